Source: an optimization exercise on an open RTL-to-GDS flow (aim: small area, a short achievable clock period and few clock cycles). Production flows keep margins and buffers that such runs may drop.
At most, simulation tests tie the RTL to the original design; equivalence was not proved.
The runs stand in the order in which they began. Some may have run side by side, so a run need not build on the results above it, and the first need not be the original design.
The series may have gaps, and a smaller design here may also do less where the tests do not look.
Function not checked in runs 1 to 8, 15 to 17, 22 and 23: the RTL went through the layout flow alone.
Power and IR drop assume default switching activity.

$ cat flow/design.v
typedef enum logic [4:0] {
	S_IDLE,
	S_UART_RX,
	S_M1,
	S_M2,
	S_M3
} top_state_type;
typedef enum logic [1:0] {
	S_RXC_IDLE,
	S_RXC_SYNC,
	S_RXC_ASSEMBLE_DATA,
	S_RXC_STOP_BIT
} RX_Controller_state_type;
typedef enum logic [2:0] {
	S_US_IDLE,
	S_US_STRIP_FILE_HEADER_1,
	S_US_STRIP_FILE_HEADER_2,
	S_US_START_FIRST_BYTE_RECEIVE,
	S_US_WRITE_FIRST_BYTE,
	S_US_START_SECOND_BYTE_RECEIVE,
	S_US_WRITE_SECOND_BYTE
} UART_SRAM_state_type;
typedef enum logic [3:0] {
	S_VS_WAIT_NEW_PIXEL_ROW,
	S_VS_NEW_PIXEL_ROW_DELAY_1,
	S_VS_NEW_PIXEL_ROW_DELAY_2,
	S_VS_NEW_PIXEL_ROW_DELAY_3,
	S_VS_NEW_PIXEL_ROW_DELAY_4,
	S_VS_NEW_PIXEL_ROW_DELAY_5,
	S_VS_FETCH_PIXEL_DATA_0,
	S_VS_FETCH_PIXEL_DATA_1,
	S_VS_FETCH_PIXEL_DATA_2,
	S_VS_FETCH_PIXEL_DATA_3
} VGA_SRAM_state_type;
typedef enum logic[6:0]{
    S_LEADIN_0,
    S_LEADIN_1,
    S_LEADIN_2,
    S_LEADIN_3,
    S_LEADIN_4,
    S_LEADIN_5,
    S_LEADIN_6,
    S_LEADIN_7,
    S_LEADIN_8,
    S_LEADIN_9,
    S_LEADIN_10,
    S_LEADIN_11,
    S_LEADIN_12,
    S_LEADIN_13,
    S_LEADIN_14,
    S_LEADIN_15,
    S_LEADIN_16,
    S_LEADIN_17,
    S_LEADIN_18,
    CC_0,
    CC_1,
    CC_2,
    CC_3,
    CC_4,
    CC_5,
    CC_6,
    S_LEADOUT_0,
    S_LEADOUT_1,
    S_LEADOUT_2,
    S_LEADOUT_3,
    S_LEADOUT_4,
    S_LEADOUT_5,
    S_LEADOUT_6,
    S_LEADOUT_7,
    S_LEADOUT_8,
    S_LEADOUT_9,
    S_LEADOUT_10,
    S_LEADOUT_11,
    S_LEADOUT_12,
    S_LEADOUT_13,
    S_LEADOUT_14,
    S_LEADOUT_15,
    S_LEADOUT_16,
    S_LEADOUT_17
} M1_state_type;
typedef enum logic[8:0]{
	S_IDLE_M2,
	 S_LEADIN_Fs_0,
    S_LEADIN_Fs_1,
    S_LEADIN_Fs_2,
    S_LEADIN_Fs_3,
    S_LEADIN_Fs_4,
    S_LEADIN_Fs_5,
    S_LEADIN_Fs_6,
    S_LEADIN_Fs_7,
    S_LEADIN_Fs_8,
    S_LEADIN_Fs_9,
    S_LEADIN_Fs_10,
    S_LEADIN_Fs_11,
    S_LEADIN_Fs_12,
    S_LEADIN_Fs_13,
    S_LEADIN_Fs_14,
    S_LEADIN_Fs_15,
    S_LEADIN_Fs_16,
    S_LEADIN_Fs_17,
    S_LEADIN_Fs_18,
	 S_LEADIN_CC_Fs,
    CC_Fs_0,
    CC_Fs_1,
    CC_Fs_2,
    CC_Fs_3,
    CC_Fs_4,
    CC_Fs_5,
    CC_Fs_6,
    S_LEADOUT_Fs_0,
    S_LEADOUT_Fs_1,
    S_LEADOUT_Fs_2,
    S_LEADOUT_Fs_3,
    S_LEADOUT_Fs_4,
    S_LEADOUT_Fs_5,
    S_LEADOUT_Fs_6,
    S_LEADOUT_Fs_7,
    S_LEADOUT_Fs_8,
    S_LEADOUT_Fs_9,
    S_LEADOUT_Fs_10,
    S_LEADOUT_Fs_11,
    S_LEADOUT_Fs_12,
    S_LEADOUT_Fs_13,
    S_LEADOUT_Fs_14,
    S_LEADOUT_Fs_15,
    S_LEADOUT_Fs_16,
    S_LEADOUT_Fs_17,
	 S_WS_CT_LI_WRITE_LAST_S,
	 S_LEADIN_CT_0_0,
	 S_LEADIN_CT_0,
    S_LEADIN_CT_1,
    S_LEADIN_CT_2,
    S_LEADIN_CT_3,
    S_LEADIN_CT_4,
    S_LEADIN_CT_5,
    S_LEADIN_CT_6,
    S_LEADIN_CT_7,
    S_LEADIN_CT_8,
    S_LEADIN_CT_9,
    S_LEADIN_CT_10,
    S_LEADIN_CT_11,
    S_LEADIN_CT_12,
    S_LEADIN_CT_13,
    S_LEADIN_CT_14,
    S_LEADIN_CT_15,
    S_LEADIN_CT_16,
    S_LEADIN_CT_17,
    S_LEADIN_CT_18,
    S_CC_CT_0,
    S_CC_CT_1,
    S_CC_CT_2,
    S_CC_CT_3,
    S_CC_CT_4,
    S_CC_CT_5,
    S_CC_CT_6,
	 S_CC_CT_7,
	 S_CC_CT_LO_0,
	 S_CC_CT_LO_1,
    S_LEADOUT_CT_0,
    S_LEADOUT_CT_1,
    S_LEADOUT_CT_2,
    S_LEADOUT_CT_3,
    S_LEADOUT_CT_4,
    S_LEADOUT_CT_5,
    S_LEADOUT_CT_6,
    S_LEADOUT_CT_7,
    S_LEADOUT_CT_8,
    S_LEADOUT_CT_9,
    S_LEADOUT_CT_10,
    S_LEADOUT_CT_11,
    S_LEADOUT_CT_12,
    S_LEADOUT_CT_13,
    S_LEADOUT_CT_14,
    S_LEADOUT_CT_15,
    S_LEADOUT_CT_16,
    S_LEADOUT_CT_17,
	 S_WS_CT_LI_hold,
	 S_CS_FS_LI_0,
	 S_CS_FS_LI_1,
	 S_CS_FS_LI_2,
	 S_CS_FS_LI_3,
	 S_CS_FS_LI_4,
	 S_CS_FS_LI_5,
	 S_CS_FS_LI_6,
	 S_CS_FS_LI_7,
	 S_CS_FS_LI_8,
	 S_CS_FS_CC_0,
	 S_CS_FS_CC_1,
	 S_CS_FS_CC_2,
	 S_CS_FS_CC_3,
	 S_CS_FS_CC_4,
	 S_CS_FS_CC_5,
	 S_CS_FS_CC_6,
	 S_CS_FS_CC_7,
	 S_CS_FS_LO_0,
	 S_CS_FS_LO_1,
	 S_CS_FS_LO_2,
	 S_WS_CT_LI_0,
	 S_WS_CT_LI_1,
	 S_WS_CT_LI_2,
	 S_WS_CT_LI_3,
	 S_WS_CT_LI_4,
	 S_WS_CT_LI_5,
	 S_WS_CT_LI_6,
	 S_WS_CT_LI_7,
	 S_WS_CT_LI_8,
	 S_WS_CT_LI_9,
	 S_WS_CT_CC_0,
	 S_WS_CT_CC_1,
	 S_WS_CT_CC_2,
	 S_WS_CT_CC_3,
	 S_WS_CT_CC_4,
	 S_WS_CT_CC_5,
	 S_WS_CT_CC_6,
	 S_WS_CT_CC_7,
	 S_WS_CT_CC_8,
	 S_WS_CT_LO_0,
	 S_LAST_WRITE_LI_0,
	 S_LAST_WRITE_LI_1,
	 S_LAST_WRITE_LI_2,
	 S_LAST_WRITE_LI_3,
	 S_LAST_WRITE_LO_0
} M2_state_type;
typedef enum logic[6:0]{
	S_IDLE_M3,
	S_THE_HUB,
   S_READ_16_BIT_1,
	S_READ_16_BIT_2,
	S_READ_16_BIT_3,
	S_READ_16_BIT_4,
	S_WRITE_WORD_2,
	S_WRITE_WORD_3,
	S_WRITE_WORD_4,
	S_00X,
	S_01X,
	S_100,
	S_101,
	S_110,
	S_111,
	S_ONE_DEL,
	S_READ_HEADER_0,
	S_READ_HEADER_1,
	S_READ_HEADER_2,
	S_READ_HEADER_3,
	S_READ_HEADER_4,
	S_DEQUANT
} M3_state_type;
parameter 
   VIEW_AREA_LEFT = 160,
   VIEW_AREA_RIGHT = 480,
   VIEW_AREA_TOP = 120,
   VIEW_AREA_BOTTOM = 360;
module dual_port_RAM_0 (
	input  logic        clock,
	input  logic        wren,
	input  logic [5:0]  waddr,
	input  logic [21:0] wdata,
	input  logic [5:0]  raddr,
	output logic [21:0] rdata
);
logic [21:0] mem [0:63];
always_ff @ (posedge clock) begin
	if (wren) mem[waddr] <= wdata;
end
assign rdata = mem[raddr];
endmodule
`timescale 1ns/100ps
`default_nettype none
module M2 (
	input  logic        Clock_50,
	input  logic        Resetn,
	input  logic [15:0] SRAM_read_data,
	input  logic        M2_start,
	output logic        SRAM_we_n,
	output logic        M2_done,
	output logic [15:0] SRAM_write_data,
	output logic [17:0] SRAM_address
);
function automatic logic signed [11:0] coef(input logic [2:0] n, input logic [1:0] j);
	case ({n, j})
		{3'd0,2'd0}: coef =  12'sd1448; {3'd0,2'd1}: coef =  12'sd1448; {3'd0,2'd2}: coef =  12'sd1448; {3'd0,2'd3}: coef =  12'sd1448;
		{3'd1,2'd0}: coef =  12'sd2008; {3'd1,2'd1}: coef =  12'sd1702; {3'd1,2'd2}: coef =  12'sd1137; {3'd1,2'd3}: coef =  12'sd399;
		{3'd2,2'd0}: coef =  12'sd1892; {3'd2,2'd1}: coef =  12'sd783;  {3'd2,2'd2}: coef = -12'sd783;  {3'd2,2'd3}: coef = -12'sd1892;
		{3'd3,2'd0}: coef =  12'sd1702; {3'd3,2'd1}: coef = -12'sd399;  {3'd3,2'd2}: coef = -12'sd2008; {3'd3,2'd3}: coef = -12'sd1137;
		{3'd4,2'd0}: coef =  12'sd1448; {3'd4,2'd1}: coef = -12'sd1448; {3'd4,2'd2}: coef = -12'sd1448; {3'd4,2'd3}: coef =  12'sd1448;
		{3'd5,2'd0}: coef =  12'sd1137; {3'd5,2'd1}: coef = -12'sd2008; {3'd5,2'd2}: coef =  12'sd399;  {3'd5,2'd3}: coef =  12'sd1702;
		{3'd6,2'd0}: coef =  12'sd783;  {3'd6,2'd1}: coef = -12'sd1892; {3'd6,2'd2}: coef =  12'sd1892; {3'd6,2'd3}: coef = -12'sd783;
		default:     coef = (j == 2'd0) ? 12'sd399 : (j == 2'd1) ? -12'sd1137 : (j == 2'd2) ? 12'sd1702 : -12'sd2008;
	endcase
endfunction
function automatic logic [7:0] clip(input logic [31:0] s);
	clip = s[31] ? 8'd0 : (|s[30:24]) ? 8'd255 : s[23:16];
endfunction
logic        run, go;
logic [1:0]  ph;             
logic        rd_on;          
assign go = run | (M2_start & ~M2_done);
logic [17:0] raddr;
logic [2:0]  rn, rk;
logic [5:0]  rbc;
logic [4:0]  rbr;
logic [1:0]  rpl;
logic        r_last_bc;
logic [17:0] rinc;
assign r_last_bc = (rpl == 2'd0) ? (rbc == 6'd39) : (rbc == 6'd19);
always_comb begin
	if (rn != 3'd7)      rinc = 18'd1;
	else if (rk != 3'd7) rinc = (rpl == 2'd0) ? 18'd313 : 18'd153;
	else if (!r_last_bc) rinc = (rpl == 2'd0) ? -18'sd2239 : -18'sd1119;
	else                 rinc = 18'd1;
end
logic [16:0] waddr;
logic [2:0]  wk;
logic [1:0]  wp;
logic [5:0]  wbc;
logic [4:0]  wbr;
logic [1:0]  wpl;
logic        w_last_bc;
logic [16:0] winc;
assign w_last_bc = (wpl == 2'd0) ? (wbc == 6'd39) : (wbc == 6'd19);
always_comb begin
	if (wk != 3'd7)                    winc = (wpl == 2'd0) ? 17'd160 : 17'd80;
	else if (wp != 2'd3 || !w_last_bc) winc = (wpl == 2'd0) ? -17'sd1119 : -17'sd559;
	else                               winc = 17'd1;
end
logic [15:0] wb [0:7];
logic [3:0]  wb_cnt;
logic        last_write;
assign last_write = (wpl == 2'd2) && (wbr == 5'd29) && w_last_bc && (wp == 2'd3) && (wk == 3'd7);
logic iss0, iss1, iss2;
always_ff @(posedge Clock_50 or negedge Resetn) begin
	if (!Resetn) begin
		run <= 1'b0; ph <= 2'd0; rd_on <= 1'b1;
		raddr <= 18'd76800; rn <= 3'd0; rk <= 3'd0; rbc <= 6'd0; rbr <= 5'd0; rpl <= 2'd0;
		waddr <= 17'd0; wk <= 3'd0; wp <= 2'd0; wbc <= 6'd0; wbr <= 5'd0; wpl <= 2'd0;
		SRAM_address <= 18'd0; SRAM_we_n <= 1'b1; SRAM_write_data <= 16'd0;
		M2_done <= 1'b0;
		iss0 <= 1'b0; iss1 <= 1'b0; iss2 <= 1'b0;
	end else begin
		iss1 <= iss0; iss2 <= iss1;
		iss0 <= 1'b0;
		SRAM_we_n <= 1'b1;
		if (go) begin
			run <= 1'b1;
			ph <= (ph == 2'd2) ? 2'd0 : ph + 2'd1;
			if (ph != 2'd2) begin
				if (rd_on) begin
					SRAM_address <= raddr;
					iss0 <= 1'b1;
					raddr <= raddr + rinc;
					rn <= rn + 3'd1;
					if (rn == 3'd7) begin
						rk <= rk + 3'd1;
						if (rk == 3'd7) begin
							if (!r_last_bc) rbc <= rbc + 6'd1;
							else begin
								rbc <= 6'd0;
								if (rbr != 5'd29) rbr <= rbr + 5'd1;
								else begin
									rbr <= 5'd0;
									if (rpl == 2'd2) rd_on <= 1'b0;
									else rpl <= rpl + 2'd1;
								end
							end
						end
					end
				end
			end else if (wb_cnt != 4'd0) begin
				SRAM_address <= {1'b0, waddr};
				SRAM_we_n <= 1'b0;
				SRAM_write_data <= wb[0];
				waddr <= waddr + winc;
				wk <= wk + 3'd1;
				if (wk == 3'd7) begin
					wp <= wp + 2'd1;
					if (wp == 2'd3) begin
						if (!w_last_bc) wbc <= wbc + 6'd1;
						else begin
							wbc <= 6'd0;
							if (wbr != 5'd29) wbr <= wbr + 5'd1;
							else begin
								wbr <= 5'd0;
								wpl <= wpl + 2'd1;
							end
						end
					end
				end
				if (last_write) begin
					M2_done <= 1'b1;
					run <= 1'b0;
				end
			end
		end
	end
end
logic [15:0] xr;
logic        xv;
logic [2:0]  rp_n, rp_k;
logic        rp_par;
always_ff @(posedge Clock_50) xr <= SRAM_read_data;
logic signed [27:0] rp_p [0:3];
logic        rp_pv;
logic [2:0]  rp_pn;
logic signed [29:0] rp_a [0:3];
logic signed [29:0] rp_b [0:3];
logic signed [29:0] rp_an [0:3];
logic signed [29:0] rp_bn [0:3];
always_ff @(posedge Clock_50) begin
	for (int j = 0; j < 4; j++) rp_p[j] <= $signed(xr) * coef(rp_n, j[1:0]);
	rp_pn <= rp_n;
end
always_comb begin
	for (int j = 0; j < 4; j++) begin
		rp_an[j] = (rp_pn == 3'd0 ? 30'sd0 : rp_a[j]) + rp_p[j];
		rp_bn[j] = (rp_pn == 3'd0 ? 30'sd0 : rp_b[j]) + (rp_pn[0] ? -rp_p[j] : rp_p[j]);
	end
end
always_ff @(posedge Clock_50) begin
	if (rp_pv) begin
		for (int j = 0; j < 4; j++) begin
			rp_a[j] <= rp_an[j];
			rp_b[j] <= rp_bn[j];
		end
	end
end
logic [21:0] stg [0:7];
logic        row_end;
logic [3:0]  tw_cnt;
logic [2:0]  tw_m, tw_k;
logic        tw_par;
assign row_end = rp_pv && (rp_pn == 3'd7);
always_ff @(posedge Clock_50) begin
	if (row_end) begin
		for (int j = 0; j < 4; j++) begin
			stg[j]     <= rp_an[j][29:8];
			stg[7 - j] <= rp_bn[j][29:8];
		end
	end else begin
		for (int j = 0; j < 7; j++) stg[j] <= stg[j + 1];
	end
end
logic        cp_on;
logic [2:0]  cp_m;
logic [3:0]  cp_t;
logic        cp_par;
always_ff @(posedge Clock_50 or negedge Resetn) begin
	if (!Resetn) begin
		xv <= 1'b0; rp_n <= 3'd0; rp_k <= 3'd0; rp_par <= 1'b0; rp_pv <= 1'b0;
		tw_cnt <= 4'd0; tw_m <= 3'd0; tw_k <= 3'd0; tw_par <= 1'b0;
		cp_on <= 1'b0; cp_m <= 3'd0; cp_t <= 4'd0; cp_par <= 1'b0;
	end else begin
		xv <= iss2;
		rp_pv <= xv;
		if (xv) rp_n <= rp_n + 3'd1;
		if (row_end) begin
			rp_k <= rp_k + 3'd1;
			if (rp_k == 3'd7) rp_par <= ~rp_par;
			tw_cnt <= 4'd8; tw_m <= 3'd0; tw_k <= rp_k; tw_par <= rp_par;
		end else if (tw_cnt != 4'd0) begin
			tw_cnt <= tw_cnt - 4'd1;
			tw_m <= tw_m + 3'd1;
		end
		if (row_end && rp_k == 3'd7) begin
			cp_on <= 1'b1; cp_m <= 3'd0; cp_t <= 4'd0; cp_par <= rp_par;
		end else if (cp_on) begin
			if (cp_t == 4'd11) begin
				cp_t <= 4'd0;
				cp_m <= cp_m + 3'd1;
				if (cp_m == 3'd7) cp_on <= 1'b0;
			end else cp_t <= cp_t + 4'd1;
		end
	end
end
logic [5:0]  tb_waddr, tb_raddr;
logic [21:0] tb_rdata;
assign tb_waddr = tw_par ? {tw_m, tw_k} : {tw_k, tw_m};
assign tb_raddr = cp_par ? {cp_m, cp_t[2:0]} : {cp_t[2:0], cp_m};
dual_port_RAM_0 tbuf (
	.clock(Clock_50), .wren(tw_cnt != 4'd0), .waddr(tb_waddr), .wdata(stg[0]),
	.raddr(tb_raddr), .rdata(tb_rdata)
);
logic [21:0] cx;
logic        cxv, cx_odd;
logic [2:0]  cxn;
logic signed [31:0] cp_p [0:3];
logic        cp_pv, cp_p_odd;
logic [2:0]  cp_pn;
logic signed [31:0] cp_a [0:3];
logic signed [31:0] cp_b [0:3];
logic        col_done, col_odd;
always_ff @(posedge Clock_50) begin
	cx <= tb_rdata;
	cxn <= cp_t[2:0];
	cx_odd <= cp_m[0];
	for (int j = 0; j < 4; j++) cp_p[j] <= $signed(cx) * coef(cxn, j[1:0]);
	cp_pn <= cxn;
	cp_p_odd <= cx_odd;
	if (cp_pv) begin
		for (int j = 0; j < 4; j++) begin
			cp_a[j] <= (cp_pn == 3'd0 ? 32'sd0 : cp_a[j]) + cp_p[j];
			cp_b[j] <= (cp_pn == 3'd0 ? 32'sd0 : cp_b[j]) + (cp_pn[0] ? -cp_p[j] : cp_p[j]);
		end
	end
	col_odd <= cp_p_odd;
end
always_ff @(posedge Clock_50 or negedge Resetn) begin
	if (!Resetn) begin
		cxv <= 1'b0; cp_pv <= 1'b0; col_done <= 1'b0;
	end else begin
		cxv <= cp_on && (cp_t < 4'd8);
		cp_pv <= cxv;
		col_done <= cp_pv && (cp_pn == 3'd7);
	end
end
logic [7:0] ev [0:7];
always_ff @(posedge Clock_50) begin
	if (col_done && !col_odd) begin
		for (int j = 0; j < 4; j++) begin
			ev[j]     <= clip(cp_a[j]);
			ev[7 - j] <= clip(cp_b[j]);
		end
	end
	if (col_done && col_odd) begin
		for (int j = 0; j < 4; j++) begin
			wb[j]     <= {ev[j], clip(cp_a[j])};
			wb[7 - j] <= {ev[7 - j], clip(cp_b[j])};
		end
	end else if (go && ph == 2'd2 && wb_cnt != 4'd0) begin
		for (int j = 0; j < 7; j++) wb[j] <= wb[j + 1];
	end
end
always_ff @(posedge Clock_50 or negedge Resetn) begin
	if (!Resetn) wb_cnt <= 4'd0;
	else if (col_done && col_odd) wb_cnt <= 4'd8;
	else if (go && ph == 2'd2 && wb_cnt != 4'd0) wb_cnt <= wb_cnt - 4'd1;
end
endmodule
$ cat flow/run.sh
#!/bin/bash
# synth_recipe.tcl (not shown) runs the flow's synth.tcl, then flattens the netlist and writes it again
# the make line also repeats each setting of config.mk as NAME=value (left out here)
make -C /OpenROAD-flow-scripts/flow DESIGN_CONFIG=/design/flow/config.mk WORK_HOME=/design/flow/orfs CLKGATE_MAP_FILE= SYNTH_SCRIPT=/design/flow/synth_recipe.tcl finish
$ cat flow/config.mk
export PLATFORM = sky130hd
export DESIGN_NAME = M2
export DESIGN_NICKNAME = M2
export VERILOG_FILES = /design/flow/design.v
export SDC_FILE = /design/flow/constraint.sdc
export NUM_CORES = 8
export LEC_CHECK = 0
export CAP_MARGIN = 20
export CORE_MARGIN = 2
export CORE_UTILIZATION = 40
export SLEW_MARGIN = 20
export SYNTH_MEMORY_MAX_BITS = 4096
$ cat flow/constraint.sdc
create_clock -name core_clock -period 12.0 [get_ports {Clock_50}]
set_input_delay 2.4000 -clock core_clock [delete_from_list [all_inputs] [get_ports {Clock_50}]]
set_output_delay 2.4000 -clock core_clock [all_outputs]
set_load 0.01 [all_outputs]
==> summary.txt, run 1 <==
TIMING
------------------------------------------------------------------------------------
Setup repair after global routing missed its margin                               no
Final-report max-slew violation count                                              0
Slew at the pin closest to its max-slew limit                                1.34 ns
Count of final hold-check violations                                               0
Post-route setup slack                                                       2.88 ns
Fmax achieved                                                                110 MHz
Setup TNS                                                                       0 ns
Worst slew margin                                                              10.3%
Final worst clock skew                                                     0.0921 ns
Number of setup violations in the final report                                     0
Fin crit share                                                                 76.0%
Min Clock Period, post-route                                                 9.12 ns

DIE
------------------------------------------------------------------------------------
Ports                                                                             55
Die width                                                                692 microns
Die footprint                                                            0.479 sq mm
Number of standard-cell rows in the floorplan                                    252
Area of the placeable core                                               0.471 sq mm
Die Y                                                                    692 microns
Starting utilization of the core area                                          40.2%

LOGIC SYNTHESIS
------------------------------------------------------------------------------------
Post-synth EDFFs                                                                2118
Post-Syn Area                                                            0.189 sq mm
Post-synthesis area per instance                                          11.1 sq um
Prevailing post-synth register cell                                         edfxtp_1
Sequential cell area fraction in the yosys report                              40.3%
Syn Inst Count                                                                 17.1k
Total of flip-flops plus latches after synthesis                                2713
Share of flip-flops with an asynchronous set or reset after synthesis          5.57%
Warnings, synthesis                                                               24
Number of distinct library cells after synthesis                                 102

PLACED DESIGN
------------------------------------------------------------------------------------
Number of buffer cells added on primary ports                                     54
Setup slack after placement                                                  3.03 ns
HPWL after DPL                                                          342000 microns
Area post-placement                                                      0.197 sq mm
Last weighted congestion value of the routability-driven placer                0.889
Placed cell count                                                              22.9k

CELLS AND AREA
------------------------------------------------------------------------------------
Final Non-Filler Cells                                                         23.4k
Commonest cells after routing, fill and taps aside                      nand2_1, inv_1, edfxtp_1, fa_1, ha_1
Commonest non-fill, non-tap cell in the layout                               nand2_1
Share of cells above drive strength 1                                          7.64%
Sequential cell area                                                    0.0763 sq mm
Area taken by multi-input logic gates                                    0.103 sq mm
Post-Layout Inst Area                                                    0.207 sq mm
Number of fill cells in the layout                                             44.0k
Nets@finish                                                                    19.6k
Area growth, synth to finish                                                   9.38%

CLOCK TREE
------------------------------------------------------------------------------------
Post CTS Setup Buffer Count                                                        0
Clock latency on the worst-skew pair                                         0.97 ns
H-tree level count                                                                 5
Total number of clock tree sinks                                                2713
CTS tree                                                                       built
Clock transition at the registers of the reported paths                      0.06 ns
Resized cells post-CTS                                                             0
Total of hold buffers inserted after clock tree synthesis                          0
Maximum clock path buffer count                                                    4
CTS root buf                                                               clkbuf_16
CTS buffer count                                                                 303

WORST HOLD PATH
------------------------------------------------------------------------------------
Worst hold path stage count                                                        0
Type of the worst min-delay path                                        register to register

GLOBAL ROUTE
------------------------------------------------------------------------------------
Via count of the first global-routing pass                                      127k
Overall global routing resource usage                                          20.5%
Gr ovfl total                                                                      0
First-pass GRT wire length                                              764000 microns
Largest net degree at the start of global routing                                137
Antenna violations before repair                                                  19

SETUP PATH
------------------------------------------------------------------------------------
Critical path endpoint category                                             register
Required time worst endpoint                                                12.77 ns
Number of cells traversed by the worst register-to-register path                  27
Worst-path fanout max                                                             39
Crit start category                                                         register
Worst Path Class, Setup                                                 register to register
Arrival time of the worst setup path                                         9.89 ns

PWR
------------------------------------------------------------------------------------
Cell area power density                                                  121 mW/mm^2
Worst IR Drop VDD                                                         0.000111 V
Total power                                                                  25.0 mW
Leakage component of the power                                               87.4 nW

RUN
------------------------------------------------------------------------------------
Max-capacitance violation count                                                    0

DRT
------------------------------------------------------------------------------------
Drt first pass iters                                                               6
Wire length after detailed routing                                      496000 microns
Via count                                                                       124k
Via density                                                                     5.31
Drt drc                                                                            0
Number of routed nets with antenna violations                                      0
Routed length per placed instance                                       21.2 microns
DRC marker count from the first detailed-route iteration                        9336

STATUS
------------------------------------------------------------------------------------
Outcome                                                                 complete, no violations

==> flip-flops by register name (all words and copies together) (netlist names), 5 cells and up <==
register / count
rp_a: 120
cp_a: 128
tbuf.mem: 1408
rbc: 6
wbr: 5
waddr: 17
wbc: 6
rp_p: 112
rbr: 5
SRAM_address: 18
raddr: 18
cp_p: 128
cp_b: 128
cx: 22
SRAM_write_data: 16
ev: 64
rp_b: 120
stg: 176
xr: 16
wb: 128
==> layer usage <==
layer | wire length, microns | global-route usage, %
met1 | 214000 | 27.2
met2 | 239000 | 35.1
met3 | 26400 | 2.47
met4 | 16900 | 6.50
met5 | 9 | 0
==> final timing paths <==
path / end / startpoint / slack (ns)
min in group asynchronous: raddr[15]$_DFFE_PN0P_ / Resetn / 1.47
setup reg to reg: cp_p[0][30]$_DFF_P_ / cxn[1]$_DFF_P_ / 2.88
hold reg to reg: iss2$_DFF_PN0_ / iss1$_DFF_PN0_ / 0.35
max in group asynchronous: rp_pv$_DFF_PN0_ / Resetn / 9.14
setup / recovery: cp_p[0][30]$_DFF_P_ / cxn[1]$_DFF_P_ / 2.88
hold / removal: iss2$_DFF_PN0_ / iss1$_DFF_PN0_ / 0.35
==> report_power, final <==
group	internal, mW	switching (mW)	leakage [nW]
clock network	5.32	3.97	4.82
logic	2.05	2.93	57.5
registers	10.3	0.444	25.1
==> per-stage QoR <==
stage	utilization, %	hold slack, ns
2_1_floorplan	-	0.310
3_3_place_gp	41.8	0.333
3_5_place_dp	41.8	0.337
4_1_cts	43.9	0.350
5_1_grt	43.9	0.355
6_report	43.9	0.348
==> worst max-delay path, cell delays in order, from the launching register on <==
cell and delay [ns]:
dfxtp_2 0.70, buf_4 0.53, nor2_2 0.09, or2_2 0.30, buf_4 0.27, nand2_1 0.57, nand2_1 0.55, nand2_1 0.18
buf_4 0.29, nand2_1 0.12, fa_1 0.55, inv_1 0.06, fa_1 0.54, fa_1 0.43, fa_1 0.50, inv_1 0.05
fa_1 0.47, inv_1 0.04, ha_1 0.34, a21oi_1 0.15, nor2b_1 0.10, o41ai_2 0.52, a211oi_1 0.20, o2111ai_1 0.35
a21oi_1 0.16, o31ai_1 0.47, mux2i_1 0.27, o2111ai_1 0.14
==> cell families (layout without fill, tap and decap cells) <==
group / count (synthesis) / in the layout / synth area share (%)
muxes: 455 / 455 / 4.78
AOI/OAI and AO/OA: 2304 / 2304 / 7.90
xor gates and xnor gates: 928 / 928 / 4.30
and+or+nand+nor: 5111 / 5111 / 12.9
adders and majority gates: 2671 / 2671 / 24.0
buffers and inverters: 2907 / 3008 / 5.80
other: 0 / 9 / 0
DFF: 2713 / 2713 / 40.3
==> cell type report <==
class	instances	area share (%)
antenna	9	0.0109
clock buffer	426	4.20
clock inverter	132	0.575
inverter	2212	4.01
multi-input combinational	11500	49.6
sequential	2713	36.9
tap	6223	3.76
timing repair buffer	238	0.985
==> cell usage after synthesis (77+ instances only) <==
cell	instances	area [sq um]
xor2_1	191	1670
o21a_1	119	893
inv_1	2206	8280
dfxtp_1	444	8890
nor3_1	166	831
a31oi_1	105	657
o31ai_1	133	998
clkbuf_1	635	2380
nor2b_1	188	1180
a21o_1	263	1970
and3_1	131	820
edfxtp_1	2118	63600
o21ai_0	476	2380
nor2_1	711	2670
nand2b_1	190	1190
a211oi_1	173	1300
nand2_1	2270	8520
xnor2_1	736	6450
nand3_1	130	651
fa_1	1602	32100
a21oi_1	587	2940
or3_1	77	482
and2_1	969	6060
dfrtp_1	145	3630
ha_1	1069	13400
mux4_2	352	7930
==> run 2: changes to the inputs <==
--- a/flow/design.v
+++ b/flow/design.v
@@ -264,6 +264,344 @@
 end
 assign rdata = mem[raddr];
 endmodule
+module row_pass (input logic clk, input logic [15:0] x, input logic [3:0] p1, input logic [3:0] p2,
+  output logic [29:0] ra0, ra1, ra2, ra3, rb0, rb1, rb2, rb3);
+logic [29:0] X; assign X = {{14{x[15]}}, x};
+function automatic logic [59:0] csa(input logic [29:0] a, b, c);
+  logic [29:0] s, cy; s = a ^ b ^ c; cy = ((a & b) | (a & c) | (b & c)) << 1; csa = {s, cy};
+endfunction
+logic [1:0] sel0; always_comb case (p1)
+  4'd0: sel0 = 2'd0;
+  4'd1: sel0 = 2'd0;
+  4'd3: sel0 = 2'd0;
+  4'd4: sel0 = 2'd1;
+  4'd6: sel0 = 2'd0;
+  4'd7: sel0 = 2'd1;
+  4'd9: sel0 = 2'd2;
+  4'd10: sel0 = 2'd2;
+  default: sel0 = 2'd3;
+endcase
+logic [29:0] r0 [0:5];
+assign r0[0] = (sel0==2'd0 ? (X << 11) : sel0==2'd1 ? (X << 11) : sel0==2'd2 ? (X << 11) : 30'd0);
+assign r0[1] = (sel0==2'd0 ? ~(X << 5) : sel0==2'd1 ? ~(X << 7) : sel0==2'd2 ? ~(X << 9) : 30'd0);
+assign r0[2] = (sel0==2'd0 ? ~(X << 3) : sel0==2'd1 ? ~(X << 5) : sel0==2'd2 ? ~(X << 7) : 30'd0);
+assign r0[3] = (sel0==2'd0 ? 30'd0 : sel0==2'd1 ? (X << 2) : sel0==2'd2 ? (X << 5) : 30'd0);
+assign r0[4] = (sel0==2'd0 ? 30'd0 : sel0==2'd1 ? 30'd0 : sel0==2'd2 ? (X << 3) : 30'd0);
+assign r0[5] = (sel0==2'd0 ? 30'd2 : sel0==2'd1 ? 30'd2 : sel0==2'd2 ? 30'd2 : 30'd0);
+logic [29:0] t0_0s, t0_0c; assign {t0_0s, t0_0c} = csa(r0[0], r0[1], r0[2]);
+logic [29:0] t0_1s, t0_1c; assign {t0_1s, t0_1c} = csa(r0[3], r0[4], r0[5]);
+logic [29:0] t0_2s, t0_2c; assign {t0_2s, t0_2c} = csa(t0_0s, t0_0c, t0_1s);
+logic [29:0] t0_3s, t0_3c; assign {t0_3s, t0_3c} = csa(t0_2s, t0_2c, t0_1c);
+logic [29:0] ps0, pc0; always_ff @(posedge clk) begin ps0 <= t0_3s; pc0 <= t0_3c; end
+logic [1:0] sel1; always_comb case (p1)
+  4'd0: sel1 = 2'd0;
+  4'd1: sel1 = 2'd0;
+  4'd3: sel1 = 2'd0;
+  4'd4: sel1 = 2'd1;
+  4'd6: sel1 = 2'd0;
+  4'd7: sel1 = 2'd1;
+  4'd9: sel1 = 2'd2;
+  4'd10: sel1 = 2'd2;
+  default: sel1 = 2'd3;
+endcase
+logic [29:0] r1 [0:6];
+assign r1[0] = (sel1==2'd0 ? (X << 11) : sel1==2'd1 ? (X << 10) : sel1==2'd2 ? (X << 11) : 30'd0);
+assign r1[1] = (sel1==2'd0 ? ~(X << 9) : sel1==2'd1 ? ~(X << 8) : sel1==2'd2 ? ~(X << 9) : 30'd0);
+assign r1[2] = (sel1==2'd0 ? (X << 7) : sel1==2'd1 ? (X << 4) : sel1==2'd2 ? ~(X << 7) : 30'd0);
+assign r1[3] = (sel1==2'd0 ? (X << 5) : sel1==2'd1 ? ~(X << 0) : sel1==2'd2 ? (X << 5) : 30'd0);
+assign r1[4] = (sel1==2'd0 ? (X << 3) : sel1==2'd1 ? 30'd0 : sel1==2'd2 ? (X << 3) : 30'd0);
+assign r1[5] = (sel1==2'd0 ? ~(X << 1) : sel1==2'd1 ? 30'd0 : sel1==2'd2 ? 30'd0 : 30'd0);
+assign r1[6] = (sel1==2'd0 ? 30'd2 : sel1==2'd1 ? 30'd2 : sel1==2'd2 ? 30'd2 : 30'd0);
+logic [29:0] t1_0s, t1_0c; assign {t1_0s, t1_0c} = csa(r1[0], r1[1], r1[2]);
+logic [29:0] t1_1s, t1_1c; assign {t1_1s, t1_1c} = csa(r1[3], r1[4], r1[5]);
+logic [29:0] t1_2s, t1_2c; assign {t1_2s, t1_2c} = csa(t1_0s, t1_0c, t1_1s);
+logic [29:0] t1_3s, t1_3c; assign {t1_3s, t1_3c} = csa(t1_2s, t1_2c, t1_1c);
+logic [29:0] t1_4s, t1_4c; assign {t1_4s, t1_4c} = csa(t1_3s, t1_3c, r1[6]);
+logic [29:0] ps1, pc1; always_ff @(posedge clk) begin ps1 <= t1_4s; pc1 <= t1_4c; end
+logic [1:0] sel2; always_comb case (p1)
+  4'd0: sel2 = 2'd0;
+  4'd1: sel2 = 2'd0;
+  4'd3: sel2 = 2'd0;
+  4'd4: sel2 = 2'd1;
+  4'd6: sel2 = 2'd0;
+  4'd7: sel2 = 2'd1;
+  4'd9: sel2 = 2'd2;
+  4'd10: sel2 = 2'd2;
+  default: sel2 = 2'd3;
+endcase
+logic [29:0] r2 [0:5];
+assign r2[0] = (sel2==2'd0 ? (X << 10) : sel2==2'd1 ? (X << 10) : sel2==2'd2 ? (X << 11) : 30'd0);
+assign r2[1] = (sel2==2'd0 ? (X << 7) : sel2==2'd1 ? ~(X << 8) : sel2==2'd2 ? ~(X << 9) : 30'd0);
+assign r2[2] = (sel2==2'd0 ? ~(X << 4) : sel2==2'd1 ? (X << 4) : sel2==2'd2 ? ~(X << 7) : 30'd0);
+assign r2[3] = (sel2==2'd0 ? (X << 0) : sel2==2'd1 ? ~(X << 0) : sel2==2'd2 ? (X << 5) : 30'd0);
+assign r2[4] = (sel2==2'd0 ? 30'd0 : sel2==2'd1 ? 30'd0 : sel2==2'd2 ? (X << 3) : 30'd0);
+assign r2[5] = (sel2==2'd0 ? 30'd1 : sel2==2'd1 ? 30'd2 : sel2==2'd2 ? 30'd2 : 30'd0);
+logic [29:0] t2_0s, t2_0c; assign {t2_0s, t2_0c} = csa(r2[0], r2[1], r2[2]);
+logic [29:0] t2_1s, t2_1c; assign {t2_1s, t2_1c} = csa(r2[3], r2[4], r2[5]);
+logic [29:0] t2_2s, t2_2c; assign {t2_2s, t2_2c} = csa(t2_0s, t2_0c, t2_1s);
+logic [29:0] t2_3s, t2_3c; assign {t2_3s, t2_3c} = csa(t2_2s, t2_2c, t2_1c);
+logic [29:0] ps2, pc2; always_ff @(posedge clk) begin ps2 <= t2_3s; pc2 <= t2_3c; end
+logic [1:0] sel3; always_comb case (p1)
+  4'd0: sel3 = 2'd0;
+  4'd1: sel3 = 2'd0;
+  4'd3: sel3 = 2'd0;
+  4'd4: sel3 = 2'd1;
+  4'd6: sel3 = 2'd0;
+  4'd7: sel3 = 2'd1;
+  4'd9: sel3 = 2'd2;
+  4'd10: sel3 = 2'd2;
+  default: sel3 = 2'd3;
+endcase
+logic [29:0] r3 [0:5];
+assign r3[0] = (sel3==2'd0 ? (X << 9) : sel3==2'd1 ? (X << 11) : sel3==2'd2 ? (X << 11) : 30'd0);
+assign r3[1] = (sel3==2'd0 ? ~(X << 7) : sel3==2'd1 ? ~(X << 7) : sel3==2'd2 ? ~(X << 9) : 30'd0);
+assign r3[2] = (sel3==2'd0 ? (X << 4) : sel3==2'd1 ? ~(X << 5) : sel3==2'd2 ? ~(X << 7) : 30'd0);
+assign r3[3] = (sel3==2'd0 ? ~(X << 0) : sel3==2'd1 ? (X << 2) : sel3==2'd2 ? (X << 5) : 30'd0);
+assign r3[4] = (sel3==2'd0 ? 30'd0 : sel3==2'd1 ? 30'd0 : sel3==2'd2 ? (X << 3) : 30'd0);
+assign r3[5] = (sel3==2'd0 ? 30'd2 : sel3==2'd1 ? 30'd2 : sel3==2'd2 ? 30'd2 : 30'd0);
+logic [29:0] t3_0s, t3_0c; assign {t3_0s, t3_0c} = csa(r3[0], r3[1], r3[2]);
+logic [29:0] t3_1s, t3_1c; assign {t3_1s, t3_1c} = csa(r3[3], r3[4], r3[5]);
+logic [29:0] t3_2s, t3_2c; assign {t3_2s, t3_2c} = csa(t3_0s, t3_0c, t3_1s);
+logic [29:0] t3_3s, t3_3c; assign {t3_3s, t3_3c} = csa(t3_2s, t3_2c, t3_1c);
+logic [29:0] ps3, pc3; always_ff @(posedge clk) begin ps3 <= t3_3s; pc3 <= t3_3c; end
+logic [3:0] sa; always_comb case (p2)
+  4'd0: sa = 4'b0000;
+  4'd1: sa = 4'b1101;
+  4'd3: sa = 4'b0001;
+  4'd4: sa = 4'b1100;
+  4'd6: sa = 4'b0101;
+  4'd7: sa = 4'b0011;
+  4'd9: sa = 4'b0000;
+  4'd10: sa = 4'b0110;
+  default: sa = 4'b0000;
+endcase
+logic [3:0] sb; always_comb case (p2)
+  4'd0: sb = 4'b1111;
+  4'd1: sb = 4'b0010;
+  4'd3: sb = 4'b1110;
+  4'd4: sb = 4'b1100;
+  4'd6: sb = 4'b1010;
+  4'd7: sb = 4'b0011;
+  4'd9: sb = 4'b0000;
+  4'd10: sb = 4'b0110;
+  default: sb = 4'b0000;
+endcase
+logic [29:0] ra [0:3]; logic [29:0] rb [0:3];
+logic clr; assign clr = (p2 == 4'd0);
+logic [29:0] ua0p, ua0x, ua0y, ua0s, ua0c;
+assign ua0p = clr ? 30'd0 : ra[2];
+assign ua0x = ps0 ^ {30{sa[0]}}; assign ua0y = pc0 ^ {30{sa[0]}};
+assign ua0s = ua0p ^ ua0x ^ ua0y; assign ua0c = {((ua0p & ua0x) | (ua0p & ua0y) | (ua0x & ua0y)), sa[0]};
+always_ff @(posedge clk) ra[0] <= ua0s + ua0c + 30'(sa[0]);
+logic [29:0] ub0p, ub0x, ub0y, ub0s, ub0c;
+assign ub0p = clr ? 30'd0 : rb[2];
+assign ub0x = ps0 ^ {30{sb[0]}}; assign ub0y = pc0 ^ {30{sb[0]}};
+assign ub0s = ub0p ^ ub0x ^ ub0y; assign ub0c = {((ub0p & ub0x) | (ub0p & ub0y) | (ub0x & ub0y)), sb[0]};
+always_ff @(posedge clk) rb[0] <= ub0s + ub0c + 30'(sb[0]);
+logic [29:0] ua1p, ua1x, ua1y, ua1s, ua1c;
+assign ua1p = clr ? 30'd0 : ra[0];
+assign ua1x = ps1 ^ {30{sa[1]}}; assign ua1y = pc1 ^ {30{sa[1]}};
+assign ua1s = ua1p ^ ua1x ^ ua1y; assign ua1c = {((ua1p & ua1x) | (ua1p & ua1y) | (ua1x & ua1y)), sa[1]};
+always_ff @(posedge clk) ra[1] <= ua1s + ua1c + 30'(sa[1]);
+logic [29:0] ub1p, ub1x, ub1y, ub1s, ub1c;
+assign ub1p = clr ? 30'd0 : rb[0];
+assign ub1x = ps1 ^ {30{sb[1]}}; assign ub1y = pc1 ^ {30{sb[1]}};
+assign ub1s = ub1p ^ ub1x ^ ub1y; assign ub1c = {((ub1p & ub1x) | (ub1p & ub1y) | (ub1x & ub1y)), sb[1]};
+always_ff @(posedge clk) rb[1] <= ub1s + ub1c + 30'(sb[1]);
+logic [29:0] ua2p, ua2x, ua2y, ua2s, ua2c;
+assign ua2p = clr ? 30'd0 : ra[3];
+assign ua2x = ps2 ^ {30{sa[2]}}; assign ua2y = pc2 ^ {30{sa[2]}};
+assign ua2s = ua2p ^ ua2x ^ ua2y; assign ua2c = {((ua2p & ua2x) | (ua2p & ua2y) | (ua2x & ua2y)), sa[2]};
+always_ff @(posedge clk) ra[2] <= ua2s + ua2c + 30'(sa[2]);
+logic [29:0] ub2p, ub2x, ub2y, ub2s, ub2c;
+assign ub2p = clr ? 30'd0 : rb[3];
+assign ub2x = ps2 ^ {30{sb[2]}}; assign ub2y = pc2 ^ {30{sb[2]}};
+assign ub2s = ub2p ^ ub2x ^ ub2y; assign ub2c = {((ub2p & ub2x) | (ub2p & ub2y) | (ub2x & ub2y)), sb[2]};
+always_ff @(posedge clk) rb[2] <= ub2s + ub2c + 30'(sb[2]);
+logic [29:0] ua3p, ua3x, ua3y, ua3s, ua3c;
+assign ua3p = clr ? 30'd0 : ra[1];
+assign ua3x = ps3 ^ {30{sa[3]}}; assign ua3y = pc3 ^ {30{sa[3]}};
+assign ua3s = ua3p ^ ua3x ^ ua3y; assign ua3c = {((ua3p & ua3x) | (ua3p & ua3y) | (ua3x & ua3y)), sa[3]};
+always_ff @(posedge clk) ra[3] <= ua3s + ua3c + 30'(sa[3]);
+logic [29:0] ub3p, ub3x, ub3y, ub3s, ub3c;
+assign ub3p = clr ? 30'd0 : rb[1];
+assign ub3x = ps3 ^ {30{sb[3]}}; assign ub3y = pc3 ^ {30{sb[3]}};
+assign ub3s = ub3p ^ ub3x ^ ub3y; assign ub3c = {((ub3p & ub3x) | (ub3p & ub3y) | (ub3x & ub3y)), sb[3]};
+always_ff @(posedge clk) rb[3] <= ub3s + ub3c + 30'(sb[3]);
+assign ra0 = ra[0]; assign rb0 = rb[0];
+assign ra1 = ra[1]; assign rb1 = rb[1];
+assign ra2 = ra[2]; assign rb2 = rb[2];
+assign ra3 = ra[3]; assign rb3 = rb[3];
+endmodule
+module col_pass (input logic clk, input logic [21:0] x, input logic [3:0] p1, input logic [3:0] p2,
+  output logic [31:0] ra0, ra1, ra2, ra3, rb0, rb1, rb2, rb3);
+logic [31:0] X; assign X = {{10{x[21]}}, x};
+function automatic logic [63:0] csa(input logic [31:0] a, b, c);
+  logic [31:0] s, cy; s = a ^ b ^ c; cy = ((a & b) | (a & c) | (b & c)) << 1; csa = {s, cy};
+endfunction
+logic [1:0] sel0; always_comb case (p1)
+  4'd0: sel0 = 2'd0;
+  4'd1: sel0 = 2'd0;
+  4'd3: sel0 = 2'd0;
+  4'd4: sel0 = 2'd1;
+  4'd6: sel0 = 2'd0;
+  4'd7: sel0 = 2'd1;
+  4'd9: sel0 = 2'd2;
+  4'd10: sel0 = 2'd2;
+  default: sel0 = 2'd3;
+endcase
+logic [31:0] r0 [0:5];
+assign r0[0] = (sel0==2'd0 ? (X << 11) : sel0==2'd1 ? (X << 11) : sel0==2'd2 ? (X << 11) : 32'd0);
+assign r0[1] = (sel0==2'd0 ? ~(X << 5) : sel0==2'd1 ? ~(X << 7) : sel0==2'd2 ? ~(X << 9) : 32'd0);
+assign r0[2] = (sel0==2'd0 ? ~(X << 3) : sel0==2'd1 ? ~(X << 5) : sel0==2'd2 ? ~(X << 7) : 32'd0);
+assign r0[3] = (sel0==2'd0 ? 32'd0 : sel0==2'd1 ? (X << 2) : sel0==2'd2 ? (X << 5) : 32'd0);
+assign r0[4] = (sel0==2'd0 ? 32'd0 : sel0==2'd1 ? 32'd0 : sel0==2'd2 ? (X << 3) : 32'd0);
+assign r0[5] = (sel0==2'd0 ? 32'd2 : sel0==2'd1 ? 32'd2 : sel0==2'd2 ? 32'd2 : 32'd0);
+logic [31:0] t0_0s, t0_0c; assign {t0_0s, t0_0c} = csa(r0[0], r0[1], r0[2]);
+logic [31:0] t0_1s, t0_1c; assign {t0_1s, t0_1c} = csa(r0[3], r0[4], r0[5]);
+logic [31:0] t0_2s, t0_2c; assign {t0_2s, t0_2c} = csa(t0_0s, t0_0c, t0_1s);
+logic [31:0] t0_3s, t0_3c; assign {t0_3s, t0_3c} = csa(t0_2s, t0_2c, t0_1c);
+logic [31:0] ps0, pc0; always_ff @(posedge clk) begin ps0 <= t0_3s; pc0 <= t0_3c; end
+logic [1:0] sel1; always_comb case (p1)
+  4'd0: sel1 = 2'd0;
+  4'd1: sel1 = 2'd0;
+  4'd3: sel1 = 2'd0;
+  4'd4: sel1 = 2'd1;
+  4'd6: sel1 = 2'd0;
+  4'd7: sel1 = 2'd1;
+  4'd9: sel1 = 2'd2;
+  4'd10: sel1 = 2'd2;
+  default: sel1 = 2'd3;
+endcase
+logic [31:0] r1 [0:6];
+assign r1[0] = (sel1==2'd0 ? (X << 11) : sel1==2'd1 ? (X << 10) : sel1==2'd2 ? (X << 11) : 32'd0);
+assign r1[1] = (sel1==2'd0 ? ~(X << 9) : sel1==2'd1 ? ~(X << 8) : sel1==2'd2 ? ~(X << 9) : 32'd0);
+assign r1[2] = (sel1==2'd0 ? (X << 7) : sel1==2'd1 ? (X << 4) : sel1==2'd2 ? ~(X << 7) : 32'd0);
+assign r1[3] = (sel1==2'd0 ? (X << 5) : sel1==2'd1 ? ~(X << 0) : sel1==2'd2 ? (X << 5) : 32'd0);
+assign r1[4] = (sel1==2'd0 ? (X << 3) : sel1==2'd1 ? 32'd0 : sel1==2'd2 ? (X << 3) : 32'd0);
+assign r1[5] = (sel1==2'd0 ? ~(X << 1) : sel1==2'd1 ? 32'd0 : sel1==2'd2 ? 32'd0 : 32'd0);
+assign r1[6] = (sel1==2'd0 ? 32'd2 : sel1==2'd1 ? 32'd2 : sel1==2'd2 ? 32'd2 : 32'd0);
+logic [31:0] t1_0s, t1_0c; assign {t1_0s, t1_0c} = csa(r1[0], r1[1], r1[2]);
+logic [31:0] t1_1s, t1_1c; assign {t1_1s, t1_1c} = csa(r1[3], r1[4], r1[5]);
+logic [31:0] t1_2s, t1_2c; assign {t1_2s, t1_2c} = csa(t1_0s, t1_0c, t1_1s);
+logic [31:0] t1_3s, t1_3c; assign {t1_3s, t1_3c} = csa(t1_2s, t1_2c, t1_1c);
+logic [31:0] t1_4s, t1_4c; assign {t1_4s, t1_4c} = csa(t1_3s, t1_3c, r1[6]);
+logic [31:0] ps1, pc1; always_ff @(posedge clk) begin ps1 <= t1_4s; pc1 <= t1_4c; end
+logic [1:0] sel2; always_comb case (p1)
+  4'd0: sel2 = 2'd0;
+  4'd1: sel2 = 2'd0;
+  4'd3: sel2 = 2'd0;
+  4'd4: sel2 = 2'd1;
+  4'd6: sel2 = 2'd0;
+  4'd7: sel2 = 2'd1;
+  4'd9: sel2 = 2'd2;
+  4'd10: sel2 = 2'd2;
+  default: sel2 = 2'd3;
+endcase
+logic [31:0] r2 [0:5];
+assign r2[0] = (sel2==2'd0 ? (X << 10) : sel2==2'd1 ? (X << 10) : sel2==2'd2 ? (X << 11) : 32'd0);
+assign r2[1] = (sel2==2'd0 ? (X << 7) : sel2==2'd1 ? ~(X << 8) : sel2==2'd2 ? ~(X << 9) : 32'd0);
+assign r2[2] = (sel2==2'd0 ? ~(X << 4) : sel2==2'd1 ? (X << 4) : sel2==2'd2 ? ~(X << 7) : 32'd0);
+assign r2[3] = (sel2==2'd0 ? (X << 0) : sel2==2'd1 ? ~(X << 0) : sel2==2'd2 ? (X << 5) : 32'd0);
+assign r2[4] = (sel2==2'd0 ? 32'd0 : sel2==2'd1 ? 32'd0 : sel2==2'd2 ? (X << 3) : 32'd0);
+assign r2[5] = (sel2==2'd0 ? 32'd1 : sel2==2'd1 ? 32'd2 : sel2==2'd2 ? 32'd2 : 32'd0);
+logic [31:0] t2_0s, t2_0c; assign {t2_0s, t2_0c} = csa(r2[0], r2[1], r2[2]);
+logic [31:0] t2_1s, t2_1c; assign {t2_1s, t2_1c} = csa(r2[3], r2[4], r2[5]);
+logic [31:0] t2_2s, t2_2c; assign {t2_2s, t2_2c} = csa(t2_0s, t2_0c, t2_1s);
+logic [31:0] t2_3s, t2_3c; assign {t2_3s, t2_3c} = csa(t2_2s, t2_2c, t2_1c);
+logic [31:0] ps2, pc2; always_ff @(posedge clk) begin ps2 <= t2_3s; pc2 <= t2_3c; end
+logic [1:0] sel3; always_comb case (p1)
+  4'd0: sel3 = 2'd0;
+  4'd1: sel3 = 2'd0;
+  4'd3: sel3 = 2'd0;
+  4'd4: sel3 = 2'd1;
+  4'd6: sel3 = 2'd0;
+  4'd7: sel3 = 2'd1;
+  4'd9: sel3 = 2'd2;
+  4'd10: sel3 = 2'd2;
+  default: sel3 = 2'd3;
+endcase
+logic [31:0] r3 [0:5];
+assign r3[0] = (sel3==2'd0 ? (X << 9) : sel3==2'd1 ? (X << 11) : sel3==2'd2 ? (X << 11) : 32'd0);
+assign r3[1] = (sel3==2'd0 ? ~(X << 7) : sel3==2'd1 ? ~(X << 7) : sel3==2'd2 ? ~(X << 9) : 32'd0);
+assign r3[2] = (sel3==2'd0 ? (X << 4) : sel3==2'd1 ? ~(X << 5) : sel3==2'd2 ? ~(X << 7) : 32'd0);
+assign r3[3] = (sel3==2'd0 ? ~(X << 0) : sel3==2'd1 ? (X << 2) : sel3==2'd2 ? (X << 5) : 32'd0);
+assign r3[4] = (sel3==2'd0 ? 32'd0 : sel3==2'd1 ? 32'd0 : sel3==2'd2 ? (X << 3) : 32'd0);
+assign r3[5] = (sel3==2'd0 ? 32'd2 : sel3==2'd1 ? 32'd2 : sel3==2'd2 ? 32'd2 : 32'd0);
+logic [31:0] t3_0s, t3_0c; assign {t3_0s, t3_0c} = csa(r3[0], r3[1], r3[2]);
+logic [31:0] t3_1s, t3_1c; assign {t3_1s, t3_1c} = csa(r3[3], r3[4], r3[5]);
+logic [31:0] t3_2s, t3_2c; assign {t3_2s, t3_2c} = csa(t3_0s, t3_0c, t3_1s);
+logic [31:0] t3_3s, t3_3c; assign {t3_3s, t3_3c} = csa(t3_2s, t3_2c, t3_1c);
+logic [31:0] ps3, pc3; always_ff @(posedge clk) begin ps3 <= t3_3s; pc3 <= t3_3c; end
+logic [3:0] sa; always_comb case (p2)
+  4'd0: sa = 4'b0000;
+  4'd1: sa = 4'b1101;
+  4'd3: sa = 4'b0001;
+  4'd4: sa = 4'b1100;
+  4'd6: sa = 4'b0101;
+  4'd7: sa = 4'b0011;
+  4'd9: sa = 4'b0000;
+  4'd10: sa = 4'b0110;
+  default: sa = 4'b0000;
+endcase
+logic [3:0] sb; always_comb case (p2)
+  4'd0: sb = 4'b1111;
+  4'd1: sb = 4'b0010;
+  4'd3: sb = 4'b1110;
+  4'd4: sb = 4'b1100;
+  4'd6: sb = 4'b1010;
+  4'd7: sb = 4'b0011;
+  4'd9: sb = 4'b0000;
+  4'd10: sb = 4'b0110;
+  default: sb = 4'b0000;
+endcase
+logic [31:0] ra [0:3]; logic [31:0] rb [0:3];
+logic clr; assign clr = (p2 == 4'd0);
+logic [31:0] ua0p, ua0x, ua0y, ua0s, ua0c;
+assign ua0p = clr ? 32'd0 : ra[2];
+assign ua0x = ps0 ^ {32{sa[0]}}; assign ua0y = pc0 ^ {32{sa[0]}};
+assign ua0s = ua0p ^ ua0x ^ ua0y; assign ua0c = {((ua0p & ua0x) | (ua0p & ua0y) | (ua0x & ua0y)), sa[0]};
+always_ff @(posedge clk) ra[0] <= ua0s + ua0c + 32'(sa[0]);
+logic [31:0] ub0p, ub0x, ub0y, ub0s, ub0c;
+assign ub0p = clr ? 32'd0 : rb[2];
+assign ub0x = ps0 ^ {32{sb[0]}}; assign ub0y = pc0 ^ {32{sb[0]}};
+assign ub0s = ub0p ^ ub0x ^ ub0y; assign ub0c = {((ub0p & ub0x) | (ub0p & ub0y) | (ub0x & ub0y)), sb[0]};
+always_ff @(posedge clk) rb[0] <= ub0s + ub0c + 32'(sb[0]);
+logic [31:0] ua1p, ua1x, ua1y, ua1s, ua1c;
+assign ua1p = clr ? 32'd0 : ra[0];
+assign ua1x = ps1 ^ {32{sa[1]}}; assign ua1y = pc1 ^ {32{sa[1]}};
+assign ua1s = ua1p ^ ua1x ^ ua1y; assign ua1c = {((ua1p & ua1x) | (ua1p & ua1y) | (ua1x & ua1y)), sa[1]};
+always_ff @(posedge clk) ra[1] <= ua1s + ua1c + 32'(sa[1]);
+logic [31:0] ub1p, ub1x, ub1y, ub1s, ub1c;
+assign ub1p = clr ? 32'd0 : rb[0];
+assign ub1x = ps1 ^ {32{sb[1]}}; assign ub1y = pc1 ^ {32{sb[1]}};
+assign ub1s = ub1p ^ ub1x ^ ub1y; assign ub1c = {((ub1p & ub1x) | (ub1p & ub1y) | (ub1x & ub1y)), sb[1]};
+always_ff @(posedge clk) rb[1] <= ub1s + ub1c + 32'(sb[1]);
+logic [31:0] ua2p, ua2x, ua2y, ua2s, ua2c;
+assign ua2p = clr ? 32'd0 : ra[3];
+assign ua2x = ps2 ^ {32{sa[2]}}; assign ua2y = pc2 ^ {32{sa[2]}};
+assign ua2s = ua2p ^ ua2x ^ ua2y; assign ua2c = {((ua2p & ua2x) | (ua2p & ua2y) | (ua2x & ua2y)), sa[2]};
+always_ff @(posedge clk) ra[2] <= ua2s + ua2c + 32'(sa[2]);
+logic [31:0] ub2p, ub2x, ub2y, ub2s, ub2c;
+assign ub2p = clr ? 32'd0 : rb[3];
+assign ub2x = ps2 ^ {32{sb[2]}}; assign ub2y = pc2 ^ {32{sb[2]}};
+assign ub2s = ub2p ^ ub2x ^ ub2y; assign ub2c = {((ub2p & ub2x) | (ub2p & ub2y) | (ub2x & ub2y)), sb[2]};
+always_ff @(posedge clk) rb[2] <= ub2s + ub2c + 32'(sb[2]);
+logic [31:0] ua3p, ua3x, ua3y, ua3s, ua3c;
+assign ua3p = clr ? 32'd0 : ra[1];
+assign ua3x = ps3 ^ {32{sa[3]}}; assign ua3y = pc3 ^ {32{sa[3]}};
+assign ua3s = ua3p ^ ua3x ^ ua3y; assign ua3c = {((ua3p & ua3x) | (ua3p & ua3y) | (ua3x & ua3y)), sa[3]};
+always_ff @(posedge clk) ra[3] <= ua3s + ua3c + 32'(sa[3]);
+logic [31:0] ub3p, ub3x, ub3y, ub3s, ub3c;
+assign ub3p = clr ? 32'd0 : rb[1];
+assign ub3x = ps3 ^ {32{sb[3]}}; assign ub3y = pc3 ^ {32{sb[3]}};
+assign ub3s = ub3p ^ ub3x ^ ub3y; assign ub3c = {((ub3p & ub3x) | (ub3p & ub3y) | (ub3x & ub3y)), sb[3]};
+always_ff @(posedge clk) rb[3] <= ub3s + ub3c + 32'(sb[3]);
+assign ra0 = ra[0]; assign rb0 = rb[0];
+assign ra1 = ra[1]; assign rb1 = rb[1];
+assign ra2 = ra[2]; assign rb2 = rb[2];
+assign ra3 = ra[3]; assign rb3 = rb[3];
+endmodule
 `timescale 1ns/100ps
 `default_nettype none
 module M2 (
@@ -276,38 +614,39 @@
 	output logic [15:0] SRAM_write_data,
 	output logic [17:0] SRAM_address
 );
-function automatic logic signed [11:0] coef(input logic [2:0] n, input logic [1:0] j);
-	case ({n, j})
-		{3'd0,2'd0}: coef =  12'sd1448; {3'd0,2'd1}: coef =  12'sd1448; {3'd0,2'd2}: coef =  12'sd1448; {3'd0,2'd3}: coef =  12'sd1448;
-		{3'd1,2'd0}: coef =  12'sd2008; {3'd1,2'd1}: coef =  12'sd1702; {3'd1,2'd2}: coef =  12'sd1137; {3'd1,2'd3}: coef =  12'sd399;
-		{3'd2,2'd0}: coef =  12'sd1892; {3'd2,2'd1}: coef =  12'sd783;  {3'd2,2'd2}: coef = -12'sd783;  {3'd2,2'd3}: coef = -12'sd1892;
-		{3'd3,2'd0}: coef =  12'sd1702; {3'd3,2'd1}: coef = -12'sd399;  {3'd3,2'd2}: coef = -12'sd2008; {3'd3,2'd3}: coef = -12'sd1137;
-		{3'd4,2'd0}: coef =  12'sd1448; {3'd4,2'd1}: coef = -12'sd1448; {3'd4,2'd2}: coef = -12'sd1448; {3'd4,2'd3}: coef =  12'sd1448;
-		{3'd5,2'd0}: coef =  12'sd1137; {3'd5,2'd1}: coef = -12'sd2008; {3'd5,2'd2}: coef =  12'sd399;  {3'd5,2'd3}: coef =  12'sd1702;
-		{3'd6,2'd0}: coef =  12'sd783;  {3'd6,2'd1}: coef = -12'sd1892; {3'd6,2'd2}: coef =  12'sd1892; {3'd6,2'd3}: coef = -12'sd783;
-		default:     coef = (j == 2'd0) ? 12'sd399 : (j == 2'd1) ? -12'sd1137 : (j == 2'd2) ? 12'sd1702 : -12'sd2008;
-	endcase
-endfunction
 function automatic logic [7:0] clip(input logic [31:0] s);
 	clip = s[31] ? 8'd0 : (|s[30:24]) ? 8'd255 : s[23:16];
 endfunction
 logic        run, go;
-logic [1:0]  ph;             
+logic [3:0]  q;              
+logic [3:0]  rp1, rp2;       
+logic [3:0]  cp0, cp1;       
 logic        rd_on;          
 assign go = run | (M2_start & ~M2_done);
-logic [17:0] raddr;
-logic [2:0]  rn, rk;
+function automatic logic [3:0] inc12(input logic [3:0] v);
+	inc12 = (v == 4'd11) ? 4'd0 : v + 4'd1;
+endfunction
+function automatic logic [2:0] nof(input logic [3:0] p);
+	case (p)
+		4'd0: nof = 3'd1; 4'd1: nof = 3'd3; 4'd3: nof = 3'd5; 4'd4: nof = 3'd2;
+		4'd6: nof = 3'd7; 4'd7: nof = 3'd6; 4'd9: nof = 3'd0; default: nof = 3'd4;
+	endcase
+endfunction
+logic q_rd, q_wr;
+assign q_rd = (q != 4'd2) && (q != 4'd5) && (q != 4'd8) && (q != 4'd11);
+assign q_wr = ~q_rd;
+logic [14:0] rowb;
+logic [2:0]  rk;
 logic [5:0]  rbc;
 logic [4:0]  rbr;
 logic [1:0]  rpl;
 logic        r_last_bc;
-logic [17:0] rinc;
+logic [14:0] rinc;
 assign r_last_bc = (rpl == 2'd0) ? (rbc == 6'd39) : (rbc == 6'd19);
 always_comb begin
-	if (rn != 3'd7)      rinc = 18'd1;
-	else if (rk != 3'd7) rinc = (rpl == 2'd0) ? 18'd313 : 18'd153;
-	else if (!r_last_bc) rinc = (rpl == 2'd0) ? -18'sd2239 : -18'sd1119;
-	else                 rinc = 18'd1;
+	if (rk != 3'd7)      rinc = (rpl == 2'd0) ? 15'd40 : 15'd20;
+	else if (!r_last_bc) rinc = (rpl == 2'd0) ? -15'sd279 : -15'sd139;
+	else                 rinc = 15'd1;
 end
 logic [16:0] waddr;
 logic [2:0]  wk;
@@ -326,30 +665,33 @@
 logic [15:0] wb [0:7];
 logic [3:0]  wb_cnt;
 logic        last_write;
+logic        do_write;
 assign last_write = (wpl == 2'd2) && (wbr == 5'd29) && w_last_bc && (wp == 2'd3) && (wk == 3'd7);
-logic iss0, iss1, iss2;
+assign do_write = go && q_wr && (wb_cnt != 4'd0);
+logic iss0, iss1, iss2, xv;
 always_ff @(posedge Clock_50 or negedge Resetn) begin
 	if (!Resetn) begin
-		run <= 1'b0; ph <= 2'd0; rd_on <= 1'b1;
-		raddr <= 18'd76800; rn <= 3'd0; rk <= 3'd0; rbc <= 6'd0; rbr <= 5'd0; rpl <= 2'd0;
+		run <= 1'b0; rd_on <= 1'b1;
+		q <= 4'd0; rp1 <= 4'd8; rp2 <= 4'd7; cp0 <= 4'd2; cp1 <= 4'd1;
+		rowb <= 15'd9600; rk <= 3'd0; rbc <= 6'd0; rbr <= 5'd0; rpl <= 2'd0;
 		waddr <= 17'd0; wk <= 3'd0; wp <= 2'd0; wbc <= 6'd0; wbr <= 5'd0; wpl <= 2'd0;
 		SRAM_address <= 18'd0; SRAM_we_n <= 1'b1; SRAM_write_data <= 16'd0;
 		M2_done <= 1'b0;
-		iss0 <= 1'b0; iss1 <= 1'b0; iss2 <= 1'b0;
+		iss0 <= 1'b0; iss1 <= 1'b0; iss2 <= 1'b0; xv <= 1'b0;
 	end else begin
-		iss1 <= iss0; iss2 <= iss1;
+		iss1 <= iss0; iss2 <= iss1; xv <= iss2;
 		iss0 <= 1'b0;
 		SRAM_we_n <= 1'b1;
 		if (go) begin
 			run <= 1'b1;
-			ph <= (ph == 2'd2) ? 2'd0 : ph + 2'd1;
-			if (ph != 2'd2) begin
+			q <= inc12(q); rp1 <= inc12(rp1); rp2 <= inc12(rp2);
+			cp0 <= inc12(cp0); cp1 <= inc12(cp1);
+			if (q_rd) begin
 				if (rd_on) begin
-					SRAM_address <= raddr;
+					SRAM_address <= {rowb, nof(q)};
 					iss0 <= 1'b1;
-					raddr <= raddr + rinc;
-					rn <= rn + 3'd1;
-					if (rn == 3'd7) begin
+					if (q == 4'd10) begin
+						rowb <= rowb + rinc;
 						rk <= rk + 3'd1;
 						if (rk == 3'd7) begin
 							if (!r_last_bc) rbc <= rbc + 6'd1;
@@ -394,144 +736,119 @@
 	end
 end
 logic [15:0] xr;
-logic        xv;
-logic [2:0]  rp_n, rp_k;
-logic        rp_par;
 always_ff @(posedge Clock_50) xr <= SRAM_read_data;
-logic signed [27:0] rp_p [0:3];
-logic        rp_pv;
-logic [2:0]  rp_pn;
-logic signed [29:0] rp_a [0:3];
-logic signed [29:0] rp_b [0:3];
-logic signed [29:0] rp_an [0:3];
-logic signed [29:0] rp_bn [0:3];
-always_ff @(posedge Clock_50) begin
-	for (int j = 0; j < 4; j++) rp_p[j] <= $signed(xr) * coef(rp_n, j[1:0]);
-	rp_pn <= rp_n;
-end
-always_comb begin
-	for (int j = 0; j < 4; j++) begin
-		rp_an[j] = (rp_pn == 3'd0 ? 30'sd0 : rp_a[j]) + rp_p[j];
-		rp_bn[j] = (rp_pn == 3'd0 ? 30'sd0 : rp_b[j]) + (rp_pn[0] ? -rp_p[j] : rp_p[j]);
-	end
-end
-always_ff @(posedge Clock_50) begin
-	if (rp_pv) begin
-		for (int j = 0; j < 4; j++) begin
-			rp_a[j] <= rp_an[j];
-			rp_b[j] <= rp_bn[j];
-		end
-	end
-end
-logic [21:0] stg [0:7];
+logic [29:0] rpa [0:3];
+logic [29:0] rpb [0:3];
+row_pass rpass (
+	.clk(Clock_50), .x(xr), .p1(rp1), .p2(rp2),
+	.ra0(rpa[0]), .ra1(rpa[1]), .ra2(rpa[2]), .ra3(rpa[3]),
+	.rb0(rpb[0]), .rb1(rpb[1]), .rb2(rpb[2]), .rb3(rpb[3])
+);
+logic        row_v;          
 logic        row_end;
+logic [2:0]  rp_k;
+logic        rp_par;
+assign row_end = (rp2 == 4'd11) && row_v;
+logic [21:0] stg [0:7];
 logic [3:0]  tw_cnt;
-logic [2:0]  tw_m, tw_k;
+logic [2:0]  tw_i, tw_k, tw_m;
 logic        tw_par;
-assign row_end = rp_pv && (rp_pn == 3'd7);
 always_ff @(posedge Clock_50) begin
 	if (row_end) begin
-		for (int j = 0; j < 4; j++) begin
-			stg[j]     <= rp_an[j][29:8];
-			stg[7 - j] <= rp_bn[j][29:8];
-		end
+		stg[0] <= rpa[2][29:8];    
+		stg[1] <= rpa[0][29:8];    
+		stg[2] <= rpb[1][29:8];    
+		stg[3] <= rpa[1][29:8];    
+		stg[4] <= rpb[3][29:8];    
+		stg[5] <= rpb[2][29:8];    
+		stg[6] <= rpa[3][29:8];    
+		stg[7] <= rpb[0][29:8];    
 	end else begin
 		for (int j = 0; j < 7; j++) stg[j] <= stg[j + 1];
 	end
 end
-logic        cp_on;
+always_comb begin
+	case (tw_i)
+		3'd0: tw_m = 3'd1; 3'd1: tw_m = 3'd3; 3'd2: tw_m = 3'd5; 3'd3: tw_m = 3'd2;
+		3'd4: tw_m = 3'd7; 3'd5: tw_m = 3'd6; 3'd6: tw_m = 3'd0; default: tw_m = 3'd4;
+	endcase
+end
+logic        cp_on, cp_pend, cp_par, cp_pend_par;
 logic [2:0]  cp_m;
-logic [3:0]  cp_t;
-logic        cp_par;
+logic        cv1, cv2;
+logic [2:0]  cm1, cm2;
 always_ff @(posedge Clock_50 or negedge Resetn) begin
 	if (!Resetn) begin
-		xv <= 1'b0; rp_n <= 3'd0; rp_k <= 3'd0; rp_par <= 1'b0; rp_pv <= 1'b0;
-		tw_cnt <= 4'd0; tw_m <= 3'd0; tw_k <= 3'd0; tw_par <= 1'b0;
-		cp_on <= 1'b0; cp_m <= 3'd0; cp_t <= 4'd0; cp_par <= 1'b0;
+		row_v <= 1'b0; rp_k <= 3'd0; rp_par <= 1'b0;
+		tw_cnt <= 4'd0; tw_i <= 3'd0; tw_k <= 3'd0; tw_par <= 1'b0;
+		cp_on <= 1'b0; cp_pend <= 1'b0; cp_par <= 1'b0; cp_pend_par <= 1'b0; cp_m <= 3'd0;
+		cv1 <= 1'b0; cv2 <= 1'b0; cm1 <= 3'd0; cm2 <= 3'd0;
 	end else begin
-		xv <= iss2;
-		rp_pv <= xv;
-		if (xv) rp_n <= rp_n + 3'd1;
+		if (rp1 == 4'd0) row_v <= xv;
 		if (row_end) begin
 			rp_k <= rp_k + 3'd1;
 			if (rp_k == 3'd7) rp_par <= ~rp_par;
-			tw_cnt <= 4'd8; tw_m <= 3'd0; tw_k <= rp_k; tw_par <= rp_par;
+			tw_cnt <= 4'd8; tw_i <= 3'd0; tw_k <= rp_k; tw_par <= rp_par;
 		end else if (tw_cnt != 4'd0) begin
 			tw_cnt <= tw_cnt - 4'd1;
-			tw_m <= tw_m + 3'd1;
+			tw_i <= tw_i + 3'd1;
 		end
 		if (row_end && rp_k == 3'd7) begin
-			cp_on <= 1'b1; cp_m <= 3'd0; cp_t <= 4'd0; cp_par <= rp_par;
-		end else if (cp_on) begin
-			if (cp_t == 4'd11) begin
-				cp_t <= 4'd0;
+			cp_pend <= 1'b1; cp_pend_par <= rp_par;
+		end
+		if (go && cp0 == 4'd11) begin
+			if (cp_pend) begin
+				cp_on <= 1'b1; cp_m <= 3'd0; cp_par <= cp_pend_par; cp_pend <= 1'b0;
+			end else if (cp_on) begin
 				cp_m <= cp_m + 3'd1;
 				if (cp_m == 3'd7) cp_on <= 1'b0;
-			end else cp_t <= cp_t + 4'd1;
+			end
 		end
+		cv1 <= cp_on; cm1 <= cp_m;
+		cv2 <= cv1;   cm2 <= cm1;
 	end
 end
 logic [5:0]  tb_waddr, tb_raddr;
 logic [21:0] tb_rdata;
+logic [2:0]  cp_n;
+assign cp_n = nof(cp0);
 assign tb_waddr = tw_par ? {tw_m, tw_k} : {tw_k, tw_m};
-assign tb_raddr = cp_par ? {cp_m, cp_t[2:0]} : {cp_t[2:0], cp_m};
+assign tb_raddr = cp_par ? {cp_m, cp_n} : {cp_n, cp_m};
 dual_port_RAM_0 tbuf (
 	.clock(Clock_50), .wren(tw_cnt != 4'd0), .waddr(tb_waddr), .wdata(stg[0]),
 	.raddr(tb_raddr), .rdata(tb_rdata)
 );
 logic [21:0] cx;
-logic        cxv, cx_odd;
-logic [2:0]  cxn;
-logic signed [31:0] cp_p [0:3];
-logic        cp_pv, cp_p_odd;
-logic [2:0]  cp_pn;
-logic signed [31:0] cp_a [0:3];
-logic signed [31:0] cp_b [0:3];
-logic        col_done, col_odd;
-always_ff @(posedge Clock_50) begin
-	cx <= tb_rdata;
-	cxn <= cp_t[2:0];
-	cx_odd <= cp_m[0];
-	for (int j = 0; j < 4; j++) cp_p[j] <= $signed(cx) * coef(cxn, j[1:0]);
-	cp_pn <= cxn;
-	cp_p_odd <= cx_odd;
-	if (cp_pv) begin
-		for (int j = 0; j < 4; j++) begin
-			cp_a[j] <= (cp_pn == 3'd0 ? 32'sd0 : cp_a[j]) + cp_p[j];
-			cp_b[j] <= (cp_pn == 3'd0 ? 32'sd0 : cp_b[j]) + (cp_pn[0] ? -cp_p[j] : cp_p[j]);
-		end
-	end
-	col_odd <= cp_p_odd;
-end
-always_ff @(posedge Clock_50 or negedge Resetn) begin
-	if (!Resetn) begin
-		cxv <= 1'b0; cp_pv <= 1'b0; col_done <= 1'b0;
-	end else begin
-		cxv <= cp_on && (cp_t < 4'd8);
-		cp_pv <= cxv;
-		col_done <= cp_pv && (cp_pn == 3'd7);
-	end
-end
+always_ff @(posedge Clock_50) cx <= tb_rdata;
+logic [31:0] cpa [0:3];
+logic [31:0] cpb [0:3];
+col_pass cpass (
+	.clk(Clock_50), .x(cx), .p1(cp1), .p2(q),
+	.ra0(cpa[0]), .ra1(cpa[1]), .ra2(cpa[2]), .ra3(cpa[3]),
+	.rb0(cpb[0]), .rb1(cpb[1]), .rb2(cpb[2]), .rb3(cpb[3])
+);
+logic       col_done;
 logic [7:0] ev [0:7];
+assign col_done = (q == 4'd11) && cv2;
 always_ff @(posedge Clock_50) begin
-	if (col_done && !col_odd) begin
-		for (int j = 0; j < 4; j++) begin
-			ev[j]     <= clip(cp_a[j]);
-			ev[7 - j] <= clip(cp_b[j]);
+	if (col_done && !cm2[0]) begin
+		for (int c = 0; c < 4; c++) begin
+			ev[3 - c] <= clip(cpa[c]);
+			ev[4 + c] <= clip(cpb[c]);
 		end
 	end
-	if (col_done && col_odd) begin
-		for (int j = 0; j < 4; j++) begin
-			wb[j]     <= {ev[j], clip(cp_a[j])};
-			wb[7 - j] <= {ev[7 - j], clip(cp_b[j])};
+	if (col_done && cm2[0]) begin
+		for (int c = 0; c < 4; c++) begin
+			wb[3 - c] <= {ev[3 - c], clip(cpa[c])};
+			wb[4 + c] <= {ev[4 + c], clip(cpb[c])};
 		end
-	end else if (go && ph == 2'd2 && wb_cnt != 4'd0) begin
+	end else if (do_write) begin
 		for (int j = 0; j < 7; j++) wb[j] <= wb[j + 1];
 	end
 end
 always_ff @(posedge Clock_50 or negedge Resetn) begin
 	if (!Resetn) wb_cnt <= 4'd0;
-	else if (col_done && col_odd) wb_cnt <= 4'd8;
-	else if (go && ph == 2'd2 && wb_cnt != 4'd0) wb_cnt <= wb_cnt - 4'd1;
+	else if (col_done && cm2[0]) wb_cnt <= 4'd8;
+	else if (do_write) wb_cnt <= wb_cnt - 4'd1;
 end
 endmodule
==> summary.txt, run 2 <==
DRT
------------------------------------------------------------------------------------
Via density                                                                     5.29   was 5.31
Number of routed nets with antenna violations                                      0   unchanged
Routed length per placed instance                                       22.4 microns   was 21.2 microns
Wire length after detailed routing                                      510000 microns   was 496000 microns
DRC marker count from the first detailed-route iteration                       11.0k   was 9336
Drt drc                                                                            0   unchanged
Via count                                                                       120k   was 124k
Drt first pass iters                                                               8   was 6

TIMING
------------------------------------------------------------------------------------
Number of setup violations in the final report                                     0   unchanged
Slew at the pin closest to its max-slew limit                                1.26 ns   was 1.34 ns
Min Clock Period, post-route                                                 6.85 ns   was 9.12 ns
Count of final hold-check violations                                               0   unchanged
Setup repair after global routing missed its margin                               no   unchanged
Final-report max-slew violation count                                              0   unchanged
Setup TNS                                                                       0 ns   unchanged
Fin crit share                                                                 57.1%   was 76.0%
Worst slew margin                                                              15.0%   was 10.3%
Fmax achieved                                                                146 MHz   was 110 MHz
Final worst clock skew                                                     0.0799 ns   was 0.0921 ns

LOGIC SYNTHESIS
------------------------------------------------------------------------------------
Post-synth EDFFs                                                                1622   was 2118
Post-synthesis area per instance                                          10.1 sq um   was 11.1 sq um
Area leader, netlist                                                        edfxtp_1   unchanged
Syn Inst Count                                                                 17.0k   was 17.1k
Share of flip-flops with an asynchronous set or reset after synthesis          5.41%   was 5.57%
Total of flip-flops plus latches after synthesis                                2939   was 2713
Prevailing post-synth register cell                                         edfxtp_1   unchanged
Number of distinct library cells after synthesis                                 104   was 102
Top-area cell type share of the netlist area                                   28.4%   was 33.6%
Most frequent cells after synthesis                                     nand2_1, inv_1, edfxtp_1   unchanged
Dominant cells by area after synthesis                                  edfxtp_1, dfxtp_1, fa_1   was edfxtp_1, fa_1, ha_1
Post-Syn Area                                                            0.171 sq mm   was 0.189 sq mm
Sequential cell area fraction in the yosys report                              44.3%   was 40.3%
Warnings, synthesis                                                               26   was 24
Most frequent cell after synthesis                                           nand2_1   unchanged

SETUP PATH
------------------------------------------------------------------------------------
Crit start category                                                         register   unchanged
Worst Path Class, Setup                                                 register to register   unchanged
Critical path endpoint category                                             register   unchanged
Worst-path fanout max                                                            139   was 39
Buffers plus inverters on the worst setup path                                     4   was 6
Arrival time of the worst setup path                                         7.73 ns   was 9.89 ns
Launch instance of the worst register-to-register path                  rp2[0]$_DFFE_PN1N_   was cxn[1]$_DFF_P_
Highest-delay cell along the critical path                                    nor4_1   was dfxtp_2
Critical Path Start                                                     rp2[0]$_DFFE_PN1N_   was cxn[1]$_DFF_P_
Critical-path cell list                                                 inv_1 > ha_1 > or3b_4 > buf_4 > buf_12 > nand2_1 > fa_1 > inv_1 > ha_1 > a21o_1 > a21o_1 > a21oi_1 > nand2b_1 > a31oi_1 > nor4_1 > o31ai_1 > or4_1 > nand4_1
Maximum cell stage delay along the critical path                             1.06 ns   was 0.70 ns
Required time worst endpoint                                                12.88 ns   was 12.77 ns
Family with the most delay on the worst path                            simple AND/OR/NAND/NOR gates   was adder cells

PLACED DESIGN
------------------------------------------------------------------------------------
Number of buffer cells added on primary ports                                     54   unchanged
Last weighted congestion value of the routability-driven placer                0.962   was 0.889
Area post-placement                                                      0.178 sq mm   was 0.197 sq mm
HPWL after DPL                                                          366000 microns   was 342000 microns

WORST HOLD PATH
------------------------------------------------------------------------------------
Type of the worst min-delay path                                        register to register   unchanged
Startpoint of the worst hold path                                       iss0$_DFF_PN0_   was iss1$_DFF_PN0_

CELLS AND AREA
------------------------------------------------------------------------------------
Largest register by flop count                                              tbuf.mem   unchanged
Post-route core utilization                                                    44.3%   was 43.9%
Share of cells above drive strength 1                                          5.94%   was 7.64%
Top Registers                                                           tbuf.mem (1408), stg (176)   unchanged
Nets@finish                                                                    18.7k   was 19.6k
Number of flip-flops under the largest register name                            1408   unchanged
Commonest cells after routing, fill and taps aside                      nand2_1, inv_1, edfxtp_1, xnor2_1, dfxtp_1   was nand2_1, inv_1, edfxtp_1, fa_1, ha_1
Number of fill cells in the layout                                             40.4k   was 44.0k
Area taken by multi-input logic gates                                   0.0861 sq mm   was 0.103 sq mm
Commonest non-fill, non-tap cell in the layout                               nand2_1   unchanged
Sequential cell area                                                    0.0759 sq mm   was 0.0763 sq mm
Area growth, synth to finish                                                   10.4%   was 9.38%
Post-Layout Inst Area                                                    0.189 sq mm   was 0.207 sq mm

CLOCK TREE
------------------------------------------------------------------------------------
Clock transition at the registers of the reported paths                      0.06 ns   about the same
Total of hold buffers inserted after clock tree synthesis                          0   unchanged
Total number of clock tree sinks                                                2939   was 2713
CTS root buf                                                               clkbuf_16   unchanged
Post CTS Setup Buffer Count                                                        0   unchanged
Resized cells post-CTS                                                             0   unchanged
CTS buffer count                                                                 331   was 303
Clock latency on the worst-skew pair                                         0.98 ns   was 0.97 ns
H-tree level count                                                                 5   unchanged
CTS tree                                                                       built   unchanged
Maximum clock path buffer count                                                    4   unchanged

GLOBAL ROUTE
------------------------------------------------------------------------------------
Via count of the first global-routing pass                                      118k   was 127k
Gr ovfl total                                                                      0   unchanged
Overall global routing resource usage                                          23.1%   was 20.5%
Antenna violations before repair                                                  17   was 19
Largest net degree at the start of global routing                                159   was 137
First-pass GRT wire length                                              761000 microns   was 764000 microns

PWR
------------------------------------------------------------------------------------
Worst IR Drop VDD                                                         0.000129 V   was 0.000111 V
Cell area power density                                                  159 mW/mm^2   was 121 mW/mm^2
Leakage component of the power                                               79.6 nW   was 87.4 nW

DIE
------------------------------------------------------------------------------------
Die Y                                                                    658 microns   was 692 microns
Number of standard-cell rows in the floorplan                                    240   was 252
Starting utilization of the core area                                          40.1%   was 40.2%
Area of the placeable core                                               0.427 sq mm   was 0.471 sq mm
Ports                                                                             55   unchanged
Die width                                                                658 microns   was 692 microns
Die footprint                                                            0.433 sq mm   was 0.479 sq mm

STATUS
------------------------------------------------------------------------------------
Outcome                                                                 complete, no violations   unchanged

RUN
------------------------------------------------------------------------------------
Max-capacitance violation count                                                    0   unchanged

## run 2: changes by cell type in the layout (fill, tap and decap cells not counted), moves of 90 or more
cell / before / now
edfxtp_1: 2118 / 1622
a211oi_1: 170 / 57
and2_1: 969 / 135
ha_1: 1068 / 815
dfxtp_1: 399 / 1136
xor2_1: 191 / 298
inv_1: 2206 / 1790
fa_1: 1602 / 1042
nand3_1: 130 / 833
nor2b_1: 186 / 96
mux4_2: 352 / 0
xnor2_1: 736 / 1157
a311oi_1: 57 / 189
nand2_1: 2268 / 3051
## run 2: cell type report
type	count	area share, %
Antenna cell	7	0.00927
Clock buffer	439	4.76
Clock inverter	160	0.875
Inverter	1809	3.60
Multi-Input combinational cell	11500	45.6
Sequential cell	2939	40.2
Tap cell	5687	3.77
Timing Repair Buffer	277	1.25
## run 2: kinds of logic after synthesis
kind of cell | count (synthesis) | share of synthesized area, %
compound gates | 2409 | 9.13
xor+xnor | 1455 | 7.44
fa+ha+maj | 1865 | 18.2
buf+inv | 2592 | 5.71
flops | 2939 | 44.3
mux | 184 | 1.13
other cells | 2 | 0.00439
simple gates | 5547 | 14.1
## run 2: layer usage
layer  track usage (%)  vias to the layer above  wire (microns)
met3              2.72                      908           30600
met1              30.7                    59300          216000
met4              9.62                        2           24100
met5                 0                        -              13
li1                  -                    56300               -
met2              38.3                     3980          239000
## run 2: final timing paths
check / endpoint / slack, ns / cells past startpoint
worst max-delay path: rpass.ra[3][23]$_DFF_P_ / 5.15 / 18
worst min-delay path: iss1$_DFF_PN0_ / 0.35 / 0
worst max register to register: rpass.ra[3][23]$_DFF_P_ / 5.15 / 18
worst min register to register: iss1$_DFF_PN0_ / 0.35 / 0
max in group asynchronous: SRAM_write_data[1]$_DFFE_PN0P_ / 9.19 / 2
min in group asynchronous: wpl[0]$_DFFE_PN0P_ / 1.50 / 1
## run 2: power by group
| part | internal [mW] | total, mW | switching [mW] |
|---|---|---|---|
| Sequential | 11.5 | 12.2 | 0.703 |
| Clock | 5.78 | 10.1 | 4.31 |
| Combinational | 3.09 | 7.83 | 4.73 |
## run 2: per-stage QoR
stage	setup WS, ns	total power, mW	hold WS (ns)	std cells
floorplan	5.62	17.7	0.331	17000
detailed placement	5.27	20.1	0.335	22200
finish	5.15	30.1	0.347	22800
global route	4.82	31.6	0.366	22800
CTS	5.26	30.2	0.347	22800
global placement	5.26	20.0	0.337	22200
## run 2: worst register-to-register path: stages (launching register included)
cell	delay [ns]
dfstp_2	0.57
inv_1	0.12
ha_1	0.25
or3b_4	0.79
buf_4	0.62
buf_12	0.52
nand2_1	0.33
fa_1	0.51
inv_1	0.04
ha_1	0.35
a21o_1	0.18
a21o_1	0.17
a21oi_1	0.16
nand2b_1	0.17
a31oi_1	0.18
nor4_1	1.06
o31ai_1	0.26
or4_1	0.46
nand4_1	0.09
--- run 3: outline of the changes from run 2 ---
flow/design.v: 854 -> 853 lines; modules unchanged: 1
  row_pass: edited, 169 -> 165 lines, not shown
  col_pass: edited, 169 -> 165 lines, shown in part
  M2: edited, 248 -> 255 lines, not shown
==> module col_pass, changes in run 3, first 26 of 282 lines <==
@@ -1,167 +1,163 @@
-module col_pass (input logic clk, input logic [21:0] x, input logic [3:0] p1, input logic [3:0] p2,
+module col_pass (input logic clk, input logic [21:0] x, input logic [3:0] p0,
   output logic [31:0] ra0, ra1, ra2, ra3, rb0, rb1, rb2, rb3);
-logic [31:0] X; assign X = {{10{x[21]}}, x};
 function automatic logic [63:0] csa(input logic [31:0] a, b, c);
   logic [31:0] s, cy; s = a ^ b ^ c; cy = ((a & b) | (a & c) | (b & c)) << 1; csa = {s, cy};
 endfunction
-logic [1:0] sel0; always_comb case (p1)
-  4'd0: sel0 = 2'd0;
-  4'd1: sel0 = 2'd0;
-  4'd3: sel0 = 2'd0;
-  4'd4: sel0 = 2'd1;
-  4'd6: sel0 = 2'd0;
-  4'd7: sel0 = 2'd1;
-  4'd9: sel0 = 2'd2;
-  4'd10: sel0 = 2'd2;
-  default: sel0 = 2'd3;
+logic [1:0] sel0; logic sg0; logic [31:0] k0;
+always_ff @(posedge clk) case (p0)
+  4'd0: begin sel0 <= 2'd0; sg0 <= 1'b0; k0 <= 32'd4211081218; end
+  4'd1: begin sel0 <= 2'd0; sg0 <= 1'b1; k0 <= 32'd4211083226; end
+  4'd3: begin sel0 <= 2'd0; sg0 <= 1'b1; k0 <= 32'd4211083226; end
+  4'd4: begin sel0 <= 2'd1; sg0 <= 1'b0; k0 <= 32'd3951034370; end
+  4'd6: begin sel0 <= 2'd0; sg0 <= 1'b1; k0 <= 32'd4211083226; end
+  4'd7: begin sel0 <= 2'd1; sg0 <= 1'b1; k0 <= 32'd3951036262; end
==> summary.txt, run 3 <==
LOGIC SYNTHESIS
------------------------------------------------------------------------------------
Top-area cell type share of the netlist area                                   28.6%   was 28.4%
Total of flip-flops plus latches after synthesis                                2999   was 2939
Prevailing post-synth register cell                                         edfxtp_1   unchanged
Post-synthesis area per instance                                          11.7 sq um   was 10.1 sq um
Area leader, netlist                                                        edfxtp_1   unchanged
Sequential cell area fraction in the yosys report                              45.3%   was 44.3%
Syn Inst Count                                                                 14.6k   was 17.0k
Post-synth EDFFs                                                                1622   unchanged
Share of flip-flops with an asynchronous set or reset after synthesis          5.27%   was 5.41%
Most frequent cell after synthesis                                             inv_1   was nand2_1
Post-Syn Area                                                            0.170 sq mm   was 0.171 sq mm
Dominant cells by area after synthesis                                  edfxtp_1, dfxtp_1, fa_1   unchanged
Most frequent cells after synthesis                                     inv_1, edfxtp_1, dfxtp_1   was nand2_1, inv_1, edfxtp_1
Warnings, synthesis                                                               26   unchanged
Number of distinct library cells after synthesis                                 105   was 104

TIMING
------------------------------------------------------------------------------------
Final worst clock skew                                                     0.0760 ns   was 0.0799 ns
Fin crit share                                                                 53.3%   was 57.1%
Final-report max-slew violation count                                              0   unchanged
Count of final hold-check violations                                               0   unchanged
Setup TNS                                                                       0 ns   unchanged
Worst slew margin                                                              13.0%   was 15.0%
Setup repair after global routing missed its margin                               no   unchanged
Number of setup violations in the final report                                     0   unchanged
Slew at the pin closest to its max-slew limit                                1.31 ns   was 1.26 ns
Fmax achieved                                                                156 MHz   was 146 MHz
Post-route setup slack                                                       5.60 ns   was 5.15 ns
Min Clock Period, post-route                                                 6.40 ns   was 6.85 ns

CLOCK TREE
------------------------------------------------------------------------------------
Clock transition at the registers of the reported paths                      0.08 ns   was 0.06 ns
Resized cells post-CTS                                                             0   unchanged
CTS tree                                                                       built   unchanged
Total number of clock tree sinks                                                2999   was 2939
H-tree level count                                                                 5   unchanged
Clock latency on the worst-skew pair                                         0.99 ns   was 0.98 ns
Post CTS Setup Buffer Count                                                        0   unchanged
Total of hold buffers inserted after clock tree synthesis                          0   unchanged
CTS buffer count                                                                 337   was 331
CTS root buf                                                               clkbuf_16   unchanged
Maximum clock path buffer count                                                    4   unchanged

SETUP PATH
------------------------------------------------------------------------------------
Worst setup slack for register-to-register paths                             5.60 ns   was 5.15 ns
Worst R2R End                                                           rpass.rb[1][29]$_DFF_P_   was rpass.ra[3][23]$_DFF_P_
Critical Path Start                                                     rpass.nb$_SDFF_PP0_   was rp2[0]$_DFFE_PN1N_
Launch instance of the worst register-to-register path                  rpass.nb$_SDFF_PP0_   was rp2[0]$_DFFE_PN1N_
Required time worst endpoint                                                12.92 ns   was 12.88 ns
Number of cells traversed by the worst register-to-register path                  16   was 18
Worst-path fanout max                                                             59   was 139
Critical path endpoint category                                             register   unchanged
Destination of the critical timing path                                 rpass.rb[1][29]$_DFF_P_   was rpass.ra[3][23]$_DFF_P_
Crit start category                                                         register   unchanged
Worst Path Class, Setup                                                 register to register   unchanged
Arrival time of the worst setup path                                         7.32 ns   was 7.73 ns

DIE
------------------------------------------------------------------------------------
Ports                                                                             55   unchanged
Starting utilization of the core area                                          40.2%   was 40.1%
Area of the placeable core                                               0.424 sq mm   was 0.427 sq mm
Die footprint                                                            0.431 sq mm   was 0.433 sq mm
Number of standard-cell rows in the floorplan                                    239   was 240
Die Y                                                                    656 microns   was 658 microns
Die width                                                                656 microns   was 658 microns

DRT
------------------------------------------------------------------------------------
Routed length per placed instance                                       23.2 microns   was 22.4 microns
Wire length after detailed routing                                      476000 microns   was 510000 microns
Via density                                                                     5.29   about the same
DRC marker count from the first detailed-route iteration                       10.3k   was 11.0k
Drt first pass iters                                                               6   was 8
Number of routed nets with antenna violations                                      0   unchanged
Via count                                                                       109k   was 120k
Drt drc                                                                            0   unchanged

CELLS AND AREA
------------------------------------------------------------------------------------
Commonest non-fill, non-tap cell in the layout                                 inv_1   was nand2_1
Top Registers                                                           tbuf.mem (1408), stg (176)   unchanged
Area growth, synth to finish                                                   11.3%   was 10.4%
Final Non-Filler Cells                                                         20.5k   was 22.8k
Sequential cell area                                                    0.0772 sq mm   was 0.0759 sq mm
Share of cells above drive strength 1                                          10.8%   was 5.94%
Nets@finish                                                                    16.5k   was 18.7k
Commonest cells after routing, fill and taps aside                      inv_1, edfxtp_1, dfxtp_1, fa_1, nand2_1   was nand2_1, inv_1, edfxtp_1, xnor2_1, dfxtp_1
Largest register by flop count                                              tbuf.mem   unchanged
Post-Layout Inst Area                                                    0.189 sq mm   about the same
Number of fill cells in the layout                                             39.0k   was 40.4k
Number of flip-flops under the largest register name                            1408   unchanged
Area taken by multi-input logic gates                                   0.0835 sq mm   was 0.0861 sq mm

GLOBAL ROUTE
------------------------------------------------------------------------------------
First-pass GRT wire length                                              707000 microns   was 761000 microns
Via count of the first global-routing pass                                      110k   was 118k
Largest net degree at the start of global routing                                216   was 159
Gr ovfl total                                                                      0   unchanged
Overall global routing resource usage                                          21.8%   was 23.1%
Antenna violations before repair                                                  29   was 17

PLACED DESIGN
------------------------------------------------------------------------------------
Setup slack after placement                                                  5.49 ns   was 5.27 ns
Area post-placement                                                      0.178 sq mm   about the same
Number of buffer cells added on primary ports                                     54   unchanged
HPWL after DPL                                                          343000 microns   was 366000 microns
Placed cell count                                                              19.9k   was 22.2k
Last weighted congestion value of the routability-driven placer                0.954   was 0.962

WORST HOLD PATH
------------------------------------------------------------------------------------
Type of the worst min-delay path                                        register to register   unchanged

STATUS
------------------------------------------------------------------------------------
Outcome                                                                 complete, no violations   unchanged

RUN
------------------------------------------------------------------------------------
Max-capacitance violation count                                                    0   unchanged

==> run 3: cell types whose count changed after synthesis, sizes merged, moves of 85 or more <==
| cell | before | now |
|---|---|---|
| a311oi | 190 | 12 |
| a31oi | 171 | 58 |
| and2 | 136 | 37 |
| and3 | 147 | 60 |
| clkbuf | 661 | 460 |
| inv | 1792 | 2062 |
| mux2 | 74 | 159 |
| mux4 | 0 | 462 |
| nand2 | 3055 | 878 |
| nand2b | 104 | 445 |
| nand3 | 834 | 138 |
| nor2b | 100 | 203 |
| xnor2 | 1157 | 858 |
| xor2 | 298 | 387 |
==> run 3: worst max-delay path, stage by stage, from the launching register on <==
cell and delay (ns):
dfxtp_4 0.56, buf_4 0.45, buf_16 0.31, buf_4 0.81, xnor2_1 0.22, fa_1 0.57
inv_1 0.04, ha_1 0.32, a21oi_1 0.23, a21oi_1 0.13, o21a_1 0.27, o31ai_1 0.60
a31oi_1 0.44, a221oi_1 0.66, o2111ai_1 0.21, a21oi_1 0.21, xnor2_1 0.13
==> run 3: area by class of cell <==
cell class / instances / share of cell area, %
clock inverters: 182 / 1.28
diodes: 5 / 0.00660
well taps: 5663 / 3.74
repair buffers: 261 / 1.15
flip-flops and latches: 2999 / 40.7
inverters: 2068 / 4.10
multi-input cells: 8909 / 44.1
clock buffers: 442 / 4.94
==> run 3: how the worst min path moves through the flow <==
stage | start | endpoint | slack, ns | cells after the start
final | rpass.p1[0]$_DFF_P_ | rpass.clr$_DFF_P_ | 0.39 | 1
after global routing | rpass.p1[0]$_DFF_P_ | rpass.clr$_DFF_P_ | 0.41 | 1
after CTS | rpass.p1[0]$_DFF_P_ | rpass.clr$_DFF_P_ | 0.39 | 1
after detailed placement | ev[7][2]$_DFFE_PP_ | wb[7][10]$_DFFE_PP_ | 0.41 | 0
after global placement | ev[7][7]$_DFFE_PP_ | wb[7][15]$_DFFE_PP_ | 0.40 | 0
after floorplan | cm1$_DFF_PN0_ | col_odd$_DFF_PN0_ | 0.33 | 0
==> run 3: kinds of logic (layout without fill, tap and decap cells) <==
logic type	Yosys count	count (layout)	synth area share, %
flops	2999	2999	45.3
simple gates	2864	2864	7.91
buf+inv	2660	2953	5.88
compound gates	2241	2241	8.47
fa+ha+maj	1891	1891	18.6
xor+xnor	1245	1245	6.40
mux	662	662	7.40
other cells	2	11	0.00441
==> run 3: routing by layer <==
layer  wire length, microns  global-route usage (%)  vias to the layer above
li1                       -                       -                    49400
met1                 201000                    29.2                    54600
met2                 226000                    36.4                     3822
met3                  29800                    2.72                      853
met4                  19100                    7.81                       10
met5                     69                       0                        -
==> run 3: through the flow <==
step	util (%)	hold slack, ns
global route	44.7	0.409
global placement	41.9	0.402
CTS	44.7	0.395
detailed placement	41.9	0.406
floorplan	-	0.331
finish	44.7	0.394
Power of run 3 is left out: the tool's default activity adds up to more than one toggle a clock period on the data nets, which glitch-free logic cannot reach.
==> run 4: changes to the inputs <==
--- a/flow/config.mk
+++ b/flow/config.mk
@@ -5,8 +5,10 @@
 export SDC_FILE = /design/flow/constraint.sdc
 export NUM_CORES = 8
 export LEC_CHECK = 0
+export ABC_CLOCK_PERIOD_IN_PS = 4000
 export CAP_MARGIN = 20
 export CORE_MARGIN = 2
 export CORE_UTILIZATION = 40
+export SETUP_SLACK_MARGIN = 5
 export SLEW_MARGIN = 20
 export SYNTH_MEMORY_MAX_BITS = 4096
==> summary.txt, run 4 <==
LOGIC SYNTHESIS
------------------------------------------------------------------------------------
Share of flip-flops with an asynchronous set or reset after synthesis          5.27%   unchanged
Prevailing post-synth register cell                                         edfxtp_1   unchanged
Post-synth EDFFs                                                                1622   unchanged
Sequential cell area fraction in the yosys report                              45.3%   unchanged
Most frequent cell after synthesis                                             inv_1   unchanged
Number of distinct library cells after synthesis                                 105   unchanged
Post-Syn Area                                                            0.170 sq mm   unchanged
Area leader, netlist                                                        edfxtp_1   unchanged
Dominant cells by area after synthesis                                  edfxtp_1, dfxtp_1, fa_1   unchanged
Syn Inst Count                                                                 14.6k   unchanged
Top-area cell type share of the netlist area                                   28.6%   unchanged
Total of flip-flops plus latches after synthesis                                2999   unchanged
Most frequent cells after synthesis                                     inv_1, edfxtp_1, dfxtp_1   unchanged
Warnings, synthesis                                                               26   unchanged
Post-synthesis area per instance                                          11.7 sq um   unchanged

TIMING
------------------------------------------------------------------------------------
Number of setup violations in the final report                                     0   unchanged
Fin crit share                                                                 53.3%   unchanged
Post-route setup slack                                                       5.60 ns   unchanged
Min Clock Period, post-route                                                 6.40 ns   unchanged
Count of final hold-check violations                                               0   unchanged
Final worst clock skew                                                     0.0760 ns   unchanged
Fmax achieved                                                                156 MHz   unchanged
Slew at the pin closest to its max-slew limit                                1.31 ns   unchanged
Setup repair after global routing missed its margin                               no   unchanged
Setup TNS                                                                       0 ns   unchanged
Worst slew margin                                                              13.0%   unchanged
Final-report max-slew violation count                                              0   unchanged

SETUP PATH
------------------------------------------------------------------------------------
Worst-path fanout max                                                             59   unchanged
Crit start category                                                         register   unchanged
Worst Path Class, Setup                                                 register to register   unchanged
Critical path endpoint category                                             register   unchanged
Maximum cell stage delay along the critical path                             0.81 ns   about the same
Most used cell, CP                                                           a21oi_1   unchanged
Required time worst endpoint                                                12.92 ns   about the same
Critical-path cell list                                                 buf_4 > buf_16 > buf_4 > xnor2_1 > fa_1 > inv_1 > ha_1 > a21oi_1 > a21oi_1 > o21a_1 > o31ai_1 > a31oi_1 > a221oi_1 > o2111ai_1 > a21oi_1 > xnor2_1   unchanged
Arrival time of the worst setup path                                         7.32 ns   about the same
Highest-delay cell along the critical path                                     buf_4   unchanged

CLOCK TREE
------------------------------------------------------------------------------------
Total of hold buffers inserted after clock tree synthesis                          0   unchanged
Post CTS Setup Buffer Count                                                        0   unchanged
Clock transition at the registers of the reported paths                      0.08 ns   about the same
CTS tree                                                                       built   unchanged
H-tree level count                                                                 5   unchanged
Clock latency on the worst-skew pair                                         0.99 ns   about the same
CTS root buf                                                               clkbuf_16   unchanged
Total number of clock tree sinks                                                2999   unchanged
Resized cells post-CTS                                                             0   unchanged
CTS buffer count                                                                 337   unchanged
Maximum clock path buffer count                                                    4   unchanged

CELLS AND AREA
------------------------------------------------------------------------------------
Commonest non-fill, non-tap cell in the layout                                 inv_1   unchanged
Nets@finish                                                                    16.5k   unchanged
Largest register by flop count                                              tbuf.mem   unchanged
Sequential cell area                                                    0.0772 sq mm   unchanged
Commonest cells after routing, fill and taps aside                      inv_1, edfxtp_1, dfxtp_1, fa_1, nand2_1   unchanged
Share of cells above drive strength 1                                          10.8%   unchanged
Area taken by multi-input logic gates                                   0.0835 sq mm   unchanged
Top Registers                                                           tbuf.mem (1408), stg (176)   unchanged
Area growth, synth to finish                                                   11.3%   unchanged
Number of flip-flops under the largest register name                            1408   unchanged
Post-route core utilization                                                    44.7%   unchanged
Number of fill cells in the layout                                             39.0k   unchanged

DRT
------------------------------------------------------------------------------------
Via density                                                                     5.29   unchanged
Number of routed nets with antenna violations                                      0   unchanged
Drt drc                                                                            0   unchanged
Wire length after detailed routing                                      476000 microns   unchanged
DRC marker count from the first detailed-route iteration                       10.3k   unchanged
Routed length per placed instance                                       23.2 microns   unchanged
Via count                                                                       109k   unchanged
Drt first pass iters                                                               6   unchanged

DIE
------------------------------------------------------------------------------------
Starting utilization of the core area                                          40.2%   unchanged
Ports                                                                             55   unchanged
Die width                                                                656 microns   unchanged
Die footprint                                                            0.431 sq mm   unchanged
Number of standard-cell rows in the floorplan                                    239   unchanged
Area of the placeable core                                               0.424 sq mm   unchanged
Die Y                                                                    656 microns   unchanged

PLACED DESIGN
------------------------------------------------------------------------------------
Number of buffer cells added on primary ports                                     54   unchanged
Setup slack after placement                                                  5.49 ns   unchanged
HPWL after DPL                                                          343000 microns   unchanged
Last weighted congestion value of the routability-driven placer                0.954   unchanged

STATUS
------------------------------------------------------------------------------------
Outcome                                                                 complete, no violations   unchanged

GLOBAL ROUTE
------------------------------------------------------------------------------------
Via count of the first global-routing pass                                      110k   unchanged
Overall global routing resource usage                                          21.8%   unchanged
Largest net degree at the start of global routing                                216   unchanged
Antenna violations before repair                                                  29   unchanged
First-pass GRT wire length                                              707000 microns   unchanged
Gr ovfl total                                                                      0   unchanged

RUN
------------------------------------------------------------------------------------
Max-capacitance violation count                                                    0   unchanged

WORST HOLD PATH
------------------------------------------------------------------------------------
Type of the worst min-delay path                                        register to register   unchanged

==> run 4: cell counts in the layout (fill, tap and decap cells not counted) <==
Identical to the previous run, type by type.
==> run 4: cell type report <==
cell class                      count  area share (%)
Multi-Input combinational cell   8909            44.1
Inverter                         2068            4.10
Clock buffer                      442            4.94
Timing Repair Buffer              261            1.15
Clock inverter                    182            1.28
Tap cell                         5663            3.74
Antenna cell                        5         0.00660
Sequential cell                  2999            40.7
==> run 4: path summary, 6_finish.rpt <==
kind / start / to / slack, ns / cells after the start
hold reg to reg: rpass.p1[0]$_DFF_P_ / rpass.clr$_DFF_P_ / 0.39 / 1
setup / recovery: rpass.nb$_SDFF_PP0_ / rpass.rb[1][29]$_DFF_P_ / 5.60 / 16
setup reg to reg: rpass.nb$_SDFF_PP0_ / rpass.rb[1][29]$_DFF_P_ / 5.60 / 16
min in group asynchronous: Resetn / wbc[5]$_DFFE_PN0P_ / 1.47 / 1
max in group asynchronous: Resetn / run$_DFF_PN0_ / 9.20 / 2
hold / removal: rpass.p1[0]$_DFF_P_ / rpass.clr$_DFF_P_ / 0.39 / 1
==> run 4: through the flow <==
stage               cell area, sq um  std cells  hold WS (ns)
global route                  189000      20500         0.409
detailed placement            178000      19900         0.406
CTS                           189000      20500         0.395
finish                        189000      20500         0.394
global placement              178000      19900         0.402
floorplan                     170000      14600         0.331
==> run 4: critical path, delay by kind of cell, from the launching register on <==
| kind | cells | cell delay (ns) |
|---|---|---|
| AO/OA/AOI/OAI | 8 | 2.75 |
| flip-flops | 1 | 0.56 |
| adder cells (fa/ha/maj) | 2 | 0.89 |
| XOR/XNOR | 2 | 0.35 |
| buffers and inverters | 4 | 1.61 |
==> run 4: kinds of logic (layout without fill, tap and decap cells) <==
logic type / after synthesis / count (layout) / synth area share (%)
DFF: 2999 / 2999 / 45.3
and+or+nand+nor: 2864 / 2864 / 7.91
buffers and inverters: 2660 / 2953 / 5.88
AOI/OAI and AO/OA: 2241 / 2241 / 8.47
adders and majority gates: 1891 / 1891 / 18.6
xor gates and xnor gates: 1245 / 1245 / 6.40
muxes: 662 / 662 / 7.40
other: 2 / 11 / 0.00441
==> run 4: routing by layer <==
metal,GRT usage [%],share of wire [%]
met1,29.2,42
met2,36.4,48
met3,2.72,6.3
met4,7.81,4.0
met5,0,0.015
Power of run 4 is left out for the same reason.
==> run 5: changes to the inputs <==
--- a/flow/design.v
+++ b/flow/design.v
@@ -269,6 +269,92 @@
 function automatic logic [59:0] csa(input logic [29:0] a, b, c);
   logic [29:0] s, cy; s = a ^ b ^ c; cy = ((a & b) | (a & c) | (b & c)) << 1; csa = {s, cy};
 endfunction
+function automatic logic [29:0] add30(input logic [29:0] a, b, input logic ci);
+  logic [29:0] g, p, G, P, Gn, Pn;
+  g = a & b; p = a ^ b; g[0] = g[0] | (p[0] & ci); G = g; P = p;
+  Gn = G; Pn = P;
+  Gn[1] = G[1] | (P[1] & G[0]); Pn[1] = P[1] & P[0];
+  Gn[3] = G[3] | (P[3] & G[2]); Pn[3] = P[3] & P[2];
+  Gn[5] = G[5] | (P[5] & G[4]); Pn[5] = P[5] & P[4];
+  Gn[7] = G[7] | (P[7] & G[6]); Pn[7] = P[7] & P[6];
+  Gn[9] = G[9] | (P[9] & G[8]); Pn[9] = P[9] & P[8];
+  Gn[11] = G[11] | (P[11] & G[10]); Pn[11] = P[11] & P[10];
+  Gn[13] = G[13] | (P[13] & G[12]); Pn[13] = P[13] & P[12];
+  Gn[15] = G[15] | (P[15] & G[14]); Pn[15] = P[15] & P[14];
+  Gn[17] = G[17] | (P[17] & G[16]); Pn[17] = P[17] & P[16];
+  Gn[19] = G[19] | (P[19] & G[18]); Pn[19] = P[19] & P[18];
+  Gn[21] = G[21] | (P[21] & G[20]); Pn[21] = P[21] & P[20];
+  Gn[23] = G[23] | (P[23] & G[22]); Pn[23] = P[23] & P[22];
+  Gn[25] = G[25] | (P[25] & G[24]); Pn[25] = P[25] & P[24];
+  Gn[27] = G[27] | (P[27] & G[26]); Pn[27] = P[27] & P[26];
+  Gn[29] = G[29] | (P[29] & G[28]); Pn[29] = P[29] & P[28];
+  G = Gn; P = Pn;
+  Gn = G; Pn = P;
+  Gn[2] = G[2] | (P[2] & G[1]); Pn[2] = P[2] & P[1];
+  Gn[3] = G[3] | (P[3] & G[1]); Pn[3] = P[3] & P[1];
+  Gn[6] = G[6] | (P[6] & G[5]); Pn[6] = P[6] & P[5];
+  Gn[7] = G[7] | (P[7] & G[5]); Pn[7] = P[7] & P[5];
+  Gn[10] = G[10] | (P[10] & G[9]); Pn[10] = P[10] & P[9];
+  Gn[11] = G[11] | (P[11] & G[9]); Pn[11] = P[11] & P[9];
+  Gn[14] = G[14] | (P[14] & G[13]); Pn[14] = P[14] & P[13];
+  Gn[15] = G[15] | (P[15] & G[13]); Pn[15] = P[15] & P[13];
+  Gn[18] = G[18] | (P[18] & G[17]); Pn[18] = P[18] & P[17];
+  Gn[19] = G[19] | (P[19] & G[17]); Pn[19] = P[19] & P[17];
+  Gn[22] = G[22] | (P[22] & G[21]); Pn[22] = P[22] & P[21];
+  Gn[23] = G[23] | (P[23] & G[21]); Pn[23] = P[23] & P[21];
+  Gn[26] = G[26] | (P[26] & G[25]); Pn[26] = P[26] & P[25];
+  Gn[27] = G[27] | (P[27] & G[25]); Pn[27] = P[27] & P[25];
+  G = Gn; P = Pn;
+  Gn = G; Pn = P;
+  Gn[4] = G[4] | (P[4] & G[3]); Pn[4] = P[4] & P[3];
+  Gn[5] = G[5] | (P[5] & G[3]); Pn[5] = P[5] & P[3];
+  Gn[6] = G[6] | (P[6] & G[3]); Pn[6] = P[6] & P[3];
+  Gn[7] = G[7] | (P[7] & G[3]); Pn[7] = P[7] & P[3];
+  Gn[12] = G[12] | (P[12] & G[11]); Pn[12] = P[12] & P[11];
+  Gn[13] = G[13] | (P[13] & G[11]); Pn[13] = P[13] & P[11];
+  Gn[14] = G[14] | (P[14] & G[11]); Pn[14] = P[14] & P[11];
+  Gn[15] = G[15] | (P[15] & G[11]); Pn[15] = P[15] & P[11];
+  Gn[20] = G[20] | (P[20] & G[19]); Pn[20] = P[20] & P[19];
+  Gn[21] = G[21] | (P[21] & G[19]); Pn[21] = P[21] & P[19];
+  Gn[22] = G[22] | (P[22] & G[19]); Pn[22] = P[22] & P[19];
+  Gn[23] = G[23] | (P[23] & G[19]); Pn[23] = P[23] & P[19];
+  Gn[28] = G[28] | (P[28] & G[27]); Pn[28] = P[28] & P[27];
+  Gn[29] = G[29] | (P[29] & G[27]); Pn[29] = P[29] & P[27];
+  G = Gn; P = Pn;
+  Gn = G; Pn = P;
+  Gn[8] = G[8] | (P[8] & G[7]); Pn[8] = P[8] & P[7];
+  Gn[9] = G[9] | (P[9] & G[7]); Pn[9] = P[9] & P[7];
+  Gn[10] = G[10] | (P[10] & G[7]); Pn[10] = P[10] & P[7];
+  Gn[11] = G[11] | (P[11] & G[7]); Pn[11] = P[11] & P[7];
+  Gn[12] = G[12] | (P[12] & G[7]); Pn[12] = P[12] & P[7];
+  Gn[13] = G[13] | (P[13] & G[7]); Pn[13] = P[13] & P[7];
+  Gn[14] = G[14] | (P[14] & G[7]); Pn[14] = P[14] & P[7];
+  Gn[15] = G[15] | (P[15] & G[7]); Pn[15] = P[15] & P[7];
+  Gn[24] = G[24] | (P[24] & G[23]); Pn[24] = P[24] & P[23];
+  Gn[25] = G[25] | (P[25] & G[23]); Pn[25] = P[25] & P[23];
+  Gn[26] = G[26] | (P[26] & G[23]); Pn[26] = P[26] & P[23];
+  Gn[27] = G[27] | (P[27] & G[23]); Pn[27] = P[27] & P[23];
+  Gn[28] = G[28] | (P[28] & G[23]); Pn[28] = P[28] & P[23];
+  Gn[29] = G[29] | (P[29] & G[23]); Pn[29] = P[29] & P[23];
+  G = Gn; P = Pn;
+  Gn = G; Pn = P;
+  Gn[16] = G[16] | (P[16] & G[15]); Pn[16] = P[16] & P[15];
+  Gn[17] = G[17] | (P[17] & G[15]); Pn[17] = P[17] & P[15];
+  Gn[18] = G[18] | (P[18] & G[15]); Pn[18] = P[18] & P[15];
+  Gn[19] = G[19] | (P[19] & G[15]); Pn[19] = P[19] & P[15];
+  Gn[20] = G[20] | (P[20] & G[15]); Pn[20] = P[20] & P[15];
+  Gn[21] = G[21] | (P[21] & G[15]); Pn[21] = P[21] & P[15];
+  Gn[22] = G[22] | (P[22] & G[15]); Pn[22] = P[22] & P[15];
+  Gn[23] = G[23] | (P[23] & G[15]); Pn[23] = P[23] & P[15];
+  Gn[24] = G[24] | (P[24] & G[15]); Pn[24] = P[24] & P[15];
+  Gn[25] = G[25] | (P[25] & G[15]); Pn[25] = P[25] & P[15];
+  Gn[26] = G[26] | (P[26] & G[15]); Pn[26] = P[26] & P[15];
+  Gn[27] = G[27] | (P[27] & G[15]); Pn[27] = P[27] & P[15];
+  Gn[28] = G[28] | (P[28] & G[15]); Pn[28] = P[28] & P[15];
+  Gn[29] = G[29] | (P[29] & G[15]); Pn[29] = P[29] & P[15];
+  G = Gn; P = Pn;
+  add30 = p ^ {G[28:0], ci};
+endfunction
 logic [1:0] sel0; logic sg0; logic [29:0] k0;
 always_ff @(posedge clk) case (p0)
   4'd0: begin sel0 <= 2'd0; sg0 <= 1'b0; k0 <= 30'd1005322242; end
@@ -391,39 +477,39 @@
 logic [29:0] ua0p, ua0s, ua0c;
 assign ua0p = clr ? 30'd0 : ra[2];
 assign ua0s = ua0p ^ ps0 ^ pc0; assign ua0c = {((ua0p & ps0) | (ua0p & pc0) | (ps0 & pc0)), 1'b0};
-always_ff @(posedge clk) ra[0] <= ua0s + ua0c;
+always_ff @(posedge clk) ra[0] <= add30(ua0s, ua0c, 1'b0);
 logic [29:0] ub0p, ub0x, ub0y, ub0s, ub0c;
 assign ub0p = clr ? 30'd0 : rb[2];
 assign ub0x = ps0 ^ {30{nb}}; assign ub0y = pc0 ^ {30{nb}};
 assign ub0s = ub0p ^ ub0x ^ ub0y; assign ub0c = {((ub0p & ub0x) | (ub0p & ub0y) | (ub0x & ub0y)), nb};
-always_ff @(posedge clk) rb[0] <= ub0s + ub0c + 30'(nb);
+always_ff @(posedge clk) rb[0] <= add30(ub0s, ub0c, nb);
 logic [29:0] ua1p, ua1s, ua1c;
 assign ua1p = clr ? 30'd0 : ra[0];
 assign ua1s = ua1p ^ ps1 ^ pc1; assign ua1c = {((ua1p & ps1) | (ua1p & pc1) | (ps1 & pc1)), 1'b0};
-always_ff @(posedge clk) ra[1] <= ua1s + ua1c;
+always_ff @(posedge clk) ra[1] <= add30(ua1s, ua1c, 1'b0);
 logic [29:0] ub1p, ub1x, ub1y, ub1s, ub1c;
 assign ub1p = clr ? 30'd0 : rb[0];
 assign ub1x = ps1 ^ {30{nb}}; assign ub1y = pc1 ^ {30{nb}};
 assign ub1s = ub1p ^ ub1x ^ ub1y; assign ub1c = {((ub1p & ub1x) | (ub1p & ub1y) | (ub1x & ub1y)), nb};
-always_ff @(posedge clk) rb[1] <= ub1s + ub1c + 30'(nb);
+always_ff @(posedge clk) rb[1] <= add30(ub1s, ub1c, nb);
 logic [29:0] ua2p, ua2s, ua2c;
 assign ua2p = clr ? 30'd0 : ra[3];
 assign ua2s = ua2p ^ ps2 ^ pc2; assign ua2c = {((ua2p & ps2) | (ua2p & pc2) | (ps2 & pc2)), 1'b0};
-always_ff @(posedge clk) ra[2] <= ua2s + ua2c;
+always_ff @(posedge clk) ra[2] <= add30(ua2s, ua2c, 1'b0);
 logic [29:0] ub2p, ub2x, ub2y, ub2s, ub2c;
 assign ub2p = clr ? 30'd0 : rb[3];
 assign ub2x = ps2 ^ {30{nb}}; assign ub2y = pc2 ^ {30{nb}};
 assign ub2s = ub2p ^ ub2x ^ ub2y; assign ub2c = {((ub2p & ub2x) | (ub2p & ub2y) | (ub2x & ub2y)), nb};
-always_ff @(posedge clk) rb[2] <= ub2s + ub2c + 30'(nb);
+always_ff @(posedge clk) rb[2] <= add30(ub2s, ub2c, nb);
 logic [29:0] ua3p, ua3s, ua3c;
 assign ua3p = clr ? 30'd0 : ra[1];
 assign ua3s = ua3p ^ ps3 ^ pc3; assign ua3c = {((ua3p & ps3) | (ua3p & pc3) | (ps3 & pc3)), 1'b0};
-always_ff @(posedge clk) ra[3] <= ua3s + ua3c;
+always_ff @(posedge clk) ra[3] <= add30(ua3s, ua3c, 1'b0);
 logic [29:0] ub3p, ub3x, ub3y, ub3s, ub3c;
 assign ub3p = clr ? 30'd0 : rb[1];
 assign ub3x = ps3 ^ {30{nb}}; assign ub3y = pc3 ^ {30{nb}};
 assign ub3s = ub3p ^ ub3x ^ ub3y; assign ub3c = {((ub3p & ub3x) | (ub3p & ub3y) | (ub3x & ub3y)), nb};
-always_ff @(posedge clk) rb[3] <= ub3s + ub3c + 30'(nb);
+always_ff @(posedge clk) rb[3] <= add30(ub3s, ub3c, nb);
 assign ra0 = ra[0]; assign rb0 = rb[0];
 assign ra1 = ra[1]; assign rb1 = rb[1];
 assign ra2 = ra[2]; assign rb2 = rb[2];
@@ -434,6 +520,101 @@
 function automatic logic [63:0] csa(input logic [31:0] a, b, c);
   logic [31:0] s, cy; s = a ^ b ^ c; cy = ((a & b) | (a & c) | (b & c)) << 1; csa = {s, cy};
 endfunction
+function automatic logic [31:0] add32(input logic [31:0] a, b, input logic ci);
+  logic [31:0] g, p, G, P, Gn, Pn;
+  g = a & b; p = a ^ b; g[0] = g[0] | (p[0] & ci); G = g; P = p;
+  Gn = G; Pn = P;
+  Gn[1] = G[1] | (P[1] & G[0]); Pn[1] = P[1] & P[0];
+  Gn[3] = G[3] | (P[3] & G[2]); Pn[3] = P[3] & P[2];
+  Gn[5] = G[5] | (P[5] & G[4]); Pn[5] = P[5] & P[4];
+  Gn[7] = G[7] | (P[7] & G[6]); Pn[7] = P[7] & P[6];
+  Gn[9] = G[9] | (P[9] & G[8]); Pn[9] = P[9] & P[8];
+  Gn[11] = G[11] | (P[11] & G[10]); Pn[11] = P[11] & P[10];
+  Gn[13] = G[13] | (P[13] & G[12]); Pn[13] = P[13] & P[12];
+  Gn[15] = G[15] | (P[15] & G[14]); Pn[15] = P[15] & P[14];
+  Gn[17] = G[17] | (P[17] & G[16]); Pn[17] = P[17] & P[16];
+  Gn[19] = G[19] | (P[19] & G[18]); Pn[19] = P[19] & P[18];
+  Gn[21] = G[21] | (P[21] & G[20]); Pn[21] = P[21] & P[20];
+  Gn[23] = G[23] | (P[23] & G[22]); Pn[23] = P[23] & P[22];
+  Gn[25] = G[25] | (P[25] & G[24]); Pn[25] = P[25] & P[24];
+  Gn[27] = G[27] | (P[27] & G[26]); Pn[27] = P[27] & P[26];
+  Gn[29] = G[29] | (P[29] & G[28]); Pn[29] = P[29] & P[28];
+  Gn[31] = G[31] | (P[31] & G[30]); Pn[31] = P[31] & P[30];
+  G = Gn; P = Pn;
+  Gn = G; Pn = P;
+  Gn[2] = G[2] | (P[2] & G[1]); Pn[2] = P[2] & P[1];
+  Gn[3] = G[3] | (P[3] & G[1]); Pn[3] = P[3] & P[1];
+  Gn[6] = G[6] | (P[6] & G[5]); Pn[6] = P[6] & P[5];
+  Gn[7] = G[7] | (P[7] & G[5]); Pn[7] = P[7] & P[5];
+  Gn[10] = G[10] | (P[10] & G[9]); Pn[10] = P[10] & P[9];
+  Gn[11] = G[11] | (P[11] & G[9]); Pn[11] = P[11] & P[9];
+  Gn[14] = G[14] | (P[14] & G[13]); Pn[14] = P[14] & P[13];
+  Gn[15] = G[15] | (P[15] & G[13]); Pn[15] = P[15] & P[13];
+  Gn[18] = G[18] | (P[18] & G[17]); Pn[18] = P[18] & P[17];
+  Gn[19] = G[19] | (P[19] & G[17]); Pn[19] = P[19] & P[17];
+  Gn[22] = G[22] | (P[22] & G[21]); Pn[22] = P[22] & P[21];
+  Gn[23] = G[23] | (P[23] & G[21]); Pn[23] = P[23] & P[21];
+  Gn[26] = G[26] | (P[26] & G[25]); Pn[26] = P[26] & P[25];
+  Gn[27] = G[27] | (P[27] & G[25]); Pn[27] = P[27] & P[25];
+  Gn[30] = G[30] | (P[30] & G[29]); Pn[30] = P[30] & P[29];
+  Gn[31] = G[31] | (P[31] & G[29]); Pn[31] = P[31] & P[29];
+  G = Gn; P = Pn;
+  Gn = G; Pn = P;
+  Gn[4] = G[4] | (P[4] & G[3]); Pn[4] = P[4] & P[3];
+  Gn[5] = G[5] | (P[5] & G[3]); Pn[5] = P[5] & P[3];
+  Gn[6] = G[6] | (P[6] & G[3]); Pn[6] = P[6] & P[3];
+  Gn[7] = G[7] | (P[7] & G[3]); Pn[7] = P[7] & P[3];
+  Gn[12] = G[12] | (P[12] & G[11]); Pn[12] = P[12] & P[11];
+  Gn[13] = G[13] | (P[13] & G[11]); Pn[13] = P[13] & P[11];
+  Gn[14] = G[14] | (P[14] & G[11]); Pn[14] = P[14] & P[11];
+  Gn[15] = G[15] | (P[15] & G[11]); Pn[15] = P[15] & P[11];
+  Gn[20] = G[20] | (P[20] & G[19]); Pn[20] = P[20] & P[19];
+  Gn[21] = G[21] | (P[21] & G[19]); Pn[21] = P[21] & P[19];
+  Gn[22] = G[22] | (P[22] & G[19]); Pn[22] = P[22] & P[19];
+  Gn[23] = G[23] | (P[23] & G[19]); Pn[23] = P[23] & P[19];
+  Gn[28] = G[28] | (P[28] & G[27]); Pn[28] = P[28] & P[27];
+  Gn[29] = G[29] | (P[29] & G[27]); Pn[29] = P[29] & P[27];
+  Gn[30] = G[30] | (P[30] & G[27]); Pn[30] = P[30] & P[27];
+  Gn[31] = G[31] | (P[31] & G[27]); Pn[31] = P[31] & P[27];
+  G = Gn; P = Pn;
+  Gn = G; Pn = P;
+  Gn[8] = G[8] | (P[8] & G[7]); Pn[8] = P[8] & P[7];
+  Gn[9] = G[9] | (P[9] & G[7]); Pn[9] = P[9] & P[7];
+  Gn[10] = G[10] | (P[10] & G[7]); Pn[10] = P[10] & P[7];
+  Gn[11] = G[11] | (P[11] & G[7]); Pn[11] = P[11] & P[7];
+  Gn[12] = G[12] | (P[12] & G[7]); Pn[12] = P[12] & P[7];
+  Gn[13] = G[13] | (P[13] & G[7]); Pn[13] = P[13] & P[7];
+  Gn[14] = G[14] | (P[14] & G[7]); Pn[14] = P[14] & P[7];
+  Gn[15] = G[15] | (P[15] & G[7]); Pn[15] = P[15] & P[7];
+  Gn[24] = G[24] | (P[24] & G[23]); Pn[24] = P[24] & P[23];
+  Gn[25] = G[25] | (P[25] & G[23]); Pn[25] = P[25] & P[23];
+  Gn[26] = G[26] | (P[26] & G[23]); Pn[26] = P[26] & P[23];
+  Gn[27] = G[27] | (P[27] & G[23]); Pn[27] = P[27] & P[23];
+  Gn[28] = G[28] | (P[28] & G[23]); Pn[28] = P[28] & P[23];
+  Gn[29] = G[29] | (P[29] & G[23]); Pn[29] = P[29] & P[23];
+  Gn[30] = G[30] | (P[30] & G[23]); Pn[30] = P[30] & P[23];
+  Gn[31] = G[31] | (P[31] & G[23]); Pn[31] = P[31] & P[23];
+  G = Gn; P = Pn;
+  Gn = G; Pn = P;
+  Gn[16] = G[16] | (P[16] & G[15]); Pn[16] = P[16] & P[15];
+  Gn[17] = G[17] | (P[17] & G[15]); Pn[17] = P[17] & P[15];
+  Gn[18] = G[18] | (P[18] & G[15]); Pn[18] = P[18] & P[15];
+  Gn[19] = G[19] | (P[19] & G[15]); Pn[19] = P[19] & P[15];
+  Gn[20] = G[20] | (P[20] & G[15]); Pn[20] = P[20] & P[15];
+  Gn[21] = G[21] | (P[21] & G[15]); Pn[21] = P[21] & P[15];
+  Gn[22] = G[22] | (P[22] & G[15]); Pn[22] = P[22] & P[15];
+  Gn[23] = G[23] | (P[23] & G[15]); Pn[23] = P[23] & P[15];
+  Gn[24] = G[24] | (P[24] & G[15]); Pn[24] = P[24] & P[15];
+  Gn[25] = G[25] | (P[25] & G[15]); Pn[25] = P[25] & P[15];
+  Gn[26] = G[26] | (P[26] & G[15]); Pn[26] = P[26] & P[15];
+  Gn[27] = G[27] | (P[27] & G[15]); Pn[27] = P[27] & P[15];
+  Gn[28] = G[28] | (P[28] & G[15]); Pn[28] = P[28] & P[15];
+  Gn[29] = G[29] | (P[29] & G[15]); Pn[29] = P[29] & P[15];
+  Gn[30] = G[30] | (P[30] & G[15]); Pn[30] = P[30] & P[15];
+  Gn[31] = G[31] | (P[31] & G[15]); Pn[31] = P[31] & P[15];
+  G = Gn; P = Pn;
+  add32 = p ^ {G[30:0], ci};
+endfunction
 logic [1:0] sel0; logic sg0; logic [31:0] k0;
 always_ff @(posedge clk) case (p0)
   4'd0: begin sel0 <= 2'd0; sg0 <= 1'b0; k0 <= 32'd4211081218; end
@@ -556,39 +737,39 @@
 logic [31:0] ua0p, ua0s, ua0c;
 assign ua0p = clr ? 32'd0 : ra[2];
 assign ua0s = ua0p ^ ps0 ^ pc0; assign ua0c = {((ua0p & ps0) | (ua0p & pc0) | (ps0 & pc0)), 1'b0};
-always_ff @(posedge clk) ra[0] <= ua0s + ua0c;
+always_ff @(posedge clk) ra[0] <= add32(ua0s, ua0c, 1'b0);
 logic [31:0] ub0p, ub0x, ub0y, ub0s, ub0c;
 assign ub0p = clr ? 32'd0 : rb[2];
 assign ub0x = ps0 ^ {32{nb}}; assign ub0y = pc0 ^ {32{nb}};
 assign ub0s = ub0p ^ ub0x ^ ub0y; assign ub0c = {((ub0p & ub0x) | (ub0p & ub0y) | (ub0x & ub0y)), nb};
-always_ff @(posedge clk) rb[0] <= ub0s + ub0c + 32'(nb);
+always_ff @(posedge clk) rb[0] <= add32(ub0s, ub0c, nb);
 logic [31:0] ua1p, ua1s, ua1c;
 assign ua1p = clr ? 32'd0 : ra[0];
 assign ua1s = ua1p ^ ps1 ^ pc1; assign ua1c = {((ua1p & ps1) | (ua1p & pc1) | (ps1 & pc1)), 1'b0};
-always_ff @(posedge clk) ra[1] <= ua1s + ua1c;
+always_ff @(posedge clk) ra[1] <= add32(ua1s, ua1c, 1'b0);
 logic [31:0] ub1p, ub1x, ub1y, ub1s, ub1c;
 assign ub1p = clr ? 32'd0 : rb[0];
 assign ub1x = ps1 ^ {32{nb}}; assign ub1y = pc1 ^ {32{nb}};
 assign ub1s = ub1p ^ ub1x ^ ub1y; assign ub1c = {((ub1p & ub1x) | (ub1p & ub1y) | (ub1x & ub1y)), nb};
-always_ff @(posedge clk) rb[1] <= ub1s + ub1c + 32'(nb);
+always_ff @(posedge clk) rb[1] <= add32(ub1s, ub1c, nb);
 logic [31:0] ua2p, ua2s, ua2c;
 assign ua2p = clr ? 32'd0 : ra[3];
 assign ua2s = ua2p ^ ps2 ^ pc2; assign ua2c = {((ua2p & ps2) | (ua2p & pc2) | (ps2 & pc2)), 1'b0};
-always_ff @(posedge clk) ra[2] <= ua2s + ua2c;
+always_ff @(posedge clk) ra[2] <= add32(ua2s, ua2c, 1'b0);
 logic [31:0] ub2p, ub2x, ub2y, ub2s, ub2c;
 assign ub2p = clr ? 32'd0 : rb[3];
 assign ub2x = ps2 ^ {32{nb}}; assign ub2y = pc2 ^ {32{nb}};
 assign ub2s = ub2p ^ ub2x ^ ub2y; assign ub2c = {((ub2p & ub2x) | (ub2p & ub2y) | (ub2x & ub2y)), nb};
-always_ff @(posedge clk) rb[2] <= ub2s + ub2c + 32'(nb);
+always_ff @(posedge clk) rb[2] <= add32(ub2s, ub2c, nb);
 logic [31:0] ua3p, ua3s, ua3c;
 assign ua3p = clr ? 32'd0 : ra[1];
 assign ua3s = ua3p ^ ps3 ^ pc3; assign ua3c = {((ua3p & ps3) | (ua3p & pc3) | (ps3 & pc3)), 1'b0};
-always_ff @(posedge clk) ra[3] <= ua3s + ua3c;
+always_ff @(posedge clk) ra[3] <= add32(ua3s, ua3c, 1'b0);
 logic [31:0] ub3p, ub3x, ub3y, ub3s, ub3c;
 assign ub3p = clr ? 32'd0 : rb[1];
 assign ub3x = ps3 ^ {32{nb}}; assign ub3y = pc3 ^ {32{nb}};
 assign ub3s = ub3p ^ ub3x ^ ub3y; assign ub3c = {((ub3p & ub3x) | (ub3p & ub3y) | (ub3x & ub3y)), nb};
-always_ff @(posedge clk) rb[3] <= ub3s + ub3c + 32'(nb);
+always_ff @(posedge clk) rb[3] <= add32(ub3s, ub3c, nb);
 assign ra0 = ra[0]; assign rb0 = rb[0];
 assign ra1 = ra[1]; assign rb1 = rb[1];
 assign ra2 = ra[2]; assign rb2 = rb[2];
==> flow/config.mk (replaced) <==
export PLATFORM = sky130hd
export DESIGN_NAME = M2
export DESIGN_NICKNAME = M2
export VERILOG_FILES = /design/flow/design.v
export SDC_FILE = /design/flow/constraint.sdc
export NUM_CORES = 8
export LEC_CHECK = 0
export CAP_MARGIN = 60
export CORE_MARGIN = 2
export CORE_UTILIZATION = 40
export SETUP_SLACK_MARGIN = 5
export SLEW_MARGIN = 60
export SYNTH_MEMORY_MAX_BITS = 4096
==> summary.txt, run 5 <==
STATUS
------------------------------------------------------------------------------------
Outcome                                                                 complete, no violations   unchanged

CLOCK TREE
------------------------------------------------------------------------------------
CTS root buf                                                               clkbuf_16   unchanged
CTS tree                                                                       built   unchanged
Total number of clock tree sinks                                                2999   unchanged
Resized cells post-CTS                                                             0   unchanged
Maximum clock path buffer count                                                    4   unchanged
Post CTS Setup Buffer Count                                                        0   unchanged
CTS buffer count                                                                 329   was 337
Total of hold buffers inserted after clock tree synthesis                          0   unchanged
Clock latency on the worst-skew pair                                         0.98 ns   was 0.99 ns
Clock transition at the registers of the reported paths                      0.06 ns   was 0.08 ns
H-tree level count                                                                 5   unchanged

DRT
------------------------------------------------------------------------------------
DRC marker count from the first detailed-route iteration                        9163   was 10.3k
Number of routed nets with antenna violations                                      0   unchanged
Drt drc                                                                            0   unchanged
Via density                                                                     5.16   was 5.29
Drt first pass iters                                                               8   was 6
Via count                                                                       100k   was 109k
Wire length after detailed routing                                      436000 microns   was 476000 microns
Routed length per placed instance                                       22.4 microns   was 23.2 microns

LOGIC SYNTHESIS
------------------------------------------------------------------------------------
Post-synthesis area per instance                                          12.1 sq um   was 11.7 sq um
Top-area cell type share of the netlist area                                   29.5%   was 28.6%
Sequential cell area fraction in the yosys report                              46.6%   was 45.3%
Warnings, synthesis                                                               26   unchanged
Post-synth EDFFs                                                                1622   unchanged
Dominant cells by area after synthesis                                  edfxtp_1, dfxtp_1, fa_1   unchanged
Total of flip-flops plus latches after synthesis                                2999   unchanged
Prevailing post-synth register cell                                         edfxtp_1   unchanged
Area leader, netlist                                                        edfxtp_1   unchanged
Share of flip-flops with an asynchronous set or reset after synthesis          5.27%   unchanged
Most frequent cell after synthesis                                             inv_1   unchanged
Number of distinct library cells after synthesis                                  98   was 105
Most frequent cells after synthesis                                     inv_1, edfxtp_1, dfxtp_1   unchanged
Syn Inst Count                                                                 13.7k   was 14.6k
Post-Syn Area                                                            0.165 sq mm   was 0.170 sq mm

TIMING
------------------------------------------------------------------------------------
Min Clock Period, post-route                                                 5.42 ns   was 6.40 ns
Slew at the pin closest to its max-slew limit                               0.646 ns   was 1.31 ns
Fmax achieved                                                                184 MHz   was 156 MHz
Count of final hold-check violations                                               0   unchanged
Number of setup violations in the final report                                     0   unchanged
Final-report max-slew violation count                                              0   unchanged
Post-route setup slack                                                       6.58 ns   was 5.60 ns
Final worst clock skew                                                      0.102 ns   was 0.0760 ns
Worst slew margin                                                              56.9%   was 13.0%
Setup repair after global routing missed its margin                               no   unchanged
Fin crit share                                                                 45.2%   was 53.3%
Worst hold margin                                                           0.408 ns   was 0.394 ns
Setup TNS                                                                       0 ns   unchanged

CELLS AND AREA
------------------------------------------------------------------------------------
Share of cells above drive strength 1                                          12.5%   was 10.8%
Post-Layout Inst Area                                                    0.186 sq mm   was 0.189 sq mm
Number of flip-flops under the largest register name                            1408   unchanged
Area growth, synth to finish                                                   12.4%   was 11.3%
Nets@finish                                                                    15.6k   was 16.5k
Commonest non-fill, non-tap cell in the layout                                 inv_1   unchanged
Commonest cells after routing, fill and taps aside                      inv_1, edfxtp_1, dfxtp_1, fa_1, ha_1   was inv_1, edfxtp_1, dfxtp_1, fa_1, nand2_1
Largest register by flop count                                              tbuf.mem   unchanged
Top Registers                                                           tbuf.mem (1408), stg (176)   unchanged

RUN
------------------------------------------------------------------------------------
Max-capacitance violation count                                                    0   unchanged

SETUP PATH
------------------------------------------------------------------------------------
Worst Path Class, Setup                                                 register to register   unchanged
Critical path endpoint category                                             register   unchanged
Crit start category                                                         register   unchanged
Arrival time of the worst setup path                                         6.25 ns   was 7.32 ns
Required time worst endpoint                                                12.83 ns   was 12.92 ns
Worst-path fanout max                                                             53   was 59

DIE
------------------------------------------------------------------------------------
Die Y                                                                    647 microns   was 656 microns
Die footprint                                                            0.419 sq mm   was 0.431 sq mm
Ports                                                                             55   unchanged
Number of standard-cell rows in the floorplan                                    236   was 239
Starting utilization of the core area                                          40.1%   was 40.2%
Die width                                                                647 microns   was 656 microns
Area of the placeable core                                               0.413 sq mm   was 0.424 sq mm

PLACED DESIGN
------------------------------------------------------------------------------------
Number of buffer cells added on primary ports                                     54   unchanged
Last weighted congestion value of the routability-driven placer                0.916   was 0.954
HPWL after DPL                                                          311000 microns   was 343000 microns
Area post-placement                                                      0.174 sq mm   was 0.178 sq mm
Setup slack after placement                                                  6.43 ns   was 5.49 ns

GLOBAL ROUTE
------------------------------------------------------------------------------------
Largest net degree at the start of global routing                                 91   was 216
Gr ovfl total                                                                      0   unchanged
Overall global routing resource usage                                          20.9%   was 21.8%
Via count of the first global-routing pass                                      103k   was 110k
Antenna violations before repair                                                  23   was 29
First-pass GRT wire length                                              660000 microns   was 707000 microns

WORST HOLD PATH
------------------------------------------------------------------------------------
Type of the worst min-delay path                                        register to register   unchanged

[run 5: routing by layer]
layer	wire, microns	vias to the layer above	track usage [%]	share of wire, %
met5	80	-	0	0.018
met4	12400	12	5.49	2.9
met3	25400	633	2.45	5.8
met2	208000	3133	34.8	48
met1	190000	50700	28.8	44
li1	-	46000	-	-
[run 5: layout make-up]
type / count / area, sq um
clock buffer: 451 / 9240
inverter: 2040 / 7660
antenna: 6 / 15.0
fill: 37400 / 227000
clock inverter: 154 / 1690
sequential: 2999 / 77200
multi-input combinational: 8052 / 79800
timing repair buffer: 293 / 3410
tap: 5474 / 6850
[run 5: per-stage QoR]
stage	std cells	util [%]
5_1_grt	19500	45.1
2_1_floorplan	13700	-
3_3_place_gp	18800	41.8
6_report	19500	45.1
3_5_place_dp	18800	42.3
4_1_cts	19500	44.9
[run 5: kinds of logic (layout without fill, tap and decap cells)]
group | count (synthesis) | count (layout) | share of synthesized area [%]
other | 2 | 12 | 0.00454
xor gates and xnor gates | 1167 | 1167 | 6.18
and+or+nand+nor | 2562 | 2562 | 7.25
AOI/OAI and AO/OA | 1736 | 1736 | 6.75
DFF | 2999 | 2999 | 46.6
buffers and inverters | 2609 | 2938 | 5.93
muxes | 662 | 662 | 7.62
adders and majority gates | 1919 | 1919 | 19.7
[run 5: final timing paths]
path / start / end / slack [ns] / cells past startpoint
max: cpass.nb$_SDFF_PP0_ / cpass.rb[3][31]$_DFF_P_ / 6.58 / 19
min: rpass.p1[0]$_DFF_P_ / rpass.clr$_DFF_P_ / 0.41 / 1
max reg2reg: cpass.nb$_SDFF_PP0_ / cpass.rb[3][31]$_DFF_P_ / 6.58 / 19
min reg2reg: rpass.p1[0]$_DFF_P_ / rpass.clr$_DFF_P_ / 0.41 / 1
max in group asynchronous: Resetn / SRAM_we_n$_DFF_PN1_ / 9.65 / 3
min in group asynchronous: Resetn / rp0[2]$_DFFE_PN0P_ / 1.46 / 1
[run 5: worst max-delay path: stages, from the launching register on]
cell and delay, ns:
dfxtp_4 0.35, buf_12 0.25, buf_16 0.35, buf_16 0.31, buf_8 0.35, buf_16 0.27
xnor2_1 0.14, fa_1 0.54, inv_1 0.04, ha_1 0.32, a21o_1 0.17, a21o_1 0.18
a21o_1 0.18, a21o_1 0.19, a21oi_1 0.32, o22ai_1 0.17, a21oi_2 0.37, o21ai_0 0.22
o41ai_1 0.34, xnor2_1 0.16
Power of run 5 is left out for the same reason.
==> run 6: changes to the inputs <==
==> flow/flow/run.sh (new file) <==
#!/bin/bash
# The standard layout, with timing repair aiming at 7.5 ns of setup slack
# (4.5 ns paths) instead of 0.  The clock period and constraints are the standard flow's.
set -euo pipefail
bash standard.sh SETUP_SLACK_MARGIN=7.5 finish > standard.log 2>&1
==> flow/standard.sh (new file) <==
#!/bin/bash
# synth_recipe.tcl (not shown) runs the flow's synth.tcl, then flattens the netlist and writes it again
# the make line also repeats each setting of config.mk as NAME=value (left out here)
make -C /OpenROAD-flow-scripts/flow DESIGN_CONFIG=/design/flow/config.mk WORK_HOME=/design/flow/orfs CLKGATE_MAP_FILE= SYNTH_SCRIPT=/design/flow/synth_recipe.tcl "${@:-finish}"
==> flow/config.mk (replaced) <==
export PLATFORM = sky130hd
export DESIGN_NAME = M2
export DESIGN_NICKNAME = M2
export VERILOG_FILES = /design/flow/design.v
export SDC_FILE = /design/flow/constraint.sdc
export NUM_CORES = 8
export LEC_CHECK = 0
export CAP_MARGIN = 20
export CORE_MARGIN = 2
export CORE_UTILIZATION = 40
export SLEW_MARGIN = 20
export SYNTH_MEMORY_MAX_BITS = 4096
removed: flow/run.sh
==> summary.txt, run 6 <==
DIE
------------------------------------------------------------------------------------
Die width                                                                647 microns   unchanged
Die Y                                                                    647 microns   unchanged
Die footprint                                                            0.419 sq mm   unchanged
Ports                                                                             55   unchanged
Area of the placeable core                                               0.413 sq mm   unchanged
Starting utilization of the core area                                          40.1%   unchanged
Number of standard-cell rows in the floorplan                                    236   unchanged

PLACED DESIGN
------------------------------------------------------------------------------------
Number of buffer cells added on primary ports                                     54   unchanged
HPWL after DPL                                                          305000 microns   was 311000 microns
Last weighted congestion value of the routability-driven placer                0.921   was 0.916
Placed cell count                                                              18.8k   about the same
Area post-placement                                                      0.172 sq mm   was 0.174 sq mm

SETUP PATH
------------------------------------------------------------------------------------
Critical-path cell list                                                 buf_4 > buf_12 > buf_16 > buf_16 > nand2b_1 > fa_1 > inv_1 > ha_1 > a21o_1 > a21o_1 > a21oi_2 > o21ai_1 > a21oi_2 > or4b_2 > o21ai_4 > o2111ai_2 > a21oi_2 > xnor2_1   was buf_12 > buf_16 > buf_16 > buf_8 > buf_16 > xnor2_1 > fa_1 > inv_1 > ha_1 > a21o_1 > a21o_1 > a21o_1 > a21o_1 > a21oi_1 > o22ai_1 > a21oi_2 > o21ai_0 > o41ai_1 > xnor2_1
Crit start category                                                         register   unchanged
Worst-path fanout max                                                             35   was 53
Highest-delay cell along the critical path                                    or4b_2   was fa_1
Critical Path Start                                                     rpass.clr$_DFF_P_   was cpass.nb$_SDFF_PP0_
Required time worst endpoint                                                12.87 ns   was 12.83 ns
Family with the most delay on the worst path                            compound AO/OA/AOI/OAI gates   unchanged
Worst R2R End                                                           rpass.rb[3][29]$_DFF_P_   was cpass.rb[3][31]$_DFF_P_
Buffers plus inverters on the worst setup path                                     5   was 6
Most used cell, CP                                                           a21oi_2   was a21o_1
Critical path endpoint category                                             register   unchanged
Worst setup slack for register-to-register paths                             7.54 ns   was 6.58 ns
Maximum cell stage delay along the critical path                             0.65 ns   was 0.54 ns
Number of cells traversed by the worst register-to-register path                  18   was 19
Launch instance of the worst register-to-register path                  rpass.clr$_DFF_P_   was cpass.nb$_SDFF_PP0_
Arrival time of the worst setup path                                         5.33 ns   was 6.25 ns
Worst Path Class, Setup                                                 register to register   unchanged

GLOBAL ROUTE
------------------------------------------------------------------------------------
Antenna violations before repair                                                  22   was 23
Gr ovfl total                                                                      0   unchanged
First-pass GRT wire length                                              663000 microns   was 660000 microns
Overall global routing resource usage                                          21.0%   was 20.9%
Largest net degree at the start of global routing                                128   was 91
Via count of the first global-routing pass                                      103k   about the same

LOGIC SYNTHESIS
------------------------------------------------------------------------------------
Share of flip-flops with an asynchronous set or reset after synthesis          5.27%   unchanged
Total of flip-flops plus latches after synthesis                                2999   unchanged
Post-synth EDFFs                                                                1622   unchanged
Warnings, synthesis                                                               26   unchanged
Most frequent cell after synthesis                                             inv_1   unchanged
Post-synthesis area per instance                                          12.1 sq um   unchanged
Dominant cells by area after synthesis                                  edfxtp_1, dfxtp_1, fa_1   unchanged
Number of distinct library cells after synthesis                                  98   unchanged
Area leader, netlist                                                        edfxtp_1   unchanged
Sequential cell area fraction in the yosys report                              46.6%   unchanged
Most frequent cells after synthesis                                     inv_1, edfxtp_1, dfxtp_1   unchanged
Top-area cell type share of the netlist area                                   29.5%   unchanged
Prevailing post-synth register cell                                         edfxtp_1   unchanged
Post-Syn Area                                                            0.165 sq mm   unchanged
Syn Inst Count                                                                 13.7k   unchanged

DRT
------------------------------------------------------------------------------------
Drt first pass iters                                                               6   was 8
Drt drc                                                                            0   unchanged
Via density                                                                     5.20   was 5.16
DRC marker count from the first detailed-route iteration                        9453   was 9163
Wire length after detailed routing                                      442000 microns   was 436000 microns
Routed length per placed instance                                       22.7 microns   was 22.4 microns
Via count                                                                       101k   was 100k
Number of routed nets with antenna violations                                      0   unchanged

CLOCK TREE
------------------------------------------------------------------------------------
CTS root buf                                                               clkbuf_16   unchanged
CTS buffer count                                                                 326   was 329
Total number of clock tree sinks                                                2999   unchanged
H-tree level count                                                                 5   unchanged
Maximum clock path buffer count                                                    4   unchanged
Clock transition at the registers of the reported paths                      0.06 ns   about the same
Clock latency on the worst-skew pair                                         0.98 ns   about the same
CTS tree                                                                       built   unchanged
Total of hold buffers inserted after clock tree synthesis                          0   unchanged

TIMING
------------------------------------------------------------------------------------
Final-report max-slew violation count                                              0   unchanged
Setup repair after global routing missed its margin                              yes   was no
Min Clock Period, post-route                                                 4.46 ns   was 5.42 ns
Fin crit share                                                                 37.2%   was 45.2%
Fmax achieved                                                                224 MHz   was 184 MHz
Final worst clock skew                                                     0.0882 ns   was 0.102 ns
Number of setup violations in the final report                                     0   unchanged
Setup TNS                                                                       0 ns   unchanged
Worst slew margin                                                              27.2%   was 56.9%
Worst hold margin                                                           0.418 ns   was 0.408 ns
Slew at the pin closest to its max-slew limit                                1.09 ns   was 0.646 ns
Count of final hold-check violations                                               0   unchanged

STATUS
------------------------------------------------------------------------------------
Outcome                                                                 complete, no violations   unchanged

CELLS AND AREA
------------------------------------------------------------------------------------
Area growth, synth to finish                                                   12.3%   was 12.4%
Largest register by flop count                                              tbuf.mem   unchanged
Post-Layout Inst Area                                                    0.186 sq mm   about the same
Share of cells above drive strength 1                                          11.9%   was 12.5%
Nets@finish                                                                    15.7k   was 15.6k
Final Non-Filler Cells                                                         19.5k   about the same
Commonest non-fill, non-tap cell in the layout                                 inv_1   unchanged
Number of fill cells in the layout                                             37.4k   about the same
Commonest cells after routing, fill and taps aside                      inv_1, edfxtp_1, dfxtp_1, fa_1, ha_1   unchanged
Top Registers                                                           tbuf.mem (1408), stg (176)   unchanged
Number of flip-flops under the largest register name                            1408   unchanged

WORST HOLD PATH
------------------------------------------------------------------------------------
Worst hold path stage count                                                        1   unchanged
Type of the worst min-delay path                                        register to register   unchanged
Startpoint of the worst hold path                                       rpass.p1[0]$_DFF_P_   unchanged
Terminating pin of the worst hold path                                  rpass.clr$_DFF_P_   unchanged

RUN
------------------------------------------------------------------------------------
Max-capacitance violation count                                                    0   unchanged

==> run 6: cell counts after synthesis <==
No cell type changed its count.
==> run 6: worst max path at each step <==
stage,endpoint,slack (ns),cells after the start
2_1_floorplan,rpass.rb[1][29]$_DFF_P_,7.54,17
3_3_place_gp,cpass.rb[1][31]$_DFF_P_,5.83,16
3_5_place_dp,cpass.rb[1][31]$_DFF_P_,5.77,16
4_1_cts,rpass.rb[3][29]$_DFF_P_,7.47,17
5_1_grt,rpass.rb[3][27]$_DFF_P_,7.39,18
6_report,rpass.rb[3][29]$_DFF_P_,7.54,18
==> run 6: routing by layer <==
layer,track usage [%],wire (microns),up-vias,part of all wire [%]
met5,0,59,-,0.013
met4,6.06,13700,8,3.1
met3,2.70,27800,658,6.3
met2,34.6,209000,3396,47
met1,29.0,192000,51200,43
li1,-,-,46100,-
==> run 6: final cells by class <==
type | count | area [sq um] | area share, %
multi-input cells | 8052 | 79400 | 42.7
flip-flops and latches | 2999 | 77100 | 41.6
clock buffers | 439 | 8950 | 4.82
inverters | 2040 | 7690 | 4.14
well taps | 5474 | 6850 | 3.69
repair buffers | 331 | 3610 | 1.95
clock inverters | 166 | 2000 | 1.08
diodes | 12 | 30.0 | 0.0162
==> run 6: through the flow <==
step	util [%]	setup slack, ns
floorplan	-	7.54
global placement	41.8	5.83
detailed placement	41.8	5.77
CTS	44.8	7.47
global route	45.0	7.39
finish	45.0	7.54
==> run 6: what timing repair did <==
item                                    in CTS  in global routing
gates cloned                                12                  6
resized for setup                          124                 88
setup buffers                               38                 40
hold endpoints to repair                     0                  0
pin swaps                                   13                 21
endpoints found under the setup margin     652                166
==> run 6: worst reg2reg max path, cell delays in order (launching register included) <==
cell       delay (ns)
dfxtp_4          0.40
buf_4            0.16
buf_12           0.15
buf_16           0.19
buf_16           0.25
nand2b_1         0.16
fa_1             0.49
inv_1            0.05
ha_1             0.34
a21o_1           0.18
a21o_1           0.20
a21oi_2          0.19
o21ai_1          0.11
a21oi_2          0.19
or4b_2           0.65
o21ai_4          0.23
o2111ai_2        0.19
a21oi_2          0.17
xnor2_1          0.12
==> run 6: logic make-up (layout without fill, tap and decap cells) <==
family                     count (synthesis)  in the layout  share of synthesized area (%)
AOI/OAI and AO/OA                       1736           1736                           6.75
xor gates and xnor gates                1167           1167                           6.18
adders and majority gates               1919           1919                           19.7
buffers and inverters                   2609           2976                           5.93
DFF                                     2999           2999                           46.6
muxes                                    662            662                           7.62
other                                      2             18                        0.00454
and+or+nand+nor                         2562           2562                           7.25
Power of run 6 is left out for the same reason.
==> run 7: too many edits to list; what changed since run 6 <==
flow/design.v: 1034 -> 1018 lines; modules unchanged: 2
  row_pass: edited, 251 -> 243 lines, not shown
  col_pass: edited, 260 -> 252 lines, not shown
==> flow/flow/run.sh (replaced) <==
#!/bin/bash
# The standard layout, with timing repair aiming at 8 ns of setup slack
# instead of 0.  The clock period and constraints are the standard flow's.
set -euo pipefail
bash standard.sh SETUP_SLACK_MARGIN=8 finish > standard.log 2>&1
==> summary.txt, run 7 <==
CELLS AND AREA
-----------------------------------------------------------------------------------------------------
Share of cells above drive strength 1                                                           15.4%   was 11.9%
Largest register by flop count                                                               tbuf.mem   unchanged
Commonest non-fill, non-tap cell in the layout                                               edfxtp_1   was inv_1
Area growth, synth to finish                                                                    13.4%   was 12.3%
Top Registers                                                                            tbuf.mem (1408), stg (176)   unchanged
Commonest cells after routing, fill and taps aside                                       edfxtp_1, dfxtp_1, nor2_1, fa_1, inv_1   was inv_1, edfxtp_1, dfxtp_1, fa_1, ha_1
Number of fill cells in the layout                                                              33.4k   was 37.4k
Number of flip-flops under the largest register name                                             1408   unchanged
Nets@finish                                                                                     13.5k   was 15.7k

GLOBAL ROUTE
-----------------------------------------------------------------------------------------------------
Largest net degree at the start of global routing                                                 141   was 128
Via count of the first global-routing pass                                                      95.3k   was 103k
Antenna violations before repair                                                                   17   was 22
First-pass GRT wire length                                                               618000 microns   was 663000 microns
Gr ovfl total                                                                                       0   unchanged
Overall global routing resource usage                                                           21.5%   was 21.0%

TIMING
-----------------------------------------------------------------------------------------------------
Setup repair after global routing missed its margin                                               yes   unchanged
Setup TNS                                                                                        0 ns   unchanged
Final worst clock skew                                                                      0.0629 ns   was 0.0882 ns
Slew at the pin closest to its max-slew limit                                                 1.16 ns   was 1.09 ns
Final-report max-slew violation count                                                               0   unchanged
Worst hold margin                                                                            0.377 ns   was 0.418 ns
Worst slew margin                                                                               22.7%   was 27.2%
Min Clock Period, post-route                                                                  4.20 ns   was 4.46 ns
Fin crit share                                                                                  35.0%   was 37.2%
Number of setup violations in the final report                                                      0   unchanged
Fmax achieved                                                                                 238 MHz   was 224 MHz
Count of final hold-check violations                                                                0   unchanged

CLOCK TREE
-----------------------------------------------------------------------------------------------------
Total number of clock tree sinks                                                                 2934   was 2999
Total of hold buffers inserted after clock tree synthesis                                           0   unchanged
CTS tree                                                                                        built   unchanged
Clock latency on the worst-skew pair                                                          0.96 ns   was 0.98 ns
CTS root buf                                                                                clkbuf_16   unchanged
Clock transition at the registers of the reported paths                                       0.06 ns   about the same
H-tree level count                                                                                  5   unchanged
CTS buffer count                                                                                  322   was 326
Maximum clock path buffer count                                                                     4   unchanged

DIE
-----------------------------------------------------------------------------------------------------
Die footprint                                                                             0.383 sq mm   was 0.419 sq mm
Die Y                                                                                     619 microns   was 647 microns
Ports                                                                                              55   unchanged
Area of the placeable core                                                                0.376 sq mm   was 0.413 sq mm
Number of standard-cell rows in the floorplan                                                     225   was 236
Starting utilization of the core area                                                           40.2%   was 40.1%
Die width                                                                                 619 microns   was 647 microns

RUN
-----------------------------------------------------------------------------------------------------
Max-capacitance violation count                                                                     0   unchanged

DRT
-----------------------------------------------------------------------------------------------------
Drt drc                                                                                             0   unchanged
Drt first pass iters                                                                                6   unchanged
Number of routed nets with antenna violations                                                       0   unchanged
DRC marker count from the first detailed-route iteration                                         8119   was 9453
Via count                                                                                       92.1k   was 101k
Routed length per placed instance                                                        24.4 microns   was 22.7 microns
Via density                                                                                      5.39   was 5.20
Wire length after detailed routing                                                       416000 microns   was 442000 microns

LOGIC SYNTHESIS
-----------------------------------------------------------------------------------------------------
Share of flip-flops with an asynchronous set or reset after synthesis                           5.39%   was 5.27%
Syn Inst Count                                                                                  11.6k   was 13.7k
Sequential cell area fraction in the yosys report                                               50.1%   was 46.6%
Total of flip-flops plus latches after synthesis                                                 2934   was 2999
Number of distinct library cells after synthesis                                                   99   was 98
Fraction of the mapped netlist area in compound gates                                           6.19%   was 6.75%
Top-area cell type share of the netlist area                                                    32.2%   was 29.5%
Post-synthesis share of cell area spent on full adders, half adders and majority gates          18.0%   was 19.7%
Prevailing post-synth register cell                                                          edfxtp_1   unchanged
Share of cell area taken by muxes after synthesis                                               8.80%   was 7.62%
Largest family of logic cells by synthesized area                                         adder cells   unchanged
Area leader, netlist                                                                         edfxtp_1   unchanged
Simple-Gate Fraction of Synth Area                                                              6.99%   was 7.25%
Post-Syn Area                                                                             0.151 sq mm   was 0.165 sq mm
Dominant cells by area after synthesis                                                   edfxtp_1, dfxtp_1, fa_1   unchanged
Warnings, synthesis                                                                                26   unchanged
Most frequent cells after synthesis                                                      edfxtp_1, dfxtp_1, nor2_1   was inv_1, edfxtp_1, dfxtp_1
Post-synthesis area per instance                                                           13.0 sq um   was 12.1 sq um
Parity-gate share of the synthesized area counting xor and xnor cells                           6.63%   was 6.18%
Most frequent cell after synthesis                                                           edfxtp_1   was inv_1
Post-synth EDFFs                                                                                 1622   unchanged

SETUP PATH
-----------------------------------------------------------------------------------------------------
Critical path endpoint category                                                              register   unchanged
Path length in cells of the critical path                                                          17   was 18
Launch instance of the worst register-to-register path                                   cpass.nb$_SDFF_PP0_   was rpass.clr$_DFF_P_
Required time worst endpoint                                                                 12.75 ns   was 12.87 ns
Family with the most delay on the worst path                                             compound AO/OA/AOI/OAI gates   unchanged
Critical-path cell list                                                                  buf_12 > buf_16 > buf_12 > xnor2_1 > fa_1 > inv_1 > ha_1 > o21ai_0 > nand2_1 > nor4b_4 > o41a_1 > buf_6 > o41a_1 > a21o_1 > a21oi_2 > xor2_1 > nand2_1   was buf_4 > buf_12 > buf_16 > buf_16 > nand2b_1 > fa_1 > inv_1 > ha_1 > a21o_1 > a21o_1 > a21oi_2 > o21ai_1 > a21oi_2 > or4b_2 > o21ai_4 > o2111ai_2 > a21oi_2 > xnor2_1
Worst Path Class, Setup                                                                  register to register   unchanged
Number of cells traversed by the worst register-to-register path                                   17   was 18
Buffers plus inverters on the worst setup path                                                      5   unchanged
Worst setup slack for register-to-register paths                                              7.80 ns   was 7.54 ns
Worst-path fanout max                                                                              12   was 35
Crit start category                                                                          register   unchanged
Maximum cell stage delay along the critical path                                              0.52 ns   was 0.65 ns
Highest-delay cell along the critical path                                                    dfxtp_4   was or4b_2
Arrival time of the worst setup path                                                          4.96 ns   was 5.33 ns
Worst R2R End                                                                            cpass.rb[3][30]$_SDFF_PP1_   was rpass.rb[3][29]$_DFF_P_

WORST HOLD PATH
-----------------------------------------------------------------------------------------------------
Worst hold path stage count                                                                         0   was 1
Startpoint of the worst hold path                                                        cm1$_DFF_PN0_   was rpass.p1[0]$_DFF_P_
Type of the worst min-delay path                                                         register to register   unchanged
Terminating pin of the worst hold path                                                   col_odd$_DFF_PN0_   was rpass.clr$_DFF_P_

PLACED DESIGN
-----------------------------------------------------------------------------------------------------
HPWL after DPL                                                                           282000 microns   was 305000 microns
Last weighted congestion value of the routability-driven placer                                 0.948   was 0.921
Number of buffer cells added on primary ports                                                      54   unchanged

STATUS
-----------------------------------------------------------------------------------------------------
Outcome                                                                                  complete, no violations   unchanged

## run 7: cell types whose count changed in the layout (fill, tap and decap cells not counted), sizes merged, moves of 65 or more
| cell | previous run | this run |
|---|---|---|
| nand2b | 396 | 111 |
| dfxtp | 1219 | 1154 |
| nor2b | 195 | 120 |
| xnor2 | 755 | 628 |
| xor2 | 412 | 517 |
| nor2 | 813 | 996 |
| inv | 2058 | 814 |
| fa | 1135 | 898 |
| buf | 260 | 334 |
| o21ai | 379 | 294 |
## run 7: final cells by class
class	count	area (sq um)	area share [%]
sequential	2934	75900	44.3
timing repair buffer	366	3730	2.17
antenna	6	15.0	0.00876
clock inverter	176	1900	1.11
tap	4994	6250	3.64
clock buffer	411	8620	5.02
multi-input combinational	7404	72100	42.0
inverter	801	3010	1.76
## run 7: cells by family after synthesis
logic type / Yosys count
AO/OA/AOI/OAI: 1495
XOR/XNOR: 1145
adder cells (fa/ha/maj): 1633
buffers and inverters: 1320
flip-flops: 2934
multiplexers: 727
other: 1
AND/OR/NAND/NOR: 2394
## run 7: worst register-to-register path: cells and delay by family, from the launching register on
kind            cells  cell delay (ns)
compound gates      5             1.27
fa+ha+maj           2             0.79
buf+inv             5             0.76
flops               1             0.52
simple gates        3             0.48
xor+xnor            2             0.24
## run 7: worst max-delay path by stage
stage                             start                    endpoint
global placement    rpass.nb$_SDFF_PP0_  rpass.rb[2][29]$_SDFF_PP1_
global route        cpass.nb$_SDFF_PP0_  cpass.rb[3][31]$_SDFF_PP1_
CTS                 cpass.nb$_SDFF_PP0_  cpass.rb[3][31]$_SDFF_PP1_
detailed placement  rpass.nb$_SDFF_PP0_  rpass.rb[2][29]$_SDFF_PP1_
floorplan           rpass.nb$_SDFF_PP0_  rpass.rb[1][23]$_SDFF_PP0_
finish              cpass.nb$_SDFF_PP0_  cpass.rb[3][30]$_SDFF_PP1_
## run 7: metrics by stage
step,setup WS [ns],area [sq um],instances,utilization (%)
after floorplan,7.89,151000,11700,-
after CTS,7.81,170000,17000,45.3
after detailed placement,6.06,158000,16400,42.0
after global routing,7.68,171000,17100,45.6
final,7.80,171000,17100,45.6
after global placement,6.15,158000,16400,42.0
## run 7: routing by layer
metal | share of wire (%) | up-vias | global-route usage (%) | wire length [microns]
li1 | - | 41100 | - | -
met1 | 42 | 47200 | 29.0 | 175000
met4 | 3.2 | 4 | 6.23 | 13300
met3 | 6.4 | 666 | 3.08 | 26600
met2 | 48 | 3166 | 36.0 | 201000
met5 | 0.018 | - | 0.126 | 73
## run 7: repair_timing
item | CTS | global route
buffers inserted | 64 | 55
pin swaps | 48 | 75
resized for setup | 324 | 129
endpoints found under the setup margin | 477 | 163
cloned | 19 | 4
Power of run 7 is left out for the same reason.
==> run 8: changes to the inputs <==
==> flow/flow/run.sh (replaced) <==
#!/bin/bash
# The standard layout, with timing repair aiming at 8.5 ns of setup slack
# instead of 0.  The clock period and constraints are the standard flow's.
set -euo pipefail
bash standard.sh SETUP_SLACK_MARGIN=8.5 finish > standard.log 2>&1
==> summary.txt, run 8 <==
DIE
-----------------------------------------------------------------------------------------------------
Die Y                                                                                     619 microns   unchanged
Die footprint                                                                             0.383 sq mm   unchanged
Number of standard-cell rows in the floorplan                                                     225   unchanged
Die width                                                                                 619 microns   unchanged
Ports                                                                                              55   unchanged
Starting utilization of the core area                                                           40.2%   unchanged
Area of the placeable core                                                                0.376 sq mm   unchanged

TIMING
-----------------------------------------------------------------------------------------------------
Slew at the pin closest to its max-slew limit                                                 1.05 ns   was 1.16 ns
Fin crit share                                                                                  34.9%   was 35.0%
Fmax achieved                                                                                 238 MHz   about the same
Setup TNS                                                                                        0 ns   unchanged
Min Clock Period, post-route                                                                  4.19 ns   was 4.20 ns
Final-report max-slew violation count                                                               0   unchanged
Setup repair after global routing missed its margin                                               yes   unchanged
Final worst clock skew                                                                      0.0899 ns   was 0.0629 ns
Count of final hold-check violations                                                                0   unchanged
Post-route setup slack                                                                        7.81 ns   was 7.80 ns
Worst slew margin                                                                               29.8%   was 22.7%
Number of setup violations in the final report                                                      0   unchanged

CELLS AND AREA
-----------------------------------------------------------------------------------------------------
Top Registers                                                                            tbuf.mem (1408), stg (176)   unchanged
Nets@finish                                                                                     13.7k   was 13.5k
Area growth, synth to finish                                                                    17.9%   was 13.4%
Largest register by flop count                                                               tbuf.mem   unchanged
Sequential cell area                                                                     0.0760 sq mm   was 0.0759 sq mm
Number of fill cells in the layout                                                              32.7k   was 33.4k
Area taken by multi-input logic gates                                                    0.0757 sq mm   was 0.0721 sq mm
Commonest non-fill, non-tap cell in the layout                                               edfxtp_1   unchanged
Number of flip-flops under the largest register name                                             1408   unchanged
Share of cells above drive strength 1                                                           21.3%   was 15.4%
Commonest cells after routing, fill and taps aside                                       edfxtp_1, dfxtp_1, nor2_1, fa_1, inv_1   unchanged

DRT
-----------------------------------------------------------------------------------------------------
Drt first pass iters                                                                                8   was 6
Drt drc                                                                                             0   unchanged
Routed length per placed instance                                                        24.4 microns   about the same
Number of routed nets with antenna violations                                                       0   unchanged
DRC marker count from the first detailed-route iteration                                         8395   was 8119
Via density                                                                                      5.39   about the same
Via count                                                                                       93.7k   was 92.1k
Wire length after detailed routing                                                       424000 microns   was 416000 microns

CLOCK TREE
-----------------------------------------------------------------------------------------------------
Total of hold buffers inserted after clock tree synthesis                                           0   unchanged
Clock latency on the worst-skew pair                                                          0.98 ns   was 0.96 ns
CTS tree                                                                                        built   unchanged
Maximum clock path buffer count                                                                     4   unchanged
CTS buffer count                                                                                  325   was 322
H-tree level count                                                                                  5   unchanged
CTS root buf                                                                                clkbuf_16   unchanged
Clock transition at the registers of the reported paths                                       0.06 ns   about the same
Total number of clock tree sinks                                                                 2934   unchanged

LOGIC SYNTHESIS
-----------------------------------------------------------------------------------------------------
Prevailing post-synth register cell                                                          edfxtp_1   unchanged
Largest family of logic cells by synthesized area                                         adder cells   unchanged
Fraction of the mapped netlist area in compound gates                                           6.19%   unchanged
Top-area cell type share of the netlist area                                                    32.2%   unchanged
Share of flip-flops with an asynchronous set or reset after synthesis                           5.39%   unchanged
Post-Syn Area                                                                             0.151 sq mm   unchanged
Parity-gate share of the synthesized area counting xor and xnor cells                           6.63%   unchanged
Area leader, netlist                                                                         edfxtp_1   unchanged
Syn Inst Count                                                                                  11.6k   unchanged
Post-synthesis area per instance                                                           13.0 sq um   unchanged
Simple-Gate Fraction of Synth Area                                                              6.99%   unchanged
Post-synthesis share of cell area spent on full adders, half adders and majority gates          18.0%   unchanged
Most frequent cell after synthesis                                                           edfxtp_1   unchanged
Dominant cells by area after synthesis                                                   edfxtp_1, dfxtp_1, fa_1   unchanged
Total of flip-flops plus latches after synthesis                                                 2934   unchanged
Warnings, synthesis                                                                                26   unchanged
Sequential cell area fraction in the yosys report                                               50.1%   unchanged
Number of distinct library cells after synthesis                                                   99   unchanged
Most frequent cells after synthesis                                                      edfxtp_1, dfxtp_1, nor2_1   unchanged
Post-synth EDFFs                                                                                 1622   unchanged
Share of cell area taken by muxes after synthesis                                               8.80%   unchanged

SETUP PATH
-----------------------------------------------------------------------------------------------------
Worst R2R End                                                                            cpass.rb[3][31]$_SDFF_PP1_   was cpass.rb[3][30]$_SDFF_PP1_
Destination of the critical timing path                                                  cpass.rb[3][31]$_SDFF_PP1_   was cpass.rb[3][30]$_SDFF_PP1_
Crit start category                                                                          register   unchanged
Critical Path Start                                                                      cpass.nb$_SDFF_PP0_   unchanged
Highest-delay cell along the critical path                                                       fa_1   was dfxtp_4
Critical-path cell list                                                                  buf_12 > buf_12 > buf_16 > buf_12 > xnor2_2 > fa_1 > inv_2 > ha_4 > or2_4 > a2111oi_4 > o211a_4 > nor4b_4 > o41a_1 > o41a_1 > buf_4 > nand4_1 > nand4b_1 > xnor2_1 > nand2_1   was buf_12 > buf_16 > buf_12 > xnor2_1 > fa_1 > inv_1 > ha_1 > o21ai_0 > nand2_1 > nor4b_4 > o41a_1 > buf_6 > o41a_1 > a21o_1 > a21oi_2 > xor2_1 > nand2_1
Worst Path Class, Setup                                                                  register to register   unchanged
Worst setup slack for register-to-register paths                                              7.81 ns   was 7.80 ns
Launch instance of the worst register-to-register path                                   cpass.nb$_SDFF_PP0_   unchanged
Critical path endpoint category                                                              register   unchanged
Most used cell, CP                                                                             buf_12
Number of cells traversed by the worst register-to-register path                                   19   was 17
Maximum cell stage delay along the critical path                                              0.49 ns   was 0.52 ns
Arrival time of the worst setup path                                                          4.96 ns   about the same
Worst-path fanout max                                                                               7   was 12
Required time worst endpoint                                                                 12.77 ns   was 12.75 ns

GLOBAL ROUTE
-----------------------------------------------------------------------------------------------------
First-pass GRT wire length                                                               626000 microns   was 618000 microns
Largest net degree at the start of global routing                                                 175   was 141
Gr ovfl total                                                                                       0   unchanged
Antenna violations before repair                                                                    9   was 17
Via count of the first global-routing pass                                                      97.3k   was 95.3k
Overall global routing resource usage                                                           21.8%   was 21.5%

PLACED DESIGN
-----------------------------------------------------------------------------------------------------
HPWL after DPL                                                                           279000 microns   was 282000 microns
Setup slack after placement                                                                   6.20 ns   was 6.06 ns
Number of buffer cells added on primary ports                                                      54   unchanged
Last weighted congestion value of the routability-driven placer                                 0.917   was 0.948

STATUS
-----------------------------------------------------------------------------------------------------
Outcome                                                                                  complete, no violations   unchanged

WORST HOLD PATH
-----------------------------------------------------------------------------------------------------
Type of the worst min-delay path                                                         register to register   unchanged

RUN
-----------------------------------------------------------------------------------------------------
Max-capacitance violation count                                                                     0   unchanged

run 8: cell counts after synthesis:
Identical to the previous run, type by type.
run 8: layout make-up:
cell class / count / share of cell area [%]
Inverter: 801 / 1.70
Multi-Input combinational cell: 7406 / 42.4
Tap cell: 4994 / 3.51
Clock inverter: 163 / 0.959
Timing Repair Buffer: 625 / 3.71
Antenna cell: 4 / 0.00562
Sequential cell: 2934 / 42.6
Clock buffer: 435 / 5.07
run 8: per-layer routing:
layer	track usage, %	up-vias	share of wire, %
met3	2.98	838	6.0
met4	8.15	0	4.1
met1	29.0	47900	42
met2	36.2	3352	48
met5	0	-	0
li1	-	41600	-
run 8: cells by family (layout without fill, tap and decap cells):
logic type,Yosys count,after routing
multiplexers,727,727
flip-flops,2934,2934
buffers and inverters,1320,2024
AO/OA/AOI/OAI,1495,1495
adder cells (fa/ha/maj),1633,1633
XOR/XNOR,1145,1145
other,1,12
AND/OR/NAND/NOR,2394,2398
run 8: worst max-delay path: cells and delay by family (launching register included):
family                     cells  cell delay [ns]
AOI/OAI and AO/OA              4             1.32
adders and majority gates      2             0.64
and+or+nand+nor                5             0.62
xor gates and xnor gates       2             0.31
buffers and inverters          6             0.75
DFF                            1             0.40
run 8: repair_timing:
item | 4_1_cts | 5_1_grt
setup endpoints to repair | 663 | 397
cloned | 25 | 6
setup buffers | 201 | 167
hold endpoints to repair | 0 | 0
resized for setup | 729 | 444
pin swaps | 211 | 300
run 8: worst min path at each step:
stage                             start                 to  slack [ns]  cells past startpoint
after floorplan           cm1$_DFF_PN0_  col_odd$_DFF_PN0_        0.33                      0
after global placement    cm1$_DFF_PN0_  col_odd$_DFF_PN0_        0.34                      0
after detailed placement  cm1$_DFF_PN0_  col_odd$_DFF_PN0_        0.35                      0
after CTS                 cm1$_DFF_PN0_  col_odd$_DFF_PN0_        0.36                      0
after global routing      cm1$_DFF_PN0_  col_odd$_DFF_PN0_        0.38                      0
final                     cm1$_DFF_PN0_  col_odd$_DFF_PN0_        0.36                      0
run 8: stage by stage:
step / utilization (%) / std cells / hold WS [ns] / area, sq um
2_1_floorplan: - / 11700 / 0.331 / 152000
3_3_place_gp: 42.1 / 16400 / 0.341 / 158000
3_5_place_dp: 42.1 / 16400 / 0.350 / 158000
4_1_cts: 46.4 / 17200 / 0.363 / 175000
5_1_grt: 47.4 / 17400 / 0.377 / 178000
6_report: 47.4 / 17400 / 0.359 / 178000
Power of run 8 is left out for the same reason.
==> run 9: changes to the inputs <==
--- a/flow/design.v
+++ b/flow/design.v
@@ -355,6 +355,7 @@
   G = Gn; P = Pn;
   add30 = p ^ {G[28:0], ci};
 endfunction
+logic [17:0] x3; assign x3 = {{2{x[15]}}, x} + {x[15], x, 1'b0};
 logic [1:0] sel0; logic sg0;
 always_ff @(posedge clk) case (p0)
   4'd0: begin sel0 <= 2'd0; sg0 <= 1'b0; end
@@ -368,17 +369,15 @@
   default: begin sel0 <= 2'd3; sg0 <= 1'b0; end
 endcase
 logic [15:0] yu0; assign yu0 = (x ^ {16{sg0}}) ^ {1'b1, 15'd0};
-logic [29:0] Y0; assign Y0 = 30'(yu0);
-logic [29:0] r0 [0:4];
-assign r0[0] = (sel0==2'd0 ? (Y0 << 11) : sel0==2'd1 ? (Y0 << 11) : sel0==2'd2 ? (Y0 << 11) : 30'd0);
-assign r0[1] = (sel0==2'd0 ? (30'({~yu0, 5'd0})) : sel0==2'd1 ? (30'({~yu0, 7'd0})) : sel0==2'd2 ? (30'({~yu0, 9'd0})) : 30'd0);
-assign r0[2] = (sel0==2'd0 ? (30'({~yu0, 3'd0})) : sel0==2'd1 ? (30'({~yu0, 5'd0})) : sel0==2'd2 ? (30'({~yu0, 7'd0})) : 30'd0);
-assign r0[3] = (sel0==2'd0 ? 30'd0 : sel0==2'd1 ? (Y0 << 2) : sel0==2'd2 ? (Y0 << 5) : 30'd0);
-assign r0[4] = (sel0==2'd0 ? 30'd0 : sel0==2'd1 ? 30'd0 : sel0==2'd2 ? (Y0 << 3) : 30'd0);
+logic [17:0] zu0; assign zu0 = (x3 ^ {18{sg0}}) ^ {1'b1, 17'd0};
+logic [29:0] r0 [0:3];
+assign r0[0] = (sel0==2'd0 ? (30'({yu0, 11'd0})) : sel0==2'd1 ? (30'({yu0, 11'd0})) : sel0==2'd2 ? (30'({zu0, 9'd0})) : 30'd0);
+assign r0[1] = (sel0==2'd0 ? (30'({~zu0, 4'd0})) : sel0==2'd1 ? (30'({~zu0, 6'd0})) : sel0==2'd2 ? (30'({~zu0, 5'd0})) : 30'd0);
+assign r0[2] = (sel0==2'd0 ? (30'({yu0, 3'd0})) : sel0==2'd1 ? (30'({yu0, 5'd0})) : sel0==2'd2 ? (30'({yu0, 3'd0})) : 30'd0);
+assign r0[3] = (sel0==2'd0 ? 30'd0 : sel0==2'd1 ? (30'({yu0, 2'd0})) : sel0==2'd2 ? 30'd0 : 30'd0);
 logic [29:0] t0_0s, t0_0c; assign {t0_0s, t0_0c} = csa(r0[0], r0[1], r0[2]);
 logic [29:0] t0_1s, t0_1c; assign {t0_1s, t0_1c} = csa(t0_0s, t0_0c, r0[3]);
-logic [29:0] t0_2s, t0_2c; assign {t0_2s, t0_2c} = csa(t0_1s, t0_1c, r0[4]);
-logic [29:0] ps0, pc0; always_ff @(posedge clk) begin ps0 <= t0_2s; pc0 <= t0_2c; end
+logic [29:0] ps0, pc0; always_ff @(posedge clk) begin ps0 <= t0_1s; pc0 <= t0_1c; end
 logic [1:0] sel1; logic sg1;
 always_ff @(posedge clk) case (p0)
   4'd0: begin sel1 <= 2'd0; sg1 <= 1'b0; end
@@ -392,19 +391,15 @@
   default: begin sel1 <= 2'd3; sg1 <= 1'b0; end
 endcase
 logic [15:0] yu1; assign yu1 = (x ^ {16{sg1}}) ^ {1'b1, 15'd0};
-logic [29:0] Y1; assign Y1 = 30'(yu1);
-logic [29:0] r1 [0:5];
-assign r1[0] = (sel1==2'd0 ? (Y1 << 11) : sel1==2'd1 ? (Y1 << 10) : sel1==2'd2 ? (Y1 << 11) : 30'd0);
-assign r1[1] = (sel1==2'd0 ? (30'({~yu1, 9'd0})) : sel1==2'd1 ? (30'({~yu1, 8'd0})) : sel1==2'd2 ? (30'({~yu1, 9'd0})) : 30'd0);
-assign r1[2] = (sel1==2'd0 ? (Y1 << 7) : sel1==2'd1 ? (Y1 << 4) : sel1==2'd2 ? (30'({~yu1, 7'd0})) : 30'd0);
-assign r1[3] = (sel1==2'd0 ? (Y1 << 5) : sel1==2'd1 ? ({14'd0, ~yu1}) : sel1==2'd2 ? (Y1 << 5) : 30'd0);
-assign r1[4] = (sel1==2'd0 ? (Y1 << 3) : sel1==2'd1 ? 30'd0 : sel1==2'd2 ? (Y1 << 3) : 30'd0);
-assign r1[5] = (sel1==2'd0 ? (30'({~yu1, 1'd0})) : sel1==2'd1 ? 30'd0 : sel1==2'd2 ? 30'd0 : 30'd0);
+logic [17:0] zu1; assign zu1 = (x3 ^ {18{sg1}}) ^ {1'b1, 17'd0};
+logic [29:0] r1 [0:3];
+assign r1[0] = (sel1==2'd0 ? (30'({zu1, 9'd0})) : sel1==2'd1 ? (30'({zu1, 8'd0})) : sel1==2'd2 ? (30'({zu1, 9'd0})) : 30'd0);
+assign r1[1] = (sel1==2'd0 ? (30'({yu1, 7'd0})) : sel1==2'd1 ? (30'({yu1, 4'd0})) : sel1==2'd2 ? (30'({~zu1, 5'd0})) : 30'd0);
+assign r1[2] = (sel1==2'd0 ? (30'({yu1, 5'd0})) : sel1==2'd1 ? ({14'd0, ~yu1}) : sel1==2'd2 ? (30'({yu1, 3'd0})) : 30'd0);
+assign r1[3] = (sel1==2'd0 ? (30'({zu1, 1'd0})) : sel1==2'd1 ? 30'd0 : sel1==2'd2 ? 30'd0 : 30'd0);
 logic [29:0] t1_0s, t1_0c; assign {t1_0s, t1_0c} = csa(r1[0], r1[1], r1[2]);
-logic [29:0] t1_1s, t1_1c; assign {t1_1s, t1_1c} = csa(r1[3], r1[4], r1[5]);
-logic [29:0] t1_2s, t1_2c; assign {t1_2s, t1_2c} = csa(t1_0s, t1_0c, t1_1s);
-logic [29:0] t1_3s, t1_3c; assign {t1_3s, t1_3c} = csa(t1_2s, t1_2c, t1_1c);
-logic [29:0] ps1, pc1; always_ff @(posedge clk) begin ps1 <= t1_3s; pc1 <= t1_3c; end
+logic [29:0] t1_1s, t1_1c; assign {t1_1s, t1_1c} = csa(t1_0s, t1_0c, r1[3]);
+logic [29:0] ps1, pc1; always_ff @(posedge clk) begin ps1 <= t1_1s; pc1 <= t1_1c; end
 logic [1:0] sel2; logic sg2;
 always_ff @(posedge clk) case (p0)
   4'd0: begin sel2 <= 2'd0; sg2 <= 1'b0; end
@@ -418,17 +413,15 @@
   default: begin sel2 <= 2'd3; sg2 <= 1'b0; end
 endcase
 logic [15:0] yu2; assign yu2 = (x ^ {16{sg2}}) ^ {1'b1, 15'd0};
-logic [29:0] Y2; assign Y2 = 30'(yu2);
-logic [29:0] r2 [0:4];
-assign r2[0] = (sel2==2'd0 ? (Y2 << 10) : sel2==2'd1 ? (Y2 << 10) : sel2==2'd2 ? (Y2 << 11) : 30'd0);
-assign r2[1] = (sel2==2'd0 ? (Y2 << 7) : sel2==2'd1 ? (30'({~yu2, 8'd0})) : sel2==2'd2 ? (30'({~yu2, 9'd0})) : 30'd0);
-assign r2[2] = (sel2==2'd0 ? (30'({~yu2, 4'd0})) : sel2==2'd1 ? (Y2 << 4) : sel2==2'd2 ? (30'({~yu2, 7'd0})) : 30'd0);
-assign r2[3] = (sel2==2'd0 ? (Y2 << 0) : sel2==2'd1 ? ({14'd0, ~yu2}) : sel2==2'd2 ? (Y2 << 5) : 30'd0);
-assign r2[4] = (sel2==2'd0 ? 30'd0 : sel2==2'd1 ? 30'd0 : sel2==2'd2 ? (Y2 << 3) : 30'd0);
+logic [17:0] zu2; assign zu2 = (x3 ^ {18{sg2}}) ^ {1'b1, 17'd0};
+logic [29:0] r2 [0:3];
+assign r2[0] = (sel2==2'd0 ? (30'({yu2, 10'd0})) : sel2==2'd1 ? (30'({zu2, 8'd0})) : sel2==2'd2 ? (30'({zu2, 9'd0})) : 30'd0);
+assign r2[1] = (sel2==2'd0 ? (30'({zu2, 5'd0})) : sel2==2'd1 ? (30'({yu2, 4'd0})) : sel2==2'd2 ? (30'({~zu2, 5'd0})) : 30'd0);
+assign r2[2] = (sel2==2'd0 ? (30'({yu2, 4'd0})) : sel2==2'd1 ? ({14'd0, ~yu2}) : sel2==2'd2 ? (30'({yu2, 3'd0})) : 30'd0);
+assign r2[3] = (sel2==2'd0 ? (30'(yu2)) : sel2==2'd1 ? 30'd0 : sel2==2'd2 ? 30'd0 : 30'd0);
 logic [29:0] t2_0s, t2_0c; assign {t2_0s, t2_0c} = csa(r2[0], r2[1], r2[2]);
 logic [29:0] t2_1s, t2_1c; assign {t2_1s, t2_1c} = csa(t2_0s, t2_0c, r2[3]);
-logic [29:0] t2_2s, t2_2c; assign {t2_2s, t2_2c} = csa(t2_1s, t2_1c, r2[4]);
-logic [29:0] ps2, pc2; always_ff @(posedge clk) begin ps2 <= t2_2s; pc2 <= t2_2c; end
+logic [29:0] ps2, pc2; always_ff @(posedge clk) begin ps2 <= t2_1s; pc2 <= t2_1c; end
 logic [1:0] sel3; logic sg3;
 always_ff @(posedge clk) case (p0)
   4'd0: begin sel3 <= 2'd0; sg3 <= 1'b0; end
@@ -442,66 +435,58 @@
   default: begin sel3 <= 2'd3; sg3 <= 1'b0; end
 endcase
 logic [15:0] yu3; assign yu3 = (x ^ {16{sg3}}) ^ {1'b1, 15'd0};
-logic [29:0] Y3; assign Y3 = 30'(yu3);
-logic [29:0] r3 [0:4];
-assign r3[0] = (sel3==2'd0 ? (Y3 << 9) : sel3==2'd1 ? (Y3 << 11) : sel3==2'd2 ? (Y3 << 11) : 30'd0);
-assign r3[1] = (sel3==2'd0 ? (30'({~yu3, 7'd0})) : sel3==2'd1 ? (30'({~yu3, 7'd0})) : sel3==2'd2 ? (30'({~yu3, 9'd0})) : 30'd0);
-assign r3[2] = (sel3==2'd0 ? (Y3 << 4) : sel3==2'd1 ? (30'({~yu3, 5'd0})) : sel3==2'd2 ? (30'({~yu3, 7'd0})) : 30'd0);
-assign r3[3] = (sel3==2'd0 ? ({14'd0, ~yu3}) : sel3==2'd1 ? (Y3 << 2) : sel3==2'd2 ? (Y3 << 5) : 30'd0);
-assign r3[4] = (sel3==2'd0 ? 30'd0 : sel3==2'd1 ? 30'd0 : sel3==2'd2 ? (Y3 << 3) : 30'd0);
+logic [17:0] zu3; assign zu3 = (x3 ^ {18{sg3}}) ^ {1'b1, 17'd0};
+logic [29:0] r3 [0:3];
+assign r3[0] = (sel3==2'd0 ? (30'({zu3, 7'd0})) : sel3==2'd1 ? (30'({yu3, 11'd0})) : sel3==2'd2 ? (30'({zu3, 9'd0})) : 30'd0);
+assign r3[1] = (sel3==2'd0 ? (30'({yu3, 4'd0})) : sel3==2'd1 ? (30'({~zu3, 6'd0})) : sel3==2'd2 ? (30'({~zu3, 5'd0})) : 30'd0);
+assign r3[2] = (sel3==2'd0 ? ({14'd0, ~yu3}) : sel3==2'd1 ? (30'({yu3, 5'd0})) : sel3==2'd2 ? (30'({yu3, 3'd0})) : 30'd0);
+assign r3[3] = (sel3==2'd0 ? 30'd0 : sel3==2'd1 ? (30'({yu3, 2'd0})) : sel3==2'd2 ? 30'd0 : 30'd0);
 logic [29:0] t3_0s, t3_0c; assign {t3_0s, t3_0c} = csa(r3[0], r3[1], r3[2]);
 logic [29:0] t3_1s, t3_1c; assign {t3_1s, t3_1c} = csa(t3_0s, t3_0c, r3[3]);
-logic [29:0] t3_2s, t3_2c; assign {t3_2s, t3_2c} = csa(t3_1s, t3_1c, r3[4]);
-logic [29:0] ps3, pc3; always_ff @(posedge clk) begin ps3 <= t3_2s; pc3 <= t3_2c; end
+logic [29:0] ps3, pc3; always_ff @(posedge clk) begin ps3 <= t3_1s; pc3 <= t3_1c; end
 logic [3:0] p1; always_ff @(posedge clk) p1 <= p0;
-logic nb, ld; always_ff @(posedge clk) begin ld <= (p1 == 4'd11); case (p1)
-  4'd0: nb <= 1'b1;
-  4'd1: nb <= 1'b1;
-  4'd3: nb <= 1'b1;
-  4'd4: nb <= 1'b0;
-  4'd6: nb <= 1'b1;
-  4'd7: nb <= 1'b0;
-  4'd9: nb <= 1'b0;
-  4'd10: nb <= 1'b0;
-  default: nb <= 1'b0;
+logic xb, ld; always_ff @(posedge clk) begin ld <= (p1 == 4'd11); case (p1)
+  4'd1: xb <= 1'b1;
+  4'd2: xb <= 1'b1;
+  4'd3: xb <= 1'b1;
+  4'd5: xb <= 1'b1;
+  4'd6: xb <= 1'b1;
+  4'd11: xb <= 1'b1;
+  default: xb <= 1'b0;
 endcase end
 logic [29:0] ra [0:3]; logic [29:0] rb [0:3];
 logic [29:0] ua0p, ua0s, ua0c;
 assign ua0p = ra[2];
 assign ua0s = ua0p ^ ps0 ^ pc0; assign ua0c = {((ua0p & ps0) | (ua0p & pc0) | (ps0 & pc0)), 1'b0};
-always_ff @(posedge clk) ra[0] <= ld ? 30'd562275392 : add30(ua0s, ua0c, 1'b0);
-logic [29:0] ub0p, ub0x, ub0y, ub0s, ub0c;
+always_ff @(posedge clk) ra[0] <= ld ? 30'd622106390 : add30(ua0s, ua0c, 1'b0);
+logic [29:0] ub0p, ub0s, ub0c;
 assign ub0p = rb[2];
-assign ub0x = ps0 ^ {30{nb}}; assign ub0y = pc0 ^ {30{nb}};
-assign ub0s = ub0p ^ ub0x ^ ub0y; assign ub0c = {((ub0p & ub0x) | (ub0p & ub0y) | (ub0x & ub0y)), 1'b0};
-always_ff @(posedge clk) rb[0] <= ld ? 30'd997688098 : add30(ub0s, ub0c, 1'b0);
+assign ub0s = ub0p ^ ps0 ^ pc0; assign ub0c = {((ub0p & ps0) | (ub0p & pc0) | (ps0 & pc0)), 1'b0};
+always_ff @(posedge clk) rb[0] <= ld ? 30'd56197755 : (add30(ub0s, ub0c, 1'b0) ^ {30{xb}});
 logic [29:0] ua1p, ua1s, ua1c;
 assign ua1p = ra[0];
 assign ua1s = ua1p ^ ps1 ^ pc1; assign ua1c = {((ua1p & ps1) | (ua1p & pc1) | (ps1 & pc1)), 1'b0};
-always_ff @(posedge clk) ra[1] <= ld ? 30'd562274328 : add30(ua1s, ua1c, 1'b0);
-logic [29:0] ub1p, ub1x, ub1y, ub1s, ub1c;
+always_ff @(posedge clk) ra[1] <= ld ? 30'd622106030 : add30(ua1s, ua1c, 1'b0);
+logic [29:0] ub1p, ub1s, ub1c;
 assign ub1p = rb[0];
-assign ub1x = ps1 ^ {30{nb}}; assign ub1y = pc1 ^ {30{nb}};
-assign ub1s = ub1p ^ ub1x ^ ub1y; assign ub1c = {((ub1p & ub1x) | (ub1p & ub1y) | (ub1x & ub1y)), 1'b0};
-always_ff @(posedge clk) rb[1] <= ld ? 30'd997687832 : add30(ub1s, ub1c, 1'b0);
+assign ub1s = ub1p ^ ps1 ^ pc1; assign ub1c = {((ub1p & ps1) | (ub1p & pc1) | (ps1 & pc1)), 1'b0};
+always_ff @(posedge clk) rb[1] <= ld ? 30'd56197829 : (add30(ub1s, ub1c, 1'b0) ^ {30{xb}});
 logic [29:0] ua2p, ua2s, ua2c;
 assign ua2p = ra[3];
 assign ua2s = ua2p ^ ps2 ^ pc2; assign ua2c = {((ua2p & ps2) | (ua2p & pc2) | (ps2 & pc2)), 1'b0};
-always_ff @(posedge clk) ra[2] <= ld ? 30'd562268508 : add30(ua2s, ua2c, 1'b0);
-logic [29:0] ub2p, ub2x, ub2y, ub2s, ub2c;
+always_ff @(posedge clk) ra[2] <= ld ? 30'd622100626 : add30(ua2s, ua2c, 1'b0);
+logic [29:0] ub2p, ub2s, ub2c;
 assign ub2p = rb[3];
-assign ub2x = ps2 ^ {30{nb}}; assign ub2y = pc2 ^ {30{nb}};
-assign ub2s = ub2p ^ ub2x ^ ub2y; assign ub2c = {((ub2p & ub2x) | (ub2p & ub2y) | (ub2x & ub2y)), 1'b0};
-always_ff @(posedge clk) rb[2] <= ld ? 30'd997688302 : add30(ub2s, ub2c, 1'b0);
+assign ub2s = ub2p ^ ps2 ^ pc2; assign ub2c = {((ub2p & ps2) | (ub2p & pc2) | (ps2 & pc2)), 1'b0};
+always_ff @(posedge clk) rb[2] <= ld ? 30'd56197007 : (add30(ub2s, ub2c, 1'b0) ^ {30{xb}});
 logic [29:0] ua3p, ua3s, ua3c;
 assign ua3p = ra[1];
 assign ua3s = ua3p ^ ps3 ^ pc3; assign ua3c = {((ua3p & ps3) | (ua3p & pc3) | (ps3 & pc3)), 1'b0};
-always_ff @(posedge clk) ra[3] <= ld ? 30'd562272747 : add30(ua3s, ua3c, 1'b0);
-logic [29:0] ub3p, ub3x, ub3y, ub3s, ub3c;
+always_ff @(posedge clk) ra[3] <= ld ? 30'd622103425 : add30(ua3s, ua3c, 1'b0);
+logic [29:0] ub3p, ub3s, ub3c;
 assign ub3p = rb[1];
-assign ub3x = ps3 ^ {30{nb}}; assign ub3y = pc3 ^ {30{nb}};
-assign ub3s = ub3p ^ ub3x ^ ub3y; assign ub3c = {((ub3p & ub3x) | (ub3p & ub3y) | (ub3x & ub3y)), 1'b0};
-always_ff @(posedge clk) rb[3] <= ld ? 30'd997688525 : add30(ub3s, ub3c, 1'b0);
+assign ub3s = ub3p ^ ps3 ^ pc3; assign ub3c = {((ub3p & ps3) | (ub3p & pc3) | (ps3 & pc3)), 1'b0};
+always_ff @(posedge clk) rb[3] <= ld ? 30'd56198288 : (add30(ub3s, ub3c, 1'b0) ^ {30{xb}});
 assign ra0 = ra[0]; assign rb0 = rb[0];
 assign ra1 = ra[1]; assign rb1 = rb[1];
 assign ra2 = ra[2]; assign rb2 = rb[2];
@@ -607,6 +592,7 @@
   G = Gn; P = Pn;
   add32 = p ^ {G[30:0], ci};
 endfunction
+logic [23:0] x3; assign x3 = {{2{x[21]}}, x} + {x[21], x, 1'b0};
 logic [1:0] sel0; logic sg0;
 always_ff @(posedge clk) case (p0)
   4'd0: begin sel0 <= 2'd0; sg0 <= 1'b0; end
@@ -620,17 +606,15 @@
   default: begin sel0 <= 2'd3; sg0 <= 1'b0; end
 endcase
 logic [21:0] yu0; assign yu0 = (x ^ {22{sg0}}) ^ {1'b1, 21'd0};
-logic [31:0] Y0; assign Y0 = 32'(yu0);
-logic [31:0] r0 [0:4];
-assign r0[0] = (sel0==2'd0 ? (Y0 << 11) : sel0==2'd1 ? (Y0 << 11) : sel0==2'd2 ? (Y0 << 11) : 32'd0);
-assign r0[1] = (sel0==2'd0 ? (32'({~yu0, 5'd0})) : sel0==2'd1 ? (32'({~yu0, 7'd0})) : sel0==2'd2 ? (32'({~yu0, 9'd0})) : 32'd0);
-assign r0[2] = (sel0==2'd0 ? (32'({~yu0, 3'd0})) : sel0==2'd1 ? (32'({~yu0, 5'd0})) : sel0==2'd2 ? (32'({~yu0, 7'd0})) : 32'd0);
-assign r0[3] = (sel0==2'd0 ? 32'd0 : sel0==2'd1 ? (Y0 << 2) : sel0==2'd2 ? (Y0 << 5) : 32'd0);
-assign r0[4] = (sel0==2'd0 ? 32'd0 : sel0==2'd1 ? 32'd0 : sel0==2'd2 ? (Y0 << 3) : 32'd0);
+logic [23:0] zu0; assign zu0 = (x3 ^ {24{sg0}}) ^ {1'b1, 23'd0};
+logic [31:0] r0 [0:3];
+assign r0[0] = (sel0==2'd0 ? (32'({yu0, 11'd0})) : sel0==2'd1 ? (32'({yu0, 11'd0})) : sel0==2'd2 ? (32'({zu0, 9'd0})) : 32'd0);
+assign r0[1] = (sel0==2'd0 ? (32'({~zu0, 4'd0})) : sel0==2'd1 ? (32'({~zu0, 6'd0})) : sel0==2'd2 ? (32'({~zu0, 5'd0})) : 32'd0);
+assign r0[2] = (sel0==2'd0 ? (32'({yu0, 3'd0})) : sel0==2'd1 ? (32'({yu0, 5'd0})) : sel0==2'd2 ? (32'({yu0, 3'd0})) : 32'd0);
+assign r0[3] = (sel0==2'd0 ? 32'd0 : sel0==2'd1 ? (32'({yu0, 2'd0})) : sel0==2'd2 ? 32'd0 : 32'd0);
 logic [31:0] t0_0s, t0_0c; assign {t0_0s, t0_0c} = csa(r0[0], r0[1], r0[2]);
 logic [31:0] t0_1s, t0_1c; assign {t0_1s, t0_1c} = csa(t0_0s, t0_0c, r0[3]);
-logic [31:0] t0_2s, t0_2c; assign {t0_2s, t0_2c} = csa(t0_1s, t0_1c, r0[4]);
-logic [31:0] ps0, pc0; always_ff @(posedge clk) begin ps0 <= t0_2s; pc0 <= t0_2c; end
+logic [31:0] ps0, pc0; always_ff @(posedge clk) begin ps0 <= t0_1s; pc0 <= t0_1c; end
 logic [1:0] sel1; logic sg1;
 always_ff @(posedge clk) case (p0)
   4'd0: begin sel1 <= 2'd0; sg1 <= 1'b0; end
@@ -644,19 +628,15 @@
   default: begin sel1 <= 2'd3; sg1 <= 1'b0; end
 endcase
 logic [21:0] yu1; assign yu1 = (x ^ {22{sg1}}) ^ {1'b1, 21'd0};
-logic [31:0] Y1; assign Y1 = 32'(yu1);
-logic [31:0] r1 [0:5];
-assign r1[0] = (sel1==2'd0 ? (Y1 << 11) : sel1==2'd1 ? (Y1 << 10) : sel1==2'd2 ? (Y1 << 11) : 32'd0);
-assign r1[1] = (sel1==2'd0 ? (32'({~yu1, 9'd0})) : sel1==2'd1 ? (32'({~yu1, 8'd0})) : sel1==2'd2 ? (32'({~yu1, 9'd0})) : 32'd0);
-assign r1[2] = (sel1==2'd0 ? (Y1 << 7) : sel1==2'd1 ? (Y1 << 4) : sel1==2'd2 ? (32'({~yu1, 7'd0})) : 32'd0);
-assign r1[3] = (sel1==2'd0 ? (Y1 << 5) : sel1==2'd1 ? ({10'd0, ~yu1}) : sel1==2'd2 ? (Y1 << 5) : 32'd0);
-assign r1[4] = (sel1==2'd0 ? (Y1 << 3) : sel1==2'd1 ? 32'd0 : sel1==2'd2 ? (Y1 << 3) : 32'd0);
-assign r1[5] = (sel1==2'd0 ? (32'({~yu1, 1'd0})) : sel1==2'd1 ? 32'd0 : sel1==2'd2 ? 32'd0 : 32'd0);
+logic [23:0] zu1; assign zu1 = (x3 ^ {24{sg1}}) ^ {1'b1, 23'd0};
+logic [31:0] r1 [0:3];
+assign r1[0] = (sel1==2'd0 ? (32'({zu1, 9'd0})) : sel1==2'd1 ? (32'({zu1, 8'd0})) : sel1==2'd2 ? (32'({zu1, 9'd0})) : 32'd0);
+assign r1[1] = (sel1==2'd0 ? (32'({yu1, 7'd0})) : sel1==2'd1 ? (32'({yu1, 4'd0})) : sel1==2'd2 ? (32'({~zu1, 5'd0})) : 32'd0);
+assign r1[2] = (sel1==2'd0 ? (32'({yu1, 5'd0})) : sel1==2'd1 ? ({10'd0, ~yu1}) : sel1==2'd2 ? (32'({yu1, 3'd0})) : 32'd0);
+assign r1[3] = (sel1==2'd0 ? (32'({zu1, 1'd0})) : sel1==2'd1 ? 32'd0 : sel1==2'd2 ? 32'd0 : 32'd0);
 logic [31:0] t1_0s, t1_0c; assign {t1_0s, t1_0c} = csa(r1[0], r1[1], r1[2]);
-logic [31:0] t1_1s, t1_1c; assign {t1_1s, t1_1c} = csa(r1[3], r1[4], r1[5]);
-logic [31:0] t1_2s, t1_2c; assign {t1_2s, t1_2c} = csa(t1_0s, t1_0c, t1_1s);
-logic [31:0] t1_3s, t1_3c; assign {t1_3s, t1_3c} = csa(t1_2s, t1_2c, t1_1c);
-logic [31:0] ps1, pc1; always_ff @(posedge clk) begin ps1 <= t1_3s; pc1 <= t1_3c; end
+logic [31:0] t1_1s, t1_1c; assign {t1_1s, t1_1c} = csa(t1_0s, t1_0c, r1[3]);
+logic [31:0] ps1, pc1; always_ff @(posedge clk) begin ps1 <= t1_1s; pc1 <= t1_1c; end
 logic [1:0] sel2; logic sg2;
 always_ff @(posedge clk) case (p0)
   4'd0: begin sel2 <= 2'd0; sg2 <= 1'b0; end
@@ -670,17 +650,15 @@
   default: begin sel2 <= 2'd3; sg2 <= 1'b0; end
 endcase
 logic [21:0] yu2; assign yu2 = (x ^ {22{sg2}}) ^ {1'b1, 21'd0};
-logic [31:0] Y2; assign Y2 = 32'(yu2);
-logic [31:0] r2 [0:4];
-assign r2[0] = (sel2==2'd0 ? (Y2 << 10) : sel2==2'd1 ? (Y2 << 10) : sel2==2'd2 ? (Y2 << 11) : 32'd0);
-assign r2[1] = (sel2==2'd0 ? (Y2 << 7) : sel2==2'd1 ? (32'({~yu2, 8'd0})) : sel2==2'd2 ? (32'({~yu2, 9'd0})) : 32'd0);
-assign r2[2] = (sel2==2'd0 ? (32'({~yu2, 4'd0})) : sel2==2'd1 ? (Y2 << 4) : sel2==2'd2 ? (32'({~yu2, 7'd0})) : 32'd0);
-assign r2[3] = (sel2==2'd0 ? (Y2 << 0) : sel2==2'd1 ? ({10'd0, ~yu2}) : sel2==2'd2 ? (Y2 << 5) : 32'd0);
-assign r2[4] = (sel2==2'd0 ? 32'd0 : sel2==2'd1 ? 32'd0 : sel2==2'd2 ? (Y2 << 3) : 32'd0);
+logic [23:0] zu2; assign zu2 = (x3 ^ {24{sg2}}) ^ {1'b1, 23'd0};
+logic [31:0] r2 [0:3];
+assign r2[0] = (sel2==2'd0 ? (32'({yu2, 10'd0})) : sel2==2'd1 ? (32'({zu2, 8'd0})) : sel2==2'd2 ? (32'({zu2, 9'd0})) : 32'd0);
+assign r2[1] = (sel2==2'd0 ? (32'({zu2, 5'd0})) : sel2==2'd1 ? (32'({yu2, 4'd0})) : sel2==2'd2 ? (32'({~zu2, 5'd0})) : 32'd0);
+assign r2[2] = (sel2==2'd0 ? (32'({yu2, 4'd0})) : sel2==2'd1 ? ({10'd0, ~yu2}) : sel2==2'd2 ? (32'({yu2, 3'd0})) : 32'd0);
+assign r2[3] = (sel2==2'd0 ? (32'(yu2)) : sel2==2'd1 ? 32'd0 : sel2==2'd2 ? 32'd0 : 32'd0);
 logic [31:0] t2_0s, t2_0c; assign {t2_0s, t2_0c} = csa(r2[0], r2[1], r2[2]);
 logic [31:0] t2_1s, t2_1c; assign {t2_1s, t2_1c} = csa(t2_0s, t2_0c, r2[3]);
-logic [31:0] t2_2s, t2_2c; assign {t2_2s, t2_2c} = csa(t2_1s, t2_1c, r2[4]);
-logic [31:0] ps2, pc2; always_ff @(posedge clk) begin ps2 <= t2_2s; pc2 <= t2_2c; end
+logic [31:0] ps2, pc2; always_ff @(posedge clk) begin ps2 <= t2_1s; pc2 <= t2_1c; end
 logic [1:0] sel3; logic sg3;
 always_ff @(posedge clk) case (p0)
   4'd0: begin sel3 <= 2'd0; sg3 <= 1'b0; end
@@ -694,66 +672,58 @@
   default: begin sel3 <= 2'd3; sg3 <= 1'b0; end
 endcase
 logic [21:0] yu3; assign yu3 = (x ^ {22{sg3}}) ^ {1'b1, 21'd0};
-logic [31:0] Y3; assign Y3 = 32'(yu3);
-logic [31:0] r3 [0:4];
-assign r3[0] = (sel3==2'd0 ? (Y3 << 9) : sel3==2'd1 ? (Y3 << 11) : sel3==2'd2 ? (Y3 << 11) : 32'd0);
-assign r3[1] = (sel3==2'd0 ? (32'({~yu3, 7'd0})) : sel3==2'd1 ? (32'({~yu3, 7'd0})) : sel3==2'd2 ? (32'({~yu3, 9'd0})) : 32'd0);
-assign r3[2] = (sel3==2'd0 ? (Y3 << 4) : sel3==2'd1 ? (32'({~yu3, 5'd0})) : sel3==2'd2 ? (32'({~yu3, 7'd0})) : 32'd0);
-assign r3[3] = (sel3==2'd0 ? ({10'd0, ~yu3}) : sel3==2'd1 ? (Y3 << 2) : sel3==2'd2 ? (Y3 << 5) : 32'd0);
-assign r3[4] = (sel3==2'd0 ? 32'd0 : sel3==2'd1 ? 32'd0 : sel3==2'd2 ? (Y3 << 3) : 32'd0);
+logic [23:0] zu3; assign zu3 = (x3 ^ {24{sg3}}) ^ {1'b1, 23'd0};
+logic [31:0] r3 [0:3];
+assign r3[0] = (sel3==2'd0 ? (32'({zu3, 7'd0})) : sel3==2'd1 ? (32'({yu3, 11'd0})) : sel3==2'd2 ? (32'({zu3, 9'd0})) : 32'd0);
+assign r3[1] = (sel3==2'd0 ? (32'({yu3, 4'd0})) : sel3==2'd1 ? (32'({~zu3, 6'd0})) : sel3==2'd2 ? (32'({~zu3, 5'd0})) : 32'd0);
+assign r3[2] = (sel3==2'd0 ? ({10'd0, ~yu3}) : sel3==2'd1 ? (32'({yu3, 5'd0})) : sel3==2'd2 ? (32'({yu3, 3'd0})) : 32'd0);
+assign r3[3] = (sel3==2'd0 ? 32'd0 : sel3==2'd1 ? (32'({yu3, 2'd0})) : sel3==2'd2 ? 32'd0 : 32'd0);
 logic [31:0] t3_0s, t3_0c; assign {t3_0s, t3_0c} = csa(r3[0], r3[1], r3[2]);
 logic [31:0] t3_1s, t3_1c; assign {t3_1s, t3_1c} = csa(t3_0s, t3_0c, r3[3]);
-logic [31:0] t3_2s, t3_2c; assign {t3_2s, t3_2c} = csa(t3_1s, t3_1c, r3[4]);
-logic [31:0] ps3, pc3; always_ff @(posedge clk) begin ps3 <= t3_2s; pc3 <= t3_2c; end
+logic [31:0] ps3, pc3; always_ff @(posedge clk) begin ps3 <= t3_1s; pc3 <= t3_1c; end
 logic [3:0] p1; always_ff @(posedge clk) p1 <= p0;
-logic nb, ld; always_ff @(posedge clk) begin ld <= (p1 == 4'd11); case (p1)
-  4'd0: nb <= 1'b1;
-  4'd1: nb <= 1'b1;
-  4'd3: nb <= 1'b1;
-  4'd4: nb <= 1'b0;
-  4'd6: nb <= 1'b1;
-  4'd7: nb <= 1'b0;
-  4'd9: nb <= 1'b0;
-  4'd10: nb <= 1'b0;
-  default: nb <= 1'b0;
+logic xb, ld; always_ff @(posedge clk) begin ld <= (p1 == 4'd11); case (p1)
+  4'd1: xb <= 1'b1;
+  4'd2: xb <= 1'b1;
+  4'd3: xb <= 1'b1;
+  4'd5: xb <= 1'b1;
+  4'd6: xb <= 1'b1;
+  4'd11: xb <= 1'b1;
+  default: xb <= 1'b0;
 endcase end
 logic [31:0] ra [0:3]; logic [31:0] rb [0:3];
 logic [31:0] ua0p, ua0s, ua0c;
 assign ua0p = ra[2];
 assign ua0s = ua0p ^ ps0 ^ pc0; assign ua0c = {((ua0p & ps0) | (ua0p & pc0) | (ps0 & pc0)), 1'b0};
-always_ff @(posedge clk) ra[0] <= ld ? 32'd1625302080 : add32(ua0s, ua0c, 1'b0);
-logic [31:0] ub0p, ub0x, ub0y, ub0s, ub0c;
+always_ff @(posedge clk) ra[0] <= ld ? 32'd1159730966 : add32(ua0s, ua0c, 1'b0);
+logic [31:0] ub0p, ub0s, ub0c;
 assign ub0p = rb[2];
-assign ub0x = ps0 ^ {32{nb}}; assign ub0y = pc0 ^ {32{nb}};
-assign ub0s = ub0p ^ ub0x ^ ub0y; assign ub0c = {((ub0p & ub0x) | (ub0p & ub0y) | (ub0x & ub0y)), 1'b0};
-always_ff @(posedge clk) rb[0] <= ld ? 32'd3722445602 : add32(ub0s, ub0c, 1'b0);
+assign ub0s = ub0p ^ ps0 ^ pc0; assign ub0c = {((ub0p & ps0) | (ub0p & pc0) | (ps0 & pc0)), 1'b0};
+always_ff @(posedge clk) rb[0] <= ld ? 32'd3596616315 : (add32(ub0s, ub0c, 1'b0) ^ {32{xb}});
 logic [31:0] ua1p, ua1s, ua1c;
 assign ua1p = ra[0];
 assign ua1s = ua1p ^ ps1 ^ pc1; assign ua1c = {((ua1p & ps1) | (ua1p & pc1) | (ps1 & pc1)), 1'b0};
-always_ff @(posedge clk) ra[1] <= ld ? 32'd1625301016 : add32(ua1s, ua1c, 1'b0);
-logic [31:0] ub1p, ub1x, ub1y, ub1s, ub1c;
+always_ff @(posedge clk) ra[1] <= ld ? 32'd1159730606 : add32(ua1s, ua1c, 1'b0);
+logic [31:0] ub1p, ub1s, ub1c;
 assign ub1p = rb[0];
-assign ub1x = ps1 ^ {32{nb}}; assign ub1y = pc1 ^ {32{nb}};
-assign ub1s = ub1p ^ ub1x ^ ub1y; assign ub1c = {((ub1p & ub1x) | (ub1p & ub1y) | (ub1x & ub1y)), 1'b0};
-always_ff @(posedge clk) rb[1] <= ld ? 32'd3722445336 : add32(ub1s, ub1c, 1'b0);
+assign ub1s = ub1p ^ ps1 ^ pc1; assign ub1c = {((ub1p & ps1) | (ub1p & pc1) | (ps1 & pc1)), 1'b0};
+always_ff @(posedge clk) rb[1] <= ld ? 32'd3596616389 : (add32(ub1s, ub1c, 1'b0) ^ {32{xb}});
 logic [31:0] ua2p, ua2s, ua2c;
 assign ua2p = ra[3];
 assign ua2s = ua2p ^ ps2 ^ pc2; assign ua2c = {((ua2p & ps2) | (ua2p & pc2) | (ps2 & pc2)), 1'b0};
-always_ff @(posedge clk) ra[2] <= ld ? 32'd1625295196 : add32(ua2s, ua2c, 1'b0);
-logic [31:0] ub2p, ub2x, ub2y, ub2s, ub2c;
+always_ff @(posedge clk) ra[2] <= ld ? 32'd1159725202 : add32(ua2s, ua2c, 1'b0);
+logic [31:0] ub2p, ub2s, ub2c;
 assign ub2p = rb[3];
-assign ub2x = ps2 ^ {32{nb}}; assign ub2y = pc2 ^ {32{nb}};
-assign ub2s = ub2p ^ ub2x ^ ub2y; assign ub2c = {((ub2p & ub2x) | (ub2p & ub2y) | (ub2x & ub2y)), 1'b0};
-always_ff @(posedge clk) rb[2] <= ld ? 32'd3722445806 : add32(ub2s, ub2c, 1'b0);
+assign ub2s = ub2p ^ ps2 ^ pc2; assign ub2c = {((ub2p & ps2) | (ub2p & pc2) | (ps2 & pc2)), 1'b0};
+always_ff @(posedge clk) rb[2] <= ld ? 32'd3596615567 : (add32(ub2s, ub2c, 1'b0) ^ {32{xb}});
 logic [31:0] ua3p, ua3s, ua3c;
 assign ua3p = ra[1];
 assign ua3s = ua3p ^ ps3 ^ pc3; assign ua3c = {((ua3p & ps3) | (ua3p & pc3) | (ps3 & pc3)), 1'b0};
-always_ff @(posedge clk) ra[3] <= ld ? 32'd1625299435 : add32(ua3s, ua3c, 1'b0);
-logic [31:0] ub3p, ub3x, ub3y, ub3s, ub3c;
+always_ff @(posedge clk) ra[3] <= ld ? 32'd1159728001 : add32(ua3s, ua3c, 1'b0);
+logic [31:0] ub3p, ub3s, ub3c;
 assign ub3p = rb[1];
-assign ub3x = ps3 ^ {32{nb}}; assign ub3y = pc3 ^ {32{nb}};
-assign ub3s = ub3p ^ ub3x ^ ub3y; assign ub3c = {((ub3p & ub3x) | (ub3p & ub3y) | (ub3x & ub3y)), 1'b0};
-always_ff @(posedge clk) rb[3] <= ld ? 32'd3722446029 : add32(ub3s, ub3c, 1'b0);
+assign ub3s = ub3p ^ ps3 ^ pc3; assign ub3c = {((ub3p & ps3) | (ub3p & pc3) | (ps3 & pc3)), 1'b0};
+always_ff @(posedge clk) rb[3] <= ld ? 32'd3596616848 : (add32(ub3s, ub3c, 1'b0) ^ {32{xb}});
 assign ra0 = ra[0]; assign rb0 = rb[0];
 assign ra1 = ra[1]; assign rb1 = rb[1];
 assign ra2 = ra[2]; assign rb2 = rb[2];
==> flow/flow/run.sh (replaced) <==
#!/bin/bash
# The standard layout, with timing repair aiming at 8 ns of setup slack
# instead of 0.  The clock period and constraints are the standard flow's.
set -euo pipefail
bash standard.sh SETUP_SLACK_MARGIN=8 finish > standard.log 2>&1
==> summary.txt, run 9 <==
STATUS
------------------------------------------------------------------------------------
Outcome                                                                 complete, no violations   unchanged

LOGIC SYNTHESIS
------------------------------------------------------------------------------------
Prevailing post-synth register cell                                         edfxtp_1   unchanged
Sequential cell area fraction in the yosys report                              51.7%   was 50.1%
Dominant cells by area after synthesis                                  edfxtp_1, dfxtp_1, fa_1   unchanged
Warnings, synthesis                                                               26   unchanged
Syn Inst Count                                                                 11.1k   was 11.6k
Share of flip-flops with an asynchronous set or reset after synthesis          5.39%   about the same
Area leader, netlist                                                        edfxtp_1   unchanged
Number of distinct library cells after synthesis                                 107   was 99
Post-synthesis area per instance                                          13.1 sq um   was 13.0 sq um
Total of flip-flops plus latches after synthesis                                2932   was 2934
Post-synth EDFFs                                                                1622   unchanged
Top-area cell type share of the netlist area                                   33.3%   was 32.2%
Most frequent cells after synthesis                                     edfxtp_1, dfxtp_1, nor2_1   unchanged
Post-Syn Area                                                            0.146 sq mm   was 0.151 sq mm
Most frequent cell after synthesis                                          edfxtp_1   unchanged

PLACED DESIGN
------------------------------------------------------------------------------------
Number of buffer cells added on primary ports                                     54   unchanged
HPWL after DPL                                                          280000 microns   was 279000 microns
Last weighted congestion value of the routability-driven placer                0.934   was 0.917

CELLS AND AREA
------------------------------------------------------------------------------------
Commonest non-fill, non-tap cell in the layout                              edfxtp_1   unchanged
Area growth, synth to finish                                                   13.9%   was 17.9%
Share of cells above drive strength 1                                          16.8%   was 21.3%
Top Registers                                                           tbuf.mem (1408), stg (176)   unchanged
Number of fill cells in the layout                                             32.3k   was 32.7k
Number of flip-flops under the largest register name                            1408   unchanged
Commonest cells after routing, fill and taps aside                      edfxtp_1, dfxtp_1, nor2_1, nand2_1, ha_1   was edfxtp_1, dfxtp_1, nor2_1, fa_1, inv_1
Post-route core utilization                                                    45.7%   was 47.4%
Largest register by flop count                                              tbuf.mem   unchanged
Nets@finish                                                                    12.7k   was 13.7k

GLOBAL ROUTE
------------------------------------------------------------------------------------
Largest net degree at the start of global routing                                154   was 175
Gr ovfl total                                                                      0   unchanged
Overall global routing resource usage                                          21.6%   was 21.8%
Via count of the first global-routing pass                                     92.4k   was 97.3k
Antenna violations before repair                                                  17   was 9
First-pass GRT wire length                                              605000 microns   was 626000 microns

WORST HOLD PATH
------------------------------------------------------------------------------------
Type of the worst min-delay path                                        register to register   unchanged

TIMING
------------------------------------------------------------------------------------
Slew at the pin closest to its max-slew limit                                1.17 ns   was 1.05 ns
Setup repair after global routing missed its margin                              yes   unchanged
Fmax achieved                                                                244 MHz   was 238 MHz
Worst slew margin                                                              21.2%   was 29.8%
Final worst clock skew                                                     0.0655 ns   was 0.0899 ns
Min Clock Period, post-route                                                 4.10 ns   was 4.19 ns
Setup TNS                                                                       0 ns   unchanged
Final-report max-slew violation count                                              0   unchanged
Number of setup violations in the final report                                     0   unchanged
Count of final hold-check violations                                               0   unchanged
Fin crit share                                                                 34.2%   was 34.9%

CLOCK TREE
------------------------------------------------------------------------------------
Total number of clock tree sinks                                                2932   was 2934
CTS root buf                                                               clkbuf_16   unchanged
CTS buffer count                                                                 322   was 325
Maximum clock path buffer count                                                    4   unchanged
Total of hold buffers inserted after clock tree synthesis                          0   unchanged
H-tree level count                                                                 5   unchanged
Clock latency on the worst-skew pair                                         0.96 ns   was 0.98 ns
Clock transition at the registers of the reported paths                      0.06 ns   about the same
CTS tree                                                                       built   unchanged

DIE
------------------------------------------------------------------------------------
Die width                                                                609 microns   was 619 microns
Number of standard-cell rows in the floorplan                                    222   was 225
Starting utilization of the core area                                          40.1%   was 40.2%
Die Y                                                                    609 microns   was 619 microns
Area of the placeable core                                               0.365 sq mm   was 0.376 sq mm
Die footprint                                                            0.371 sq mm   was 0.383 sq mm
Ports                                                                             55   unchanged

SETUP PATH
------------------------------------------------------------------------------------
Crit start category                                                         register   unchanged
Required time worst endpoint                                                12.84 ns   was 12.77 ns
Critical-path cell list                                                 ha_4 > inv_2 > fa_2 > nand2b_4 > a21oi_4 > o41a_1 > buf_6 > o31ai_4 > buf_12 > a21oi_4 > a21oi_4 > xnor2_2 > buf_6 > buf_6 > xnor2_4 > buf_6 > a221oi_4 > fa_1 > inv_2 > fa_1   was buf_12 > buf_12 > buf_16 > buf_12 > xnor2_2 > fa_1 > inv_2 > ha_4 > or2_4 > a2111oi_4 > o211a_4 > nor4b_4 > o41a_1 > o41a_1 > buf_4 > nand4_1 > nand4b_1 > xnor2_1 > nand2_1
Maximum cell stage delay along the critical path                             0.46 ns   was 0.49 ns
Worst-path fanout max                                                              4   was 7
Worst Path Class, Setup                                                 register to register   unchanged
Most used cell, CP                                                             buf_6   was buf_12
Highest-delay cell along the critical path                                      fa_1   unchanged
Family with the most delay on the worst path                            compound AO/OA/AOI/OAI gates   unchanged
Buffers plus inverters on the worst setup path                                     7   was 6
Arrival time of the worst setup path                                         4.94 ns   was 4.96 ns
Critical path endpoint category                                             register   unchanged

DRT
------------------------------------------------------------------------------------
Drt drc                                                                            0   unchanged
Number of routed nets with antenna violations                                      0   unchanged
Routed length per placed instance                                       24.8 microns   was 24.4 microns
Drt first pass iters                                                               7   was 8
Via density                                                                     5.49   was 5.39
DRC marker count from the first detailed-route iteration                        8724   was 8395
Via count                                                                      89.8k   was 93.7k
Wire length after detailed routing                                      406000 microns   was 424000 microns

RUN
------------------------------------------------------------------------------------
Max-capacitance violation count                                                    0   unchanged

-- run 9: worst register-to-register path: stages, from the launching register on --
cell	delay (ns)
dfxtp_4	0.36
ha_4	0.16
inv_2	0.05
fa_2	0.19
nand2b_4	0.14
a21oi_4	0.06
o41a_1	0.41
buf_6	0.14
o31ai_4	0.22
buf_12	0.16
a21oi_4	0.09
a21oi_4	0.22
xnor2_2	0.08
buf_6	0.15
buf_6	0.13
xnor2_4	0.14
buf_6	0.17
a221oi_4	0.25
fa_1	0.46
inv_2	0.07
fa_1	0.40
-- run 9: worst paths after layout --
kind,start,endpoint,slack [ns],cells after the start
max reg2reg,cx[1]$_DFF_P_,cpass.ps0[20]$_DFF_P_,7.90,20
min reg2reg,rpass.ra[2][1]$_SDFF_PP1_,rpass.ra[0][1]$_SDFF_PP1_,0.41,1
min in group asynchronous,Resetn,SRAM_address[10]$_DFFE_PN0P_,1.58,1
max in group asynchronous,Resetn,row_end$_DFF_PN0_,8.75,2
max,cx[1]$_DFF_P_,cpass.ps0[20]$_DFF_P_,7.90,20
min,rpass.ra[2][1]$_SDFF_PP1_,rpass.ra[0][1]$_SDFF_PP1_,0.41,1
-- run 9: logic make-up after synthesis --
kind of cell,count (synthesis),synth area share (%)
AO/OA/AOI/OAI,1688,7.40
buffers and inverters,913,2.35
adder cells (fa/ha/maj),1451,16.1
XOR/XNOR,1117,6.72
flip-flops,2932,51.7
AND/OR/NAND/NOR,2366,6.99
other,1,0.00256
multiplexers,671,8.68
-- run 9: layout make-up --
type | instances | area, sq um | share of cell area, %
timing repair buffer | 331 | 2970 | 1.78
clock buffer | 453 | 9180 | 5.50
tap | 4816 | 6030 | 3.62
sequential | 2932 | 75900 | 45.6
clock inverter | 136 | 1540 | 0.923
inverter | 384 | 1450 | 0.867
antenna | 5 | 12.5 | 0.00751
multi-input combinational | 7304 | 69600 | 41.7
-- run 9: timing repair --
| item | in CTS | in global routing |
|---|---|---|
| gates resized for setup | 350 | 218 |
| pin swaps | 66 | 121 |
| hold endpoints to repair | 0 | 0 |
| endpoints found under the setup margin | 446 | 245 |
| buffers inserted | 56 | 59 |
| cloned | 2 | 0 |
-- run 9: metrics by stage --
step	area, sq um	setup WS, ns	cells	hold slack [ns]
floorplan	146000	8.00	11100	0.331
global placement	153000	6.89	15600	0.397
detailed placement	153000	6.91	15600	0.399
CTS	165000	7.88	16300	0.411
global route	167000	7.78	16400	0.417
finish	167000	7.90	16400	0.409
-- run 9: layer usage --
| layer | global-route usage (%) | vias up | wire length, microns |
|---|---|---|---|
| met5 | 0 | - | 19 |
| met2 | 34.8 | 3072 | 190000 |
| met3 | 2.87 | 643 | 25400 |
| met4 | 5.73 | 4 | 11300 |
| met1 | 30.7 | 46000 | 180000 |
| li1 | - | 40100 | - |
Testbench counts for the RTL of run 9, summed over its fixed seeds: cycles 1,383,204.
Power of run 9 is left out for the same reason.
==> run 10: changes to the inputs <==
--- a/flow/config.mk
+++ b/flow/config.mk
@@ -8,5 +8,6 @@
 export CAP_MARGIN = 20
 export CORE_MARGIN = 2
 export CORE_UTILIZATION = 40
+export CTS_BUF_LIST = sky130_fd_sc_hd__clkbuf_4 sky130_fd_sc_hd__clkbuf_8
 export SLEW_MARGIN = 20
 export SYNTH_MEMORY_MAX_BITS = 4096
==> summary.txt, run 10 <==
CELLS AND AREA
------------------------------------------------------------------------------------
Top Registers                                                           tbuf.mem (1408), stg (176)   unchanged
Commonest non-fill, non-tap cell in the layout                              edfxtp_1   unchanged
Nets@finish                                                                    13.0k   was 12.7k
Share of cells above drive strength 1                                          20.1%   was 16.8%
Commonest cells after routing, fill and taps aside                      edfxtp_1, dfxtp_1, nor2_1, nand2_1, ha_1   unchanged
Largest register by flop count                                              tbuf.mem   unchanged
Area growth, synth to finish                                                   14.1%   was 13.9%
Number of flip-flops under the largest register name                            1408   unchanged
Final Non-Filler Cells                                                         16.7k   was 16.4k

GLOBAL ROUTE
------------------------------------------------------------------------------------
Met3 Usage GRT                                                                 3.05%   was 2.87%
Met1 track demand over resource                                                30.6%   was 30.7%
Grt peak-use layer                                                              met2   unchanged
Largest net degree at the start of global routing                                154   unchanged
Via count of the first global-routing pass                                     94.1k   was 92.4k
First-pass GRT wire length                                              609000 microns   was 605000 microns
Overall global routing resource usage                                          21.7%   was 21.6%
Gr ovfl total                                                                      0   unchanged
Global Route met2 Usage                                                        34.8%   about the same
Antenna violations before repair                                                  19   was 17

CLOCK TREE
------------------------------------------------------------------------------------
Clock transition at the registers of the reported paths                      0.06 ns   about the same
CTS root buf                                                                clkbuf_8   was clkbuf_16
Maximum clock path buffer count                                                    4   unchanged
Total of hold buffers inserted after clock tree synthesis                          0   unchanged
Clock latency on the worst-skew pair                                         1.20 ns   was 0.96 ns
CTS tree                                                                       built   unchanged
CTS buffer count                                                                 518   was 322
H-tree level count                                                                 6   was 5
Total number of clock tree sinks                                                2932   unchanged

SETUP PATH
------------------------------------------------------------------------------------
Highest-delay cell along the critical path                                      fa_1   unchanged
Maximum cell stage delay along the critical path                             0.57 ns   was 0.46 ns
Critical path endpoint category                                             register   unchanged
Arrival time of the worst setup path                                         5.25 ns   was 4.94 ns
Buffers plus inverters on the worst setup path                                     4   was 7
Crit start category                                                         register   unchanged
Worst setup slack for register-to-register paths                             7.84 ns   was 7.90 ns
Critical-path cell list                                                 buf_6 > ha_4 > o211ai_1 > a21oi_4 > o41a_1 > o31ai_4 > buf_12 > a21oi_4 > a21oi_4 > xnor2_2 > buf_6 > xnor2_4 > a21oi_2 > a2bb2oi_2 > fa_1 > inv_1 > fa_2   was ha_4 > inv_2 > fa_2 > nand2b_4 > a21oi_4 > o41a_1 > buf_6 > o31ai_4 > buf_12 > a21oi_4 > a21oi_4 > xnor2_2 > buf_6 > buf_6 > xnor2_4 > buf_6 > a221oi_4 > fa_1 > inv_2 > fa_1
Worst-path fanout max                                                              4   unchanged
Worst Path Class, Setup                                                 register to register   unchanged
Family with the most delay on the worst path                            compound AO/OA/AOI/OAI gates   unchanged
Number of cells traversed by the worst register-to-register path                  17   was 20
Launch instance of the worst register-to-register path                  cx[4]$_DFF_P_   was cx[1]$_DFF_P_
Most used cell, CP                                                           a21oi_4   was buf_6
Critical Path Start                                                     cx[4]$_DFF_P_   was cx[1]$_DFF_P_
Required time worst endpoint                                                13.10 ns   was 12.84 ns
Worst R2R End                                                           cpass.ps0[19]$_DFF_P_   was cpass.ps0[20]$_DFF_P_

DRT
------------------------------------------------------------------------------------
DRC marker count from the first detailed-route iteration                        8470   was 8724
Drt drc                                                                            0   unchanged
Via density                                                                     5.44   was 5.49
Wire length after detailed routing                                      408000 microns   was 406000 microns
Drt first pass iters                                                               8   was 7
Via count                                                                      91.0k   was 89.8k
Number of routed nets with antenna violations                                      0   unchanged
Routed length per placed instance                                       24.4 microns   was 24.8 microns

LOGIC SYNTHESIS
------------------------------------------------------------------------------------
Warnings, synthesis                                                               26   unchanged
Number of distinct library cells after synthesis                                 107   unchanged
Prevailing post-synth register cell                                         edfxtp_1   unchanged
Top-area cell type share of the netlist area                                   33.3%   unchanged
Share of flip-flops with an asynchronous set or reset after synthesis          5.39%   unchanged
Most frequent cells after synthesis                                     edfxtp_1, dfxtp_1, nor2_1   unchanged
Syn Inst Count                                                                 11.1k   unchanged
Post-synth EDFFs                                                                1622   unchanged
Total of flip-flops plus latches after synthesis                                2932   unchanged
Post-Syn Area                                                            0.146 sq mm   unchanged
Post-synthesis area per instance                                          13.1 sq um   unchanged
Dominant cells by area after synthesis                                  edfxtp_1, dfxtp_1, fa_1   unchanged
Sequential cell area fraction in the yosys report                              51.7%   unchanged
Most frequent cell after synthesis                                          edfxtp_1   unchanged
Area leader, netlist                                                        edfxtp_1   unchanged

PLACED DESIGN
------------------------------------------------------------------------------------
Number of buffer cells added on primary ports                                     54   unchanged
HPWL after DPL                                                          280000 microns   unchanged
Last weighted congestion value of the routability-driven placer                0.934   unchanged
Placed cell count                                                              15.6k   unchanged

WORST HOLD PATH
------------------------------------------------------------------------------------
Type of the worst min-delay path                                        register to register   unchanged
Startpoint of the worst hold path                                       ev[7][1]$_DFFE_PP_   was rpass.ra[2][1]$_SDFF_PP1_
Worst hold path stage count                                                        0   was 1
Terminating pin of the worst hold path                                  wb[7][9]$_DFFE_PP_   was rpass.ra[0][1]$_SDFF_PP1_

TIMING
------------------------------------------------------------------------------------
Slew at the pin closest to its max-slew limit                                1.23 ns   was 1.17 ns
Worst slew margin                                                              18.0%   was 21.2%
Setup repair after global routing missed its margin                              yes   unchanged
Worst hold margin                                                           0.411 ns   was 0.409 ns
Fmax achieved                                                                240 MHz   was 244 MHz
Count of final hold-check violations                                               0   unchanged
Setup TNS                                                                       0 ns   unchanged
Number of setup violations in the final report                                     0   unchanged
Fin crit share                                                                 34.7%   was 34.2%
Final worst clock skew                                                      0.107 ns   was 0.0655 ns
Min Clock Period, post-route                                                 4.16 ns   was 4.10 ns
Final-report max-slew violation count                                              0   unchanged

STATUS
------------------------------------------------------------------------------------
Outcome                                                                 complete, no violations   unchanged

DIE
------------------------------------------------------------------------------------
Die Y                                                                    609 microns   unchanged
Number of standard-cell rows in the floorplan                                    222   unchanged
Die width                                                                609 microns   unchanged
Ports                                                                             55   unchanged
Die footprint                                                            0.371 sq mm   unchanged
Area of the placeable core                                               0.365 sq mm   unchanged
Starting utilization of the core area                                          40.1%   unchanged

RUN
------------------------------------------------------------------------------------
Max-capacitance violation count                                                    0   unchanged

[run 10: cell counts after synthesis]
No cell type changed its count.
[run 10: timing repair]
action	in CTS	in global routing
hold endpoints to repair	0	0
pin swaps	69	113
setup buffers	71	76
setup endpoints to repair	448	280
cloned	2	0
gates resized for setup	415	230
[run 10: metrics by stage]
stage               area (sq um)  util, %  worst slack (ns)
global placement          153000     41.8              6.89
CTS                       165000     45.3              7.71
global route              167000     45.8              7.70
detailed placement        153000     41.8              6.91
finish                    167000     45.8              7.84
floorplan                 146000        -              8.00
[run 10: worst max-delay path by stage]
stage	end	slack, ns	cells after the start
floorplan	cpass.ps0[23]$_DFF_P_	8.00	15
global placement	cpass.ps0[19]$_DFF_P_	6.89	16
detailed placement	cpass.ps3[20]$_DFF_P_	6.91	15
CTS	SRAM_we_n	7.71	1
global route	cpass.ps1[18]$_DFF_P_	7.70	16
finish	cpass.ps0[19]$_DFF_P_	7.84	17
[run 10: logic make-up after synthesis]
kind of cell	Yosys count	share of synthesized area (%)
buffers and inverters	913	2.35
AO/OA/AOI/OAI	1688	7.40
AND/OR/NAND/NOR	2366	6.99
XOR/XNOR	1117	6.72
other	1	0.00256
adder cells (fa/ha/maj)	1451	16.1
flip-flops	2932	51.7
multiplexers	671	8.68
[run 10: per-layer routing]
metal	vias up	wire (microns)
li1	40600	-
met2	3263	190000
met3	697	26000
met5	-	80
met1	46300	180000
met4	10	11500
[run 10: final cells by class]
cell class | instances | area [sq um]
fill | 32500 | 198000
sequential | 2932 | 75900
multi-input combinational | 7304 | 69800
clock buffer | 745 | 9200
tap | 4816 | 6030
timing repair buffer | 365 | 3160
clock inverter | 170 | 1440
inverter | 384 | 1440
antenna | 5 | 12.5
[run 10: worst register-to-register path, stage by stage (launching register included)]
cell and delay, ns:
dfxtp_4 0.35, buf_6 0.12, ha_4 0.24, o211ai_1 0.26
a21oi_4 0.06, o41a_1 0.41, o31ai_4 0.30, buf_12 0.16
a21oi_4 0.08, a21oi_4 0.24, xnor2_2 0.14, buf_6 0.19
xnor2_4 0.16, a21oi_2 0.10, a2bb2oi_2 0.18, fa_1 0.57
inv_1 0.05, fa_2 0.50
Power of run 10 is left out for the same reason.
==> run 11: changes to the inputs <==
--- a/flow/design.v
+++ b/flow/design.v
@@ -264,7 +264,7 @@
 end
 assign rdata = mem[raddr];
 endmodule
-module row_pass (input logic clk, input logic [15:0] x, input logic [3:0] p0,
+module row_pass (input logic clk, input logic [15:0] x, input logic [17:0] x3, input logic [3:0] p0,
   output logic [29:0] ra0, ra1, ra2, ra3, rb0, rb1, rb2, rb3);
 function automatic logic [59:0] csa(input logic [29:0] a, b, c);
   logic [29:0] s, cy; s = a ^ b ^ c; cy = ((a & b) | (a & c) | (b & c)) << 1; csa = {s, cy};
@@ -355,7 +355,6 @@
   G = Gn; P = Pn;
   add30 = p ^ {G[28:0], ci};
 endfunction
-logic [17:0] x3; assign x3 = {{2{x[15]}}, x} + {x[15], x, 1'b0};
 logic [1:0] sel0; logic sg0;
 always_ff @(posedge clk) case (p0)
   4'd0: begin sel0 <= 2'd0; sg0 <= 1'b0; end
@@ -492,7 +491,7 @@
 assign ra2 = ra[2]; assign rb2 = rb[2];
 assign ra3 = ra[3]; assign rb3 = rb[3];
 endmodule
-module col_pass (input logic clk, input logic [21:0] x, input logic [3:0] p0,
+module col_pass (input logic clk, input logic [21:0] x, input logic [23:0] x3, input logic [3:0] p0,
   output logic [31:0] ra0, ra1, ra2, ra3, rb0, rb1, rb2, rb3);
 function automatic logic [63:0] csa(input logic [31:0] a, b, c);
   logic [31:0] s, cy; s = a ^ b ^ c; cy = ((a & b) | (a & c) | (b & c)) << 1; csa = {s, cy};
@@ -592,7 +591,6 @@
   G = Gn; P = Pn;
   add32 = p ^ {G[30:0], ci};
 endfunction
-logic [23:0] x3; assign x3 = {{2{x[21]}}, x} + {x[21], x, 1'b0};
 logic [1:0] sel0; logic sg0;
 always_ff @(posedge clk) case (p0)
   4'd0: begin sel0 <= 2'd0; sg0 <= 1'b0; end
@@ -757,6 +755,7 @@
 logic [3:0]  q;              
 logic [3:0]  rp0;            
 logic [3:0]  cp0;            
+logic [3:0]  cp1;            
 logic        rd_on;          
 logic        q_rd;
 assign q_rd = (q != 4'd2) && (q != 4'd5) && (q != 4'd8) && (q != 4'd11);
@@ -794,29 +793,24 @@
 logic        last_write;
 assign last_write = (wpl == 2'd2) && (wbr == 5'd29) && w_last_bc && (wp == 2'd3) && (wk == 3'd7);
 assign do_write = wslot && (wb_cnt != 4'd0);
-logic iss0, iss1, iss2, xv;
 always_ff @(posedge Clock_50 or negedge Resetn) begin
 	if (!Resetn) begin
 		run <= 1'b0; rd_on <= 1'b1;
-		q <= 4'd0; rp0 <= 4'd9; cp0 <= 4'd2; wslot <= 1'b0;
+		q <= 4'd0; rp0 <= 4'd9; cp0 <= 4'd2; cp1 <= 4'd1; wslot <= 1'b0;
 		rowb <= 15'd9600; rk <= 3'd0; rbc <= 6'd0; rbr <= 5'd0; rpl <= 2'd0;
 		waddr <= 17'd0; wk <= 3'd0; wp <= 2'd0; wbc <= 6'd0; wbr <= 5'd0; wpl <= 2'd0;
 		SRAM_address <= 18'd0; SRAM_we_n <= 1'b1; SRAM_write_data <= 16'd0;
 		M2_done <= 1'b0;
-		iss0 <= 1'b0; iss1 <= 1'b0; iss2 <= 1'b0; xv <= 1'b0;
 	end else begin
-		iss1 <= iss0; iss2 <= iss1; xv <= iss2;
-		iss0 <= 1'b0;
 		SRAM_we_n <= 1'b1;
 		if (!run) begin
 			if (M2_start && !M2_done) run <= 1'b1;
 		end else begin
-			q <= inc12(q); rp0 <= inc12(rp0); cp0 <= inc12(cp0);
+			q <= inc12(q); rp0 <= inc12(rp0); cp0 <= inc12(cp0); cp1 <= inc12(cp1);
 			wslot <= (q == 4'd1) || (q == 4'd4) || (q == 4'd7) || (q == 4'd10);
 			if (q_rd) begin
 				if (rd_on) begin
 					SRAM_address <= {rowb, nof(q)};
-					iss0 <= 1'b1;
 					if (q == 4'd10) begin
 						rowb <= rowb + rinc;
 						rk <= rk + 3'd1;
@@ -863,11 +857,15 @@
 	end
 end
 logic [15:0] xr;
-always_ff @(posedge Clock_50) xr <= SRAM_read_data;
+logic [17:0] xr3;            
+always_ff @(posedge Clock_50) begin
+	xr <= SRAM_read_data;
+	xr3 <= {{2{SRAM_read_data[15]}}, SRAM_read_data} + {SRAM_read_data[15], SRAM_read_data, 1'b0};
+end
 logic [29:0] rpa [0:3];
 logic [29:0] rpb [0:3];
 row_pass rpass (
-	.clk(Clock_50), .x(xr), .p0(rp0),
+	.clk(Clock_50), .x(xr), .x3(xr3), .p0(rp0),
 	.ra0(rpa[0]), .ra1(rpa[1]), .ra2(rpa[2]), .ra3(rpa[3]),
 	.rb0(rpb[0]), .rb1(rpb[1]), .rb2(rpb[2]), .rb3(rpb[3])
 );
@@ -905,8 +903,8 @@
 logic        cp_on_n, cp_par_n;
 logic [2:0]  cp_m_n, cp_n_n;
 logic [5:0]  cp_addr;
-logic        cv1, col_done, col_odd;
-logic [2:0]  cm1;
+logic        cv1, cv2, col_done, col_odd;
+logic [2:0]  cm1, cm2;
 always_comb begin
 	cp_on_n = cp_on; cp_m_n = cp_m; cp_par_n = cp_par;
 	if (run && cp0 == 4'd11) begin
@@ -925,7 +923,7 @@
 		tw_we <= 1'b0; tw_i <= 3'd0; tw_k <= 3'd0; tw_par <= 1'b0; tw_addr <= 6'd0;
 		cp_on <= 1'b0; cp_pend <= 1'b0; cp_par <= 1'b0; cp_pend_par <= 1'b0; cp_m <= 3'd0;
 		cp_addr <= 6'd0;
-		cv1 <= 1'b0; cm1 <= 3'd0; col_done <= 1'b0; col_odd <= 1'b0;
+		cv1 <= 1'b0; cm1 <= 3'd0; cv2 <= 1'b0; cm2 <= 3'd0; col_done <= 1'b0; col_odd <= 1'b0;
 	end else begin
 		if (run && q == 4'd10) row_v <= rd_on;
 		row_end <= run && (q == 4'd3) && row_v;
@@ -945,8 +943,9 @@
 		cp_on <= cp_on_n; cp_m <= cp_m_n; cp_par <= cp_par_n;
 		cp_addr <= cp_par_n ? {cp_m_n, cp_n_n} : {cp_n_n, cp_m_n};
 		cv1 <= cp_on; cm1 <= cp_m;
-		col_done <= (q == 4'd10) && cv1;
-		col_odd <= cm1[0];
+		cv2 <= cv1;   cm2 <= cm1;
+		col_done <= (q == 4'd11) && cv2;
+		col_odd <= cm2[0];
 	end
 end
 logic [21:0] tb_rdata;
@@ -954,12 +953,17 @@
 	.clock(Clock_50), .wren(tw_we), .waddr(tw_addr), .wdata(stg[0]),
 	.raddr(cp_addr), .rdata(tb_rdata)
 );
-logic [21:0] cx;
-always_ff @(posedge Clock_50) cx <= tb_rdata;
+logic [21:0] cx, cx2;
+logic [23:0] cx3;            
+always_ff @(posedge Clock_50) begin
+	cx <= tb_rdata;
+	cx2 <= cx;
+	cx3 <= {{2{cx[21]}}, cx} + {cx[21], cx, 1'b0};
+end
 logic [31:0] cpa [0:3];
 logic [31:0] cpb [0:3];
 col_pass cpass (
-	.clk(Clock_50), .x(cx), .p0(cp0),
+	.clk(Clock_50), .x(cx2), .x3(cx3), .p0(cp1),
 	.ra0(cpa[0]), .ra1(cpa[1]), .ra2(cpa[2]), .ra3(cpa[3]),
 	.rb0(cpb[0]), .rb1(cpb[1]), .rb2(cpb[2]), .rb3(cpb[3])
 );
--- a/flow/config.mk
+++ b/flow/config.mk
@@ -8,6 +8,7 @@
 export CAP_MARGIN = 20
 export CORE_MARGIN = 2
 export CORE_UTILIZATION = 40
-export CTS_BUF_LIST = sky130_fd_sc_hd__clkbuf_4 sky130_fd_sc_hd__clkbuf_8
+export CTS_CLUSTER_DIAMETER = 100
+export CTS_CLUSTER_SIZE = 25
 export SLEW_MARGIN = 20
 export SYNTH_MEMORY_MAX_BITS = 4096
==> summary.txt, run 11 <==
LOGIC SYNTHESIS
------------------------------------------------------------------------------------
Top-area cell type share of the netlist area                                   32.8%   was 33.3%
Syn Inst Count                                                                 11.4k   was 11.1k
Prevailing post-synth register cell                                         edfxtp_1   unchanged
Most frequent cell after synthesis                                          edfxtp_1   unchanged
Number of distinct library cells after synthesis                                  91   was 107
Warnings, synthesis                                                               26   unchanged
Post-Syn Area                                                            0.148 sq mm   was 0.146 sq mm
Post-synthesis area per instance                                          13.0 sq um   was 13.1 sq um
Total of flip-flops plus latches after synthesis                                2998   was 2932
Dominant cells by area after synthesis                                  edfxtp_1, dfxtp_1, fa_1   unchanged
Post-synth EDFFs                                                                1622   unchanged
Sequential cell area fraction in the yosys report                              52.0%   was 51.7%
Area leader, netlist                                                        edfxtp_1   unchanged
Most frequent cells after synthesis                                     edfxtp_1, dfxtp_1, nor2_1   unchanged
Share of flip-flops with an asynchronous set or reset after synthesis          5.47%   was 5.39%

PLACED DESIGN
------------------------------------------------------------------------------------
Last weighted congestion value of the routability-driven placer                0.937   was 0.934
HPWL after DPL                                                          268000 microns   was 280000 microns
Number of buffer cells added on primary ports                                     54   unchanged

DRT
------------------------------------------------------------------------------------
Number of routed nets with antenna violations                                      0   unchanged
Drt first pass iters                                                               7   was 8
Wire length after detailed routing                                      385000 microns   was 408000 microns
DRC marker count from the first detailed-route iteration                        8838   was 8470
Via count                                                                      88.2k   was 91.0k
Drt drc                                                                            0   unchanged
Routed length per placed instance                                       23.7 microns   was 24.4 microns
Via density                                                                     5.44   about the same

SETUP PATH
------------------------------------------------------------------------------------
Critical path endpoint category                                             register   unchanged
Critical-path cell list                                                 clkdlybuf4s50_1 > ha_1 > o21ai_1 > a21boi_1 > o21ai_2 > a21boi_2 > buf_4 > buf_4 > buf_4 > buf_4 > buf_4 > buf_4 > buf_4 > buf_4 > nor2_1   was buf_6 > ha_4 > o211ai_1 > a21oi_4 > o41a_1 > o31ai_4 > buf_12 > a21oi_4 > a21oi_4 > xnor2_2 > buf_6 > xnor2_4 > a21oi_2 > a2bb2oi_2 > fa_1 > inv_1 > fa_2
Highest-delay cell along the critical path                              clkdlybuf4s50_1   was fa_1
Launch instance of the worst register-to-register path                  cp_addr[1]$_DFF_PN0_   was cx[4]$_DFF_P_
Worst-path fanout max                                                              3   was 4
Required time worst endpoint                                                12.82 ns   was 13.10 ns
Worst setup slack for register-to-register paths                             8.09 ns   was 7.84 ns
Maximum cell stage delay along the critical path                             0.45 ns   was 0.57 ns
Worst Path Class, Setup                                                 input port to register   was register to register
Family with the most delay on the worst path                            buffers and inverters   was compound AO/OA/AOI/OAI gates
Most used cell, CP                                                             buf_4   was a21oi_4
Buffers plus inverters on the worst setup path                                     9   was 4
Arrival time of the worst setup path                                         4.78 ns   was 5.25 ns
Worst R2R End                                                           cx[11]$_DFF_P_   was cpass.ps0[19]$_DFF_P_
Number of cells traversed by the worst register-to-register path                   5   was 17
Crit start category                                                       input port   was register

CLOCK TREE
------------------------------------------------------------------------------------
Total number of clock tree sinks                                                2998   was 2932
Clock transition at the registers of the reported paths                      0.09 ns   was 0.06 ns
CTS root buf                                                               clkbuf_16   was clkbuf_8
H-tree level count                                                                 4   was 6
CTS buffer count                                                                 155   was 518
CTS tree                                                                       built   unchanged
Maximum clock path buffer count                                                    4   unchanged
Clock latency on the worst-skew pair                                         0.89 ns   was 1.20 ns

DIE
------------------------------------------------------------------------------------
Area of the placeable core                                               0.369 sq mm   was 0.365 sq mm
Die width                                                                613 microns   was 609 microns
Number of standard-cell rows in the floorplan                                    223   was 222
Starting utilization of the core area                                          40.2%   was 40.1%
Ports                                                                             55   unchanged
Die Y                                                                    613 microns   was 609 microns
Die footprint                                                            0.376 sq mm   was 0.371 sq mm

CELLS AND AREA
------------------------------------------------------------------------------------
Number of flip-flops under the largest register name                            1408   unchanged
Top Registers                                                           tbuf.mem (1408), stg (176)   unchanged
Share of cells above drive strength 1                                          11.0%   was 20.1%
Commonest non-fill, non-tap cell in the layout                              edfxtp_1   unchanged
Largest register by flop count                                              tbuf.mem   unchanged
Commonest cells after routing, fill and taps aside                      edfxtp_1, dfxtp_1, nor2_1, nand2_1, xnor2_1   was edfxtp_1, dfxtp_1, nor2_1, nand2_1, ha_1
Area growth, synth to finish                                                   7.71%   was 14.1%
Nets@finish                                                                    12.6k   was 13.0k

TIMING
------------------------------------------------------------------------------------
Number of setup violations in the final report                                     0   unchanged
Count of final hold-check violations                                               0   unchanged
Final worst clock skew                                                     0.0645 ns   was 0.107 ns
Slew at the pin closest to its max-slew limit                                1.15 ns   was 1.23 ns
Worst slew margin                                                              23.2%   was 18.0%
Fmax achieved                                                                253 MHz   was 240 MHz
Final-report max-slew violation count                                              0   unchanged
Setup repair after global routing missed its margin                              yes   unchanged
Fin crit share                                                                 33.0%   was 34.7%
Min Clock Period, post-route                                                 3.96 ns   was 4.16 ns
Setup TNS                                                                       0 ns   unchanged

WORST HOLD PATH
------------------------------------------------------------------------------------
Type of the worst min-delay path                                        register to register   unchanged
Terminating pin of the worst hold path                                  col_odd$_DFF_PN0_   was wb[7][9]$_DFFE_PP_
Worst hold path stage count                                                        0   unchanged
Startpoint of the worst hold path                                       cm2$_DFF_PN0_   was ev[7][1]$_DFFE_PP_

GLOBAL ROUTE
------------------------------------------------------------------------------------
Gr ovfl total                                                                      0   unchanged
Met1 track demand over resource                                                28.5%   was 30.6%
Grt peak-use layer                                                              met2   unchanged
Global Route met2 Usage                                                        34.0%   was 34.8%
First-pass GRT wire length                                              577000 microns   was 609000 microns
Largest net degree at the start of global routing                                176   was 154
Met3 Usage GRT                                                                 2.33%   was 3.05%
Antenna violations before repair                                                  17   was 19
Overall global routing resource usage                                          20.4%   was 21.7%
Via count of the first global-routing pass                                     89.8k   was 94.1k

RUN
------------------------------------------------------------------------------------
Max-capacitance violation count                                                    0   unchanged

STATUS
------------------------------------------------------------------------------------
Outcome                                                                 complete, no violations   unchanged

==> run 11: worst max-delay path by stage <==
stage / slack (ns) / end / start / cells after the start
final: 8.04 / xr3[7]$_DFF_P_ / SRAM_read_data[4] / 15
after global routing: 7.91 / cpass.rb[3][29]$_SDFF_PP0_ / cpass.pc3[3]$_DFF_P_ / 16
after CTS: 8.00 / SRAM_write_data[8] / SRAM_write_data[8]$_DFFE_PN0P_ / 1
after detailed placement: 6.89 / xr3[16]$_DFF_P_ / SRAM_read_data[1] / 12
after global placement: 6.81 / xr3[15]$_DFF_P_ / SRAM_read_data[1] / 14
after floorplan: 7.81 / xr3[15]$_DFF_P_ / SRAM_read_data[2] / 11
==> run 11: kinds of logic (layout without fill, tap and decap cells) <==
kind of cell | count (synthesis) | count (layout) | share of synthesized area (%)
xor gates and xnor gates | 1184 | 1184 | 6.99
muxes | 675 | 675 | 8.59
other | 1 | 13 | 0.00253
AOI/OAI and AO/OA | 1693 | 1693 | 7.11
and+or+nand+nor | 2371 | 2371 | 6.88
adders and majority gates | 1448 | 1448 | 15.9
buffers and inverters | 1018 | 892 | 2.58
DFF | 2998 | 2998 | 52.0
==> run 11: cell type report <==
cell class / instances / area [sq um]
fill: 33300 / 209000
sequential: 2998 / 77200
clock inverter: 30 / 352
antenna: 3 / 7.51
tap: 4950 / 6190
clock buffer: 229 / 4270
multi-input combinational: 7381 / 68300
timing repair buffer: 204 / 1830
inverter: 429 / 1610
==> run 11: per-layer routing <==
metal	up-vias	routed length (microns)
li1	39800	-
met1	45200	168000
met2	2787	184000
met3	454	23000
met4	2	9700
met5	-	14
==> run 11: what timing repair did <==
action,in CTS,in global routing
setup endpoints to repair,232,90
hold buffers,0,0
gates resized for setup,85,57
cloned,1,0
pin swaps,10,18
setup buffers,15,19
==> run 11: metrics by stage <==
| stage | std cells | hold WS (ns) | area, sq um | worst slack (ns) | utilization (%) |
|---|---|---|---|---|---|
| after floorplan | 11400 | 0.331 | 148000 | 7.81 | - |
| after global placement | 15900 | 0.340 | 154000 | 6.81 | 41.8 |
| after detailed placement | 15900 | 0.337 | 154000 | 6.89 | 41.8 |
| after CTS | 16200 | 0.360 | 159000 | 8.00 | 43.2 |
| after global routing | 16200 | 0.365 | 160000 | 7.91 | 43.3 |
| final | 16200 | 0.356 | 160000 | 8.04 | 43.3 |
Testbench counts for the RTL of run 11, summed over its fixed seeds: cycles 1,383,204.
Power of run 11 is left out for the same reason.
==> run 12: changes to the inputs <==
--- a/flow/config.mk
+++ b/flow/config.mk
@@ -8,7 +8,7 @@
 export CAP_MARGIN = 20
 export CORE_MARGIN = 2
 export CORE_UTILIZATION = 40
-export CTS_CLUSTER_DIAMETER = 100
-export CTS_CLUSTER_SIZE = 25
+export CTS_CLUSTER_DIAMETER = 70
+export CTS_CLUSTER_SIZE = 30
 export SLEW_MARGIN = 20
 export SYNTH_MEMORY_MAX_BITS = 4096
==> summary.txt, run 12 <==
CELLS AND AREA
------------------------------------------------------------------------------------
Top Registers                                                           tbuf.mem (1408), stg (176)   unchanged
Commonest non-fill, non-tap cell in the layout                              edfxtp_1   unchanged
Area taken by multi-input logic gates                                   0.0683 sq mm   about the same
Commonest cells after routing, fill and taps aside                      edfxtp_1, dfxtp_1, nor2_1, nand2_1, xnor2_1   unchanged
Number of flip-flops under the largest register name                            1408   unchanged
Number of fill cells in the layout                                             33.2k   was 33.3k
Largest register by flop count                                              tbuf.mem   unchanged
Final Non-Filler Cells                                                         16.3k   was 16.2k
Area growth, synth to finish                                                   8.46%   was 7.71%
Nets@finish                                                                    12.6k   about the same
Share of cells above drive strength 1                                          11.7%   was 11.0%
Sequential cell area                                                    0.0772 sq mm   about the same

DIE
------------------------------------------------------------------------------------
Ports                                                                             55   unchanged
Number of standard-cell rows in the floorplan                                    223   unchanged
Die footprint                                                            0.376 sq mm   unchanged
Die Y                                                                    613 microns   unchanged
Starting utilization of the core area                                          40.2%   unchanged
Die width                                                                613 microns   unchanged
Area of the placeable core                                               0.369 sq mm   unchanged

DRT
------------------------------------------------------------------------------------
Drt first pass iters                                                               6   was 7
Via density                                                                     5.44   about the same
Via count                                                                      88.4k   was 88.2k
Drt drc                                                                            0   unchanged
DRC marker count from the first detailed-route iteration                        8473   was 8838
Number of routed nets with antenna violations                                      0   unchanged
Routed length per placed instance                                       23.8 microns   was 23.7 microns
Wire length after detailed routing                                      386000 microns   was 385000 microns

GLOBAL ROUTE
------------------------------------------------------------------------------------
Largest net degree at the start of global routing                                176   unchanged
First-pass GRT wire length                                              578000 microns   was 577000 microns
Via count of the first global-routing pass                                     90.1k   was 89.8k
Antenna violations before repair                                                  17   unchanged
Overall global routing resource usage                                          20.4%   about the same
Gr ovfl total                                                                      0   unchanged

SETUP PATH
------------------------------------------------------------------------------------
Worst-path fanout max                                                              2   was 3
Maximum cell stage delay along the critical path                             0.38 ns   was 0.45 ns
Critical Path Start                                                     M2_done$_DFFE_PN0P_   was SRAM_read_data[4]
Buffers plus inverters on the worst setup path                                     1   was 9
Number of cells traversed by the worst register-to-register path                   9   was 5
Worst R2R End                                                           rpass.ps0[15]$_DFF_P_   was cx[11]$_DFF_P_
Required time worst endpoint                                                 9.60 ns   was 12.82 ns
Arrival time of the worst setup path                                         1.52 ns   was 4.78 ns
Critical-path cell list                                                 dlygate4sd2_1   was clkdlybuf4s50_1 > ha_1 > o21ai_1 > a21boi_1 > o21ai_2 > a21boi_2 > buf_4 > buf_4 > buf_4 > buf_4 > buf_4 > buf_4 > buf_4 > buf_4 > nor2_1
Family with the most delay on the worst path                              flip-flops   was buffers and inverters
Crit start category                                                         register   was input port
Critical path endpoint category                                          output port   was register
Launch instance of the worst register-to-register path                  rpass.sel2[0]$_DFF_P_   was cp_addr[1]$_DFF_PN0_
Highest-delay cell along the critical path                                   dfrtp_1   was clkdlybuf4s50_1
Worst setup slack for register-to-register paths                             8.12 ns   was 8.09 ns
Worst Path Class, Setup                                                 register to output port   was input port to register

LOGIC SYNTHESIS
------------------------------------------------------------------------------------
Post-Syn Area                                                            0.148 sq mm   unchanged
Area leader, netlist                                                        edfxtp_1   unchanged
Post-synthesis area per instance                                          13.0 sq um   unchanged
Sequential cell area fraction in the yosys report                              52.0%   unchanged
Post-synth EDFFs                                                                1622   unchanged
Number of distinct library cells after synthesis                                  91   unchanged
Top-area cell type share of the netlist area                                   32.8%   unchanged
Syn Inst Count                                                                 11.4k   unchanged
Most frequent cells after synthesis                                     edfxtp_1, dfxtp_1, nor2_1   unchanged
Share of flip-flops with an asynchronous set or reset after synthesis          5.47%   unchanged
Prevailing post-synth register cell                                         edfxtp_1   unchanged
Total of flip-flops plus latches after synthesis                                2998   unchanged
Warnings, synthesis                                                               26   unchanged
Most frequent cell after synthesis                                          edfxtp_1   unchanged
Dominant cells by area after synthesis                                  edfxtp_1, dfxtp_1, fa_1   unchanged

PLACED DESIGN
------------------------------------------------------------------------------------
Placed cell count                                                              15.9k   unchanged
Number of buffer cells added on primary ports                                     54   unchanged
Setup slack after placement                                                  6.89 ns   unchanged
Last weighted congestion value of the routability-driven placer                0.937   unchanged
HPWL after DPL                                                          268000 microns   unchanged

TIMING
------------------------------------------------------------------------------------
Fmax achieved                                                                255 MHz   was 253 MHz
Fin crit share                                                                 32.7%   was 33.0%
Worst slew margin                                                              17.1%   was 23.2%
Final worst clock skew                                                     0.0986 ns   was 0.0645 ns
Slew at the pin closest to its max-slew limit                                1.24 ns   was 1.15 ns
Final-report max-slew violation count                                              0   unchanged
Post-route setup slack                                                       8.08 ns   was 8.04 ns
Number of setup violations in the final report                                     0   unchanged
Setup TNS                                                                       0 ns   unchanged
Count of final hold-check violations                                               0   unchanged
Setup repair after global routing missed its margin                              yes   unchanged
Min Clock Period, post-route                                                 3.92 ns   was 3.96 ns

CLOCK TREE
------------------------------------------------------------------------------------
Clock transition at the registers of the reported paths                      0.09 ns   about the same
CTS buffer count                                                                 166   was 155
CTS root buf                                                               clkbuf_16   unchanged
Maximum clock path buffer count                                                    4   unchanged
Total number of clock tree sinks                                                2998   unchanged
Clock latency on the worst-skew pair                                         0.93 ns   was 0.89 ns
CTS tree                                                                       built   unchanged
H-tree level count                                                                 4   unchanged
Total of hold buffers inserted after clock tree synthesis                          0   unchanged

WORST HOLD PATH
------------------------------------------------------------------------------------
Worst hold path stage count                                                        0   unchanged
Type of the worst min-delay path                                        register to register   unchanged
Startpoint of the worst hold path                                       cm2$_DFF_PN0_   unchanged
Terminating pin of the worst hold path                                  col_odd$_DFF_PN0_   unchanged

STATUS
------------------------------------------------------------------------------------
Outcome                                                                 complete, no violations   unchanged

RUN
------------------------------------------------------------------------------------
Max-capacitance violation count                                                    0   unchanged

==> run 12: per-layer routing <==
metal	wire [microns]	up-vias	track usage, %
met1	169000	45400	28.4
met4	10200	2	5.07
met3	23000	479	2.39
met5	12	-	0
met2	184000	2702	33.9
li1	-	39900	-
==> run 12: worst max path at each step <==
stage	end	slack [ns]	cells after the start
6_report	M2_done	8.08	1
5_1_grt	rowb[13]$_DFFE_PN1P_	7.93	17
4_1_cts	SRAM_address[0]	8.00	1
3_5_place_dp	xr3[16]$_DFF_P_	6.89	12
3_3_place_gp	xr3[15]$_DFF_P_	6.81	14
2_1_floorplan	xr3[15]$_DFF_P_	7.81	11
==> run 12: stage by stage <==
| step | cell area (sq um) | util, % | hold slack [ns] |
|---|---|---|---|
| 2_1_floorplan | 148000 | - | 0.331 |
| 3_3_place_gp | 154000 | 41.8 | 0.340 |
| 3_5_place_dp | 154000 | 41.8 | 0.337 |
| 4_1_cts | 160000 | 43.5 | 0.358 |
| 5_1_grt | 161000 | 43.6 | 0.361 |
| 6_report | 161000 | 43.6 | 0.355 |
==> run 12: what timing repair did <==
item / in CTS / in global routing
resized for setup: 98 / 50
setup endpoints to repair: 224 / 99
buffers inserted: 22 / 15
pin swaps: 10 / 20
hold endpoints to repair: 0 / 0
gates cloned: 1 / 0
==> run 12: cells by family (layout without fill, tap and decap cells) <==
group / count (synthesis) / after routing / share of synthesized area [%]
compound gates: 1693 / 1693 / 7.11
xor+xnor: 1184 / 1184 / 6.99
fa+ha+maj: 1448 / 1448 / 15.9
buf+inv: 1018 / 930 / 2.58
flops: 2998 / 2998 / 52.0
mux: 675 / 675 / 8.59
other cells: 1 / 13 / 0.00253
simple gates: 2371 / 2371 / 6.88
==> run 12: area by class of cell <==
cell class | instances | share of cell area [%]
diodes | 3 | 0.00467
clock buffers | 187 | 2.73
clock inverters | 106 | 0.806
inverters | 429 | 1.00
multi-input cells | 7381 | 42.4
flip-flops and latches | 2998 | 48.0
well taps | 4950 | 3.85
repair buffers | 208 | 1.19
Power of run 12 is left out for the same reason.
==> run 13: changes to the inputs <==
--- a/flow/config.mk
+++ b/flow/config.mk
@@ -5,6 +5,7 @@
 export SDC_FILE = /design/flow/constraint.sdc
 export NUM_CORES = 8
 export LEC_CHECK = 0
+export ABC_AREA = 1
 export CAP_MARGIN = 20
 export CORE_MARGIN = 2
 export CORE_UTILIZATION = 40
==> summary.txt, run 13 <==
STATUS
------------------------------------------------------------------------------------
Outcome                                                                 complete, no violations   unchanged

CLOCK TREE
------------------------------------------------------------------------------------
Total number of clock tree sinks                                                2998   unchanged
Clock latency on the worst-skew pair                                         0.99 ns   was 0.93 ns
Clock transition at the registers of the reported paths                      0.10 ns   was 0.09 ns
CTS buffer count                                                                 189   was 166
Total of hold buffers inserted after clock tree synthesis                          0   unchanged
CTS root buf                                                               clkbuf_16   unchanged
Maximum clock path buffer count                                                    4   unchanged
CTS tree                                                                       built   unchanged
H-tree level count                                                                 4   unchanged

LOGIC SYNTHESIS
------------------------------------------------------------------------------------
Dominant cells by area after synthesis                                  edfxtp_1, dfxtp_1, fa_1   unchanged
Post-Syn Area                                                            0.151 sq mm   was 0.148 sq mm
Post-synth EDFFs                                                                1622   unchanged
Top-area cell type share of the netlist area                                   32.3%   was 32.8%
Sequential cell area fraction in the yosys report                              51.1%   was 52.0%
Number of distinct library cells after synthesis                                  77   was 91
Most frequent cell after synthesis                                           nand2_1   was edfxtp_1
Total of flip-flops plus latches after synthesis                                2998   unchanged
Area leader, netlist                                                        edfxtp_1   unchanged
Most frequent cells after synthesis                                     nand2_1, nor2_1, edfxtp_1   was edfxtp_1, dfxtp_1, nor2_1
Prevailing post-synth register cell                                         edfxtp_1   unchanged
Warnings, synthesis                                                               26   unchanged
Syn Inst Count                                                                 15.0k   was 11.4k
Share of flip-flops with an asynchronous set or reset after synthesis          5.47%   unchanged
Post-synthesis area per instance                                          10.0 sq um   was 13.0 sq um

SETUP PATH
------------------------------------------------------------------------------------
Worst-path fanout max                                                              1   was 2
Family with the most delay on the worst path                              flip-flops   unchanged
Highest-delay cell along the critical path                                   dfstp_2   was dfrtp_1
Crit start category                                                         register   unchanged
Arrival time of the worst setup path                                         1.59 ns   was 1.52 ns
Buffers plus inverters on the worst setup path                                     1   unchanged
Critical-path cell list                                                        buf_6   was dlygate4sd2_1
Required time worst endpoint                                                 9.60 ns   about the same
Maximum cell stage delay along the critical path                             0.54 ns   was 0.38 ns
Worst Path Class, Setup                                                 register to output port   unchanged
Number of cells traversed by the worst register-to-register path                   9   unchanged
Destination of the critical timing path                                    SRAM_we_n   was M2_done
Launch instance of the worst register-to-register path                  cpass.sel2[0]$_DFF_P_   was rpass.sel2[0]$_DFF_P_
Path length in cells of the critical path                                          1   unchanged
Worst setup slack for register-to-register paths                             8.08 ns   was 8.12 ns
Worst R2R End                                                           cpass.ps1[8]$_DFF_P_   was rpass.ps0[15]$_DFF_P_
Critical path endpoint category                                          output port   unchanged
Critical Path Start                                                     SRAM_we_n$_DFF_PN1_   was M2_done$_DFFE_PN0P_

DIE
------------------------------------------------------------------------------------
Die Y                                                                    618 microns   was 613 microns
Die footprint                                                            0.382 sq mm   was 0.376 sq mm
Ports                                                                             55   unchanged
Area of the placeable core                                               0.376 sq mm   was 0.369 sq mm
Die width                                                                618 microns   was 613 microns
Starting utilization of the core area                                          40.2%   about the same
Number of standard-cell rows in the floorplan                                    225   was 223

CELLS AND AREA
------------------------------------------------------------------------------------
Commonest cells after routing, fill and taps aside                      nand2_1, nor2_1, edfxtp_1, inv_1, o21ai_0   was edfxtp_1, dfxtp_1, nor2_1, nand2_1, xnor2_1
Top Registers                                                           tbuf.mem (1408), stg (176)   unchanged
Number of fill cells in the layout                                             35.8k   was 33.2k
Largest register by flop count                                              tbuf.mem   unchanged
Final Non-Filler Cells                                                         19.9k   was 16.3k
Share of cells above drive strength 1                                          5.75%   was 11.7%
Nets@finish                                                                    16.2k   was 12.6k
Commonest non-fill, non-tap cell in the layout                               nand2_1   was edfxtp_1
Number of flip-flops under the largest register name                            1408   unchanged
Area growth, synth to finish                                                   8.57%   was 8.46%

PLACED DESIGN
------------------------------------------------------------------------------------
Number of buffer cells added on primary ports                                     54   unchanged
Last weighted congestion value of the routability-driven placer                0.930   was 0.937
HPWL after DPL                                                          291000 microns   was 268000 microns
Placed cell count                                                              19.5k   was 15.9k

TIMING
------------------------------------------------------------------------------------
Min Clock Period, post-route                                                 3.99 ns   was 3.92 ns
Final-report max-slew violation count                                              0   unchanged
Slew at the pin closest to its max-slew limit                                1.12 ns   was 1.24 ns
Setup repair after global routing missed its margin                              yes   unchanged
Fin crit share                                                                 33.3%   was 32.7%
Number of setup violations in the final report                                     0   unchanged
Count of final hold-check violations                                               0   unchanged
Fmax achieved                                                                250 MHz   was 255 MHz
Final worst clock skew                                                     0.0757 ns   was 0.0986 ns
Worst slew margin                                                              24.4%   was 17.1%
Setup TNS                                                                       0 ns   unchanged

DRT
------------------------------------------------------------------------------------
Drt first pass iters                                                               7   was 6
Via density                                                                     5.40   was 5.44
Number of routed nets with antenna violations                                      0   unchanged
DRC marker count from the first detailed-route iteration                       11.6k   was 8473
Via count                                                                       108k   was 88.4k
Wire length after detailed routing                                      434000 microns   was 386000 microns
Drt drc                                                                            0   unchanged
Routed length per placed instance                                       21.8 microns   was 23.8 microns

GLOBAL ROUTE
------------------------------------------------------------------------------------
First-pass GRT wire length                                              649000 microns   was 578000 microns
Gr ovfl total                                                                      0   unchanged
Antenna violations before repair                                                  11   was 17
Overall global routing resource usage                                          22.2%   was 20.4%
Via count of the first global-routing pass                                      102k   was 90.1k
Largest net degree at the start of global routing                                188   was 176

RUN
------------------------------------------------------------------------------------
Max-capacitance violation count                                                    0   unchanged

WORST HOLD PATH
------------------------------------------------------------------------------------
Type of the worst min-delay path                                        register to register   unchanged

run 13: through the flow:
step	utilization (%)	setup slack (ns)	area, sq um	hold slack, ns
floorplan	-	7.96	151000	0.331
global placement	41.7	7.09	156000	0.335
detailed placement	41.7	7.08	156000	0.336
CTS	43.5	7.90	164000	0.333
global route	43.6	7.93	164000	0.344
finish	43.6	8.01	164000	0.332
run 13: how the worst min path moves through the flow:
| stage | end | from | depth (start not counted) | slack (ns) |
|---|---|---|---|---|
| floorplan | cm2$_DFF_PN0_ | cm1$_DFF_PN0_ | 0 | 0.33 |
| detailed placement | cm2$_DFF_PN0_ | cm1$_DFF_PN0_ | 0 | 0.34 |
| CTS | cm2$_DFF_PN0_ | cm1$_DFF_PN0_ | 0 | 0.33 |
| global placement | cm2$_DFF_PN0_ | cm1$_DFF_PN0_ | 0 | 0.33 |
| global route | cm2$_DFF_PN0_ | cm1$_DFF_PN0_ | 0 | 0.34 |
| finish | cm2$_DFF_PN0_ | cm1$_DFF_PN0_ | 0 | 0.33 |
run 13: logic make-up (layout without fill, tap and decap cells):
family | after synthesis | count (layout) | synth area share, %
other | 1 | 18 | 0.00249
AND/OR/NAND/NOR | 5014 | 5014 | 13.5
multiplexers | 5 | 5 | 0.0365
XOR/XNOR | 514 | 514 | 2.98
buffers and inverters | 1957 | 1831 | 5.03
adder cells (fa/ha/maj) | 1446 | 1446 | 15.6
AO/OA/AOI/OAI | 3075 | 3075 | 11.7
flip-flops | 2998 | 2998 | 51.1
run 13: layout make-up:
| class | count | area, sq um | area share (%) |
|---|---|---|---|
| clock buffers | 206 | 4930 | 3.01 |
| multi-input cells | 10100 | 66700 | 40.7 |
| inverters | 1259 | 4810 | 2.94 |
| well taps | 4994 | 6250 | 3.82 |
| repair buffers | 224 | 1850 | 1.13 |
| diodes | 8 | 20.0 | 0.0122 |
| flip-flops and latches | 2998 | 77200 | 47.1 |
| clock inverters | 142 | 2020 | 1.23 |
run 13: repair_timing:
action                                  4_1_cts  5_1_grt
pin swaps                                     0        2
endpoints found under the setup margin      109       48
setup buffers                                15        8
resized for setup                           178       26
run 13: per-layer routing:
layer / wire length (microns) / track usage [%] / up-vias
met5: 8 / 0 / -
met2: 195000 / 35.1 / 3950
met4: 12700 / 5.99 / 2
li1: - / - / 50400
met1: 193000 / 32.1 / 52500
met3: 32600 / 3.02 / 636
Power of run 13 is not shown: the default activity estimate is doubtful for this run.
==> run 14: changes to the inputs <==
--- a/flow/config.mk
+++ b/flow/config.mk
@@ -5,10 +5,9 @@
 export SDC_FILE = /design/flow/constraint.sdc
 export NUM_CORES = 8
 export LEC_CHECK = 0
-export ABC_AREA = 1
 export CAP_MARGIN = 20
 export CORE_MARGIN = 2
-export CORE_UTILIZATION = 40
+export CORE_UTILIZATION = 55
 export CTS_CLUSTER_DIAMETER = 70
 export CTS_CLUSTER_SIZE = 30
 export SLEW_MARGIN = 20
==> summary.txt, run 14 <==
TIMING
------------------------------------------------------------------------------------
Post-route setup slack                                                       8.07 ns   was 8.01 ns
Min Clock Period, post-route                                                 3.93 ns   was 3.99 ns
Slew at the pin closest to its max-slew limit                                1.32 ns   was 1.12 ns
Worst hold margin                                                           0.392 ns   was 0.332 ns
Final worst clock skew                                                     0.0458 ns   was 0.0757 ns
Worst slew margin                                                              12.2%   was 24.4%
Fmax achieved                                                                255 MHz   was 250 MHz
Count of final hold-check violations                                               0   unchanged
Final-report max-slew violation count                                              0   unchanged
Setup repair after global routing missed its margin                              yes   unchanged
Setup TNS                                                                       0 ns   unchanged
Fin crit share                                                                 32.7%   was 33.3%
Number of setup violations in the final report                                     0   unchanged

SETUP PATH
------------------------------------------------------------------------------------
Crit start category                                                         register   unchanged
Worst Path Class, Setup                                                 register to register   was register to output port
Worst-path fanout max                                                              4   was 1
Required time worst endpoint                                                12.85 ns   was 9.60 ns
Critical path endpoint category                                             register   was output port
Arrival time of the worst setup path                                         4.77 ns   was 1.59 ns

CELLS AND AREA
------------------------------------------------------------------------------------
Share of cells above drive strength 1                                          12.5%   was 5.75%
Area growth, synth to finish                                                   7.82%   was 8.57%
Largest register by flop count                                              tbuf.mem   unchanged
Top Registers                                                           tbuf.mem (1408), stg (176)   unchanged
Number of flip-flops under the largest register name                            1408   unchanged
Commonest non-fill, non-tap cell in the layout                              edfxtp_1   was nand2_1
Nets@finish                                                                    12.7k   was 16.2k
Final Non-Filler Cells                                                         14.9k   was 19.9k
Commonest cells after routing, fill and taps aside                      edfxtp_1, dfxtp_1, nor2_1, nand2_1, xnor2_1   was nand2_1, nor2_1, edfxtp_1, inv_1, o21ai_0

LOGIC SYNTHESIS
------------------------------------------------------------------------------------
Most frequent cell after synthesis                                          edfxtp_1   was nand2_1
Most frequent cells after synthesis                                     edfxtp_1, dfxtp_1, nor2_1   was nand2_1, nor2_1, edfxtp_1
Post-synth EDFFs                                                                1622   unchanged
Sequential cell area fraction in the yosys report                              52.0%   was 51.1%
Area leader, netlist                                                        edfxtp_1   unchanged
Syn Inst Count                                                                 11.4k   was 15.0k
Total of flip-flops plus latches after synthesis                                2998   unchanged
Post-Syn Area                                                            0.148 sq mm   was 0.151 sq mm
Prevailing post-synth register cell                                         edfxtp_1   unchanged
Warnings, synthesis                                                               26   unchanged
Number of distinct library cells after synthesis                                  91   was 77
Top-area cell type share of the netlist area                                   32.8%   was 32.3%
Post-synthesis area per instance                                          13.0 sq um   was 10.0 sq um
Share of flip-flops with an asynchronous set or reset after synthesis          5.47%   unchanged
Dominant cells by area after synthesis                                  edfxtp_1, dfxtp_1, fa_1   unchanged

PLACED DESIGN
------------------------------------------------------------------------------------
Setup slack after placement                                                  6.89 ns   was 7.08 ns
Last weighted congestion value of the routability-driven placer                0.931   was 0.930
HPWL after DPL                                                          272000 microns   was 291000 microns
Number of buffer cells added on primary ports                                     54   unchanged
Placed cell count                                                              14.6k   was 19.5k

DRT
------------------------------------------------------------------------------------
DRC marker count from the first detailed-route iteration                        8552   was 11.6k
Wire length after detailed routing                                      392000 microns   was 434000 microns
Drt drc                                                                            0   unchanged
Drt first pass iters                                                               6   was 7
Routed length per placed instance                                       26.2 microns   was 21.8 microns
Via count                                                                      89.1k   was 108k
Via density                                                                     5.97   was 5.40
Number of routed nets with antenna violations                                      0   unchanged

CLOCK TREE
------------------------------------------------------------------------------------
CTS root buf                                                               clkbuf_16   unchanged
H-tree level count                                                                 4   unchanged
Maximum clock path buffer count                                                    4   unchanged
Clock latency on the worst-skew pair                                         0.91 ns   was 0.99 ns
CTS tree                                                                       built   unchanged
Total of hold buffers inserted after clock tree synthesis                          0   unchanged
CTS buffer count                                                                 176   was 189
Total number of clock tree sinks                                                2998   unchanged
Clock transition at the registers of the reported paths                      0.11 ns   was 0.10 ns

DIE
------------------------------------------------------------------------------------
Die footprint                                                            0.274 sq mm   was 0.382 sq mm
Die Y                                                                    523 microns   was 618 microns
Area of the placeable core                                               0.268 sq mm   was 0.376 sq mm
Number of standard-cell rows in the floorplan                                    190   was 225
Starting utilization of the core area                                          55.3%   was 40.2%
Ports                                                                             55   unchanged
Die width                                                                523 microns   was 618 microns

GLOBAL ROUTE
------------------------------------------------------------------------------------
Gr ovfl total                                                                      0   unchanged
Largest net degree at the start of global routing                                148   was 188
Overall global routing resource usage                                          28.5%   was 22.2%
First-pass GRT wire length                                              582000 microns   was 649000 microns
Via count of the first global-routing pass                                     89.4k   was 102k
Antenna violations before repair                                                  35   was 11

STATUS
------------------------------------------------------------------------------------
Outcome                                                                 complete, no violations   unchanged

WORST HOLD PATH
------------------------------------------------------------------------------------
Type of the worst min-delay path                                        register to register   unchanged

RUN
------------------------------------------------------------------------------------
Max-capacitance violation count                                                    0   unchanged

## run 14: metrics by stage
stage                     utilization [%]  cell area (sq um)
after detailed placement             57.0             153000
final                                59.6             160000
after global placement               57.0             153000
after floorplan                         -             148000
after global routing                 59.6             160000
after CTS                            59.5             159000
## run 14: kinds of logic after synthesis
group | share of synthesized area (%)
AO/OA/AOI/OAI | 7.11
flip-flops | 52.0
adder cells (fa/ha/maj) | 15.9
other | 0.00253
multiplexers | 8.59
buffers and inverters | 2.58
XOR/XNOR | 6.99
AND/OR/NAND/NOR | 6.88
## run 14: area by class of cell
cell class | count | area, sq um
Multi-Input combinational cell | 7381 | 68200
Fill cell | 21200 | 108000
Inverter | 429 | 1610
Clock inverter | 121 | 1620
Tap cell | 3552 | 4440
Sequential cell | 2998 | 77200
Clock buffer | 199 | 4690
Antenna cell | 11 | 27.5
Timing Repair Buffer | 232 | 2080
## run 14: layer usage
layer	track usage (%)	up-vias	share of wire (%)
met4	7.49	8	2.7
met1	41.9	45700	44
met5	0	-	0.014
li1	-	40000	-
met2	45.8	2870	47
met3	2.79	536	6.0
## run 14: path summary, 6_finish.rpt
path,from,to,slack (ns),cells after the start
max,rpass.pc2[2]$_DFF_P_,rpass.rb[2][29]$_SDFF_PP0_,8.07,13
min,cx[0]$_DFF_P_,cx3[0]$_DFF_P_,0.39,0
max reg2reg,rpass.pc2[2]$_DFF_P_,rpass.rb[2][29]$_SDFF_PP0_,8.07,13
min reg2reg,cx[0]$_DFF_P_,cx3[0]$_DFF_P_,0.39,0
max in group asynchronous,Resetn,cp_addr[2]$_DFF_PN0_,9.10,2
min in group asynchronous,Resetn,rp0[2]$_DFFE_PN0P_,1.45,1
## run 14: what timing repair did
item	in CTS	in global routing
gates cloned	2	0
pin swaps	9	25
endpoints found under the setup margin	270	127
gates resized for setup	149	72
buffers inserted	12	12
## run 14: worst max-delay path, stage by stage, from the launching register on
cell and delay (ns):
dfxtp_1 0.35, fa_1 0.59, ha_1 0.25, a21o_1 0.16
a21o_1 0.26, a2111oi_4 0.51, o31ai_2 0.20, o211ai_1 0.20
buf_4 0.18, a2111o_1 0.27, a31oi_2 0.22, a31o_2 0.33
a211o_1 0.29, nand2_1 0.05
Power of run 14 is left out: the tool's default activity adds up to more than one toggle a clock period on the data nets, which glitch-free logic cannot reach.
==> run 15: changes to the inputs <==
--- a/flow/design.v
+++ b/flow/design.v
@@ -370,10 +370,10 @@
 logic [15:0] yu0; assign yu0 = (x ^ {16{sg0}}) ^ {1'b1, 15'd0};
 logic [17:0] zu0; assign zu0 = (x3 ^ {18{sg0}}) ^ {1'b1, 17'd0};
 logic [29:0] r0 [0:3];
-assign r0[0] = (sel0==2'd0 ? (30'({yu0, 11'd0})) : sel0==2'd1 ? (30'({yu0, 11'd0})) : sel0==2'd2 ? (30'({zu0, 9'd0})) : 30'd0);
-assign r0[1] = (sel0==2'd0 ? (30'({~zu0, 4'd0})) : sel0==2'd1 ? (30'({~zu0, 6'd0})) : sel0==2'd2 ? (30'({~zu0, 5'd0})) : 30'd0);
-assign r0[2] = (sel0==2'd0 ? (30'({yu0, 3'd0})) : sel0==2'd1 ? (30'({yu0, 5'd0})) : sel0==2'd2 ? (30'({yu0, 3'd0})) : 30'd0);
-assign r0[3] = (sel0==2'd0 ? 30'd0 : sel0==2'd1 ? (30'({yu0, 2'd0})) : sel0==2'd2 ? 30'd0 : 30'd0);
+assign r0[0] = (sel0==2'd0 ? (30'({yu0, 3'd0})) : sel0==2'd1 ? (30'({~zu0, 2'd0})) : sel0==2'd2 ? (30'({yu0, 3'd0})) : 30'd0);
+assign r0[1] = (sel0==2'd0 ? (30'({yu0, 11'd0})) : sel0==2'd1 ? (30'({yu0, 11'd0})) : sel0==2'd2 ? (30'({yu0, 11'd0})) : 30'd0);
+assign r0[2] = (sel0==2'd0 ? (30'({~zu0, 4'd0})) : sel0==2'd1 ? (30'({~zu0, 4'd0})) : sel0==2'd2 ? (30'({~yu0, 9'd0})) : 30'd0);
+assign r0[3] = (sel0==2'd0 ? 30'd0 : sel0==2'd1 ? (30'({~zu0, 5'd0})) : sel0==2'd2 ? (30'({~zu0, 5'd0})) : 30'd0);
 logic [29:0] t0_0s, t0_0c; assign {t0_0s, t0_0c} = csa(r0[0], r0[1], r0[2]);
 logic [29:0] t0_1s, t0_1c; assign {t0_1s, t0_1c} = csa(t0_0s, t0_0c, r0[3]);
 logic [29:0] ps0, pc0; always_ff @(posedge clk) begin ps0 <= t0_1s; pc0 <= t0_1c; end
@@ -392,10 +392,10 @@
 logic [15:0] yu1; assign yu1 = (x ^ {16{sg1}}) ^ {1'b1, 15'd0};
 logic [17:0] zu1; assign zu1 = (x3 ^ {18{sg1}}) ^ {1'b1, 17'd0};
 logic [29:0] r1 [0:3];
-assign r1[0] = (sel1==2'd0 ? (30'({zu1, 9'd0})) : sel1==2'd1 ? (30'({zu1, 8'd0})) : sel1==2'd2 ? (30'({zu1, 9'd0})) : 30'd0);
-assign r1[1] = (sel1==2'd0 ? (30'({yu1, 7'd0})) : sel1==2'd1 ? (30'({yu1, 4'd0})) : sel1==2'd2 ? (30'({~zu1, 5'd0})) : 30'd0);
-assign r1[2] = (sel1==2'd0 ? (30'({yu1, 5'd0})) : sel1==2'd1 ? ({14'd0, ~yu1}) : sel1==2'd2 ? (30'({yu1, 3'd0})) : 30'd0);
-assign r1[3] = (sel1==2'd0 ? (30'({zu1, 1'd0})) : sel1==2'd1 ? 30'd0 : sel1==2'd2 ? 30'd0 : 30'd0);
+assign r1[0] = (sel1==2'd0 ? (30'({yu1, 10'd0})) : sel1==2'd1 ? (30'({yu1, 3'd0})) : sel1==2'd2 ? (30'({yu1, 3'd0})) : 30'd0);
+assign r1[1] = (sel1==2'd0 ? (30'({zu1, 1'd0})) : sel1==2'd1 ? (30'({zu1, 1'd0})) : sel1==2'd2 ? (30'({zu1, 8'd0})) : 30'd0);
+assign r1[2] = (sel1==2'd0 ? (30'({zu1, 8'd0})) : sel1==2'd1 ? (30'({zu1, 8'd0})) : sel1==2'd2 ? (30'({zu1, 8'd0})) : 30'd0);
+assign r1[3] = (sel1==2'd0 ? (30'({~zu1, 5'd0})) : sel1==2'd1 ? (30'(yu1)) : sel1==2'd2 ? (30'({~zu1, 5'd0})) : 30'd0);
 logic [29:0] t1_0s, t1_0c; assign {t1_0s, t1_0c} = csa(r1[0], r1[1], r1[2]);
 logic [29:0] t1_1s, t1_1c; assign {t1_1s, t1_1c} = csa(t1_0s, t1_0c, r1[3]);
 logic [29:0] ps1, pc1; always_ff @(posedge clk) begin ps1 <= t1_1s; pc1 <= t1_1c; end
@@ -414,10 +414,10 @@
 logic [15:0] yu2; assign yu2 = (x ^ {16{sg2}}) ^ {1'b1, 15'd0};
 logic [17:0] zu2; assign zu2 = (x3 ^ {18{sg2}}) ^ {1'b1, 17'd0};
 logic [29:0] r2 [0:3];
-assign r2[0] = (sel2==2'd0 ? (30'({yu2, 10'd0})) : sel2==2'd1 ? (30'({zu2, 8'd0})) : sel2==2'd2 ? (30'({zu2, 9'd0})) : 30'd0);
-assign r2[1] = (sel2==2'd0 ? (30'({zu2, 5'd0})) : sel2==2'd1 ? (30'({yu2, 4'd0})) : sel2==2'd2 ? (30'({~zu2, 5'd0})) : 30'd0);
-assign r2[2] = (sel2==2'd0 ? (30'({yu2, 4'd0})) : sel2==2'd1 ? ({14'd0, ~yu2}) : sel2==2'd2 ? (30'({yu2, 3'd0})) : 30'd0);
-assign r2[3] = (sel2==2'd0 ? (30'(yu2)) : sel2==2'd1 ? 30'd0 : sel2==2'd2 ? 30'd0 : 30'd0);
+assign r2[0] = (sel2==2'd0 ? (30'(yu2)) : sel2==2'd1 ? ({14'd0, ~yu2}) : sel2==2'd2 ? (30'({zu2, 3'd0})) : 30'd0);
+assign r2[1] = (sel2==2'd0 ? (30'({yu2, 4'd0})) : sel2==2'd1 ? (30'({yu2, 4'd0})) : sel2==2'd2 ? (30'({yu2, 4'd0})) : 30'd0);
+assign r2[2] = (sel2==2'd0 ? (30'({yu2, 10'd0})) : sel2==2'd1 ? (30'({yu2, 10'd0})) : sel2==2'd2 ? (30'({yu2, 10'd0})) : 30'd0);
+assign r2[3] = (sel2==2'd0 ? (30'({zu2, 5'd0})) : sel2==2'd1 ? (30'({~yu2, 8'd0})) : sel2==2'd2 ? (30'({zu2, 7'd0})) : 30'd0);
 logic [29:0] t2_0s, t2_0c; assign {t2_0s, t2_0c} = csa(r2[0], r2[1], r2[2]);
 logic [29:0] t2_1s, t2_1c; assign {t2_1s, t2_1c} = csa(t2_0s, t2_0c, r2[3]);
 logic [29:0] ps2, pc2; always_ff @(posedge clk) begin ps2 <= t2_1s; pc2 <= t2_1c; end
@@ -436,10 +436,10 @@
 logic [15:0] yu3; assign yu3 = (x ^ {16{sg3}}) ^ {1'b1, 15'd0};
 logic [17:0] zu3; assign zu3 = (x3 ^ {18{sg3}}) ^ {1'b1, 17'd0};
 logic [29:0] r3 [0:3];
-assign r3[0] = (sel3==2'd0 ? (30'({zu3, 7'd0})) : sel3==2'd1 ? (30'({yu3, 11'd0})) : sel3==2'd2 ? (30'({zu3, 9'd0})) : 30'd0);
-assign r3[1] = (sel3==2'd0 ? (30'({yu3, 4'd0})) : sel3==2'd1 ? (30'({~zu3, 6'd0})) : sel3==2'd2 ? (30'({~zu3, 5'd0})) : 30'd0);
-assign r3[2] = (sel3==2'd0 ? ({14'd0, ~yu3}) : sel3==2'd1 ? (30'({yu3, 5'd0})) : sel3==2'd2 ? (30'({yu3, 3'd0})) : 30'd0);
-assign r3[3] = (sel3==2'd0 ? 30'd0 : sel3==2'd1 ? (30'({yu3, 2'd0})) : sel3==2'd2 ? 30'd0 : 30'd0);
+assign r3[0] = (sel3==2'd0 ? (30'({yu3, 4'd0})) : sel3==2'd1 ? (30'({~yu3, 5'd0})) : sel3==2'd2 ? (30'({yu3, 4'd0})) : 30'd0);
+assign r3[1] = (sel3==2'd0 ? ({14'd0, ~yu3}) : sel3==2'd1 ? (30'({yu3, 2'd0})) : sel3==2'd2 ? (30'({zu3, 3'd0})) : 30'd0);
+assign r3[2] = (sel3==2'd0 ? (30'({zu3, 7'd0})) : sel3==2'd1 ? (30'({zu3, 7'd0})) : sel3==2'd2 ? (30'({zu3, 7'd0})) : 30'd0);
+assign r3[3] = (sel3==2'd0 ? 30'd0 : sel3==2'd1 ? (30'({zu3, 9'd0})) : sel3==2'd2 ? (30'({yu3, 10'd0})) : 30'd0);
 logic [29:0] t3_0s, t3_0c; assign {t3_0s, t3_0c} = csa(r3[0], r3[1], r3[2]);
 logic [29:0] t3_1s, t3_1c; assign {t3_1s, t3_1c} = csa(t3_0s, t3_0c, r3[3]);
 logic [29:0] ps3, pc3; always_ff @(posedge clk) begin ps3 <= t3_1s; pc3 <= t3_1c; end
@@ -457,35 +457,35 @@
 logic [29:0] ua0p, ua0s, ua0c;
 assign ua0p = ra[2];
 assign ua0s = ua0p ^ ps0 ^ pc0; assign ua0c = {((ua0p & ps0) | (ua0p & pc0) | (ps0 & pc0)), 1'b0};
-always_ff @(posedge clk) ra[0] <= ld ? 30'd622106390 : add30(ua0s, ua0c, 1'b0);
+always_ff @(posedge clk) ra[0] <= ld ? 30'd665229697 : add30(ua0s, ua0c, 1'b0);
 logic [29:0] ub0p, ub0s, ub0c;
 assign ub0p = rb[2];
 assign ub0s = ub0p ^ ps0 ^ pc0; assign ub0c = {((ub0p & ps0) | (ub0p & pc0) | (ps0 & pc0)), 1'b0};
-always_ff @(posedge clk) rb[0] <= ld ? 30'd56197755 : (add30(ub0s, ub0c, 1'b0) ^ {30{xb}});
+always_ff @(posedge clk) rb[0] <= ld ? 30'd15171664 : (add30(ub0s, ub0c, 1'b0) ^ {30{xb}});
 logic [29:0] ua1p, ua1s, ua1c;
 assign ua1p = ra[0];
 assign ua1s = ua1p ^ ps1 ^ pc1; assign ua1c = {((ua1p & ps1) | (ua1p & pc1) | (ps1 & pc1)), 1'b0};
-always_ff @(posedge clk) ra[1] <= ld ? 30'd622106030 : add30(ua1s, ua1c, 1'b0);
+always_ff @(posedge clk) ra[1] <= ld ? 30'd617648649 : add30(ua1s, ua1c, 1'b0);
 logic [29:0] ub1p, ub1s, ub1c;
 assign ub1p = rb[0];
 assign ub1s = ub1p ^ ps1 ^ pc1; assign ub1c = {((ub1p & ps1) | (ub1p & pc1) | (ps1 & pc1)), 1'b0};
-always_ff @(posedge clk) rb[1] <= ld ? 30'd56197829 : (add30(ub1s, ub1c, 1'b0) ^ {30{xb}});
+always_ff @(posedge clk) rb[1] <= ld ? 30'd62752426 : (add30(ub1s, ub1c, 1'b0) ^ {30{xb}});
 logic [29:0] ua2p, ua2s, ua2c;
 assign ua2p = ra[3];
 assign ua2s = ua2p ^ ps2 ^ pc2; assign ua2c = {((ua2p & ps2) | (ua2p & pc2) | (ps2 & pc2)), 1'b0};
-always_ff @(posedge clk) ra[2] <= ld ? 30'd622100626 : add30(ua2s, ua2c, 1'b0);
+always_ff @(posedge clk) ra[2] <= ld ? 30'd637174150 : add30(ua2s, ua2c, 1'b0);
 logic [29:0] ub2p, ub2s, ub2c;
 assign ub2p = rb[3];
 assign ub2s = ub2p ^ ps2 ^ pc2; assign ub2c = {((ub2p & ps2) | (ub2p & pc2) | (ps2 & pc2)), 1'b0};
-always_ff @(posedge clk) rb[2] <= ld ? 30'd56197007 : (add30(ub2s, ub2c, 1'b0) ^ {30{xb}});
+always_ff @(posedge clk) rb[2] <= ld ? 30'd43220699 : (add30(ub2s, ub2c, 1'b0) ^ {30{xb}});
 logic [29:0] ua3p, ua3s, ua3c;
 assign ua3p = ra[1];
 assign ua3s = ua3p ^ ps3 ^ pc3; assign ua3c = {((ua3p & ps3) | (ua3p & pc3) | (ps3 & pc3)), 1'b0};
-always_ff @(posedge clk) ra[3] <= ld ? 30'd622103425 : add30(ua3s, ua3c, 1'b0);
+always_ff @(posedge clk) ra[3] <= ld ? 30'd589598849 : add30(ua3s, ua3c, 1'b0);
 logic [29:0] ub3p, ub3s, ub3c;
 assign ub3p = rb[1];
 assign ub3s = ub3p ^ ps3 ^ pc3; assign ub3c = {((ub3p & ps3) | (ub3p & pc3) | (ps3 & pc3)), 1'b0};
-always_ff @(posedge clk) rb[3] <= ld ? 30'd56198288 : (add30(ub3s, ub3c, 1'b0) ^ {30{xb}});
+always_ff @(posedge clk) rb[3] <= ld ? 30'd90800080 : (add30(ub3s, ub3c, 1'b0) ^ {30{xb}});
 assign ra0 = ra[0]; assign rb0 = rb[0];
 assign ra1 = ra[1]; assign rb1 = rb[1];
 assign ra2 = ra[2]; assign rb2 = rb[2];
@@ -606,10 +606,10 @@
 logic [21:0] yu0; assign yu0 = (x ^ {22{sg0}}) ^ {1'b1, 21'd0};
 logic [23:0] zu0; assign zu0 = (x3 ^ {24{sg0}}) ^ {1'b1, 23'd0};
 logic [31:0] r0 [0:3];
-assign r0[0] = (sel0==2'd0 ? (32'({yu0, 11'd0})) : sel0==2'd1 ? (32'({yu0, 11'd0})) : sel0==2'd2 ? (32'({zu0, 9'd0})) : 32'd0);
-assign r0[1] = (sel0==2'd0 ? (32'({~zu0, 4'd0})) : sel0==2'd1 ? (32'({~zu0, 6'd0})) : sel0==2'd2 ? (32'({~zu0, 5'd0})) : 32'd0);
-assign r0[2] = (sel0==2'd0 ? (32'({yu0, 3'd0})) : sel0==2'd1 ? (32'({yu0, 5'd0})) : sel0==2'd2 ? (32'({yu0, 3'd0})) : 32'd0);
-assign r0[3] = (sel0==2'd0 ? 32'd0 : sel0==2'd1 ? (32'({yu0, 2'd0})) : sel0==2'd2 ? 32'd0 : 32'd0);
+assign r0[0] = (sel0==2'd0 ? (32'({yu0, 3'd0})) : sel0==2'd1 ? (32'({~zu0, 2'd0})) : sel0==2'd2 ? (32'({yu0, 3'd0})) : 32'd0);
+assign r0[1] = (sel0==2'd0 ? (32'({yu0, 11'd0})) : sel0==2'd1 ? (32'({yu0, 11'd0})) : sel0==2'd2 ? (32'({yu0, 11'd0})) : 32'd0);
+assign r0[2] = (sel0==2'd0 ? (32'({~zu0, 4'd0})) : sel0==2'd1 ? (32'({~zu0, 4'd0})) : sel0==2'd2 ? (32'({~yu0, 9'd0})) : 32'd0);
+assign r0[3] = (sel0==2'd0 ? 32'd0 : sel0==2'd1 ? (32'({~zu0, 5'd0})) : sel0==2'd2 ? (32'({~zu0, 5'd0})) : 32'd0);
 logic [31:0] t0_0s, t0_0c; assign {t0_0s, t0_0c} = csa(r0[0], r0[1], r0[2]);
 logic [31:0] t0_1s, t0_1c; assign {t0_1s, t0_1c} = csa(t0_0s, t0_0c, r0[3]);
 logic [31:0] ps0, pc0; always_ff @(posedge clk) begin ps0 <= t0_1s; pc0 <= t0_1c; end
@@ -628,10 +628,10 @@
 logic [21:0] yu1; assign yu1 = (x ^ {22{sg1}}) ^ {1'b1, 21'd0};
 logic [23:0] zu1; assign zu1 = (x3 ^ {24{sg1}}) ^ {1'b1, 23'd0};
 logic [31:0] r1 [0:3];
-assign r1[0] = (sel1==2'd0 ? (32'({zu1, 9'd0})) : sel1==2'd1 ? (32'({zu1, 8'd0})) : sel1==2'd2 ? (32'({zu1, 9'd0})) : 32'd0);
-assign r1[1] = (sel1==2'd0 ? (32'({yu1, 7'd0})) : sel1==2'd1 ? (32'({yu1, 4'd0})) : sel1==2'd2 ? (32'({~zu1, 5'd0})) : 32'd0);
-assign r1[2] = (sel1==2'd0 ? (32'({yu1, 5'd0})) : sel1==2'd1 ? ({10'd0, ~yu1}) : sel1==2'd2 ? (32'({yu1, 3'd0})) : 32'd0);
-assign r1[3] = (sel1==2'd0 ? (32'({zu1, 1'd0})) : sel1==2'd1 ? 32'd0 : sel1==2'd2 ? 32'd0 : 32'd0);
+assign r1[0] = (sel1==2'd0 ? (32'({yu1, 10'd0})) : sel1==2'd1 ? (32'({yu1, 3'd0})) : sel1==2'd2 ? (32'({yu1, 3'd0})) : 32'd0);
+assign r1[1] = (sel1==2'd0 ? (32'({zu1, 1'd0})) : sel1==2'd1 ? (32'({zu1, 1'd0})) : sel1==2'd2 ? (32'({zu1, 8'd0})) : 32'd0);
+assign r1[2] = (sel1==2'd0 ? (32'({zu1, 8'd0})) : sel1==2'd1 ? (32'({zu1, 8'd0})) : sel1==2'd2 ? (32'({zu1, 8'd0})) : 32'd0);
+assign r1[3] = (sel1==2'd0 ? (32'({~zu1, 5'd0})) : sel1==2'd1 ? (32'(yu1)) : sel1==2'd2 ? (32'({~zu1, 5'd0})) : 32'd0);
 logic [31:0] t1_0s, t1_0c; assign {t1_0s, t1_0c} = csa(r1[0], r1[1], r1[2]);
 logic [31:0] t1_1s, t1_1c; assign {t1_1s, t1_1c} = csa(t1_0s, t1_0c, r1[3]);
 logic [31:0] ps1, pc1; always_ff @(posedge clk) begin ps1 <= t1_1s; pc1 <= t1_1c; end
@@ -650,10 +650,10 @@
 logic [21:0] yu2; assign yu2 = (x ^ {22{sg2}}) ^ {1'b1, 21'd0};
 logic [23:0] zu2; assign zu2 = (x3 ^ {24{sg2}}) ^ {1'b1, 23'd0};
 logic [31:0] r2 [0:3];
-assign r2[0] = (sel2==2'd0 ? (32'({yu2, 10'd0})) : sel2==2'd1 ? (32'({zu2, 8'd0})) : sel2==2'd2 ? (32'({zu2, 9'd0})) : 32'd0);
-assign r2[1] = (sel2==2'd0 ? (32'({zu2, 5'd0})) : sel2==2'd1 ? (32'({yu2, 4'd0})) : sel2==2'd2 ? (32'({~zu2, 5'd0})) : 32'd0);
-assign r2[2] = (sel2==2'd0 ? (32'({yu2, 4'd0})) : sel2==2'd1 ? ({10'd0, ~yu2}) : sel2==2'd2 ? (32'({yu2, 3'd0})) : 32'd0);
-assign r2[3] = (sel2==2'd0 ? (32'(yu2)) : sel2==2'd1 ? 32'd0 : sel2==2'd2 ? 32'd0 : 32'd0);
+assign r2[0] = (sel2==2'd0 ? (32'(yu2)) : sel2==2'd1 ? ({10'd0, ~yu2}) : sel2==2'd2 ? (32'({zu2, 3'd0})) : 32'd0);
+assign r2[1] = (sel2==2'd0 ? (32'({yu2, 4'd0})) : sel2==2'd1 ? (32'({yu2, 4'd0})) : sel2==2'd2 ? (32'({yu2, 4'd0})) : 32'd0);
+assign r2[2] = (sel2==2'd0 ? (32'({yu2, 10'd0})) : sel2==2'd1 ? (32'({yu2, 10'd0})) : sel2==2'd2 ? (32'({yu2, 10'd0})) : 32'd0);
+assign r2[3] = (sel2==2'd0 ? (32'({zu2, 5'd0})) : sel2==2'd1 ? (32'({~yu2, 8'd0})) : sel2==2'd2 ? (32'({zu2, 7'd0})) : 32'd0);
 logic [31:0] t2_0s, t2_0c; assign {t2_0s, t2_0c} = csa(r2[0], r2[1], r2[2]);
 logic [31:0] t2_1s, t2_1c; assign {t2_1s, t2_1c} = csa(t2_0s, t2_0c, r2[3]);
 logic [31:0] ps2, pc2; always_ff @(posedge clk) begin ps2 <= t2_1s; pc2 <= t2_1c; end
@@ -672,10 +672,10 @@
 logic [21:0] yu3; assign yu3 = (x ^ {22{sg3}}) ^ {1'b1, 21'd0};
 logic [23:0] zu3; assign zu3 = (x3 ^ {24{sg3}}) ^ {1'b1, 23'd0};
 logic [31:0] r3 [0:3];
-assign r3[0] = (sel3==2'd0 ? (32'({zu3, 7'd0})) : sel3==2'd1 ? (32'({yu3, 11'd0})) : sel3==2'd2 ? (32'({zu3, 9'd0})) : 32'd0);
-assign r3[1] = (sel3==2'd0 ? (32'({yu3, 4'd0})) : sel3==2'd1 ? (32'({~zu3, 6'd0})) : sel3==2'd2 ? (32'({~zu3, 5'd0})) : 32'd0);
-assign r3[2] = (sel3==2'd0 ? ({10'd0, ~yu3}) : sel3==2'd1 ? (32'({yu3, 5'd0})) : sel3==2'd2 ? (32'({yu3, 3'd0})) : 32'd0);
-assign r3[3] = (sel3==2'd0 ? 32'd0 : sel3==2'd1 ? (32'({yu3, 2'd0})) : sel3==2'd2 ? 32'd0 : 32'd0);
+assign r3[0] = (sel3==2'd0 ? (32'({yu3, 4'd0})) : sel3==2'd1 ? (32'({~yu3, 5'd0})) : sel3==2'd2 ? (32'({yu3, 4'd0})) : 32'd0);
+assign r3[1] = (sel3==2'd0 ? ({10'd0, ~yu3}) : sel3==2'd1 ? (32'({yu3, 2'd0})) : sel3==2'd2 ? (32'({zu3, 3'd0})) : 32'd0);
+assign r3[2] = (sel3==2'd0 ? (32'({zu3, 7'd0})) : sel3==2'd1 ? (32'({zu3, 7'd0})) : sel3==2'd2 ? (32'({zu3, 7'd0})) : 32'd0);
+assign r3[3] = (sel3==2'd0 ? 32'd0 : sel3==2'd1 ? (32'({zu3, 9'd0})) : sel3==2'd2 ? (32'({yu3, 10'd0})) : 32'd0);
 logic [31:0] t3_0s, t3_0c; assign {t3_0s, t3_0c} = csa(r3[0], r3[1], r3[2]);
 logic [31:0] t3_1s, t3_1c; assign {t3_1s, t3_1c} = csa(t3_0s, t3_0c, r3[3]);
 logic [31:0] ps3, pc3; always_ff @(posedge clk) begin ps3 <= t3_1s; pc3 <= t3_1c; end
@@ -693,35 +693,35 @@
 logic [31:0] ua0p, ua0s, ua0c;
 assign ua0p = ra[2];
 assign ua0s = ua0p ^ ps0 ^ pc0; assign ua0c = {((ua0p & ps0) | (ua0p & pc0) | (ps0 & pc0)), 1'b0};
-always_ff @(posedge clk) ra[0] <= ld ? 32'd1159730966 : add32(ua0s, ua0c, 1'b0);
+always_ff @(posedge clk) ra[0] <= ld ? 32'd3919583617 : add32(ua0s, ua0c, 1'b0);
 logic [31:0] ub0p, ub0s, ub0c;
 assign ub0p = rb[2];
 assign ub0s = ub0p ^ ps0 ^ pc0; assign ub0c = {((ub0p & ps0) | (ub0p & pc0) | (ps0 & pc0)), 1'b0};
-always_ff @(posedge clk) rb[0] <= ld ? 32'd3596616315 : (add32(ub0s, ub0c, 1'b0) ^ {32{xb}});
+always_ff @(posedge clk) rb[0] <= ld ? 32'd970981456 : (add32(ub0s, ub0c, 1'b0) ^ {32{xb}});
 logic [31:0] ua1p, ua1s, ua1c;
 assign ua1p = ra[0];
 assign ua1s = ua1p ^ ps1 ^ pc1; assign ua1c = {((ua1p & ps1) | (ua1p & pc1) | (ps1 & pc1)), 1'b0};
-always_ff @(posedge clk) ra[1] <= ld ? 32'd1159730606 : add32(ua1s, ua1c, 1'b0);
+always_ff @(posedge clk) ra[1] <= ld ? 32'd874517001 : add32(ua1s, ua1c, 1'b0);
 logic [31:0] ub1p, ub1s, ub1c;
 assign ub1p = rb[0];
 assign ub1s = ub1p ^ ps1 ^ pc1; assign ub1c = {((ub1p & ps1) | (ub1p & pc1) | (ps1 & pc1)), 1'b0};
-always_ff @(posedge clk) rb[1] <= ld ? 32'd3596616389 : (add32(ub1s, ub1c, 1'b0) ^ {32{xb}});
+always_ff @(posedge clk) rb[1] <= ld ? 32'd4016047786 : (add32(ub1s, ub1c, 1'b0) ^ {32{xb}});
 logic [31:0] ua2p, ua2s, ua2c;
 assign ua2p = ra[3];
 assign ua2s = ua2p ^ ps2 ^ pc2; assign ua2c = {((ua2p & ps2) | (ua2p & pc2) | (ps2 & pc2)), 1'b0};
-always_ff @(posedge clk) ra[2] <= ld ? 32'd1159725202 : add32(ua2s, ua2c, 1'b0);
+always_ff @(posedge clk) ra[2] <= ld ? 32'd2124415366 : add32(ua2s, ua2c, 1'b0);
 logic [31:0] ub2p, ub2s, ub2c;
 assign ub2p = rb[3];
 assign ub2s = ub2p ^ ps2 ^ pc2; assign ub2c = {((ub2p & ps2) | (ub2p & pc2) | (ps2 & pc2)), 1'b0};
-always_ff @(posedge clk) rb[2] <= ld ? 32'd3596615567 : (add32(ub2s, ub2c, 1'b0) ^ {32{xb}});
+always_ff @(posedge clk) rb[2] <= ld ? 32'd2766143195 : (add32(ub2s, ub2c, 1'b0) ^ {32{xb}});
 logic [31:0] ua3p, ua3s, ua3c;
 assign ua3p = ra[1];
 assign ua3s = ua3p ^ ps3 ^ pc3; assign ua3c = {((ua3p & ps3) | (ua3p & pc3) | (ps3 & pc3)), 1'b0};
-always_ff @(posedge clk) ra[3] <= ld ? 32'd1159728001 : add32(ua3s, ua3c, 1'b0);
+always_ff @(posedge clk) ra[3] <= ld ? 32'd3374321793 : add32(ua3s, ua3c, 1'b0);
 logic [31:0] ub3p, ub3s, ub3c;
 assign ub3p = rb[1];
 assign ub3s = ub3p ^ ps3 ^ pc3; assign ub3c = {((ub3p & ps3) | (ub3p & pc3) | (ps3 & pc3)), 1'b0};
-always_ff @(posedge clk) rb[3] <= ld ? 32'd3596616848 : (add32(ub3s, ub3c, 1'b0) ^ {32{xb}});
+always_ff @(posedge clk) rb[3] <= ld ? 32'd1516240848 : (add32(ub3s, ub3c, 1'b0) ^ {32{xb}});
 assign ra0 = ra[0]; assign rb0 = rb[0];
 assign ra1 = ra[1]; assign rb1 = rb[1];
 assign ra2 = ra[2]; assign rb2 = rb[2];
@@ -796,7 +796,7 @@
 always_ff @(posedge Clock_50 or negedge Resetn) begin
 	if (!Resetn) begin
 		run <= 1'b0; rd_on <= 1'b1;
-		q <= 4'd0; rp0 <= 4'd9; cp0 <= 4'd2; cp1 <= 4'd1; wslot <= 1'b0;
+		q <= 4'd0; rp0 <= 4'd8; cp0 <= 4'd2; cp1 <= 4'd1; wslot <= 1'b0;
 		rowb <= 15'd9600; rk <= 3'd0; rbc <= 6'd0; rbr <= 5'd0; rpl <= 2'd0;
 		waddr <= 17'd0; wk <= 3'd0; wp <= 2'd0; wbc <= 6'd0; wbr <= 5'd0; wpl <= 2'd0;
 		SRAM_address <= 18'd0; SRAM_we_n <= 1'b1; SRAM_write_data <= 16'd0;
@@ -856,16 +856,17 @@
 		end
 	end
 end
-logic [15:0] xr;
+logic [15:0] xr, xr2;
 logic [17:0] xr3;            
 always_ff @(posedge Clock_50) begin
 	xr <= SRAM_read_data;
-	xr3 <= {{2{SRAM_read_data[15]}}, SRAM_read_data} + {SRAM_read_data[15], SRAM_read_data, 1'b0};
+	xr2 <= xr;
+	xr3 <= {{2{xr[15]}}, xr} + {xr[15], xr, 1'b0};
 end
 logic [29:0] rpa [0:3];
 logic [29:0] rpb [0:3];
 row_pass rpass (
-	.clk(Clock_50), .x(xr), .x3(xr3), .p0(rp0),
+	.clk(Clock_50), .x(xr2), .x3(xr3), .p0(rp0),
 	.ra0(rpa[0]), .ra1(rpa[1]), .ra2(rpa[2]), .ra3(rpa[3]),
 	.rb0(rpb[0]), .rb1(rpb[1]), .rb2(rpb[2]), .rb3(rpb[3])
 );
@@ -926,7 +927,7 @@
 		cv1 <= 1'b0; cm1 <= 3'd0; cv2 <= 1'b0; cm2 <= 3'd0; col_done <= 1'b0; col_odd <= 1'b0;
 	end else begin
 		if (run && q == 4'd10) row_v <= rd_on;
-		row_end <= run && (q == 4'd3) && row_v;
+		row_end <= run && (q == 4'd4) && row_v;
 		if (row_end) begin
 			rp_k <= rp_k + 3'd1;
 			if (rp_k == 3'd7) rp_par <= ~rp_par;
--- a/flow/config.mk
+++ b/flow/config.mk
@@ -7,7 +7,7 @@
 export LEC_CHECK = 0
 export CAP_MARGIN = 20
 export CORE_MARGIN = 2
-export CORE_UTILIZATION = 55
+export CORE_UTILIZATION = 40
 export CTS_CLUSTER_DIAMETER = 70
 export CTS_CLUSTER_SIZE = 30
 export SLEW_MARGIN = 20
==> summary.txt, run 15 <==
DIE
------------------------------------------------------------------------------------
Die width                                                                608 microns   was 523 microns
Die Y                                                                    608 microns   was 523 microns
Starting utilization of the core area                                          40.2%   was 55.3%
Ports                                                                             55   unchanged
Area of the placeable core                                               0.363 sq mm   was 0.268 sq mm
Die footprint                                                            0.369 sq mm   was 0.274 sq mm
Number of standard-cell rows in the floorplan                                    221   was 190

SETUP PATH
------------------------------------------------------------------------------------
Most used cell, CP                                                            a21o_1   unchanged
Critical-path cell list                                                 fa_1 > ha_1 > a21o_1 > a21o_1 > a2111oi_4 > o31ai_2 > nand4_1 > a21oi_1 > buf_4 > a41o_4 > o21ai_2 > or4b_2 > and3_1   was fa_1 > ha_1 > a21o_1 > a21o_1 > a2111oi_4 > o31ai_2 > o211ai_1 > buf_4 > a2111o_1 > a31oi_2 > a31o_2 > a211o_1 > nand2_1
Worst-path fanout max                                                              4   unchanged
Arrival time of the worst setup path                                         4.80 ns   was 4.77 ns
Critical path endpoint category                                             register   unchanged
Worst Path Class, Setup                                                 register to register   unchanged
Required time worst endpoint                                                12.83 ns   was 12.85 ns
Highest-delay cell along the critical path                                    or4b_2   was fa_1
Maximum cell stage delay along the critical path                             0.60 ns   was 0.59 ns
Crit start category                                                         register   unchanged

CELLS AND AREA
------------------------------------------------------------------------------------
Commonest non-fill, non-tap cell in the layout                              edfxtp_1   unchanged
Commonest cells after routing, fill and taps aside                      edfxtp_1, dfxtp_1, nand2_1, nor2_1, fa_1   was edfxtp_1, dfxtp_1, nor2_1, nand2_1, xnor2_1
Nets@finish                                                                    12.4k   was 12.7k
Share of cells above drive strength 1                                          13.1%   was 12.5%
Area growth, synth to finish                                                   9.17%   was 7.82%
Number of flip-flops under the largest register name                            1408   unchanged
Top Registers                                                           tbuf.mem (1408), stg (176)   unchanged
Post-Layout Inst Area                                                    0.159 sq mm   was 0.160 sq mm
Largest register by flop count                                              tbuf.mem   unchanged

TIMING
------------------------------------------------------------------------------------
Setup TNS                                                                       0 ns   unchanged
Final-report max-slew violation count                                              0   unchanged
Final worst clock skew                                                     0.0615 ns   was 0.0458 ns
Number of setup violations in the final report                                     0   unchanged
Fmax achieved                                                                251 MHz   was 255 MHz
Slew at the pin closest to its max-slew limit                                1.23 ns   was 1.32 ns
Setup repair after global routing missed its margin                              yes   unchanged
Worst slew margin                                                              17.8%   was 12.2%
Count of final hold-check violations                                               0   unchanged
Fin crit share                                                                 33.1%   was 32.7%
Min Clock Period, post-route                                                 3.98 ns   was 3.93 ns
Worst hold margin                                                           0.367 ns   was 0.392 ns

LOGIC SYNTHESIS
------------------------------------------------------------------------------------
Number of distinct library cells after synthesis                                  89   was 91
Dominant cells by area after synthesis                                  edfxtp_1, dfxtp_1, fa_1   unchanged
Most frequent cells after synthesis                                     edfxtp_1, dfxtp_1, nor2_1   unchanged
Area leader, netlist                                                        edfxtp_1   unchanged
Syn Inst Count                                                                 11.1k   was 11.4k
Total of flip-flops plus latches after synthesis                                2999   was 2998
Most frequent cell after synthesis                                          edfxtp_1   unchanged
Post-synth EDFFs                                                                1622   unchanged
Top-area cell type share of the netlist area                                   33.4%   was 32.8%
Warnings, synthesis                                                               26   unchanged
Post-Syn Area                                                            0.146 sq mm   was 0.148 sq mm
Post-synthesis area per instance                                          13.2 sq um   was 13.0 sq um
Share of flip-flops with an asynchronous set or reset after synthesis          5.47%   about the same
Sequential cell area fraction in the yosys report                              52.9%   was 52.0%
Prevailing post-synth register cell                                         edfxtp_1   unchanged

CLOCK TREE
------------------------------------------------------------------------------------
H-tree level count                                                                 4   unchanged
CTS root buf                                                               clkbuf_16   unchanged
CTS buffer count                                                                 176   unchanged
Clock latency on the worst-skew pair                                         0.96 ns   was 0.91 ns
CTS tree                                                                       built   unchanged
Total number of clock tree sinks                                                2999   was 2998
Maximum clock path buffer count                                                    4   unchanged
Clock transition at the registers of the reported paths                      0.10 ns   was 0.11 ns

GLOBAL ROUTE
------------------------------------------------------------------------------------
Via count of the first global-routing pass                                     89.2k   was 89.4k
First-pass GRT wire length                                              587000 microns   was 582000 microns
Antenna violations before repair                                                  17   was 35
Overall global routing resource usage                                          21.1%   was 28.5%
Largest net degree at the start of global routing                                164   was 148
Gr ovfl total                                                                      0   unchanged

PLACED DESIGN
------------------------------------------------------------------------------------
HPWL after DPL                                                          271000 microns   was 272000 microns
Area post-placement                                                      0.152 sq mm   was 0.153 sq mm
Number of buffer cells added on primary ports                                     54   unchanged
Last weighted congestion value of the routability-driven placer                0.914   was 0.931

DRT
------------------------------------------------------------------------------------
Drt drc                                                                            0   unchanged
Via count                                                                      87.2k   was 89.1k
Routed length per placed instance                                       24.9 microns   was 26.2 microns
Via density                                                                     5.48   was 5.97
DRC marker count from the first detailed-route iteration                        8535   was 8552
Wire length after detailed routing                                      396000 microns   was 392000 microns
Drt first pass iters                                                               6   unchanged
Number of routed nets with antenna violations                                      0   unchanged

WORST HOLD PATH
------------------------------------------------------------------------------------
Type of the worst min-delay path                                        register to register   unchanged

RUN
------------------------------------------------------------------------------------
Max-capacitance violation count                                                    0   unchanged

STATUS
------------------------------------------------------------------------------------
Outcome                                                                 complete, no violations   unchanged

==> run 15: cell count changes after synthesis, moves of 16 or more <==
cell      before  now
a211o_1       22    6
a21oi_1      565  430
nand2_1      805  898
nor2_1      1019  957
xnor2_1      758  668
o22ai_1      214   73
clkbuf_1     451  393
xor2_1       426  394
o21ai_0      290  353
nand3_1       70   87
==> run 15: through the flow <==
step / worst slack, ns / util (%) / instances
6_report: 8.02 / 43.9 / 15900
5_1_grt: 7.94 / 43.9 / 15900
4_1_cts: 7.95 / 43.8 / 15900
3_5_place_dp: 7.27 / 41.9 / 15500
3_3_place_gp: 7.29 / 41.9 / 15500
2_1_floorplan: 8.00 / - / 11100
==> run 15: final cells by class <==
| type | count | area [sq um] |
|---|---|---|
| clock inverters | 128 | 1850 |
| clock buffers | 195 | 4640 |
| well taps | 4794 | 6000 |
| multi-input cells | 7095 | 65700 |
| inverters | 435 | 1640 |
| fillers | 32300 | 203000 |
| diodes | 10 | 25.0 |
| flip-flops and latches | 2999 | 77200 |
| repair buffers | 248 | 2040 |
==> run 15: cells by family (layout without fill, tap and decap cells) <==
logic type	count (synthesis)	in the layout	share of synthesized area, %
adders and majority gates	1425	1425	15.9
DFF	2999	2999	52.9
buffers and inverters	970	1006	2.50
AOI/OAI and AO/OA	1502	1502	6.45
and+or+nand+nor	2445	2445	7.24
xor gates and xnor gates	1062	1062	6.38
muxes	661	661	8.64
other	0	10	0
==> run 15: final timing paths <==
path,end,start,slack [ns],cells after the start
worst max-delay path,cpass.rb[1][31]$_SDFF_PP1_,cpass.rb[0][2]$_SDFF_PP0_,8.02,13
worst min-delay path,cm2$_DFF_PN0_,cm1$_DFF_PN0_,0.37,0
worst max register to register,cpass.rb[1][31]$_SDFF_PP1_,cpass.rb[0][2]$_SDFF_PP0_,8.02,13
worst min register to register,cm2$_DFF_PN0_,cm1$_DFF_PN0_,0.37,0
max in group asynchronous,q[1]$_DFFE_PN0P_,Resetn,9.27,2
min in group asynchronous,SRAM_address[14]$_DFFE_PN0P_,Resetn,1.52,1
==> run 15: metal layers <==
metal / GRT usage, % / part of all wire [%] / vias up
met5: 0 / 0.0030 / -
met4: 5.62 / 2.9 / 2
met3: 2.69 / 6.5 / 592
met2: 34.7 / 47 / 2926
met1: 29.6 / 44 / 44800
li1: - / - / 38900
==> run 15: critical path, delay by kind of cell (launching register included) <==
family / cells / cell delay [ns]
AO/OA/AOI/OAI: 7 / 1.47
AND/OR/NAND/NOR: 3 / 1.07
buffers and inverters: 1 / 0.18
adder cells (fa/ha/maj): 2 / 0.82
flip-flops: 1 / 0.33
==> run 15: timing repair <==
item | CTS | global route
endpoints found under the hold margin | 0 | 0
resized for setup | 204 | 48
endpoints found under the setup margin | 175 | 83
hold buffers | 0 | 0
gates cloned | 2 | 0
pin swaps | 15 | 25
setup buffers | 25 | 14
Power of run 15 is left out for the same reason.
==> run 16: changes to the inputs <==
--- a/flow/config.mk
+++ b/flow/config.mk
@@ -8,7 +8,7 @@
 export CAP_MARGIN = 20
 export CORE_MARGIN = 2
 export CORE_UTILIZATION = 40
-export CTS_CLUSTER_DIAMETER = 70
-export CTS_CLUSTER_SIZE = 30
+export CTS_CLUSTER_DIAMETER = 60
+export CTS_CLUSTER_SIZE = 35
 export SLEW_MARGIN = 20
 export SYNTH_MEMORY_MAX_BITS = 4096
==> summary.txt, run 16 <==
CLOCK TREE
-----------------------------------------------------------------------------------------------------
CTS root buf                                                                                clkbuf_16   unchanged
Total number of clock tree sinks                                                                 2999   unchanged
H-tree level count                                                                                  5   was 4
Maximum clock path buffer count                                                                     4   unchanged
Clock transition at the registers of the reported paths                                       0.08 ns   was 0.10 ns
CTS buffer count                                                                                  263   was 176
CTS tree                                                                                        built   unchanged
Clock latency on the worst-skew pair                                                          0.94 ns   was 0.96 ns

DRT
-----------------------------------------------------------------------------------------------------
Drt drc                                                                                             0   unchanged
Via density                                                                                      5.46   was 5.48
Via count                                                                                       87.7k   was 87.2k
Wire length after detailed routing                                                       398000 microns   was 396000 microns
DRC marker count from the first detailed-route iteration                                         8756   was 8535
Number of routed nets with antenna violations                                                       0   unchanged
Routed length per placed instance                                                        24.8 microns   was 24.9 microns
Drt first pass iters                                                                                6   unchanged

TIMING
-----------------------------------------------------------------------------------------------------
Count of final hold-check violations                                                                0   unchanged
Setup repair after global routing missed its margin                                               yes   unchanged
Setup TNS                                                                                        0 ns   unchanged
Number of setup violations in the final report                                                      0   unchanged
Worst slew margin                                                                               17.8%   about the same
Worst hold margin                                                                            0.342 ns   was 0.367 ns
Post-route setup slack                                                                        8.06 ns   was 8.02 ns
Final worst clock skew                                                                      0.0502 ns   was 0.0615 ns
Slew at the pin closest to its max-slew limit                                                 1.23 ns   about the same
Min Clock Period, post-route                                                                  3.94 ns   was 3.98 ns
Fin crit share                                                                                  32.9%   was 33.1%
Fmax achieved                                                                                 254 MHz   was 251 MHz
Final-report max-slew violation count                                                               0   unchanged

CELLS AND AREA
-----------------------------------------------------------------------------------------------------
Largest register by flop count                                                               tbuf.mem   unchanged
Top Registers                                                                            tbuf.mem (1408), stg (176)   unchanged
Commonest non-fill, non-tap cell in the layout                                               edfxtp_1   unchanged
Nets@finish                                                                                     12.5k   was 12.4k
Commonest cells after routing, fill and taps aside                                       edfxtp_1, dfxtp_1, nand2_1, nor2_1, fa_1   unchanged
Number of fill cells in the layout                                                              32.0k   was 32.3k
Area growth, synth to finish                                                                    11.0%   was 9.17%
Number of flip-flops under the largest register name                                             1408   unchanged
Share of cells above drive strength 1                                                           14.2%   was 13.1%
Final Non-Filler Cells                                                                          16.1k   was 15.9k

SETUP PATH
-----------------------------------------------------------------------------------------------------
Buffers plus inverters on the worst setup path                                                      1   unchanged
Critical-path cell list                                                                         buf_6   was fa_1 > ha_1 > a21o_1 > a21o_1 > a2111oi_4 > o31ai_2 > nand4_1 > a21oi_1 > buf_4 > a41o_4 > o21ai_2 > or4b_2 > and3_1
Required time worst endpoint                                                                  9.60 ns   was 12.83 ns
Worst Path Class, Setup                                                                  register to output port   was register to register
Worst setup slack for register-to-register paths                                              8.09 ns   was 8.02 ns
Worst-path fanout max                                                                               1   was 4
Crit start category                                                                          register   unchanged
Critical path endpoint category                                                           output port   was register
Maximum cell stage delay along the critical path                                              0.53 ns   was 0.60 ns
Highest-delay cell along the critical path                                                    dfstp_2   was or4b_2
Family with the most delay on the worst path                                               flip-flops   was compound AO/OA/AOI/OAI gates
Arrival time of the worst setup path                                                          1.54 ns   was 4.80 ns

LOGIC SYNTHESIS
-----------------------------------------------------------------------------------------------------
Share of flip-flops with an asynchronous set or reset after synthesis                           5.47%   unchanged
Parity-gate share of the synthesized area counting xor and xnor cells                           6.38%   unchanged
Post-synth EDFFs                                                                                 1622   unchanged
Syn Inst Count                                                                                  11.1k   unchanged
Post-synthesis share of cell area spent on full adders, half adders and majority gates          15.9%   unchanged
Area leader, netlist                                                                         edfxtp_1   unchanged
Dominant cells by area after synthesis                                                   edfxtp_1, dfxtp_1, fa_1   unchanged
Top-area cell type share of the netlist area                                                    33.4%   unchanged
Share of cell area taken by muxes after synthesis                                               8.64%   unchanged
Most frequent cell after synthesis                                                           edfxtp_1   unchanged
Post-Syn Area                                                                             0.146 sq mm   unchanged
Simple-Gate Fraction of Synth Area                                                              7.24%   unchanged
Prevailing post-synth register cell                                                          edfxtp_1   unchanged
Number of distinct library cells after synthesis                                                   89   unchanged
Post-synthesis area per instance                                                           13.2 sq um   unchanged
Most frequent cells after synthesis                                                      edfxtp_1, dfxtp_1, nor2_1   unchanged
Largest family of logic cells by synthesized area                                         adder cells   unchanged
Fraction of the mapped netlist area in compound gates                                           6.45%   unchanged
Total of flip-flops plus latches after synthesis                                                 2999   unchanged
Sequential cell area fraction in the yosys report                                               52.9%   unchanged
Warnings, synthesis                                                                                26   unchanged

STATUS
-----------------------------------------------------------------------------------------------------
Outcome                                                                                  complete, no violations   unchanged

PLACED DESIGN
-----------------------------------------------------------------------------------------------------
Number of buffer cells added on primary ports                                                      54   unchanged
HPWL after DPL                                                                           271000 microns   unchanged
Setup slack after placement                                                                   7.27 ns   unchanged
Last weighted congestion value of the routability-driven placer                                 0.914   unchanged
Placed cell count                                                                               15.5k   unchanged

DIE
-----------------------------------------------------------------------------------------------------
Die Y                                                                                     608 microns   unchanged
Ports                                                                                              55   unchanged
Number of standard-cell rows in the floorplan                                                     221   unchanged
Die footprint                                                                             0.369 sq mm   unchanged
Area of the placeable core                                                                0.363 sq mm   unchanged
Die width                                                                                 608 microns   unchanged
Starting utilization of the core area                                                           40.2%   unchanged

GLOBAL ROUTE
-----------------------------------------------------------------------------------------------------
First-pass GRT wire length                                                               590000 microns   was 587000 microns
Antenna violations before repair                                                                   20   was 17
Overall global routing resource usage                                                           21.2%   was 21.1%
Via count of the first global-routing pass                                                      90.2k   was 89.2k
Gr ovfl total                                                                                       0   unchanged
Largest net degree at the start of global routing                                                 164   unchanged

WORST HOLD PATH
-----------------------------------------------------------------------------------------------------
Type of the worst min-delay path                                                         register to register   unchanged

RUN
-----------------------------------------------------------------------------------------------------
Max-capacitance violation count                                                                     0   unchanged

run 16: cell types whose count changed in the layout (fill, tap and decap cells not counted), moves of 5 or more:
cell,before,now
inv_16,10,4
clkinv_4,6,14
clkinvlp_4,11,21
inv_6,27,37
clkinv_2,6,15
clkbuf_1,9,17
inv_8,16,26
clkinv_8,10,37
buf_2,34,29
clkinv_16,8,0
clkbuf_16,182,276
run 16: area by class of cell:
| class | count | area, sq um | area share [%] |
|---|---|---|---|
| multi-input cells | 7095 | 65700 | 40.6 |
| diodes | 7 | 17.5 | 0.0108 |
| repair buffers | 245 | 2050 | 1.26 |
| well taps | 4794 | 6000 | 3.71 |
| clock buffers | 298 | 7040 | 4.35 |
| clock inverters | 181 | 2140 | 1.32 |
| flip-flops and latches | 2999 | 77200 | 47.7 |
| inverters | 435 | 1640 | 1.01 |
run 16: repair_timing:
action | CTS | global route
resized for setup | 194 | 55
endpoints found under the setup margin | 179 | 106
hold buffers | 0 | 0
setup buffers | 20 | 16
pin swaps | 12 | 27
gates cloned | 2 | 0
run 16: metrics by stage:
| step | util, % | area, sq um |
|---|---|---|
| after floorplan | - | 146000 |
| after global placement | 41.9 | 152000 |
| after detailed placement | 41.9 | 152000 |
| after CTS | 44.5 | 161000 |
| after global routing | 44.6 | 162000 |
| final | 44.7 | 162000 |
run 16: cells by family after synthesis:
family / Yosys count
buffers and inverters: 970
DFF: 2999
and+or+nand+nor: 2445
AOI/OAI and AO/OA: 1502
muxes: 661
adders and majority gates: 1425
xor gates and xnor gates: 1062
run 16: final timing paths:
path,end,cells past startpoint,from
max,SRAM_we_n,1,SRAM_we_n$_DFF_PN1_
min,cm2$_DFF_PN0_,0,cm1$_DFF_PN0_
max reg2reg,waddr[14]$_DFFE_PN0P_,18,wpl[1]$_DFFE_PN0P_
min reg2reg,cm2$_DFF_PN0_,0,cm1$_DFF_PN0_
max in group asynchronous,SRAM_address[4]$_DFFE_PN0P_,2,Resetn
min in group asynchronous,SRAM_address[14]$_DFFE_PN0P_,1,Resetn
run 16: routing by layer:
metal | global-route usage [%] | routed length (microns) | up-vias
met4 | 5.89 | 11600 | 8
met5 | 0 | 53 | -
met3 | 2.82 | 25500 | 610
met1 | 29.6 | 174000 | 44900
met2 | 34.9 | 187000 | 3022
li1 | - | - | 39100
Power of run 16 is left out for the same reason.
==> run 17: changes to the inputs <==
--- a/flow/design.v
+++ b/flow/design.v
@@ -376,7 +376,7 @@
 assign r0[3] = (sel0==2'd0 ? 30'd0 : sel0==2'd1 ? (30'({~zu0, 5'd0})) : sel0==2'd2 ? (30'({~zu0, 5'd0})) : 30'd0);
 logic [29:0] t0_0s, t0_0c; assign {t0_0s, t0_0c} = csa(r0[0], r0[1], r0[2]);
 logic [29:0] t0_1s, t0_1c; assign {t0_1s, t0_1c} = csa(t0_0s, t0_0c, r0[3]);
-logic [29:0] ps0, pc0; always_ff @(posedge clk) begin ps0 <= t0_1s; pc0 <= t0_1c; end
+logic [29:0] ps0, pc0; assign ps0 = t0_1s; assign pc0 = t0_1c;
 logic [1:0] sel1; logic sg1;
 always_ff @(posedge clk) case (p0)
   4'd0: begin sel1 <= 2'd0; sg1 <= 1'b0; end
@@ -398,7 +398,7 @@
 assign r1[3] = (sel1==2'd0 ? (30'({~zu1, 5'd0})) : sel1==2'd1 ? (30'(yu1)) : sel1==2'd2 ? (30'({~zu1, 5'd0})) : 30'd0);
 logic [29:0] t1_0s, t1_0c; assign {t1_0s, t1_0c} = csa(r1[0], r1[1], r1[2]);
 logic [29:0] t1_1s, t1_1c; assign {t1_1s, t1_1c} = csa(t1_0s, t1_0c, r1[3]);
-logic [29:0] ps1, pc1; always_ff @(posedge clk) begin ps1 <= t1_1s; pc1 <= t1_1c; end
+logic [29:0] ps1, pc1; assign ps1 = t1_1s; assign pc1 = t1_1c;
 logic [1:0] sel2; logic sg2;
 always_ff @(posedge clk) case (p0)
   4'd0: begin sel2 <= 2'd0; sg2 <= 1'b0; end
@@ -420,7 +420,7 @@
 assign r2[3] = (sel2==2'd0 ? (30'({zu2, 5'd0})) : sel2==2'd1 ? (30'({~yu2, 8'd0})) : sel2==2'd2 ? (30'({zu2, 7'd0})) : 30'd0);
 logic [29:0] t2_0s, t2_0c; assign {t2_0s, t2_0c} = csa(r2[0], r2[1], r2[2]);
 logic [29:0] t2_1s, t2_1c; assign {t2_1s, t2_1c} = csa(t2_0s, t2_0c, r2[3]);
-logic [29:0] ps2, pc2; always_ff @(posedge clk) begin ps2 <= t2_1s; pc2 <= t2_1c; end
+logic [29:0] ps2, pc2; assign ps2 = t2_1s; assign pc2 = t2_1c;
 logic [1:0] sel3; logic sg3;
 always_ff @(posedge clk) case (p0)
   4'd0: begin sel3 <= 2'd0; sg3 <= 1'b0; end
@@ -442,8 +442,8 @@
 assign r3[3] = (sel3==2'd0 ? 30'd0 : sel3==2'd1 ? (30'({zu3, 9'd0})) : sel3==2'd2 ? (30'({yu3, 10'd0})) : 30'd0);
 logic [29:0] t3_0s, t3_0c; assign {t3_0s, t3_0c} = csa(r3[0], r3[1], r3[2]);
 logic [29:0] t3_1s, t3_1c; assign {t3_1s, t3_1c} = csa(t3_0s, t3_0c, r3[3]);
-logic [29:0] ps3, pc3; always_ff @(posedge clk) begin ps3 <= t3_1s; pc3 <= t3_1c; end
-logic [3:0] p1; always_ff @(posedge clk) p1 <= p0;
+logic [29:0] ps3, pc3; assign ps3 = t3_1s; assign pc3 = t3_1c;
+logic [3:0] p1; assign p1 = p0;
 logic xb, ld; always_ff @(posedge clk) begin ld <= (p1 == 4'd11); case (p1)
   4'd1: xb <= 1'b1;
   4'd2: xb <= 1'b1;
@@ -612,7 +612,7 @@
 assign r0[3] = (sel0==2'd0 ? 32'd0 : sel0==2'd1 ? (32'({~zu0, 5'd0})) : sel0==2'd2 ? (32'({~zu0, 5'd0})) : 32'd0);
 logic [31:0] t0_0s, t0_0c; assign {t0_0s, t0_0c} = csa(r0[0], r0[1], r0[2]);
 logic [31:0] t0_1s, t0_1c; assign {t0_1s, t0_1c} = csa(t0_0s, t0_0c, r0[3]);
-logic [31:0] ps0, pc0; always_ff @(posedge clk) begin ps0 <= t0_1s; pc0 <= t0_1c; end
+logic [31:0] ps0, pc0; assign ps0 = t0_1s; assign pc0 = t0_1c;
 logic [1:0] sel1; logic sg1;
 always_ff @(posedge clk) case (p0)
   4'd0: begin sel1 <= 2'd0; sg1 <= 1'b0; end
@@ -634,7 +634,7 @@
 assign r1[3] = (sel1==2'd0 ? (32'({~zu1, 5'd0})) : sel1==2'd1 ? (32'(yu1)) : sel1==2'd2 ? (32'({~zu1, 5'd0})) : 32'd0);
 logic [31:0] t1_0s, t1_0c; assign {t1_0s, t1_0c} = csa(r1[0], r1[1], r1[2]);
 logic [31:0] t1_1s, t1_1c; assign {t1_1s, t1_1c} = csa(t1_0s, t1_0c, r1[3]);
-logic [31:0] ps1, pc1; always_ff @(posedge clk) begin ps1 <= t1_1s; pc1 <= t1_1c; end
+logic [31:0] ps1, pc1; assign ps1 = t1_1s; assign pc1 = t1_1c;
 logic [1:0] sel2; logic sg2;
 always_ff @(posedge clk) case (p0)
   4'd0: begin sel2 <= 2'd0; sg2 <= 1'b0; end
@@ -656,7 +656,7 @@
 assign r2[3] = (sel2==2'd0 ? (32'({zu2, 5'd0})) : sel2==2'd1 ? (32'({~yu2, 8'd0})) : sel2==2'd2 ? (32'({zu2, 7'd0})) : 32'd0);
 logic [31:0] t2_0s, t2_0c; assign {t2_0s, t2_0c} = csa(r2[0], r2[1], r2[2]);
 logic [31:0] t2_1s, t2_1c; assign {t2_1s, t2_1c} = csa(t2_0s, t2_0c, r2[3]);
-logic [31:0] ps2, pc2; always_ff @(posedge clk) begin ps2 <= t2_1s; pc2 <= t2_1c; end
+logic [31:0] ps2, pc2; assign ps2 = t2_1s; assign pc2 = t2_1c;
 logic [1:0] sel3; logic sg3;
 always_ff @(posedge clk) case (p0)
   4'd0: begin sel3 <= 2'd0; sg3 <= 1'b0; end
@@ -678,8 +678,8 @@
 assign r3[3] = (sel3==2'd0 ? 32'd0 : sel3==2'd1 ? (32'({zu3, 9'd0})) : sel3==2'd2 ? (32'({yu3, 10'd0})) : 32'd0);
 logic [31:0] t3_0s, t3_0c; assign {t3_0s, t3_0c} = csa(r3[0], r3[1], r3[2]);
 logic [31:0] t3_1s, t3_1c; assign {t3_1s, t3_1c} = csa(t3_0s, t3_0c, r3[3]);
-logic [31:0] ps3, pc3; always_ff @(posedge clk) begin ps3 <= t3_1s; pc3 <= t3_1c; end
-logic [3:0] p1; always_ff @(posedge clk) p1 <= p0;
+logic [31:0] ps3, pc3; assign ps3 = t3_1s; assign pc3 = t3_1c;
+logic [3:0] p1; assign p1 = p0;
 logic xb, ld; always_ff @(posedge clk) begin ld <= (p1 == 4'd11); case (p1)
   4'd1: xb <= 1'b1;
   4'd2: xb <= 1'b1;
@@ -904,8 +904,8 @@
 logic        cp_on_n, cp_par_n;
 logic [2:0]  cp_m_n, cp_n_n;
 logic [5:0]  cp_addr;
-logic        cv1, cv2, col_done, col_odd;
-logic [2:0]  cm1, cm2;
+logic        cv1, col_done, col_odd;
+logic [2:0]  cm1;
 always_comb begin
 	cp_on_n = cp_on; cp_m_n = cp_m; cp_par_n = cp_par;
 	if (run && cp0 == 4'd11) begin
@@ -924,10 +924,10 @@
 		tw_we <= 1'b0; tw_i <= 3'd0; tw_k <= 3'd0; tw_par <= 1'b0; tw_addr <= 6'd0;
 		cp_on <= 1'b0; cp_pend <= 1'b0; cp_par <= 1'b0; cp_pend_par <= 1'b0; cp_m <= 3'd0;
 		cp_addr <= 6'd0;
-		cv1 <= 1'b0; cm1 <= 3'd0; cv2 <= 1'b0; cm2 <= 3'd0; col_done <= 1'b0; col_odd <= 1'b0;
+		cv1 <= 1'b0; cm1 <= 3'd0; col_done <= 1'b0; col_odd <= 1'b0;
 	end else begin
 		if (run && q == 4'd10) row_v <= rd_on;
-		row_end <= run && (q == 4'd4) && row_v;
+		row_end <= run && (q == 4'd3) && row_v;
 		if (row_end) begin
 			rp_k <= rp_k + 3'd1;
 			if (rp_k == 3'd7) rp_par <= ~rp_par;
@@ -944,9 +944,8 @@
 		cp_on <= cp_on_n; cp_m <= cp_m_n; cp_par <= cp_par_n;
 		cp_addr <= cp_par_n ? {cp_m_n, cp_n_n} : {cp_n_n, cp_m_n};
 		cv1 <= cp_on; cm1 <= cp_m;
-		cv2 <= cv1;   cm2 <= cm1;
-		col_done <= (q == 4'd11) && cv2;
-		col_odd <= cm2[0];
+		col_done <= (q == 4'd10) && cv1;
+		col_odd <= cm1[0];
 	end
 end
 logic [21:0] tb_rdata;
--- a/flow/config.mk
+++ b/flow/config.mk
@@ -8,7 +8,7 @@
 export CAP_MARGIN = 20
 export CORE_MARGIN = 2
 export CORE_UTILIZATION = 40
-export CTS_CLUSTER_DIAMETER = 60
-export CTS_CLUSTER_SIZE = 35
+export CTS_CLUSTER_DIAMETER = 70
+export CTS_CLUSTER_SIZE = 30
 export SLEW_MARGIN = 20
 export SYNTH_MEMORY_MAX_BITS = 4096
==> summary.txt, run 17 <==
LOGIC SYNTHESIS
-----------------------------------------------------------------------------------------------------
Parity-gate share of the synthesized area counting xor and xnor cells                           6.63%   was 6.38%
Post-synth EDFFs                                                                                 1622   unchanged
Number of distinct library cells after synthesis                                                   94   was 89
Dominant cells by area after synthesis                                                   edfxtp_1, dfxtp_1, fa_1   unchanged
Share of flip-flops with an asynchronous set or reset after synthesis                           6.32%   was 5.47%
Sequential cell area fraction in the yosys report                                               48.9%   was 52.9%
Top-area cell type share of the netlist area                                                    34.8%   was 33.4%
Total of flip-flops plus latches after synthesis                                                 2564   was 2999
Share of cell area taken by muxes after synthesis                                               8.99%   was 8.64%
Prevailing post-synth register cell                                                          edfxtp_1   unchanged
Simple-Gate Fraction of Synth Area                                                              8.03%   was 7.24%
Largest family of logic cells by synthesized area                                         adder cells   unchanged
Fraction of the mapped netlist area in compound gates                                           7.72%   was 6.45%
Most frequent cells after synthesis                                                      edfxtp_1, nor2_1, nand2_1   was edfxtp_1, dfxtp_1, nor2_1
Area leader, netlist                                                                         edfxtp_1   unchanged
Post-Syn Area                                                                             0.140 sq mm   was 0.146 sq mm
Syn Inst Count                                                                                  11.2k   was 11.1k
Most frequent cell after synthesis                                                           edfxtp_1   unchanged
Warnings, synthesis                                                                                26   unchanged
Post-synthesis share of cell area spent on full adders, half adders and majority gates          16.5%   was 15.9%
Post-synthesis area per instance                                                           12.5 sq um   was 13.2 sq um

TIMING
-----------------------------------------------------------------------------------------------------
Setup TNS                                                                                        0 ns   unchanged
Slew at the pin closest to its max-slew limit                                                 1.18 ns   was 1.23 ns
Fin crit share                                                                                  45.8%   was 32.9%
Number of setup violations in the final report                                                      0   unchanged
Final worst clock skew                                                                      0.0457 ns   was 0.0502 ns
Worst slew margin                                                                               21.6%   was 17.8%
Fmax achieved                                                                                 182 MHz   was 254 MHz
Setup repair after global routing missed its margin                                               yes   unchanged
Count of final hold-check violations                                                                0   unchanged
Min Clock Period, post-route                                                                  5.50 ns   was 3.94 ns
Final-report max-slew violation count                                                               0   unchanged

STATUS
-----------------------------------------------------------------------------------------------------
Outcome                                                                                  complete, no violations   unchanged

DIE
-----------------------------------------------------------------------------------------------------
Area of the placeable core                                                                0.349 sq mm   was 0.363 sq mm
Die Y                                                                                     595 microns   was 608 microns
Number of standard-cell rows in the floorplan                                                     217   was 221
Ports                                                                                              55   unchanged
Die footprint                                                                             0.354 sq mm   was 0.369 sq mm
Die width                                                                                 595 microns   was 608 microns
Starting utilization of the core area                                                           40.1%   was 40.2%

SETUP PATH
-----------------------------------------------------------------------------------------------------
Worst-path fanout max                                                                               6   was 1
Crit start category                                                                          register   unchanged
Arrival time of the worst setup path                                                          6.30 ns   was 1.54 ns
Worst Path Class, Setup                                                                  register to register   was register to output port
Critical path endpoint category                                                              register   was output port
Required time worst endpoint                                                                 12.80 ns   was 9.60 ns

CLOCK TREE
-----------------------------------------------------------------------------------------------------
CTS root buf                                                                                clkbuf_16   unchanged
CTS tree                                                                                        built   unchanged
Maximum clock path buffer count                                                                     4   unchanged
Clock transition at the registers of the reported paths                                       0.10 ns   was 0.08 ns
CTS buffer count                                                                                  158   was 263
Clock latency on the worst-skew pair                                                          0.92 ns   was 0.94 ns
Total of hold buffers inserted after clock tree synthesis                                           0   unchanged
Total number of clock tree sinks                                                                 2564   was 2999
H-tree level count                                                                                  4   was 5

CELLS AND AREA
-----------------------------------------------------------------------------------------------------
Largest register by flop count                                                               tbuf.mem   unchanged
Area growth, synth to finish                                                                    21.8%   was 11.0%
Share of cells above drive strength 1                                                           28.8%   was 14.2%
Commonest non-fill, non-tap cell in the layout                                               edfxtp_1   unchanged
Top Registers                                                                            tbuf.mem (1408), stg (176)   unchanged
Final Non-Filler Cells                                                                          16.5k   was 16.1k
Sequential cell area                                                                     0.0686 sq mm   was 0.0772 sq mm
Commonest cells after routing, fill and taps aside                                       edfxtp_1, nand2_1, nor2_1, dfxtp_1, fa_1   was edfxtp_1, dfxtp_1, nand2_1, nor2_1, fa_1
Number of flip-flops under the largest register name                                             1408   unchanged
Area taken by multi-input logic gates                                                    0.0769 sq mm   was 0.0657 sq mm
Number of fill cells in the layout                                                              29.8k   was 32.0k
Nets@finish                                                                                     13.2k   was 12.5k

DRT
-----------------------------------------------------------------------------------------------------
Via density                                                                                      5.66   was 5.46
Drt first pass iters                                                                               10   was 6
DRC marker count from the first detailed-route iteration                                         9864   was 8756
Routed length per placed instance                                                        26.6 microns   was 24.8 microns
Wire length after detailed routing                                                       439000 microns   was 398000 microns
Drt drc                                                                                             0   unchanged
Number of routed nets with antenna violations                                                       0   unchanged
Via count                                                                                       93.5k   was 87.7k

RUN
-----------------------------------------------------------------------------------------------------
Max-capacitance violation count                                                                     0   unchanged

GLOBAL ROUTE
-----------------------------------------------------------------------------------------------------
First-pass GRT wire length                                                               639000 microns   was 590000 microns
Overall global routing resource usage                                                           24.2%   was 21.2%
Gr ovfl total                                                                                       0   unchanged
Largest net degree at the start of global routing                                                 144   was 164
Antenna violations before repair                                                                   18   was 20
Via count of the first global-routing pass                                                      95.1k   was 90.2k

PLACED DESIGN
-----------------------------------------------------------------------------------------------------
Last weighted congestion value of the routability-driven placer                                 0.955   was 0.914
Placed cell count                                                                               15.5k   about the same
Number of buffer cells added on primary ports                                                      54   unchanged
HPWL after DPL                                                                           281000 microns   was 271000 microns

WORST HOLD PATH
-----------------------------------------------------------------------------------------------------
Type of the worst min-delay path                                                         register to register   unchanged

run 17: critical path, stage by stage (launching register included):
cell and delay [ns]:
dfxtp_4 0.44, buf_12 0.13, buf_12 0.15, nor2_4 0.07, buf_12 0.13, buf_12 0.13
buf_16 0.12, a211oi_2 0.20, a21oi_2 0.07, fa_2 0.40, fa_1 0.56, inv_2 0.07
buf_6 0.11, fa_1 0.50, inv_2 0.06, ha_4 0.26, a211oi_2 0.27, nand2_2 0.13
o221ai_4 0.32, a211oi_4 0.12, buf_12 0.16, or2_4 0.26, a211oi_4 0.29, o21bai_1 0.11
mux2_4 0.32
run 17: final timing paths:
path / cells past startpoint / from / endpoint / slack [ns]
min in group asynchronous: 1 / Resetn / rowb[12]$_DFFE_PN0P_ / 1.37
setup reg to reg: 24 / cpass.sel1[1]$_SDFF_PP1_ / cpass.ra[3][28]$_SDFF_PP0_ / 6.50
max in group asynchronous: 2 / Resetn / row_end$_DFF_PN0_ / 9.25
hold reg to reg: 0 / cx[0]$_DFF_P_ / cx3[0]$_DFF_P_ / 0.36
setup / recovery: 24 / cpass.sel1[1]$_SDFF_PP1_ / cpass.ra[3][28]$_SDFF_PP0_ / 6.50
hold / removal: 0 / cx[0]$_DFF_P_ / cx3[0]$_DFF_P_ / 0.36
run 17: per-stage QoR:
stage / hold slack (ns) / util, % / setup WS (ns) / area (sq um)
final: 0.361 / 48.8 / 6.50 / 170000
after global routing: 0.371 / 48.8 / 6.45 / 170000
after CTS: 0.363 / 47.4 / 6.66 / 165000
after detailed placement: 0.351 / 42.3 / 4.91 / 147000
after global placement: 0.353 / 42.3 / 4.99 / 147000
after floorplan: 0.331 / - / 7.12 / 142000
run 17: cell families after synthesis:
| group | after synthesis |
|---|---|
| multiplexers | 657 |
| AO/OA/AOI/OAI | 1691 |
| XOR/XNOR | 1058 |
| adder cells (fa/ha/maj) | 1426 |
| buffers and inverters | 1186 |
| flip-flops | 2564 |
| AND/OR/NAND/NOR | 2633 |
run 17: final cells by class:
cell class	instances	share of cell area (%)
well taps	4599	3.38
inverters	599	1.38
diodes	7	0.0103
multi-input cells	7473	45.2
flip-flops and latches	2564	40.3
repair buffers	986	6.36
repair inverters	6	0.0411
clock inverters	108	0.943
clock buffers	179	2.46
run 17: repair_timing:
action	CTS	global route
gates cloned	62	5
resized for setup	1453	610
pin swaps	580	609
setup buffers	464	230
setup endpoints to repair	538	418
run 17: metal layers:
metal | vias up | part of all wire, % | track usage, %
li1 | 40800 | - | -
met4 | 6 | 4.4 | 8.30
met5 | - | 0.0098 | 0.0135
met1 | 47700 | 42 | 33.1
met3 | 1003 | 8.3 | 4.81
met2 | 3984 | 46 | 38.4
Power of run 17 is left out for the same reason.
==> run 18: changes to the inputs <==
--- a/flow/design.v
+++ b/flow/design.v
@@ -376,7 +376,7 @@
 assign r0[3] = (sel0==2'd0 ? 30'd0 : sel0==2'd1 ? (30'({~zu0, 5'd0})) : sel0==2'd2 ? (30'({~zu0, 5'd0})) : 30'd0);
 logic [29:0] t0_0s, t0_0c; assign {t0_0s, t0_0c} = csa(r0[0], r0[1], r0[2]);
 logic [29:0] t0_1s, t0_1c; assign {t0_1s, t0_1c} = csa(t0_0s, t0_0c, r0[3]);
-logic [29:0] ps0, pc0; assign ps0 = t0_1s; assign pc0 = t0_1c;
+logic [29:0] ps0, pc0; always_ff @(posedge clk) begin ps0 <= t0_1s; pc0 <= t0_1c; end
 logic [1:0] sel1; logic sg1;
 always_ff @(posedge clk) case (p0)
   4'd0: begin sel1 <= 2'd0; sg1 <= 1'b0; end
@@ -398,7 +398,7 @@
 assign r1[3] = (sel1==2'd0 ? (30'({~zu1, 5'd0})) : sel1==2'd1 ? (30'(yu1)) : sel1==2'd2 ? (30'({~zu1, 5'd0})) : 30'd0);
 logic [29:0] t1_0s, t1_0c; assign {t1_0s, t1_0c} = csa(r1[0], r1[1], r1[2]);
 logic [29:0] t1_1s, t1_1c; assign {t1_1s, t1_1c} = csa(t1_0s, t1_0c, r1[3]);
-logic [29:0] ps1, pc1; assign ps1 = t1_1s; assign pc1 = t1_1c;
+logic [29:0] ps1, pc1; always_ff @(posedge clk) begin ps1 <= t1_1s; pc1 <= t1_1c; end
 logic [1:0] sel2; logic sg2;
 always_ff @(posedge clk) case (p0)
   4'd0: begin sel2 <= 2'd0; sg2 <= 1'b0; end
@@ -420,7 +420,7 @@
 assign r2[3] = (sel2==2'd0 ? (30'({zu2, 5'd0})) : sel2==2'd1 ? (30'({~yu2, 8'd0})) : sel2==2'd2 ? (30'({zu2, 7'd0})) : 30'd0);
 logic [29:0] t2_0s, t2_0c; assign {t2_0s, t2_0c} = csa(r2[0], r2[1], r2[2]);
 logic [29:0] t2_1s, t2_1c; assign {t2_1s, t2_1c} = csa(t2_0s, t2_0c, r2[3]);
-logic [29:0] ps2, pc2; assign ps2 = t2_1s; assign pc2 = t2_1c;
+logic [29:0] ps2, pc2; always_ff @(posedge clk) begin ps2 <= t2_1s; pc2 <= t2_1c; end
 logic [1:0] sel3; logic sg3;
 always_ff @(posedge clk) case (p0)
   4'd0: begin sel3 <= 2'd0; sg3 <= 1'b0; end
@@ -442,8 +442,8 @@
 assign r3[3] = (sel3==2'd0 ? 30'd0 : sel3==2'd1 ? (30'({zu3, 9'd0})) : sel3==2'd2 ? (30'({yu3, 10'd0})) : 30'd0);
 logic [29:0] t3_0s, t3_0c; assign {t3_0s, t3_0c} = csa(r3[0], r3[1], r3[2]);
 logic [29:0] t3_1s, t3_1c; assign {t3_1s, t3_1c} = csa(t3_0s, t3_0c, r3[3]);
-logic [29:0] ps3, pc3; assign ps3 = t3_1s; assign pc3 = t3_1c;
-logic [3:0] p1; assign p1 = p0;
+logic [29:0] ps3, pc3; always_ff @(posedge clk) begin ps3 <= t3_1s; pc3 <= t3_1c; end
+logic [3:0] p1; always_ff @(posedge clk) p1 <= p0;
 logic xb, ld; always_ff @(posedge clk) begin ld <= (p1 == 4'd11); case (p1)
   4'd1: xb <= 1'b1;
   4'd2: xb <= 1'b1;
@@ -612,7 +612,7 @@
 assign r0[3] = (sel0==2'd0 ? 32'd0 : sel0==2'd1 ? (32'({~zu0, 5'd0})) : sel0==2'd2 ? (32'({~zu0, 5'd0})) : 32'd0);
 logic [31:0] t0_0s, t0_0c; assign {t0_0s, t0_0c} = csa(r0[0], r0[1], r0[2]);
 logic [31:0] t0_1s, t0_1c; assign {t0_1s, t0_1c} = csa(t0_0s, t0_0c, r0[3]);
-logic [31:0] ps0, pc0; assign ps0 = t0_1s; assign pc0 = t0_1c;
+logic [31:0] ps0, pc0; always_ff @(posedge clk) begin ps0 <= t0_1s; pc0 <= t0_1c; end
 logic [1:0] sel1; logic sg1;
 always_ff @(posedge clk) case (p0)
   4'd0: begin sel1 <= 2'd0; sg1 <= 1'b0; end
@@ -634,7 +634,7 @@
 assign r1[3] = (sel1==2'd0 ? (32'({~zu1, 5'd0})) : sel1==2'd1 ? (32'(yu1)) : sel1==2'd2 ? (32'({~zu1, 5'd0})) : 32'd0);
 logic [31:0] t1_0s, t1_0c; assign {t1_0s, t1_0c} = csa(r1[0], r1[1], r1[2]);
 logic [31:0] t1_1s, t1_1c; assign {t1_1s, t1_1c} = csa(t1_0s, t1_0c, r1[3]);
-logic [31:0] ps1, pc1; assign ps1 = t1_1s; assign pc1 = t1_1c;
+logic [31:0] ps1, pc1; always_ff @(posedge clk) begin ps1 <= t1_1s; pc1 <= t1_1c; end
 logic [1:0] sel2; logic sg2;
 always_ff @(posedge clk) case (p0)
   4'd0: begin sel2 <= 2'd0; sg2 <= 1'b0; end
@@ -656,7 +656,7 @@
 assign r2[3] = (sel2==2'd0 ? (32'({zu2, 5'd0})) : sel2==2'd1 ? (32'({~yu2, 8'd0})) : sel2==2'd2 ? (32'({zu2, 7'd0})) : 32'd0);
 logic [31:0] t2_0s, t2_0c; assign {t2_0s, t2_0c} = csa(r2[0], r2[1], r2[2]);
 logic [31:0] t2_1s, t2_1c; assign {t2_1s, t2_1c} = csa(t2_0s, t2_0c, r2[3]);
-logic [31:0] ps2, pc2; assign ps2 = t2_1s; assign pc2 = t2_1c;
+logic [31:0] ps2, pc2; always_ff @(posedge clk) begin ps2 <= t2_1s; pc2 <= t2_1c; end
 logic [1:0] sel3; logic sg3;
 always_ff @(posedge clk) case (p0)
   4'd0: begin sel3 <= 2'd0; sg3 <= 1'b0; end
@@ -678,8 +678,8 @@
 assign r3[3] = (sel3==2'd0 ? 32'd0 : sel3==2'd1 ? (32'({zu3, 9'd0})) : sel3==2'd2 ? (32'({yu3, 10'd0})) : 32'd0);
 logic [31:0] t3_0s, t3_0c; assign {t3_0s, t3_0c} = csa(r3[0], r3[1], r3[2]);
 logic [31:0] t3_1s, t3_1c; assign {t3_1s, t3_1c} = csa(t3_0s, t3_0c, r3[3]);
-logic [31:0] ps3, pc3; assign ps3 = t3_1s; assign pc3 = t3_1c;
-logic [3:0] p1; assign p1 = p0;
+logic [31:0] ps3, pc3; always_ff @(posedge clk) begin ps3 <= t3_1s; pc3 <= t3_1c; end
+logic [3:0] p1; always_ff @(posedge clk) p1 <= p0;
 logic xb, ld; always_ff @(posedge clk) begin ld <= (p1 == 4'd11); case (p1)
   4'd1: xb <= 1'b1;
   4'd2: xb <= 1'b1;
@@ -782,7 +782,8 @@
 logic [16:0] winc;
 assign w_last_bc = (wpl == 2'd0) ? (wbc == 6'd39) : (wbc == 6'd19);
 always_comb begin
-	if (wk != 3'd7)                    winc = (wpl == 2'd0) ? 17'd160 : 17'd80;
+	if (wk == 3'd3)                    winc = (wpl == 2'd0) ? -17'sd800 : -17'sd400;
+	else if (wk != 3'd7)               winc = (wpl == 2'd0) ? 17'd320 : 17'd160;
 	else if (wp != 2'd3 || !w_last_bc) winc = (wpl == 2'd0) ? -17'sd1119 : -17'sd559;
 	else                               winc = 17'd1;
 end
@@ -799,7 +800,7 @@
 		q <= 4'd0; rp0 <= 4'd8; cp0 <= 4'd2; cp1 <= 4'd1; wslot <= 1'b0;
 		rowb <= 15'd9600; rk <= 3'd0; rbc <= 6'd0; rbr <= 5'd0; rpl <= 2'd0;
 		waddr <= 17'd0; wk <= 3'd0; wp <= 2'd0; wbc <= 6'd0; wbr <= 5'd0; wpl <= 2'd0;
-		SRAM_address <= 18'd0; SRAM_we_n <= 1'b1; SRAM_write_data <= 16'd0;
+		SRAM_we_n <= 1'b1;
 		M2_done <= 1'b0;
 	end else begin
 		SRAM_we_n <= 1'b1;
@@ -810,7 +811,6 @@
 			wslot <= (q == 4'd1) || (q == 4'd4) || (q == 4'd7) || (q == 4'd10);
 			if (q_rd) begin
 				if (rd_on) begin
-					SRAM_address <= {rowb, nof(q)};
 					if (q == 4'd10) begin
 						rowb <= rowb + rinc;
 						rk <= rk + 3'd1;
@@ -829,9 +829,7 @@
 					end
 				end
 			end else if (wb_cnt != 4'd0) begin
-				SRAM_address <= {1'b0, waddr};
 				SRAM_we_n <= 1'b0;
-				SRAM_write_data <= wb[0];
 				waddr <= waddr + winc;
 				wk <= wk + 3'd1;
 				if (wk == 3'd7) begin
@@ -856,6 +854,15 @@
 		end
 	end
 end
+always_ff @(posedge Clock_50) begin
+	if (run) begin
+		if (q_rd) SRAM_address <= {rowb, nof(q)};
+		else begin
+			SRAM_address <= {1'b0, waddr};
+			SRAM_write_data <= wb[wk];
+		end
+	end
+end
 logic [15:0] xr, xr2;
 logic [17:0] xr3;            
 always_ff @(posedge Clock_50) begin
@@ -904,8 +911,8 @@
 logic        cp_on_n, cp_par_n;
 logic [2:0]  cp_m_n, cp_n_n;
 logic [5:0]  cp_addr;
-logic        cv1, col_done, col_odd;
-logic [2:0]  cm1;
+logic        cv1, cv2, col_done, col_odd;
+logic [2:0]  cm1, cm2;
 always_comb begin
 	cp_on_n = cp_on; cp_m_n = cp_m; cp_par_n = cp_par;
 	if (run && cp0 == 4'd11) begin
@@ -924,10 +931,10 @@
 		tw_we <= 1'b0; tw_i <= 3'd0; tw_k <= 3'd0; tw_par <= 1'b0; tw_addr <= 6'd0;
 		cp_on <= 1'b0; cp_pend <= 1'b0; cp_par <= 1'b0; cp_pend_par <= 1'b0; cp_m <= 3'd0;
 		cp_addr <= 6'd0;
-		cv1 <= 1'b0; cm1 <= 3'd0; col_done <= 1'b0; col_odd <= 1'b0;
+		cv1 <= 1'b0; cm1 <= 3'd0; cv2 <= 1'b0; cm2 <= 3'd0; col_done <= 1'b0; col_odd <= 1'b0;
 	end else begin
 		if (run && q == 4'd10) row_v <= rd_on;
-		row_end <= run && (q == 4'd3) && row_v;
+		row_end <= run && (q == 4'd4) && row_v;
 		if (row_end) begin
 			rp_k <= rp_k + 3'd1;
 			if (rp_k == 3'd7) rp_par <= ~rp_par;
@@ -944,8 +951,9 @@
 		cp_on <= cp_on_n; cp_m <= cp_m_n; cp_par <= cp_par_n;
 		cp_addr <= cp_par_n ? {cp_m_n, cp_n_n} : {cp_n_n, cp_m_n};
 		cv1 <= cp_on; cm1 <= cp_m;
-		col_done <= (q == 4'd10) && cv1;
-		col_odd <= cm1[0];
+		cv2 <= cv1;   cm2 <= cm1;
+		col_done <= (q == 4'd11) && cv2;
+		col_odd <= cm2[0];
 	end
 end
 logic [21:0] tb_rdata;
@@ -967,21 +975,22 @@
 	.ra0(cpa[0]), .ra1(cpa[1]), .ra2(cpa[2]), .ra3(cpa[3]),
 	.rb0(cpb[0]), .rb1(cpb[1]), .rb2(cpb[2]), .rb3(cpb[3])
 );
-logic [7:0] ev [0:7];
+logic [7:0] smp [0:7];
+always_comb begin
+	for (int c = 0; c < 4; c++) begin
+		smp[3 - c] = clip(cpa[c]);
+		smp[4 + c] = clip(cpb[c]);
+	end
+end
 always_ff @(posedge Clock_50) begin
 	if (col_done && !col_odd) begin
-		for (int c = 0; c < 4; c++) begin
-			ev[3 - c] <= clip(cpa[c]);
-			ev[4 + c] <= clip(cpb[c]);
-		end
+		for (int j = 0; j < 4; j++) wb[j] <= {smp[2 * j], smp[2 * j + 1]};
 	end
 	if (col_done && col_odd) begin
-		for (int c = 0; c < 4; c++) begin
-			wb[3 - c] <= {ev[3 - c], clip(cpa[c])};
-			wb[4 + c] <= {ev[4 + c], clip(cpb[c])};
+		for (int j = 0; j < 4; j++) begin
+			wb[j]     <= {wb[j][15:8], smp[2 * j]};
+			wb[4 + j] <= {wb[j][7:0], smp[2 * j + 1]};
 		end
-	end else if (do_write) begin
-		for (int j = 0; j < 7; j++) wb[j] <= wb[j + 1];
 	end
 end
 always_ff @(posedge Clock_50 or negedge Resetn) begin
==> summary.txt, run 18 <==
LOGIC SYNTHESIS
-----------------------------------------------------------------------------------------------------
Parity-gate share of the synthesized area counting xor and xnor cells                           6.25%   was 6.63%
Largest family of logic cells by synthesized area                                         adder cells   unchanged
Total of flip-flops plus latches after synthesis                                                 2935   was 2564
Share of flip-flops with an asynchronous set or reset after synthesis                           4.43%   was 6.32%
Prevailing post-synth register cell                                                          edfxtp_1   unchanged
Warnings, synthesis                                                                                26   unchanged
Share of cell area taken by muxes after synthesis                                               9.11%   was 8.99%
Most frequent cell after synthesis                                                           edfxtp_1   unchanged
Syn Inst Count                                                                                  10.7k   was 11.2k
Post-synthesis area per instance                                                           13.4 sq um   was 12.5 sq um
Most frequent cells after synthesis                                                      edfxtp_1, dfxtp_1, nor2_1   was edfxtp_1, nor2_1, nand2_1
Sequential cell area fraction in the yosys report                                               52.5%   was 48.9%
Area leader, netlist                                                                         edfxtp_1   unchanged
Fraction of the mapped netlist area in compound gates                                           6.92%   was 7.72%
Simple-Gate Fraction of Synth Area                                                              6.47%   was 8.03%
Post-Syn Area                                                                             0.143 sq mm   was 0.140 sq mm
Post-synth EDFFs                                                                                 1592   was 1622
Number of distinct library cells after synthesis                                                   98   was 94
Top-area cell type share of the netlist area                                                    33.3%   was 34.8%
Dominant cells by area after synthesis                                                   edfxtp_1, dfxtp_1, fa_1   unchanged
Post-synthesis share of cell area spent on full adders, half adders and majority gates          16.2%   was 16.5%

CELLS AND AREA
-----------------------------------------------------------------------------------------------------
Largest register by flop count                                                               tbuf.mem   unchanged
Commonest non-fill, non-tap cell in the layout                                               edfxtp_1   unchanged
Number of fill cells in the layout                                                              32.0k   was 29.8k
Sequential cell area                                                                     0.0755 sq mm   was 0.0686 sq mm
Top Registers                                                                            tbuf.mem (1408), stg (176)   unchanged
Area taken by multi-input logic gates                                                    0.0651 sq mm   was 0.0769 sq mm
Nets@finish                                                                                     12.0k   was 13.2k
Commonest cells after routing, fill and taps aside                                       edfxtp_1, dfxtp_1, nor2_1, ha_1, fa_1   was edfxtp_1, nand2_1, nor2_1, dfxtp_1, fa_1
Area growth, synth to finish                                                                    8.97%   was 21.8%
Share of cells above drive strength 1                                                           13.5%   was 28.8%
Number of flip-flops under the largest register name                                             1408   unchanged

SETUP PATH
-----------------------------------------------------------------------------------------------------
Crit start category                                                                          register   unchanged
Highest-delay cell along the critical path                                                   edfxtp_1   was fa_1
Required time worst endpoint                                                                  9.60 ns   was 12.80 ns
Worst R2R End                                                                            rpass.ps2[11]$_DFF_P_   was cpass.ra[3][28]$_SDFF_PP0_
Number of cells traversed by the worst register-to-register path                                    9   was 24
Family with the most delay on the worst path                                               flip-flops   was adder cells
Arrival time of the worst setup path                                                          1.55 ns   was 6.30 ns
Worst setup slack for register-to-register paths                                              8.08 ns   was 6.50 ns
Critical path endpoint category                                                           output port   was register
Maximum cell stage delay along the critical path                                              0.47 ns   was 0.56 ns
Buffers plus inverters on the worst setup path                                                      1   was 9
Worst-path fanout max                                                                               1   was 6
Worst Path Class, Setup                                                                  register to output port   was register to register
Launch instance of the worst register-to-register path                                   rpass.sel3[1]$_SDFF_PP1_   was cpass.sel1[1]$_SDFF_PP1_
Critical-path cell list                                                                         buf_2   was buf_12 > buf_12 > nor2_4 > buf_12 > buf_12 > buf_16 > a211oi_2 > a21oi_2 > fa_2 > fa_1 > inv_2 > buf_6 > fa_1 > inv_2 > ha_4 > a211oi_2 > nand2_2 > o221ai_4 > a211oi_4 > buf_12 > or2_4 > a211oi_4 > o21bai_1 > mux2_4

WORST HOLD PATH
-----------------------------------------------------------------------------------------------------
Terminating pin of the worst hold path                                                   xr2[12]$_DFF_P_   was cx3[0]$_DFF_P_
Startpoint of the worst hold path                                                        xr[12]$_DFF_P_   was cx[0]$_DFF_P_
Worst hold path stage count                                                                         0   unchanged
Type of the worst min-delay path                                                         register to register   unchanged

CLOCK TREE
-----------------------------------------------------------------------------------------------------
CTS buffer count                                                                                  171   was 158
Total number of clock tree sinks                                                                 2935   was 2564
H-tree level count                                                                                  4   unchanged
Maximum clock path buffer count                                                                     4   unchanged
Total of hold buffers inserted after clock tree synthesis                                           0   unchanged
CTS root buf                                                                                clkbuf_16   unchanged
Clock transition at the registers of the reported paths                                       0.09 ns   was 0.10 ns
CTS tree                                                                                        built   unchanged
Clock latency on the worst-skew pair                                                          0.93 ns   was 0.92 ns

TIMING
-----------------------------------------------------------------------------------------------------
Fin crit share                                                                                  32.9%   was 45.8%
Fmax achieved                                                                                 253 MHz   was 182 MHz
Final-report max-slew violation count                                                               0   unchanged
Setup repair after global routing missed its margin                                               yes   unchanged
Slew at the pin closest to its max-slew limit                                                 1.11 ns   was 1.18 ns
Count of final hold-check violations                                                                0   unchanged
Worst slew margin                                                                               25.8%   was 21.6%
Setup TNS                                                                                        0 ns   unchanged
Final worst clock skew                                                                      0.0732 ns   was 0.0457 ns
Number of setup violations in the final report                                                      0   unchanged
Min Clock Period, post-route                                                                  3.95 ns   was 5.50 ns

GLOBAL ROUTE
-----------------------------------------------------------------------------------------------------
Gr ovfl total                                                                                       0   unchanged
First-pass GRT wire length                                                               576000 microns   was 639000 microns
Antenna violations before repair                                                                   24   was 18
Largest net degree at the start of global routing                                                 138   was 144
Via count of the first global-routing pass                                                      86.9k   was 95.1k
Overall global routing resource usage                                                           21.2%   was 24.2%

DIE
-----------------------------------------------------------------------------------------------------
Starting utilization of the core area                                                           40.2%   was 40.1%
Number of standard-cell rows in the floorplan                                                     219   was 217
Die width                                                                                 603 microns   was 595 microns
Area of the placeable core                                                                0.356 sq mm   was 0.349 sq mm
Die footprint                                                                             0.363 sq mm   was 0.354 sq mm
Die Y                                                                                     603 microns   was 595 microns
Ports                                                                                              55   unchanged

DRT
-----------------------------------------------------------------------------------------------------
Via count                                                                                       84.8k   was 93.5k
Via density                                                                                      5.48   was 5.66
Routed length per placed instance                                                        25.1 microns   was 26.6 microns
Drt drc                                                                                             0   unchanged
Wire length after detailed routing                                                       388000 microns   was 439000 microns
Number of routed nets with antenna violations                                                       0   unchanged
DRC marker count from the first detailed-route iteration                                         7882   was 9864
Drt first pass iters                                                                                9   was 10

PLACED DESIGN
-----------------------------------------------------------------------------------------------------
Number of buffer cells added on primary ports                                                      54   unchanged
Last weighted congestion value of the routability-driven placer                                 0.932   was 0.955
HPWL after DPL                                                                           268000 microns   was 281000 microns

RUN
-----------------------------------------------------------------------------------------------------
Max-capacitance violation count                                                                     0   unchanged

STATUS
-----------------------------------------------------------------------------------------------------
Outcome                                                                                  complete, no violations   unchanged

run 18: cell types whose count changed in the layout (fill, tap and decap cells not counted), sizes merged, moves of 32 or more:
cell / change
nor2: -154
dfrtp: -32
xor2: -78
dfxtp: +433
nand2: -327
nor3: -47
o22ai: +36
buf: -741
o31ai: -78
a21oi: -109
mux2: +42
inv: -138
xnor2: +42
run 18: cell families (layout without fill, tap and decap cells):
logic type	Yosys count	in the layout
AND/OR/NAND/NOR	2120	2121
adder cells (fa/ha/maj)	1434	1434
buffers and inverters	945	978
other	0	7
flip-flops	2935	2935
XOR/XNOR	1023	1023
multiplexers	702	702
AO/OA/AOI/OAI	1526	1526
run 18: stage by stage:
stage | instances | area, sq um | setup WS (ns) | hold WS [ns] | util (%)
3_5_place_dp | 15100 | 150000 | 7.47 | 0.351 | 41.9
4_1_cts | 15500 | 156000 | 7.95 | 0.360 | 43.7
6_report | 15500 | 156000 | 8.05 | 0.361 | 43.8
3_3_place_gp | 15100 | 149000 | 7.41 | 0.345 | 41.9
5_1_grt | 15500 | 156000 | 7.98 | 0.378 | 43.8
2_1_floorplan | 10700 | 143000 | 8.09 | 0.331 | -
run 18: worst max-delay path by stage:
stage                               from                          to  slack (ns)  depth (start not counted)
2_1_floorplan         rpl[0]$_DFFE_PN0P_        rowb[13]$_DFFE_PN1P_        8.09                         17
3_3_place_gp        cpass.pc1[2]$_DFF_P_  cpass.rb[1][31]$_SDFF_PP1_        7.41                         12
3_5_place_dp        cpass.pc1[2]$_DFF_P_  cpass.rb[1][31]$_SDFF_PP1_        7.47                         12
4_1_cts        SRAM_address[1]$_DFFE_PP_             SRAM_address[1]        7.95                          1
5_1_grt        SRAM_address[1]$_DFFE_PP_             SRAM_address[1]        7.98                          1
6_report       SRAM_address[1]$_DFFE_PP_             SRAM_address[1]        8.05                          1
run 18: area by class of cell:
type | instances | area share (%)
inverter | 446 | 1.08
multi-input combinational | 6806 | 41.6
clock inverter | 113 | 1.03
clock buffer | 197 | 2.92
tap | 4751 | 3.80
timing repair buffer | 222 | 1.23
antenna | 7 | 0.0112
sequential | 2935 | 48.3
run 18: per-layer routing:
layer,vias up,track usage (%),part of all wire (%)
met5,-,0,0.0077
met4,6,5.95,3.2
met3,517,2.67,6.2
met2,2715,35.4,48
met1,43800,29.0,43
li1,37900,-,-
run 18: what timing repair did:
action,in CTS,in global routing
cloned,1,1
gates resized for setup,148,46
endpoints found under the setup margin,124,75
pin swaps,7,12
buffers inserted,9,7
Testbench counts for the RTL of run 18, summed over its fixed seeds: cycles 1,383,204.
Power of run 18 is left out for the same reason.
==> run 19: changes to the inputs <==
==> flow/flow/run.sh (replaced) <==
#!/bin/bash
# The standard layout, with timing repair aiming at 8.1 ns of setup slack
# instead of 0.  The clock period and constraints are the standard flow's.
set -euo pipefail
bash standard.sh SETUP_SLACK_MARGIN=8.1 finish > standard.log 2>&1
==> summary.txt, run 19 <==
STATUS
------------------------------------------------------------------------------------
Outcome                                                                 complete, no violations   unchanged

LOGIC SYNTHESIS
------------------------------------------------------------------------------------
Sequential cell area fraction in the yosys report                              52.5%   unchanged
Area leader, netlist                                                        edfxtp_1   unchanged
Post-synth EDFFs                                                                1592   unchanged
Most frequent cells after synthesis                                     edfxtp_1, dfxtp_1, nor2_1   unchanged
Top-area cell type share of the netlist area                                   33.3%   unchanged
Post-Syn Area                                                            0.143 sq mm   unchanged
Dominant cells by area after synthesis                                  edfxtp_1, dfxtp_1, fa_1   unchanged
Share of flip-flops with an asynchronous set or reset after synthesis          4.43%   unchanged
Prevailing post-synth register cell                                         edfxtp_1   unchanged
Total of flip-flops plus latches after synthesis                                2935   unchanged
Post-synthesis area per instance                                          13.4 sq um   unchanged
Number of distinct library cells after synthesis                                  98   unchanged
Most frequent cell after synthesis                                          edfxtp_1   unchanged
Syn Inst Count                                                                 10.7k   unchanged
Warnings, synthesis                                                               26   unchanged

DIE
------------------------------------------------------------------------------------
Ports                                                                             55   unchanged
Die width                                                                603 microns   unchanged
Die Y                                                                    603 microns   unchanged
Area of the placeable core                                               0.356 sq mm   unchanged
Number of standard-cell rows in the floorplan                                    219   unchanged
Starting utilization of the core area                                          40.2%   unchanged
Die footprint                                                            0.363 sq mm   unchanged

TIMING
------------------------------------------------------------------------------------
Worst slew margin                                                              24.0%   was 25.8%
Setup repair after global routing missed its margin                              yes   unchanged
Final worst clock skew                                                     0.0925 ns   was 0.0732 ns
Number of setup violations in the final report                                     0   unchanged
Fmax achieved                                                                253 MHz   about the same
Slew at the pin closest to its max-slew limit                                1.14 ns   was 1.11 ns
Count of final hold-check violations                                               0   unchanged
Final-report max-slew violation count                                              0   unchanged
Fin crit share                                                                 32.9%   about the same
Post-route setup slack                                                       8.05 ns   about the same
Min Clock Period, post-route                                                 3.95 ns   about the same
Setup TNS                                                                       0 ns   unchanged

GLOBAL ROUTE
------------------------------------------------------------------------------------
Gr ovfl total                                                                      0   unchanged
First-pass GRT wire length                                              581000 microns   was 576000 microns
Overall global routing resource usage                                          21.3%   was 21.2%
Antenna violations before repair                                                  14   was 24
Largest net degree at the start of global routing                                 93   was 138
Via count of the first global-routing pass                                     87.1k   was 86.9k

CELLS AND AREA
------------------------------------------------------------------------------------
Area taken by multi-input logic gates                                   0.0652 sq mm   was 0.0651 sq mm
Largest register by flop count                                              tbuf.mem   unchanged
Number of fill cells in the layout                                             31.7k   was 32.0k
Top Registers                                                           tbuf.mem (1408), stg (176)   unchanged
Area growth, synth to finish                                                   9.12%   was 8.97%
Share of cells above drive strength 1                                          13.9%   was 13.5%
Nets@finish                                                                    12.0k   about the same
Commonest cells after routing, fill and taps aside                      edfxtp_1, dfxtp_1, nor2_1, ha_1, fa_1   unchanged
Post-Layout Inst Area                                                    0.156 sq mm   about the same
Commonest non-fill, non-tap cell in the layout                              edfxtp_1   unchanged
Sequential cell area                                                    0.0755 sq mm   about the same
Number of flip-flops under the largest register name                            1408   unchanged

PLACED DESIGN
------------------------------------------------------------------------------------
Setup slack after placement                                                  7.11 ns   was 7.47 ns
HPWL after DPL                                                          268000 microns   about the same
Number of buffer cells added on primary ports                                     54   unchanged
Last weighted congestion value of the routability-driven placer                0.925   was 0.932
Area post-placement                                                      0.149 sq mm   was 0.150 sq mm

SETUP PATH
------------------------------------------------------------------------------------
Worst setup slack for register-to-register paths                             8.10 ns   was 8.08 ns
Arrival time of the worst setup path                                         1.55 ns   about the same
Launch instance of the worst register-to-register path                  cpass.sel3[1]$_SDFF_PP1_   was rpass.sel3[1]$_SDFF_PP1_
Worst Path Class, Setup                                                 register to output port   unchanged
Critical path endpoint category                                          output port   unchanged
Critical-path cell list                                                        buf_2   unchanged
Maximum cell stage delay along the critical path                             0.48 ns   was 0.47 ns
Worst R2R End                                                           cpass.pc1[23]$_DFF_P_   was rpass.ps2[11]$_DFF_P_
Family with the most delay on the worst path                              flip-flops   unchanged
Crit start category                                                         register   unchanged
Path length in cells of the critical path                                          1   unchanged
Worst-path fanout max                                                              1   unchanged
Highest-delay cell along the critical path                                  edfxtp_1   unchanged
Number of cells traversed by the worst register-to-register path                   9   unchanged
Buffers plus inverters on the worst setup path                                     1   unchanged
Required time worst endpoint                                                 9.60 ns   about the same

DRT
------------------------------------------------------------------------------------
Routed length per placed instance                                       25.2 microns   was 25.1 microns
Via density                                                                     5.50   was 5.48
Number of routed nets with antenna violations                                      0   unchanged
DRC marker count from the first detailed-route iteration                        8917   was 7882
Wire length after detailed routing                                      391000 microns   was 388000 microns
Drt first pass iters                                                               6   was 9
Drt drc                                                                            0   unchanged
Via count                                                                      85.2k   was 84.8k

CLOCK TREE
------------------------------------------------------------------------------------
Maximum clock path buffer count                                                    4   unchanged
CTS tree                                                                       built   unchanged
CTS root buf                                                               clkbuf_16   unchanged
Total number of clock tree sinks                                                2935   unchanged
Clock transition at the registers of the reported paths                      0.10 ns   was 0.09 ns
Clock latency on the worst-skew pair                                         0.94 ns   was 0.93 ns
H-tree level count                                                                 4   unchanged
CTS buffer count                                                                 170   was 171
Total of hold buffers inserted after clock tree synthesis                          0   unchanged

WORST HOLD PATH
------------------------------------------------------------------------------------
Type of the worst min-delay path                                        register to register   unchanged
Terminating pin of the worst hold path                                  xr2[14]$_DFF_P_   was xr2[12]$_DFF_P_
Worst hold path stage count                                                        0   unchanged
Startpoint of the worst hold path                                       xr[14]$_DFF_P_   was xr[12]$_DFF_P_

RUN
------------------------------------------------------------------------------------
Max-capacitance violation count                                                    0   unchanged

run 19: routing by layer:
layer,vias up,wire length [microns],track usage (%)
li1,37800,-,-
met1,43900,167000,29.4
met2,2868,188000,35.7
met3,534,24700,2.61
met4,6,11100,5.55
met5,-,43,0
run 19: cells by family after synthesis:
kind of cell / share of synthesized area, %
DFF: 52.5
AOI/OAI and AO/OA: 6.92
adders and majority gates: 16.2
buffers and inverters: 2.48
and+or+nand+nor: 6.47
xor gates and xnor gates: 6.25
muxes: 9.11
run 19: final cells by class:
cell class,count,area share (%)
Antenna cell,3,0.00480
Clock inverter,110,1.05
Sequential cell,2935,48.2
Timing Repair Buffer,231,1.19
Multi-Input combinational cell,6806,41.7
Tap cell,4751,3.80
Inverter,446,1.08
Clock buffer,198,2.97
run 19: timing repair:
action                                  4_1_cts  5_1_grt
gates resized for setup                     207       66
endpoints found under the setup margin      170      102
gates cloned                                  0        1
buffers inserted                             18       12
pin swaps                                    18       26
run 19: how the worst max path moves through the flow:
stage                     slack, ns                       from                   end
after floorplan                8.28         rpl[0]$_DFFE_PN0P_  rowb[13]$_DFFE_PN1P_
final                          8.05  SRAM_address[0]$_DFFE_PP_       SRAM_address[0]
after CTS                      7.94  SRAM_address[0]$_DFFE_PP_       SRAM_address[0]
after global placement         7.21       cp_addr[0]$_DFF_PN0_        cx[14]$_DFF_P_
after detailed placement       7.11       cp_addr[0]$_DFF_PN0_        cx[17]$_DFF_P_
after global routing           7.98  SRAM_address[1]$_DFFE_PP_       SRAM_address[1]
run 19: per-stage QoR:
| step | util, % | hold slack (ns) | instances |
|---|---|---|---|
| after floorplan | - | 0.331 | 10700 |
| after global placement | 41.9 | 0.339 | 15100 |
| after detailed placement | 41.9 | 0.344 | 15100 |
| after CTS | 43.8 | 0.360 | 15500 |
| after global routing | 43.9 | 0.361 | 15500 |
| final | 43.9 | 0.359 | 15500 |
Power of run 19 is left out for the same reason.
==> run 20: changes to the inputs <==
--- a/flow/config.mk
+++ b/flow/config.mk
@@ -12,3 +12,4 @@
 export CTS_CLUSTER_SIZE = 30
 export SLEW_MARGIN = 20
 export SYNTH_MEMORY_MAX_BITS = 4096
+export TNS_END_PERCENT = 10
==> summary.txt, run 20 <==
STATUS
------------------------------------------------------------------------------------
Outcome                                                                 complete, no violations   unchanged

DRT
------------------------------------------------------------------------------------
Routed length per placed instance                                       25.2 microns   about the same
Drt first pass iters                                                               7   was 6
Via count                                                                      85.1k   was 85.2k
Number of routed nets with antenna violations                                      0   unchanged
Met1 wire length                                                        167000 microns   about the same
Routed length on met3                                                   24300 microns   was 24700 microns
Wire length after detailed routing                                      390000 microns   was 391000 microns
Drt drc                                                                            0   unchanged
Via density                                                                     5.50   about the same
DRC marker count from the first detailed-route iteration                        8572   was 8917
Highest metal used                                                              met5   unchanged
Detailed route wirelength on metal2                                     188000 microns   about the same

LOGIC SYNTHESIS
------------------------------------------------------------------------------------
Prevailing post-synth register cell                                         edfxtp_1   unchanged
Area leader, netlist                                                        edfxtp_1   unchanged
Post-synthesis area per instance                                          13.4 sq um   unchanged
Share of flip-flops with an asynchronous set or reset after synthesis          4.43%   unchanged
Dominant cells by area after synthesis                                  edfxtp_1, dfxtp_1, fa_1   unchanged
Post-Syn Area                                                            0.143 sq mm   unchanged
Syn Inst Count                                                                 10.7k   unchanged
Warnings, synthesis                                                               26   unchanged
Most frequent cells after synthesis                                     edfxtp_1, dfxtp_1, nor2_1   unchanged
Sequential cell area fraction in the yosys report                              52.5%   unchanged
Post-synth EDFFs                                                                1592   unchanged
Total of flip-flops plus latches after synthesis                                2935   unchanged
Number of distinct library cells after synthesis                                  98   unchanged
Top-area cell type share of the netlist area                                   33.3%   unchanged
Most frequent cell after synthesis                                          edfxtp_1   unchanged

CELLS AND AREA
------------------------------------------------------------------------------------
Nets@finish                                                                    12.0k   about the same
Commonest non-fill, non-tap cell in the layout                              edfxtp_1   unchanged
Number of flip-flops under the largest register name                            1408   unchanged
Area growth, synth to finish                                                   9.09%   was 9.12%
Post-Layout Inst Area                                                    0.156 sq mm   about the same
Number of fill cells in the layout                                             31.7k   about the same
Share of cells above drive strength 1                                          13.4%   was 13.9%
Largest register by flop count                                              tbuf.mem   unchanged
Top Registers                                                           tbuf.mem (1408), stg (176)   unchanged
Commonest cells after routing, fill and taps aside                      edfxtp_1, dfxtp_1, nor2_1, ha_1, fa_1   unchanged

SETUP PATH
------------------------------------------------------------------------------------
Arrival time of the worst setup path                                         1.64 ns   was 1.55 ns
Buffers plus inverters on the worst setup path                                     1   unchanged
Highest-delay cell along the critical path                                  edfxtp_1   unchanged
Family with the most delay on the worst path                              flip-flops   unchanged
Maximum cell stage delay along the critical path                             0.48 ns   about the same
Worst Path Class, Setup                                                 register to output port   unchanged
Critical-path cell list                                                 clkdlybuf4s15_1   was buf_2
Required time worst endpoint                                                 9.60 ns   about the same
Worst-path fanout max                                                              1   unchanged
Critical path endpoint category                                          output port   unchanged
Crit start category                                                         register   unchanged

CLOCK TREE
------------------------------------------------------------------------------------
Total of hold buffers inserted after clock tree synthesis                          0   unchanged
Clock latency on the worst-skew pair                                         0.94 ns   about the same
Clock transition at the registers of the reported paths                      0.08 ns   was 0.10 ns
CTS root buf                                                               clkbuf_16   unchanged
Maximum clock path buffer count                                                    4   unchanged
H-tree level count                                                                 4   unchanged
Total number of clock tree sinks                                                2935   unchanged
CTS tree                                                                       built   unchanged
CTS buffer count                                                                 170   unchanged

TIMING
------------------------------------------------------------------------------------
Fin crit share                                                                 33.6%   was 32.9%
Number of setup violations in the final report                                     0   unchanged
Count of final hold-check violations                                               0   unchanged
Fmax achieved                                                                248 MHz   was 253 MHz
Final-report max-slew violation count                                              0   unchanged
Worst slew margin                                                              24.9%   was 24.0%
Slew at the pin closest to its max-slew limit                                1.13 ns   was 1.14 ns
Final worst clock skew                                                     0.0923 ns   was 0.0925 ns
Min Clock Period, post-route                                                 4.04 ns   was 3.95 ns
Setup repair after global routing missed its margin                              yes   unchanged
Setup TNS                                                                       0 ns   unchanged

GLOBAL ROUTE
------------------------------------------------------------------------------------
Gr ovfl total                                                                      0   unchanged
First-pass GRT wire length                                              581000 microns   about the same
Overall global routing resource usage                                          21.3%   about the same
Antenna violations before repair                                                  15   was 14
Via count of the first global-routing pass                                     87.0k   was 87.1k
Largest net degree at the start of global routing                                 93   unchanged

DIE
------------------------------------------------------------------------------------
Number of standard-cell rows in the floorplan                                    219   unchanged
Die footprint                                                            0.363 sq mm   unchanged
Starting utilization of the core area                                          40.2%   unchanged
Die Y                                                                    603 microns   unchanged
Die width                                                                603 microns   unchanged
Area of the placeable core                                               0.356 sq mm   unchanged
Ports                                                                             55   unchanged

PLACED DESIGN
------------------------------------------------------------------------------------
HPWL after DPL                                                          268000 microns   unchanged
Area post-placement                                                      0.149 sq mm   unchanged
Number of buffer cells added on primary ports                                     54   unchanged
Last weighted congestion value of the routability-driven placer                0.925   unchanged

RUN
------------------------------------------------------------------------------------
Max-capacitance violation count                                                    0   unchanged

WORST HOLD PATH
------------------------------------------------------------------------------------
Type of the worst min-delay path                                        register to register   unchanged

run 20: cell count changes in the layout (fill, tap and decap cells not counted), sizes merged:
cell / before / now
buf: 213 / 176
clkbuf: 199 / 200
dlygate4sd2: 0 / 33
clkdlybuf4s15: 0 / 1
nor2: 894 / 893
diode: 3 / 8
inv: 493 / 494
clkinv: 50 / 51
clkinvlp: 6 / 4
run 20: routing by layer:
metal  vias up  global-route usage, %
met1     43900                   29.4
met5         -                      0
li1      37800                      -
met4         6                   5.53
met3       537                   2.60
met2      2879                   35.6
run 20: stage by stage:
| step | cells | hold WS [ns] | util [%] | setup slack [ns] |
|---|---|---|---|---|
| detailed placement | 15100 | 0.344 | 41.9 | 7.11 |
| global route | 15500 | 0.361 | 43.9 | 7.88 |
| finish | 15500 | 0.360 | 43.9 | 7.96 |
| CTS | 15500 | 0.360 | 43.7 | 7.80 |
| global placement | 15100 | 0.339 | 41.9 | 7.21 |
| floorplan | 10700 | 0.331 | - | 8.28 |
run 20: logic make-up (layout without fill, tap and decap cells):
family          Yosys count  in the layout  share of synthesized area, %
fa+ha+maj              1434           1434                          16.2
mux                     702            702                          9.11
buf+inv                 945            983                          2.48
other cells               0              8                             0
flops                  2935           2935                          52.5
compound gates         1526           1526                          6.92
simple gates           2120           2120                          6.47
xor+xnor               1023           1023                          6.25
run 20: final cells by class:
cell class / instances / area (sq um) / area share [%]
clock inverters: 110 / 1650 / 1.05
diodes: 8 / 20.0 / 0.0128
inverters: 446 / 1680 / 1.07
multi-input cells: 6805 / 65100 / 41.6
repair buffers: 229 / 1930 / 1.23
flip-flops and latches: 2935 / 75500 / 48.3
clock buffers: 198 / 4650 / 2.97
well taps: 4751 / 5940 / 3.80
run 20: final timing paths:
| kind | startpoint | endpoint | slack [ns] | cells after the start |
|---|---|---|---|---|
| max | SRAM_address[0]$_DFFE_PP_ | SRAM_address[0] | 7.96 | 1 |
| min | xr[0]$_DFF_P_ | xr3[0]$_DFF_P_ | 0.36 | 0 |
| max reg2reg | cpass.ps2[3]$_DFF_P_ | cpass.ra[2][31]$_SDFF_PP0_ | 8.06 | 12 |
| max in group asynchronous | Resetn | run$_DFF_PN0_ | 9.16 | 2 |
| min in group asynchronous | Resetn | rowb[6]$_DFFE_PN0P_ | 1.50 | 1 |
| min reg2reg | xr[0]$_DFF_P_ | xr3[0]$_DFF_P_ | 0.36 | 0 |
run 20: repair_timing:
action / in CTS / in global routing
buffers inserted: 8 / 20
endpoints found under the setup margin: 170 / 208
gates resized for setup: 61 / 75
cloned: 0 / 0
pin swaps: 3 / 30
hold endpoints to repair: 0 / 0
Power of run 20 is left out for the same reason.
==> run 21: changes to the inputs <==
--- a/flow/config.mk
+++ b/flow/config.mk
@@ -12,4 +12,4 @@
 export CTS_CLUSTER_SIZE = 30
 export SLEW_MARGIN = 20
 export SYNTH_MEMORY_MAX_BITS = 4096
-export TNS_END_PERCENT = 10
+export TNS_END_PERCENT = 40
==> summary.txt, run 21 <==
PLACED DESIGN
-----------------------------------------------------------------------------------------------------
Number of buffer cells added on primary ports                                                      54   unchanged
Last weighted congestion value of the routability-driven placer                                 0.925   unchanged
HPWL after DPL                                                                           268000 microns   unchanged

DIE
-----------------------------------------------------------------------------------------------------
Die footprint                                                                             0.363 sq mm   unchanged
Ports                                                                                              55   unchanged
Die width                                                                                 603 microns   unchanged
Number of standard-cell rows in the floorplan                                                     219   unchanged
Starting utilization of the core area                                                           40.2%   unchanged
Die Y                                                                                     603 microns   unchanged
Area of the placeable core                                                                0.356 sq mm   unchanged

SETUP PATH
-----------------------------------------------------------------------------------------------------
Buffers plus inverters on the worst setup path                                                      1   unchanged
Maximum cell stage delay along the critical path                                              0.38 ns   was 0.48 ns
Family with the most delay on the worst path                                               flip-flops   unchanged
Worst setup slack for register-to-register paths                                              8.14 ns   was 8.06 ns
Worst-path fanout max                                                                               1   unchanged
Worst Path Class, Setup                                                                  register to output port   unchanged
Crit start category                                                                          register   unchanged
Highest-delay cell along the critical path                                                   edfxtp_1   unchanged
Critical path endpoint category                                                           output port   unchanged
Required time worst endpoint                                                                  9.60 ns   about the same
Arrival time of the worst setup path                                                          1.57 ns   was 1.64 ns
Critical-path cell list                                                                  dlygate4sd2_1   was clkdlybuf4s15_1

LOGIC SYNTHESIS
-----------------------------------------------------------------------------------------------------
Share of flip-flops with an asynchronous set or reset after synthesis                           4.43%   unchanged
Simple-Gate Fraction of Synth Area                                                              6.47%   unchanged
Post-Syn Area                                                                             0.143 sq mm   unchanged
Total of flip-flops plus latches after synthesis                                                 2935   unchanged
Most frequent cell after synthesis                                                           edfxtp_1   unchanged
Post-synth EDFFs                                                                                 1592   unchanged
Dominant cells by area after synthesis                                                   edfxtp_1, dfxtp_1, fa_1   unchanged
Post-synthesis area per instance                                                           13.4 sq um   unchanged
Parity-gate share of the synthesized area counting xor and xnor cells                           6.25%   unchanged
Post-synthesis share of cell area spent on full adders, half adders and majority gates          16.2%   unchanged
Area leader, netlist                                                                         edfxtp_1   unchanged
Warnings, synthesis                                                                                26   unchanged
Fraction of the mapped netlist area in compound gates                                           6.92%   unchanged
Sequential cell area fraction in the yosys report                                               52.5%   unchanged
Number of distinct library cells after synthesis                                                   98   unchanged
Share of cell area taken by muxes after synthesis                                               9.11%   unchanged
Syn Inst Count                                                                                  10.7k   unchanged
Top-area cell type share of the netlist area                                                    33.3%   unchanged
Largest family of logic cells by synthesized area                                         adder cells   unchanged
Prevailing post-synth register cell                                                          edfxtp_1   unchanged
Most frequent cells after synthesis                                                      edfxtp_1, dfxtp_1, nor2_1   unchanged

CELLS AND AREA
-----------------------------------------------------------------------------------------------------
Area growth, synth to finish                                                                    9.13%   was 9.09%
Share of cells above drive strength 1                                                           13.7%   was 13.4%
Largest register by flop count                                                               tbuf.mem   unchanged
Post-route core utilization                                                                     43.9%   about the same
Commonest cells after routing, fill and taps aside                                       edfxtp_1, dfxtp_1, nor2_1, ha_1, fa_1   unchanged
Nets@finish                                                                                     12.0k   about the same
Commonest non-fill, non-tap cell in the layout                                               edfxtp_1   unchanged
Number of flip-flops under the largest register name                                             1408   unchanged
Top Registers                                                                            tbuf.mem (1408), stg (176)   unchanged

DRT
-----------------------------------------------------------------------------------------------------
Via density                                                                                      5.51   was 5.50
DRC marker count from the first detailed-route iteration                                         8886   was 8572
Routed length per placed instance                                                        25.2 microns   about the same
Drt drc                                                                                             0   unchanged
Via count                                                                                       85.2k   was 85.1k
Wire length after detailed routing                                                       391000 microns   was 390000 microns
Drt first pass iters                                                                                6   was 7
Number of routed nets with antenna violations                                                       0   unchanged

GLOBAL ROUTE
-----------------------------------------------------------------------------------------------------
Gr ovfl total                                                                                       0   unchanged
First-pass GRT wire length                                                               581000 microns   about the same
Largest net degree at the start of global routing                                                  93   unchanged
Overall global routing resource usage                                                           21.3%   about the same
Via count of the first global-routing pass                                                      87.0k   about the same
Antenna violations before repair                                                                   14   was 15

CLOCK TREE
-----------------------------------------------------------------------------------------------------
CTS buffer count                                                                                  170   unchanged
Clock latency on the worst-skew pair                                                          0.94 ns   about the same
Total number of clock tree sinks                                                                 2935   unchanged
Clock transition at the registers of the reported paths                                       0.10 ns   was 0.08 ns
Maximum clock path buffer count                                                                     4   unchanged
Total of hold buffers inserted after clock tree synthesis                                           0   unchanged
CTS tree                                                                                        built   unchanged
CTS root buf                                                                                clkbuf_16   unchanged
H-tree level count                                                                                  4   unchanged

TIMING
-----------------------------------------------------------------------------------------------------
Final worst clock skew                                                                      0.0925 ns   was 0.0923 ns
Slew at the pin closest to its max-slew limit                                                 1.13 ns   about the same
Min Clock Period, post-route                                                                  3.97 ns   was 4.04 ns
Setup TNS                                                                                        0 ns   unchanged
Fmax achieved                                                                                 252 MHz   was 248 MHz
Final-report max-slew violation count                                                               0   unchanged
Setup repair after global routing missed its margin                                               yes   unchanged
Fin crit share                                                                                  33.0%   was 33.6%
Count of final hold-check violations                                                                0   unchanged
Worst slew margin                                                                               24.7%   was 24.9%
Number of setup violations in the final report                                                      0   unchanged

WORST HOLD PATH
-----------------------------------------------------------------------------------------------------
Type of the worst min-delay path                                                         register to register   unchanged

STATUS
-----------------------------------------------------------------------------------------------------
Outcome                                                                                  complete, no violations   unchanged

RUN
-----------------------------------------------------------------------------------------------------
Max-capacitance violation count                                                                     0   unchanged

[run 21: cell counts after synthesis]
No cell type changed its count.
[run 21: area by class of cell]
cell class              count  area [sq um]
clock buffers             198          4650
clock inverters           110          1650
repair buffers            231          1910
diodes                      5          12.5
well taps                4751          5940
fillers                 31700        200000
flip-flops and latches   2935         75500
multi-input cells        6805         65200
inverters                 446          1680
[run 21: through the flow]
step	hold WS (ns)	cell area (sq um)	worst slack (ns)	std cells
finish	0.359	157000	8.03	15500
global route	0.361	157000	7.95	15500
CTS	0.360	156000	7.88	15500
detailed placement	0.344	149000	7.11	15100
global placement	0.339	149000	7.21	15100
floorplan	0.331	143000	8.28	10700
[run 21: logic make-up after synthesis]
family / after synthesis
multiplexers: 702
AND/OR/NAND/NOR: 2120
adder cells (fa/ha/maj): 1434
XOR/XNOR: 1023
flip-flops: 2935
buffers and inverters: 945
AO/OA/AOI/OAI: 1526
[run 21: layer usage]
metal | track usage, % | vias to the layer above | share of wire (%) | routed length, microns
met5 | 0 | - | 0.011 | 43
met4 | 5.62 | 6 | 2.9 | 11300
met3 | 2.61 | 536 | 6.3 | 24800
met2 | 35.6 | 3005 | 48 | 188000
met1 | 29.4 | 43900 | 43 | 167000
li1 | - | 37800 | - | -
[run 21: what timing repair did]
item                                    in CTS  in global routing
hold endpoints to repair                     0                  0
gates resized for setup                    146                 67
buffers inserted                            17                 13
pin swaps                                   16                 24
endpoints found under the setup margin     170                180
[run 21: worst paths after layout]
check,from,end,cells after the start
worst min register to register,xr[14]$_DFF_P_,xr2[14]$_DFF_P_,0
worst max register to register,cpass.pc0[17]$_DFF_P_,cpass.ra[0][29]$_SDFF_PP1_,13
max in group asynchronous,Resetn,wk[2]$_DFFE_PN0P_,2
worst max-delay path,SRAM_write_data[3]$_DFFE_PP_,SRAM_write_data[3],1
worst min-delay path,xr[14]$_DFF_P_,xr2[14]$_DFF_P_,0
min in group asynchronous,Resetn,rowb[5]$_DFFE_PN0P_,1
Power of run 21 is left out for the same reason.
==> run 22: changes to the inputs <==
--- a/flow/design.v
+++ b/flow/design.v
@@ -355,91 +355,120 @@
   G = Gn; P = Pn;
   add30 = p ^ {G[28:0], ci};
 endfunction
-logic [1:0] sel0; logic sg0;
+logic sg0;    
 always_ff @(posedge clk) case (p0)
-  4'd0: begin sel0 <= 2'd0; sg0 <= 1'b0; end
-  4'd1: begin sel0 <= 2'd0; sg0 <= 1'b1; end
-  4'd3: begin sel0 <= 2'd0; sg0 <= 1'b1; end
-  4'd4: begin sel0 <= 2'd1; sg0 <= 1'b0; end
-  4'd6: begin sel0 <= 2'd0; sg0 <= 1'b1; end
-  4'd7: begin sel0 <= 2'd1; sg0 <= 1'b1; end
-  4'd9: begin sel0 <= 2'd2; sg0 <= 1'b0; end
-  4'd10: begin sel0 <= 2'd2; sg0 <= 1'b0; end
-  default: begin sel0 <= 2'd3; sg0 <= 1'b0; end
+  4'd0: sg0 <= 1'b0;
+  4'd1: sg0 <= 1'b1;
+  4'd3: sg0 <= 1'b1;
+  4'd4: sg0 <= 1'b0;
+  4'd6: sg0 <= 1'b1;
+  4'd7: sg0 <= 1'b1;
+  4'd9: sg0 <= 1'b0;
+  4'd10: sg0 <= 1'b0;
+  default: sg0 <= 1'b0;
 endcase
 logic [15:0] yu0; assign yu0 = (x ^ {16{sg0}}) ^ {1'b1, 15'd0};
 logic [17:0] zu0; assign zu0 = (x3 ^ {18{sg0}}) ^ {1'b1, 17'd0};
+logic en0_0_0; always_ff @(posedge clk) en0_0_0 <= (p0 == 4'd0) || (p0 == 4'd1) || (p0 == 4'd3) || (p0 == 4'd6) || (p0 == 4'd9) || (p0 == 4'd10);
+logic en0_0_1; always_ff @(posedge clk) en0_0_1 <= (p0 == 4'd4) || (p0 == 4'd7);
+logic en0_1_0; always_ff @(posedge clk) en0_1_0 <= (p0 == 4'd0) || (p0 == 4'd1) || (p0 == 4'd3) || (p0 == 4'd4) || (p0 == 4'd6) || (p0 == 4'd7) || (p0 == 4'd9) || (p0 == 4'd10);
+logic en0_2_0; always_ff @(posedge clk) en0_2_0 <= (p0 == 4'd0) || (p0 == 4'd1) || (p0 == 4'd3) || (p0 == 4'd4) || (p0 == 4'd6) || (p0 == 4'd7);
+logic en0_2_1; always_ff @(posedge clk) en0_2_1 <= (p0 == 4'd9) || (p0 == 4'd10);
+logic en0_3_0; always_ff @(posedge clk) en0_3_0 <= (p0 == 4'd4) || (p0 == 4'd7) || (p0 == 4'd9) || (p0 == 4'd10);
 logic [29:0] r0 [0:3];
-assign r0[0] = (sel0==2'd0 ? (30'({yu0, 3'd0})) : sel0==2'd1 ? (30'({~zu0, 2'd0})) : sel0==2'd2 ? (30'({yu0, 3'd0})) : 30'd0);
-assign r0[1] = (sel0==2'd0 ? (30'({yu0, 11'd0})) : sel0==2'd1 ? (30'({yu0, 11'd0})) : sel0==2'd2 ? (30'({yu0, 11'd0})) : 30'd0);
-assign r0[2] = (sel0==2'd0 ? (30'({~zu0, 4'd0})) : sel0==2'd1 ? (30'({~zu0, 4'd0})) : sel0==2'd2 ? (30'({~yu0, 9'd0})) : 30'd0);
-assign r0[3] = (sel0==2'd0 ? 30'd0 : sel0==2'd1 ? (30'({~zu0, 5'd0})) : sel0==2'd2 ? (30'({~zu0, 5'd0})) : 30'd0);
+assign r0[0] = (({30{en0_0_0}} & (30'({yu0, 3'd0}))) | ({30{en0_0_1}} & (30'({~zu0, 2'd0}))));
+assign r0[1] = (({30{en0_1_0}} & (30'({yu0, 11'd0}))));
+assign r0[2] = (({30{en0_2_0}} & (30'({~zu0, 4'd0}))) | ({30{en0_2_1}} & (30'({~yu0, 9'd0}))));
+assign r0[3] = (({30{en0_3_0}} & (30'({~zu0, 5'd0}))));
 logic [29:0] t0_0s, t0_0c; assign {t0_0s, t0_0c} = csa(r0[0], r0[1], r0[2]);
 logic [29:0] t0_1s, t0_1c; assign {t0_1s, t0_1c} = csa(t0_0s, t0_0c, r0[3]);
 logic [29:0] ps0, pc0; always_ff @(posedge clk) begin ps0 <= t0_1s; pc0 <= t0_1c; end
-logic [1:0] sel1; logic sg1;
+logic sg1;    
 always_ff @(posedge clk) case (p0)
-  4'd0: begin sel1 <= 2'd0; sg1 <= 1'b0; end
-  4'd1: begin sel1 <= 2'd0; sg1 <= 1'b0; end
-  4'd3: begin sel1 <= 2'd0; sg1 <= 1'b0; end
-  4'd4: begin sel1 <= 2'd1; sg1 <= 1'b0; end
-  4'd6: begin sel1 <= 2'd0; sg1 <= 1'b0; end
-  4'd7: begin sel1 <= 2'd1; sg1 <= 1'b1; end
-  4'd9: begin sel1 <= 2'd2; sg1 <= 1'b0; end
-  4'd10: begin sel1 <= 2'd2; sg1 <= 1'b1; end
-  default: begin sel1 <= 2'd3; sg1 <= 1'b0; end
+  4'd0: sg1 <= 1'b0;
+  4'd1: sg1 <= 1'b0;
+  4'd3: sg1 <= 1'b0;
+  4'd4: sg1 <= 1'b0;
+  4'd6: sg1 <= 1'b0;
+  4'd7: sg1 <= 1'b1;
+  4'd9: sg1 <= 1'b0;
+  4'd10: sg1 <= 1'b1;
+  default: sg1 <= 1'b0;
 endcase
 logic [15:0] yu1; assign yu1 = (x ^ {16{sg1}}) ^ {1'b1, 15'd0};
 logic [17:0] zu1; assign zu1 = (x3 ^ {18{sg1}}) ^ {1'b1, 17'd0};
+logic en1_0_0; always_ff @(posedge clk) en1_0_0 <= (p0 == 4'd0) || (p0 == 4'd1) || (p0 == 4'd3) || (p0 == 4'd6);
+logic en1_0_1; always_ff @(posedge clk) en1_0_1 <= (p0 == 4'd4) || (p0 == 4'd7) || (p0 == 4'd9) || (p0 == 4'd10);
+logic en1_1_0; always_ff @(posedge clk) en1_1_0 <= (p0 == 4'd0) || (p0 == 4'd1) || (p0 == 4'd3) || (p0 == 4'd4) || (p0 == 4'd6) || (p0 == 4'd7);
+logic en1_1_1; always_ff @(posedge clk) en1_1_1 <= (p0 == 4'd9) || (p0 == 4'd10);
+logic en1_2_0; always_ff @(posedge clk) en1_2_0 <= (p0 == 4'd0) || (p0 == 4'd1) || (p0 == 4'd3) || (p0 == 4'd4) || (p0 == 4'd6) || (p0 == 4'd7) || (p0 == 4'd9) || (p0 == 4'd10);
+logic en1_3_0; always_ff @(posedge clk) en1_3_0 <= (p0 == 4'd0) || (p0 == 4'd1) || (p0 == 4'd3) || (p0 == 4'd6) || (p0 == 4'd9) || (p0 == 4'd10);
+logic en1_3_1; always_ff @(posedge clk) en1_3_1 <= (p0 == 4'd4) || (p0 == 4'd7);
 logic [29:0] r1 [0:3];
-assign r1[0] = (sel1==2'd0 ? (30'({yu1, 10'd0})) : sel1==2'd1 ? (30'({yu1, 3'd0})) : sel1==2'd2 ? (30'({yu1, 3'd0})) : 30'd0);
-assign r1[1] = (sel1==2'd0 ? (30'({zu1, 1'd0})) : sel1==2'd1 ? (30'({zu1, 1'd0})) : sel1==2'd2 ? (30'({zu1, 8'd0})) : 30'd0);
-assign r1[2] = (sel1==2'd0 ? (30'({zu1, 8'd0})) : sel1==2'd1 ? (30'({zu1, 8'd0})) : sel1==2'd2 ? (30'({zu1, 8'd0})) : 30'd0);
-assign r1[3] = (sel1==2'd0 ? (30'({~zu1, 5'd0})) : sel1==2'd1 ? (30'(yu1)) : sel1==2'd2 ? (30'({~zu1, 5'd0})) : 30'd0);
+assign r1[0] = (({30{en1_0_0}} & (30'({yu1, 10'd0}))) | ({30{en1_0_1}} & (30'({yu1, 3'd0}))));
+assign r1[1] = (({30{en1_1_0}} & (30'({zu1, 1'd0}))) | ({30{en1_1_1}} & (30'({zu1, 8'd0}))));
+assign r1[2] = (({30{en1_2_0}} & (30'({zu1, 8'd0}))));
+assign r1[3] = (({30{en1_3_0}} & (30'({~zu1, 5'd0}))) | ({30{en1_3_1}} & (30'(yu1))));
 logic [29:0] t1_0s, t1_0c; assign {t1_0s, t1_0c} = csa(r1[0], r1[1], r1[2]);
 logic [29:0] t1_1s, t1_1c; assign {t1_1s, t1_1c} = csa(t1_0s, t1_0c, r1[3]);
 logic [29:0] ps1, pc1; always_ff @(posedge clk) begin ps1 <= t1_1s; pc1 <= t1_1c; end
-logic [1:0] sel2; logic sg2;
+logic sg2;    
 always_ff @(posedge clk) case (p0)
-  4'd0: begin sel2 <= 2'd0; sg2 <= 1'b0; end
-  4'd1: begin sel2 <= 2'd0; sg2 <= 1'b1; end
-  4'd3: begin sel2 <= 2'd0; sg2 <= 1'b0; end
-  4'd4: begin sel2 <= 2'd1; sg2 <= 1'b1; end
-  4'd6: begin sel2 <= 2'd0; sg2 <= 1'b1; end
-  4'd7: begin sel2 <= 2'd1; sg2 <= 1'b0; end
-  4'd9: begin sel2 <= 2'd2; sg2 <= 1'b0; end
-  4'd10: begin sel2 <= 2'd2; sg2 <= 1'b1; end
-  default: begin sel2 <= 2'd3; sg2 <= 1'b0; end
+  4'd0: sg2 <= 1'b0;
+  4'd1: sg2 <= 1'b1;
+  4'd3: sg2 <= 1'b0;
+  4'd4: sg2 <= 1'b1;
+  4'd6: sg2 <= 1'b1;
+  4'd7: sg2 <= 1'b0;
+  4'd9: sg2 <= 1'b0;
+  4'd10: sg2 <= 1'b1;
+  default: sg2 <= 1'b0;
 endcase
 logic [15:0] yu2; assign yu2 = (x ^ {16{sg2}}) ^ {1'b1, 15'd0};
 logic [17:0] zu2; assign zu2 = (x3 ^ {18{sg2}}) ^ {1'b1, 17'd0};
+logic en2_0_0; always_ff @(posedge clk) en2_0_0 <= (p0 == 4'd0) || (p0 == 4'd1) || (p0 == 4'd3) || (p0 == 4'd6);
+logic en2_0_1; always_ff @(posedge clk) en2_0_1 <= (p0 == 4'd4) || (p0 == 4'd7);
+logic en2_0_2; always_ff @(posedge clk) en2_0_2 <= (p0 == 4'd9) || (p0 == 4'd10);
+logic en2_1_0; always_ff @(posedge clk) en2_1_0 <= (p0 == 4'd0) || (p0 == 4'd1) || (p0 == 4'd3) || (p0 == 4'd4) || (p0 == 4'd6) || (p0 == 4'd7) || (p0 == 4'd9) || (p0 == 4'd10);
+logic en2_2_0; always_ff @(posedge clk) en2_2_0 <= (p0 == 4'd0) || (p0 == 4'd1) || (p0 == 4'd3) || (p0 == 4'd4) || (p0 == 4'd6) || (p0 == 4'd7) || (p0 == 4'd9) || (p0 == 4'd10);
+logic en2_3_0; always_ff @(posedge clk) en2_3_0 <= (p0 == 4'd0) || (p0 == 4'd1) || (p0 == 4'd3) || (p0 == 4'd6);
+logic en2_3_1; always_ff @(posedge clk) en2_3_1 <= (p0 == 4'd4) || (p0 == 4'd7);
+logic en2_3_2; always_ff @(posedge clk) en2_3_2 <= (p0 == 4'd9) || (p0 == 4'd10);
 logic [29:0] r2 [0:3];
-assign r2[0] = (sel2==2'd0 ? (30'(yu2)) : sel2==2'd1 ? ({14'd0, ~yu2}) : sel2==2'd2 ? (30'({zu2, 3'd0})) : 30'd0);
-assign r2[1] = (sel2==2'd0 ? (30'({yu2, 4'd0})) : sel2==2'd1 ? (30'({yu2, 4'd0})) : sel2==2'd2 ? (30'({yu2, 4'd0})) : 30'd0);
-assign r2[2] = (sel2==2'd0 ? (30'({yu2, 10'd0})) : sel2==2'd1 ? (30'({yu2, 10'd0})) : sel2==2'd2 ? (30'({yu2, 10'd0})) : 30'd0);
-assign r2[3] = (sel2==2'd0 ? (30'({zu2, 5'd0})) : sel2==2'd1 ? (30'({~yu2, 8'd0})) : sel2==2'd2 ? (30'({zu2, 7'd0})) : 30'd0);
+assign r2[0] = (({30{en2_0_0}} & (30'(yu2))) | ({30{en2_0_1}} & ({14'd0, ~yu2})) | ({30{en2_0_2}} & (30'({zu2, 3'd0}))));
+assign r2[1] = (({30{en2_1_0}} & (30'({yu2, 4'd0}))));
+assign r2[2] = (({30{en2_2_0}} & (30'({yu2, 10'd0}))));
+assign r2[3] = (({30{en2_3_0}} & (30'({zu2, 5'd0}))) | ({30{en2_3_1}} & (30'({~yu2, 8'd0}))) | ({30{en2_3_2}} & (30'({zu2, 7'd0}))));
 logic [29:0] t2_0s, t2_0c; assign {t2_0s, t2_0c} = csa(r2[0], r2[1], r2[2]);
 logic [29:0] t2_1s, t2_1c; assign {t2_1s, t2_1c} = csa(t2_0s, t2_0c, r2[3]);
 logic [29:0] ps2, pc2; always_ff @(posedge clk) begin ps2 <= t2_1s; pc2 <= t2_1c; end
-logic [1:0] sel3; logic sg3;
+logic sg3;    
 always_ff @(posedge clk) case (p0)
-  4'd0: begin sel3 <= 2'd0; sg3 <= 1'b0; end
-  4'd1: begin sel3 <= 2'd0; sg3 <= 1'b1; end
-  4'd3: begin sel3 <= 2'd0; sg3 <= 1'b0; end
-  4'd4: begin sel3 <= 2'd1; sg3 <= 1'b1; end
-  4'd6: begin sel3 <= 2'd0; sg3 <= 1'b0; end
-  4'd7: begin sel3 <= 2'd1; sg3 <= 1'b0; end
-  4'd9: begin sel3 <= 2'd2; sg3 <= 1'b0; end
-  4'd10: begin sel3 <= 2'd2; sg3 <= 1'b0; end
-  default: begin sel3 <= 2'd3; sg3 <= 1'b0; end
+  4'd0: sg3 <= 1'b0;
+  4'd1: sg3 <= 1'b1;
+  4'd3: sg3 <= 1'b0;
+  4'd4: sg3 <= 1'b1;
+  4'd6: sg3 <= 1'b0;
+  4'd7: sg3 <= 1'b0;
+  4'd9: sg3 <= 1'b0;
+  4'd10: sg3 <= 1'b0;
+  default: sg3 <= 1'b0;
 endcase
 logic [15:0] yu3; assign yu3 = (x ^ {16{sg3}}) ^ {1'b1, 15'd0};
 logic [17:0] zu3; assign zu3 = (x3 ^ {18{sg3}}) ^ {1'b1, 17'd0};
+logic en3_0_0; always_ff @(posedge clk) en3_0_0 <= (p0 == 4'd0) || (p0 == 4'd1) || (p0 == 4'd3) || (p0 == 4'd6) || (p0 == 4'd9) || (p0 == 4'd10);
+logic en3_0_1; always_ff @(posedge clk) en3_0_1 <= (p0 == 4'd4) || (p0 == 4'd7);
+logic en3_1_0; always_ff @(posedge clk) en3_1_0 <= (p0 == 4'd0) || (p0 == 4'd1) || (p0 == 4'd3) || (p0 == 4'd6);
+logic en3_1_1; always_ff @(posedge clk) en3_1_1 <= (p0 == 4'd4) || (p0 == 4'd7);
+logic en3_1_2; always_ff @(posedge clk) en3_1_2 <= (p0 == 4'd9) || (p0 == 4'd10);
+logic en3_2_0; always_ff @(posedge clk) en3_2_0 <= (p0 == 4'd0) || (p0 == 4'd1) || (p0 == 4'd3) || (p0 == 4'd4) || (p0 == 4'd6) || (p0 == 4'd7) || (p0 == 4'd9) || (p0 == 4'd10);
+logic en3_3_0; always_ff @(posedge clk) en3_3_0 <= (p0 == 4'd4) || (p0 == 4'd7);
+logic en3_3_1; always_ff @(posedge clk) en3_3_1 <= (p0 == 4'd9) || (p0 == 4'd10);
 logic [29:0] r3 [0:3];
-assign r3[0] = (sel3==2'd0 ? (30'({yu3, 4'd0})) : sel3==2'd1 ? (30'({~yu3, 5'd0})) : sel3==2'd2 ? (30'({yu3, 4'd0})) : 30'd0);
-assign r3[1] = (sel3==2'd0 ? ({14'd0, ~yu3}) : sel3==2'd1 ? (30'({yu3, 2'd0})) : sel3==2'd2 ? (30'({zu3, 3'd0})) : 30'd0);
-assign r3[2] = (sel3==2'd0 ? (30'({zu3, 7'd0})) : sel3==2'd1 ? (30'({zu3, 7'd0})) : sel3==2'd2 ? (30'({zu3, 7'd0})) : 30'd0);
-assign r3[3] = (sel3==2'd0 ? 30'd0 : sel3==2'd1 ? (30'({zu3, 9'd0})) : sel3==2'd2 ? (30'({yu3, 10'd0})) : 30'd0);
+assign r3[0] = (({30{en3_0_0}} & (30'({yu3, 4'd0}))) | ({30{en3_0_1}} & (30'({~yu3, 5'd0}))));
+assign r3[1] = (({30{en3_1_0}} & ({14'd0, ~yu3})) | ({30{en3_1_1}} & (30'({yu3, 2'd0}))) | ({30{en3_1_2}} & (30'({zu3, 3'd0}))));
+assign r3[2] = (({30{en3_2_0}} & (30'({zu3, 7'd0}))));
+assign r3[3] = (({30{en3_3_0}} & (30'({zu3, 9'd0}))) | ({30{en3_3_1}} & (30'({yu3, 10'd0}))));
 logic [29:0] t3_0s, t3_0c; assign {t3_0s, t3_0c} = csa(r3[0], r3[1], r3[2]);
 logic [29:0] t3_1s, t3_1c; assign {t3_1s, t3_1c} = csa(t3_0s, t3_0c, r3[3]);
 logic [29:0] ps3, pc3; always_ff @(posedge clk) begin ps3 <= t3_1s; pc3 <= t3_1c; end
@@ -591,91 +620,120 @@
   G = Gn; P = Pn;
   add32 = p ^ {G[30:0], ci};
 endfunction
-logic [1:0] sel0; logic sg0;
+logic sg0;    
 always_ff @(posedge clk) case (p0)
-  4'd0: begin sel0 <= 2'd0; sg0 <= 1'b0; end
-  4'd1: begin sel0 <= 2'd0; sg0 <= 1'b1; end
-  4'd3: begin sel0 <= 2'd0; sg0 <= 1'b1; end
-  4'd4: begin sel0 <= 2'd1; sg0 <= 1'b0; end
-  4'd6: begin sel0 <= 2'd0; sg0 <= 1'b1; end
-  4'd7: begin sel0 <= 2'd1; sg0 <= 1'b1; end
-  4'd9: begin sel0 <= 2'd2; sg0 <= 1'b0; end
-  4'd10: begin sel0 <= 2'd2; sg0 <= 1'b0; end
-  default: begin sel0 <= 2'd3; sg0 <= 1'b0; end
+  4'd0: sg0 <= 1'b0;
+  4'd1: sg0 <= 1'b1;
+  4'd3: sg0 <= 1'b1;
+  4'd4: sg0 <= 1'b0;
+  4'd6: sg0 <= 1'b1;
+  4'd7: sg0 <= 1'b1;
+  4'd9: sg0 <= 1'b0;
+  4'd10: sg0 <= 1'b0;
+  default: sg0 <= 1'b0;
 endcase
 logic [21:0] yu0; assign yu0 = (x ^ {22{sg0}}) ^ {1'b1, 21'd0};
 logic [23:0] zu0; assign zu0 = (x3 ^ {24{sg0}}) ^ {1'b1, 23'd0};
+logic en0_0_0; always_ff @(posedge clk) en0_0_0 <= (p0 == 4'd0) || (p0 == 4'd1) || (p0 == 4'd3) || (p0 == 4'd6) || (p0 == 4'd9) || (p0 == 4'd10);
+logic en0_0_1; always_ff @(posedge clk) en0_0_1 <= (p0 == 4'd4) || (p0 == 4'd7);
+logic en0_1_0; always_ff @(posedge clk) en0_1_0 <= (p0 == 4'd0) || (p0 == 4'd1) || (p0 == 4'd3) || (p0 == 4'd4) || (p0 == 4'd6) || (p0 == 4'd7) || (p0 == 4'd9) || (p0 == 4'd10);
+logic en0_2_0; always_ff @(posedge clk) en0_2_0 <= (p0 == 4'd0) || (p0 == 4'd1) || (p0 == 4'd3) || (p0 == 4'd4) || (p0 == 4'd6) || (p0 == 4'd7);
+logic en0_2_1; always_ff @(posedge clk) en0_2_1 <= (p0 == 4'd9) || (p0 == 4'd10);
+logic en0_3_0; always_ff @(posedge clk) en0_3_0 <= (p0 == 4'd4) || (p0 == 4'd7) || (p0 == 4'd9) || (p0 == 4'd10);
 logic [31:0] r0 [0:3];
-assign r0[0] = (sel0==2'd0 ? (32'({yu0, 3'd0})) : sel0==2'd1 ? (32'({~zu0, 2'd0})) : sel0==2'd2 ? (32'({yu0, 3'd0})) : 32'd0);
-assign r0[1] = (sel0==2'd0 ? (32'({yu0, 11'd0})) : sel0==2'd1 ? (32'({yu0, 11'd0})) : sel0==2'd2 ? (32'({yu0, 11'd0})) : 32'd0);
-assign r0[2] = (sel0==2'd0 ? (32'({~zu0, 4'd0})) : sel0==2'd1 ? (32'({~zu0, 4'd0})) : sel0==2'd2 ? (32'({~yu0, 9'd0})) : 32'd0);
-assign r0[3] = (sel0==2'd0 ? 32'd0 : sel0==2'd1 ? (32'({~zu0, 5'd0})) : sel0==2'd2 ? (32'({~zu0, 5'd0})) : 32'd0);
+assign r0[0] = (({32{en0_0_0}} & (32'({yu0, 3'd0}))) | ({32{en0_0_1}} & (32'({~zu0, 2'd0}))));
+assign r0[1] = (({32{en0_1_0}} & (32'({yu0, 11'd0}))));
+assign r0[2] = (({32{en0_2_0}} & (32'({~zu0, 4'd0}))) | ({32{en0_2_1}} & (32'({~yu0, 9'd0}))));
+assign r0[3] = (({32{en0_3_0}} & (32'({~zu0, 5'd0}))));
 logic [31:0] t0_0s, t0_0c; assign {t0_0s, t0_0c} = csa(r0[0], r0[1], r0[2]);
 logic [31:0] t0_1s, t0_1c; assign {t0_1s, t0_1c} = csa(t0_0s, t0_0c, r0[3]);
 logic [31:0] ps0, pc0; always_ff @(posedge clk) begin ps0 <= t0_1s; pc0 <= t0_1c; end
-logic [1:0] sel1; logic sg1;
+logic sg1;    
 always_ff @(posedge clk) case (p0)
-  4'd0: begin sel1 <= 2'd0; sg1 <= 1'b0; end
-  4'd1: begin sel1 <= 2'd0; sg1 <= 1'b0; end
-  4'd3: begin sel1 <= 2'd0; sg1 <= 1'b0; end
-  4'd4: begin sel1 <= 2'd1; sg1 <= 1'b0; end
-  4'd6: begin sel1 <= 2'd0; sg1 <= 1'b0; end
-  4'd7: begin sel1 <= 2'd1; sg1 <= 1'b1; end
-  4'd9: begin sel1 <= 2'd2; sg1 <= 1'b0; end
-  4'd10: begin sel1 <= 2'd2; sg1 <= 1'b1; end
-  default: begin sel1 <= 2'd3; sg1 <= 1'b0; end
+  4'd0: sg1 <= 1'b0;
+  4'd1: sg1 <= 1'b0;
+  4'd3: sg1 <= 1'b0;
+  4'd4: sg1 <= 1'b0;
+  4'd6: sg1 <= 1'b0;
+  4'd7: sg1 <= 1'b1;
+  4'd9: sg1 <= 1'b0;
+  4'd10: sg1 <= 1'b1;
+  default: sg1 <= 1'b0;
 endcase
 logic [21:0] yu1; assign yu1 = (x ^ {22{sg1}}) ^ {1'b1, 21'd0};
 logic [23:0] zu1; assign zu1 = (x3 ^ {24{sg1}}) ^ {1'b1, 23'd0};
+logic en1_0_0; always_ff @(posedge clk) en1_0_0 <= (p0 == 4'd0) || (p0 == 4'd1) || (p0 == 4'd3) || (p0 == 4'd6);
+logic en1_0_1; always_ff @(posedge clk) en1_0_1 <= (p0 == 4'd4) || (p0 == 4'd7) || (p0 == 4'd9) || (p0 == 4'd10);
+logic en1_1_0; always_ff @(posedge clk) en1_1_0 <= (p0 == 4'd0) || (p0 == 4'd1) || (p0 == 4'd3) || (p0 == 4'd4) || (p0 == 4'd6) || (p0 == 4'd7);
+logic en1_1_1; always_ff @(posedge clk) en1_1_1 <= (p0 == 4'd9) || (p0 == 4'd10);
+logic en1_2_0; always_ff @(posedge clk) en1_2_0 <= (p0 == 4'd0) || (p0 == 4'd1) || (p0 == 4'd3) || (p0 == 4'd4) || (p0 == 4'd6) || (p0 == 4'd7) || (p0 == 4'd9) || (p0 == 4'd10);
+logic en1_3_0; always_ff @(posedge clk) en1_3_0 <= (p0 == 4'd0) || (p0 == 4'd1) || (p0 == 4'd3) || (p0 == 4'd6) || (p0 == 4'd9) || (p0 == 4'd10);
+logic en1_3_1; always_ff @(posedge clk) en1_3_1 <= (p0 == 4'd4) || (p0 == 4'd7);
 logic [31:0] r1 [0:3];
-assign r1[0] = (sel1==2'd0 ? (32'({yu1, 10'd0})) : sel1==2'd1 ? (32'({yu1, 3'd0})) : sel1==2'd2 ? (32'({yu1, 3'd0})) : 32'd0);
-assign r1[1] = (sel1==2'd0 ? (32'({zu1, 1'd0})) : sel1==2'd1 ? (32'({zu1, 1'd0})) : sel1==2'd2 ? (32'({zu1, 8'd0})) : 32'd0);
-assign r1[2] = (sel1==2'd0 ? (32'({zu1, 8'd0})) : sel1==2'd1 ? (32'({zu1, 8'd0})) : sel1==2'd2 ? (32'({zu1, 8'd0})) : 32'd0);
-assign r1[3] = (sel1==2'd0 ? (32'({~zu1, 5'd0})) : sel1==2'd1 ? (32'(yu1)) : sel1==2'd2 ? (32'({~zu1, 5'd0})) : 32'd0);
+assign r1[0] = (({32{en1_0_0}} & (32'({yu1, 10'd0}))) | ({32{en1_0_1}} & (32'({yu1, 3'd0}))));
+assign r1[1] = (({32{en1_1_0}} & (32'({zu1, 1'd0}))) | ({32{en1_1_1}} & (32'({zu1, 8'd0}))));
+assign r1[2] = (({32{en1_2_0}} & (32'({zu1, 8'd0}))));
+assign r1[3] = (({32{en1_3_0}} & (32'({~zu1, 5'd0}))) | ({32{en1_3_1}} & (32'(yu1))));
 logic [31:0] t1_0s, t1_0c; assign {t1_0s, t1_0c} = csa(r1[0], r1[1], r1[2]);
 logic [31:0] t1_1s, t1_1c; assign {t1_1s, t1_1c} = csa(t1_0s, t1_0c, r1[3]);
 logic [31:0] ps1, pc1; always_ff @(posedge clk) begin ps1 <= t1_1s; pc1 <= t1_1c; end
-logic [1:0] sel2; logic sg2;
+logic sg2;    
 always_ff @(posedge clk) case (p0)
-  4'd0: begin sel2 <= 2'd0; sg2 <= 1'b0; end
-  4'd1: begin sel2 <= 2'd0; sg2 <= 1'b1; end
-  4'd3: begin sel2 <= 2'd0; sg2 <= 1'b0; end
-  4'd4: begin sel2 <= 2'd1; sg2 <= 1'b1; end
-  4'd6: begin sel2 <= 2'd0; sg2 <= 1'b1; end
-  4'd7: begin sel2 <= 2'd1; sg2 <= 1'b0; end
-  4'd9: begin sel2 <= 2'd2; sg2 <= 1'b0; end
-  4'd10: begin sel2 <= 2'd2; sg2 <= 1'b1; end
-  default: begin sel2 <= 2'd3; sg2 <= 1'b0; end
+  4'd0: sg2 <= 1'b0;
+  4'd1: sg2 <= 1'b1;
+  4'd3: sg2 <= 1'b0;
+  4'd4: sg2 <= 1'b1;
+  4'd6: sg2 <= 1'b1;
+  4'd7: sg2 <= 1'b0;
+  4'd9: sg2 <= 1'b0;
+  4'd10: sg2 <= 1'b1;
+  default: sg2 <= 1'b0;
 endcase
 logic [21:0] yu2; assign yu2 = (x ^ {22{sg2}}) ^ {1'b1, 21'd0};
 logic [23:0] zu2; assign zu2 = (x3 ^ {24{sg2}}) ^ {1'b1, 23'd0};
+logic en2_0_0; always_ff @(posedge clk) en2_0_0 <= (p0 == 4'd0) || (p0 == 4'd1) || (p0 == 4'd3) || (p0 == 4'd6);
+logic en2_0_1; always_ff @(posedge clk) en2_0_1 <= (p0 == 4'd4) || (p0 == 4'd7);
+logic en2_0_2; always_ff @(posedge clk) en2_0_2 <= (p0 == 4'd9) || (p0 == 4'd10);
+logic en2_1_0; always_ff @(posedge clk) en2_1_0 <= (p0 == 4'd0) || (p0 == 4'd1) || (p0 == 4'd3) || (p0 == 4'd4) || (p0 == 4'd6) || (p0 == 4'd7) || (p0 == 4'd9) || (p0 == 4'd10);
+logic en2_2_0; always_ff @(posedge clk) en2_2_0 <= (p0 == 4'd0) || (p0 == 4'd1) || (p0 == 4'd3) || (p0 == 4'd4) || (p0 == 4'd6) || (p0 == 4'd7) || (p0 == 4'd9) || (p0 == 4'd10);
+logic en2_3_0; always_ff @(posedge clk) en2_3_0 <= (p0 == 4'd0) || (p0 == 4'd1) || (p0 == 4'd3) || (p0 == 4'd6);
+logic en2_3_1; always_ff @(posedge clk) en2_3_1 <= (p0 == 4'd4) || (p0 == 4'd7);
+logic en2_3_2; always_ff @(posedge clk) en2_3_2 <= (p0 == 4'd9) || (p0 == 4'd10);
 logic [31:0] r2 [0:3];
-assign r2[0] = (sel2==2'd0 ? (32'(yu2)) : sel2==2'd1 ? ({10'd0, ~yu2}) : sel2==2'd2 ? (32'({zu2, 3'd0})) : 32'd0);
-assign r2[1] = (sel2==2'd0 ? (32'({yu2, 4'd0})) : sel2==2'd1 ? (32'({yu2, 4'd0})) : sel2==2'd2 ? (32'({yu2, 4'd0})) : 32'd0);
-assign r2[2] = (sel2==2'd0 ? (32'({yu2, 10'd0})) : sel2==2'd1 ? (32'({yu2, 10'd0})) : sel2==2'd2 ? (32'({yu2, 10'd0})) : 32'd0);
-assign r2[3] = (sel2==2'd0 ? (32'({zu2, 5'd0})) : sel2==2'd1 ? (32'({~yu2, 8'd0})) : sel2==2'd2 ? (32'({zu2, 7'd0})) : 32'd0);
+assign r2[0] = (({32{en2_0_0}} & (32'(yu2))) | ({32{en2_0_1}} & ({10'd0, ~yu2})) | ({32{en2_0_2}} & (32'({zu2, 3'd0}))));
+assign r2[1] = (({32{en2_1_0}} & (32'({yu2, 4'd0}))));
+assign r2[2] = (({32{en2_2_0}} & (32'({yu2, 10'd0}))));
+assign r2[3] = (({32{en2_3_0}} & (32'({zu2, 5'd0}))) | ({32{en2_3_1}} & (32'({~yu2, 8'd0}))) | ({32{en2_3_2}} & (32'({zu2, 7'd0}))));
 logic [31:0] t2_0s, t2_0c; assign {t2_0s, t2_0c} = csa(r2[0], r2[1], r2[2]);
 logic [31:0] t2_1s, t2_1c; assign {t2_1s, t2_1c} = csa(t2_0s, t2_0c, r2[3]);
 logic [31:0] ps2, pc2; always_ff @(posedge clk) begin ps2 <= t2_1s; pc2 <= t2_1c; end
-logic [1:0] sel3; logic sg3;
+logic sg3;    
 always_ff @(posedge clk) case (p0)
-  4'd0: begin sel3 <= 2'd0; sg3 <= 1'b0; end
-  4'd1: begin sel3 <= 2'd0; sg3 <= 1'b1; end
-  4'd3: begin sel3 <= 2'd0; sg3 <= 1'b0; end
-  4'd4: begin sel3 <= 2'd1; sg3 <= 1'b1; end
-  4'd6: begin sel3 <= 2'd0; sg3 <= 1'b0; end
-  4'd7: begin sel3 <= 2'd1; sg3 <= 1'b0; end
-  4'd9: begin sel3 <= 2'd2; sg3 <= 1'b0; end
-  4'd10: begin sel3 <= 2'd2; sg3 <= 1'b0; end
-  default: begin sel3 <= 2'd3; sg3 <= 1'b0; end
+  4'd0: sg3 <= 1'b0;
+  4'd1: sg3 <= 1'b1;
+  4'd3: sg3 <= 1'b0;
+  4'd4: sg3 <= 1'b1;
+  4'd6: sg3 <= 1'b0;
+  4'd7: sg3 <= 1'b0;
+  4'd9: sg3 <= 1'b0;
+  4'd10: sg3 <= 1'b0;
+  default: sg3 <= 1'b0;
 endcase
 logic [21:0] yu3; assign yu3 = (x ^ {22{sg3}}) ^ {1'b1, 21'd0};
 logic [23:0] zu3; assign zu3 = (x3 ^ {24{sg3}}) ^ {1'b1, 23'd0};
+logic en3_0_0; always_ff @(posedge clk) en3_0_0 <= (p0 == 4'd0) || (p0 == 4'd1) || (p0 == 4'd3) || (p0 == 4'd6) || (p0 == 4'd9) || (p0 == 4'd10);
+logic en3_0_1; always_ff @(posedge clk) en3_0_1 <= (p0 == 4'd4) || (p0 == 4'd7);
+logic en3_1_0; always_ff @(posedge clk) en3_1_0 <= (p0 == 4'd0) || (p0 == 4'd1) || (p0 == 4'd3) || (p0 == 4'd6);
+logic en3_1_1; always_ff @(posedge clk) en3_1_1 <= (p0 == 4'd4) || (p0 == 4'd7);
+logic en3_1_2; always_ff @(posedge clk) en3_1_2 <= (p0 == 4'd9) || (p0 == 4'd10);
+logic en3_2_0; always_ff @(posedge clk) en3_2_0 <= (p0 == 4'd0) || (p0 == 4'd1) || (p0 == 4'd3) || (p0 == 4'd4) || (p0 == 4'd6) || (p0 == 4'd7) || (p0 == 4'd9) || (p0 == 4'd10);
+logic en3_3_0; always_ff @(posedge clk) en3_3_0 <= (p0 == 4'd4) || (p0 == 4'd7);
+logic en3_3_1; always_ff @(posedge clk) en3_3_1 <= (p0 == 4'd9) || (p0 == 4'd10);
 logic [31:0] r3 [0:3];
-assign r3[0] = (sel3==2'd0 ? (32'({yu3, 4'd0})) : sel3==2'd1 ? (32'({~yu3, 5'd0})) : sel3==2'd2 ? (32'({yu3, 4'd0})) : 32'd0);
-assign r3[1] = (sel3==2'd0 ? ({10'd0, ~yu3}) : sel3==2'd1 ? (32'({yu3, 2'd0})) : sel3==2'd2 ? (32'({zu3, 3'd0})) : 32'd0);
-assign r3[2] = (sel3==2'd0 ? (32'({zu3, 7'd0})) : sel3==2'd1 ? (32'({zu3, 7'd0})) : sel3==2'd2 ? (32'({zu3, 7'd0})) : 32'd0);
-assign r3[3] = (sel3==2'd0 ? 32'd0 : sel3==2'd1 ? (32'({zu3, 9'd0})) : sel3==2'd2 ? (32'({yu3, 10'd0})) : 32'd0);
+assign r3[0] = (({32{en3_0_0}} & (32'({yu3, 4'd0}))) | ({32{en3_0_1}} & (32'({~yu3, 5'd0}))));
+assign r3[1] = (({32{en3_1_0}} & ({10'd0, ~yu3})) | ({32{en3_1_1}} & (32'({yu3, 2'd0}))) | ({32{en3_1_2}} & (32'({zu3, 3'd0}))));
+assign r3[2] = (({32{en3_2_0}} & (32'({zu3, 7'd0}))));
+assign r3[3] = (({32{en3_3_0}} & (32'({zu3, 9'd0}))) | ({32{en3_3_1}} & (32'({yu3, 10'd0}))));
 logic [31:0] t3_0s, t3_0c; assign {t3_0s, t3_0c} = csa(r3[0], r3[1], r3[2]);
 logic [31:0] t3_1s, t3_1c; assign {t3_1s, t3_1c} = csa(t3_0s, t3_0c, r3[3]);
 logic [31:0] ps3, pc3; always_ff @(posedge clk) begin ps3 <= t3_1s; pc3 <= t3_1c; end
--- a/flow/config.mk
+++ b/flow/config.mk
@@ -12,4 +12,3 @@
 export CTS_CLUSTER_SIZE = 30
 export SLEW_MARGIN = 20
 export SYNTH_MEMORY_MAX_BITS = 4096
-export TNS_END_PERCENT = 40
==> summary.txt, run 22 <==
STATUS
------------------------------------------------------------------------------------
Outcome                                                                 complete, no violations   unchanged

CELLS AND AREA
------------------------------------------------------------------------------------
Sequential cell area                                                    0.0757 sq mm   was 0.0755 sq mm
Top Registers                                                           tbuf.mem (1408), stg (176)   unchanged
Post-Layout Inst Area                                                    0.160 sq mm   was 0.157 sq mm
Number of fill cells in the layout                                             32.9k   was 31.7k
Commonest cells after routing, fill and taps aside                      edfxtp_1, dfxtp_1, nand2_1, fa_1, ha_1   was edfxtp_1, dfxtp_1, nor2_1, ha_1, fa_1
Area growth, synth to finish                                                   9.45%   was 9.13%
Largest register by flop count                                              tbuf.mem   unchanged
Commonest non-fill, non-tap cell in the layout                              edfxtp_1   unchanged
Nets@finish                                                                    12.4k   was 12.0k
Share of cells above drive strength 1                                          13.9%   was 13.7%
Number of flip-flops under the largest register name                            1408   unchanged
Area taken by multi-input logic gates                                   0.0676 sq mm   was 0.0652 sq mm

PLACED DESIGN
------------------------------------------------------------------------------------
Last weighted congestion value of the routability-driven placer                0.919   was 0.925
HPWL after DPL                                                          279000 microns   was 268000 microns
Setup slack after placement                                                  7.39 ns   was 7.11 ns
Area post-placement                                                      0.152 sq mm   was 0.149 sq mm
Number of buffer cells added on primary ports                                     54   unchanged

TIMING
------------------------------------------------------------------------------------
Worst slew margin                                                              18.8%   was 24.7%
Setup TNS                                                                       0 ns   unchanged
Final worst clock skew                                                      0.125 ns   was 0.0925 ns
Fin crit share                                                                 32.9%   was 33.0%
Worst hold margin                                                           0.342 ns   was 0.359 ns
Final-report max-slew violation count                                              0   unchanged
Number of setup violations in the final report                                     0   unchanged
Post-route setup slack                                                       8.05 ns   was 8.03 ns
Fmax achieved                                                                253 MHz   was 252 MHz
Count of final hold-check violations                                               0   unchanged
Setup repair after global routing missed its margin                              yes   unchanged
Slew at the pin closest to its max-slew limit                                1.22 ns   was 1.13 ns
Min Clock Period, post-route                                                 3.95 ns   was 3.97 ns

SETUP PATH
------------------------------------------------------------------------------------
Worst setup slack for register-to-register paths                             8.22 ns   was 8.14 ns
Worst Path Class, Setup                                                 register to output port   unchanged
Critical path endpoint category                                          output port   unchanged
Worst-path fanout max                                                              1   unchanged
Arrival time of the worst setup path                                         1.55 ns   was 1.57 ns
Family with the most delay on the worst path                              flip-flops   unchanged
Buffers plus inverters on the worst setup path                                     1   unchanged
Highest-delay cell along the critical path                                   dfstp_2   was edfxtp_1
Required time worst endpoint                                                 9.60 ns   about the same
Maximum cell stage delay along the critical path                             0.54 ns   was 0.38 ns
Critical-path cell list                                                        buf_6   was dlygate4sd2_1
Crit start category                                                         register   unchanged

GLOBAL ROUTE
------------------------------------------------------------------------------------
Overall global routing resource usage                                          21.6%   was 21.3%
Via count of the first global-routing pass                                     90.0k   was 87.0k
First-pass GRT wire length                                              601000 microns   was 581000 microns
Antenna violations before repair                                                  26   was 14
Gr ovfl total                                                                      0   unchanged
Largest net degree at the start of global routing                                172   was 93

DIE
------------------------------------------------------------------------------------
Die Y                                                                    609 microns   was 603 microns
Number of standard-cell rows in the floorplan                                    222   was 219
Die footprint                                                            0.371 sq mm   was 0.363 sq mm
Die width                                                                609 microns   was 603 microns
Starting utilization of the core area                                          40.1%   was 40.2%
Area of the placeable core                                               0.365 sq mm   was 0.356 sq mm
Ports                                                                             55   unchanged

LOGIC SYNTHESIS
------------------------------------------------------------------------------------
Area leader, netlist                                                        edfxtp_1   unchanged
Total of flip-flops plus latches after synthesis                                2945   was 2935
Post-Syn Area                                                            0.146 sq mm   was 0.143 sq mm
Share of flip-flops with an asynchronous set or reset after synthesis          4.41%   was 4.43%
Number of distinct library cells after synthesis                                  86   was 98
Dominant cells by area after synthesis                                  edfxtp_1, dfxtp_1, fa_1   unchanged
Post-synthesis area per instance                                          13.2 sq um   was 13.4 sq um
Most frequent cell after synthesis                                          edfxtp_1   unchanged
Sequential cell area fraction in the yosys report                              51.6%   was 52.5%
Most frequent cells after synthesis                                     edfxtp_1, dfxtp_1, nand2_1   was edfxtp_1, dfxtp_1, nor2_1
Warnings, synthesis                                                               26   unchanged
Syn Inst Count                                                                 11.1k   was 10.7k
Post-synth EDFFs                                                                1592   unchanged
Top-area cell type share of the netlist area                                   32.7%   was 33.3%
Prevailing post-synth register cell                                         edfxtp_1   unchanged

DRT
------------------------------------------------------------------------------------
Drt first pass iters                                                               8   was 6
Via density                                                                     5.56   was 5.51
Number of routed nets with antenna violations                                      0   unchanged
Via count                                                                      88.2k   was 85.2k
Wire length after detailed routing                                      406000 microns   was 391000 microns
Routed length per placed instance                                       25.6 microns   was 25.2 microns
Drt drc                                                                            0   unchanged
DRC marker count from the first detailed-route iteration                        9071   was 8886

CLOCK TREE
------------------------------------------------------------------------------------
Clock transition at the registers of the reported paths                      0.08 ns   was 0.10 ns
CTS tree                                                                       built   unchanged
CTS root buf                                                               clkbuf_16   unchanged
H-tree level count                                                                 4   unchanged
Maximum clock path buffer count                                                    4   unchanged
Total number of clock tree sinks                                                2945   was 2935
Clock latency on the worst-skew pair                                         0.97 ns   was 0.94 ns
CTS buffer count                                                                 185   was 170

RUN
------------------------------------------------------------------------------------
Max-capacitance violation count                                                    0   unchanged

WORST HOLD PATH
------------------------------------------------------------------------------------
Type of the worst min-delay path                                        register to register   unchanged

## run 22: repair_timing
action                     4_1_cts  5_1_grt
setup endpoints to repair      143      114
gates cloned                     0        1
pin swaps                       17       42
hold buffers                     0        0
setup buffers                   24       21
gates resized for setup        211       85
## run 22: stage by stage
step	util, %	std cells
2_1_floorplan	-	11100
3_3_place_gp	41.7	15500
3_5_place_dp	41.7	15500
4_1_cts	43.7	15800
5_1_grt	43.9	15900
6_report	43.9	15900
## run 22: final timing paths
kind                                             from                    endpoint  cells past startpoint
min in group asynchronous                      Resetn          rbr[2]$_DFFE_PN0P_                      1
max in group asynchronous                      Resetn           wk[2]$_DFFE_PN0P_                      2
worst max-delay path              SRAM_we_n$_DFF_PN1_                   SRAM_we_n                      1
worst min-delay path                   xr[13]$_DFF_P_             xr2[13]$_DFF_P_                      0
worst min register to register         xr[13]$_DFF_P_             xr2[13]$_DFF_P_                      0
worst max register to register  rpass.pc3[11]$_DFF_P_  rpass.rb[3][28]$_SDFF_PP0_                     11
## run 22: layer usage
metal  global-route usage (%)  wire (microns)  vias to the layer above
met5                        0              49                        -
met4                     6.41           13800                        8
met3                     2.37           24500                      615
met2                     36.7          198000                     3145
met1                     29.1          169000                    45200
li1                         -               -                    39200
## run 22: cells by family after synthesis
family	synth area share (%)
compound gates	7.56
xor+xnor	5.98
fa+ha+maj	16.1
buf+inv	2.89
flops	51.6
mux	8.86
simple gates	7.02
## run 22: final cells by class
cell class,count,area share [%]
Sequential cell,2945,47.3
Timing Repair Buffer,218,1.11
Multi-Input combinational cell,6986,42.2
Tap cell,4816,3.76
Clock buffer,196,2.94
Inverter,565,1.33
Clock inverter,141,1.40
Antenna cell,5,0.00781
Power of run 22 is not shown: the default activity estimate is doubtful for this run.
==> run 23: changes to the inputs <==
--- a/flow/design.v
+++ b/flow/design.v
@@ -264,7 +264,7 @@
 end
 assign rdata = mem[raddr];
 endmodule
-module row_pass (input logic clk, input logic [15:0] x, input logic [17:0] x3, input logic [3:0] p0,
+module row_pass (input logic clk, input logic [15:0] x, input logic [3:0] p0,
   output logic [29:0] ra0, ra1, ra2, ra3, rb0, rb1, rb2, rb3);
 function automatic logic [59:0] csa(input logic [29:0] a, b, c);
   logic [29:0] s, cy; s = a ^ b ^ c; cy = ((a & b) | (a & c) | (b & c)) << 1; csa = {s, cy};
@@ -355,6 +355,7 @@
   G = Gn; P = Pn;
   add30 = p ^ {G[28:0], ci};
 endfunction
+logic [17:0] x3; assign x3 = {{2{x[15]}}, x} + {x[15], x, 1'b0};
 logic sg0;    
 always_ff @(posedge clk) case (p0)
   4'd0: sg0 <= 1'b0;
@@ -520,7 +521,7 @@
 assign ra2 = ra[2]; assign rb2 = rb[2];
 assign ra3 = ra[3]; assign rb3 = rb[3];
 endmodule
-module col_pass (input logic clk, input logic [21:0] x, input logic [23:0] x3, input logic [3:0] p0,
+module col_pass (input logic clk, input logic [21:0] x, input logic [3:0] p0,
   output logic [31:0] ra0, ra1, ra2, ra3, rb0, rb1, rb2, rb3);
 function automatic logic [63:0] csa(input logic [31:0] a, b, c);
   logic [31:0] s, cy; s = a ^ b ^ c; cy = ((a & b) | (a & c) | (b & c)) << 1; csa = {s, cy};
@@ -620,6 +621,7 @@
   G = Gn; P = Pn;
   add32 = p ^ {G[30:0], ci};
 endfunction
+logic [23:0] x3; assign x3 = {{2{x[21]}}, x} + {x[21], x, 1'b0};
 logic sg0;    
 always_ff @(posedge clk) case (p0)
   4'd0: sg0 <= 1'b0;
@@ -813,7 +815,6 @@
 logic [3:0]  q;              
 logic [3:0]  rp0;            
 logic [3:0]  cp0;            
-logic [3:0]  cp1;            
 logic        rd_on;          
 logic        q_rd;
 assign q_rd = (q != 4'd2) && (q != 4'd5) && (q != 4'd8) && (q != 4'd11);
@@ -855,7 +856,7 @@
 always_ff @(posedge Clock_50 or negedge Resetn) begin
 	if (!Resetn) begin
 		run <= 1'b0; rd_on <= 1'b1;
-		q <= 4'd0; rp0 <= 4'd8; cp0 <= 4'd2; cp1 <= 4'd1; wslot <= 1'b0;
+		q <= 4'd0; rp0 <= 4'd9; cp0 <= 4'd2; wslot <= 1'b0;
 		rowb <= 15'd9600; rk <= 3'd0; rbc <= 6'd0; rbr <= 5'd0; rpl <= 2'd0;
 		waddr <= 17'd0; wk <= 3'd0; wp <= 2'd0; wbc <= 6'd0; wbr <= 5'd0; wpl <= 2'd0;
 		SRAM_we_n <= 1'b1;
@@ -865,7 +866,7 @@
 		if (!run) begin
 			if (M2_start && !M2_done) run <= 1'b1;
 		end else begin
-			q <= inc12(q); rp0 <= inc12(rp0); cp0 <= inc12(cp0); cp1 <= inc12(cp1);
+			q <= inc12(q); rp0 <= inc12(rp0); cp0 <= inc12(cp0);
 			wslot <= (q == 4'd1) || (q == 4'd4) || (q == 4'd7) || (q == 4'd10);
 			if (q_rd) begin
 				if (rd_on) begin
@@ -921,17 +922,12 @@
 		end
 	end
 end
-logic [15:0] xr, xr2;
-logic [17:0] xr3;            
-always_ff @(posedge Clock_50) begin
-	xr <= SRAM_read_data;
-	xr2 <= xr;
-	xr3 <= {{2{xr[15]}}, xr} + {xr[15], xr, 1'b0};
-end
+logic [15:0] xr;
+always_ff @(posedge Clock_50) xr <= SRAM_read_data;
 logic [29:0] rpa [0:3];
 logic [29:0] rpb [0:3];
 row_pass rpass (
-	.clk(Clock_50), .x(xr2), .x3(xr3), .p0(rp0),
+	.clk(Clock_50), .x(xr), .p0(rp0),
 	.ra0(rpa[0]), .ra1(rpa[1]), .ra2(rpa[2]), .ra3(rpa[3]),
 	.rb0(rpb[0]), .rb1(rpb[1]), .rb2(rpb[2]), .rb3(rpb[3])
 );
@@ -969,8 +965,8 @@
 logic        cp_on_n, cp_par_n;
 logic [2:0]  cp_m_n, cp_n_n;
 logic [5:0]  cp_addr;
-logic        cv1, cv2, col_done, col_odd;
-logic [2:0]  cm1, cm2;
+logic        cv1, col_done, col_odd;
+logic [2:0]  cm1;
 always_comb begin
 	cp_on_n = cp_on; cp_m_n = cp_m; cp_par_n = cp_par;
 	if (run && cp0 == 4'd11) begin
@@ -989,10 +985,10 @@
 		tw_we <= 1'b0; tw_i <= 3'd0; tw_k <= 3'd0; tw_par <= 1'b0; tw_addr <= 6'd0;
 		cp_on <= 1'b0; cp_pend <= 1'b0; cp_par <= 1'b0; cp_pend_par <= 1'b0; cp_m <= 3'd0;
 		cp_addr <= 6'd0;
-		cv1 <= 1'b0; cm1 <= 3'd0; cv2 <= 1'b0; cm2 <= 3'd0; col_done <= 1'b0; col_odd <= 1'b0;
+		cv1 <= 1'b0; cm1 <= 3'd0; col_done <= 1'b0; col_odd <= 1'b0;
 	end else begin
 		if (run && q == 4'd10) row_v <= rd_on;
-		row_end <= run && (q == 4'd4) && row_v;
+		row_end <= run && (q == 4'd3) && row_v;
 		if (row_end) begin
 			rp_k <= rp_k + 3'd1;
 			if (rp_k == 3'd7) rp_par <= ~rp_par;
@@ -1009,9 +1005,8 @@
 		cp_on <= cp_on_n; cp_m <= cp_m_n; cp_par <= cp_par_n;
 		cp_addr <= cp_par_n ? {cp_m_n, cp_n_n} : {cp_n_n, cp_m_n};
 		cv1 <= cp_on; cm1 <= cp_m;
-		cv2 <= cv1;   cm2 <= cm1;
-		col_done <= (q == 4'd11) && cv2;
-		col_odd <= cm2[0];
+		col_done <= (q == 4'd10) && cv1;
+		col_odd <= cm1[0];
 	end
 end
 logic [21:0] tb_rdata;
@@ -1019,17 +1014,12 @@
 	.clock(Clock_50), .wren(tw_we), .waddr(tw_addr), .wdata(stg[0]),
 	.raddr(cp_addr), .rdata(tb_rdata)
 );
-logic [21:0] cx, cx2;
-logic [23:0] cx3;            
-always_ff @(posedge Clock_50) begin
-	cx <= tb_rdata;
-	cx2 <= cx;
-	cx3 <= {{2{cx[21]}}, cx} + {cx[21], cx, 1'b0};
-end
+logic [21:0] cx;
+always_ff @(posedge Clock_50) cx <= tb_rdata;
 logic [31:0] cpa [0:3];
 logic [31:0] cpb [0:3];
 col_pass cpass (
-	.clk(Clock_50), .x(cx2), .x3(cx3), .p0(cp1),
+	.clk(Clock_50), .x(cx), .p0(cp0),
 	.ra0(cpa[0]), .ra1(cpa[1]), .ra2(cpa[2]), .ra3(cpa[3]),
 	.rb0(cpb[0]), .rb1(cpb[1]), .rb2(cpb[2]), .rb3(cpb[3])
 );
==> summary.txt, run 23 <==
SETUP PATH
------------------------------------------------------------------------------------
Critical path endpoint category                                             register   was output port
Maximum cell stage delay along the critical path                             0.51 ns   was 0.54 ns
Worst-path fanout max                                                              9   was 1
Critical-path cell list                                                 buf_4 > ha_4 > a21oi_4 > o21a_1 > o211ai_1 > nand2_1 > xnor2_1 > buf_4 > xnor2_1 > nand2_1 > and3_1 > fa_1 > inv_1 > fa_1   was buf_6
Number of cells traversed by the worst register-to-register path                  14   was 11
Worst Path Class, Setup                                                 register to register   was register to output port
Required time worst endpoint                                                12.75 ns   was 9.60 ns
Launch instance of the worst register-to-register path                  cx[2]$_DFF_P_   was rpass.pc3[11]$_DFF_P_
Worst R2R End                                                           cpass.ps2[15]$_DFF_P_   was rpass.rb[3][28]$_SDFF_PP0_
Critical Path Start                                                     cx[2]$_DFF_P_   was SRAM_we_n$_DFF_PN1_
Arrival time of the worst setup path                                         4.78 ns   was 1.55 ns
Highest-delay cell along the critical path                                      fa_1   was dfstp_2
Crit start category                                                         register   unchanged
Worst setup slack for register-to-register paths                             7.97 ns   was 8.22 ns

CLOCK TREE
------------------------------------------------------------------------------------
Total number of clock tree sinks                                                2863   was 2945
Clock latency on the worst-skew pair                                         0.95 ns   was 0.97 ns
Maximum clock path buffer count                                                    4   unchanged
CTS root buf                                                               clkbuf_16   unchanged
CTS buffer count                                                                 181   was 185
Clock transition at the registers of the reported paths                      0.08 ns   about the same
H-tree level count                                                                 4   unchanged
Total of hold buffers inserted after clock tree synthesis                          0   unchanged
CTS tree                                                                       built   unchanged

DIE
------------------------------------------------------------------------------------
Die footprint                                                            0.365 sq mm   was 0.371 sq mm
Area of the placeable core                                               0.359 sq mm   was 0.365 sq mm
Die Y                                                                    604 microns   was 609 microns
Starting utilization of the core area                                          40.2%   was 40.1%
Number of standard-cell rows in the floorplan                                    220   was 222
Die width                                                                604 microns   was 609 microns
Ports                                                                             55   unchanged

LOGIC SYNTHESIS
------------------------------------------------------------------------------------
Post-synthesis area per instance                                          13.3 sq um   was 13.2 sq um
Post-synth EDFFs                                                                1592   unchanged
Most frequent cell after synthesis                                          edfxtp_1   unchanged
Warnings, synthesis                                                               26   unchanged
Post-Syn Area                                                            0.144 sq mm   was 0.146 sq mm
Syn Inst Count                                                                 10.8k   was 11.1k
Prevailing post-synth register cell                                         edfxtp_1   unchanged
Area leader, netlist                                                        edfxtp_1   unchanged
Sequential cell area fraction in the yosys report                              51.3%   was 51.6%
Top-area cell type share of the netlist area                                   33.2%   was 32.7%
Dominant cells by area after synthesis                                  edfxtp_1, dfxtp_1, fa_1   unchanged
Most frequent cells after synthesis                                     edfxtp_1, dfxtp_1, nor2_1   was edfxtp_1, dfxtp_1, nand2_1
Number of distinct library cells after synthesis                                  93   was 86
Share of flip-flops with an asynchronous set or reset after synthesis          4.33%   was 4.41%
Total of flip-flops plus latches after synthesis                                2863   was 2945

DRT
------------------------------------------------------------------------------------
Via density                                                                     5.54   was 5.56
Number of routed nets with antenna violations                                      0   unchanged
Via count                                                                      87.6k   was 88.2k
DRC marker count from the first detailed-route iteration                        8923   was 9071
Drt first pass iters                                                               7   was 8
Routed length per placed instance                                       25.8 microns   was 25.6 microns
Wire length after detailed routing                                      408000 microns   was 406000 microns
Drt drc                                                                            0   unchanged

TIMING
------------------------------------------------------------------------------------
Number of setup violations in the final report                                     0   unchanged
Worst hold margin                                                           0.422 ns   was 0.342 ns
Setup TNS                                                                       0 ns   unchanged
Post-route setup slack                                                       7.97 ns   was 8.05 ns
Final-report max-slew violation count                                              0   unchanged
Slew at the pin closest to its max-slew limit                                1.14 ns   was 1.22 ns
Setup repair after global routing missed its margin                              yes   unchanged
Worst slew margin                                                              24.1%   was 18.8%
Count of final hold-check violations                                               0   unchanged
Min Clock Period, post-route                                                 4.03 ns   was 3.95 ns
Fin crit share                                                                 33.6%   was 32.9%
Fmax achieved                                                                248 MHz   was 253 MHz
Final worst clock skew                                                     0.0929 ns   was 0.125 ns

WORST HOLD PATH
------------------------------------------------------------------------------------
Terminating pin of the worst hold path                                  cpass.ra[0][0]$_SDFF_PP1_   was xr2[13]$_DFF_P_
Startpoint of the worst hold path                                       cpass.ra[2][0]$_SDFF_PP0_   was xr[13]$_DFF_P_
Type of the worst min-delay path                                        register to register   unchanged
Worst hold path stage count                                                        1   was 0

PLACED DESIGN
------------------------------------------------------------------------------------
Setup slack after placement                                                  6.93 ns   was 7.39 ns
Number of buffer cells added on primary ports                                     54   unchanged
HPWL after DPL                                                          281000 microns   was 279000 microns
Last weighted congestion value of the routability-driven placer                0.931   was 0.919

CELLS AND AREA
------------------------------------------------------------------------------------
Number of fill cells in the layout                                             31.8k   was 32.9k
Top Registers                                                           tbuf.mem (1408), stg (176)   unchanged
Sequential cell area                                                    0.0741 sq mm   was 0.0757 sq mm
Post-route core utilization                                                    44.7%   was 43.9%
Share of cells above drive strength 1                                          17.0%   was 13.9%
Nets@finish                                                                    12.3k   was 12.4k
Commonest non-fill, non-tap cell in the layout                              edfxtp_1   unchanged
Number of flip-flops under the largest register name                            1408   unchanged
Area growth, synth to finish                                                   11.3%   was 9.45%
Commonest cells after routing, fill and taps aside                      edfxtp_1, dfxtp_1, fa_1, ha_1, nor2_1   was edfxtp_1, dfxtp_1, nand2_1, fa_1, ha_1
Largest register by flop count                                              tbuf.mem   unchanged
Area taken by multi-input logic gates                                   0.0688 sq mm   was 0.0676 sq mm

GLOBAL ROUTE
------------------------------------------------------------------------------------
Antenna violations before repair                                                  21   was 26
Largest net degree at the start of global routing                                196   was 172
Gr ovfl total                                                                      0   unchanged
First-pass GRT wire length                                              604000 microns   was 601000 microns
Via count of the first global-routing pass                                     89.9k   was 90.0k
Overall global routing resource usage                                          22.2%   was 21.6%

RUN
------------------------------------------------------------------------------------
Max-capacitance violation count                                                    0   unchanged

STATUS
------------------------------------------------------------------------------------
Outcome                                                                 complete, no violations   unchanged

==> run 23: changes by cell type in the layout (fill, tap and decap cells not counted), moves of 98 or more <==
cell | previous run | this run
nor2_1 | 572 | 685
a21oi_1 | 335 | 438
inv_1 | 559 | 432
nand2_1 | 762 | 661
buf_4 | 146 | 268
a31oi_1 | 144 | 46
dfxtp_1 | 1171 | 1063
==> run 23: cells by family after synthesis <==
kind of cell    synth area share [%]
flops                           51.3
simple gates                    7.03
compound gates                  7.47
buf+inv                         2.53
xor+xnor                        6.25
fa+ha+maj                       16.3
mux                             9.16
==> run 23: worst max-delay path, delay by kind of cell, from the launching register on <==
family                   cells  cell delay [ns]
flip-flops                   1             0.36
AO/OA/AOI/OAI                3             0.57
XOR/XNOR                     2             0.46
adder cells (fa/ha/maj)      3             1.32
AND/OR/NAND/NOR              3             0.70
buffers and inverters        3             0.47
==> run 23: how the worst max path moves through the flow <==
stage | endpoint | slack [ns] | depth (start not counted)
after floorplan | rpass.ps2[18]$_DFF_P_ | 8.11 | 16
after global routing | cpass.ps2[15]$_DFF_P_ | 7.90 | 14
after CTS | SRAM_write_data[6] | 7.98 | 1
after global placement | rpass.ps1[14]$_DFF_P_ | 6.99 | 15
after detailed placement | cpass.ps3[21]$_DFF_P_ | 6.93 | 13
final | cpass.ps2[15]$_DFF_P_ | 7.97 | 14
==> run 23: area by class of cell <==
| cell class | instances | area share [%] |
|---|---|---|
| inverters | 452 | 1.06 |
| well taps | 4773 | 3.73 |
| clock inverters | 127 | 1.08 |
| repair buffers | 368 | 1.95 |
| clock buffers | 204 | 2.97 |
| multi-input cells | 7001 | 42.9 |
| flip-flops and latches | 2863 | 46.3 |
| diodes | 9 | 0.0141 |
==> run 23: what timing repair did <==
action	4_1_cts	5_1_grt
endpoints found under the setup margin	447	285
setup buffers	82	58
hold endpoints to repair	0	0
resized for setup	402	211
pin swaps	67	104
==> run 23: layer usage <==
metal / vias up / global-route usage (%) / part of all wire [%]
met5: - / 0 / 0
met2: 3056 / 37.0 / 48
met1: 44900 / 30.4 / 43
li1: 38900 / - / -
met4: 0 / 6.72 / 3.5
met3: 659 / 2.52 / 5.9
==> run 23: metrics by stage <==
step                      cell area (sq um)  std cells
after floorplan                      144000      10800
after global placement               150000      15300
after detailed placement             150000      15300
after CTS                            159000      15700
after global routing                 160000      15800
final                                160000      15800
Power of run 23 is not shown: default switching activity piles up to over one toggle a cycle in this logic, so the estimate is an artifact.
## Run 24: large edit since run 23, in outline
flow/design.v: 1049 -> 1003 lines; modules unchanged: 1
  row_pass: edited, 257 -> 227 lines, not shown
  col_pass: edited, 266 -> 236 lines, not shown
  M2: edited, 258 -> 272 lines, not shown
==> flow/flow/run.sh (replaced) <==
#!/bin/bash
# The standard layout, with timing repair aiming at 8.2 ns of setup slack
# instead of 0.  The clock period and constraints are the standard flow's.
set -euo pipefail
bash standard.sh SETUP_SLACK_MARGIN=8.2 finish > standard.log 2>&1
==> summary.txt, run 24 <==
CELLS AND AREA
------------------------------------------------------------------------------------
Post-route core utilization                                                    44.2%   was 44.7%
Top Registers                                                           tbuf.mem (1408), stg (176)   unchanged
Nets@finish                                                                    12.0k   was 12.3k
Commonest cells after routing, fill and taps aside                      edfxtp_1, dfxtp_1, nor2_1, fa_1, ha_1   was edfxtp_1, dfxtp_1, fa_1, ha_1, nor2_1
Number of flip-flops under the largest register name                            1408   unchanged
Commonest non-fill, non-tap cell in the layout                              edfxtp_1   unchanged
Area growth, synth to finish                                                   9.88%   was 11.3%
Share of cells above drive strength 1                                          15.0%   was 17.0%
Number of fill cells in the layout                                             31.6k   was 31.8k
Largest register by flop count                                              tbuf.mem   unchanged

WORST HOLD PATH
------------------------------------------------------------------------------------
Type of the worst min-delay path                                        register to register   unchanged
Startpoint of the worst hold path                                       cm1$_DFF_PN0_   was cpass.ra[2][0]$_SDFF_PP0_

LOGIC SYNTHESIS
------------------------------------------------------------------------------------
Warnings, synthesis                                                               26   unchanged
Most frequent cell after synthesis                                          edfxtp_1   unchanged
Post-Syn Area                                                            0.143 sq mm   was 0.144 sq mm
Number of distinct library cells after synthesis                                  95   was 93
Dominant cells by area after synthesis                                  edfxtp_1, dfxtp_1, fa_1   unchanged
Prevailing post-synth register cell                                         edfxtp_1   unchanged
Post-synth EDFFs                                                                1592   unchanged
Most frequent cells after synthesis                                     edfxtp_1, dfxtp_1, nor2_1   unchanged
Top-area cell type share of the netlist area                                   33.3%   was 33.2%
Post-synthesis area per instance                                          13.5 sq um   was 13.3 sq um
Sequential cell area fraction in the yosys report                              52.5%   was 51.3%
Share of flip-flops with an asynchronous set or reset after synthesis          4.43%   was 4.33%
Syn Inst Count                                                                 10.6k   was 10.8k
Total of flip-flops plus latches after synthesis                                2935   was 2863
Area leader, netlist                                                        edfxtp_1   unchanged

CLOCK TREE
------------------------------------------------------------------------------------
CTS buffer count                                                                 174   was 181
Total number of clock tree sinks                                                2935   was 2863
Clock transition at the registers of the reported paths                      0.11 ns   was 0.08 ns
Total of hold buffers inserted after clock tree synthesis                          0   unchanged
Maximum clock path buffer count                                                    4   unchanged
CTS root buf                                                               clkbuf_16   unchanged
CTS tree                                                                       built   unchanged
Clock latency on the worst-skew pair                                         0.94 ns   was 0.95 ns
H-tree level count                                                                 4   unchanged

SETUP PATH
------------------------------------------------------------------------------------
Critical path endpoint category                                          output port   was register
Buffers plus inverters on the worst setup path                                     1   was 3
Worst Path Class, Setup                                                 register to output port   was register to register
Worst-path fanout max                                                              1   was 9
Crit start category                                                         register   unchanged
Critical Path Start                                                     SRAM_write_data[15]$_DFFE_PP_   was cx[2]$_DFF_P_
Highest-delay cell along the critical path                                  edfxtp_1   was fa_1
Maximum cell stage delay along the critical path                             0.46 ns   was 0.51 ns
Launch instance of the worst register-to-register path                  cpass.rb[0][5]$_SDFF_PP0_   was cx[2]$_DFF_P_
Family with the most delay on the worst path                              flip-flops   was adder cells
Required time worst endpoint                                                 9.60 ns   was 12.75 ns
Arrival time of the worst setup path                                         1.55 ns   was 4.78 ns
Worst setup slack for register-to-register paths                             8.19 ns   was 7.97 ns
Critical-path cell list                                                        buf_2   was buf_4 > ha_4 > a21oi_4 > o21a_1 > o211ai_1 > nand2_1 > xnor2_1 > buf_4 > xnor2_1 > nand2_1 > and3_1 > fa_1 > inv_1 > fa_1

DIE
------------------------------------------------------------------------------------
Ports                                                                             55   unchanged
Number of standard-cell rows in the floorplan                                    219   was 220
Area of the placeable core                                               0.356 sq mm   was 0.359 sq mm
Starting utilization of the core area                                          40.2%   about the same
Die footprint                                                            0.364 sq mm   was 0.365 sq mm
Die Y                                                                    603 microns   was 604 microns
Die width                                                                603 microns   was 604 microns

GLOBAL ROUTE
------------------------------------------------------------------------------------
First-pass GRT wire length                                              564000 microns   was 604000 microns
Largest net degree at the start of global routing                                187   was 196
Gr ovfl total                                                                      0   unchanged
Overall global routing resource usage                                          20.7%   was 22.2%
Antenna violations before repair                                                  21   unchanged
Via count of the first global-routing pass                                     86.1k   was 89.9k

TIMING
------------------------------------------------------------------------------------
Min Clock Period, post-route                                                 3.95 ns   was 4.03 ns
Number of setup violations in the final report                                     0   unchanged
Final worst clock skew                                                     0.0715 ns   was 0.0929 ns
Slew at the pin closest to its max-slew limit                                1.18 ns   was 1.14 ns
Final-report max-slew violation count                                              0   unchanged
Setup TNS                                                                       0 ns   unchanged
Fin crit share                                                                 32.9%   was 33.6%
Worst slew margin                                                              21.5%   was 24.1%
Count of final hold-check violations                                               0   unchanged
Setup repair after global routing missed its margin                              yes   unchanged
Fmax achieved                                                                253 MHz   was 248 MHz

RUN
------------------------------------------------------------------------------------
Max-capacitance violation count                                                    0   unchanged

DRT
------------------------------------------------------------------------------------
Number of routed nets with antenna violations                                      0   unchanged
Via density                                                                     5.43   was 5.54
Drt drc                                                                            0   unchanged
Wire length after detailed routing                                      379000 microns   was 408000 microns
Routed length per placed instance                                       24.5 microns   was 25.8 microns
DRC marker count from the first detailed-route iteration                        8309   was 8923
Drt first pass iters                                                               9   was 7
Via count                                                                      83.9k   was 87.6k

PLACED DESIGN
------------------------------------------------------------------------------------
Last weighted congestion value of the routability-driven placer                0.924   was 0.931
HPWL after DPL                                                          259000 microns   was 281000 microns
Number of buffer cells added on primary ports                                     54   unchanged

STATUS
------------------------------------------------------------------------------------
Outcome                                                                 complete, no violations   unchanged

==> run 24: cell count changes after synthesis, sizes merged, moves of 28 or more <==
cell    delta
a221oi    -81
nor2     +131
o22ai     +57
nand2    -177
clkbuf    -33
a22oi     -46
a211oi    +28
and2     -150
o211ai    -37
a21oi     -40
nand2b    +85
dfxtp     +66
==> run 24: final timing paths <==
kind,cells past startpoint,endpoint
max,1,SRAM_write_data[15]
min,0,cm2$_DFF_PN0_
max reg2reg,13,cpass.rb[1][31]$_SDFF_PP1_
min reg2reg,0,cm2$_DFF_PN0_
max in group asynchronous,2,row_end$_DFF_PN0_
min in group asynchronous,1,rowb[12]$_DFFE_PN0P_
==> run 24: what timing repair did <==
action,in CTS,in global routing
pin swaps,29,67
gates cloned,2,0
setup buffers,28,28
gates resized for setup,274,130
setup endpoints to repair,183,135
==> run 24: stage by stage <==
step / worst slack [ns] / hold slack, ns / cells / instance area (sq um)
after floorplan: 8.27 / 0.331 / 10600 / 143000
after global placement: 6.88 / 0.346 / 15100 / 150000
after detailed placement: 6.97 / 0.347 / 15100 / 150000
after CTS: 7.92 / 0.378 / 15400 / 157000
after global routing: 7.97 / 0.381 / 15400 / 158000
final: 8.05 / 0.376 / 15500 / 158000
==> run 24: cells by family (layout without fill, tap and decap cells) <==
kind of cell	Yosys count	after routing	share of synthesized area [%]
AO/OA/AOI/OAI	1464	1464	6.61
XOR/XNOR	1038	1038	6.34
adder cells (fa/ha/maj)	1434	1434	16.2
buffers and inverters	947	1021	2.48
flip-flops	2935	2935	52.5
multiplexers	709	709	9.16
other	0	11	0
AND/OR/NAND/NOR	2096	2096	6.67
==> run 24: final cells by class <==
cell class                      instances  area (sq um)  area share (%)
Sequential cell                      2935         75500            47.9
Multi-Input combinational cell       6741         65900            41.8
Tap cell                             4751          5940            3.77
Clock buffer                          191          4620            2.93
Timing Repair Buffer                  251          2130            1.35
Clock inverter                        125          1860            1.18
Inverter                              454          1710            1.08
Antenna cell                           11          27.5          0.0175
==> run 24: per-layer routing <==
layer / routed length (microns) / vias to the layer above / GRT usage, %
met4: 10500 / 4 / 5.28
met1: 166000 / 43100 / 28.7
met5: 27 / - / 0
met3: 21800 / 529 / 2.43
met2: 181000 / 2679 / 34.4
li1: - / 37600 / -
Testbench counts for the RTL of run 24, summed over its fixed seeds: cycles 1,383,204.
Power of run 24 is left out for the same reason.
==> run 25: changes to the inputs <==
--- a/flow/config.mk
+++ b/flow/config.mk
@@ -7,7 +7,7 @@
 export LEC_CHECK = 0
 export CAP_MARGIN = 20
 export CORE_MARGIN = 2
-export CORE_UTILIZATION = 40
+export CORE_UTILIZATION = 50
 export CTS_CLUSTER_DIAMETER = 70
 export CTS_CLUSTER_SIZE = 30
 export SLEW_MARGIN = 20
==> summary.txt, run 25 <==
DRT
------------------------------------------------------------------------------------
Drt first pass iters                                                               6   was 9
Routed length per placed instance                                       26.6 microns   was 24.5 microns
Detailed route wirelength on metal2                                     185000 microns   was 181000 microns
Met1 wire length                                                        164000 microns   was 166000 microns
Via count                                                                      84.2k   was 83.9k
Routed length on met3                                                   22400 microns   was 21800 microns
Wire length after detailed routing                                      384000 microns   was 379000 microns
Highest metal used                                                              met5   unchanged
Via density                                                                     5.83   was 5.43
Number of routed nets with antenna violations                                      0   unchanged
Drt drc                                                                            0   unchanged
DRC marker count from the first detailed-route iteration                        8015   was 8309

CLOCK TREE
------------------------------------------------------------------------------------
H-tree level count                                                                 4   unchanged
Clock transition at the registers of the reported paths                      0.10 ns   was 0.11 ns
Total number of clock tree sinks                                                2935   unchanged
CTS buffer count                                                                 173   was 174
Clock latency on the worst-skew pair                                         0.91 ns   was 0.94 ns
CTS tree                                                                       built   unchanged
Maximum clock path buffer count                                                    4   unchanged
CTS root buf                                                               clkbuf_16   unchanged
Total of hold buffers inserted after clock tree synthesis                          0   unchanged

SETUP PATH
------------------------------------------------------------------------------------
Worst-path fanout max                                                              1   unchanged
Buffers plus inverters on the worst setup path                                     1   unchanged
Maximum cell stage delay along the critical path                             0.49 ns   was 0.46 ns
Family with the most delay on the worst path                              flip-flops   unchanged
Highest-delay cell along the critical path                                  edfxtp_1   unchanged
Critical path endpoint category                                          output port   unchanged
Critical-path cell list                                                        buf_6   was buf_2
Arrival time of the worst setup path                                         1.54 ns   was 1.55 ns
Required time worst endpoint                                                 9.60 ns   about the same
Crit start category                                                         register   unchanged
Worst Path Class, Setup                                                 register to output port   unchanged

GLOBAL ROUTE
------------------------------------------------------------------------------------
Overall global routing resource usage                                          26.4%   was 20.7%
Via count of the first global-routing pass                                     86.4k   was 86.1k
First-pass GRT wire length                                              573000 microns   was 564000 microns
Largest net degree at the start of global routing                                191   was 187
Antenna violations before repair                                                  22   was 21
Gr ovfl total                                                                      0   unchanged

STATUS
------------------------------------------------------------------------------------
Outcome                                                                 complete, no violations   unchanged

LOGIC SYNTHESIS
------------------------------------------------------------------------------------
Sequential cell area fraction in the yosys report                              52.5%   unchanged
Prevailing post-synth register cell                                         edfxtp_1   unchanged
Post-Syn Area                                                            0.143 sq mm   unchanged
Total of flip-flops plus latches after synthesis                                2935   unchanged
Most frequent cells after synthesis                                     edfxtp_1, dfxtp_1, nor2_1   unchanged
Dominant cells by area after synthesis                                  edfxtp_1, dfxtp_1, fa_1   unchanged
Post-synth EDFFs                                                                1592   unchanged
Number of distinct library cells after synthesis                                  95   unchanged
Area leader, netlist                                                        edfxtp_1   unchanged
Top-area cell type share of the netlist area                                   33.3%   unchanged
Most frequent cell after synthesis                                          edfxtp_1   unchanged
Syn Inst Count                                                                 10.6k   unchanged
Share of flip-flops with an asynchronous set or reset after synthesis          4.43%   unchanged
Warnings, synthesis                                                               26   unchanged
Post-synthesis area per instance                                          13.5 sq um   unchanged

WORST HOLD PATH
------------------------------------------------------------------------------------
Type of the worst min-delay path                                        register to register   unchanged

TIMING
------------------------------------------------------------------------------------
Final-report max-slew violation count                                              0   unchanged
Setup repair after global routing missed its margin                              yes   unchanged
Number of setup violations in the final report                                     0   unchanged
Fmax achieved                                                                254 MHz   was 253 MHz
Min Clock Period, post-route                                                 3.94 ns   was 3.95 ns
Final worst clock skew                                                     0.0602 ns   was 0.0715 ns
Fin crit share                                                                 32.8%   was 32.9%
Worst slew margin                                                              25.9%   was 21.5%
Slew at the pin closest to its max-slew limit                                1.11 ns   was 1.18 ns
Setup TNS                                                                       0 ns   unchanged
Count of final hold-check violations                                               0   unchanged

CELLS AND AREA
------------------------------------------------------------------------------------
Nets@finish                                                                    12.0k   about the same
Top Registers                                                           tbuf.mem (1408), stg (176)   unchanged
Number of flip-flops under the largest register name                            1408   unchanged
Area growth, synth to finish                                                   8.72%   was 9.88%
Number of fill cells in the layout                                             23.3k   was 31.6k
Share of cells above drive strength 1                                          14.8%   was 15.0%
Commonest cells after routing, fill and taps aside                      edfxtp_1, dfxtp_1, nor2_1, fa_1, ha_1   unchanged
Commonest non-fill, non-tap cell in the layout                              edfxtp_1   unchanged
Largest register by flop count                                              tbuf.mem   unchanged

RUN
------------------------------------------------------------------------------------
Max-capacitance violation count                                                    0   unchanged

DIE
------------------------------------------------------------------------------------
Die width                                                                540 microns   was 603 microns
Starting utilization of the core area                                          50.3%   was 40.2%
Die Y                                                                    540 microns   was 603 microns
Number of standard-cell rows in the floorplan                                    196   was 219
Area of the placeable core                                               0.285 sq mm   was 0.356 sq mm
Die footprint                                                            0.291 sq mm   was 0.364 sq mm
Ports                                                                             55   unchanged

PLACED DESIGN
------------------------------------------------------------------------------------
Number of buffer cells added on primary ports                                     54   unchanged
Last weighted congestion value of the routability-driven placer                0.915   was 0.924
HPWL after DPL                                                          261000 microns   was 259000 microns

## run 25: cell counts after synthesis
No cell type changed its count.
## run 25: per-stage QoR
step,area (sq um),instances,hold WS [ns],util [%],worst slack [ns]
floorplan,143000,10600,0.331,-,8.27
global placement,148000,14100,0.337,52.0,7.21
detailed placement,148000,14100,0.335,52.0,7.19
CTS,155000,14400,0.363,54.4,7.97
global route,156000,14500,0.372,54.7,8.00
finish,156000,14500,0.359,54.7,8.06
## run 25: path summary, 6_finish.rpt
check                                           from                         end  slack (ns)  cells past startpoint
setup / recovery           SRAM_address[0]$_DFFE_PP_             SRAM_address[0]        8.06                      1
hold / removal                         cv1$_DFF_PN0_               cv2$_DFF_PN0_        0.36                      0
setup reg to reg           cpass.rb[0][5]$_SDFF_PP0_  cpass.rb[1][31]$_SDFF_PP1_        8.22                     14
hold reg to reg                        cv1$_DFF_PN0_               cv2$_DFF_PN0_        0.36                      0
max in group asynchronous                     Resetn        cp_addr[3]$_DFF_PN0_        8.95                      2
min in group asynchronous                     Resetn           wk[2]$_DFFE_PN0P_        1.50                      1
## run 25: layer usage
metal  vias to the layer above  GRT usage [%]
met3                       573           2.84
met2                      2777           43.6
li1                      37600              -
met5                         -              0
met4                         6           8.47
met1                     43300           36.6
## run 25: layout make-up
class / instances / area, sq um / share of cell area, %
Antenna cell: 3 / 7.51 / 0.00481
Inverter: 454 / 1710 / 1.10
Timing Repair Buffer: 238 / 1990 / 1.27
Clock inverter: 123 / 1680 / 1.08
Tap cell: 3762 / 4710 / 3.02
Sequential cell: 2935 / 75500 / 48.4
Clock buffer: 196 / 4580 / 2.94
Multi-Input combinational cell: 6741 / 65800 / 42.2
## run 25: kinds of logic after synthesis
family | after synthesis | synth area share, %
DFF | 2935 | 52.5
muxes | 709 | 9.16
adders and majority gates | 1434 | 16.2
buffers and inverters | 947 | 2.48
xor gates and xnor gates | 1038 | 6.34
AOI/OAI and AO/OA | 1464 | 6.61
and+or+nand+nor | 2096 | 6.67
## run 25: timing repair
item,in CTS,in global routing
endpoints found under the hold margin,0,0
gates cloned,2,0
setup buffers,24,21
endpoints found under the setup margin,216,151
pin swaps,24,67
resized for setup,275,112
Power of run 25 is left out for the same reason.
==> run 26: changes to the inputs <==
--- a/flow/config.mk
+++ b/flow/config.mk
@@ -7,8 +7,8 @@
 export LEC_CHECK = 0
 export CAP_MARGIN = 20
 export CORE_MARGIN = 2
-export CORE_UTILIZATION = 50
-export CTS_CLUSTER_DIAMETER = 70
-export CTS_CLUSTER_SIZE = 30
+export CORE_UTILIZATION = 40
+export CTS_CLUSTER_DIAMETER = 50
+export CTS_CLUSTER_SIZE = 20
 export SLEW_MARGIN = 20
 export SYNTH_MEMORY_MAX_BITS = 4096
==> summary.txt, run 26 <==
STATUS
-----------------------------------------------------------------------------------------------------
Outcome                                                                                  complete, no violations   unchanged

TIMING
-----------------------------------------------------------------------------------------------------
Min Clock Period, post-route                                                                  3.94 ns   about the same
Number of setup violations in the final report                                                      0   unchanged
Fin crit share                                                                                  32.8%   about the same
Final worst clock skew                                                                      0.0749 ns   was 0.0602 ns
Setup TNS                                                                                        0 ns   unchanged
Setup repair after global routing missed its margin                                               yes   unchanged
Final-report max-slew violation count                                                               0   unchanged
Worst slew margin                                                                               24.9%   was 25.9%
Slew at the pin closest to its max-slew limit                                                 1.13 ns   was 1.11 ns
Count of final hold-check violations                                                                0   unchanged
Fmax achieved                                                                                 254 MHz   about the same
Worst hold margin                                                                            0.356 ns   was 0.359 ns

LOGIC SYNTHESIS
-----------------------------------------------------------------------------------------------------
Number of distinct library cells after synthesis                                                   95   unchanged
Most frequent cells after synthesis                                                      edfxtp_1, dfxtp_1, nor2_1   unchanged
Total of flip-flops plus latches after synthesis                                                 2935   unchanged
Sequential cell area fraction in the yosys report                                               52.5%   unchanged
Fraction of the mapped netlist area in compound gates                                           6.61%   unchanged
Warnings, synthesis                                                                                26   unchanged
Post-synth EDFFs                                                                                 1592   unchanged
Simple-Gate Fraction of Synth Area                                                              6.67%   unchanged
Post-synthesis share of cell area spent on full adders, half adders and majority gates          16.2%   unchanged
Syn Inst Count                                                                                  10.6k   unchanged
Post-synthesis area per instance                                                           13.5 sq um   unchanged
Dominant cells by area after synthesis                                                   edfxtp_1, dfxtp_1, fa_1   unchanged
Parity-gate share of the synthesized area counting xor and xnor cells                           6.34%   unchanged
Share of cell area taken by muxes after synthesis                                               9.16%   unchanged
Largest family of logic cells by synthesized area                                         adder cells   unchanged
Area leader, netlist                                                                         edfxtp_1   unchanged
Post-Syn Area                                                                             0.143 sq mm   unchanged
Share of flip-flops with an asynchronous set or reset after synthesis                           4.43%   unchanged
Top-area cell type share of the netlist area                                                    33.3%   unchanged
Most frequent cell after synthesis                                                           edfxtp_1   unchanged
Prevailing post-synth register cell                                                          edfxtp_1   unchanged

CELLS AND AREA
-----------------------------------------------------------------------------------------------------
Area growth, synth to finish                                                                    13.8%   was 8.72%
Number of fill cells in the layout                                                              31.1k   was 23.3k
Nets@finish                                                                                     12.2k   was 12.0k
Largest register by flop count                                                               tbuf.mem   unchanged
Commonest non-fill, non-tap cell in the layout                                               edfxtp_1   unchanged
Top Registers                                                                            tbuf.mem (1408), stg (176)   unchanged
Number of flip-flops under the largest register name                                             1408   unchanged
Final Non-Filler Cells                                                                          15.8k   was 14.5k
Share of cells above drive strength 1                                                           17.1%   was 14.8%
Commonest cells after routing, fill and taps aside                                       edfxtp_1, dfxtp_1, nor2_1, fa_1, ha_1   unchanged

SETUP PATH
-----------------------------------------------------------------------------------------------------
Maximum cell stage delay along the critical path                                              0.44 ns   was 0.49 ns
Buffers plus inverters on the worst setup path                                                      1   unchanged
Critical path endpoint category                                                           output port   unchanged
Worst-path fanout max                                                                               1   unchanged
Family with the most delay on the worst path                                               flip-flops   unchanged
Required time worst endpoint                                                                  9.60 ns   about the same
Worst Path Class, Setup                                                                  register to output port   unchanged
Critical-path cell list                                                                         buf_2   was buf_6
Crit start category                                                                          register   unchanged
Highest-delay cell along the critical path                                                   edfxtp_1   unchanged
Arrival time of the worst setup path                                                          1.54 ns   about the same

DRT
-----------------------------------------------------------------------------------------------------
Drt first pass iters                                                                                6   unchanged
DRC marker count from the first detailed-route iteration                                         8443   was 8015
Via count                                                                                       85.1k   was 84.2k
Wire length after detailed routing                                                       384000 microns   about the same
Via density                                                                                      5.39   was 5.83
Number of routed nets with antenna violations                                                       0   unchanged
Drt drc                                                                                             0   unchanged
Routed length per placed instance                                                        24.3 microns   was 26.6 microns

CLOCK TREE
-----------------------------------------------------------------------------------------------------
CTS root buf                                                                                clkbuf_16   unchanged
Maximum clock path buffer count                                                                     4   unchanged
CTS buffer count                                                                                  343   was 173
H-tree level count                                                                                  5   was 4
Clock latency on the worst-skew pair                                                          0.97 ns   was 0.91 ns
Clock transition at the registers of the reported paths                                       0.06 ns   was 0.10 ns
Total number of clock tree sinks                                                                 2935   unchanged
CTS tree                                                                                        built   unchanged

WORST HOLD PATH
-----------------------------------------------------------------------------------------------------
Type of the worst min-delay path                                                         register to register   unchanged

PLACED DESIGN
-----------------------------------------------------------------------------------------------------
Last weighted congestion value of the routability-driven placer                                 0.924   was 0.915
Number of buffer cells added on primary ports                                                      54   unchanged
HPWL after DPL                                                                           259000 microns   was 261000 microns
Placed cell count                                                                               15.1k   was 14.1k

GLOBAL ROUTE
-----------------------------------------------------------------------------------------------------
Gr ovfl total                                                                                       0   unchanged
Largest net degree at the start of global routing                                                 187   was 191
Via count of the first global-routing pass                                                      87.9k   was 86.4k
Overall global routing resource usage                                                           20.9%   was 26.4%
First-pass GRT wire length                                                               571000 microns   was 573000 microns
Antenna violations before repair                                                                   22   unchanged

DIE
-----------------------------------------------------------------------------------------------------
Die footprint                                                                             0.364 sq mm   was 0.291 sq mm
Number of standard-cell rows in the floorplan                                                     219   was 196
Starting utilization of the core area                                                           40.2%   was 50.3%
Die Y                                                                                     603 microns   was 540 microns
Die width                                                                                 603 microns   was 540 microns
Ports                                                                                              55   unchanged
Area of the placeable core                                                                0.356 sq mm   was 0.285 sq mm

RUN
-----------------------------------------------------------------------------------------------------
Max-capacitance violation count                                                                     0   unchanged

[run 26: area by class of cell]
type | count | area [sq um] | area share (%)
diodes | 7 | 17.5 | 0.0107
clock buffers | 392 | 9120 | 5.59
clock inverters | 250 | 2950 | 1.81
inverters | 454 | 1710 | 1.05
multi-input cells | 6741 | 65900 | 40.4
flip-flops and latches | 2935 | 75500 | 46.2
well taps | 4751 | 5940 | 3.64
repair buffers | 249 | 2110 | 1.29
[run 26: timing repair]
item | 4_1_cts | 5_1_grt
cloned | 2 | 0
resized for setup | 272 | 115
hold buffers | 0 | 0
pin swaps | 27 | 59
setup buffers | 27 | 27
endpoints found under the setup margin | 188 | 138
[run 26: metal layers]
metal	wire length [microns]	track usage, %
met5	27	0
met4	10500	5.68
met3	24000	2.98
met2	182000	34.5
met1	167000	28.8
[run 26: final timing paths]
kind                                          startpoint                    endpoint  slack [ns]  depth (start not counted)
hold / removal                             xr[0]$_DFF_P_              xr3[0]$_DFF_P_        0.36                          0
setup reg to reg               cpass.rb[0][5]$_SDFF_PP0_  cpass.rb[1][31]$_SDFF_PP1_        8.23                         13
min in group asynchronous                         Resetn        rowb[12]$_DFFE_PN0P_        1.52                          1
max in group asynchronous                         Resetn        cp_addr[4]$_DFF_PN0_        9.11                          2
hold reg to reg                            xr[0]$_DFF_P_              xr3[0]$_DFF_P_        0.36                          0
setup / recovery           SRAM_write_data[15]$_DFFE_PP_         SRAM_write_data[15]        8.06                          1
[run 26: cells by family after synthesis]
group,count (synthesis)
compound gates,1464
mux,709
xor+xnor,1038
fa+ha+maj,1434
flops,2935
buf+inv,947
simple gates,2096
[run 26: metrics by stage]
step | worst slack (ns) | instance area [sq um] | utilization, %
finish | 8.06 | 163000 | 45.8
global route | 8.00 | 163000 | 45.8
CTS | 7.95 | 162000 | 45.5
detailed placement | 6.97 | 150000 | 42.0
global placement | 6.88 | 150000 | 42.0
floorplan | 8.27 | 143000 | -
[run 26: worst reg2reg max path, cell delays in order (launching register included)]
cell,delay (ns)
dfxtp_1,0.32
fa_1,0.58
ha_4,0.22
o21a_1,0.20
o21a_4,0.23
a2111oi_4,0.48
o21a_4,0.25
nor4_4,0.07
o41a_1,0.48
a31oi_4,0.29
o21bai_4,0.11
o31ai_4,0.23
xnor2_1,0.14
nand2b_1,0.07
Power of run 26 is left out for the same reason.
==> run 27: changes to the inputs <==
==> flow/flow/run.sh (replaced) <==
#!/bin/bash
# The standard layout, with timing repair aiming at 8.1 ns of setup slack
# instead of 0.  The clock period and constraints are the standard flow's.
set -euo pipefail
bash standard.sh SETUP_SLACK_MARGIN=8.1 finish > standard.log 2>&1
--- a/flow/config.mk
+++ b/flow/config.mk
@@ -8,7 +8,7 @@
 export CAP_MARGIN = 20
 export CORE_MARGIN = 2
 export CORE_UTILIZATION = 40
-export CTS_CLUSTER_DIAMETER = 50
-export CTS_CLUSTER_SIZE = 20
+export CTS_CLUSTER_DIAMETER = 70
+export CTS_CLUSTER_SIZE = 30
 export SLEW_MARGIN = 20
 export SYNTH_MEMORY_MAX_BITS = 4096
==> summary.txt, run 27 <==
CLOCK TREE
------------------------------------------------------------------------------------
Clock transition at the registers of the reported paths                      0.10 ns   was 0.06 ns
CTS buffer count                                                                 166   was 343
Total number of clock tree sinks                                                2935   unchanged
CTS tree                                                                       built   unchanged
Clock latency on the worst-skew pair                                         0.94 ns   was 0.97 ns
H-tree level count                                                                 4   was 5
CTS root buf                                                               clkbuf_16   unchanged
Maximum clock path buffer count                                                    4   unchanged

SETUP PATH
------------------------------------------------------------------------------------
Worst R2R End                                                           cpass.rb[1][31]$_SDFF_PP1_   unchanged
Critical path endpoint category                                          output port   unchanged
Critical-path cell list                                                        buf_2   unchanged
Crit start category                                                         register   unchanged
Number of cells traversed by the worst register-to-register path                  13   unchanged
Required time worst endpoint                                                 9.60 ns   about the same
Buffers plus inverters on the worst setup path                                     1   unchanged
Worst-path fanout max                                                              1   unchanged
Worst setup slack for register-to-register paths                             8.12 ns   was 8.23 ns
Destination of the critical timing path                                 SRAM_write_data[7]   was SRAM_write_data[15]
Worst Path Class, Setup                                                 register to output port   unchanged
Maximum cell stage delay along the critical path                             0.46 ns   was 0.44 ns
Path length in cells of the critical path                                          1   unchanged
Arrival time of the worst setup path                                         1.51 ns   was 1.54 ns
Family with the most delay on the worst path                              flip-flops   unchanged
Launch instance of the worst register-to-register path                  cpass.rb[0][5]$_SDFF_PP0_   unchanged
Highest-delay cell along the critical path                                  edfxtp_1   unchanged
Critical Path Start                                                     SRAM_write_data[7]$_DFFE_PP_   was SRAM_write_data[15]$_DFFE_PP_

TIMING
------------------------------------------------------------------------------------
Min Clock Period, post-route                                                 3.91 ns   was 3.94 ns
Setup TNS                                                                       0 ns   unchanged
Final-report max-slew violation count                                              0   unchanged
Setup repair after global routing missed its margin                              yes   unchanged
Worst slew margin                                                              27.0%   was 24.9%
Slew at the pin closest to its max-slew limit                                1.09 ns   was 1.13 ns
Count of final hold-check violations                                               0   unchanged
Fin crit share                                                                 32.5%   was 32.8%
Fmax achieved                                                                256 MHz   was 254 MHz
Number of setup violations in the final report                                     0   unchanged
Final worst clock skew                                                     0.0930 ns   was 0.0749 ns

DRT
------------------------------------------------------------------------------------
DRC marker count from the first detailed-route iteration                        8335   was 8443
Wire length after detailed routing                                      377000 microns   was 384000 microns
Drt first pass iters                                                               6   unchanged
Via density                                                                     5.45   was 5.39
Via count                                                                      84.0k   was 85.1k
Drt drc                                                                            0   unchanged
Number of routed nets with antenna violations                                      0   unchanged
Routed length per placed instance                                       24.4 microns   was 24.3 microns

DIE
------------------------------------------------------------------------------------
Number of standard-cell rows in the floorplan                                    219   unchanged
Starting utilization of the core area                                          40.2%   unchanged
Die Y                                                                    603 microns   unchanged
Die width                                                                603 microns   unchanged
Die footprint                                                            0.364 sq mm   unchanged
Ports                                                                             55   unchanged
Area of the placeable core                                               0.356 sq mm   unchanged

CELLS AND AREA
------------------------------------------------------------------------------------
Commonest non-fill, non-tap cell in the layout                              edfxtp_1   unchanged
Nets@finish                                                                    12.0k   was 12.2k
Area growth, synth to finish                                                   9.25%   was 13.8%
Commonest cells after routing, fill and taps aside                      edfxtp_1, dfxtp_1, nor2_1, ha_1, fa_1   was edfxtp_1, dfxtp_1, nor2_1, fa_1, ha_1
Largest register by flop count                                              tbuf.mem   unchanged
Share of cells above drive strength 1                                          14.4%   was 17.1%
Top Registers                                                           tbuf.mem (1408), stg (176)   unchanged
Number of fill cells in the layout                                             31.7k   was 31.1k
Number of flip-flops under the largest register name                            1408   unchanged

PLACED DESIGN
------------------------------------------------------------------------------------
Number of buffer cells added on primary ports                                     54   unchanged
Last weighted congestion value of the routability-driven placer                0.909   was 0.924
HPWL after DPL                                                          261000 microns   was 259000 microns

GLOBAL ROUTE
------------------------------------------------------------------------------------
First-pass GRT wire length                                              563000 microns   was 571000 microns
Via count of the first global-routing pass                                     86.0k   was 87.9k
Gr ovfl total                                                                      0   unchanged
Largest net degree at the start of global routing                                112   was 187
Overall global routing resource usage                                          20.6%   was 20.9%
Antenna violations before repair                                                  27   was 22

LOGIC SYNTHESIS
------------------------------------------------------------------------------------
Area leader, netlist                                                        edfxtp_1   unchanged
Post-synth EDFFs                                                                1592   unchanged
Prevailing post-synth register cell                                         edfxtp_1   unchanged
Dominant cells by area after synthesis                                  edfxtp_1, dfxtp_1, fa_1   unchanged
Total of flip-flops plus latches after synthesis                                2935   unchanged
Sequential cell area fraction in the yosys report                              52.5%   unchanged
Syn Inst Count                                                                 10.6k   unchanged
Number of distinct library cells after synthesis                                  95   unchanged
Post-synthesis area per instance                                          13.5 sq um   unchanged
Most frequent cells after synthesis                                     edfxtp_1, dfxtp_1, nor2_1   unchanged
Warnings, synthesis                                                               26   unchanged
Most frequent cell after synthesis                                          edfxtp_1   unchanged
Share of flip-flops with an asynchronous set or reset after synthesis          4.43%   unchanged
Post-Syn Area                                                            0.143 sq mm   unchanged
Top-area cell type share of the netlist area                                   33.3%   unchanged

RUN
------------------------------------------------------------------------------------
Max-capacitance violation count                                                    0   unchanged

WORST HOLD PATH
------------------------------------------------------------------------------------
Type of the worst min-delay path                                        register to register   unchanged

STATUS
------------------------------------------------------------------------------------
Outcome                                                                 complete, no violations   unchanged

## run 27: worst min-delay path by stage
stage | from | end | slack [ns] | cells after the start
after floorplan | cm1$_DFF_PN0_ | cm2$_DFF_PN0_ | 0.33 | 0
after global placement | xr[0]$_DFF_P_ | xr3[0]$_DFF_P_ | 0.35 | 0
after detailed placement | cm1$_DFF_PN0_ | cm2$_DFF_PN0_ | 0.35 | 0
after CTS | xr[0]$_DFF_P_ | xr3[0]$_DFF_P_ | 0.37 | 0
after global routing | cm1$_DFF_PN0_ | cm2$_DFF_PN0_ | 0.38 | 0
final | xr[0]$_DFF_P_ | xr3[0]$_DFF_P_ | 0.36 | 0
## run 27: cell families after synthesis
family                     synth area share, %
muxes                                     9.16
adders and majority gates                 16.2
and+or+nand+nor                           6.67
DFF                                       52.5
buffers and inverters                     2.48
AOI/OAI and AO/OA                         6.61
xor gates and xnor gates                  6.34
## run 27: metal layers
layer / share of wire [%] / track usage (%) / vias to the layer above
met5: 0.0034 / 0 / -
met4: 3.1 / 5.74 / 2
met3: 5.9 / 2.51 / 542
met2: 48 / 34.2 / 2622
met1: 43 / 28.5 / 43300
li1: - / - / 37600
## run 27: repair_timing
item / 4_1_cts / 5_1_grt
cloned: 1 / 0
setup endpoints to repair: 214 / 108
hold endpoints to repair: 0 / 0
pin swaps: 22 / 43
hold buffers: 0 / 0
buffers inserted: 22 / 18
gates resized for setup: 238 / 104
## run 27: cell type report
type                            count  area (sq um)  share of cell area (%)
Antenna cell                        4          10.0                 0.00639
Clock buffer                      183          4350                    2.78
Clock inverter                    114          1670                    1.07
Inverter                          454          1710                    1.09
Multi-Input combinational cell   6741         65600                    41.9
Sequential cell                  2935         75500                    48.1
Tap cell                         4751          5940                    3.79
Timing Repair Buffer              247          1980                    1.26
## run 27: stage by stage
stage	hold slack, ns	utilization [%]	cell area (sq um)	setup WS, ns	instances
after floorplan	0.331	-	143000	8.16	10600
after global placement	0.347	42.0	150000	6.66	15100
after detailed placement	0.350	42.0	150000	6.81	15100
after CTS	0.367	43.8	156000	8.00	15400
after global routing	0.376	44.0	157000	7.98	15400
final	0.365	44.0	157000	8.09	15400
Power of run 27 is left out for the same reason.
==> run 28: changes to the inputs <==
--- a/flow/config.mk
+++ b/flow/config.mk
@@ -10,5 +10,6 @@
 export CORE_UTILIZATION = 40
 export CTS_CLUSTER_DIAMETER = 70
 export CTS_CLUSTER_SIZE = 30
+export PLACE_DENSITY_LB_ADDON = 0.2
 export SLEW_MARGIN = 20
 export SYNTH_MEMORY_MAX_BITS = 4096
==> summary.txt, run 28 <==
CLOCK TREE
-----------------------------------------------------------------------------------------------------
Clock latency on the worst-skew pair                                                          0.94 ns   about the same
Total of hold buffers inserted after clock tree synthesis                                           0   unchanged
CTS tree                                                                                        built   unchanged
CTS buffer count                                                                                  192   was 166
H-tree level count                                                                                  4   unchanged
Clock transition at the registers of the reported paths                                       0.07 ns   was 0.10 ns
Maximum clock path buffer count                                                                     4   unchanged
Total number of clock tree sinks                                                                 2935   unchanged
CTS root buf                                                                                clkbuf_16   unchanged

LOGIC SYNTHESIS
-----------------------------------------------------------------------------------------------------
Share of cell area taken by muxes after synthesis                                               9.16%   unchanged
Top-area cell type share of the netlist area                                                    33.3%   unchanged
Area leader, netlist                                                                         edfxtp_1   unchanged
Post-synthesis share of cell area spent on full adders, half adders and majority gates          16.2%   unchanged
Post-synth EDFFs                                                                                 1592   unchanged
Simple-Gate Fraction of Synth Area                                                              6.67%   unchanged
Share of flip-flops with an asynchronous set or reset after synthesis                           4.43%   unchanged
Dominant cells by area after synthesis                                                   edfxtp_1, dfxtp_1, fa_1   unchanged
Warnings, synthesis                                                                                26   unchanged
Post-Syn Area                                                                             0.143 sq mm   unchanged
Prevailing post-synth register cell                                                          edfxtp_1   unchanged
Parity-gate share of the synthesized area counting xor and xnor cells                           6.34%   unchanged
Most frequent cell after synthesis                                                           edfxtp_1   unchanged
Total of flip-flops plus latches after synthesis                                                 2935   unchanged
Number of distinct library cells after synthesis                                                   95   unchanged
Post-synthesis area per instance                                                           13.5 sq um   unchanged
Sequential cell area fraction in the yosys report                                               52.5%   unchanged
Syn Inst Count                                                                                  10.6k   unchanged
Most frequent cells after synthesis                                                      edfxtp_1, dfxtp_1, nor2_1   unchanged
Largest family of logic cells by synthesized area                                         adder cells   unchanged
Fraction of the mapped netlist area in compound gates                                           6.61%   unchanged

WORST HOLD PATH
-----------------------------------------------------------------------------------------------------
Worst hold path stage count                                                                         0   unchanged
Startpoint of the worst hold path                                                        cm2$_DFF_PN0_   was xr[0]$_DFF_P_
Terminating pin of the worst hold path                                                   col_odd$_DFF_PN0_   was xr3[0]$_DFF_P_
Type of the worst min-delay path                                                         register to register   unchanged

TIMING
-----------------------------------------------------------------------------------------------------
Min Clock Period, post-route                                                                  3.90 ns   was 3.91 ns
Final-report max-slew violation count                                                               0   unchanged
Setup TNS                                                                                        0 ns   unchanged
Worst slew margin                                                                               18.6%   was 27.0%
Slew at the pin closest to its max-slew limit                                                 1.22 ns   was 1.09 ns
Number of setup violations in the final report                                                      0   unchanged
Fmax achieved                                                                                 256 MHz   about the same
Setup repair after global routing missed its margin                                               yes   unchanged
Fin crit share                                                                                  32.5%   about the same
Count of final hold-check violations                                                                0   unchanged
Final worst clock skew                                                                      0.0745 ns   was 0.0930 ns

RUN
-----------------------------------------------------------------------------------------------------
Max-capacitance violation count                                                                     0   unchanged

DRT
-----------------------------------------------------------------------------------------------------
Via count                                                                                       84.4k   was 84.0k
Detailed route wirelength on metal2                                                      189000 microns   was 180000 microns
DRC marker count from the first detailed-route iteration                                         8290   was 8335
Routed length per placed instance                                                        25.4 microns   was 24.4 microns
Routed length on met3                                                                    23000 microns   was 22200 microns
Met1 wire length                                                                         171000 microns   was 163000 microns
Drt first pass iters                                                                                9   was 6
Highest metal used                                                                               met4   was met5
Drt drc                                                                                             0   unchanged
Number of routed nets with antenna violations                                                       0   unchanged
Via density                                                                                      5.46   was 5.45
Wire length after detailed routing                                                       394000 microns   was 377000 microns

SETUP PATH
-----------------------------------------------------------------------------------------------------
Critical path endpoint category                                                           output port   unchanged
Launch instance of the worst register-to-register path                                   wk[2]$_DFFE_PN0P_   was cpass.rb[0][5]$_SDFF_PP0_
Worst Path Class, Setup                                                                  register to output port   unchanged
Worst-path fanout max                                                                               1   unchanged
Number of cells traversed by the worst register-to-register path                                   17   was 13
Arrival time of the worst setup path                                                          1.50 ns   was 1.51 ns
Critical-path cell list                                                                         buf_2   unchanged
Worst setup slack for register-to-register paths                                              8.15 ns   was 8.12 ns
Required time worst endpoint                                                                  9.60 ns   about the same
Buffers plus inverters on the worst setup path                                                      1   unchanged
Worst R2R End                                                                            waddr[16]$_DFFE_PN0P_   was cpass.rb[1][31]$_SDFF_PP1_
Highest-delay cell along the critical path                                                   edfxtp_1   unchanged
Family with the most delay on the worst path                                               flip-flops   unchanged
Maximum cell stage delay along the critical path                                              0.44 ns   was 0.46 ns
Critical Path Start                                                                      SRAM_address[17]$_SDFFCE_PN0P_   was SRAM_write_data[7]$_DFFE_PP_
Crit start category                                                                          register   unchanged

CELLS AND AREA
-----------------------------------------------------------------------------------------------------
Sequential cell area                                                                     0.0755 sq mm   about the same
Commonest cells after routing, fill and taps aside                                       edfxtp_1, dfxtp_1, nor2_1, ha_1, fa_1   unchanged
Commonest non-fill, non-tap cell in the layout                                               edfxtp_1   unchanged
Nets@finish                                                                                     12.0k   about the same
Number of flip-flops under the largest register name                                             1408   unchanged
Area growth, synth to finish                                                                    9.94%   was 9.25%
Top Registers                                                                            tbuf.mem (1408), stg (176)   unchanged
Area taken by multi-input logic gates                                                    0.0656 sq mm   about the same
Share of cells above drive strength 1                                                           14.7%   was 14.4%
Number of fill cells in the layout                                                              31.7k   about the same
Largest register by flop count                                                               tbuf.mem   unchanged

GLOBAL ROUTE
-----------------------------------------------------------------------------------------------------
Antenna violations before repair                                                                   14   was 27
Gr ovfl total                                                                                       0   unchanged
First-pass GRT wire length                                                               584000 microns   was 563000 microns
Overall global routing resource usage                                                           21.5%   was 20.6%
Largest net degree at the start of global routing                                                 156   was 112
Via count of the first global-routing pass                                                      87.0k   was 86.0k

DIE
-----------------------------------------------------------------------------------------------------
Ports                                                                                              55   unchanged
Number of standard-cell rows in the floorplan                                                     219   unchanged
Area of the placeable core                                                                0.356 sq mm   unchanged
Die footprint                                                                             0.364 sq mm   unchanged
Die Y                                                                                     603 microns   unchanged
Starting utilization of the core area                                                           40.2%   unchanged
Die width                                                                                 603 microns   unchanged

PLACED DESIGN
-----------------------------------------------------------------------------------------------------
Number of buffer cells added on primary ports                                                      54   unchanged
HPWL after DPL                                                                           266000 microns   was 261000 microns
Last weighted congestion value of the routability-driven placer                                 0.910   was 0.909

STATUS
-----------------------------------------------------------------------------------------------------
Outcome                                                                                  complete, no violations   unchanged

## run 28: cell counts after synthesis
No cell type changed its count.
## run 28: kinds of logic after synthesis
family	after synthesis
xor+xnor	1038
flops	2935
compound gates	1464
buf+inv	947
mux	709
fa+ha+maj	1434
simple gates	2096
## run 28: per-layer routing
metal / global-route usage (%) / vias up
met5: 0 / -
met4: 5.22 / 0
met3: 2.58 / 521
met2: 36.1 / 2765
met1: 29.8 / 43500
li1: - / 37600
## run 28: layout make-up
class | instances | share of cell area [%]
flip-flops and latches | 2935 | 47.9
clock inverters | 150 | 1.29
multi-input cells | 6742 | 41.6
clock buffers | 207 | 3.15
inverters | 454 | 1.08
diodes | 4 | 0.00635
well taps | 4751 | 3.77
repair buffers | 233 | 1.25
## run 28: worst max-delay path by stage
| stage | to | slack (ns) | depth (start not counted) |
|---|---|---|---|
| 4_1_cts | SRAM_address[17] | 8.00 | 1 |
| 3_3_place_gp | waddr[15]$_DFFE_PN0P_ | 6.83 | 16 |
| 5_1_grt | waddr[16]$_DFFE_PN0P_ | 7.92 | 22 |
| 6_report | SRAM_address[17] | 8.10 | 1 |
| 3_5_place_dp | waddr[15]$_DFFE_PN0P_ | 6.96 | 16 |
| 2_1_floorplan | rowb[14]$_DFFE_PN0P_ | 8.16 | 18 |
## run 28: what timing repair did
| item | 4_1_cts | 5_1_grt |
|---|---|---|
| setup endpoints to repair | 197 | 134 |
| pin swaps | 19 | 41 |
| resized for setup | 239 | 105 |
| buffers inserted | 21 | 12 |
| gates cloned | 3 | 1 |
## run 28: worst reg2reg max path, cell delays in order (launching register included)
cell        delay [ns]
dfrtp_2           0.72
clkinvlp_4        0.23
ha_1              0.23
buf_4             0.23
o21bai_1          0.23
a21oi_1           0.16
ha_1              0.29
a21o_1            0.18
a21o_1            0.18
a21oi_1           0.17
o21ai_0           0.12
a21oi_1           0.20
o21bai_1          0.10
a21oi_2           0.18
o21ai_0           0.14
xnor2_1           0.16
nand2_1           0.08
xnor2_1           0.14
## run 28: per-stage QoR
| step | setup WS, ns | utilization, % | area (sq um) | instances | hold WS, ns |
|---|---|---|---|---|---|
| floorplan | 8.16 | - | 143000 | 10600 | 0.331 |
| global placement | 6.83 | 42.0 | 150000 | 15100 | 0.346 |
| detailed placement | 6.96 | 42.0 | 150000 | 15100 | 0.356 |
| CTS | 8.00 | 44.1 | 157000 | 15500 | 0.374 |
| global route | 7.92 | 44.2 | 158000 | 15500 | 0.375 |
| finish | 8.10 | 44.2 | 158000 | 15500 | 0.369 |
Power of run 28 is left out for the same reason.
==> run 29: changes to the inputs <==
==> flow/flow/run.sh (replaced) <==
#!/bin/bash
# The standard layout, with timing repair aiming at 8.25 ns of setup slack
# instead of 0.  The clock period and constraints are the standard flow's.
set -euo pipefail
bash standard.sh SETUP_SLACK_MARGIN=8.25 finish > standard.log 2>&1
--- a/flow/config.mk
+++ b/flow/config.mk
@@ -7,9 +7,8 @@
 export LEC_CHECK = 0
 export CAP_MARGIN = 20
 export CORE_MARGIN = 2
-export CORE_UTILIZATION = 40
+export CORE_UTILIZATION = 45
 export CTS_CLUSTER_DIAMETER = 70
 export CTS_CLUSTER_SIZE = 30
-export PLACE_DENSITY_LB_ADDON = 0.2
 export SLEW_MARGIN = 20
 export SYNTH_MEMORY_MAX_BITS = 4096
==> summary.txt, run 29 <==
STATUS
------------------------------------------------------------------------------------
Outcome                                                                 complete, no violations   unchanged

CELLS AND AREA
------------------------------------------------------------------------------------
Share of cells above drive strength 1                                          15.3%   was 14.7%
Commonest non-fill, non-tap cell in the layout                              edfxtp_1   unchanged
Commonest cells after routing, fill and taps aside                      edfxtp_1, dfxtp_1, nor2_1, fa_1, ha_1   was edfxtp_1, dfxtp_1, nor2_1, ha_1, fa_1
Top Registers                                                           tbuf.mem (1408), stg (176)   unchanged
Largest register by flop count                                              tbuf.mem   unchanged
Final Non-Filler Cells                                                         14.9k   was 15.5k
Area growth, synth to finish                                                   9.35%   was 9.94%
Number of flip-flops under the largest register name                            1408   unchanged
Number of fill cells in the layout                                             27.1k   was 31.7k
Nets@finish                                                                    12.0k   about the same

TIMING
------------------------------------------------------------------------------------
Slew at the pin closest to its max-slew limit                                1.15 ns   was 1.22 ns
Setup repair after global routing missed its margin                              yes   unchanged
Worst slew margin                                                              23.4%   was 18.6%
Final worst clock skew                                                     0.0757 ns   was 0.0745 ns
Final-report max-slew violation count                                              0   unchanged
Setup TNS                                                                       0 ns   unchanged
Post-route setup slack                                                       8.12 ns   was 8.10 ns
Number of setup violations in the final report                                     0   unchanged
Count of final hold-check violations                                               0   unchanged
Min Clock Period, post-route                                                 3.88 ns   was 3.90 ns
Fin crit share                                                                 32.3%   was 32.5%
Fmax achieved                                                                258 MHz   was 256 MHz

DIE
------------------------------------------------------------------------------------
Number of standard-cell rows in the floorplan                                    207   was 219
Die Y                                                                    569 microns   was 603 microns
Die width                                                                569 microns   was 603 microns
Area of the placeable core                                               0.318 sq mm   was 0.356 sq mm
Ports                                                                             55   unchanged
Die footprint                                                            0.323 sq mm   was 0.364 sq mm
Starting utilization of the core area                                          45.2%   was 40.2%

SETUP PATH
------------------------------------------------------------------------------------
Critical-path cell list                                                        buf_2   unchanged
Critical path endpoint category                                          output port   unchanged
Worst-path fanout max                                                              1   unchanged
Required time worst endpoint                                                 9.60 ns   about the same
Worst Path Class, Setup                                                 register to output port   unchanged
Crit start category                                                         register   unchanged
Maximum cell stage delay along the critical path                             0.45 ns   was 0.44 ns
Arrival time of the worst setup path                                         1.48 ns   was 1.50 ns
Buffers plus inverters on the worst setup path                                     1   unchanged
Family with the most delay on the worst path                              flip-flops   unchanged
Highest-delay cell along the critical path                                  edfxtp_1   unchanged

GLOBAL ROUTE
------------------------------------------------------------------------------------
Largest net degree at the start of global routing                                190   was 156
Via count of the first global-routing pass                                     86.7k   was 87.0k
Gr ovfl total                                                                      0   unchanged
Antenna violations before repair                                                  19   was 14
Met1 track demand over resource                                                32.6%   was 29.8%
First-pass GRT wire length                                              571000 microns   was 584000 microns
Global Route met2 Usage                                                        39.9%   was 36.1%
Grt peak-use layer                                                              met2   unchanged
Met3 Usage GRT                                                                 2.53%   was 2.58%
Overall global routing resource usage                                          23.7%   was 21.5%

CLOCK TREE
------------------------------------------------------------------------------------
CTS buffer count                                                                 172   was 192
CTS root buf                                                               clkbuf_16   unchanged
Clock transition at the registers of the reported paths                      0.09 ns   was 0.07 ns
H-tree level count                                                                 4   unchanged
Clock latency on the worst-skew pair                                         0.93 ns   was 0.94 ns
Maximum clock path buffer count                                                    4   unchanged
Total number of clock tree sinks                                                2935   unchanged
CTS tree                                                                       built   unchanged
Total of hold buffers inserted after clock tree synthesis                          0   unchanged

PLACED DESIGN
------------------------------------------------------------------------------------
Last weighted congestion value of the routability-driven placer                0.932   was 0.910
Placed cell count                                                              14.5k   was 15.1k
HPWL after DPL                                                          262000 microns   was 266000 microns
Number of buffer cells added on primary ports                                     54   unchanged
Setup slack after placement                                                  7.24 ns   was 6.96 ns

LOGIC SYNTHESIS
------------------------------------------------------------------------------------
Warnings, synthesis                                                               26   unchanged
Post-synth EDFFs                                                                1592   unchanged
Area leader, netlist                                                        edfxtp_1   unchanged
Prevailing post-synth register cell                                         edfxtp_1   unchanged
Number of distinct library cells after synthesis                                  95   unchanged
Most frequent cell after synthesis                                          edfxtp_1   unchanged
Share of flip-flops with an asynchronous set or reset after synthesis          4.43%   unchanged
Sequential cell area fraction in the yosys report                              52.5%   unchanged
Dominant cells by area after synthesis                                  edfxtp_1, dfxtp_1, fa_1   unchanged
Top-area cell type share of the netlist area                                   33.3%   unchanged
Syn Inst Count                                                                 10.6k   unchanged
Post-Syn Area                                                            0.143 sq mm   unchanged
Most frequent cells after synthesis                                     edfxtp_1, dfxtp_1, nor2_1   unchanged
Total of flip-flops plus latches after synthesis                                2935   unchanged
Post-synthesis area per instance                                          13.5 sq um   unchanged

DRT
------------------------------------------------------------------------------------
Drt first pass iters                                                               6   was 9
Routed length per placed instance                                       25.8 microns   was 25.4 microns
Wire length after detailed routing                                      384000 microns   was 394000 microns
Drt drc                                                                            0   unchanged
Number of routed nets with antenna violations                                      0   unchanged
Via density                                                                     5.67   was 5.46
Via count                                                                      84.4k   about the same
DRC marker count from the first detailed-route iteration                        8359   was 8290

WORST HOLD PATH
------------------------------------------------------------------------------------
Type of the worst min-delay path                                        register to register   unchanged

RUN
------------------------------------------------------------------------------------
Max-capacitance violation count                                                    0   unchanged

[run 29: metal layers]
metal | up-vias | share of wire [%]
met2 | 2816 | 49
met5 | - | 0.0070
li1 | 37600 | -
met4 | 4 | 3.0
met1 | 43400 | 42
met3 | 532 | 5.9
[run 29: path summary, 6_finish.rpt]
check                                           start                         end  slack (ns)  cells past startpoint
setup / recovery            SRAM_address[4]$_DFFE_PP_             SRAM_address[4]        8.12                      1
hold / removal                          cv1$_DFF_PN0_               cv2$_DFF_PN0_        0.36                      0
setup reg to reg           cpass.rb[0][17]$_SDFF_PP0_  cpass.rb[1][31]$_SDFF_PP1_        8.25                     12
hold reg to reg                         cv1$_DFF_PN0_               cv2$_DFF_PN0_        0.36                      0
max in group asynchronous                      Resetn        cp_addr[3]$_DFF_PN0_        9.12                      2
min in group asynchronous                      Resetn        rowb[12]$_DFFE_PN0P_        1.57                      1
[run 29: cell families (layout without fill, tap and decap cells)]
family                   count (synthesis)  count (layout)  share of synthesized area, %
AO/OA/AOI/OAI                         1464            1464                          6.61
multiplexers                           709             709                          9.16
XOR/XNOR                              1038            1038                          6.34
adder cells (fa/ha/maj)               1434            1434                          16.2
AND/OR/NAND/NOR                       2096            2097                          6.67
buffers and inverters                  947            1024                          2.48
flip-flops                            2935            2935                          52.5
other                                    0               3                             0
[run 29: repair_timing]
action / 4_1_cts / 5_1_grt
buffers inserted: 27 / 34
setup endpoints to repair: 306 / 146
cloned: 3 / 0
pin swaps: 34 / 99
gates resized for setup: 289 / 150
[run 29: cell type report]
type,instances,area (sq um),area share [%]
Sequential cell,2935,75500,48.1
Multi-Input combinational cell,6742,66000,42.0
Tap cell,4180,5230,3.33
Clock buffer,199,4650,2.96
Timing Repair Buffer,258,2170,1.39
Inverter,454,1710,1.09
Clock inverter,113,1640,1.05
Antenna cell,3,7.51,0.00478
[run 29: stage by stage]
step | instance area [sq um] | util (%) | hold slack, ns
floorplan | 143000 | - | 0.331
finish | 157000 | 49.4 | 0.362
CTS | 156000 | 49.1 | 0.364
detailed placement | 149000 | 46.9 | 0.344
global route | 157000 | 49.4 | 0.368
global placement | 149000 | 46.9 | 0.342
Power of run 29 is left out for the same reason.
==> run 30: changes to the inputs <==
==> flow/flow/run.sh (replaced) <==
#!/bin/bash
# The standard layout, with timing repair aiming at 8.15 ns of setup slack
# instead of 0.  The clock period and constraints are the standard flow's.
set -euo pipefail
bash standard.sh SETUP_SLACK_MARGIN=8.15 finish > standard.log 2>&1
==> summary.txt, run 30 <==
CELLS AND AREA
------------------------------------------------------------------------------------
Sequential cell area                                                    0.0755 sq mm   about the same
Commonest cells after routing, fill and taps aside                      edfxtp_1, dfxtp_1, nor2_1, fa_1, ha_1   unchanged
Area taken by multi-input logic gates                                   0.0657 sq mm   was 0.0660 sq mm
Nets@finish                                                                    12.0k   about the same
Area growth, synth to finish                                                   8.98%   was 9.35%
Largest register by flop count                                              tbuf.mem   unchanged
Number of flip-flops under the largest register name                            1408   unchanged
Number of fill cells in the layout                                             27.2k   was 27.1k
Commonest non-fill, non-tap cell in the layout                              edfxtp_1   unchanged
Top Registers                                                           tbuf.mem (1408), stg (176)   unchanged
Share of cells above drive strength 1                                          14.6%   was 15.3%
Post-route core utilization                                                    49.2%   was 49.4%

DIE
------------------------------------------------------------------------------------
Ports                                                                             55   unchanged
Starting utilization of the core area                                          45.2%   unchanged
Die Y                                                                    569 microns   unchanged
Area of the placeable core                                               0.318 sq mm   unchanged
Number of standard-cell rows in the floorplan                                    207   unchanged
Die width                                                                569 microns   unchanged
Die footprint                                                            0.323 sq mm   unchanged

LOGIC SYNTHESIS
------------------------------------------------------------------------------------
Top-area cell type share of the netlist area                                   33.3%   unchanged
Dominant cells by area after synthesis                                  edfxtp_1, dfxtp_1, fa_1   unchanged
Warnings, synthesis                                                               26   unchanged
Total of flip-flops plus latches after synthesis                                2935   unchanged
Share of flip-flops with an asynchronous set or reset after synthesis          4.43%   unchanged
Most frequent cell after synthesis                                          edfxtp_1   unchanged
Post-synthesis area per instance                                          13.5 sq um   unchanged
Syn Inst Count                                                                 10.6k   unchanged
Number of distinct library cells after synthesis                                  95   unchanged
Post-Syn Area                                                            0.143 sq mm   unchanged
Sequential cell area fraction in the yosys report                              52.5%   unchanged
Prevailing post-synth register cell                                         edfxtp_1   unchanged
Area leader, netlist                                                        edfxtp_1   unchanged
Post-synth EDFFs                                                                1592   unchanged
Most frequent cells after synthesis                                     edfxtp_1, dfxtp_1, nor2_1   unchanged

DRT
------------------------------------------------------------------------------------
Wire length after detailed routing                                      378000 microns   was 384000 microns
DRC marker count from the first detailed-route iteration                        7986   was 8359
Via density                                                                     5.65   was 5.67
Routed length per placed instance                                       25.4 microns   was 25.8 microns
Number of routed nets with antenna violations                                      0   unchanged
Drt first pass iters                                                               8   was 6
Via count                                                                      84.0k   was 84.4k
Drt drc                                                                            0   unchanged

SETUP PATH
------------------------------------------------------------------------------------
Worst setup slack for register-to-register paths                             8.25 ns   about the same
Critical-path cell list                                                        buf_6   was buf_2
Number of cells traversed by the worst register-to-register path                  14   was 12
Critical path endpoint category                                          output port   unchanged
Highest-delay cell along the critical path                                  edfxtp_1   unchanged
Family with the most delay on the worst path                              flip-flops   unchanged
Worst R2R End                                                           cpass.rb[1][31]$_SDFF_PP1_   unchanged
Buffers plus inverters on the worst setup path                                     1   unchanged
Maximum cell stage delay along the critical path                             0.44 ns   was 0.45 ns
Required time worst endpoint                                                 9.60 ns   about the same
Arrival time of the worst setup path                                         1.46 ns   was 1.48 ns
Worst Path Class, Setup                                                 register to output port   unchanged
Worst-path fanout max                                                              1   unchanged
Launch instance of the worst register-to-register path                  cpass.rb[0][5]$_SDFF_PP0_   was cpass.rb[0][17]$_SDFF_PP0_
Crit start category                                                         register   unchanged

TIMING
------------------------------------------------------------------------------------
Number of setup violations in the final report                                     0   unchanged
Worst slew margin                                                              26.4%   was 23.4%
Setup TNS                                                                       0 ns   unchanged
Setup repair after global routing missed its margin                              yes   unchanged
Fmax achieved                                                                259 MHz   was 258 MHz
Final worst clock skew                                                     0.0749 ns   was 0.0757 ns
Count of final hold-check violations                                               0   unchanged
Slew at the pin closest to its max-slew limit                                1.10 ns   was 1.15 ns
Fin crit share                                                                 32.2%   was 32.3%
Post-route setup slack                                                       8.14 ns   was 8.12 ns
Final-report max-slew violation count                                              0   unchanged
Min Clock Period, post-route                                                 3.86 ns   was 3.88 ns

GLOBAL ROUTE
------------------------------------------------------------------------------------
Overall global routing resource usage                                          23.3%   was 23.7%
Largest net degree at the start of global routing                                173   was 190
Via count of the first global-routing pass                                     86.2k   was 86.7k
Antenna violations before repair                                                  19   unchanged
Gr ovfl total                                                                      0   unchanged
First-pass GRT wire length                                              563000 microns   was 571000 microns

RUN
------------------------------------------------------------------------------------
Max-capacitance violation count                                                    0   unchanged

CLOCK TREE
------------------------------------------------------------------------------------
Clock transition at the registers of the reported paths                      0.10 ns   was 0.09 ns
Clock latency on the worst-skew pair                                         0.89 ns   was 0.93 ns
CTS root buf                                                               clkbuf_16   unchanged
CTS tree                                                                       built   unchanged
Total number of clock tree sinks                                                2935   unchanged
H-tree level count                                                                 4   unchanged
CTS buffer count                                                                 171   was 172
Maximum clock path buffer count                                                    4   unchanged

STATUS
------------------------------------------------------------------------------------
Outcome                                                                 complete, no violations   unchanged

PLACED DESIGN
------------------------------------------------------------------------------------
Setup slack after placement                                                  7.04 ns   was 7.24 ns
HPWL after DPL                                                          260000 microns   was 262000 microns
Last weighted congestion value of the routability-driven placer                0.931   was 0.932
Number of buffer cells added on primary ports                                     54   unchanged

WORST HOLD PATH
------------------------------------------------------------------------------------
Startpoint of the worst hold path                                       cv1$_DFF_PN0_   unchanged
Terminating pin of the worst hold path                                  cv2$_DFF_PN0_   unchanged
Type of the worst min-delay path                                        register to register   unchanged
Worst hold path stage count                                                        0   unchanged

run 30: final cells by class:
cell class              instances  share of cell area, %
diodes                         10                 0.0160
clock buffers                 184                   2.81
clock inverters               125                   1.13
inverters                     454                   1.09
multi-input cells            6741                   42.0
flip-flops and latches       2935                   48.3
well taps                    4180                   3.34
repair buffers                246                   1.32
run 30: cell families (layout without fill, tap and decap cells):
logic type / Yosys count / in the layout / share of synthesized area [%]
AO/OA/AOI/OAI: 1464 / 1464 / 6.61
XOR/XNOR: 1038 / 1038 / 6.34
adder cells (fa/ha/maj): 1434 / 1434 / 16.2
buffers and inverters: 947 / 1009 / 2.48
flip-flops: 2935 / 2935 / 52.5
multiplexers: 709 / 709 / 9.16
other: 0 / 10 / 0
AND/OR/NAND/NOR: 2096 / 2096 / 6.67
run 30: layer usage:
layer | track usage (%) | vias up | wire length [microns]
li1 | - | 37600 | -
met2 | 38.8 | 2722 | 182000
met5 | 0 | - | 17
met1 | 32.5 | 43300 | 162000
met3 | 2.45 | 464 | 22600
met4 | 6.14 | 2 | 10600
run 30: repair_timing:
action / 4_1_cts / 5_1_grt
gates cloned: 0 / 1
hold buffers: 0 / 0
pin swaps: 26 / 51
setup endpoints to repair: 176 / 113
hold endpoints to repair: 0 / 0
resized for setup: 258 / 116
buffers inserted: 22 / 18
run 30: worst max-delay path by stage:
stage / startpoint / to / depth (start not counted)
final: SRAM_address[3]$_DFFE_PP_ / SRAM_address[3] / 1
after global routing: wpl[1]$_DFFE_PN0P_ / waddr[16]$_DFFE_PN0P_ / 22
after CTS: SRAM_address[4]$_DFFE_PP_ / SRAM_address[4] / 1
after detailed placement: wk[2]$_DFFE_PN0P_ / waddr[15]$_DFFE_PN0P_ / 16
after global placement: wk[2]$_DFFE_PN0P_ / waddr[15]$_DFFE_PN0P_ / 16
after floorplan: rpl[0]$_DFFE_PN0P_ / rowb[14]$_DFFE_PN0P_ / 18
run 30: per-stage QoR:
stage	area, sq um	hold WS [ns]	std cells
detailed placement	149000	0.336	14500
global placement	149000	0.338	14500
finish	156000	0.357	14900
global route	156000	0.369	14900
floorplan	143000	0.331	10600
CTS	156000	0.359	14800
Power of run 30 is left out for the same reason.
==> run 31: changes to the inputs <==
--- a/flow/config.mk
+++ b/flow/config.mk
@@ -7,7 +7,7 @@
 export LEC_CHECK = 0
 export CAP_MARGIN = 20
 export CORE_MARGIN = 2
-export CORE_UTILIZATION = 45
+export CORE_UTILIZATION = 42
 export CTS_CLUSTER_DIAMETER = 70
 export CTS_CLUSTER_SIZE = 30
 export SLEW_MARGIN = 20
==> summary.txt, run 31 <==
PLACED DESIGN
------------------------------------------------------------------------------------
HPWL after DPL                                                          260000 microns   about the same
Last weighted congestion value of the routability-driven placer                0.915   was 0.931
Placed cell count                                                              14.9k   was 14.5k
Number of buffer cells added on primary ports                                     54   unchanged

CELLS AND AREA
------------------------------------------------------------------------------------
Sequential cell area                                                    0.0755 sq mm   about the same
Commonest non-fill, non-tap cell in the layout                              edfxtp_1   unchanged
Final Non-Filler Cells                                                         15.2k   was 14.9k
Area growth, synth to finish                                                   9.39%   was 8.98%
Number of flip-flops under the largest register name                            1408   unchanged
Top Registers                                                           tbuf.mem (1408), stg (176)   unchanged
Share of cells above drive strength 1                                          14.8%   was 14.6%
Commonest cells after routing, fill and taps aside                      edfxtp_1, dfxtp_1, nor2_1, fa_1, ha_1   unchanged
Area taken by multi-input logic gates                                   0.0657 sq mm   about the same
Number of fill cells in the layout                                             29.7k   was 27.2k
Nets@finish                                                                    12.0k   about the same
Largest register by flop count                                              tbuf.mem   unchanged

DRT
------------------------------------------------------------------------------------
Number of routed nets with antenna violations                                      0   unchanged
Via count                                                                      83.7k   was 84.0k
Drt drc                                                                            0   unchanged
Drt first pass iters                                                               6   was 8
DRC marker count from the first detailed-route iteration                        7829   was 7986
Routed length per placed instance                                       24.9 microns   was 25.4 microns
Via density                                                                     5.49   was 5.65
Wire length after detailed routing                                      379000 microns   was 378000 microns

DIE
------------------------------------------------------------------------------------
Die Y                                                                    588 microns   was 569 microns
Starting utilization of the core area                                          42.2%   was 45.2%
Number of standard-cell rows in the floorplan                                    214   was 207
Ports                                                                             55   unchanged
Die width                                                                588 microns   was 569 microns
Die footprint                                                            0.346 sq mm   was 0.323 sq mm
Area of the placeable core                                               0.340 sq mm   was 0.318 sq mm

CLOCK TREE
------------------------------------------------------------------------------------
Clock transition at the registers of the reported paths                      0.10 ns   about the same
CTS tree                                                                       built   unchanged
CTS buffer count                                                                 173   was 171
Clock latency on the worst-skew pair                                         0.95 ns   was 0.89 ns
CTS root buf                                                               clkbuf_16   unchanged
Total number of clock tree sinks                                                2935   unchanged
Maximum clock path buffer count                                                    4   unchanged
H-tree level count                                                                 4   unchanged

SETUP PATH
------------------------------------------------------------------------------------
Worst Path Class, Setup                                                 register to output port   unchanged
Critical-path cell list                                                        buf_6   unchanged
Crit start category                                                         register   unchanged
Family with the most delay on the worst path                              flip-flops   unchanged
Buffers plus inverters on the worst setup path                                     1   unchanged
Arrival time of the worst setup path                                         1.60 ns   was 1.46 ns
Critical path endpoint category                                          output port   unchanged
Highest-delay cell along the critical path                                  edfxtp_1   unchanged
Worst-path fanout max                                                              1   unchanged
Maximum cell stage delay along the critical path                             0.49 ns   was 0.44 ns
Required time worst endpoint                                                 9.60 ns   about the same

LOGIC SYNTHESIS
------------------------------------------------------------------------------------
Share of flip-flops with an asynchronous set or reset after synthesis          4.43%   unchanged
Most frequent cells after synthesis                                     edfxtp_1, dfxtp_1, nor2_1   unchanged
Total of flip-flops plus latches after synthesis                                2935   unchanged
Sequential cell area fraction in the yosys report                              52.5%   unchanged
Warnings, synthesis                                                               26   unchanged
Post-Syn Area                                                            0.143 sq mm   unchanged
Number of distinct library cells after synthesis                                  95   unchanged
Area leader, netlist                                                        edfxtp_1   unchanged
Top-area cell type share of the netlist area                                   33.3%   unchanged
Dominant cells by area after synthesis                                  edfxtp_1, dfxtp_1, fa_1   unchanged
Prevailing post-synth register cell                                         edfxtp_1   unchanged
Syn Inst Count                                                                 10.6k   unchanged
Post-synthesis area per instance                                          13.5 sq um   unchanged
Post-synth EDFFs                                                                1592   unchanged
Most frequent cell after synthesis                                          edfxtp_1   unchanged

GLOBAL ROUTE
------------------------------------------------------------------------------------
Gr ovfl total                                                                      0   unchanged
Overall global routing resource usage                                          21.7%   was 23.3%
Antenna violations before repair                                                  30   was 19
Via count of the first global-routing pass                                     86.5k   was 86.2k
First-pass GRT wire length                                              565000 microns   was 563000 microns
Largest net degree at the start of global routing                                189   was 173

TIMING
------------------------------------------------------------------------------------
Fmax achieved                                                                250 MHz   was 259 MHz
Final-report max-slew violation count                                              0   unchanged
Final worst clock skew                                                     0.0574 ns   was 0.0749 ns
Setup TNS                                                                       0 ns   unchanged
Count of final hold-check violations                                               0   unchanged
Slew at the pin closest to its max-slew limit                                1.13 ns   was 1.10 ns
Setup repair after global routing missed its margin                              yes   unchanged
Fin crit share                                                                 33.3%   was 32.2%
Min Clock Period, post-route                                                 4.00 ns   was 3.86 ns
Worst slew margin                                                              24.4%   was 26.4%
Worst hold margin                                                           0.356 ns   was 0.357 ns
Number of setup violations in the final report                                     0   unchanged

WORST HOLD PATH
------------------------------------------------------------------------------------
Type of the worst min-delay path                                        register to register   unchanged

STATUS
------------------------------------------------------------------------------------
Outcome                                                                 complete, no violations   unchanged

RUN
------------------------------------------------------------------------------------
Max-capacitance violation count                                                    0   unchanged

run 31: cell type report:
class                           instances  area share, %
Antenna cell                            8         0.0128
Clock buffer                          196           2.91
Clock inverter                        118           1.08
Inverter                              454           1.09
Multi-Input combinational cell       6741           41.8
Sequential cell                      2935           48.1
Tap cell                             4536           3.62
Timing Repair Buffer                  257           1.36
run 31: worst paths after layout:
check / startpoint / end / slack (ns) / depth (start not counted)
setup / recovery: SRAM_address[0]$_DFFE_PP_ / SRAM_address[0] / 8.00 / 1
hold / removal: cm1$_DFF_PN0_ / cm2$_DFF_PN0_ / 0.36 / 0
setup reg to reg: cpass.rb[0][5]$_SDFF_PP0_ / cpass.rb[1][31]$_SDFF_PP1_ / 8.27 / 13
hold reg to reg: cm1$_DFF_PN0_ / cm2$_DFF_PN0_ / 0.36 / 0
max in group asynchronous: Resetn / row_end$_DFF_PN0_ / 9.07 / 2
min in group asynchronous: Resetn / rowb[4]$_DFFE_PN0P_ / 1.51 / 1
run 31: cells by family after synthesis:
group,synth area share (%)
AOI/OAI and AO/OA,6.61
xor gates and xnor gates,6.34
adders and majority gates,16.2
buffers and inverters,2.48
DFF,52.5
muxes,9.16
and+or+nand+nor,6.67
run 31: timing repair:
| item | in CTS | in global routing |
|---|---|---|
| hold buffers | 0 | 0 |
| setup endpoints to repair | 193 | 185 |
| cloned | 1 | 0 |
| pin swaps | 23 | 53 |
| gates resized for setup | 255 | 124 |
| buffers inserted | 26 | 29 |
run 31: metrics by stage:
stage               util [%]  instance area [sq um]  setup WS, ns
finish                  46.2                 157000          8.00
global route            46.2                 157000          7.96
global placement        43.9                 149000          7.11
CTS                     45.9                 156000          7.94
floorplan                  -                 143000          8.16
detailed placement      43.9                 149000          7.15
run 31: metal layers:
metal,vias to the layer above,wire (microns),GRT usage (%)
met4,4,12700,6.67
li1,37600,-,-
met1,42800,164000,30.1
met3,545,23100,2.71
met2,2741,179000,35.8
met5,-,27,0
Power of run 31 is left out for the same reason.
==> run 32: changes to the inputs <==
--- a/flow/config.mk
+++ b/flow/config.mk
@@ -7,8 +7,8 @@
 export LEC_CHECK = 0
 export CAP_MARGIN = 20
 export CORE_MARGIN = 2
-export CORE_UTILIZATION = 42
-export CTS_CLUSTER_DIAMETER = 70
-export CTS_CLUSTER_SIZE = 30
+export CORE_UTILIZATION = 45
+export CTS_CLUSTER_DIAMETER = 60
+export CTS_CLUSTER_SIZE = 35
 export SLEW_MARGIN = 20
 export SYNTH_MEMORY_MAX_BITS = 4096
==> summary.txt, run 32 <==
TIMING
------------------------------------------------------------------------------------
Final worst clock skew                                                      0.104 ns   was 0.0574 ns
Setup repair after global routing missed its margin                              yes   unchanged
Final-report max-slew violation count                                              0   unchanged
Slew at the pin closest to its max-slew limit                                1.18 ns   was 1.13 ns
Count of final hold-check violations                                               0   unchanged
Fmax achieved                                                                256 MHz   was 250 MHz
Min Clock Period, post-route                                                 3.90 ns   was 4.00 ns
Setup TNS                                                                       0 ns   unchanged
Number of setup violations in the final report                                     0   unchanged
Fin crit share                                                                 32.5%   was 33.3%
Post-route setup slack                                                       8.10 ns   was 8.00 ns
Worst slew margin                                                              21.4%   was 24.4%

DRT
------------------------------------------------------------------------------------
DRC marker count from the first detailed-route iteration                        7931   was 7829
Via count                                                                      84.3k   was 83.7k
Drt drc                                                                            0   unchanged
Drt first pass iters                                                               8   was 6
Number of routed nets with antenna violations                                      0   unchanged
Via density                                                                     5.62   was 5.49
Routed length per placed instance                                       25.3 microns   was 24.9 microns
Wire length after detailed routing                                      379000 microns   about the same

DIE
------------------------------------------------------------------------------------
Ports                                                                             55   unchanged
Area of the placeable core                                               0.318 sq mm   was 0.340 sq mm
Number of standard-cell rows in the floorplan                                    207   was 214
Die width                                                                569 microns   was 588 microns
Die footprint                                                            0.323 sq mm   was 0.346 sq mm
Die Y                                                                    569 microns   was 588 microns
Starting utilization of the core area                                          45.2%   was 42.2%

PLACED DESIGN
------------------------------------------------------------------------------------
Last weighted congestion value of the routability-driven placer                0.931   was 0.915
Setup slack after placement                                                  7.04 ns   was 7.15 ns
Placed cell count                                                              14.5k   was 14.9k
HPWL after DPL                                                          260000 microns   about the same
Number of buffer cells added on primary ports                                     54   unchanged

SETUP PATH
------------------------------------------------------------------------------------
Buffers plus inverters on the worst setup path                                     1   unchanged
Critical Path Start                                                     SRAM_address[4]$_DFFE_PP_   was SRAM_address[0]$_DFFE_PP_
Number of cells traversed by the worst register-to-register path                  13   unchanged
Crit start category                                                         register   unchanged
Worst setup slack for register-to-register paths                             8.19 ns   was 8.27 ns
Worst Path Class, Setup                                                 register to output port   unchanged
Critical-path cell list                                                        buf_2   was buf_6
Critical path endpoint category                                          output port   unchanged
Required time worst endpoint                                                 9.60 ns   about the same
Launch instance of the worst register-to-register path                  rpass.rb[2][9]$_SDFF_PP1_   was cpass.rb[0][5]$_SDFF_PP0_
Arrival time of the worst setup path                                         1.50 ns   was 1.60 ns
Maximum cell stage delay along the critical path                             0.43 ns   was 0.49 ns
Path length in cells of the critical path                                          1   unchanged
Destination of the critical timing path                                 SRAM_address[4]   was SRAM_address[0]
Worst-path fanout max                                                              1   unchanged
Worst R2R End                                                           rpass.rb[0][28]$_SDFF_PP0_   was cpass.rb[1][31]$_SDFF_PP1_
Highest-delay cell along the critical path                                  edfxtp_1   unchanged
Family with the most delay on the worst path                              flip-flops   unchanged

CLOCK TREE
------------------------------------------------------------------------------------
CTS tree                                                                       built   unchanged
Total of hold buffers inserted after clock tree synthesis                          0   unchanged
Total number of clock tree sinks                                                2935   unchanged
Clock transition at the registers of the reported paths                      0.09 ns   was 0.10 ns
CTS buffer count                                                                 229   was 173
Maximum clock path buffer count                                                    4   unchanged
Clock latency on the worst-skew pair                                         0.98 ns   was 0.95 ns
H-tree level count                                                                 4   unchanged
CTS root buf                                                               clkbuf_16   unchanged

CELLS AND AREA
------------------------------------------------------------------------------------
Commonest cells after routing, fill and taps aside                      edfxtp_1, dfxtp_1, nor2_1, ha_1, fa_1   was edfxtp_1, dfxtp_1, nor2_1, fa_1, ha_1
Top Registers                                                           tbuf.mem (1408), stg (176)   unchanged
Nets@finish                                                                    12.1k   was 12.0k
Post-route core utilization                                                    49.9%   was 46.2%
Final Non-Filler Cells                                                         15.0k   was 15.2k
Commonest non-fill, non-tap cell in the layout                              edfxtp_1   unchanged
Area growth, synth to finish                                                   10.5%   was 9.39%
Number of flip-flops under the largest register name                            1408   unchanged
Share of cells above drive strength 1                                          15.5%   was 14.8%
Largest register by flop count                                              tbuf.mem   unchanged

LOGIC SYNTHESIS
------------------------------------------------------------------------------------
Syn Inst Count                                                                 10.6k   unchanged
Sequential cell area fraction in the yosys report                              52.5%   unchanged
Share of flip-flops with an asynchronous set or reset after synthesis          4.43%   unchanged
Prevailing post-synth register cell                                         edfxtp_1   unchanged
Number of distinct library cells after synthesis                                  95   unchanged
Most frequent cells after synthesis                                     edfxtp_1, dfxtp_1, nor2_1   unchanged
Post-synth EDFFs                                                                1592   unchanged
Post-Syn Area                                                            0.143 sq mm   unchanged
Top-area cell type share of the netlist area                                   33.3%   unchanged
Post-synthesis area per instance                                          13.5 sq um   unchanged
Area leader, netlist                                                        edfxtp_1   unchanged
Warnings, synthesis                                                               26   unchanged
Dominant cells by area after synthesis                                  edfxtp_1, dfxtp_1, fa_1   unchanged
Total of flip-flops plus latches after synthesis                                2935   unchanged
Most frequent cell after synthesis                                          edfxtp_1   unchanged

RUN
------------------------------------------------------------------------------------
Max-capacitance violation count                                                    0   unchanged

STATUS
------------------------------------------------------------------------------------
Outcome                                                                 complete, no violations   unchanged

GLOBAL ROUTE
------------------------------------------------------------------------------------
Via count of the first global-routing pass                                     86.8k   was 86.5k
Gr ovfl total                                                                      0   unchanged
Overall global routing resource usage                                          23.4%   was 21.7%
Largest net degree at the start of global routing                                173   was 189
First-pass GRT wire length                                              566000 microns   was 565000 microns
Antenna violations before repair                                                  21   was 30

WORST HOLD PATH
------------------------------------------------------------------------------------
Type of the worst min-delay path                                        register to register   unchanged

[run 32: final cells by class]
type	instances	area [sq um]
inverter	454	1710
fill	27000	159000
multi-input combinational	6741	65600
clock inverter	181	2440
sequential	2935	75500
timing repair buffer	244	2030
tap	4180	5230
antenna	12	30.0
clock buffer	250	6040
[run 32: metrics by stage]
stage	hold WS, ns	area, sq um
2_1_floorplan	0.331	143000
3_3_place_gp	0.338	149000
3_5_place_dp	0.336	149000
4_1_cts	0.356	158000
5_1_grt	0.360	159000
6_report	0.353	159000
[run 32: worst min-delay path by stage]
stage	from	end	depth (start not counted)
detailed placement	cv1$_DFF_PN0_	cv2$_DFF_PN0_	0
floorplan	cm1$_DFF_PN0_	cm2$_DFF_PN0_	0
global route	xr[15]$_DFF_P_	xr2[15]$_DFF_P_	0
global placement	cv1$_DFF_PN0_	cv2$_DFF_PN0_	0
CTS	cv1$_DFF_PN0_	cv2$_DFF_PN0_	0
finish	cv1$_DFF_PN0_	cv2$_DFF_PN0_	0
[run 32: cell families (layout without fill, tap and decap cells)]
logic type,Yosys count,count (layout),synth area share [%]
flip-flops,2935,2935,52.5
adder cells (fa/ha/maj),1434,1434,16.2
multiplexers,709,709,9.16
buffers and inverters,947,1129,2.48
AO/OA/AOI/OAI,1464,1464,6.61
XOR/XNOR,1038,1038,6.34
AND/OR/NAND/NOR,2096,2096,6.67
other,0,12,0
[run 32: layer usage]
| metal | share of wire (%) | global-route usage, % |
|---|---|---|
| met1 | 43 | 32.4 |
| met3 | 5.8 | 2.68 |
| met5 | 0.0074 | 0 |
| met2 | 48 | 38.9 |
| met4 | 3.1 | 6.51 |
[run 32: what timing repair did]
item,in CTS,in global routing
buffers inserted,21,18
setup endpoints to repair,171,126
gates resized for setup,252,101
gates cloned,0,0
pin swaps,21,43
Power of run 32 is left out for the same reason.

-- separate check: timing with driven ports --
How much do the figures lean on ideal ports? The routed layouts below were timed once more, with nothing changed but the port constraints. Step 1, drivers: a clkbuf_16 drives Clock_50 and a buf_2 each remaining input, both assumed. Step 2 adds t to the input delays and takes it off the output delays; t is the mean of the earliest and latest rising clock arrival at the registers after step 1. Input paths then give back, and output paths get back, about the clock's delay inside the block. Slacks: ideal / step 1 / step 2; pairs: ideal / step 1.
run	shift t [ns]	slack for setup (ns)	clock arrival spread, ns	slew at the worst register clock pin (ns)	worst data-port slew with drivers (ns)
run 1	1.034	2.879 / 2.879 / 2.879	0.094 / 0.095	0.08 / 0.08	0.08
run 2	1.032	5.146 / 5.146 / 5.146	0.104 / 0.103	0.07 / 0.07	0.06
run 3	1.061	5.598 / 5.598 / 5.598	0.090 / 0.090	0.08 / 0.08	0.06
run 4	1.061	5.598 / 5.598 / 5.598	0.090 / 0.090	0.08 / 0.08	0.06
run 5	1.022	6.576 / 6.576 / 6.576	0.118 / 0.119	0.07 / 0.07	0.04
run 6	1.024	7.540 / 7.538 / 7.540	0.118 / 0.119	0.08 / 0.08	0.07
run 7	1.014	7.795 / 7.795 / 7.795	0.096 / 0.095	0.07 / 0.07	0.04
run 8	1.018	7.806 / 7.806 / 7.806	0.134 / 0.133	0.07 / 0.07	0.05
run 9	1.030	7.897 / 7.897 / 7.755	0.073 / 0.073	0.07 / 0.07	0.07
run 10	1.245	7.841 / 7.754 / 7.793	0.108 / 0.108	0.07 / 0.07	0.07
run 11	0.957	8.040 / 7.974 / 7.167	0.096 / 0.096	0.11 / 0.11	0.04
run 12	0.991	8.078 / 7.974 / 7.238	0.104 / 0.104	0.12 / 0.12	0.04
run 13	1.045	8.006 / 7.900 / 7.207	0.097 / 0.098	0.12 / 0.12	0.06
run 14	0.980	8.074 / 7.988 / 7.248	0.052 / 0.053	0.11 / 0.11	0.05
run 15	1.030	8.024 / 7.927 / 8.024	0.068 / 0.067	0.11 / 0.11	0.05
run 16	1.019	8.057 / 7.953 / 8.092	0.058 / 0.058	0.10 / 0.10	0.05
run 17	0.999	6.504 / 6.504 / 6.504	0.047 / 0.047	0.11 / 0.11	0.12
run 18	0.986	8.054 / 7.962 / 8.077	0.081 / 0.081	0.12 / 0.12	0.05
run 19	0.997	8.049 / 7.948 / 8.104	0.092 / 0.092	0.12 / 0.12	0.04
run 20	0.995	7.964 / 7.863 / 8.055	0.095 / 0.095	0.11 / 0.11	0.04
run 21	0.996	8.035 / 7.934 / 8.139	0.093 / 0.092	0.12 / 0.12	0.04
run 22	1.007	8.051 / 7.950 / 8.142	0.130 / 0.130	0.12 / 0.12	0.10
run 23	0.998	7.974 / 7.974 / 7.974	0.114 / 0.114	0.11 / 0.11	0.10
run 24	1.005	8.048 / 7.947 / 8.090	0.078 / 0.078	0.11 / 0.11	0.06
run 25	0.973	8.059 / 7.966 / 7.955	0.075 / 0.075	0.12 / 0.12	0.11
run 26	1.038	8.060 / 7.958 / 8.131	0.077 / 0.077	0.08 / 0.08	0.06
run 27	0.995	8.094 / 7.989 / 8.089	0.095 / 0.095	0.12 / 0.12	0.05
run 28	1.015	8.101 / 7.999 / 8.130	0.087 / 0.087	0.11 / 0.11	0.05
run 29	0.984	8.123 / 8.027 / 8.181	0.083 / 0.083	0.11 / 0.11	0.06
run 30	0.966	8.138 / 8.043 / 8.249	0.109 / 0.109	0.11 / 0.11	0.07
run 31	1.014	8.004 / 7.908 / 8.100	0.061 / 0.061	0.11 / 0.11	0.07
run 32	1.016	8.100 / 7.999 / 8.190	0.128 / 0.129	0.11 / 0.11	0.07
After both steps setup and hold are still met in every run listed. The setup slack of run 11, which loses most, moves by -0.066 ns with the drivers and by -0.873 ns with both steps. The worst setup slack also covers recovery checks on asynchronous resets.
